Background: an optimization exercise with open tools, aiming at small area and a short achievable clock period. Do not read the settings as production practice.
At most, simulation tests tie the RTL to the original design; equivalence was not proved.
The runs stand in the order in which they began. Some may have run side by side, so a run need not build on the results above it, and the first need not be the original design.
Not every run is shown, and edits may drop behaviour that the tests do not exercise.
For runs 2 to 4, 6, 9, 35 and 36, only the layout was checked, not whether the RTL still works.
The flow treats the clock pin as an ideal source, which a real chip does not have.

`flow/constraint.sdc`:
```
create_clock -name core_clock -period 3.5 [get_ports {clk}]
set_input_delay 0.7000 -clock core_clock [delete_from_list [all_inputs] [get_ports {clk}]]
set_output_delay 0.7000 -clock core_clock [all_outputs]
set_load 0.01 [all_outputs]
```
`flow/run.sh`:
```
#!/bin/bash
# synth_recipe.tcl (not shown) runs the flow's synth.tcl, then flattens the netlist and writes it again
# the make line also repeats each setting of config.mk as NAME=value (left out here)
make -C /OpenROAD-flow-scripts/flow DESIGN_CONFIG=/design/flow/config.mk WORK_HOME=/design/flow/orfs CLKGATE_MAP_FILE= SYNTH_SCRIPT=/design/flow/synth_recipe.tcl finish
```
`flow/design.v`:
```
module sync_fifo
(
input               clk,
input               rst_n,
input               wen,
input   [15:0]      data_in,
output              full,
input               ren,
output  [15:0]      data_out,
output              empty
);
reg  [4:0] wr_cnt;
reg  [4:0] rd_cnt;
wire [3:0] wr_p,rd_p;
assign wr_p = wr_cnt[3:0];
assign rd_p = rd_cnt[3:0];
reg [15:0] mem [16-1:0];
reg [15:0] data_out_r;
assign data_out = data_out_r;
assign full = (wr_cnt[4]!= rd_cnt[4]&&wr_p==rd_p)? 1:0;
assign empty = (wr_cnt== rd_cnt)?1:0;
always@(posedge clk or negedge rst_n)
begin
    if(!rst_n)
    begin
        wr_cnt <=0;
        rd_cnt <=0;
    end
    else
    begin
        if(!full&&wen)  
        begin
            mem[wr_p] <=  data_in;
            wr_cnt <= wr_cnt +1;
        end
        if(!empty&&ren)
        begin
            data_out_r  <= mem[rd_p];
            rd_cnt <= rd_cnt + 1;
        end
    end
end
endmodule
```
`flow/config.mk`:
```
export PLATFORM = sky130hd
export DESIGN_NAME = sync_fifo
export DESIGN_NICKNAME = sync_fifo
export VERILOG_FILES = /design/flow/design.v
export SDC_FILE = /design/flow/constraint.sdc
export NUM_CORES = 4
export LEC_CHECK = 0
export CAP_MARGIN = 20
export CORE_MARGIN = 2
export CORE_UTILIZATION = 40
export SLEW_MARGIN = 20
```
==> results.txt, run 1 <==
Clock Root Buffer -> clkbuf_16
Vias after detailed routing -> 6557
Total area of sequential cells -> 0.00842 mm²
Result of the run -> complete, no violations
Clock tree from TritonCTS -> done
Number of sinks handled by clock tree synthesis -> 282
Total iterations of the first detailed-routing run -> 6
Startpoint kind of the worst setup timing path -> flip-flop
Required time at the worst-slack endpoint -> 2.80 ns
Clock Tree Buf Depth -> 3
Share of flip-flops with an asynchronous set or reset after synthesis -> 3.55%
Initial DRC count -> 757
Global-route wire length before repair -> 42200 µm
Cell accounting for the most synthesized area -> edfxtp_1
Number of nets at the end of the flow -> 752
# setup viols final -> 0
Slew at the pin closest to its max-slew limit -> 0.809 ns
Max-slew violation count -> 0
Unrepaired setup endpoints after global routing -> false
Minimum period implied by the final worst setup slack -> 3.07 ns
Number of buffers added by the clock tree synthesis step -> 29
Hold buffer count at cts -> 0
Fmax -> 0.326 GHz
Critical R2R Launch -> rd_cnt[2]
Depth of the most critical reg-to-reg path -> 5
Max-cap violations -> 0
Number of different library cells in the post-synthesis netlist -> 55
Weighted congestion at the end of routability-driven global placement -> 0.824
Number of remaining DRC errors -> 0
Avg Synthesized Cell Area -> 16.4 µm²
Beginning of the critical path -> rd_cnt[2]
Post-route fraction of the period consumed by the critical path -> 87.7%
Maximum net fanout on the critical path -> 16
Net count after synthesis -> 698
Worst r2r dst -> data_out_r[15]
Layout overhead on the synthesized area -> 16.9%
Synthesized area -> 0.0110 mm²
Count of final hold-check violations -> 0
Via-per-instance ratio -> 6.03
Type of the worst setup path -> reg2out
Critical path capture point type -> output pin
Clock latency reported for the late side of the worst-skew pair -> 0.54 ns
Reg-to-reg slack, setup -> 0.94 ns
Top post-synthesis cells by count -> 272 x edfxtp_1, 37 x a22oi_1, 28 x nand2_1, 27 x a21oi_1, 24 x nor2_1
Flip-flop cell with the highest count after synthesis -> edfxtp_1
Worst clock skew on the final layout -> 0.0120 ns
Worst relative slew slack -> 46.0%
Number of instances in the synthesized netlist -> 670
Sum of negative setup slack -> 0 ns
Leftover overflow at the end of global routing -> 0
Height of the die -> 170 µm
Std cell rows -> 60
Number of post-CTS setup repair buffers -> 0
Port Buffers -> 37
Number of diodes added for antenna fixing -> 0
Number of enable-type register cells in the synthesized netlist -> 272
Count of warnings emitted by yosys -> 2
Vias in the first global route -> 6547
Number of gates given a new drive strength after cts -> 0
Arrival time worst endpoint -> 2.37 ns
FILL cells -> 2269
Die span in x -> 170 µm
Clock-pin transition on the worst setup and hold timing paths -> 0.06 ns
Number of nets still failing antenna checks after routing -> 0
Placed wire-length estimate -> 16200 µm
Pin count of the biggest net entering global routing -> 59
Seq/Total Area, Yosys -> 76.7%
Io pins -> 38
Global Route Usage Sum -> 19.9%
Share of post-route cells with drive strength above 1 -> 13.8%
Effective utilization at floorplan -> 40.7%
Number of synthesized register bits -> 282
Worst min path class -> in2async
Multi-input gate area -> 0.00239 mm²
Die area -> 0.0288 mm²
Ranking of synthesized cells by area -> edfxtp_1 74%, a22oi_1 2.5%, dfrtp_1 2.3%, mux2i_1 1.7%, a222oi_1 1.3%
Number of levels the H-tree was split into -> 1
Number of antenna violations at the first check in global routing -> 0
Most frequent cell after synthesis -> edfxtp_1
Detailed-route wire length -> 28700 µm
Share of Yosys cell area claimed by the top area cell type -> 74.4%
Core outline area -> 0.0270 mm²
Routed length per instance -> 26.4 µm
==> critical path: stages (launching register included) <==
cell and delay, ns:
dfrtp_2 0.55, xnor2_1 0.26, nand4_2 0.30, nor2_1 0.17
clkdlybuf4s50_1 0.55
==> cells by family after synthesis <==
family | share of synthesized area [%]
flops | 76.7
compound gates | 11.7
simple gates | 5.11
buf+inv | 2.36
mux | 2.14
xor+xnor | 1.12
fa+ha+maj | 0.912
==> how the worst max path moves through the flow <==
stage,end,slack [ns],cells after the start
2_1_floorplan,mem[0][0],0.45,5
3_3_place_gp,data_out_r[12],0.85,6
3_5_place_dp,data_out_r[15],0.76,7
4_1_cts,full,0.40,4
5_1_grt,empty,0.28,4
6_report,full,0.43,4
==> per-stage QoR <==
stage | setup slack [ns] | cells | util (%) | hold slack [ns] | instance area (µm²)
2_1_floorplan | 0.450 | 670 | - | 0.404 | 11000
3_3_place_gp | 0.854 | 1034 | 44.2 | 0.524 | 11900
3_5_place_dp | 0.761 | 1034 | 44.2 | 0.532 | 11900
4_1_cts | 0.396 | 1087 | 47.6 | 0.413 | 12800
5_1_grt | 0.276 | 1087 | 47.6 | 0.443 | 12800
6_report | 0.432 | 1087 | 47.6 | 0.425 | 12800
==> metal layers <==
metal  global-route usage (%)  vias up  wire [µm]
li1                         -     2828          -
met1                     28.2     3352      12100
met2                     32.0      324      13500
met3                     3.59       53       2540
met4                     5.20        0        557
met5                        0        -          0
==> flip-flops by register name, summed over array words and instances, names as in the netlist <==
register	flops
mem	256
data_out_r	16
rd_cnt	5
wr_cnt	5
==> cell usage in the layout (no fill, tap or decap), types with 5 or more instances in the layout <==
| master | n |
|---|---|
| and3_1 | 7 |
| nor3_2 | 12 |
| inv_1 | 11 |
| o22ai_1 | 10 |
| o211ai_1 | 6 |
| o21ai_0 | 14 |
| a221oi_1 | 9 |
| edfxtp_1 | 272 |
| a22oi_1 | 37 |
| clkdlybuf4s50_1 | 37 |
| nor2_1 | 23 |
| a211oi_1 | 9 |
| clkinv_1 | 6 |
| clkinv_2 | 9 |
| o221ai_1 | 5 |
| nand3_1 | 14 |
| a31oi_1 | 12 |
| clkbuf_16 | 29 |
| mux2i_1 | 19 |
| xnor2_1 | 13 |
| nand2b_1 | 5 |
| nand2_1 | 28 |
| a22o_1 | 6 |
| a21oi_1 | 27 |
| dfrtp_1 | 8 |
| buf_4 | 29 |
| a222oi_1 | 14 |
==> final cells by class <==
| class | instances | share of cell area, % |
|---|---|---|
| flip-flops and latches | 282 | 65.6 |
| well taps | 341 | 3.33 |
| repair buffers | 68 | 4.90 |
| multi-input cells | 332 | 18.7 |
| clock inverters | 20 | 1.38 |
| clock buffers | 33 | 5.77 |
| inverters | 11 | 0.322 |
Power of run 1 is not shown: the default activity estimate is doubtful for this run.
==> inputs of run 2 (changes only) <==
==> flow/design.v (replaced) <==
module sync_fifo
(
input               clk,
input               rst_n,
input               wen,
input   [15:0]      data_in,
output              full,
input               ren,
output  [15:0]      data_out,
output              empty
);
reg  [3:0]  wr_p;
reg  [15:0] rd_oh;
reg         full_r;
reg         empty_r;
reg  [15:0] mem [0:15];
reg  [15:0] data_out_r;
assign full     = full_r;
assign empty    = empty_r;
assign data_out = data_out_r;
wire push = wen & ~full_r;
wire pop  = ren & ~empty_r;
wire [3:0]  wr_p1      = wr_p + 4'd1;
wire [15:0] wr_dec     = 16'd1 << wr_p;
wire [15:0] wr_dec1    = {wr_dec[14:0], wr_dec[15]};
wire [15:0] rd_oh1     = {rd_oh[14:0], rd_oh[15]};
wire        last_word  = |(rd_oh1 & wr_dec);
wire        last_space = |(wr_dec1 & rd_oh);
always @(posedge clk or negedge rst_n)
begin
    if (!rst_n) begin
        wr_p    <= 4'd0;
        rd_oh   <= 16'd1;
        full_r  <= 1'b0;
        empty_r <= 1'b1;
    end else begin
        if (push) wr_p  <= wr_p1;
        if (pop)  rd_oh <= rd_oh1;
        if (push)
            empty_r <= 1'b0;
        else if (pop)
            empty_r <= last_word;
        if (pop)
            full_r <= 1'b0;
        else if (push)
            full_r <= last_space;
    end
end
reg [15:0] rd_word;
integer k;
always @*
begin
    rd_word = 16'd0;
    for (k = 0; k < 16; k = k + 1)
        rd_word = rd_word | (mem[k] & {16{rd_oh[k]}});
end
always @(posedge clk)
begin
    if (!full_r)
        mem[wr_p] <= data_in;
    if (pop)
        data_out_r <= rd_word;
end
endmodule
--- a/flow/config.mk
+++ b/flow/config.mk
@@ -7,5 +7,6 @@
 export LEC_CHECK = 0
 export CAP_MARGIN = 20
 export CORE_MARGIN = 2
-export CORE_UTILIZATION = 40
+export CORE_UTILIZATION = 55
+export SETUP_SLACK_MARGIN = 1.6
 export SLEW_MARGIN = 20
==> run 2 against run 1 <==
First-iteration DRC count up 13%. Count of clock-buffer cells in the layout down 1. Setup slack better by 1.2 ns. Global-route usage up 7.8 points. Design area up 1.6%. Critical path type is now reg2reg. Critical endpoint is now data_out_r[12]. Highest routed layer unchanged.
==> results.txt, run 2 <==
Count of final hold-check violations -> 0 (unchanged)
Number of antenna violations at the first check in global routing -> 0 (unchanged)
Clock-pin transition on the worst setup and hold timing paths -> 0.06 ns (about the same)
Top Usage Layer GRT -> met1 (was met2)
Number of nets still failing antenna checks after routing -> 0 (unchanged)
Flip-flop count of the largest register after layout -> 256 (unchanged)
Top register by number of flip-flops -> mem (unchanged)
Clock Root Buffer -> clkbuf_16 (unchanged)
Depth of the most critical reg-to-reg path -> 3 (was 5)
Slowest-stage cell, CP -> dfrtp_2 (unchanged)
Type of the worst setup path -> reg2reg (was reg2out)
Core outline area -> 0.0194 mm² (was 0.0270 mm²)
GR Util met3 -> 6.32% (was 3.59%)
Height of the die -> 144 µm (was 170 µm)
Max-cap violations -> 0 (unchanged)
FILL cells -> 1338 (was 2269)
Startpoint kind of the worst setup timing path -> flip-flop (unchanged)
Global routing usage on met1 -> 42.8% (was 28.2%)
Global-route wire length before repair -> 40500 µm (was 42200 µm)
Required time at the worst-slack endpoint -> 3.75 ns (was 2.80 ns)
Share of flip-flops with an asynchronous set or reset after synthesis -> 7.48% (was 3.55%)
Unrepaired setup endpoints after global routing -> true (was false)
Die area -> 0.0209 mm² (was 0.0288 mm²)
Pin count of the biggest net entering global routing -> 23 (was 59)
Final cell area excluding filler cells -> 0.0130 mm² (was 0.0128 mm²)
Routed length per instance -> 29.9 µm (was 26.4 µm)
Effective utilization at floorplan -> 55.9% (was 40.7%)
Worst r2r dst -> data_out_r[12] (was data_out_r[15])
Worst relative slew slack -> 30.8% (was 46.0%)
Share of post-route cells with drive strength above 1 -> 23.2% (was 13.8%)
Clock Tree Buf Depth -> 3 (unchanged)
Met2 layer usage reported by global route -> 40.6% (was 32.0%)
Via-per-instance ratio -> 6.58 (was 6.03)
Worst min path class -> in2async (unchanged)
Port Buffers -> 37 (unchanged)
Slew at the pin closest to its max-slew limit -> 1.04 ns (was 0.809 ns)
Top Registers -> mem (256), data_out_r (16), rd_oh (16) (was mem (256), data_out_r (16))
Critical R2R Launch -> rd_oh[5] (was rd_cnt[2])
Std cell rows -> 51 (was 60)
Die span in x -> 144 µm (was 170 µm)
Io pins -> 38 (unchanged)
Total iterations of the first detailed-routing run -> 5 (was 6)
Number of remaining DRC errors -> 0 (unchanged)
Placed wire-length estimate -> 16300 µm (was 16200 µm)
Clock latency reported for the late side of the worst-skew pair -> 0.54 ns (about the same)
Minimum period implied by the final worst setup slack -> 1.89 ns (was 3.07 ns)
Share of Yosys cell area claimed by the top area cell type -> 75.3% (was 74.4%)
Largest incremental delay on the critical path -> 0.60 ns (was 0.55 ns)
Number of diodes added for antenna fixing -> 0 (unchanged)
Synthesized area -> 0.0108 mm² (was 0.0110 mm²)
Flip-flop cell with the highest count after synthesis -> edfxtp_1 (unchanged)
CP Cell Sequence -> a22o_1 -> a221oi_1 -> nand4_1 (was xnor2_1 -> nand4_2 -> nor2_1 -> clkdlybuf4s50_1)
Detailed-route wire length -> 27900 µm (was 28700 µm)
Initial DRC count -> 859 (was 757)
Layout overhead on the synthesized area -> 20.3% (was 16.9%)
Worst clock skew on the final layout -> 0.00985 ns (was 0.0120 ns)
# setup viols final -> 0 (unchanged)
Fmax -> 0.529 GHz (was 0.326 GHz)
Count of warnings emitted by yosys -> 1 (was 2)
Clock tree from TritonCTS -> done (unchanged)
Number of levels the H-tree was split into -> 1 (unchanged)
Reg-to-reg slack, setup -> 1.61 ns (was 0.94 ns)
Weighted congestion at the end of routability-driven global placement -> 0.803 (was 0.824)
Ranking of synthesized cells by area -> edfxtp_1 75%, a221oi_1 5.2%, a22o_1 5.2%, dfrtp_1 4.6%, mux2_2 1.7% (was edfxtp_1 74%, a22oi_1 2.5%, dfrtp_1 2.3%, mux2i_1 1.7%, a222oi_1 1.3%)
Vias in the first global route -> 6009 (was 6547)
Arrival time worst endpoint -> 2.14 ns (was 2.37 ns)
Number of different library cells in the post-synthesis netlist -> 36 (was 55)
Critical path capture point type -> flip-flop (was output pin)
Post-place instance area -> 0.0115 mm² (was 0.0119 mm²)
Result of the run -> complete, no violations (unchanged)
Worst setup slack before clock tree synthesis -> 1.12 ns (was 0.761 ns)
Number of synthesized register bits -> 294 (was 282)
Sum of negative setup slack -> 0 ns (unchanged)
Number of buffers added by the clock tree synthesis step -> 30 (was 29)
Global Route Usage Sum -> 27.7% (was 19.9%)
Maximum net fanout on the critical path -> 20 (was 16)
Number of instances in the synthesized netlist -> 581 (was 670)
Net count after synthesis -> 607 (was 698)
Most frequent cell after synthesis -> edfxtp_1 (unchanged)
Vias after detailed routing -> 6136 (was 6557)
Number of nets at the end of the flow -> 669 (was 752)
Leftover overflow at the end of global routing -> 0 (unchanged)
Top post-synthesis cells by count -> 272 x edfxtp_1, 64 x a221oi_1, 64 x a22o_1, 20 x dfrtp_1 (was 272 x edfxtp_1, 37 x a22oi_1, 28 x nand2_1, 27 x a21oi_1, 24 x nor2_1)
Max-slew violation count -> 0 (unchanged)
Avg Synthesized Cell Area -> 18.7 µm² (was 16.4 µm²)
Number of sinks handled by clock tree synthesis -> 294 (was 282)
Seq/Total Area, Yosys -> 80.4% (was 76.7%)
Number of enable-type register cells in the synthesized netlist -> 272 (unchanged)
Commonest cells after routing, fill and taps aside -> 272 x edfxtp_1, 64 x a22o_1, 58 x a221oi_1 (was 272 x edfxtp_1, 37 x a22oi_1, 37 x clkdlybuf4s50_1)
Cell accounting for the most synthesized area -> edfxtp_1 (unchanged)
Setup slack of the critical path after layout -> 1.61 ns (was 0.432 ns)
Post-route fraction of the period consumed by the critical path -> 54.0% (was 87.7%)
Most common cell after layout, fill and taps aside -> edfxtp_1 (unchanged)
Core Util, Final -> 67.2% (was 47.6%)
run 2: cell count changes after synthesis, moves of 12 or more:
cell and delta:
mux2_2 +14, a21oi_1 -21, nor2_1 -12, xnor2_1 -12, nand2_1 -18, a222oi_1 -13, a22o_1 +58, mux2i_1 -17
a221oi_1 +55, a22oi_1 -34, nand4_1 +16
run 2: kinds of logic (layout without fill, tap and decap cells):
family,Yosys count,count (layout),share of synthesized area [%]
buf+inv,46,132,2.00
flops,294,294,80.4
fa+ha+maj,6,6,0.692
compound gates,155,155,12.0
xor+xnor,2,2,0.162
mux,18,18,1.85
simple gates,60,60,2.90
run 2: worst max path at each step:
stage                  startpoint        endpoint  slack [ns]
global placement              ren   data_out_r[2]        1.13
detailed placement        wr_p[0]      mem[12][4]        1.12
floorplan                 wr_p[2]      mem[13][0]        1.47
global route              empty_r           empty        1.59
finish                   rd_oh[5]  data_out_r[12]        1.61
CTS                 data_out_r[5]     data_out[5]        1.60
run 2: worst max-delay path: cells and delay by family, from the launching register on:
kind             cells  cell delay, ns
flip-flops           1            0.60
AND/OR/NAND/NOR      1            0.20
AO/OA/AOI/OAI        2            0.81
run 2: routing by layer:
| layer | wire [µm] | up-vias |
|---|---|---|
| met5 | 0 | - |
| met3 | 2930 | 43 |
| li1 | - | 2577 |
| met2 | 12600 | 360 |
| met1 | 11800 | 3156 |
| met4 | 471 | 0 |
run 2: area by class of cell:
cell class	count	area, µm²	area share [%]
clock buffer	32	779	5.98
clock inverter	24	345	2.65
inverter	7	28.8	0.221
multi-input combinational	241	2080	16.0
sequential	294	8740	67.0
tap	265	332	2.54
timing repair buffer	69	733	5.62
run 2: metrics by stage:
stage	cells	hold slack [ns]
finish	932	0.125
global route	932	0.145
CTS	930	0.542
detailed placement	855	0.527
global placement	855	0.524
floorplan	581	0.404
run 2: repair_timing:
action	4_1_cts	5_1_grt
endpoints found under the setup margin	235	129
pin swaps	11	1
hold buffers	0	0
resized for setup	70	18
setup buffers	19	2
endpoints found under the hold margin	0	0
gates cloned	0	0
Power of run 2 is not shown: the default activity estimate is doubtful for this run.
==> inputs of run 3 (changes only) <==
--- a/flow/config.mk
+++ b/flow/config.mk
@@ -8,5 +8,5 @@
 export CAP_MARGIN = 20
 export CORE_MARGIN = 2
 export CORE_UTILIZATION = 55
-export SETUP_SLACK_MARGIN = 1.6
+export SETUP_SLACK_MARGIN = 2.4
 export SLEW_MARGIN = 20
==> run 3 against run 2 <==
Global-route usage increased by 3.6 points. Critical path depth fell by 2. Routed wire length increased by 21%.
==> results.txt, run 3 <==
Commonest cells after routing, fill and taps aside -> 272 x edfxtp_1, 63 x a22o_1, 62 x a221oi_2 (was 272 x edfxtp_1, 64 x a22o_1, 58 x a221oi_1)
Clock latency reported for the late side of the worst-skew pair -> 0.56 ns (was 0.54 ns)
Slowest-stage cell, CP -> dfstp_2 (was dfrtp_2)
Routed length per instance -> 33.1 µm (was 29.9 µm)
Top Registers -> mem (256), data_out_r (16), rd_oh (16) (unchanged)
Number of synthesized register bits -> 294 (unchanged)
CP Cell Sequence -> buf_6 (was a22o_1 -> a221oi_1 -> nand4_1)
Fmax -> 0.525 GHz (was 0.529 GHz)
Area fraction in compound gates after synthesis -> 12.0% (unchanged)
Core outline area -> 0.0194 mm² (unchanged)
Most frequent cell after synthesis -> edfxtp_1 (unchanged)
Die area -> 0.0209 mm² (unchanged)
Avg Synthesized Cell Area -> 18.7 µm² (unchanged)
Placed wire-length estimate -> 14600 µm (was 16300 µm)
Worst clock skew on the final layout -> 0.0151 ns (was 0.00985 ns)
Std cell rows -> 51 (unchanged)
Global Route Usage Sum -> 31.4% (was 27.7%)
Post-route fraction of the period consumed by the critical path -> 54.4% (was 54.0%)
Leftover overflow at the end of global routing -> 0 (unchanged)
Count of warnings emitted by yosys -> 1 (unchanged)
Kind of cell adding the most delay to the critical path -> flip-flops (was compound AO/OA/AOI/OAI gates)
Number of levels the H-tree was split into -> 1 (unchanged)
Worst setup slack before clock tree synthesis -> 1.04 ns (was 1.12 ns)
Clock Root Buffer -> clkbuf_16 (unchanged)
Hold buffer count at cts -> 0 (unchanged)
Sum of negative setup slack -> 0 ns (unchanged)
Vias after detailed routing -> 6819 (was 6136)
Setup slack of the critical path after layout -> 1.60 ns (was 1.61 ns)
Result of the run -> complete, no violations (unchanged)
Layout overhead on the synthesized area -> 36.3% (was 20.3%)
Seq/Total Area, Yosys -> 80.4% (unchanged)
Cell accounting for the most synthesized area -> edfxtp_1 (unchanged)
Startpoint kind of the worst setup timing path -> flip-flop (unchanged)
Number of antenna violations at the first check in global routing -> 0 (unchanged)
Placed Cells incl. Taps -> 859 (was 855)
Height of the die -> 144 µm (unchanged)
Reg-to-reg slack, setup -> 1.66 ns (was 1.61 ns)
Maximum net fanout on the critical path -> 2 (was 20)
Number of instances in the synthesized netlist -> 581 (unchanged)
Number of nets still failing antenna checks after routing -> 0 (unchanged)
Port Buffers -> 37 (unchanged)
# setup viols final -> 0 (unchanged)
FILL cells -> 1090 (was 1338)
Filler-free cell count of the finished design -> 1022 (was 932)
Largest incremental delay on the critical path -> 0.55 ns (was 0.60 ns)
Weighted congestion at the end of routability-driven global placement -> 0.770 (was 0.803)
Number of enable-type register cells in the synthesized netlist -> 272 (unchanged)
Flip-flop count of the largest register after layout -> 256 (unchanged)
Top register by number of flip-flops -> mem (unchanged)
Max-cap violations -> 0 (unchanged)
Pin count of the biggest net entering global routing -> 23 (unchanged)
Io pins -> 38 (unchanged)
Number of sinks handled by clock tree synthesis -> 294 (unchanged)
Clock Tree Buf Depth -> 3 (unchanged)
Top post-synthesis cells by count -> 272 x edfxtp_1, 64 x a221oi_1, 64 x a22o_1, 20 x dfrtp_1 (unchanged)
Initial DRC count -> 757 (was 859)
Minimum period implied by the final worst setup slack -> 1.90 ns (was 1.89 ns)
Count of final hold-check violations -> 0 (unchanged)
Worst relative slew slack -> 58.3% (was 30.8%)
Simple-gate share of the synthesized area -> 2.90% (unchanged)
Combinational family with the most area after synthesis -> compound AO/OA/AOI/OAI gates (unchanged)
Via-per-instance ratio -> 6.67 (was 6.58)
Clock tree from TritonCTS -> done (unchanged)
Number of different library cells in the post-synthesis netlist -> 36 (unchanged)
Share of flip-flops with an asynchronous set or reset after synthesis -> 7.48% (unchanged)
Total iterations of the first detailed-routing run -> 5 (unchanged)
Slew at the pin closest to its max-slew limit -> 0.626 ns (was 1.04 ns)
Most common cell after layout, fill and taps aside -> edfxtp_1 (unchanged)
Share of Yosys cell area claimed by the top area cell type -> 75.3% (unchanged)
Clock-pin transition on the worst setup and hold timing paths -> 0.07 ns (was 0.06 ns)
Share of the synthesized netlist area taken by xor and xnor gates -> 0.162% (unchanged)
Ranking of synthesized cells by area -> edfxtp_1 75%, a221oi_1 5.2%, a22o_1 5.2%, dfrtp_1 4.6%, mux2_2 1.7% (unchanged)
Vias in the first global route -> 6579 (was 6009)
Die span in x -> 144 µm (unchanged)
Mux share of post-synthesis cell area -> 1.85% (unchanged)
Critical path buffers and inverters -> 1 (was 0)
Global-route wire length before repair -> 44900 µm (was 40500 µm)
Synthesized area -> 0.0108 mm² (unchanged)
Arrival time worst endpoint -> 1.20 ns (was 2.14 ns)
Net count after synthesis -> 607 (unchanged)
Adder-cell area share of the yosys netlist -> 0.692% (unchanged)
Required time at the worst-slack endpoint -> 2.80 ns (was 3.75 ns)
Share of post-route cells with drive strength above 1 -> 42.8% (was 23.2%)
Flip-flop cell with the highest count after synthesis -> edfxtp_1 (unchanged)
Type of the worst setup path -> reg2out (was reg2reg)
Worst min path class -> in2async (unchanged)
Number of buffers added by the clock tree synthesis step -> 30 (unchanged)
Effective utilization at floorplan -> 55.9% (unchanged)
Number of diodes added for antenna fixing -> 0 (unchanged)
Max-slew violation count -> 0 (unchanged)
Unrepaired setup endpoints after global routing -> true (unchanged)
Critical path capture point type -> output pin (was flip-flop)
Number of remaining DRC errors -> 0 (unchanged)
Detailed-route wire length -> 33800 µm (was 27900 µm)
Number of nets at the end of the flow -> 759 (was 669)
-- run 3: area by class of cell --
type | count | area, µm² | share of cell area, %
Sequential cell | 294 | 8770 | 59.3
Multi-Input combinational cell | 242 | 2680 | 18.1
Timing Repair Buffer | 158 | 1970 | 13.3
Clock buffer | 38 | 781 | 5.28
Tap cell | 265 | 332 | 2.24
Clock inverter | 18 | 209 | 1.41
Inverter | 7 | 37.5 | 0.254
-- run 3: cells by family (layout without fill, tap and decap cells) --
family,after synthesis,after routing
AND/OR/NAND/NOR,60,61
flip-flops,294,294
XOR/XNOR,2,2
multiplexers,18,18
buffers and inverters,46,221
adder cells (fa/ha/maj),6,6
AO/OA/AOI/OAI,155,155
-- run 3: what timing repair did --
| action | CTS | global route |
|---|---|---|
| pin swaps | 35 | 24 |
| buffers inserted | 85 | 14 |
| setup endpoints to repair | 605 | 328 |
| cloned | 6 | 2 |
| resized for setup | 207 | 34 |
-- run 3: final timing paths --
kind                                      end  cells after the start  startpoint
min in group core_clock         data_out_r[9]                      2  mem[13][9]
worst min register to register  data_out_r[9]                      2  mem[13][9]
worst max-delay path                    empty                      1     empty_r
max in group asynchronous            rd_oh[4]                      1       rst_n
worst min-delay path                rd_oh[15]                      1       rst_n
worst max register to register      mem[2][9]                      7     wr_p[1]
-- run 3: per-stage QoR --
| stage | util, % | instance area (µm²) | hold WS, ns |
|---|---|---|---|
| detailed placement | 62.0 | 12000 | 0.543 |
| global placement | 62.0 | 12000 | 0.532 |
| global route | 76.2 | 14800 | 0.280 |
| floorplan | - | 11600 | 0.404 |
| CTS | 74.4 | 14400 | 0.233 |
| finish | 76.2 | 14800 | 0.238 |
-- run 3: metal layers --
| layer | up-vias | track usage, % | share of wire, % |
|---|---|---|---|
| met5 | - | 0 | 0 |
| met4 | 0 | 12.2 | 4.4 |
| met3 | 120 | 5.73 | 10 |
| met2 | 436 | 48.3 | 47 |
| met1 | 3499 | 45.2 | 39 |
| li1 | 2764 | - | - |
Power of run 3 is not shown: the default activity estimate is doubtful for this run.
==> inputs of run 4 (changes only) <==
--- a/flow/config.mk
+++ b/flow/config.mk
@@ -8,5 +8,5 @@
 export CAP_MARGIN = 20
 export CORE_MARGIN = 2
 export CORE_UTILIZATION = 55
-export SETUP_SLACK_MARGIN = 2.4
+export SETUP_SLACK_MARGIN = 2.0
 export SLEW_MARGIN = 20
==> run 4 against run 3 <==
Register-to-register slack got worse by 0.03 ns. Non-clock buffer count rose by 7. Utilization fell by 0.39 points.
==> results.txt, run 4 <==
Worst relative slew slack -> 53.3% (was 58.3%)
Critical path capture point type -> output pin (unchanged)
Number of sinks handled by clock tree synthesis -> 294 (unchanged)
Startpoint kind of the worst setup timing path -> flip-flop (unchanged)
Fmax -> 0.526 GHz (was 0.525 GHz)
Critical R2R Launch -> wr_p[1] (unchanged)
Cell accounting for the most synthesized area -> edfxtp_1 (unchanged)
Global-route wire length before repair -> 47700 µm (was 44900 µm)
Synthesized area -> 0.0108 mm² (unchanged)
Core outline area -> 0.0194 mm² (unchanged)
Number of enable-type register cells in the synthesized netlist -> 272 (unchanged)
Vias after detailed routing -> 6982 (was 6819)
Number of nets still failing antenna checks after routing -> 0 (unchanged)
Layout overhead on the synthesized area -> 35.6% (was 36.3%)
Kind of cell adding the most delay to the critical path -> flip-flops (unchanged)
Global Route Usage Sum -> 33.6% (was 31.4%)
Effective utilization at floorplan -> 55.9% (unchanged)
Initial DRC count -> 1015 (was 757)
Pin count of the biggest net entering global routing -> 25 (was 23)
Worst r2r dst -> full_r (was mem[2][9])
Post-route fraction of the period consumed by the critical path -> 54.3% (was 54.4%)
Count of warnings emitted by yosys -> 1 (unchanged)
Most frequent cell after synthesis -> edfxtp_1 (unchanged)
Port Buffers -> 37 (unchanged)
Share of post-route cells with drive strength above 1 -> 42.8% (about the same)
Reg-to-reg slack, setup -> 1.63 ns (was 1.66 ns)
Max-cap violations -> 0 (unchanged)
Arrival time worst endpoint -> 1.20 ns (about the same)
Leftover overflow at the end of global routing -> 0 (unchanged)
Io pins -> 38 (unchanged)
Critical path buffers and inverters -> 1 (unchanged)
Ranking of synthesized cells by area -> edfxtp_1 75%, a221oi_1 5.2%, a22o_1 5.2%, dfrtp_1 4.6%, mux2_2 1.7% (unchanged)
Clock latency reported for the late side of the worst-skew pair -> 0.56 ns (about the same)
Detailed-route wire length -> 34400 µm (was 33800 µm)
Worst min path class -> in2async (unchanged)
Weighted congestion at the end of routability-driven global placement -> 0.827 (was 0.770)
Flip-flop cell with the highest count after synthesis -> edfxtp_1 (unchanged)
Seq/Total Area, Yosys -> 80.4% (unchanged)
Routed length per instance -> 33.5 µm (was 33.1 µm)
Via-per-instance ratio -> 6.80 (was 6.67)
Max-slew violation count -> 0 (unchanged)
Clock Tree Buf Depth -> 3 (unchanged)
Avg Synthesized Cell Area -> 18.7 µm² (unchanged)
Clock tree from TritonCTS -> done (unchanged)
Number of levels the H-tree was split into -> 1 (unchanged)
Vias in the first global route -> 6775 (was 6579)
Number of synthesized register bits -> 294 (unchanged)
Number of different library cells in the post-synthesis netlist -> 36 (unchanged)
Number of buffers added by the clock tree synthesis step -> 30 (unchanged)
Largest incremental delay on the critical path -> 0.54 ns (was 0.55 ns)
Slowest-stage cell, CP -> dfstp_2 (unchanged)
Flip-flop count of the largest register after layout -> 256 (unchanged)
Net count after synthesis -> 607 (unchanged)
Share of flip-flops with an asynchronous set or reset after synthesis -> 7.48% (unchanged)
Commonest cells after routing, fill and taps aside -> 272 x edfxtp_1, 62 x a22o_1, 53 x a221oi_2 (was 272 x edfxtp_1, 63 x a22o_1, 62 x a221oi_2)
Placed wire-length estimate -> 14900 µm (was 14600 µm)
Depth of the most critical reg-to-reg path -> 7 (unchanged)
Share of Yosys cell area claimed by the top area cell type -> 75.3% (unchanged)
Number of remaining DRC errors -> 0 (unchanged)
Clock-pin transition on the worst setup and hold timing paths -> 0.07 ns (about the same)
Total iterations of the first detailed-routing run -> 6 (was 5)
Std cell rows -> 51 (unchanged)
Worst clock skew on the final layout -> 0.0124 ns (was 0.0151 ns)
Most common cell after layout, fill and taps aside -> edfxtp_1 (unchanged)
Minimum period implied by the final worst setup slack -> 1.90 ns (about the same)
CP Cell Sequence -> buf_6 (unchanged)
Top register by number of flip-flops -> mem (unchanged)
Top Registers -> mem (256), data_out_r (16), rd_oh (16) (unchanged)
Number of nets at the end of the flow -> 765 (was 759)
# setup viols final -> 0 (unchanged)
Sum of negative setup slack -> 0 ns (unchanged)
Number of diodes added for antenna fixing -> 0 (unchanged)
Count of final hold-check violations -> 0 (unchanged)
Slew at the pin closest to its max-slew limit -> 0.700 ns (was 0.626 ns)
Clock Root Buffer -> clkbuf_16 (unchanged)
Height of the die -> 144 µm (unchanged)
Number of antenna violations at the first check in global routing -> 0 (unchanged)
Type of the worst setup path -> reg2out (unchanged)
Unrepaired setup endpoints after global routing -> true (unchanged)
Number of instances in the synthesized netlist -> 581 (unchanged)
Die span in x -> 144 µm (unchanged)
Required time at the worst-slack endpoint -> 2.80 ns (about the same)
Maximum net fanout on the critical path -> 2 (unchanged)
Result of the run -> complete, no violations (unchanged)
Top post-synthesis cells by count -> 272 x edfxtp_1, 64 x a221oi_1, 64 x a22o_1, 20 x dfrtp_1 (unchanged)
Die area -> 0.0209 mm² (unchanged)
-- run 4: cell counts after synthesis --
No cell type changed its count.
-- run 4: worst max path at each step --
stage / to / startpoint / depth (start not counted) / slack [ns]
after floorplan: mem[1][0] / wr_p[1] / 5 / 1.76
after global placement: mem[11][3] / wr_p[3] / 2 / 1.15
after detailed placement: mem[11][3] / wr_p[3] / 2 / 1.06
after CTS: empty / empty_r / 1 / 1.60
after global routing: empty / empty_r / 1 / 1.57
final: empty / empty_r / 1 / 1.60
-- run 4: kinds of logic after synthesis --
family                     Yosys count  synth area share, %
buffers and inverters               46                 2.00
adders and majority gates            6                0.692
xor gates and xnor gates             2                0.162
and+or+nand+nor                     60                 2.90
muxes                               18                 1.85
AOI/OAI and AO/OA                  155                 12.0
DFF                                294                 80.4
-- run 4: cell type report --
| type | instances | area (µm²) |
|---|---|---|
| clock buffers | 34 | 787 |
| clock inverters | 21 | 230 |
| fillers | 1097 | 4700 |
| inverters | 7 | 37.5 |
| multi-input cells | 241 | 2550 |
| flip-flops and latches | 294 | 8780 |
| well taps | 265 | 332 |
| repair buffers | 165 | 1980 |
-- run 4: layer usage --
metal  wire length (µm)  GRT usage (%)  share of wire [%]
met1              13300           47.9                 39
met4               1640           12.7                4.8
met5                  0              0                  0
met2              15500           50.9                 45
met3               3980           8.28                 12
-- run 4: what timing repair did --
action / 4_1_cts / 5_1_grt
gates resized for setup: 222 / 29
endpoints found under the setup margin: 310 / 306
hold buffers: 0 / 0
setup buffers: 107 / 7
pin swaps: 32 / 32
gates cloned: 6 / 1
-- run 4: per-stage QoR --
stage                     area, µm²  hold WS (ns)  utilization, %  std cells  setup WS, ns
after global routing          14700         0.157            75.8       1027          1.57
after global placement        11600         0.537            59.7        851          1.15
final                         14700         0.127            75.8       1027          1.60
after floorplan               11000         0.404               -        581          1.76
after detailed placement      11600         0.542            59.7        851          1.06
after CTS                     14500         0.560            74.6       1019          1.60
Power of run 4 is not shown: the default activity estimate is doubtful for this run.
==> inputs of run 5 (changes only) <==
==> flow/design.v (replaced) <==
module sync_fifo
(
input               clk,
input               rst_n,
input               wen,
input   [15:0]      data_in,
output              full,
input               ren,
output  [15:0]      data_out,
output              empty
);
reg  [15:0] wr_oh;
reg  [15:0] rd_oh;
reg         full_r;
reg         nempty_r;
reg  [15:0] mem [0:15];
reg  [15:0] data_out_r;
assign full     = full_r;
assign empty    = ~nempty_r;
assign data_out = data_out_r;
wire push = wen & ~full_r;
wire pop  = ren & nempty_r;
wire [15:0] wr_oh1     = {wr_oh[14:0], wr_oh[15]};
wire [15:0] rd_oh1     = {rd_oh[14:0], rd_oh[15]};
wire        last_word  = |(rd_oh1 & wr_oh);
wire        last_space = |(wr_oh1 & rd_oh);
always @(posedge clk or negedge rst_n)
begin
    if (!rst_n) begin
        wr_oh    <= 16'd1;
        rd_oh    <= 16'd1;
        full_r   <= 1'b0;
        nempty_r <= 1'b0;
    end else begin
        if (push) wr_oh <= wr_oh1;
        if (pop)  rd_oh <= rd_oh1;
        if (push)
            nempty_r <= 1'b1;
        else if (pop)
            nempty_r <= ~last_word;
        if (pop)
            full_r <= 1'b0;
        else if (push)
            full_r <= last_space;
    end
end
reg [15:0] rd_word;
integer k;
always @*
begin
    rd_word = 16'd0;
    for (k = 0; k < 16; k = k + 1)
        rd_word = rd_word | (mem[k] & {16{rd_oh[k]}});
end
genvar i;
generate
    for (i = 0; i < 16; i = i + 1) begin : row
        always @(posedge clk)
            if (wr_oh[i] & ~full_r)
                mem[i] <= data_in;
    end
endgenerate
always @(posedge clk)
    if (pop)
        data_out_r <= rd_word;
endmodule
--- a/flow/config.mk
+++ b/flow/config.mk
@@ -8,5 +8,5 @@
 export CAP_MARGIN = 20
 export CORE_MARGIN = 2
 export CORE_UTILIZATION = 55
-export SETUP_SLACK_MARGIN = 2.0
+export SETUP_SLACK_MARGIN = 1.7
 export SLEW_MARGIN = 20
==> run 5 against run 4 <==
Still clean on timing, DRC and antenna. First-iteration DRC count down 50%. Register-to-register slack improved by 0.13 ns. Final cell count is 12% lower. Setup slack improved by 0.044 ns. Sequential cell count up 12. Critical path depth unchanged. Global-route usage down 7.9 points.
==> results.txt, run 5 <==
Result of the run -> complete, no violations (unchanged)
Critical path capture point type -> output pin (unchanged)
Vias in the first global route -> 5818 (was 6775)
FILL cells -> 1372 (was 1097)
Reg-to-reg slack, setup -> 1.76 ns (was 1.63 ns)
Port Buffers -> 37 (unchanged)
Max-cap violations -> 0 (unchanged)
Synthesized area -> 0.0111 mm² (was 0.0108 mm²)
Ranking of synthesized cells by area -> edfxtp_1 74%, dfrtp_1 7.2%, a22o_1 5.1%, a221oi_1 5.1%, mux2_2 3.1% (was edfxtp_1 75%, a221oi_1 5.2%, a22o_1 5.2%, dfrtp_1 4.6%, mux2_2 1.7%)
Fmax -> 0.539 GHz (was 0.526 GHz)
Weighted congestion at the end of routability-driven global placement -> 0.765 (was 0.827)
Startpoint kind of the worst setup timing path -> flip-flop (unchanged)
Filler-free cell count of the finished design -> 907 (was 1027)
Global-route wire length before repair -> 39600 µm (was 47700 µm)
Share of Yosys cell area claimed by the top area cell type -> 73.7% (was 75.3%)
Most common cell after layout, fill and taps aside -> edfxtp_1 (unchanged)
Vias after detailed routing -> 5901 (was 6982)
Die area -> 0.0213 mm² (was 0.0209 mm²)
Initial DRC count -> 509 (was 1015)
Number of levels the H-tree was split into -> 1 (unchanged)
Required time at the worst-slack endpoint -> 2.80 ns (about the same)
Share of flip-flops with an asynchronous set or reset after synthesis -> 11.1% (was 7.48%)
Number of different library cells in the post-synthesis netlist -> 28 (was 36)
Number of nets at the end of the flow -> 639 (was 765)
Hold buffer count at cts -> 0 (unchanged)
Type of the worst setup path -> reg2out (unchanged)
Slowest-stage cell, CP -> dfrtp_4 (was dfstp_2)
Slew at the pin closest to its max-slew limit -> 0.686 ns (was 0.700 ns)
Critical path buffers and inverters -> 1 (unchanged)
Total area of sequential cells -> 0.00904 mm² (was 0.00878 mm²)
Clock tree from TritonCTS -> done (unchanged)
Number of remaining DRC errors -> 0 (unchanged)
Die span in x -> 146 µm (was 144 µm)
Detailed-route wire length -> 26900 µm (was 34400 µm)
Most frequent cell after synthesis -> edfxtp_1 (unchanged)
Number of instances in the synthesized netlist -> 561 (was 581)
Number of sinks handled by clock tree synthesis -> 306 (was 294)
Routed length per instance -> 29.7 µm (was 33.5 µm)
Avg Synthesized Cell Area -> 19.8 µm² (was 18.7 µm²)
Count of warnings emitted by yosys -> 2 (was 1)
Number of buffers added by the clock tree synthesis step -> 30 (unchanged)
Flip-flop count of the largest register after layout -> 256 (unchanged)
Worst min-delay path startpoint -> mem[14][11]
Clock latency reported for the late side of the worst-skew pair -> 0.56 ns (about the same)
Placed wire-length estimate -> 13800 µm (was 14900 µm)
Number of diodes added for antenna fixing -> 0 (unchanged)
Share of post-route cells with drive strength above 1 -> 24.1% (was 42.8%)
Number of nets still failing antenna checks after routing -> 0 (unchanged)
Largest incremental delay on the critical path -> 0.48 ns (was 0.54 ns)
Top register by number of flip-flops -> mem (unchanged)
Layout overhead on the synthesized area -> 15.6% (was 35.6%)
Pin count of the biggest net entering global routing -> 35 (was 25)
Multi-input gate area -> 0.00194 mm² (was 0.00255 mm²)
Global Route Usage Sum -> 25.7% (was 33.6%)
Endpoint, Worst Hold -> data_out_r[11]
Cell accounting for the most synthesized area -> edfxtp_1 (unchanged)
Clock-pin transition on the worst setup and hold timing paths -> 0.06 ns (was 0.07 ns)
Effective utilization at floorplan -> 56.4% (was 55.9%)
Placed Cells incl. Taps -> 844 (was 851)
Top post-synthesis cells by count -> 272 x edfxtp_1, 65 x a22o_1, 64 x a221oi_1, 32 x dfrtp_1, 31 x mux2_2 (was 272 x edfxtp_1, 64 x a221oi_1, 64 x a22o_1, 20 x dfrtp_1)
Critical R2R Launch -> rd_oh[5] (was wr_p[1])
Worst Hold Path Cells -> 2
Leftover overflow at the end of global routing -> 0 (unchanged)
Worst relative slew slack -> 54.3% (was 53.3%)
Worst min path class -> reg2reg (was in2async)
Worst clock skew on the final layout -> 0.0132 ns (was 0.0124 ns)
Max-slew violation count -> 0 (unchanged)
Sum of negative setup slack -> 0 ns (unchanged)
Clock Root Buffer -> clkbuf_16 (unchanged)
Post-route fraction of the period consumed by the critical path -> 53.0% (was 54.3%)
CP Cell Sequence -> buf_6 (unchanged)
Minimum period implied by the final worst setup slack -> 1.86 ns (was 1.90 ns)
Worst r2r dst -> full_r (unchanged)
Unrepaired setup endpoints after global routing -> true (unchanged)
Core outline area -> 0.0197 mm² (was 0.0194 mm²)
Via-per-instance ratio -> 6.51 (was 6.80)
Number of enable-type register cells in the synthesized netlist -> 272 (unchanged)
Depth of the most critical reg-to-reg path -> 4 (was 7)
Seq/Total Area, Yosys -> 81.4% (was 80.4%)
Io pins -> 38 (unchanged)
Count of final hold-check violations -> 0 (unchanged)
Total iterations of the first detailed-routing run -> 5 (was 6)
Net count after synthesis -> 581 (was 607)
Number of synthesized register bits -> 306 (was 294)
Number of antenna violations at the first check in global routing -> 1 (was 0)
Flip-flop cell with the highest count after synthesis -> edfxtp_1 (unchanged)
Clock Tree Buf Depth -> 3 (unchanged)
# setup viols final -> 0 (unchanged)
Maximum net fanout on the critical path -> 2 (unchanged)
Kind of cell adding the most delay to the critical path -> flip-flops (unchanged)
Std cell rows -> 51 (unchanged)
Arrival time worst endpoint -> 1.16 ns (was 1.20 ns)
Commonest cells after routing, fill and taps aside -> 272 x edfxtp_1, 65 x a22o_1, 64 x a221oi_1 (was 272 x edfxtp_1, 62 x a22o_1, 53 x a221oi_2)
Height of the die -> 146 µm (was 144 µm)
==> run 5: routing by layer <==
metal | track usage, % | part of all wire [%]
met5 | 0 | 0
met4 | 6.26 | 1.9
met3 | 3.79 | 6.8
met2 | 41.4 | 48
met1 | 37.7 | 43
==> run 5: cell type report <==
class	count	share of cell area, %
sequential	306	70.5
clock buffer	34	6.14
multi-input combinational	217	15.1
inverter	2	0.0878
tap	265	2.59
clock inverter	21	1.49
timing repair buffer	62	4.05
==> run 5: worst max-delay path by stage <==
stage	startpoint	end	slack, ns	depth (start not counted)
after CTS	full_r	full	1.62	1
after floorplan	full_r	mem[0][0]	1.64	2
final	full_r	full	1.64	1
after global placement	ren	data_out_r[9]	1.05	4
after global routing	full_r	full	1.61	1
after detailed placement	ren	data_out_r[9]	0.98	4
==> run 5: cells by family after synthesis <==
| family | share of synthesized area (%) |
|---|---|
| muxes | 3.28 |
| DFF | 81.4 |
| AOI/OAI and AO/OA | 11.5 |
| buffers and inverters | 1.61 |
| and+or+nand+nor | 2.26 |
==> run 5: repair_timing <==
item,CTS,global route
setup endpoints to repair,133,28
gates resized for setup,92,9
buffers inserted,7,1
==> run 5: stage by stage <==
step	instance area (µm²)	hold slack (ns)	setup WS, ns	utilization [%]
after global placement	11800	0.536	1.05	59.9
after CTS	12800	0.557	1.62	65.0
after detailed placement	11800	0.545	0.984	59.9
final	12800	0.553	1.64	65.2
after global routing	12800	0.586	1.61	65.2
after floorplan	11100	0.404	1.64	-
Power of run 5 is not shown: the default activity estimate is doubtful for this run.
==> inputs of run 6 (changes only) <==
--- a/flow/design.v
+++ b/flow/design.v
@@ -11,15 +11,17 @@
 );
 reg  [15:0] wr_oh;
 reg  [15:0] rd_oh;
-reg         full_r;
-reg         nempty_r;
+reg         full_r;      
+reg         nempty_r;    
+reg         nfull_i;     
+reg         empty_i;     
 reg  [15:0] mem [0:15];
 reg  [15:0] data_out_r;
 assign full     = full_r;
 assign empty    = ~nempty_r;
 assign data_out = data_out_r;
-wire push = wen & ~full_r;
-wire pop  = ren & nempty_r;
+wire push = wen & nfull_i;
+wire pop  = ren & ~empty_i;
 wire [15:0] wr_oh1     = {wr_oh[14:0], wr_oh[15]};
 wire [15:0] rd_oh1     = {rd_oh[14:0], rd_oh[15]};
 wire        last_word  = |(rd_oh1 & wr_oh);
@@ -31,17 +33,25 @@
         rd_oh    <= 16'd1;
         full_r   <= 1'b0;
         nempty_r <= 1'b0;
+        nfull_i  <= 1'b1;
+        empty_i  <= 1'b1;
     end else begin
         if (push) wr_oh <= wr_oh1;
         if (pop)  rd_oh <= rd_oh1;
-        if (push)
+        if (push) begin
             nempty_r <= 1'b1;
-        else if (pop)
+            empty_i  <= 1'b0;
+        end else if (pop) begin
             nempty_r <= ~last_word;
-        if (pop)
-            full_r <= 1'b0;
-        else if (push)
-            full_r <= last_space;
+            empty_i  <= last_word;
+        end
+        if (pop) begin
+            full_r  <= 1'b0;
+            nfull_i <= 1'b1;
+        end else if (push) begin
+            full_r  <= last_space;
+            nfull_i <= ~last_space;
+        end
     end
 end
 reg [15:0] rd_word;
@@ -56,7 +66,7 @@
 generate
     for (i = 0; i < 16; i = i + 1) begin : row
         always @(posedge clk)
-            if (wr_oh[i] & ~full_r)
+            if (wr_oh[i] & nfull_i)
                 mem[i] <= data_in;
     end
 endgenerate
--- a/flow/config.mk
+++ b/flow/config.mk
@@ -7,6 +7,8 @@
 export LEC_CHECK = 0
 export CAP_MARGIN = 20
 export CORE_MARGIN = 2
-export CORE_UTILIZATION = 55
-export SETUP_SLACK_MARGIN = 1.7
+export CORE_UTILIZATION = 60
+export CTS_CLUSTER_DIAMETER = 100
+export CTS_CLUSTER_SIZE = 30
+export SETUP_SLACK_MARGIN = 1.8
 export SLEW_MARGIN = 20
==> run 6 against run 5 <==
First-iteration DRC count up 49%. Die area down 6.4%. Clock skew up 0.016 ns.
==> results.txt, run 6 <==
Result of the run -> complete, no violations (unchanged)
Number of synthesized register bits -> 308 (was 306)
Critical path capture point type -> output pin (unchanged)
Initial DRC count -> 759 (was 509)
Placed wire-length estimate -> 15300 µm (was 13800 µm)
Io pins -> 38 (unchanged)
Worst setup slack before clock tree synthesis -> 0.890 ns (was 0.984 ns)
Flip-flop cell with the highest count after synthesis -> edfxtp_1 (unchanged)
Kind of cell adding the most delay to the critical path -> flip-flops (unchanged)
Net count after synthesis -> 624 (was 581)
Type of the worst setup path -> reg2out (unchanged)
Worst min-delay path startpoint -> empty_i (was mem[14][11])
Layout overhead on the synthesized area -> 12.1% (was 15.6%)
Hold buffer count at cts -> 0 (unchanged)
Startpoint kind of the worst setup timing path -> flip-flop (unchanged)
Multi-input gate area -> 0.00202 mm² (was 0.00194 mm²)
Core Util, Final -> 68.2% (was 65.2%)
Weighted congestion at the end of routability-driven global placement -> 0.775 (was 0.765)
Clock-pin transition on the worst setup and hold timing paths -> 0.11 ns (was 0.06 ns)
Minimum period implied by the final worst setup slack -> 1.78 ns (was 1.86 ns)
Detailed-route wire length -> 28800 µm (was 26900 µm)
Clock latency reported for the late side of the worst-skew pair -> 0.51 ns (was 0.56 ns)
Port Buffers -> 37 (unchanged)
Critical path buffers and inverters -> 1 (unchanged)
Commonest cells after routing, fill and taps aside -> 272 x edfxtp_1, 68 x a22o_1, 63 x a221oi_1 (was 272 x edfxtp_1, 65 x a22o_1, 64 x a221oi_1)
Std cell rows -> 50 (was 51)
Die area -> 0.0200 mm² (was 0.0213 mm²)
Post-route fraction of the period consumed by the critical path -> 50.9% (was 53.0%)
Global-route wire length before repair -> 40700 µm (was 39600 µm)
Synthesized area -> 0.0113 mm² (was 0.0111 mm²)
Number of nets still failing antenna checks after routing -> 0 (unchanged)
Number of enable-type register cells in the synthesized netlist -> 272 (unchanged)
Effective utilization at floorplan -> 60.8% (was 56.4%)
Clock Root Buffer -> clkbuf_16 (unchanged)
Ranking of synthesized cells by area -> edfxtp_1 72%, dfrtp_1 7.1%, a22o_1 5.3%, a221oi_1 5.2%, nand2_1 1.7% (was edfxtp_1 74%, dfrtp_1 7.2%, a22o_1 5.1%, a221oi_1 5.1%, mux2_2 3.1%)
Critical R2R Launch -> rd_oh[1] (was rd_oh[5])
Unrepaired setup endpoints after global routing -> true (unchanged)
Die span in x -> 141 µm (was 146 µm)
Leftover overflow at the end of global routing -> 0 (unchanged)
Via-per-instance ratio -> 6.81 (was 6.51)
Avg Synthesized Cell Area -> 18.7 µm² (was 19.8 µm²)
FILL cells -> 1208 (was 1372)
Worst min path class -> reg2reg (unchanged)
Sum of negative setup slack -> 0 ns (unchanged)
CP Cell Sequence -> buf_2 (was buf_6)
Total area of sequential cells -> 0.00912 mm² (was 0.00904 mm²)
Share of flip-flops with an asynchronous set or reset after synthesis -> 11.7% (was 11.1%)
Core outline area -> 0.0186 mm² (was 0.0197 mm²)
Clock Tree Buf Depth -> 3 (unchanged)
Count of warnings emitted by yosys -> 2 (unchanged)
Clock tree from TritonCTS -> done (unchanged)
Max-cap violations -> 0 (unchanged)
Worst clock skew on the final layout -> 0.0294 ns (was 0.0132 ns)
Slew at the pin closest to its max-slew limit -> 0.644 ns (was 0.686 ns)
Setup slack of the critical path after layout -> 1.72 ns (was 1.64 ns)
Seq/Total Area, Yosys -> 80.3% (was 81.4%)
Vias in the first global route -> 5930 (was 5818)
Number of levels the H-tree was split into -> 1 (unchanged)
Cell accounting for the most synthesized area -> edfxtp_1 (unchanged)
Share of Yosys cell area claimed by the top area cell type -> 72.3% (was 73.7%)
Fmax -> 0.562 GHz (was 0.539 GHz)
Global Route Usage Sum -> 28.8% (was 25.7%)
Number of different library cells in the post-synthesis netlist -> 31 (was 28)
Max-slew violation count -> 0 (unchanged)
Largest incremental delay on the critical path -> 0.43 ns (was 0.48 ns)
Number of nets at the end of the flow -> 692 (was 639)
Most frequent cell after synthesis -> edfxtp_1 (unchanged)
Required time at the worst-slack endpoint -> 2.80 ns (about the same)
Height of the die -> 141 µm (was 146 µm)
# setup viols final -> 0 (unchanged)
Arrival time worst endpoint -> 1.08 ns (was 1.16 ns)
Top post-synthesis cells by count -> 272 x edfxtp_1, 68 x a22o_1, 67 x a221oi_1, 50 x nand2_1, 32 x dfrtp_1 (was 272 x edfxtp_1, 65 x a22o_1, 64 x a221oi_1, 32 x dfrtp_1, 31 x mux2_2)
Count of final hold-check violations -> 0 (unchanged)
Flip-flop count of the largest register after layout -> 256 (unchanged)
Number of antenna violations at the first check in global routing -> 1 (unchanged)
Maximum net fanout on the critical path -> 1 (was 2)
Number of buffers added by the clock tree synthesis step -> 14 (was 30)
Slowest-stage cell, CP -> edfxtp_1 (was dfrtp_4)
Share of post-route cells with drive strength above 1 -> 21.3% (was 24.1%)
Most common cell after layout, fill and taps aside -> edfxtp_1 (unchanged)
Beginning of the critical path -> data_out_r[9] (was full_r)
Pin count of the biggest net entering global routing -> 37 (was 35)
Number of instances in the synthesized netlist -> 604 (was 561)
Vias after detailed routing -> 6232 (was 5901)
Total iterations of the first detailed-routing run -> 7 (was 5)
Worst relative slew slack -> 57.1% (was 54.3%)
Number of remaining DRC errors -> 0 (unchanged)
Top register by number of flip-flops -> mem (unchanged)
Worst-case hold slack -> 0.485 ns (was 0.553 ns)
Routed length per instance -> 31.5 µm (was 29.7 µm)
Number of sinks handled by clock tree synthesis -> 308 (was 306)
run 6: cell types whose count changed in the layout (fill, tap and decap cells not counted), sizes merged, moves of 2 or more:
cell,delta
nand2,+49
buf,+29
and2,+16
clkinv,-16
mux2,-16
nor2b,-11
clkbuf,-10
and2b,-5
a22oi,-4
bufinv,-4
a221oi,+3
a22o,+3
dfstp,+2
nand4,-2
run 6: area by class of cell:
| cell class | count | area share (%) |
|---|---|---|
| sequential | 308 | 72.0 |
| clock buffer | 23 | 3.20 |
| antenna | 1 | 0.0198 |
| multi-input combinational | 253 | 16.0 |
| tap | 234 | 2.31 |
| inverter | 3 | 0.119 |
| timing repair buffer | 92 | 6.13 |
| clock inverter | 1 | 0.237 |
run 6: layer usage:
layer / routed length, µm / part of all wire (%) / GRT usage [%]
met1: 11600 / 40 / 43.9
met2: 13300 / 46 / 44.7
met3: 3110 / 11 / 4.18
met4: 741 / 2.6 / 7.63
met5: 0 / 0 / 0
run 6: through the flow:
step	instances	area, µm²
after floorplan	604	11300
final	915	12700
after global placement	860	11900
after CTS	894	12400
after detailed placement	861	11900
after global routing	915	12700
run 6: logic make-up after synthesis:
| kind of cell | after synthesis | share of synthesized area (%) |
|---|---|---|
| DFF | 308 | 80.3 |
| AOI/OAI and AO/OA | 149 | 12.0 |
| and+or+nand+nor | 88 | 3.82 |
| buffers and inverters | 43 | 2.30 |
| muxes | 16 | 1.59 |
run 6: repair_timing:
item | in CTS | in global routing
setup endpoints to repair | 153 | 56
pin swaps | 1 | 2
cloned | 0 | 0
gates resized for setup | 105 | 16
setup buffers | 9 | 20
run 6: path summary, 6_finish.rpt:
check,to,slack (ns),cells after the start
max,data_out[9],1.72,1
min,empty_i,0.48,2
max reg2reg,data_out_r[1],1.83,4
min reg2reg,empty_i,0.48,2
max in group asynchronous,rd_oh[3],2.52,2
min in group asynchronous,rd_oh[14],0.60,2
Power of run 6 is not shown: the default activity estimate is doubtful for this run.
==> inputs of run 7 (changes only) <==
==> flow/design.v (replaced) <==
module sync_fifo
(
input               clk,
input               rst_n,
input               wen,
input   [15:0]      data_in,
output              full,
input               ren,
output  [15:0]      data_out,
output              empty
);
reg  [15:0] wr_oh;
reg  [15:0] rd_oh;
reg         full_r;
reg         nempty_r;
reg  [15:0] mem [0:15];
reg  [15:0] data_out_r;
assign full     = full_r;
assign empty    = ~nempty_r;
assign data_out = data_out_r;
wire push = wen & ~full_r;
wire pop  = ren & nempty_r;
wire [15:0] wr_oh1     = {wr_oh[14:0], wr_oh[15]};
wire [15:0] rd_oh1     = {rd_oh[14:0], rd_oh[15]};
wire        last_word  = |(rd_oh1 & wr_oh);
wire        last_space = |(wr_oh1 & rd_oh);
always @(posedge clk or negedge rst_n)
begin
    if (!rst_n) begin
        wr_oh    <= 16'd1;
        rd_oh    <= 16'd1;
        full_r   <= 1'b0;
        nempty_r <= 1'b0;
    end else begin
        if (push) wr_oh <= wr_oh1;
        if (pop)  rd_oh <= rd_oh1;
        if (push)
            nempty_r <= 1'b1;
        else if (pop)
            nempty_r <= ~last_word;
        if (pop)
            full_r <= 1'b0;
        else if (push)
            full_r <= last_space;
    end
end
reg [15:0] rd_word;
integer k;
always @*
begin
    rd_word = 16'd0;
    for (k = 0; k < 16; k = k + 1)
        rd_word = rd_word | (mem[k] & {16{rd_oh[k]}});
end
genvar i;
generate
    for (i = 0; i < 16; i = i + 1) begin : row
        always @(posedge clk)
            if (wr_oh[i] & ~full_r)
                mem[i] <= data_in;
    end
endgenerate
always @(posedge clk)
    if (pop)
        data_out_r <= rd_word;
endmodule
==> run 7 against run 6 <==
Count of clock-buffer cells in the layout down 4. Sequential cell count down 2. Die area down 1.9%. Via count down 4.2%. Worst hold slack better by 0.074 ns. Global-route usage down 1.5 points. Synthesized cell count down 7.1%. Critical endpoint is now full.
==> results.txt, run 7 <==
Placed Cells incl. Taps -> 809 (was 861)
Via-per-instance ratio -> 7.09 (was 6.81)
Commonest cells after routing, fill and taps aside -> 272 x edfxtp_1, 65 x a22o_1, 64 x a221oi_1 (was 272 x edfxtp_1, 68 x a22o_1, 63 x a221oi_1)
Io pins -> 38 (unchanged)
Number of buffers added by the clock tree synthesis step -> 14 (unchanged)
Port Buffers -> 37 (unchanged)
Slowest-stage cell, CP -> dfrtp_4 (was edfxtp_1)
Share of flip-flops with an asynchronous set or reset after synthesis -> 11.1% (was 11.7%)
Placed wire-length estimate -> 13800 µm (was 15300 µm)
Die area -> 0.0196 mm² (was 0.0200 mm²)
Effective utilization at floorplan -> 61.5% (was 60.8%)
Synthesized area -> 0.0111 mm² (was 0.0113 mm²)
Slew at the pin closest to its max-slew limit -> 0.636 ns (was 0.644 ns)
Maximum net fanout on the critical path -> 2 (was 1)
# setup viols final -> 0 (unchanged)
Number of remaining DRC errors -> 0 (unchanged)
Number of sinks handled by clock tree synthesis -> 306 (was 308)
Post-route fraction of the period consumed by the critical path -> 51.9% (was 50.9%)
Clock-pin transition on the worst setup and hold timing paths -> 0.11 ns (about the same)
Count of warnings emitted by yosys -> 2 (unchanged)
Required time at the worst-slack endpoint -> 2.80 ns (about the same)
FILL cells -> 1183 (was 1208)
Kind of cell adding the most delay to the critical path -> flip-flops (unchanged)
Number of different library cells in the post-synthesis netlist -> 28 (was 31)
Most frequent cell after synthesis -> edfxtp_1 (unchanged)
Avg Synthesized Cell Area -> 19.8 µm² (was 18.7 µm²)
Net count after synthesis -> 581 (was 624)
Top post-synthesis cells by count -> 272 x edfxtp_1, 65 x a22o_1, 64 x a221oi_1, 32 x dfrtp_1, 31 x mux2_2 (was 272 x edfxtp_1, 68 x a22o_1, 67 x a221oi_1, 50 x nand2_1, 32 x dfrtp_1)
Worst-case hold slack -> 0.559 ns (was 0.485 ns)
Max-slew violation count -> 0 (unchanged)
Number of enable-type register cells in the synthesized netlist -> 272 (unchanged)
Seq/Total Area, Yosys -> 81.4% (was 80.3%)
Arrival time worst endpoint -> 1.12 ns (was 1.08 ns)
Number of antenna violations at the first check in global routing -> 0 (was 1)
Number of instances in the synthesized netlist -> 561 (was 604)
Max-cap violations -> 0 (unchanged)
Initial DRC count -> 676 (was 759)
Startpoint kind of the worst setup timing path -> flip-flop (unchanged)
Most common cell after layout, fill and taps aside -> edfxtp_1 (unchanged)
Vias in the first global route -> 5811 (was 5930)
Critical path buffers and inverters -> 1 (unchanged)
Routed length per instance -> 31.7 µm (was 31.5 µm)
Cell accounting for the most synthesized area -> edfxtp_1 (unchanged)
Clock tree from TritonCTS -> done (unchanged)
Unrepaired setup endpoints after global routing -> true (unchanged)
Share of post-route cells with drive strength above 1 -> 21.7% (was 21.3%)
Layout overhead on the synthesized area -> 11.0% (was 12.1%)
Hold buffer count at cts -> 0 (unchanged)
Core outline area -> 0.0180 mm² (was 0.0186 mm²)
Fmax -> 0.550 GHz (was 0.562 GHz)
Flip-flop cell with the highest count after synthesis -> edfxtp_1 (unchanged)
Std cell rows -> 49 (was 50)
Sum of negative setup slack -> 0 ns (unchanged)
Worst setup slack before clock tree synthesis -> 1.00 ns (was 0.890 ns)
Leftover overflow at the end of global routing -> 0 (unchanged)
Detailed-route wire length -> 26700 µm (was 28800 µm)
Critical path capture point type -> output pin (unchanged)
Number of diodes added for antenna fixing -> 0 (was 1)
Top register by number of flip-flops -> mem (unchanged)
Count of final hold-check violations -> 0 (unchanged)
Number of levels the H-tree was split into -> 1 (unchanged)
Global-route wire length before repair -> 38500 µm (was 40700 µm)
Worst relative slew slack -> 57.6% (was 57.1%)
Height of the die -> 140 µm (was 141 µm)
Pin count of the biggest net entering global routing -> 35 (was 37)
Largest incremental delay on the critical path -> 0.50 ns (was 0.43 ns)
Vias after detailed routing -> 5972 (was 6232)
Worst min path class -> reg2reg (unchanged)
Result of the run -> complete, no violations (unchanged)
CP Cell Sequence -> buf_6 (was buf_2)
Ranking of synthesized cells by area -> edfxtp_1 74%, dfrtp_1 7.2%, a22o_1 5.1%, a221oi_1 5.1%, mux2_2 3.1% (was edfxtp_1 72%, dfrtp_1 7.1%, a22o_1 5.3%, a221oi_1 5.2%, nand2_1 1.7%)
Number of synthesized register bits -> 306 (was 308)
Setup slack of the critical path after layout -> 1.68 ns (was 1.72 ns)
Type of the worst setup path -> reg2out (unchanged)
Number of nets at the end of the flow -> 629 (was 692)
Flip-flop count of the largest register after layout -> 256 (unchanged)
Clock Tree Buf Depth -> 3 (unchanged)
Minimum period implied by the final worst setup slack -> 1.82 ns (was 1.78 ns)
Worst clock skew on the final layout -> 0.0330 ns (was 0.0294 ns)
Clock Root Buffer -> clkbuf_16 (unchanged)
Filler-free cell count of the finished design -> 842 (was 915)
Number of nets still failing antenna checks after routing -> 0 (unchanged)
Die span in x -> 140 µm (was 141 µm)
Weighted congestion at the end of routability-driven global placement -> 0.792 (was 0.775)
Share of Yosys cell area claimed by the top area cell type -> 73.7% (was 72.3%)
Clock latency reported for the late side of the worst-skew pair -> 0.50 ns (was 0.51 ns)
Global Route Usage Sum -> 27.2% (was 28.8%)
Total iterations of the first detailed-routing run -> 5 (was 7)
[run 7: cell types whose count changed after synthesis, moves of 5 or more]
| cell | before | now |
|---|---|---|
| buf_6 | 8 | 2 |
| and2_1 | 16 | 0 |
| a22oi_1 | 2 | 9 |
| clkbuf_1 | 5 | 14 |
| and2b_1 | 0 | 5 |
| nand2_1 | 50 | 1 |
| buf_2 | 19 | 14 |
| mux2_2 | 16 | 31 |
| nor2b_1 | 0 | 11 |
[run 7: cell families after synthesis]
kind of cell	share of synthesized area, %
simple gates	2.26
mux	3.28
buf+inv	1.61
flops	81.4
compound gates	11.5
[run 7: metrics by stage]
step           utilization, %  cell area [µm²]
6_report                 68.3            12300
5_1_grt                  68.3            12300
4_1_cts                  67.6            12200
3_5_place_dp             65.1            11700
3_3_place_gp             65.1            11700
2_1_floorplan               -            11100
[run 7: path summary, 6_finish.rpt]
check,from,to,slack [ns],cells past startpoint
max in group asynchronous,rst_n,rd_oh[9],2.56,2
min in group asynchronous,rst_n,wr_oh[3],0.60,2
max,full_r,full,1.68,1
min reg2reg,mem[8][4],data_out_r[4],0.56,2
max reg2reg,rd_oh[12],data_out_r[8],1.80,4
min,mem[8][4],data_out_r[4],0.56,2
[run 7: per-layer routing]
layer / up-vias / wire length (µm) / GRT usage (%)
met5: - / 0 / 0
met4: 0 / 694 / 7.68
met3: 54 / 2310 / 3.69
met2: 310 / 12800 / 43.4
met1: 3148 / 10800 / 40.6
li1: 2460 / - / -
[run 7: layout make-up]
| class | instances | area [µm²] | share of cell area (%) |
|---|---|---|---|
| clock buffer | 19 | 390 | 3.17 |
| clock inverter | 1 | 30.0 | 0.244 |
| inverter | 2 | 11.3 | 0.0915 |
| multi-input combinational | 217 | 1950 | 15.8 |
| sequential | 306 | 9060 | 73.6 |
| tap | 229 | 287 | 2.33 |
| timing repair buffer | 68 | 584 | 4.75 |
[run 7: timing repair]
action | CTS | global route
setup buffers | 7 | 6
endpoints found under the setup margin | 174 | 155
pin swaps | 0 | 1
gates cloned | 0 | 0
gates resized for setup | 94 | 21
Power of run 7 is not shown: the default activity estimate is doubtful for this run.
==> inputs of run 8 (changes only) <==
--- a/flow/config.mk
+++ b/flow/config.mk
@@ -7,8 +7,8 @@
 export LEC_CHECK = 0
 export CAP_MARGIN = 20
 export CORE_MARGIN = 2
-export CORE_UTILIZATION = 60
+export CORE_UTILIZATION = 55
 export CTS_CLUSTER_DIAMETER = 100
 export CTS_CLUSTER_SIZE = 30
-export SETUP_SLACK_MARGIN = 1.8
+export SETUP_SLACK_MARGIN = 1.7
 export SLEW_MARGIN = 20
==> run 8 against run 7 <==
Sequential share of layout area rose by 0.33 points. Non-clock buffer count is 7 lower. Final cell count up 3.6%. Setup slack improved by 0.0071 ns. Die area increased by 8.8%. Utilization down 6.0 points.
==> results.txt, run 8 <==
Synthesized area -> 0.0111 mm² (unchanged)
Most frequent cell after synthesis -> edfxtp_1 (unchanged)
Slowest-stage cell, CP -> dfrtp_4 (unchanged)
Commonest cells after routing, fill and taps aside -> 272 x edfxtp_1, 65 x a22o_1, 64 x a221oi_1 (unchanged)
Slew at the pin closest to its max-slew limit -> 0.699 ns (was 0.636 ns)
Die span in x -> 146 µm (was 140 µm)
Minimum period implied by the final worst setup slack -> 1.81 ns (was 1.82 ns)
Total iterations of the first detailed-routing run -> 5 (unchanged)
Die area -> 0.0213 mm² (was 0.0196 mm²)
Top register by number of flip-flops -> mem (unchanged)
Io pins -> 38 (unchanged)
Cell accounting for the most synthesized area -> edfxtp_1 (unchanged)
Max-cap violations -> 0 (unchanged)
Share of post-route cells with drive strength above 1 -> 21.5% (was 21.7%)
Maximum net fanout on the critical path -> 2 (unchanged)
Share of flip-flops with an asynchronous set or reset after synthesis -> 11.1% (unchanged)
Flip-flop count of the largest register after layout -> 256 (unchanged)
Port Buffers -> 37 (unchanged)
Worst min path class -> reg2reg (unchanged)
Clock Root Buffer -> clkbuf_16 (unchanged)
Critical path capture point type -> output pin (unchanged)
Detailed-route wire length -> 26400 µm (was 26700 µm)
Clock latency reported for the late side of the worst-skew pair -> 0.49 ns (was 0.50 ns)
Result of the run -> complete, no violations (unchanged)
Number of synthesized register bits -> 306 (unchanged)
Type of the worst setup path -> reg2out (unchanged)
Most common cell after layout, fill and taps aside -> edfxtp_1 (unchanged)
Largest incremental delay on the critical path -> 0.50 ns (about the same)
Startpoint kind of the worst setup timing path -> flip-flop (unchanged)
Number of different library cells in the post-synthesis netlist -> 28 (unchanged)
Unrepaired setup endpoints after global routing -> true (unchanged)
Height of the die -> 146 µm (was 140 µm)
Net count after synthesis -> 581 (unchanged)
Leftover overflow at the end of global routing -> 0 (unchanged)
Vias in the first global route -> 5621 (was 5811)
Sum of negative setup slack -> 0 ns (unchanged)
CP Cell Sequence -> clkbuf_2 (was buf_6)
Effective utilization at floorplan -> 56.4% (was 61.5%)
Layout overhead on the synthesized area -> 10.4% (was 11.0%)
# setup viols final -> 0 (unchanged)
Worst clock skew on the final layout -> 0.0244 ns (was 0.0330 ns)
Core outline area -> 0.0197 mm² (was 0.0180 mm²)
Number of enable-type register cells in the synthesized netlist -> 272 (unchanged)
Ranking of synthesized cells by area -> edfxtp_1 74%, dfrtp_1 7.2%, a22o_1 5.1%, a221oi_1 5.1%, mux2_2 3.1% (unchanged)
Kind of cell adding the most delay to the critical path -> flip-flops (unchanged)
Critical path buffers and inverters -> 1 (unchanged)
Number of sinks handled by clock tree synthesis -> 306 (unchanged)
Vias after detailed routing -> 5761 (was 5972)
Placed wire-length estimate -> 13800 µm (about the same)
Pin count of the biggest net entering global routing -> 35 (unchanged)
Arrival time worst endpoint -> 1.11 ns (was 1.12 ns)
Flip-flop cell with the highest count after synthesis -> edfxtp_1 (unchanged)
Routed length per instance -> 30.3 µm (was 31.7 µm)
Count of final hold-check violations -> 0 (unchanged)
Number of remaining DRC errors -> 0 (unchanged)
Top post-synthesis cells by count -> 272 x edfxtp_1, 65 x a22o_1, 64 x a221oi_1, 32 x dfrtp_1, 31 x mux2_2 (unchanged)
Number of buffers added by the clock tree synthesis step -> 14 (unchanged)
Global Route Usage Sum -> 25.0% (was 27.2%)
Number of nets at the end of the flow -> 622 (was 629)
Count of warnings emitted by yosys -> 2 (unchanged)
Required time at the worst-slack endpoint -> 2.80 ns (about the same)
Max-slew violation count -> 0 (unchanged)
Clock tree from TritonCTS -> done (unchanged)
Worst relative slew slack -> 53.4% (was 57.6%)
Clock Tree Buf Depth -> 3 (unchanged)
Post-route fraction of the period consumed by the critical path -> 51.7% (was 51.9%)
Number of nets still failing antenna checks after routing -> 0 (unchanged)
Post-place instance area -> 0.0118 mm² (was 0.0117 mm²)
Hold buffer count at cts -> 0 (unchanged)
Weighted congestion at the end of routability-driven global placement -> 0.765 (was 0.792)
Global-route wire length before repair -> 38500 µm (unchanged)
Avg Synthesized Cell Area -> 19.8 µm² (unchanged)
Via-per-instance ratio -> 6.61 (was 7.09)
Number of instances in the synthesized netlist -> 561 (unchanged)
Initial DRC count -> 568 (was 676)
Std cell rows -> 51 (was 49)
Seq/Total Area, Yosys -> 81.4% (unchanged)
Final cell area excluding filler cells -> 0.0122 mm² (was 0.0123 mm²)
Clock-pin transition on the worst setup and hold timing paths -> 0.11 ns (about the same)
Number of antenna violations at the first check in global routing -> 1 (was 0)
FILL cells -> 1412 (was 1183)
Number of levels the H-tree was split into -> 1 (unchanged)
Fmax -> 0.552 GHz (was 0.550 GHz)
Share of Yosys cell area claimed by the top area cell type -> 73.7% (unchanged)
run 8: cell counts after synthesis:
Identical to the previous run, type by type.
run 8: cell type report:
cell class                 count  area, µm²  area share [%]
clock buffer                  19        390            3.19
multi-input combinational    217       1940            15.8
timing repair buffer          61        489            4.00
sequential                   306       9040            73.9
antenna                        1       2.50          0.0204
clock inverter                 1       30.0           0.245
inverter                       2       11.3          0.0920
tap                          265        332            2.71
run 8: worst paths after layout:
kind / startpoint / end / slack [ns] / depth (start not counted)
worst max-delay path: full_r / full / 1.69 / 1
worst min-delay path: mem[5][14] / data_out_r[14] / 0.57 / 2
worst max register to register: rd_oh[5] / full_r / 1.77 / 4
worst min register to register: mem[5][14] / data_out_r[14] / 0.57 / 2
max in group asynchronous: rst_n / full_r / 2.56 / 2
min in group asynchronous: rst_n / wr_oh[5] / 0.61 / 2
run 8: cell families (layout without fill, tap and decap cells):
kind of cell	after synthesis	in the layout	synth area share (%)
buffers and inverters	38	83	1.61
muxes	32	32	3.28
and+or+nand+nor	40	40	2.26
other	0	1	0
DFF	306	306	81.4
AOI/OAI and AO/OA	145	145	11.5
run 8: repair_timing:
item | in CTS | in global routing
setup buffers | 6 | 1
resized for setup | 91 | 8
gates cloned | 0 | 0
endpoints found under the setup margin | 133 | 33
run 8: metal layers:
metal,part of all wire (%),vias to the layer above,global-route usage (%)
met5,0,-,0
met4,1.4,0,4.66
met3,6.7,25,3.54
met2,49,220,40.8
met1,43,3060,36.9
li1,-,2456,-
run 8: metrics by stage:
| stage | utilization [%] | hold WS (ns) | std cells | setup WS [ns] |
|---|---|---|---|---|
| after global routing | 62.2 | 0.602 | 871 | 1.63 |
| final | 62.3 | 0.569 | 872 | 1.69 |
| after floorplan | - | 0.404 | 561 | 1.64 |
| after global placement | 59.9 | 0.536 | 844 | 1.05 |
| after CTS | 62.1 | 0.572 | 870 | 1.57 |
| after detailed placement | 59.9 | 0.545 | 844 | 0.984 |
Power of run 8 is not shown: the default activity estimate is doubtful for this run.
==> inputs of run 9 (changes only) <==
==> flow/design.v (replaced) <==
module sync_fifo
(
input               clk,
input               rst_n,
input               wen,
input   [15:0]      data_in,
output              full,
input               ren,
output  [15:0]      data_out,
output              empty
);
reg  [3:0]  wr_hi, wr_lo;
reg  [3:0]  rd_hi, rd_lo;
reg         full_r;
reg         nempty_r;
reg  [15:0] mem [0:15];
reg  [15:0] data_out_r;
assign full     = full_r;
assign empty    = ~nempty_r;
assign data_out = data_out_r;
wire push = wen & ~full_r;
wire pop  = ren & nempty_r;
wire [3:0] wr_lo1 = {wr_lo[2:0], wr_lo[3]};
wire [3:0] wr_hi1 = wr_lo[3] ? {wr_hi[2:0], wr_hi[3]} : wr_hi;
wire [3:0] rd_lo1 = {rd_lo[2:0], rd_lo[3]};
wire [3:0] rd_hi1 = rd_lo[3] ? {rd_hi[2:0], rd_hi[3]} : rd_hi;
wire last_word  = (|(rd_lo1 & wr_lo)) & (|(rd_hi1 & wr_hi));
wire last_space = (|(wr_lo1 & rd_lo)) & (|(wr_hi1 & rd_hi));
always @(posedge clk or negedge rst_n)
begin
    if (!rst_n) begin
        wr_hi    <= 4'd1;
        wr_lo    <= 4'd1;
        rd_hi    <= 4'd1;
        rd_lo    <= 4'd1;
        full_r   <= 1'b0;
        nempty_r <= 1'b0;
    end else begin
        if (push) begin
            wr_hi <= wr_hi1;
            wr_lo <= wr_lo1;
        end
        if (pop) begin
            rd_hi <= rd_hi1;
            rd_lo <= rd_lo1;
        end
        if (push)
            nempty_r <= 1'b1;
        else if (pop)
            nempty_r <= ~last_word;
        if (pop)
            full_r <= 1'b0;
        else if (push)
            full_r <= last_space;
    end
end
reg [15:0] rd_word;
integer k;
always @*
begin
    rd_word = 16'd0;
    for (k = 0; k < 16; k = k + 1)
        rd_word = rd_word | (mem[k] & {16{rd_hi[k/4] & rd_lo[k%4]}});
end
genvar i;
generate
    for (i = 0; i < 16; i = i + 1) begin : row
        always @(posedge clk)
            if (wr_hi[i/4] & wr_lo[i%4] & ~full_r)
                mem[i] <= data_in;
    end
endgenerate
always @(posedge clk)
    if (pop)
        data_out_r <= rd_word;
endmodule
==> run 9 against run 8 <==
Die area fell by 3.3%. Non-clock buffer count rose by 51. First-iteration DRC count rose by 48%. Synthesized cell count rose by 8.7%. Routed wire length rose by 9.1%.
==> results.txt, run 9 <==
Layout overhead on the synthesized area -> 15.7% (was 10.4%)
Height of the die -> 144 µm (was 146 µm)
Required time at the worst-slack endpoint -> 3.72 ns (was 2.80 ns)
Unrepaired setup endpoints after global routing -> true (unchanged)
Share of post-route cells with drive strength above 1 -> 21.0% (was 21.5%)
Startpoint kind of the worst setup timing path -> flip-flop (unchanged)
Core outline area -> 0.0193 mm² (was 0.0197 mm²)
Vias after detailed routing -> 6449 (was 5761)
Result of the run -> complete, no violations (unchanged)
Top post-synthesis cells by count -> 272 x edfxtp_1, 60 x a22oi_1, 42 x a222oi_1, 26 x o22ai_1, 25 x nand2_1 (was 272 x edfxtp_1, 65 x a22o_1, 64 x a221oi_1, 32 x dfrtp_1, 31 x mux2_2)
Initial DRC count -> 843 (was 568)
# setup viols final -> 0 (unchanged)
Number of buffers added by the clock tree synthesis step -> 13 (was 14)
Count of final hold-check violations -> 0 (unchanged)
Std cell rows -> 51 (unchanged)
Number of remaining DRC errors -> 0 (unchanged)
Number of nets at the end of the flow -> 718 (was 622)
Flip-flop count of the largest register after layout -> 256 (unchanged)
Vias in the first global route -> 6170 (was 5621)
Share of flip-flops with an asynchronous set or reset after synthesis -> 6.21% (was 11.1%)
Post-place instance area -> 0.0114 mm² (was 0.0118 mm²)
FILL cells -> 1414 (was 1412)
Type of the worst setup path -> reg2reg (was reg2out)
Ranking of synthesized cells by area -> edfxtp_1 76%, a22oi_1 4.2%, a222oi_1 3.9%, dfrtp_1 3.3%, o22ai_1 1.5% (was edfxtp_1 74%, dfrtp_1 7.2%, a22o_1 5.1%, a221oi_1 5.1%, mux2_2 3.1%)
Leftover overflow at the end of global routing -> 0 (unchanged)
Top Registers -> mem (256), data_out_r (16)
Number of diodes added for antenna fixing -> 0 (was 1)
Net count after synthesis -> 630 (was 581)
Share of Yosys cell area claimed by the top area cell type -> 76.2% (was 73.7%)
Number of instances in the synthesized netlist -> 610 (was 561)
Count of warnings emitted by yosys -> 2 (unchanged)
Cell accounting for the most synthesized area -> edfxtp_1 (unchanged)
Worst clock skew on the final layout -> 0.0129 ns (was 0.0244 ns)
Io pins -> 38 (unchanged)
Clock tree from TritonCTS -> done (unchanged)
Maximum net fanout on the critical path -> 6 (was 2)
Critical path capture point type -> flip-flop (was output pin)
Final cell area excluding filler cells -> 0.0124 mm² (was 0.0122 mm²)
Top register by number of flip-flops -> mem (unchanged)
Arrival time worst endpoint -> 2.33 ns (was 1.11 ns)
Global-route wire length before repair -> 40600 µm (was 38500 µm)
Placed wire-length estimate -> 14700 µm (was 13800 µm)
Most common cell after layout, fill and taps aside -> edfxtp_1 (unchanged)
Number of synthesized register bits -> 290 (was 306)
Most frequent cell after synthesis -> edfxtp_1 (unchanged)
Worst min path class -> reg2reg (unchanged)
Number of antenna violations at the first check in global routing -> 0 (was 1)
Clock Root Buffer -> clkbuf_16 (unchanged)
Via-per-instance ratio -> 6.66 (was 6.61)
Die span in x -> 144 µm (was 146 µm)
Max-slew violation count -> 0 (unchanged)
Post-route fraction of the period consumed by the critical path -> 60.3% (was 51.7%)
Flip-flop cell with the highest count after synthesis -> edfxtp_1 (unchanged)
Minimum period implied by the final worst setup slack -> 2.11 ns (was 1.81 ns)
Commonest cells after routing, fill and taps aside -> 272 x edfxtp_1, 54 x a22oi_1, 50 x buf_4 (was 272 x edfxtp_1, 65 x a22o_1, 64 x a221oi_1)
Pin count of the biggest net entering global routing -> 32 (was 35)
Number of different library cells in the post-synthesis netlist -> 31 (was 28)
Die area -> 0.0206 mm² (was 0.0213 mm²)
Number of levels the H-tree was split into -> 1 (unchanged)
Detailed-route wire length -> 28800 µm (was 26400 µm)
Number of enable-type register cells in the synthesized netlist -> 272 (unchanged)
Number of sinks handled by clock tree synthesis -> 290 (was 306)
Global Route Usage Sum -> 27.8% (was 25.0%)
Worst relative slew slack -> 38.4% (was 53.4%)
Clock latency reported for the late side of the worst-skew pair -> 0.48 ns (was 0.49 ns)
Max-cap violations -> 0 (unchanged)
Seq/Total Area, Yosys -> 80.5% (was 81.4%)
Clock-pin transition on the worst setup and hold timing paths -> 0.11 ns (about the same)
Number of nets still failing antenna checks after routing -> 0 (unchanged)
Synthesized area -> 0.0107 mm² (was 0.0111 mm²)
Total iterations of the first detailed-routing run -> 8 (was 5)
Sum of negative setup slack -> 0 ns (unchanged)
Effective utilization at floorplan -> 55.6% (was 56.4%)
Weighted congestion at the end of routability-driven global placement -> 0.749 (was 0.765)
Port Buffers -> 37 (unchanged)
Slew at the pin closest to its max-slew limit -> 0.921 ns (was 0.699 ns)
Avg Synthesized Cell Area -> 17.6 µm² (was 19.8 µm²)
Routed length per instance -> 29.7 µm (was 30.3 µm)
Clock Tree Buf Depth -> 3 (unchanged)
Fmax -> 0.474 GHz (was 0.552 GHz)
-- run 9: per-stage QoR --
stage | hold WS [ns] | utilization, % | worst slack [ns] | std cells
3_5_place_dp | 0.513 | 59.1 | 1.05 | 897
6_report | 0.532 | 64.3 | 1.39 | 969
3_3_place_gp | 0.502 | 59.1 | 1.10 | 897
2_1_floorplan | 0.404 | - | 1.81 | 610
4_1_cts | 0.524 | 62.9 | 1.50 | 949
5_1_grt | 0.545 | 64.3 | 1.39 | 969
-- run 9: area by class of cell --
| cell class | count | area [µm²] | area share [%] |
|---|---|---|---|
| Sequential cell | 290 | 8640 | 69.7 |
| Multi-Input combinational cell | 270 | 1900 | 15.3 |
| Timing Repair Buffer | 112 | 1080 | 8.73 |
| Clock buffer | 19 | 348 | 2.81 |
| Tap cell | 265 | 332 | 2.67 |
| Inverter | 11 | 73.8 | 0.596 |
| Clock inverter | 2 | 13.8 | 0.111 |
-- run 9: repair_timing --
action | in CTS | in global routing
resized for setup | 122 | 21
hold buffers | 0 | 0
pin swaps | 30 | 22
gates cloned | 1 | 4
buffers inserted | 30 | 16
endpoints found under the setup margin | 120 | 55
-- run 9: cell families (layout without fill, tap and decap cells) --
group	count (synthesis)	count (layout)	share of synthesized area, %
flops	290	290	80.5
simple gates	91	91	4.33
mux	9	9	0.888
compound gates	170	170	12.0
buf+inv	50	144	2.30
-- run 9: path summary, 6_finish.rpt --
check,start,to,slack (ns),depth (start not counted)
hold reg to reg,wr_lo[0],wr_lo[0],0.53,2
min in group asynchronous,rst_n,rd_lo[3],0.73,1
setup reg to reg,rd_hi[1],data_out_r[9],1.39,4
setup / recovery,rd_hi[1],data_out_r[9],1.39,4
max in group asynchronous,rst_n,rd_hi[1],2.11,1
hold / removal,wr_lo[0],wr_lo[0],0.53,2
-- run 9: layer usage --
metal,global-route usage [%],vias up,wire length (µm)
met4,8.36,0,1000
met3,3.67,74,2600
met1,39.4,3273,11200
li1,-,2702,-
met5,0,-,0
met2,45.8,400,14000
-- run 9: worst max-delay path, stage by stage, from the launching register on --
cell and delay (ns):
dfrtp_4 0.52, buf_8 0.15, a222oi_1 0.48, o22ai_1 0.14, or4_1 0.55
Power of run 9 is not shown: the default activity estimate is doubtful for this run.
==> inputs of run 10 (changes only) <==
==> flow/design.v (replaced) <==
module sync_fifo
(
input               clk,
input               rst_n,
input               wen,
input   [15:0]      data_in,
output              full,
input               ren,
output  [15:0]      data_out,
output              empty
);
reg  [15:0] wr_oh;
reg  [15:0] rd_oh;
reg         full_r;
reg         nempty_r;
reg  [15:0] mem [0:15];
reg  [15:0] data_out_r;
assign full     = full_r;
assign empty    = ~nempty_r;
assign data_out = data_out_r;
wire push = wen & ~full_r;
wire pop  = ren & nempty_r;
wire [15:0] wr_oh1     = {wr_oh[14:0], wr_oh[15]};
wire [15:0] rd_oh1     = {rd_oh[14:0], rd_oh[15]};
wire        last_word  = |(rd_oh1 & wr_oh);
wire        last_space = |(wr_oh1 & rd_oh);
always @(posedge clk or negedge rst_n)
begin
    if (!rst_n) begin
        wr_oh    <= 16'd1;
        rd_oh    <= 16'd1;
        full_r   <= 1'b0;
        nempty_r <= 1'b0;
    end else begin
        if (push) wr_oh <= wr_oh1;
        if (pop)  rd_oh <= rd_oh1;
        if (push)
            nempty_r <= 1'b1;
        else if (pop)
            nempty_r <= ~last_word;
        if (pop)
            full_r <= 1'b0;
        else if (push)
            full_r <= last_space;
    end
end
reg [15:0] rd_word;
integer k;
always @*
begin
    rd_word = 16'd0;
    for (k = 0; k < 16; k = k + 1)
        rd_word = rd_word | (mem[k] & {16{rd_oh[k]}});
end
genvar i;
generate
    for (i = 0; i < 16; i = i + 1) begin : row
        always @(posedge clk)
            if (wr_oh[i] & ~full_r)
                mem[i] <= data_in;
    end
endgenerate
always @(posedge clk)
    if (pop)
        data_out_r <= rd_word;
endmodule
--- a/flow/config.mk
+++ b/flow/config.mk
@@ -7,8 +7,9 @@
 export LEC_CHECK = 0
 export CAP_MARGIN = 20
 export CORE_MARGIN = 2
-export CORE_UTILIZATION = 55
+export CORE_UTILIZATION = 65
 export CTS_CLUSTER_DIAMETER = 100
 export CTS_CLUSTER_SIZE = 30
-export SETUP_SLACK_MARGIN = 1.7
+export PLACE_DENSITY = 0.7
+export SETUP_SLACK_MARGIN = 1.75
 export SLEW_MARGIN = 20
==> run 10 against run 9 <==
Register-to-register slack better by 0.36 ns. Maximum frequency up 14%. Sequential share of layout area up 3.6 points. Critical path depth fell by 3. Still clean on timing, DRC and antenna. Setup slack improved by 0.27 ns. Count of clock-buffer cells in the layout up 4. Final cell count is 13% lower. Critical path type is now reg2out. Critical endpoint is now full. Die area decreased by 12%. Sequential cell count grew 16. Routed wire length fell by 4.9%. Clock skew increased by 0.024 ns.
==> results.txt, run 10 <==
Fmax -> 0.543 GHz (was 0.474 GHz)
Vias in the first global route -> 5847 (was 6170)
Layout overhead on the synthesized area -> 11.3% (was 15.7%)
Placed wire-length estimate -> 14200 µm (was 14700 µm)
Most frequent cell after synthesis -> edfxtp_1 (unchanged)
Final cell area excluding filler cells -> 0.0123 mm² (was 0.0124 mm²)
Unrepaired setup endpoints after global routing -> true (unchanged)
Number of antenna violations at the first check in global routing -> 0 (unchanged)
Clock Tree Buf Depth -> 3 (unchanged)
Critical path capture point type -> output pin (was flip-flop)
Synthesized area -> 0.0111 mm² (was 0.0107 mm²)
Number of remaining DRC errors -> 0 (unchanged)
Number of different library cells in the post-synthesis netlist -> 28 (was 31)
Count of final hold-check violations -> 0 (unchanged)
Via-per-instance ratio -> 7.31 (was 6.66)
Pin count of the biggest net entering global routing -> 35 (was 32)
Post-route fraction of the period consumed by the critical path -> 52.6% (was 60.3%)
# setup viols final -> 0 (unchanged)
Weighted congestion at the end of routability-driven global placement -> 0.824 (was 0.749)
Io pins -> 38 (unchanged)
Max-cap violations -> 0 (unchanged)
Number of buffers added by the clock tree synthesis step -> 14 (was 13)
Share of post-route cells with drive strength above 1 -> 22.8% (was 21.0%)
Setup slack of the critical path after layout -> 1.66 ns (was 1.39 ns)
Post-place instance area -> 0.0118 mm² (was 0.0114 mm²)
Worst clock skew on the final layout -> 0.0371 ns (was 0.0129 ns)
Total iterations of the first detailed-routing run -> 13 (was 8)
Arrival time worst endpoint -> 1.14 ns (was 2.33 ns)
Initial DRC count -> 730 (was 843)
FILL cells -> 981 (was 1414)
Depth of the most critical reg-to-reg path -> 3 (was 4)
Beginning of the critical path -> full_r (was rd_hi[1])
Number of nets still failing antenna checks after routing -> 0 (unchanged)
Maximum net fanout on the critical path -> 2 (was 6)
Global Route Usage Sum -> 30.3% (was 27.8%)
Top register by number of flip-flops -> mem (unchanged)
Critical R2R Launch -> full_r (was rd_hi[1])
CP Cell Sequence -> buf_2 (was buf_8 -> a222oi_1 -> o22ai_1 -> or4_1)
Net count after synthesis -> 581 (was 630)
Worst setup slack before clock tree synthesis -> 0.972 ns (was 1.05 ns)
Critical path buffers and inverters -> 1 (unchanged)
Number of synthesized register bits -> 306 (was 290)
Share of flip-flops with an asynchronous set or reset after synthesis -> 11.1% (was 6.21%)
Required time at the worst-slack endpoint -> 2.80 ns (was 3.72 ns)
Worst relative slew slack -> 57.0% (was 38.4%)
Routed length per instance -> 32.3 µm (was 29.7 µm)
Number of enable-type register cells in the synthesized netlist -> 272 (unchanged)
Number of nets at the end of the flow -> 639 (was 718)
Max-slew violation count -> 0 (unchanged)
Clock tree from TritonCTS -> done (unchanged)
Most common cell after layout, fill and taps aside -> edfxtp_1 (unchanged)
Number of sinks handled by clock tree synthesis -> 306 (was 290)
Vias after detailed routing -> 6188 (was 6449)
Clock Root Buffer -> clkbuf_16 (unchanged)
Result of the run -> complete, no violations (unchanged)
Number of levels the H-tree was split into -> 1 (unchanged)
Std cell rows -> 47 (was 51)
Slowest-stage cell, CP -> dfrtp_4 (was or4_1)
Count of warnings emitted by yosys -> 2 (unchanged)
Top post-synthesis cells by count -> 272 x edfxtp_1, 65 x a22o_1, 64 x a221oi_1, 32 x dfrtp_1, 31 x mux2_2 (was 272 x edfxtp_1, 60 x a22oi_1, 42 x a222oi_1, 26 x o22ai_1, 25 x nand2_1)
Global-route wire length before repair -> 38400 µm (was 40600 µm)
Sum of negative setup slack -> 0 ns (unchanged)
Hold buffer count at cts -> 0 (unchanged)
Startpoint kind of the worst setup timing path -> flip-flop (unchanged)
Flip-flop count of the largest register after layout -> 256 (unchanged)
Flip-flop cell with the highest count after synthesis -> edfxtp_1 (unchanged)
Leftover overflow at the end of global routing -> 0 (unchanged)
Termination of the worst setup path -> full (was data_out_r[9])
Cell accounting for the most synthesized area -> edfxtp_1 (unchanged)
Instance count on the critical path -> 1 (was 4)
Reg-to-reg slack, setup -> 1.75 ns (was 1.39 ns)
Number of diodes added for antenna fixing -> 0 (unchanged)
Kind of cell adding the most delay to the critical path -> flip-flops (was compound AO/OA/AOI/OAI gates)
Core outline area -> 0.0166 mm² (was 0.0193 mm²)
Type of the worst setup path -> reg2out (was reg2reg)
Clock latency reported for the late side of the worst-skew pair -> 0.49 ns (was 0.48 ns)
Die area -> 0.0181 mm² (was 0.0206 mm²)
Worst min path class -> reg2reg (unchanged)
Die span in x -> 135 µm (was 144 µm)
Detailed-route wire length -> 27400 µm (was 28800 µm)
Avg Synthesized Cell Area -> 19.8 µm² (was 17.6 µm²)
Number of instances in the synthesized netlist -> 561 (was 610)
Port Buffers -> 37 (unchanged)
Share of Yosys cell area claimed by the top area cell type -> 73.7% (was 76.2%)
Core Util, Final -> 74.1% (was 64.3%)
Commonest cells after routing, fill and taps aside -> 272 x edfxtp_1, 65 x a22o_1, 64 x a221oi_1 (was 272 x edfxtp_1, 54 x a22oi_1, 50 x buf_4)
Ranking of synthesized cells by area -> edfxtp_1 74%, dfrtp_1 7.2%, a22o_1 5.1%, a221oi_1 5.1%, mux2_2 3.1% (was edfxtp_1 76%, a22oi_1 4.2%, a222oi_1 3.9%, dfrtp_1 3.3%, o22ai_1 1.5%)
Effective utilization at floorplan -> 66.6% (was 55.6%)
Minimum period implied by the final worst setup slack -> 1.84 ns (was 2.11 ns)
Height of the die -> 135 µm (was 144 µm)
Largest incremental delay on the critical path -> 0.50 ns (was 0.55 ns)
Clock-pin transition on the worst setup and hold timing paths -> 0.11 ns (about the same)
Seq/Total Area, Yosys -> 81.4% (was 80.5%)
Worst r2r dst -> mem[12][10] (was data_out_r[9])
Worst min-delay path startpoint -> mem[14][7] (was wr_lo[0])
Slew at the pin closest to its max-slew limit -> 0.644 ns (was 0.921 ns)
==> run 10: cell types whose count changed after synthesis, moves of 11 or more <==
cell | before | now
a221oi_1 | 3 | 64
o21ai_0 | 12 | 1
o22ai_1 | 26 | 0
nor2_1 | 15 | 1
dfrtp_1 | 14 | 32
nand3_1 | 14 | 1
a222oi_1 | 42 | 2
nand2_1 | 25 | 1
a21oi_1 | 15 | 0
a22o_1 | 2 | 65
and2_1 | 16 | 0
nand4_1 | 0 | 19
mux2_2 | 4 | 31
a22oi_1 | 60 | 9
==> run 10: what timing repair did <==
| item | CTS | global route |
|---|---|---|
| endpoints found under the setup margin | 156 | 67 |
| gates resized for setup | 90 | 14 |
| pin swaps | 0 | 1 |
| hold endpoints to repair | 0 | 0 |
| buffers inserted | 6 | 13 |
==> run 10: worst min-delay path by stage <==
stage	end	slack (ns)	cells after the start
5_1_grt	data_out_r[8]	0.58	2
6_report	data_out_r[7]	0.56	2
3_5_place_dp	data_out_r[7]	0.54	2
2_1_floorplan	full_r	0.40	0
4_1_cts	data_out_r[2]	0.57	2
3_3_place_gp	data_out_r[13]	0.53	2
==> run 10: layer usage <==
metal  up-vias  share of wire, %  track usage [%]
met3        76                11             5.63
met2       444                47             47.2
met5         -                 0                0
li1       2498                 -                -
met4         0               3.4             10.6
met1      3170                38             44.3
==> run 10: per-stage QoR <==
stage | instances | hold WS (ns)
after floorplan | 561 | 0.404
after global placement | 804 | 0.534
after detailed placement | 804 | 0.544
after CTS | 834 | 0.567
after global routing | 847 | 0.580
final | 847 | 0.558
==> run 10: worst register-to-register path: cells and delay by family, from the launching register on <==
| kind | cells | cell delay [ns] |
|---|---|---|
| buffers and inverters | 2 | 0.47 |
| flip-flops | 1 | 0.50 |
| AND/OR/NAND/NOR | 1 | 0.49 |
==> run 10: kinds of logic (layout without fill, tap and decap cells) <==
logic type / Yosys count / in the layout / synth area share [%]
AND/OR/NAND/NOR: 40 / 40 / 2.26
multiplexers: 32 / 32 / 3.28
buffers and inverters: 38 / 104 / 1.61
AO/OA/AOI/OAI: 145 / 145 / 11.5
flip-flops: 306 / 306 / 81.4
==> run 10: area by class of cell <==
| type | count | area [µm²] | share of cell area (%) |
|---|---|---|---|
| Sequential cell | 306 | 9050 | 73.4 |
| Multi-Input combinational cell | 217 | 1950 | 15.8 |
| Timing Repair Buffer | 78 | 617 | 5.00 |
| Clock buffer | 23 | 405 | 3.29 |
| Tap cell | 220 | 275 | 2.23 |
| Clock inverter | 1 | 30.0 | 0.243 |
| Inverter | 2 | 11.3 | 0.0913 |
Power of run 10 is not shown: the default activity estimate is doubtful for this run.
==> inputs of run 11 (changes only) <==
--- a/flow/design.v
+++ b/flow/design.v
@@ -9,7 +9,7 @@
 output  [15:0]      data_out,
 output              empty
 );
-reg  [15:0] wr_oh;
+reg  [3:0]  wr_hi, wr_lo;
 reg  [15:0] rd_oh;
 reg         full_r;
 reg         nempty_r;
@@ -20,19 +20,35 @@
 assign data_out = data_out_r;
 wire push = wen & ~full_r;
 wire pop  = ren & nempty_r;
-wire [15:0] wr_oh1     = {wr_oh[14:0], wr_oh[15]};
-wire [15:0] rd_oh1     = {rd_oh[14:0], rd_oh[15]};
+wire [15:0] wr_oh;
+genvar i;
+generate
+    for (i = 0; i < 16; i = i + 1) begin : sel
+        assign wr_oh[i] = wr_hi[i/4] & wr_lo[i%4];
+    end
+endgenerate
+wire [3:0]  wr_lo1 = {wr_lo[2:0], wr_lo[3]};
+wire [3:0]  wr_hi1 = {wr_hi[2:0], wr_hi[3]};
+wire [15:0] wr_oh1 = {wr_oh[14:0], wr_oh[15]};
+wire [15:0] rd_oh1 = {rd_oh[14:0], rd_oh[15]};
+wire [3:0]  rd_lo  = rd_oh[3:0] | rd_oh[7:4] | rd_oh[11:8] | rd_oh[15:12];
 wire        last_word  = |(rd_oh1 & wr_oh);
 wire        last_space = |(wr_oh1 & rd_oh);
 always @(posedge clk or negedge rst_n)
 begin
     if (!rst_n) begin
-        wr_oh    <= 16'd1;
+        wr_hi    <= 4'd1;
+        wr_lo    <= 4'd1;
         rd_oh    <= 16'd1;
         full_r   <= 1'b0;
         nempty_r <= 1'b0;
     end else begin
-        if (push) wr_oh <= wr_oh1;
+        if (push & wr_lo[3])
+            wr_hi <= wr_hi1;
+        if (push)
+            wr_lo <= (last_space & ~pop) ? 4'd0 : wr_lo1;
+        else if (pop & full_r)
+            wr_lo <= rd_lo;
         if (pop)  rd_oh <= rd_oh1;
         if (push)
             nempty_r <= 1'b1;
@@ -52,11 +68,10 @@
     for (k = 0; k < 16; k = k + 1)
         rd_word = rd_word | (mem[k] & {16{rd_oh[k]}});
 end
-genvar i;
 generate
     for (i = 0; i < 16; i = i + 1) begin : row
         always @(posedge clk)
-            if (wr_oh[i] & ~full_r)
+            if (wr_oh[i])
                 mem[i] <= data_in;
     end
 endgenerate
--- a/flow/config.mk
+++ b/flow/config.mk
@@ -7,9 +7,8 @@
 export LEC_CHECK = 0
 export CAP_MARGIN = 20
 export CORE_MARGIN = 2
-export CORE_UTILIZATION = 65
+export CORE_UTILIZATION = 55
 export CTS_CLUSTER_DIAMETER = 100
 export CTS_CLUSTER_SIZE = 30
-export PLACE_DENSITY = 0.7
-export SETUP_SLACK_MARGIN = 1.75
+export SETUP_SLACK_MARGIN = 1.8
 export SLEW_MARGIN = 20
==> run 11 against run 10 <==
Sequential share of layout area decreased by 1.6 points. Worst hold slack got worse by 0.35 ns. Utilization fell by 11 points. Global-route usage is 2.9 points lower. Maximum frequency is 3.3% higher. Critical path depth stayed put. Die area increased by 17%. First-iteration DRC count is 1.9% lower. Still clean. Largest cell class unchanged. Count of clock-buffer cells in the layout fell by 3. Via count rose by 3.0%. Design area grew 0.14%. Non-clock buffer count is 14 higher.
==> results.txt, run 11 <==
Type of the worst setup path -> reg2out (unchanged)
Leftover overflow at the end of global routing -> 0 (unchanged)
Total area of sequential cells -> 0.00887 mm² (was 0.00905 mm²)
Result of the run -> complete, no violations (unchanged)
Routed length per instance -> 30.7 µm (was 32.3 µm)
Number of different library cells in the post-synthesis netlist -> 31 (was 28)
Detailed-route wire length -> 29300 µm (was 27400 µm)
Clock-pin transition on the worst setup and hold timing paths -> 0.11 ns (about the same)
Weighted congestion at the end of routability-driven global placement -> 0.848 (was 0.824)
FILL cells -> 1411 (was 981)
Clock Tree Buf Depth -> 3 (unchanged)
Hold buffer count at cts -> 0 (unchanged)
Minimum period implied by the final worst setup slack -> 1.78 ns (was 1.84 ns)
Share of post-route cells with drive strength above 1 -> 19.0% (was 22.8%)
Top post-synthesis cells by count -> 272 x edfxtp_1, 76 x a22o_1, 64 x a221oi_1, 49 x nand2_1, 38 x clkbuf_1 (was 272 x edfxtp_1, 65 x a22o_1, 64 x a221oi_1, 32 x dfrtp_1, 31 x mux2_2)
Core outline area -> 0.0195 mm² (was 0.0166 mm²)
Synthesized area -> 0.0110 mm² (was 0.0111 mm²)
Net count after synthesis -> 641 (was 581)
Setup slack of the critical path after layout -> 1.72 ns (was 1.66 ns)
CP Cell Sequence -> buf_2 (unchanged)
Flip-flop cell with the highest count after synthesis -> edfxtp_1 (unchanged)
Count of warnings emitted by yosys -> 2 (unchanged)
Most common cell after layout, fill and taps aside -> edfxtp_1 (unchanged)
Maximum net fanout on the critical path -> 1 (was 2)
Die area -> 0.0212 mm² (was 0.0181 mm²)
Global Route Usage Sum -> 27.4% (was 30.3%)
Pin count of the biggest net entering global routing -> 32 (was 35)
Number of remaining DRC errors -> 0 (unchanged)
Vias in the first global route -> 6155 (was 5847)
Height of the die -> 146 µm (was 135 µm)
Most frequent cell after synthesis -> edfxtp_1 (unchanged)
Required time at the worst-slack endpoint -> 2.80 ns (about the same)
Number of buffers added by the clock tree synthesis step -> 13 (was 14)
Sum of negative setup slack -> 0 ns (unchanged)
Slew at the pin closest to its max-slew limit -> 0.611 ns (was 0.644 ns)
Ranking of synthesized cells by area -> edfxtp_1 74%, a22o_1 6.0%, dfrtp_1 5.2%, a221oi_1 5.1%, nand2_1 1.7% (was edfxtp_1 74%, dfrtp_1 7.2%, a22o_1 5.1%, a221oi_1 5.1%, mux2_2 3.1%)
Share of flip-flops with an asynchronous set or reset after synthesis -> 8.72% (was 11.1%)
Critical path capture point type -> output pin (unchanged)
Number of nets at the end of the flow -> 702 (was 639)
Number of antenna violations at the first check in global routing -> 0 (unchanged)
Reg-to-reg slack, setup -> 1.82 ns (was 1.75 ns)
Worst min path class -> in2async (was reg2reg)
# setup viols final -> 0 (unchanged)
Worst relative slew slack -> 59.3% (was 57.0%)
Startpoint kind of the worst setup timing path -> flip-flop (unchanged)
Worst setup slack before clock tree synthesis -> 0.980 ns (was 0.972 ns)
Post-route fraction of the period consumed by the critical path -> 51.0% (was 52.6%)
Number of diodes added for antenna fixing -> 0 (unchanged)
Effective utilization at floorplan -> 56.4% (was 66.6%)
Multi-input gate area -> 0.00204 mm² (was 0.00195 mm²)
Die span in x -> 146 µm (was 135 µm)
Clock Root Buffer -> clkbuf_16 (unchanged)
Clock latency reported for the late side of the worst-skew pair -> 0.50 ns (was 0.49 ns)
Std cell rows -> 51 (was 47)
Commonest cells after routing, fill and taps aside -> 272 x edfxtp_1, 76 x a22o_1, 61 x a221oi_1 (was 272 x edfxtp_1, 65 x a22o_1, 64 x a221oi_1)
Vias after detailed routing -> 6376 (was 6188)
Flip-flop count of the largest register after layout -> 256 (unchanged)
Layout overhead on the synthesized area -> 12.2% (was 11.3%)
Io pins -> 38 (unchanged)
Global-route wire length before repair -> 41600 µm (was 38400 µm)
Slowest-stage cell, CP -> edfxtp_1 (was dfrtp_4)
Top Registers -> mem (256), data_out_r (16), rd_oh (16)
Number of enable-type register cells in the synthesized netlist -> 272 (unchanged)
Arrival time worst endpoint -> 1.08 ns (was 1.14 ns)
Initial DRC count -> 716 (was 730)
Number of instances in the synthesized netlist -> 621 (was 561)
Critical path buffers and inverters -> 1 (unchanged)
Max-slew violation count -> 0 (unchanged)
Max-cap violations -> 0 (unchanged)
Count of final hold-check violations -> 0 (unchanged)
Placed wire-length estimate -> 14800 µm (was 14200 µm)
Clock tree from TritonCTS -> done (unchanged)
Worst clock skew on the final layout -> 0.0147 ns (was 0.0371 ns)
Number of sinks handled by clock tree synthesis -> 298 (was 306)
Share of Yosys cell area claimed by the top area cell type -> 74.2% (was 73.7%)
Fmax -> 0.561 GHz (was 0.543 GHz)
Number of nets still failing antenna checks after routing -> 0 (unchanged)
Cell accounting for the most synthesized area -> edfxtp_1 (unchanged)
Seq/Total Area, Yosys -> 80.1% (was 81.4%)
Top register by number of flip-flops -> mem (unchanged)
Port Buffers -> 37 (unchanged)
Total iterations of the first detailed-routing run -> 5 (was 13)
Avg Synthesized Cell Area -> 17.7 µm² (was 19.8 µm²)
Kind of cell adding the most delay to the critical path -> flip-flops (unchanged)
Largest incremental delay on the critical path -> 0.43 ns (was 0.50 ns)
Via-per-instance ratio -> 6.68 (was 7.31)
Number of levels the H-tree was split into -> 1 (unchanged)
Unrepaired setup endpoints after global routing -> true (unchanged)
Number of synthesized register bits -> 298 (was 306)
-- run 11: cells by family after synthesis --
| group | count (synthesis) | synth area share (%) |
|---|---|---|
| and+or+nand+nor | 100 | 4.54 |
| DFF | 298 | 80.1 |
| buffers and inverters | 48 | 1.75 |
| muxes | 8 | 0.773 |
| AOI/OAI and AO/OA | 167 | 12.8 |
-- run 11: stage by stage --
stage               cell area (µm²)  instances  utilization, %  hold WS (ns)
floorplan                     11000        621               -         0.404
global placement              11700        901            60.0         0.545
detailed placement            11700        901            60.0         0.548
CTS                           12200        943            62.5         0.574
global route                  12400        954            63.3         0.242
finish                        12400        954            63.3         0.204
-- run 11: worst paths after layout --
kind / from / to / depth (start not counted)
worst max-delay path: data_out_r[4] / data_out[4] / 1
worst min-delay path: rst_n / wr_hi[1] / 1
worst max register to register: rd_oh[11] / data_out_r[5] / 4
worst min register to register: mem[14][11] / data_out_r[11] / 2
max in group asynchronous: rst_n / rd_oh[0] / 2
min in group core_clock: mem[14][11] / data_out_r[11] / 2
-- run 11: metal layers --
layer	GRT usage, %	share of wire [%]	vias to the layer above
met5	0	0	-
met4	8.33	2.7	0
met3	3.61	7.2	59
met2	44.4	49	326
met1	39.4	41	3320
li1	-	-	2671
-- run 11: what timing repair did --
| action | CTS | global route |
|---|---|---|
| resized for setup | 99 | 19 |
| setup endpoints to repair | 102 | 54 |
| buffers inserted | 20 | 11 |
| pin swaps | 1 | 3 |
-- run 11: layout make-up --
type,count,share of cell area [%]
well taps,265,2.68
flip-flops and latches,298,71.8
multi-input cells,275,16.5
repair buffers,92,5.96
clock buffers,20,2.85
clock inverters,2,0.101
inverters,2,0.0608
-- run 11: worst reg2reg max path, stage by stage, from the launching register on --
cell and delay [ns]:
dfrtp_4 0.62, buf_6 0.21, a22o_1 0.21, a221oi_1 0.25
nand4_1 0.13
Power of run 11 is not shown: the default activity estimate is doubtful for this run.
==> inputs of run 12 (changes only) <==
--- a/flow/config.mk
+++ b/flow/config.mk
@@ -10,5 +10,5 @@
 export CORE_UTILIZATION = 55
 export CTS_CLUSTER_DIAMETER = 100
 export CTS_CLUSTER_SIZE = 30
-export SETUP_SLACK_MARGIN = 1.8
+export SETUP_SLACK_MARGIN = 1.6
 export SLEW_MARGIN = 20
==> run 12 against run 11 <==
Still clean. Critical path depth rose by 1. Routed wire length fell by 3.0%. Via count fell by 2.4%. Synthesized cell count did not move. First-iteration DRC count fell by 1.8%. Sequential cell count did not move. Worst hold slack improved by 0.35 ns. Sequential share of layout area rose by 1.1 points. Synthesized area did not move. Final cell count fell by 3.2%. Die area did not move. Non-clock buffer count fell by 30. Critical path type is now reg2reg. Largest cell class unchanged. Highest routed layer unchanged.
==> results.txt, run 12 <==
Result of the run -> complete, no violations (unchanged)
Critical R2R Launch -> wr_lo[2] (was rd_oh[11])
Number of different library cells in the post-synthesis netlist -> 31 (unchanged)
Clock tree from TritonCTS -> done (unchanged)
Global Route Usage Sum -> 26.8% (was 27.4%)
Routed length per instance -> 30.7 µm (about the same)
Ranking of synthesized cells by area -> edfxtp_1 74%, a22o_1 6.0%, dfrtp_1 5.2%, a221oi_1 5.1%, nand2_1 1.7% (unchanged)
Synthesized area -> 0.0110 mm² (unchanged)
Most common cell after layout, fill and taps aside -> edfxtp_1 (unchanged)
Top Registers -> mem (256), data_out_r (16), rd_oh (16) (unchanged)
Final cell area excluding filler cells -> 0.0121 mm² (was 0.0124 mm²)
Port Buffers -> 37 (unchanged)
Share of Yosys cell area claimed by the top area cell type -> 74.2% (unchanged)
Std cell rows -> 51 (unchanged)
Clock-pin transition on the worst setup and hold timing paths -> 0.12 ns (was 0.11 ns)
Layout overhead on the synthesized area -> 10.1% (was 12.2%)
Maximum net fanout on the critical path -> 12 (was 1)
Avg Synthesized Cell Area -> 17.7 µm² (unchanged)
Number of instances in the synthesized netlist -> 621 (unchanged)
Number of nets still failing antenna checks after routing -> 0 (unchanged)
Effective utilization at floorplan -> 56.4% (unchanged)
Max-cap violations -> 0 (unchanged)
Flip-flop count of the largest register after layout -> 256 (unchanged)
Worst clock skew on the final layout -> 0.0204 ns (was 0.0147 ns)
Count of warnings emitted by yosys -> 2 (unchanged)
Top register by number of flip-flops -> mem (unchanged)
Vias in the first global route -> 6029 (was 6155)
Most frequent cell after synthesis -> edfxtp_1 (unchanged)
Weighted congestion at the end of routability-driven global placement -> 0.818 (was 0.848)
Number of antenna violations at the first check in global routing -> 0 (unchanged)
Clock Root Buffer -> clkbuf_16 (unchanged)
Top post-synthesis cells by count -> 272 x edfxtp_1, 76 x a22o_1, 64 x a221oi_1, 49 x nand2_1, 38 x clkbuf_1 (unchanged)
Die area -> 0.0212 mm² (unchanged)
Slew at the pin closest to its max-slew limit -> 0.769 ns (was 0.611 ns)
Commonest cells after routing, fill and taps aside -> 272 x edfxtp_1, 76 x a22o_1, 64 x a221oi_1 (was 272 x edfxtp_1, 76 x a22o_1, 61 x a221oi_1)
Height of the die -> 146 µm (unchanged)
Detailed-route wire length -> 28400 µm (was 29300 µm)
Vias after detailed routing -> 6220 (was 6376)
Reg-to-reg slack, setup -> 1.60 ns (was 1.82 ns)
Clock Tree Buf Depth -> 3 (unchanged)
Global-route wire length before repair -> 41200 µm (was 41600 µm)
FILL cells -> 1492 (was 1411)
Depth of the most critical reg-to-reg path -> 2 (was 4)
Fmax -> 0.526 GHz (was 0.561 GHz)
Number of synthesized register bits -> 298 (unchanged)
Number of buffers added by the clock tree synthesis step -> 13 (unchanged)
Worst min path class -> in2async (unchanged)
Worst-case hold slack -> 0.553 ns (was 0.204 ns)
Die span in x -> 146 µm (unchanged)
Type of the worst setup path -> reg2reg (was reg2out)
Leftover overflow at the end of global routing -> 0 (unchanged)
# setup viols final -> 0 (unchanged)
Worst r2r dst -> mem[14][12] (was data_out_r[5])
Cell accounting for the most synthesized area -> edfxtp_1 (unchanged)
Io pins -> 38 (unchanged)
Pin count of the biggest net entering global routing -> 38 (was 32)
Critical path capture point type -> flip-flop (was output pin)
Clock latency reported for the late side of the worst-skew pair -> 0.50 ns (about the same)
Number of sinks handled by clock tree synthesis -> 298 (unchanged)
Max-slew violation count -> 0 (unchanged)
Total iterations of the first detailed-routing run -> 5 (unchanged)
Flip-flop cell with the highest count after synthesis -> edfxtp_1 (unchanged)
Number of levels the H-tree was split into -> 1 (unchanged)
Required time at the worst-slack endpoint -> 3.68 ns (was 2.80 ns)
Initial DRC count -> 703 (was 716)
Number of nets at the end of the flow -> 672 (was 702)
Net count after synthesis -> 641 (unchanged)
Count of final hold-check violations -> 0 (unchanged)
Unrepaired setup endpoints after global routing -> false (was true)
Post-place instance area -> 0.0117 mm² (about the same)
Share of flip-flops with an asynchronous set or reset after synthesis -> 8.72% (unchanged)
Seq/Total Area, Yosys -> 80.1% (unchanged)
Via-per-instance ratio -> 6.74 (was 6.68)
Sum of negative setup slack -> 0 ns (unchanged)
Share of post-route cells with drive strength above 1 -> 11.4% (was 19.0%)
Number of enable-type register cells in the synthesized netlist -> 272 (unchanged)
Worst relative slew slack -> 48.7% (was 59.3%)
Number of diodes added for antenna fixing -> 0 (unchanged)
Placed wire-length estimate -> 15000 µm (was 14800 µm)
Core outline area -> 0.0195 mm² (unchanged)
Arrival time worst endpoint -> 2.08 ns (was 1.08 ns)
Post-route fraction of the period consumed by the critical path -> 54.4% (was 51.0%)
Startpoint kind of the worst setup timing path -> flip-flop (unchanged)
Number of remaining DRC errors -> 0 (unchanged)
Minimum period implied by the final worst setup slack -> 1.90 ns (was 1.78 ns)
run 12: cell counts after synthesis:
Identical to the previous run, type by type.
run 12: layer usage:
layer	vias to the layer above	GRT usage [%]	wire length, µm
li1	2607	-	-
met1	3276	38.2	11600
met2	296	44.2	13800
met3	41	4.33	2440
met4	0	6.52	609
met5	-	0	0
run 12: area by class of cell:
cell class              count  area, µm²  share of cell area, %
flip-flops and latches    298       8840                   72.9
multi-input cells         275       2010                   16.5
clock buffers              21        365                   3.01
repair buffers             62        569                   4.70
well taps                 265        332                   2.74
inverters                   2       7.51                 0.0619
run 12: cells by family (layout without fill, tap and decap cells):
| group | after synthesis | in the layout | synth area share [%] |
|---|---|---|---|
| AOI/OAI and AO/OA | 167 | 167 | 12.8 |
| buffers and inverters | 48 | 85 | 1.75 |
| DFF | 298 | 298 | 80.1 |
| muxes | 8 | 8 | 0.773 |
| and+or+nand+nor | 100 | 100 | 4.54 |
run 12: worst max path at each step:
stage | startpoint | to | slack (ns) | cells past startpoint
after floorplan | ren | data_out_r[0] | 1.73 | 4
after global routing | data_out_r[10] | data_out[10] | 1.60 | 1
after global placement | ren | wr_lo[3] | 0.95 | 7
after detailed placement | ren | wr_lo[2] | 0.85 | 7
final | wr_lo[2] | mem[14][12] | 1.60 | 2
after CTS | full_r | full | 1.40 | 1
run 12: timing repair:
action                     CTS  global route
pin swaps                    0             0
setup buffers                2             0
hold buffers                 0             0
cloned                       0             0
gates resized for setup     38            16
setup endpoints to repair   52            26
run 12: worst max-delay path, stage by stage, from the launching register on:
cell     delay, ns
dfrtp_1       0.62
and2_1        0.58
buf_4         0.38
run 12: metrics by stage:
stage / instances / util, % / setup WS [ns]
finish: 923 / 62.1 / 1.60
detailed placement: 900 / 60.0 / 0.853
floorplan: 621 / - / 1.73
global route: 923 / 62.1 / 1.60
global placement: 899 / 59.9 / 0.947
CTS: 923 / 62.1 / 1.40
Power of run 12 is not shown: the default activity estimate is doubtful for this run.
==> inputs of run 13 (changes only) <==
--- a/flow/config.mk
+++ b/flow/config.mk
@@ -10,5 +10,5 @@
 export CORE_UTILIZATION = 55
 export CTS_CLUSTER_DIAMETER = 100
 export CTS_CLUSTER_SIZE = 30
-export SETUP_SLACK_MARGIN = 1.6
+export SETUP_SLACK_MARGIN = 1.7
 export SLEW_MARGIN = 20
==> run 13 against run 12 <==
Still clean on timing, DRC and antenna. Global-route usage grew 0.097 points. Clock skew shrank 0.0030 ns. Routed wire length grew 1.1%. Largest cell class unchanged.
==> results.txt, run 13 <==
Height of the die -> 146 µm (unchanged)
Minimum period implied by the final worst setup slack -> 1.80 ns (was 1.90 ns)
Avg Synthesized Cell Area -> 17.7 µm² (unchanged)
Worst min path class -> in2async (unchanged)
Io pins -> 38 (unchanged)
Vias after detailed routing -> 6292 (was 6220)
Global-route wire length before repair -> 41300 µm (was 41200 µm)
Share of Yosys cell area claimed by the top area cell type -> 74.2% (unchanged)
Kind of cell adding the most delay to the critical path -> flip-flops (unchanged)
Effective utilization at floorplan -> 56.4% (unchanged)
Share of post-route cells with drive strength above 1 -> 15.4% (was 11.4%)
Fmax -> 0.554 GHz (was 0.526 GHz)
Top register by number of flip-flops -> mem (unchanged)
Critical path buffers and inverters -> 1 (unchanged)
Count of final hold-check violations -> 0 (unchanged)
Max-cap violations -> 0 (unchanged)
Count of warnings emitted by yosys -> 2 (unchanged)
Die area -> 0.0212 mm² (unchanged)
Leftover overflow at the end of global routing -> 0 (unchanged)
Most common cell after layout, fill and taps aside -> edfxtp_1 (unchanged)
Maximum net fanout on the critical path -> 1 (was 12)
FILL cells -> 1486 (was 1492)
Placed wire-length estimate -> 15000 µm (unchanged)
Critical path capture point type -> output pin (was flip-flop)
Clock Root Buffer -> clkbuf_16 (unchanged)
CP Cell Sequence -> buf_2 (was and2_1 -> buf_4)
Most frequent cell after synthesis -> edfxtp_1 (unchanged)
Flip-flop count of the largest register after layout -> 256 (unchanged)
Total iterations of the first detailed-routing run -> 5 (unchanged)
Pin count of the biggest net entering global routing -> 32 (was 38)
Arrival time worst endpoint -> 1.10 ns (was 2.08 ns)
Std cell rows -> 51 (unchanged)
Top Registers -> mem (256), data_out_r (16), rd_oh (16) (unchanged)
Layout overhead on the synthesized area -> 10.5% (was 10.1%)
Required time at the worst-slack endpoint -> 2.80 ns (was 3.68 ns)
Share of flip-flops with an asynchronous set or reset after synthesis -> 8.72% (unchanged)
Cell accounting for the most synthesized area -> edfxtp_1 (unchanged)
Number of buffers added by the clock tree synthesis step -> 13 (unchanged)
Number of instances in the synthesized netlist -> 621 (unchanged)
Net count after synthesis -> 641 (unchanged)
Ranking of synthesized cells by area -> edfxtp_1 74%, a22o_1 6.0%, dfrtp_1 5.2%, a221oi_1 5.1%, nand2_1 1.7% (unchanged)
Startpoint kind of the worst setup timing path -> flip-flop (unchanged)
Slowest-stage cell, CP -> edfxtp_1 (was dfrtp_1)
Clock Tree Buf Depth -> 3 (unchanged)
Global Route Usage Sum -> 26.9% (was 26.8%)
Core outline area -> 0.0195 mm² (unchanged)
Via-per-instance ratio -> 6.75 (was 6.74)
Slew at the pin closest to its max-slew limit -> 0.743 ns (was 0.769 ns)
Sum of negative setup slack -> 0 ns (unchanged)
Top post-synthesis cells by count -> 272 x edfxtp_1, 76 x a22o_1, 64 x a221oi_1, 49 x nand2_1, 38 x clkbuf_1 (unchanged)
Post-route fraction of the period consumed by the critical path -> 51.5% (was 54.4%)
Worst relative slew slack -> 50.5% (was 48.7%)
Number of sinks handled by clock tree synthesis -> 298 (unchanged)
Detailed-route wire length -> 28700 µm (was 28400 µm)
Result of the run -> complete, no violations (unchanged)
Clock-pin transition on the worst setup and hold timing paths -> 0.12 ns (about the same)
Type of the worst setup path -> reg2out (was reg2reg)
Multi-input gate area -> 0.00201 mm² (about the same)
# setup viols final -> 0 (unchanged)
Clock latency reported for the late side of the worst-skew pair -> 0.49 ns (was 0.50 ns)
Number of diodes added for antenna fixing -> 0 (unchanged)
Seq/Total Area, Yosys -> 80.1% (unchanged)
Max-slew violation count -> 0 (unchanged)
Number of synthesized register bits -> 298 (unchanged)
Number of remaining DRC errors -> 0 (unchanged)
Unrepaired setup endpoints after global routing -> true (was false)
Number of antenna violations at the first check in global routing -> 0 (unchanged)
Weighted congestion at the end of routability-driven global placement -> 0.818 (unchanged)
Number of nets at the end of the flow -> 681 (was 672)
Clock tree from TritonCTS -> done (unchanged)
Number of enable-type register cells in the synthesized netlist -> 272 (unchanged)
Vias in the first global route -> 6044 (was 6029)
Number of nets still failing antenna checks after routing -> 0 (unchanged)
Die span in x -> 146 µm (unchanged)
Number of levels the H-tree was split into -> 1 (unchanged)
Initial DRC count -> 751 (was 703)
Commonest cells after routing, fill and taps aside -> 272 x edfxtp_1, 76 x a22o_1, 64 x a221oi_1 (unchanged)
Worst clock skew on the final layout -> 0.0173 ns (was 0.0204 ns)
Largest incremental delay on the critical path -> 0.44 ns (was 0.62 ns)
Total area of sequential cells -> 0.00885 mm² (was 0.00884 mm²)
Port Buffers -> 37 (unchanged)
Number of different library cells in the post-synthesis netlist -> 31 (unchanged)
Synthesized area -> 0.0110 mm² (unchanged)
Routed length per instance -> 30.8 µm (was 30.7 µm)
Flip-flop cell with the highest count after synthesis -> edfxtp_1 (unchanged)
==> run 13: changes by cell type in the layout (fill, tap and decap cells not counted), moves of 2 or more <==
cell / previous run / this run
and2_1: 11 / 9
buf_2: 0 / 15
buf_4: 22 / 29
buf_6: 1 / 3
clkbuf_2: 4 / 2
clkdlybuf4s15_1: 5 / 0
dfrtp_1: 9 / 7
dfrtp_4: 1 / 3
dlygate4sd2_1: 8 / 1
dlymetal6s2s_1: 2 / 0
==> run 13: cell families after synthesis <==
| family | count (synthesis) | share of synthesized area (%) |
|---|---|---|
| muxes | 8 | 0.773 |
| buffers and inverters | 48 | 1.75 |
| and+or+nand+nor | 100 | 4.54 |
| DFF | 298 | 80.1 |
| AOI/OAI and AO/OA | 167 | 12.8 |
==> run 13: routing by layer <==
| metal | vias to the layer above | track usage [%] | share of wire (%) |
|---|---|---|---|
| met1 | 3307 | 38.3 | 41 |
| met5 | - | 0 | 0 |
| li1 | 2627 | - | - |
| met3 | 55 | 4.33 | 8.4 |
| met4 | 0 | 6.57 | 2.5 |
| met2 | 303 | 44.4 | 48 |
==> run 13: final cells by class <==
cell class	instances	area share, %
flip-flops and latches	298	72.7
multi-input cells	275	16.5
repair buffers	71	4.98
clock buffers	21	3.00
well taps	265	2.72
inverters	2	0.0617
==> run 13: what timing repair did <==
action,in CTS,in global routing
setup buffers,5,5
endpoints found under the setup margin,111,15
hold buffers,0,0
pin swaps,1,0
gates resized for setup,91,11
cloned,1,0
==> run 13: through the flow <==
| stage | setup slack, ns | area [µm²] | cells | utilization [%] | hold slack [ns] |
|---|---|---|---|---|---|
| after floorplan | 1.73 | 11000 | 621 | - | 0.404 |
| after global placement | 0.947 | 11700 | 899 | 59.9 | 0.539 |
| after detailed placement | 0.853 | 11700 | 900 | 60.0 | 0.545 |
| after CTS | 1.66 | 12100 | 927 | 62.2 | 0.568 |
| after global routing | 1.65 | 12200 | 932 | 62.3 | 0.597 |
| final | 1.70 | 12200 | 932 | 62.3 | 0.556 |
==> run 13: worst paths after layout <==
kind / startpoint / endpoint / slack [ns] / cells past startpoint
setup / recovery: data_out_r[0] / data_out[0] / 1.70 / 1
hold / removal: rst_n / wr_hi[1] / 0.56 / 2
setup reg to reg: rd_oh[10] / data_out_r[4] / 1.71 / 4
hold reg to reg: mem[14][11] / data_out_r[11] / 0.57 / 2
max in group asynchronous: rst_n / rd_oh[0] / 2.63 / 2
min in group core_clock: mem[14][11] / data_out_r[11] / 0.57 / 2
Power of run 13 is not shown: the default activity estimate is doubtful for this run.
==> inputs of run 14 (changes only) <==
--- a/flow/config.mk
+++ b/flow/config.mk
@@ -8,7 +8,7 @@
 export CAP_MARGIN = 20
 export CORE_MARGIN = 2
 export CORE_UTILIZATION = 55
-export CTS_CLUSTER_DIAMETER = 100
-export CTS_CLUSTER_SIZE = 30
+export CTS_CLUSTER_DIAMETER = 80
+export CTS_CLUSTER_SIZE = 20
 export SETUP_SLACK_MARGIN = 1.7
 export SLEW_MARGIN = 20
==> run 14 against run 13 <==
Still clean on timing, DRC and antenna. Synthesized area unchanged. Sequential share of layout area decreased by 0.72 points. Non-clock buffer count decreased by 4. Via count increased by 0.57%. Setup slack improved by 0.0011 ns. First-iteration DRC count decreased by 12%. Maximum frequency about the same. Critical endpoint unchanged.
==> results.txt, run 14 <==
Vias in the first global route -> 6068 (was 6044)
Arrival time worst endpoint -> 1.10 ns (about the same)
Startpoint kind of the worst setup timing path -> flip-flop (unchanged)
Final cell area excluding filler cells -> 0.0123 mm² (was 0.0122 mm²)
Synthesized area -> 0.0110 mm² (unchanged)
Vias after detailed routing -> 6328 (was 6292)
Type of the worst setup path -> reg2out (unchanged)
Weighted congestion at the end of routability-driven global placement -> 0.818 (unchanged)
Number of levels the H-tree was split into -> 1 (unchanged)
Hold buffer count at cts -> 0 (unchanged)
Max-cap violations -> 0 (unchanged)
Clock latency reported for the late side of the worst-skew pair -> 0.51 ns (was 0.49 ns)
Share of flip-flops with an asynchronous set or reset after synthesis -> 8.72% (unchanged)
Number of instances in the synthesized netlist -> 621 (unchanged)
Maximum net fanout on the critical path -> 1 (unchanged)
Reg-to-reg slack, setup -> 1.73 ns (was 1.71 ns)
Routed length per instance -> 30.6 µm (was 30.8 µm)
Cell accounting for the most synthesized area -> edfxtp_1 (unchanged)
Number of antenna violations at the first check in global routing -> 0 (unchanged)
Global-route wire length before repair -> 41300 µm (unchanged)
Instance count on the critical path -> 1 (unchanged)
Kind of cell adding the most delay to the critical path -> flip-flops (unchanged)
Top Registers -> mem (256), data_out_r (16), rd_oh (16) (unchanged)
Top register by number of flip-flops -> mem (unchanged)
Effective utilization at floorplan -> 56.4% (unchanged)
Max-slew violation count -> 0 (unchanged)
Global Route Usage Sum -> 26.9% (about the same)
Multi-input gate area -> 0.00201 mm² (unchanged)
Flip-flop cell with the highest count after synthesis -> edfxtp_1 (unchanged)
Beginning of the critical path -> data_out_r[0] (unchanged)
Post-place instance area -> 0.0117 mm² (unchanged)
Number of diodes added for antenna fixing -> 0 (unchanged)
CP Cell Sequence -> buf_2 (unchanged)
Number of buffers added by the clock tree synthesis step -> 18 (was 13)
Avg Synthesized Cell Area -> 17.7 µm² (unchanged)
Initial DRC count -> 664 (was 751)
Result of the run -> complete, no violations (unchanged)
Worst min path class -> reg2reg (was in2async)
Fmax -> 0.555 GHz (was 0.554 GHz)
FILL cells -> 1473 (was 1486)
Top post-synthesis cells by count -> 272 x edfxtp_1, 76 x a22o_1, 64 x a221oi_1, 49 x nand2_1, 38 x clkbuf_1 (unchanged)
Core outline area -> 0.0195 mm² (unchanged)
Placed wire-length estimate -> 15000 µm (unchanged)
Clock Tree Buf Depth -> 3 (unchanged)
Pin count of the biggest net entering global routing -> 27 (was 32)
Total iterations of the first detailed-routing run -> 5 (unchanged)
Layout overhead on the synthesized area -> 11.5% (was 10.5%)
Worst Hold Path Cells -> 2
Number of synthesized register bits -> 298 (unchanged)
Ranking of synthesized cells by area -> edfxtp_1 74%, a22o_1 6.0%, dfrtp_1 5.2%, a221oi_1 5.1%, nand2_1 1.7% (unchanged)
Clock Root Buffer -> clkbuf_16 (unchanged)
Count of warnings emitted by yosys -> 2 (unchanged)
Required time at the worst-slack endpoint -> 2.80 ns (about the same)
Most common cell after layout, fill and taps aside -> edfxtp_1 (unchanged)
Number of remaining DRC errors -> 0 (unchanged)
Depth of the most critical reg-to-reg path -> 5 (was 4)
Height of the die -> 146 µm (unchanged)
Number of sinks handled by clock tree synthesis -> 298 (unchanged)
Minimum period implied by the final worst setup slack -> 1.80 ns (about the same)
Die area -> 0.0212 mm² (unchanged)
Detailed-route wire length -> 28700 µm (about the same)
Critical R2R Launch -> wr_lo[0] (was rd_oh[10])
Worst clock skew on the final layout -> 0.0225 ns (was 0.0173 ns)
Worst relative slew slack -> 50.1% (was 50.5%)
Via-per-instance ratio -> 6.74 (was 6.75)
Clock tree from TritonCTS -> done (unchanged)
Clock-pin transition on the worst setup and hold timing paths -> 0.08 ns (was 0.12 ns)
Critical path buffers and inverters -> 1 (unchanged)
Most frequent cell after synthesis -> edfxtp_1 (unchanged)
Io pins -> 38 (unchanged)
Port Buffers -> 37 (unchanged)
Slew at the pin closest to its max-slew limit -> 0.749 ns (was 0.743 ns)
# setup viols final -> 0 (unchanged)
Number of enable-type register cells in the synthesized netlist -> 272 (unchanged)
Leftover overflow at the end of global routing -> 0 (unchanged)
Count of final hold-check violations -> 0 (unchanged)
Std cell rows -> 51 (unchanged)
Net count after synthesis -> 641 (unchanged)
Die span in x -> 146 µm (unchanged)
Share of Yosys cell area claimed by the top area cell type -> 74.2% (unchanged)
Flip-flop count of the largest register after layout -> 256 (unchanged)
Total area of sequential cells -> 0.00884 mm² (was 0.00885 mm²)
Largest incremental delay on the critical path -> 0.43 ns (was 0.44 ns)
Share of post-route cells with drive strength above 1 -> 15.4% (about the same)
Commonest cells after routing, fill and taps aside -> 272 x edfxtp_1, 76 x a22o_1, 64 x a221oi_1 (unchanged)
Seq/Total Area, Yosys -> 80.1% (unchanged)
Critical path capture point type -> output pin (unchanged)
Unrepaired setup endpoints after global routing -> true (unchanged)
Number of nets at the end of the flow -> 682 (was 681)
Slowest-stage cell, CP -> edfxtp_1 (unchanged)
Worst r2r dst -> nempty_r (was data_out_r[4])
Post-route fraction of the period consumed by the critical path -> 51.5% (about the same)
Number of different library cells in the post-synthesis netlist -> 31 (unchanged)
Sum of negative setup slack -> 0 ns (unchanged)
Number of nets still failing antenna checks after routing -> 0 (unchanged)
Termination of the worst setup path -> data_out[0] (unchanged)
-- run 14: worst min-delay path by stage --
stage / startpoint / to / slack [ns]
global route: mem[13][7] / data_out_r[7] / 0.59
CTS: rst_n / rd_oh[8] / 0.56
global placement: mem[13][9] / data_out_r[9] / 0.54
finish: mem[14][11] / data_out_r[11] / 0.56
detailed placement: mem[14][11] / data_out_r[11] / 0.54
floorplan: rst_n / full_r / 0.40
-- run 14: layer usage --
metal	global-route usage, %	vias up	wire [µm]
met5	0	-	0
met4	7.16	0	809
met3	4.23	51	2370
met2	44.2	316	13700
met1	38.3	3322	11800
li1	-	2639	-
-- run 14: per-stage QoR --
step / hold WS [ns] / setup WS (ns) / utilization (%) / instances
floorplan: 0.404 / 1.73 / - / 621
global placement: 0.539 / 0.947 / 59.9 / 899
detailed placement: 0.545 / 0.853 / 60.0 / 900
CTS: 0.561 / 1.66 / 62.9 / 938
global route: 0.590 / 1.66 / 62.9 / 939
finish: 0.555 / 1.70 / 62.9 / 939
-- run 14: cell type report --
type                    count  area share, %
multi-input cells         275           16.4
well taps                 265           2.70
clock inverters             2          0.163
repair buffers             67           4.69
clock buffers              30           4.03
flip-flops and latches    298           72.0
inverters                   2         0.0611
-- run 14: repair_timing --
item                                    CTS  global route
pin swaps                                 1             0
gates resized for setup                  93             7
gates cloned                              1             0
endpoints found under the setup margin  104            10
setup buffers                             5             1
-- run 14: cells by family after synthesis --
kind of cell | Yosys count | share of synthesized area (%)
flip-flops | 298 | 80.1
AO/OA/AOI/OAI | 167 | 12.8
AND/OR/NAND/NOR | 100 | 4.54
buffers and inverters | 48 | 1.75
multiplexers | 8 | 0.773
Power of run 14 is not shown: the default activity estimate is doubtful for this run.
==> inputs of run 15 (changes only) <==
--- a/flow/config.mk
+++ b/flow/config.mk
@@ -8,7 +8,8 @@
 export CAP_MARGIN = 20
 export CORE_MARGIN = 2
 export CORE_UTILIZATION = 55
-export CTS_CLUSTER_DIAMETER = 80
-export CTS_CLUSTER_SIZE = 20
-export SETUP_SLACK_MARGIN = 1.7
+export CTS_CLUSTER_DIAMETER = 100
+export CTS_CLUSTER_SIZE = 30
+export SETUP_SLACK_MARGIN = 1.75
 export SLEW_MARGIN = 20
+export TNS_END_PERCENT = 5
==> run 15 against run 14 <==
Non-clock buffer count grew 4. Sequential cell count unchanged. Sequential share of layout area rose by 0.92 points. Design area fell by 1.3%. Final cell count shrank 0.64%. Maximum frequency down 0.97%. Setup slack worse by 0.018 ns. First-iteration DRC count increased by 9.8%. Global-route usage down 0.075 points. Die area stayed put. Clock skew shrank 0.0080 ns.
==> results.txt, run 15 <==
Result of the run -> complete, no violations (unchanged)
Top Usage Layer GRT -> met2 (unchanged)
Most common cell after layout, fill and taps aside -> edfxtp_1 (unchanged)
Core outline area -> 0.0195 mm² (unchanged)
Total iterations of the first detailed-routing run -> 5 (unchanged)
Clock tree from TritonCTS -> done (unchanged)
Post-route fraction of the period consumed by the critical path -> 52.0% (was 51.5%)
Flip-flop cell with the highest count after synthesis -> edfxtp_1 (unchanged)
CP Cell Sequence -> and2_1 -> buf_4 (was buf_2)
Number of instances in the synthesized netlist -> 621 (unchanged)
Initial DRC count -> 729 (was 664)
Global-route wire length before repair -> 40900 µm (was 41300 µm)
Kind of cell adding the most delay to the critical path -> flip-flops (unchanged)
Vias in the first global route -> 6058 (was 6068)
Largest incremental delay on the critical path -> 0.68 ns (was 0.43 ns)
Count of final hold-check violations -> 0 (unchanged)
Top Registers -> mem (256), data_out_r (16), rd_oh (16) (unchanged)
Std cell rows -> 51 (unchanged)
Count of warnings emitted by yosys -> 2 (unchanged)
Minimum period implied by the final worst setup slack -> 1.82 ns (was 1.80 ns)
Slew at the pin closest to its max-slew limit -> 0.701 ns (was 0.749 ns)
Number of buffers added by the clock tree synthesis step -> 13 (was 18)
Io pins -> 38 (unchanged)
Cell accounting for the most synthesized area -> edfxtp_1 (unchanged)
Ranking of synthesized cells by area -> edfxtp_1 74%, a22o_1 6.0%, dfrtp_1 5.2%, a221oi_1 5.1%, nand2_1 1.7% (unchanged)
Worst min path class -> in2async (was reg2reg)
Worst relative slew slack -> 53.3% (was 50.1%)
Commonest cells after routing, fill and taps aside -> 272 x edfxtp_1, 76 x a22o_1, 63 x a221oi_1 (was 272 x edfxtp_1, 76 x a22o_1, 64 x a221oi_1)
Share of flip-flops with an asynchronous set or reset after synthesis -> 8.72% (unchanged)
Number of enable-type register cells in the synthesized netlist -> 272 (unchanged)
Arrival time worst endpoint -> 2.00 ns (was 1.10 ns)
Number of nets still failing antenna checks after routing -> 0 (unchanged)
Share of Yosys cell area claimed by the top area cell type -> 74.2% (unchanged)
Number of sinks handled by clock tree synthesis -> 298 (unchanged)
Via-per-instance ratio -> 6.64 (was 6.74)
Unrepaired setup endpoints after global routing -> true (unchanged)
Weighted congestion at the end of routability-driven global placement -> 0.848 (was 0.818)
Slowest-stage cell, CP -> dfstp_2 (was edfxtp_1)
Startpoint kind of the worst setup timing path -> flip-flop (unchanged)
Global routing usage on met1 -> 38.2% (was 38.3%)
Number of remaining DRC errors -> 0 (unchanged)
Net count after synthesis -> 641 (unchanged)
Detailed-route wire length -> 28200 µm (was 28700 µm)
Number of levels the H-tree was split into -> 1 (unchanged)
Leftover overflow at the end of global routing -> 0 (unchanged)
Maximum net fanout on the critical path -> 13 (was 1)
GR Util met3 -> 3.92% (was 4.23%)
Hold buffer count at cts -> 0 (unchanged)
FILL cells -> 1437 (was 1473)
Clock latency reported for the late side of the worst-skew pair -> 0.50 ns (was 0.51 ns)
Critical path capture point type -> flip-flop (was output pin)
Avg Synthesized Cell Area -> 17.7 µm² (unchanged)
Met2 layer usage reported by global route -> 44.1% (was 44.2%)
Height of the die -> 146 µm (unchanged)
Flip-flop count of the largest register after layout -> 256 (unchanged)
Routed length per instance -> 30.2 µm (was 30.6 µm)
Global Route Usage Sum -> 26.8% (was 26.9%)
Number of antenna violations at the first check in global routing -> 0 (unchanged)
Vias after detailed routing -> 6199 (was 6328)
Seq/Total Area, Yosys -> 80.1% (unchanged)
Total area of sequential cells -> 0.00884 mm² (unchanged)
Max-cap violations -> 0 (unchanged)
Die area -> 0.0212 mm² (unchanged)
Clock Root Buffer -> clkbuf_16 (unchanged)
Pin count of the biggest net entering global routing -> 32 (was 27)
Share of post-route cells with drive strength above 1 -> 14.2% (was 15.4%)
Clock-pin transition on the worst setup and hold timing paths -> 0.11 ns (was 0.08 ns)
Sum of negative setup slack -> 0 ns (unchanged)
# setup viols final -> 0 (unchanged)
Critical path buffers and inverters -> 1 (unchanged)
Number of synthesized register bits -> 298 (unchanged)
Type of the worst setup path -> reg2reg (was reg2out)
Fmax -> 0.549 GHz (was 0.555 GHz)
Number of nets at the end of the flow -> 681 (was 682)
Port Buffers -> 37 (unchanged)
Most frequent cell after synthesis -> edfxtp_1 (unchanged)
Top post-synthesis cells by count -> 272 x edfxtp_1, 76 x a22o_1, 64 x a221oi_1, 49 x nand2_1, 38 x clkbuf_1 (unchanged)
Worst clock skew on the final layout -> 0.0146 ns (was 0.0225 ns)
Die span in x -> 146 µm (unchanged)
Effective utilization at floorplan -> 56.4% (unchanged)
Max-slew violation count -> 0 (unchanged)
Top register by number of flip-flops -> mem (unchanged)
Layout overhead on the synthesized area -> 10.1% (was 11.5%)
Number of different library cells in the post-synthesis netlist -> 31 (unchanged)
Synthesized area -> 0.0110 mm² (unchanged)
Number of diodes added for antenna fixing -> 0 (unchanged)
Required time at the worst-slack endpoint -> 3.68 ns (was 2.80 ns)
Clock Tree Buf Depth -> 3 (unchanged)
Multi-input gate area -> 0.00201 mm² (about the same)
Placed wire-length estimate -> 14800 µm (was 15000 µm)
run 15: cell counts after synthesis:
Identical to the previous run, type by type.
run 15: timing repair:
action	4_1_cts	5_1_grt
pin swaps	0	1
setup buffers	2	8
gates resized for setup	32	38
endpoints found under the setup margin	91	109
run 15: cell type report:
type                    count  area share (%)
flip-flops and latches    298            72.9
multi-input cells         275            16.6
repair buffers             71            4.70
clock buffers              20            2.90
well taps                 265            2.73
clock inverters             2           0.103
inverters                   2          0.0619
run 15: final timing paths:
check	start	to	slack, ns	cells after the start
max	wr_lo[0]	mem[0][8]	1.68	2
min	rst_n	wr_hi[1]	0.20	1
max reg2reg	wr_lo[0]	mem[0][8]	1.68	2
min reg2reg	mem[13][6]	data_out_r[6]	0.57	2
max in group asynchronous	rst_n	rd_oh[0]	2.74	2
min in group core_clock	mem[13][6]	data_out_r[6]	0.57	2
run 15: logic make-up (layout without fill, tap and decap cells):
group | Yosys count | in the layout | synth area share (%)
buffers and inverters | 48 | 95 | 1.75
AND/OR/NAND/NOR | 100 | 100 | 4.54
flip-flops | 298 | 298 | 80.1
multiplexers | 8 | 8 | 0.773
AO/OA/AOI/OAI | 167 | 167 | 12.8
run 15: metal layers:
| layer | up-vias | share of wire, % |
|---|---|---|
| met2 | 305 | 49 |
| met3 | 42 | 7.2 |
| li1 | 2629 | - |
| met1 | 3223 | 41 |
| met4 | 0 | 2.3 |
| met5 | - | 0 |
run 15: through the flow:
step / cell area, µm² / utilization [%] / hold slack [ns] / setup slack, ns / instances
global placement: 11700 / 60.0 / 0.545 / 1.02 / 901
floorplan: 11000 / - / 0.404 / 1.85 / 621
global route: 12100 / 62.1 / 0.243 / 1.64 / 933
CTS: 12100 / 61.8 / 0.574 / 1.52 / 925
finish: 12100 / 62.1 / 0.202 / 1.68 / 933
detailed placement: 11700 / 60.0 / 0.548 / 0.980 / 901
Power of run 15 is not shown: the default activity estimate is doubtful for this run.
==> inputs of run 16 (changes only) <==
==> flow/flow/run.sh (new file) <==
#!/bin/bash
# The standard layout (standard.sh: standard synthesis, floorplan,
# placement, CTS, routing, finish) with one change, made by a hook at the end
# of the CTS step (post_cts.tcl): the clock tree's upper levels are replaced by
# a few buffers fed straight from the clock port, each driving the nearest leaf
# buffers. Every register still gets its clock through two buffers, with the
# same arrival time for all of them; only the tree's depth shrinks.
set -euo pipefail
here=$(pwd)
export POST_CTS_TCL="$here/flow/post_cts.tcl"
export CLOCK_ROOTS=4
bash standard.sh > "$here/standard.log" 2>&1
==> flow/flow/post_cts.tcl (new file) <==
# Sourced by ORFS's cts.tcl (POST_CTS_TCL) after CTS and its timing repair.
# Replaces the clock tree's upper levels by CLOCK_ROOTS buffers fed straight
# from the clock port; each drives the leaf buffers nearest to it (k-means on
# the leaf buffers' positions). Then legalizes and repairs timing again.

proc restructure_clock {K} {
  set block [ord::get_db_block]
  set clknet [[$block findBTerm clk] getNet]
  set leaves {}
  set upper {}
  foreach inst [$block getInsts] {
    set n [$inst getName]
    if {[string match clkbuf_leaf_* $n]} {
      lappend leaves $inst
    } elseif {[string match clkbuf_* $n]} {
      lappend upper $inst
    }
  }
  set n [llength $leaves]
  if {$n < $K || [llength $upper] == 0} {
    puts "restructure_clock: $n leaf buffers, [llength $upper] upper buffers; tree left as it is"
    return
  }
  set pts {}
  foreach l $leaves {
    set b [$l getBBox]
    lappend pts [list [expr {([$b xMin] + [$b xMax]) / 2.0}] [expr {([$b yMin] + [$b yMax]) / 2.0}]]
  }
  # k-means, seeded by the leaves sorted by angle around their centre
  set cx 0.0; set cy 0.0
  foreach p $pts { set cx [expr {$cx + [lindex $p 0]}]; set cy [expr {$cy + [lindex $p 1]}] }
  set cx [expr {$cx / $n}]; set cy [expr {$cy / $n}]
  set ang {}
  foreach p $pts { lappend ang [list [expr {atan2([lindex $p 1] - $cy, [lindex $p 0] - $cx)}] $p] }
  set ang [lsort -real -index 0 $ang]
  set cents {}
  for {set k 0} {$k < $K} {incr k} { lappend cents [lindex [lindex $ang [expr {int(($k + 0.5) * $n / $K)}]] 1] }
  set asg {}
  for {set it 0} {$it < 100} {incr it} {
    set asg {}
    foreach p $pts {
      set best 0; set bd 1e30
      for {set k 0} {$k < $K} {incr k} {
        set c [lindex $cents $k]
        set d [expr {pow([lindex $p 0] - [lindex $c 0], 2) + pow([lindex $p 1] - [lindex $c 1], 2)}]
        if {$d < $bd} { set bd $d; set best $k }
      }
      lappend asg $best
    }
    set new {}
    for {set k 0} {$k < $K} {incr k} {
      set sx 0.0; set sy 0.0; set c 0
      foreach p $pts a $asg {
        if {$a == $k} { set sx [expr {$sx + [lindex $p 0]}]; set sy [expr {$sy + [lindex $p 1]}]; incr c }
      }
      if {$c > 0} { lappend new [list [expr {$sx / $c}] [expr {$sy / $c}]] } else { lappend new [lindex $cents $k] }
    }
    set cents $new
  }
  # every load of an upper-level buffer must be a buffer of the tree or a
  # dummy load; otherwise leave the tree as it is
  foreach u $upper {
    foreach it [[[$u findITerm X] getNet] getITerms] {
      set m [[$it getInst] getName]
      if {[$it getInst] ne $u && ![string match clkbuf_* $m] && ![string match clkload* $m]} {
        puts "restructure_clock: $m hangs on an upper level; tree left as it is"
        return
      }
    }
  }
  foreach u $upper {
    set onet [[$u findITerm X] getNet]
    foreach it [$onet getITerms] {
      set i [$it getInst]
      if {$i eq $u} continue
      if {[string match clkload* [$i getName]]} { odb::dbInst_destroy $i } else { $it disconnect }
    }
    odb::dbInst_destroy $u
    odb::dbNet_destroy $onet
  }
  set master [[ord::get_db] findMaster sky130_fd_sc_hd__clkbuf_16]
  for {set k 0} {$k < $K} {incr k} {
    set cnt 0
    foreach a $asg { if {$a == $k} { incr cnt } }
    if {$cnt == 0} continue
    set b [odb::dbInst_create $block $master clkroot_$k]
    set net [odb::dbNet_create $block clknet_root_$k]
    $net setSigType CLOCK
    [$b findITerm A] connect $clknet
    [$b findITerm X] connect $net
    set c [lindex $cents $k]
    $b setLocation [expr {int([lindex $c 0])}] [expr {int([lindex $c 1])}]
    $b setPlacementStatus PLACED
    foreach l $leaves a $asg { if {$a == $k} { [$l findITerm A] connect $net } }
    puts "restructure_clock: clkroot_$k drives $cnt leaf buffers"
  }
}

restructure_clock $::env(CLOCK_ROOTS)
detailed_placement
estimate_parasitics -placement
report_clock_latency -clock [all_clocks]
repair_timing_helper
detailed_placement
check_placement -verbose
estimate_parasitics -placement
report_clock_latency -clock [all_clocks]
puts "post_cts: setup WNS [worst_slack -max], hold WNS [worst_slack -min]"
==> flow/standard.sh (new file) <==
#!/bin/bash
# synth_recipe.tcl (not shown) runs the flow's synth.tcl, then flattens the netlist and writes it again
# the make line also repeats each setting of config.mk as NAME=value (left out here)
make -C /OpenROAD-flow-scripts/flow DESIGN_CONFIG=/design/flow/config.mk WORK_HOME=/design/flow/orfs CLKGATE_MAP_FILE= SYNTH_SCRIPT=/design/flow/synth_recipe.tcl "${@:-finish}"
--- a/flow/config.mk
+++ b/flow/config.mk
@@ -10,6 +10,5 @@
 export CORE_UTILIZATION = 55
 export CTS_CLUSTER_DIAMETER = 100
 export CTS_CLUSTER_SIZE = 30
-export SETUP_SLACK_MARGIN = 1.75
+export SETUP_SLACK_MARGIN = 1.85
 export SLEW_MARGIN = 20
-export TNS_END_PERCENT = 5
removed: flow/run.sh
==> run 16 against run 15 <==
Clock skew is 0.018 ns higher. Register-to-register slack gained 0.18 ns. Synthesized cell count unchanged. First-iteration DRC count increased by 1.1%. Highest routed layer unchanged.
==> results.txt, run 16 <==
Effective utilization at floorplan -> 56.4% (unchanged)
Area fraction in compound gates after synthesis -> 12.8% (unchanged)
Depth of the most critical reg-to-reg path -> 4 (was 2)
Vias in the first global route -> 6207 (was 6058)
Top register by number of flip-flops -> mem (unchanged)
Count of warnings emitted by yosys -> 2 (unchanged)
Number of sinks handled by clock tree synthesis -> 298 (unchanged)
Std cell rows -> 51 (unchanged)
Vias after detailed routing -> 6441 (was 6199)
Startpoint kind of the worst setup timing path -> flip-flop (unchanged)
Mux share of post-synthesis cell area -> 0.773% (unchanged)
Clock tree from TritonCTS -> done (unchanged)
Placed wire-length estimate -> 14800 µm (unchanged)
Post-route fraction of the period consumed by the critical path -> 46.9% (was 52.0%)
Maximum net fanout on the critical path -> 21 (was 13)
FILL cells -> 1401 (was 1437)
Most common cell after layout, fill and taps aside -> edfxtp_1 (unchanged)
Flip-flop count of the largest register after layout -> 256 (unchanged)
Height of the die -> 146 µm (unchanged)
Clock-pin transition on the worst setup and hold timing paths -> 0.11 ns (about the same)
Io pins -> 38 (unchanged)
Fmax -> 0.609 GHz (was 0.549 GHz)
Flip-flop cell with the highest count after synthesis -> edfxtp_1 (unchanged)
Worst relative slew slack -> 60.3% (was 53.3%)
Clock latency reported for the late side of the worst-skew pair -> 0.32 ns (was 0.50 ns)
Critical path capture point type -> flip-flop (unchanged)
# setup viols final -> 0 (unchanged)
Cell accounting for the most synthesized area -> edfxtp_1 (unchanged)
Worst min path class -> in2async (unchanged)
Net count after synthesis -> 641 (unchanged)
Count of final hold-check violations -> 0 (unchanged)
Sum of negative setup slack -> 0 ns (unchanged)
Port Buffers -> 37 (unchanged)
Share of post-route cells with drive strength above 1 -> 22.2% (was 14.2%)
Global-route wire length before repair -> 41700 µm (was 40900 µm)
Number of different library cells in the post-synthesis netlist -> 31 (unchanged)
Detailed-route wire length -> 29300 µm (was 28200 µm)
Required time at the worst-slack endpoint -> 3.71 ns (was 3.68 ns)
Simple-gate share of the synthesized area -> 4.54% (unchanged)
Layout overhead on the synthesized area -> 14.1% (was 10.1%)
Leftover overflow at the end of global routing -> 0 (unchanged)
Avg Synthesized Cell Area -> 17.7 µm² (unchanged)
Routed length per instance -> 30.4 µm (was 30.2 µm)
Worst clock skew on the final layout -> 0.0324 ns (was 0.0146 ns)
Ranking of synthesized cells by area -> edfxtp_1 74%, a22o_1 6.0%, dfrtp_1 5.2%, a221oi_1 5.1%, nand2_1 1.7% (unchanged)
Adder-cell area share of the yosys netlist -> 0% (unchanged)
Share of flip-flops with an asynchronous set or reset after synthesis -> 8.72% (unchanged)
Number of instances in the synthesized netlist -> 621 (unchanged)
Die area -> 0.0212 mm² (unchanged)
Result of the run -> complete, no violations (unchanged)
Total iterations of the first detailed-routing run -> 5 (unchanged)
Top Registers -> mem (256), data_out_r (16), rd_oh (16) (unchanged)
Via-per-instance ratio -> 6.68 (was 6.64)
Share of the synthesized netlist area taken by xor and xnor gates -> 0% (unchanged)
Number of remaining DRC errors -> 0 (unchanged)
Number of enable-type register cells in the synthesized netlist -> 272 (unchanged)
Number of nets still failing antenna checks after routing -> 0 (unchanged)
Number of antenna violations at the first check in global routing -> 0 (unchanged)
Slew at the pin closest to its max-slew limit -> 0.596 ns (was 0.701 ns)
Minimum period implied by the final worst setup slack -> 1.64 ns (was 1.82 ns)
Arrival time worst endpoint -> 1.85 ns (was 2.00 ns)
Pin count of the biggest net entering global routing -> 32 (unchanged)
Most frequent cell after synthesis -> edfxtp_1 (unchanged)
Max-cap violations -> 0 (unchanged)
Max-slew violation count -> 0 (unchanged)
Commonest cells after routing, fill and taps aside -> 272 x edfxtp_1, 76 x a22o_1, 52 x a221oi_1 (was 272 x edfxtp_1, 76 x a22o_1, 63 x a221oi_1)
Number of nets at the end of the flow -> 713 (was 681)
Unrepaired setup endpoints after global routing -> true (unchanged)
Die span in x -> 146 µm (unchanged)
Core outline area -> 0.0195 mm² (unchanged)
Synthesized area -> 0.0110 mm² (unchanged)
Share of Yosys cell area claimed by the top area cell type -> 74.2% (unchanged)
Type of the worst setup path -> reg2reg (unchanged)
Number of diodes added for antenna fixing -> 0 (unchanged)
Weighted congestion at the end of routability-driven global placement -> 0.848 (unchanged)
Combinational family with the most area after synthesis -> compound AO/OA/AOI/OAI gates (unchanged)
Top post-synthesis cells by count -> 272 x edfxtp_1, 76 x a22o_1, 64 x a221oi_1, 49 x nand2_1, 38 x clkbuf_1 (unchanged)
Seq/Total Area, Yosys -> 80.1% (unchanged)
Global Route Usage Sum -> 27.5% (was 26.8%)
Initial DRC count -> 737 (was 729)
Number of synthesized register bits -> 298 (unchanged)
==> run 16: cells by family (layout without fill, tap and decap cells) <==
| family | count (synthesis) | after routing |
|---|---|---|
| compound gates | 167 | 167 |
| buf+inv | 48 | 126 |
| flops | 298 | 298 |
| mux | 8 | 8 |
| simple gates | 100 | 100 |
==> run 16: layout make-up, clock buffers not listed <==
type	instances	area [µm²]	area share [%]
plain buffers	4	100	0.796
clock inverters	1	3.75	0.0299
inverters	2	11.3	0.0896
multi-input cells	275	2110	16.8
flip-flops and latches	298	8880	70.6
well taps	265	332	2.64
repair buffers	102	860	6.84
==> run 16: routing by layer <==
metal | GRT usage [%] | wire length, µm | vias up
met3 | 4.73 | 2580 | 61
met1 | 39.2 | 11600 | 3323
met4 | 7.40 | 746 | 0
met5 | 0 | 0 | -
met2 | 44.9 | 14400 | 360
li1 | - | - | 2697
==> run 16: final timing paths <==
check,endpoint,slack (ns),start
worst max register to register,full_r,1.86,rd_oh[8]
min in group core_clock,data_out_r[1],0.56,mem[8][1]
worst max-delay path,full_r,1.86,rd_oh[8]
max in group asynchronous,rd_oh[0],2.58,rst_n
worst min register to register,data_out_r[1],0.56,mem[8][1]
worst min-delay path,wr_hi[1],0.37,rst_n
==> run 16: critical path, stage by stage (launching register included) <==
cell and delay, ns:
dfrtp_4 0.68, a22o_1 0.26, a22oi_1 0.17, nand4_2 0.16
a22o_1 0.25
==> run 16: stage by stage <==
step	hold slack (ns)	worst slack [ns]	util [%]	std cells	instance area [µm²]
after floorplan	0.404	1.85	-	621	11000
final	0.367	1.86	64.4	964	12600
after global placement	0.545	1.02	60.0	901	11700
after detailed placement	0.548	0.980	60.0	901	11700
after global routing	0.410	1.81	64.4	964	12600
Power of run 16 is not shown: the default activity estimate is doubtful for this run.
==> inputs of run 17 (changes only) <==
--- a/flow/config.mk
+++ b/flow/config.mk
@@ -10,5 +10,5 @@
 export CORE_UTILIZATION = 55
 export CTS_CLUSTER_DIAMETER = 100
 export CTS_CLUSTER_SIZE = 30
-export SETUP_SLACK_MARGIN = 1.85
+export SETUP_SLACK_MARGIN = 2.05
 export SLEW_MARGIN = 20
==> run 17 against run 16 <==
Still clean. Routed wire length is 8.5% higher. Critical path depth is 1 higher. Design area is 10% higher. Synthesized cell count stayed put. Clock skew is 0.014 ns higher. Final cell count is 4.4% higher. Via count is 4.2% higher. Largest cell class unchanged.
==> results.txt, run 17 <==
Required time at the worst-slack endpoint -> 3.73 ns (was 3.71 ns)
Critical path capture point type -> flip-flop (unchanged)
Minimum period implied by the final worst setup slack -> 1.67 ns (was 1.64 ns)
Net count after synthesis -> 641 (unchanged)
CP Cell Sequence -> buf_12 -> a22o_4 -> a22oi_2 -> nand4_4 -> a22o_1 (was a22o_1 -> a22oi_1 -> nand4_2 -> a22o_1)
Result of the run -> complete, no violations (unchanged)
# setup viols final -> 0 (unchanged)
Global Route Usage Sum -> 30.1% (was 27.5%)
Final cell area excluding filler cells -> 0.0138 mm² (was 0.0126 mm²)
Count of final hold-check violations -> 0 (unchanged)
Number of nets at the end of the flow -> 760 (was 713)
Number of enable-type register cells in the synthesized netlist -> 272 (unchanged)
Number of instances in the synthesized netlist -> 621 (unchanged)
Type of the worst setup path -> reg2reg (unchanged)
Global-route wire length before repair -> 45400 µm (was 41700 µm)
Std cell rows -> 51 (unchanged)
Number of sinks handled by clock tree synthesis -> 298 (unchanged)
Height of the die -> 146 µm (unchanged)
Routed length per instance -> 31.6 µm (was 30.4 µm)
Startpoint kind of the worst setup timing path -> flip-flop (unchanged)
Effective utilization at floorplan -> 56.4% (unchanged)
Number of diodes added for antenna fixing -> 0 (unchanged)
Setup slack of the critical path after layout -> 1.83 ns (was 1.86 ns)
Number of synthesized register bits -> 298 (unchanged)
Worst-case hold slack -> 0.367 ns (about the same)
Clock tree from TritonCTS -> done (unchanged)
Top register by number of flip-flops -> mem (unchanged)
Unrepaired setup endpoints after global routing -> true (unchanged)
Ranking of synthesized cells by area -> edfxtp_1 74%, a22o_1 6.0%, dfrtp_1 5.2%, a221oi_1 5.1%, nand2_1 1.7% (unchanged)
Depth of the most critical reg-to-reg path -> 5 (was 4)
Number of different library cells in the post-synthesis netlist -> 31 (unchanged)
Flip-flop cell with the highest count after synthesis -> edfxtp_1 (unchanged)
Reg-to-reg slack, setup -> 1.83 ns (was 1.86 ns)
Avg Synthesized Cell Area -> 17.7 µm² (unchanged)
Share of post-route cells with drive strength above 1 -> 36.3% (was 22.2%)
Max-cap violations -> 0 (unchanged)
Synthesized area -> 0.0110 mm² (unchanged)
Sum of negative setup slack -> 0 ns (unchanged)
Vias in the first global route -> 6589 (was 6207)
Weighted congestion at the end of routability-driven global placement -> 0.839 (was 0.848)
Top post-synthesis cells by count -> 272 x edfxtp_1, 76 x a22o_1, 64 x a221oi_1, 49 x nand2_1, 38 x clkbuf_1 (unchanged)
Number of nets still failing antenna checks after routing -> 0 (unchanged)
Detailed-route wire length -> 31800 µm (was 29300 µm)
Port Buffers -> 37 (unchanged)
Total area of sequential cells -> 0.00887 mm² (was 0.00888 mm²)
Most common cell after layout, fill and taps aside -> edfxtp_1 (unchanged)
Via-per-instance ratio -> 6.67 (was 6.68)
Worst setup slack before clock tree synthesis -> 0.701 ns (was 0.980 ns)
Placed wire-length estimate -> 14900 µm (was 14800 µm)
Worst min path class -> in2async (unchanged)
Pin count of the biggest net entering global routing -> 38 (was 32)
Share of flip-flops with an asynchronous set or reset after synthesis -> 8.72% (unchanged)
Number of remaining DRC errors -> 0 (unchanged)
Count of warnings emitted by yosys -> 2 (unchanged)
Leftover overflow at the end of global routing -> 0 (unchanged)
Cell accounting for the most synthesized area -> edfxtp_1 (unchanged)
Total iterations of the first detailed-routing run -> 5 (unchanged)
Number of antenna violations at the first check in global routing -> 0 (unchanged)
Maximum net fanout on the critical path -> 8 (was 21)
Top Registers -> mem (256), data_out_r (16), rd_oh (16) (unchanged)
Arrival time worst endpoint -> 1.91 ns (was 1.85 ns)
Clock latency reported for the late side of the worst-skew pair -> 0.33 ns (was 0.32 ns)
Share of Yosys cell area claimed by the top area cell type -> 74.2% (unchanged)
Flip-flop count of the largest register after layout -> 256 (unchanged)
Multi-input gate area -> 0.00251 mm² (was 0.00211 mm²)
Post-route fraction of the period consumed by the critical path -> 47.8% (was 46.9%)
Critical R2R Launch -> rd_oh[1] (was rd_oh[8])
Post-place instance area -> 0.0117 mm² (about the same)
Max-slew violation count -> 0 (unchanged)
Worst r2r dst -> full_r (unchanged)
Core outline area -> 0.0195 mm² (unchanged)
Worst relative slew slack -> 59.2% (was 60.3%)
FILL cells -> 1243 (was 1401)
Seq/Total Area, Yosys -> 80.1% (unchanged)
Layout overhead on the synthesized area -> 25.5% (was 14.1%)
Most frequent cell after synthesis -> edfxtp_1 (unchanged)
Commonest cells after routing, fill and taps aside -> 272 x edfxtp_1, 76 x a22o_1, 56 x a221oi_2 (was 272 x edfxtp_1, 76 x a22o_1, 52 x a221oi_1)
Die span in x -> 146 µm (unchanged)
Initial DRC count -> 875 (was 737)
Worst clock skew on the final layout -> 0.0463 ns (was 0.0324 ns)
Clock-pin transition on the worst setup and hold timing paths -> 0.11 ns (about the same)
Slew at the pin closest to its max-slew limit -> 0.612 ns (was 0.596 ns)
Fmax -> 0.597 GHz (was 0.609 GHz)
Vias after detailed routing -> 6710 (was 6441)
Slowest-stage cell, CP -> dfrtp_4 (unchanged)
Io pins -> 38 (unchanged)
Die area -> 0.0212 mm² (unchanged)
Largest incremental delay on the critical path -> 0.54 ns (was 0.68 ns)
[run 17: cell counts after synthesis]
No cell type changed its count.
[run 17: cell families after synthesis]
| group | after synthesis | share of synthesized area, % |
|---|---|---|
| flip-flops | 298 | 80.1 |
| multiplexers | 8 | 0.773 |
| AND/OR/NAND/NOR | 100 | 4.54 |
| AO/OA/AOI/OAI | 167 | 12.8 |
| buffers and inverters | 48 | 1.75 |
[run 17: critical path: cells and delay by family, from the launching register on]
family / cells / cell delay (ns)
AO/OA/AOI/OAI: 3 / 0.69
flip-flops: 1 / 0.54
AND/OR/NAND/NOR: 1 / 0.18
buffers and inverters: 1 / 0.17
[run 17: area by class of cell, clock buffers not listed]
type                    count  area share, %
repair buffers            149           12.5
clock inverters             1         0.0272
multi-input cells         275           18.2
plain buffers               4          0.724
flip-flops and latches    298           64.2
well taps                 265           2.40
inverters                   2          0.172
[run 17: layer usage]
layer / routed length (µm) / global-route usage [%] / up-vias
met1: 12700 / 43.5 / 3453
li1: - / - / 2788
met5: 0 / 0 / -
met4: 1250 / 11.3 / 0
met2: 15200 / 47.6 / 393
met3: 2640 / 3.95 / 76
[run 17: worst max path at each step]
stage                   from  cells past startpoint  endpoint
finish              rd_oh[1]                      5    full_r
global route        rd_oh[3]                      5    full_r
detailed placement       ren                      6  wr_lo[1]
global placement         ren                      6  wr_lo[2]
floorplan                wen                      4  wr_hi[3]
[run 17: metrics by stage]
step / cells / util [%]
2_1_floorplan: 621 / -
3_3_place_gp: 891 / 59.8
3_5_place_dp: 891 / 59.8
5_1_grt: 1006 / 70.8
6_report: 1006 / 70.8
Power of run 17 is not shown: the default activity estimate is doubtful for this run.
==> inputs of run 18 (changes only) <==
--- a/flow/config.mk
+++ b/flow/config.mk
@@ -10,5 +10,5 @@
 export CORE_UTILIZATION = 55
 export CTS_CLUSTER_DIAMETER = 100
 export CTS_CLUSTER_SIZE = 30
-export SETUP_SLACK_MARGIN = 2.05
+export SETUP_SLACK_MARGIN = 1.95
 export SLEW_MARGIN = 20
==> run 18 against run 17 <==
Register-to-register slack improved by 0.06 ns. Routed wire length fell by 3.3%. Maximum frequency up 3.4%. Sequential share of layout area is 2.8 points higher. Critical path depth is 4 lower. Still clean. Largest cell class unchanged. Die area stayed put. Synthesized cell count did not move. Final cell count down 2.7%. First-iteration DRC count down 12%. Utilization fell by 3.0 points.
==> results.txt, run 18 <==
Result of the run -> complete, no violations (unchanged)
Avg Synthesized Cell Area -> 17.7 µm² (unchanged)
Number of nets at the end of the flow -> 732 (was 760)
Leftover overflow at the end of global routing -> 0 (unchanged)
Met2 layer usage reported by global route -> 47.5% (was 47.6%)
Seq/Total Area, Yosys -> 80.1% (unchanged)
Number of diodes added for antenna fixing -> 0 (unchanged)
Critical R2R Launch -> rd_oh[14] (was rd_oh[1])
Number of different library cells in the post-synthesis netlist -> 31 (unchanged)
Count of final hold-check violations -> 0 (unchanged)
Sum of negative setup slack -> 0 ns (unchanged)
Maximum net fanout on the critical path -> 1 (was 8)
Type of the worst setup path -> reg2out (was reg2reg)
Detailed-route wire length -> 30800 µm (was 31800 µm)
Die span in x -> 146 µm (unchanged)
FILL cells -> 1331 (was 1243)
Vias in the first global route -> 6484 (was 6589)
# setup viols final -> 0 (unchanged)
Die area -> 0.0212 mm² (unchanged)
Core Util, Final -> 67.8% (was 70.8%)
Global routing usage on met1 -> 42.1% (was 43.5%)
Std cell rows -> 51 (unchanged)
Slew at the pin closest to its max-slew limit -> 0.681 ns (was 0.612 ns)
Number of enable-type register cells in the synthesized netlist -> 272 (unchanged)
Initial DRC count -> 772 (was 875)
Most frequent cell after synthesis -> edfxtp_1 (unchanged)
Arrival time worst endpoint -> 0.92 ns (was 1.91 ns)
Most common cell after layout, fill and taps aside -> edfxtp_1 (unchanged)
Port Buffers -> 37 (unchanged)
Post-route fraction of the period consumed by the critical path -> 46.3% (was 47.8%)
Placed wire-length estimate -> 14800 µm (was 14900 µm)
Number of instances in the synthesized netlist -> 621 (unchanged)
Fmax -> 0.618 GHz (was 0.597 GHz)
Routed length per instance -> 31.4 µm (was 31.6 µm)
Via-per-instance ratio -> 6.77 (was 6.67)
Layout overhead on the synthesized area -> 20.2% (was 25.5%)
Number of sinks handled by clock tree synthesis -> 298 (unchanged)
Largest incremental delay on the critical path -> 0.44 ns (was 0.54 ns)
Worst clock skew on the final layout -> 0.0301 ns (was 0.0463 ns)
Startpoint kind of the worst setup timing path -> flip-flop (unchanged)
Number of antenna violations at the first check in global routing -> 0 (unchanged)
Required time at the worst-slack endpoint -> 2.80 ns (was 3.73 ns)
Core outline area -> 0.0195 mm² (unchanged)
Number of nets still failing antenna checks after routing -> 0 (unchanged)
Global Route Usage Sum -> 29.6% (was 30.1%)
Unrepaired setup endpoints after global routing -> true (unchanged)
Critical path capture point type -> output pin (was flip-flop)
Number of synthesized register bits -> 298 (unchanged)
Ranking of synthesized cells by area -> edfxtp_1 74%, a22o_1 6.0%, dfrtp_1 5.2%, a221oi_1 5.1%, nand2_1 1.7% (unchanged)
Net count after synthesis -> 641 (unchanged)
Io pins -> 38 (unchanged)
Top Usage Layer GRT -> met2 (unchanged)
Share of Yosys cell area claimed by the top area cell type -> 74.2% (unchanged)
Clock latency reported for the late side of the worst-skew pair -> 0.32 ns (was 0.33 ns)
Top Registers -> mem (256), data_out_r (16), rd_oh (16) (unchanged)
Critical path buffers and inverters -> 1 (unchanged)
Worst relative slew slack -> 54.6% (was 59.2%)
Count of warnings emitted by yosys -> 2 (unchanged)
Share of flip-flops with an asynchronous set or reset after synthesis -> 8.72% (unchanged)
Worst min path class -> in2async (unchanged)
Commonest cells after routing, fill and taps aside -> 272 x edfxtp_1, 76 x a22o_1, 48 x nand2_1 (was 272 x edfxtp_1, 76 x a22o_1, 56 x a221oi_2)
Cell accounting for the most synthesized area -> edfxtp_1 (unchanged)
Height of the die -> 146 µm (unchanged)
Minimum period implied by the final worst setup slack -> 1.62 ns (was 1.67 ns)
Reg-to-reg slack, setup -> 1.89 ns (was 1.83 ns)
Flip-flop count of the largest register after layout -> 256 (unchanged)
Pin count of the biggest net entering global routing -> 32 (was 38)
Weighted congestion at the end of routability-driven global placement -> 0.788 (was 0.839)
Kind of cell adding the most delay to the critical path -> flip-flops (was compound AO/OA/AOI/OAI gates)
Max-cap violations -> 0 (unchanged)
Total iterations of the first detailed-routing run -> 5 (unchanged)
Placed Cells incl. Taps -> 894 (was 891)
Synthesized area -> 0.0110 mm² (unchanged)
CP Cell Sequence -> buf_2 (was buf_12 -> a22o_4 -> a22oi_2 -> nand4_4 -> a22o_1)
Effective utilization at floorplan -> 56.4% (unchanged)
Clock-pin transition on the worst setup and hold timing paths -> 0.12 ns (was 0.11 ns)
Global-route wire length before repair -> 44600 µm (was 45400 µm)
Vias after detailed routing -> 6627 (was 6710)
Share of post-route cells with drive strength above 1 -> 31.0% (was 36.3%)
Total area of sequential cells -> 0.00887 mm² (about the same)
Multi-input gate area -> 0.00239 mm² (was 0.00251 mm²)
Flip-flop cell with the highest count after synthesis -> edfxtp_1 (unchanged)
Slowest-stage cell, CP -> edfxtp_1 (was dfrtp_4)
Worst r2r dst -> full_r (unchanged)
Top register by number of flip-flops -> mem (unchanged)
Worst-case hold slack -> 0.499 ns (was 0.367 ns)
Depth of the most critical reg-to-reg path -> 5 (unchanged)
Number of remaining DRC errors -> 0 (unchanged)
Top post-synthesis cells by count -> 272 x edfxtp_1, 76 x a22o_1, 64 x a221oi_1, 49 x nand2_1, 38 x clkbuf_1 (unchanged)
GR Util met3 -> 4.73% (was 3.95%)
Clock tree from TritonCTS -> done (unchanged)
Filler-free cell count of the finished design -> 979 (was 1006)
Max-slew violation count -> 0 (unchanged)
-- run 18: how the worst max path moves through the flow --
stage | from | end | slack [ns] | cells past startpoint
floorplan | wen | wr_hi[2] | 1.95 | 4
global placement | ren | data_out_r[13] | 0.92 | 4
detailed placement | ren | data_out_r[13] | 0.82 | 4
global route | rd_oh[3] | data_out_r[2] | 1.86 | 5
finish | data_out_r[2] | data_out[2] | 1.88 | 1
-- run 18: layer usage --
metal	part of all wire (%)	vias to the layer above
met5	0	-
met4	3.0	0
met3	8.3	65
met2	49	380
met1	40	3449
li1	-	2733
-- run 18: logic make-up after synthesis --
group,share of synthesized area (%)
compound gates,12.8
simple gates,4.54
mux,0.773
buf+inv,1.75
flops,80.1
-- run 18: area by class of cell, clock buffers not listed --
cell class                      count  area share, %
Sequential cell                   298           67.0
Multi-Input combinational cell    275           18.1
Tap cell                          265           2.51
Buffer                              4          0.756
Timing Repair Buffer              121           9.54
Inverter                            2         0.0851
-- run 18: metrics by stage --
stage,cell area (µm²),setup slack (ns)
after floorplan,11000,1.95
after global placement,11700,0.921
after detailed placement,11700,0.824
after global routing,13200,1.86
final,13200,1.88
Power of run 18 is not shown: the default activity estimate is doubtful for this run.
==> inputs of run 19 (changes only) <==
--- a/flow/config.mk
+++ b/flow/config.mk
@@ -10,5 +10,5 @@
 export CORE_UTILIZATION = 55
 export CTS_CLUSTER_DIAMETER = 100
 export CTS_CLUSTER_SIZE = 30
-export SETUP_SLACK_MARGIN = 1.95
+export SETUP_SLACK_MARGIN = 1.75
 export SLEW_MARGIN = 20
==> run 19 against run 18 <==
Still clean. Synthesized cell count did not move. Critical path depth unchanged. Register-to-register slack lost 0.12 ns.
==> results.txt, run 19 <==
Most frequent cell after synthesis -> edfxtp_1 (unchanged)
Post-route fraction of the period consumed by the critical path -> 49.4% (was 46.3%)
Ranking of synthesized cells by area -> edfxtp_1 74%, a22o_1 6.0%, dfrtp_1 5.2%, a221oi_1 5.1%, nand2_1 1.7% (unchanged)
Critical path capture point type -> flip-flop (was output pin)
Fmax -> 0.578 GHz (was 0.618 GHz)
Clock-pin transition on the worst setup and hold timing paths -> 0.11 ns (was 0.12 ns)
Most common cell after layout, fill and taps aside -> edfxtp_1 (unchanged)
Number of synthesized register bits -> 298 (unchanged)
Startpoint kind of the worst setup timing path -> flip-flop (unchanged)
Unrepaired setup endpoints after global routing -> true (unchanged)
Type of the worst setup path -> reg2reg (was reg2out)
Global Route Usage Sum -> 27.2% (was 29.6%)
Die area -> 0.0212 mm² (unchanged)
Met2 layer usage reported by global route -> 44.0% (was 47.5%)
Effective utilization at floorplan -> 56.4% (unchanged)
Synthesized area -> 0.0110 mm² (unchanged)
Die span in x -> 146 µm (unchanged)
Std cell rows -> 51 (unchanged)
Max-slew violation count -> 0 (unchanged)
Count of final hold-check violations -> 0 (unchanged)
Vias after detailed routing -> 6264 (was 6627)
Port Buffers -> 37 (unchanged)
Largest incremental delay on the critical path -> 0.70 ns (was 0.44 ns)
Arrival time worst endpoint -> 1.67 ns (was 0.92 ns)
Io pins -> 38 (unchanged)
Vias in the first global route -> 6109 (was 6484)
Top Registers -> mem (256), data_out_r (16), rd_oh (16) (unchanged)
Detailed-route wire length -> 28700 µm (was 30800 µm)
Cell accounting for the most synthesized area -> edfxtp_1 (unchanged)
Number of antenna violations at the first check in global routing -> 0 (unchanged)
Number of nets at the end of the flow -> 693 (was 732)
Global-route wire length before repair -> 41200 µm (was 44600 µm)
Sum of negative setup slack -> 0 ns (unchanged)
GR Util met3 -> 4.58% (was 4.73%)
Number of nets still failing antenna checks after routing -> 0 (unchanged)
Pin count of the biggest net entering global routing -> 32 (unchanged)
# setup viols final -> 0 (unchanged)
Placed wire-length estimate -> 14800 µm (about the same)
Clock latency reported for the late side of the worst-skew pair -> 0.32 ns (about the same)
Number of sinks handled by clock tree synthesis -> 298 (unchanged)
Kind of cell adding the most delay to the critical path -> simple AND/OR/NAND/NOR gates (was flip-flops)
Share of Yosys cell area claimed by the top area cell type -> 74.2% (unchanged)
Minimum period implied by the final worst setup slack -> 1.73 ns (was 1.62 ns)
Worst relative slew slack -> 53.6% (was 54.6%)
Number of enable-type register cells in the synthesized netlist -> 272 (unchanged)
Max-cap violations -> 0 (unchanged)
Slowest-stage cell, CP -> and2_2 (was edfxtp_1)
Required time at the worst-slack endpoint -> 3.44 ns (was 2.80 ns)
Seq/Total Area, Yosys -> 80.1% (unchanged)
Core outline area -> 0.0195 mm² (unchanged)
Worst min path class -> in2async (unchanged)
CP Cell Sequence -> and2_2 (was buf_2)
Weighted congestion at the end of routability-driven global placement -> 0.848 (was 0.788)
Worst-case hold slack -> 0.381 ns (was 0.499 ns)
Initial DRC count -> 747 (was 772)
Leftover overflow at the end of global routing -> 0 (unchanged)
Critical path buffers and inverters -> 0 (was 1)
Number of diodes added for antenna fixing -> 0 (unchanged)
Count of warnings emitted by yosys -> 2 (unchanged)
Via-per-instance ratio -> 6.64 (was 6.77)
Number of remaining DRC errors -> 0 (unchanged)
Top register by number of flip-flops -> mem (unchanged)
Number of different library cells in the post-synthesis netlist -> 31 (unchanged)
Flip-flop count of the largest register after layout -> 256 (unchanged)
Share of post-route cells with drive strength above 1 -> 17.5% (was 31.0%)
Top post-synthesis cells by count -> 272 x edfxtp_1, 76 x a22o_1, 64 x a221oi_1, 49 x nand2_1, 38 x clkbuf_1 (unchanged)
Net count after synthesis -> 641 (unchanged)
Total iterations of the first detailed-routing run -> 5 (unchanged)
Slew at the pin closest to its max-slew limit -> 0.696 ns (was 0.681 ns)
Worst clock skew on the final layout -> 0.0305 ns (was 0.0301 ns)
Flip-flop cell with the highest count after synthesis -> edfxtp_1 (unchanged)
Maximum net fanout on the critical path -> 16 (was 1)
Layout overhead on the synthesized area -> 11.5% (was 20.2%)
Avg Synthesized Cell Area -> 17.7 µm² (unchanged)
Reg-to-reg slack, setup -> 1.77 ns (was 1.89 ns)
Number of instances in the synthesized netlist -> 621 (unchanged)
Global routing usage on met1 -> 38.8% (was 42.1%)
FILL cells -> 1417 (was 1331)
Height of the die -> 146 µm (unchanged)
Top Usage Layer GRT -> met2 (unchanged)
Result of the run -> complete, no violations (unchanged)
Clock tree from TritonCTS -> done (unchanged)
Commonest cells after routing, fill and taps aside -> 272 x edfxtp_1, 76 x a22o_1, 62 x a221oi_1 (was 272 x edfxtp_1, 76 x a22o_1, 48 x nand2_1)
Routed length per instance -> 30.4 µm (was 31.4 µm)
Share of flip-flops with an asynchronous set or reset after synthesis -> 8.72% (unchanged)
-- run 19: changes by cell type in the layout (fill, tap and decap cells not counted), sizes merged --
cell and delta:
dlygate4sd2 +2, clkinv +1, clkinvlp -1, buf -39
clkdlybuf4s15 -2, inv +1, clkbuf +3
-- run 19: cells by family (layout without fill, tap and decap cells) --
group,Yosys count,after routing,share of synthesized area (%)
AO/OA/AOI/OAI,167,167,12.8
multiplexers,8,8,0.773
flip-flops,298,298,80.1
buffers and inverters,48,106,1.75
AND/OR/NAND/NOR,100,100,4.54
-- run 19: worst paths after layout --
check / startpoint / cells after the start / to
worst max-delay path: wr_lo[1] / 1 / mem[9][0]
worst min-delay path: rst_n / 1 / wr_hi[3]
worst max register to register: wr_lo[1] / 1 / mem[9][0]
worst min register to register: mem[15][0] / 2 / data_out_r[0]
max in group asynchronous: rst_n / 2 / rd_oh[0]
min in group core_clock: mem[15][0] / 2 / data_out_r[0]
-- run 19: cell type report, clock buffers not listed --
type / count / area (µm²) / share of cell area [%]
flip-flops and latches: 298 / 8870 / 72.2
multi-input cells: 275 / 2030 / 16.5
repair buffers: 82 / 663 / 5.40
well taps: 265 / 332 / 2.70
plain buffers: 4 / 100 / 0.815
inverters: 2 / 7.51 / 0.0611
clock inverters: 1 / 3.75 / 0.0306
-- run 19: metal layers --
metal,vias to the layer above,wire length (µm)
met2,320,14000
li1,2654,-
met1,3240,11700
met5,-,0
met4,0,748
met3,50,2250
-- run 19: through the flow --
step	utilization (%)	setup WS (ns)	area, µm²	cells
final	62.9	1.77	12300	944
after global routing	62.9	1.74	12300	944
after detailed placement	60.0	0.980	11700	901
after global placement	60.0	1.02	11700	901
after floorplan	-	1.85	11000	621
Power of run 19 is not shown: the default activity estimate is doubtful for this run.
==> inputs of run 20 (changes only) <==
--- a/flow/config.mk
+++ b/flow/config.mk
@@ -10,5 +10,5 @@
 export CORE_UTILIZATION = 55
 export CTS_CLUSTER_DIAMETER = 100
 export CTS_CLUSTER_SIZE = 30
-export SETUP_SLACK_MARGIN = 1.75
+export SETUP_SLACK_MARGIN = 1.8
 export SLEW_MARGIN = 20
==> run 20 against run 19 <==
Critical path type is now reg2out. Register-to-register slack better by 0.08 ns. Sequential cell count unchanged. Maximum frequency grew 4.6%. Utilization rose by 0.46 points. Synthesized cell count unchanged. Synthesized area unchanged. Still clean. First-iteration DRC count down 0.13%. Routed wire length increased by 1.4%.
==> results.txt, run 20 <==
Via-per-instance ratio -> 6.65 (was 6.64)
Routed length per instance -> 30.5 µm (was 30.4 µm)
Top register by number of flip-flops -> mem (unchanged)
Maximum net fanout on the critical path -> 2 (was 16)
Startpoint kind of the worst setup timing path -> flip-flop (unchanged)
Die area -> 0.0212 mm² (unchanged)
Clock-pin transition on the worst setup and hold timing paths -> 0.11 ns (about the same)
FILL cells -> 1404 (was 1417)
Number of different library cells in the post-synthesis netlist -> 31 (unchanged)
Std cell rows -> 51 (unchanged)
Critical path capture point type -> output pin (was flip-flop)
Worst setup slack before clock tree synthesis -> 0.980 ns (unchanged)
Slowest-stage cell, CP -> dfrtp_2 (was and2_2)
# setup viols final -> 0 (unchanged)
Effective utilization at floorplan -> 56.4% (unchanged)
Area fraction in compound gates after synthesis -> 12.8% (unchanged)
Number of sinks handled by clock tree synthesis -> 298 (unchanged)
Total iterations of the first detailed-routing run -> 5 (unchanged)
Fmax -> 0.605 GHz (was 0.578 GHz)
Commonest cells after routing, fill and taps aside -> 272 x edfxtp_1, 76 x a22o_1, 60 x a221oi_1 (was 272 x edfxtp_1, 76 x a22o_1, 62 x a221oi_1)
Vias in the first global route -> 6136 (was 6109)
Core outline area -> 0.0195 mm² (unchanged)
Number of diodes added for antenna fixing -> 0 (unchanged)
Simple-gate share of the synthesized area -> 4.54% (unchanged)
Number of antenna violations at the first check in global routing -> 0 (unchanged)
Final cell area excluding filler cells -> 0.0124 mm² (was 0.0123 mm²)
Ranking of synthesized cells by area -> edfxtp_1 74%, a22o_1 6.0%, dfrtp_1 5.2%, a221oi_1 5.1%, nand2_1 1.7% (unchanged)
Kind of cell adding the most delay to the critical path -> flip-flops (was simple AND/OR/NAND/NOR gates)
Number of nets at the end of the flow -> 703 (was 693)
Type of the worst setup path -> reg2out (was reg2reg)
Avg Synthesized Cell Area -> 17.7 µm² (unchanged)
Worst min path class -> in2async (unchanged)
Global Route Usage Sum -> 27.4% (was 27.2%)
Slew at the pin closest to its max-slew limit -> 0.614 ns (was 0.696 ns)
Cell accounting for the most synthesized area -> edfxtp_1 (unchanged)
Minimum period implied by the final worst setup slack -> 1.65 ns (was 1.73 ns)
Largest incremental delay on the critical path -> 0.41 ns (was 0.70 ns)
CP Cell Sequence -> clkdlybuf4s15_1 (was and2_2)
Top post-synthesis cells by count -> 272 x edfxtp_1, 76 x a22o_1, 64 x a221oi_1, 49 x nand2_1, 38 x clkbuf_1 (unchanged)
Sum of negative setup slack -> 0 ns (unchanged)
Pin count of the biggest net entering global routing -> 32 (unchanged)
Top Registers -> mem (256), data_out_r (16), rd_oh (16) (unchanged)
Required time at the worst-slack endpoint -> 2.80 ns (was 3.44 ns)
Post-place instance area -> 0.0117 mm² (unchanged)
Share of the synthesized netlist area taken by xor and xnor gates -> 0% (unchanged)
Share of flip-flops with an asynchronous set or reset after synthesis -> 8.72% (unchanged)
Flip-flop count of the largest register after layout -> 256 (unchanged)
Weighted congestion at the end of routability-driven global placement -> 0.848 (unchanged)
Worst relative slew slack -> 59.1% (was 53.6%)
Placed Cells incl. Taps -> 901 (unchanged)
Global-route wire length before repair -> 41500 µm (was 41200 µm)
Placed wire-length estimate -> 14800 µm (unchanged)
Share of Yosys cell area claimed by the top area cell type -> 74.2% (unchanged)
Share of post-route cells with drive strength above 1 -> 19.0% (was 17.5%)
Height of the die -> 146 µm (unchanged)
Clock latency reported for the late side of the worst-skew pair -> 0.32 ns (about the same)
Flip-flop cell with the highest count after synthesis -> edfxtp_1 (unchanged)
Clock tree from TritonCTS -> done (unchanged)
Count of final hold-check violations -> 0 (unchanged)
Die span in x -> 146 µm (unchanged)
Initial DRC count -> 746 (was 747)
Number of remaining DRC errors -> 0 (unchanged)
Most common cell after layout, fill and taps aside -> edfxtp_1 (unchanged)
Number of nets still failing antenna checks after routing -> 0 (unchanged)
Most frequent cell after synthesis -> edfxtp_1 (unchanged)
Number of instances in the synthesized netlist -> 621 (unchanged)
Leftover overflow at the end of global routing -> 0 (unchanged)
Unrepaired setup endpoints after global routing -> true (unchanged)
Seq/Total Area, Yosys -> 80.1% (unchanged)
Layout overhead on the synthesized area -> 12.3% (was 11.5%)
Detailed-route wire length -> 29100 µm (was 28700 µm)
Number of enable-type register cells in the synthesized netlist -> 272 (unchanged)
Vias after detailed routing -> 6343 (was 6264)
Filler-free cell count of the finished design -> 954 (was 944)
Io pins -> 38 (unchanged)
Port Buffers -> 37 (unchanged)
Worst clock skew on the final layout -> 0.0293 ns (was 0.0305 ns)
Critical path buffers and inverters -> 1 (was 0)
Count of warnings emitted by yosys -> 2 (unchanged)
Adder-cell area share of the yosys netlist -> 0% (unchanged)
Max-slew violation count -> 0 (unchanged)
Synthesized area -> 0.0110 mm² (unchanged)
Post-route fraction of the period consumed by the critical path -> 47.3% (was 49.4%)
Number of synthesized register bits -> 298 (unchanged)
Arrival time worst endpoint -> 0.95 ns (was 1.67 ns)
Net count after synthesis -> 641 (unchanged)
Combinational family with the most area after synthesis -> compound AO/OA/AOI/OAI gates (unchanged)
Setup slack of the critical path after layout -> 1.85 ns (was 1.77 ns)
Result of the run -> complete, no violations (unchanged)
Mux share of post-synthesis cell area -> 0.773% (unchanged)
Max-cap violations -> 0 (unchanged)
run 20: cell counts after synthesis:
Identical to the previous run, type by type.
run 20: cell type report, clock buffers not listed:
class	count	area, µm²	share of cell area (%)
Tap cell	265	332	2.68
Sequential cell	298	8870	71.7
Clock inverter	1	3.75	0.0303
Buffer	4	100	0.809
Inverter	2	7.51	0.0607
Timing Repair Buffer	92	732	5.92
Multi-Input combinational cell	275	2050	16.5
run 20: worst paths after layout:
path                       slack [ns]  startpoint            end  cells past startpoint
max                              1.85      full_r           full                      1
min                              0.37       rst_n       wr_hi[1]                      1
max reg2reg                      1.85   rd_oh[14]  data_out_r[0]                      4
min reg2reg                      0.56  mem[15][0]  data_out_r[0]                      2
max in group asynchronous        2.57       rst_n       rd_oh[0]                      2
min in group core_clock          0.56  mem[15][0]  data_out_r[0]                      2
run 20: per-layer routing:
metal / track usage (%) / vias up / share of wire (%)
met5: 0 / - / 0
met4: 7.70 / 0 / 2.4
met3: 4.14 / 47 / 6.9
met2: 44.5 / 309 / 49
met1: 39.3 / 3313 / 42
li1: - / 2674 / -
run 20: kinds of logic (layout without fill, tap and decap cells):
group,Yosys count,count (layout)
flops,298,298
compound gates,167,167
simple gates,100,100
buf+inv,48,116
mux,8,8
run 20: through the flow:
step | hold slack (ns) | utilization, %
floorplan | 0.404 | -
global placement | 0.545 | 60.0
detailed placement | 0.548 | 60.0
global route | 0.409 | 63.4
finish | 0.367 | 63.4
Power of run 20 is not shown: the default activity estimate is doubtful for this run.
==> inputs of run 21 (changes only) <==
--- a/flow/config.mk
+++ b/flow/config.mk
@@ -7,8 +7,9 @@
 export LEC_CHECK = 0
 export CAP_MARGIN = 20
 export CORE_MARGIN = 2
-export CORE_UTILIZATION = 55
+export CORE_UTILIZATION = 65
 export CTS_CLUSTER_DIAMETER = 100
 export CTS_CLUSTER_SIZE = 30
+export PLACE_DENSITY = 0.72
 export SETUP_SLACK_MARGIN = 1.8
 export SLEW_MARGIN = 20
==> run 21 against run 20 <==
Synthesized area unchanged. Clock skew down 0.0061 ns. Critical path depth up 1. Utilization is 10 points higher. Still clean. Maximum frequency decreased by 2.5%. Sequential cell count stayed put. Register-to-register slack lost 0.04 ns. Global-route usage rose by 4.6 points. First-iteration DRC count rose by 5.2%. Synthesized cell count is the same. Final cell count decreased by 6.5%.
==> results.txt, run 21 <==
Fmax -> 0.590 GHz (was 0.605 GHz)
Number of remaining DRC errors -> 0 (unchanged)
Number of antenna violations at the first check in global routing -> 0 (unchanged)
Port Buffers -> 37 (unchanged)
Net count after synthesis -> 641 (unchanged)
Global Route Usage Sum -> 32.0% (was 27.4%)
Startpoint kind of the worst setup timing path -> flip-flop (unchanged)
Setup slack of the critical path after layout -> 1.80 ns (was 1.85 ns)
Initial DRC count -> 785 (was 746)
Flip-flop cell with the highest count after synthesis -> edfxtp_1 (unchanged)
Cell accounting for the most synthesized area -> edfxtp_1 (unchanged)
Post-route fraction of the period consumed by the critical path -> 48.5% (was 47.3%)
Number of enable-type register cells in the synthesized netlist -> 272 (unchanged)
Core outline area -> 0.0166 mm² (was 0.0195 mm²)
Weighted congestion at the end of routability-driven global placement -> 0.816 (was 0.848)
Number of sinks handled by clock tree synthesis -> 298 (unchanged)
Top Registers -> mem (256), data_out_r (16), rd_oh (16) (unchanged)
Max-cap violations -> 0 (unchanged)
Number of nets still failing antenna checks after routing -> 0 (unchanged)
Std cell rows -> 47 (was 51)
Layout overhead on the synthesized area -> 10.7% (was 12.3%)
Height of the die -> 134 µm (was 146 µm)
Core Util, Final -> 73.5% (was 63.4%)
Global-route wire length before repair -> 40400 µm (was 41500 µm)
Count of warnings emitted by yosys -> 2 (unchanged)
Number of instances in the synthesized netlist -> 621 (unchanged)
Slew at the pin closest to its max-slew limit -> 0.659 ns (was 0.614 ns)
Clock latency reported for the late side of the worst-skew pair -> 0.32 ns (about the same)
# setup viols final -> 0 (unchanged)
Die span in x -> 134 µm (was 146 µm)
Arrival time worst endpoint -> 1.71 ns (was 0.95 ns)
Maximum net fanout on the critical path -> 13 (was 2)
Share of flip-flops with an asynchronous set or reset after synthesis -> 8.72% (unchanged)
Max-slew violation count -> 0 (unchanged)
Unrepaired setup endpoints after global routing -> true (unchanged)
Die area -> 0.0180 mm² (was 0.0212 mm²)
Vias after detailed routing -> 6407 (was 6343)
Seq/Total Area, Yosys -> 80.1% (unchanged)
Ranking of synthesized cells by area -> edfxtp_1 74%, a22o_1 6.0%, dfrtp_1 5.2%, a221oi_1 5.1%, nand2_1 1.7% (unchanged)
Clock tree from TritonCTS -> done (unchanged)
Worst min path class -> reg2reg (was in2async)
Detailed-route wire length -> 28100 µm (was 29100 µm)
Flip-flop count of the largest register after layout -> 256 (unchanged)
Top register by number of flip-flops -> mem (unchanged)
Pin count of the biggest net entering global routing -> 32 (unchanged)
Most frequent cell after synthesis -> edfxtp_1 (unchanged)
Worst setup slack before clock tree synthesis -> 1.03 ns (was 0.980 ns)
Commonest cells after routing, fill and taps aside -> 272 x edfxtp_1, 76 x a22o_1, 63 x a221oi_1 (was 272 x edfxtp_1, 76 x a22o_1, 60 x a221oi_1)
Synthesized area -> 0.0110 mm² (unchanged)
Type of the worst setup path -> reg2reg (was reg2out)
Leftover overflow at the end of global routing -> 0 (unchanged)
Most common cell after layout, fill and taps aside -> edfxtp_1 (unchanged)
Share of post-route cells with drive strength above 1 -> 17.7% (was 19.0%)
Sum of negative setup slack -> 0 ns (unchanged)
Effective utilization at floorplan -> 66.4% (was 56.4%)
Routed length per instance -> 31.5 µm (was 30.5 µm)
Number of diodes added for antenna fixing -> 0 (unchanged)
Required time at the worst-slack endpoint -> 3.52 ns (was 2.80 ns)
Minimum period implied by the final worst setup slack -> 1.70 ns (was 1.65 ns)
Placed wire-length estimate -> 14900 µm (was 14800 µm)
Number of nets at the end of the flow -> 686 (was 703)
Number of different library cells in the post-synthesis netlist -> 31 (unchanged)
FILL cells -> 1006 (was 1404)
Worst relative slew slack -> 56.1% (was 59.1%)
Number of synthesized register bits -> 298 (unchanged)
Result of the run -> complete, no violations (unchanged)
Share of Yosys cell area claimed by the top area cell type -> 74.2% (unchanged)
Clock-pin transition on the worst setup and hold timing paths -> 0.11 ns (about the same)
Avg Synthesized Cell Area -> 17.7 µm² (unchanged)
Total iterations of the first detailed-routing run -> 5 (unchanged)
Critical path capture point type -> flip-flop (was output pin)
Count of final hold-check violations -> 0 (unchanged)
Worst clock skew on the final layout -> 0.0232 ns (was 0.0293 ns)
Via-per-instance ratio -> 7.18 (was 6.65)
Io pins -> 38 (unchanged)
Vias in the first global route -> 6265 (was 6136)
Top post-synthesis cells by count -> 272 x edfxtp_1, 76 x a22o_1, 64 x a221oi_1, 49 x nand2_1, 38 x clkbuf_1 (unchanged)
-- run 21: changes by cell type in the layout (fill, tap and decap cells not counted), moves of 2 or more --
cell,delta
dfrtp_4,-2
and2_4,-3
buf_4,-18
buf_2,-3
buf_6,+2
buf_8,+2
and2_2,+9
and2_1,-6
dfrtp_1,-2
dfrtp_2,+4
a221oi_1,+3
a221oi_2,-3
-- run 21: cells by family after synthesis --
family / count (synthesis) / share of synthesized area [%]
muxes: 8 / 0.773
AOI/OAI and AO/OA: 167 / 12.8
and+or+nand+nor: 100 / 4.54
buffers and inverters: 48 / 1.75
DFF: 298 / 80.1
-- run 21: path summary, 6_finish.rpt --
check / start / slack [ns] / to / cells past startpoint
max in group asynchronous: rst_n / 2.44 / rd_oh[0] / 2
setup reg to reg: wr_lo[1] / 1.80 / mem[1][8] / 2
setup / recovery: wr_lo[1] / 1.80 / mem[1][8] / 2
min in group asynchronous: rst_n / 0.76 / wr_hi[1] / 2
hold reg to reg: mem[4][7] / 0.57 / data_out_r[7] / 2
hold / removal: mem[4][7] / 0.57 / data_out_r[7] / 2
-- run 21: cell type report, clock buffers not listed --
type                            instances  area (µm²)  share of cell area [%]
Timing Repair Buffer                   75         624                    5.12
Sequential cell                       298        8870                    72.8
Inverter                                2        7.51                  0.0616
Buffer                                  4         100                   0.821
Multi-Input combinational cell        275        2030                    16.6
Clock inverter                          1        3.75                  0.0308
Tap cell                              220         275                    2.26
-- run 21: through the flow --
step | hold WS (ns) | cell area, µm² | instances
2_1_floorplan | 0.404 | 11000 | 621
3_3_place_gp | 0.534 | 11600 | 848
3_5_place_dp | 0.543 | 11600 | 850
5_1_grt | 0.597 | 12200 | 892
6_report | 0.571 | 12200 | 892
-- run 21: routing by layer --
metal	GRT usage (%)	wire (µm)	vias to the layer above
li1	-	-	2638
met1	44.4	10300	3252
met2	52.5	13900	444
met3	6.27	3100	73
met4	10.1	839	0
met5	0	0	-
-- run 21: critical path: stages (launching register included) --
cell and delay [ns]:
dfrtp_1 0.63, and2_2 0.47, buf_4 0.29
Power of run 21 is not shown: the default activity estimate is doubtful for this run.
==> inputs of run 22 (changes only) <==
--- a/flow/config.mk
+++ b/flow/config.mk
@@ -7,9 +7,8 @@
 export LEC_CHECK = 0
 export CAP_MARGIN = 20
 export CORE_MARGIN = 2
-export CORE_UTILIZATION = 65
+export CORE_UTILIZATION = 55
 export CTS_CLUSTER_DIAMETER = 100
 export CTS_CLUSTER_SIZE = 30
-export PLACE_DENSITY = 0.72
-export SETUP_SLACK_MARGIN = 1.8
+export SETUP_SLACK_MARGIN = 1.9
 export SLEW_MARGIN = 20
==> run 22 against run 21 <==
Still clean on timing, DRC and antenna. Sequential cell count stayed put. Die area is 18% higher. Register-to-register slack better by 0.05 ns. Critical path type unchanged. Highest routed layer unchanged.
==> results.txt, run 22 <==
Required time at the worst-slack endpoint -> 3.51 ns (was 3.52 ns)
Adder-cell area share of the yosys netlist -> 0% (unchanged)
Top register by number of flip-flops -> mem (unchanged)
Via-per-instance ratio -> 6.78 (was 7.18)
Number of sinks handled by clock tree synthesis -> 298 (unchanged)
Std cell rows -> 51 (was 47)
CP Cell Sequence -> buf_12 -> a22o_1 -> a221oi_2 -> nand4_1 (was and2_2 -> buf_4)
Mux share of post-synthesis cell area -> 0.773% (unchanged)
# setup viols final -> 0 (unchanged)
Worst min-delay path startpoint -> rd_oh[8] (was mem[4][7])
Slew at the pin closest to its max-slew limit -> 0.641 ns (was 0.659 ns)
Clock-pin transition on the worst setup and hold timing paths -> 0.12 ns (was 0.11 ns)
Endpoint, Worst Hold -> rd_oh[9] (was data_out_r[7])
Vias after detailed routing -> 6577 (was 6407)
Count of final hold-check violations -> 0 (unchanged)
Number of synthesized register bits -> 298 (unchanged)
Count of warnings emitted by yosys -> 2 (unchanged)
Die span in x -> 146 µm (was 134 µm)
Flip-flop count of the largest register after layout -> 256 (unchanged)
Critical R2R Launch -> rd_oh[3] (was wr_lo[1])
Met2 Wirelength -> 14300 µm (was 13900 µm)
Share of post-route cells with drive strength above 1 -> 29.9% (was 17.7%)
Cell accounting for the most synthesized area -> edfxtp_1 (unchanged)
Startpoint kind of the worst setup timing path -> flip-flop (unchanged)
Synthesized area -> 0.0110 mm² (unchanged)
Number of nets at the end of the flow -> 724 (was 686)
Critical path capture point type -> flip-flop (unchanged)
Worst Hold Path Cells -> 2 (unchanged)
Die area -> 0.0212 mm² (was 0.0180 mm²)
Global-route wire length before repair -> 43300 µm (was 40400 µm)
Layout overhead on the synthesized area -> 18.6% (was 10.7%)
Arrival time worst endpoint -> 1.66 ns (was 1.71 ns)
Top Registers -> mem (256), data_out_r (16), rd_oh (16) (unchanged)
Number of remaining DRC errors -> 0 (unchanged)
Combinational family with the most area after synthesis -> compound AO/OA/AOI/OAI gates (unchanged)
Slowest-stage cell, CP -> dfrtp_4 (was dfrtp_1)
Number of enable-type register cells in the synthesized netlist -> 272 (unchanged)
Commonest cells after routing, fill and taps aside -> 272 x edfxtp_1, 76 x a22o_1, 49 x nand2_1 (was 272 x edfxtp_1, 76 x a22o_1, 63 x a221oi_1)
Vias in the first global route -> 6327 (was 6265)
Effective utilization at floorplan -> 56.4% (was 66.4%)
Total iterations of the first detailed-routing run -> 5 (unchanged)
Critical path buffers and inverters -> 1 (unchanged)
Ranking of synthesized cells by area -> edfxtp_1 74%, a22o_1 6.0%, dfrtp_1 5.2%, a221oi_1 5.1%, nand2_1 1.7% (unchanged)
Worst min path class -> reg2reg (unchanged)
Area fraction in compound gates after synthesis -> 12.8% (unchanged)
Post-route fraction of the period consumed by the critical path -> 47.1% (was 48.5%)
Met1 routed wirelength after detailed routing -> 11900 µm (was 10300 µm)
Share of Yosys cell area claimed by the top area cell type -> 74.2% (unchanged)
Simple-gate share of the synthesized area -> 4.54% (unchanged)
Number of diodes added for antenna fixing -> 0 (unchanged)
Avg Synthesized Cell Area -> 17.7 µm² (unchanged)
Fmax -> 0.606 GHz (was 0.590 GHz)
Sum of negative setup slack -> 0 ns (unchanged)
Initial DRC count -> 785 (unchanged)
Clock tree from TritonCTS -> done (unchanged)
Core outline area -> 0.0195 mm² (was 0.0166 mm²)
Io pins -> 38 (unchanged)
Top post-synthesis cells by count -> 272 x edfxtp_1, 76 x a22o_1, 64 x a221oi_1, 49 x nand2_1, 38 x clkbuf_1 (unchanged)
Routed length per instance -> 31.4 µm (was 31.5 µm)
Depth of the most critical reg-to-reg path -> 4 (was 2)
Most frequent cell after synthesis -> edfxtp_1 (unchanged)
Share of the synthesized netlist area taken by xor and xnor gates -> 0% (unchanged)
Most common cell after layout, fill and taps aside -> edfxtp_1 (unchanged)
Type of the worst setup path -> reg2reg (unchanged)
Kind of cell adding the most delay to the critical path -> flip-flops (unchanged)
Detailed-route wire length -> 30500 µm (was 28100 µm)
Clock latency reported for the late side of the worst-skew pair -> 0.32 ns (about the same)
Net count after synthesis -> 641 (unchanged)
Top metal layer carrying routed signals -> met4 (unchanged)
Unrepaired setup endpoints after global routing -> true (unchanged)
Port Buffers -> 37 (unchanged)
Maximum net fanout on the critical path -> 4 (was 13)
Placed wire-length estimate -> 15200 µm (was 14900 µm)
Number of instances in the synthesized netlist -> 621 (unchanged)
Flip-flop cell with the highest count after synthesis -> edfxtp_1 (unchanged)
Global Route Usage Sum -> 28.9% (was 32.0%)
Max-cap violations -> 0 (unchanged)
Number of nets still failing antenna checks after routing -> 0 (unchanged)
Pin count of the biggest net entering global routing -> 32 (unchanged)
Largest incremental delay on the critical path -> 0.53 ns (was 0.63 ns)
Reg-to-reg slack, setup -> 1.85 ns (was 1.80 ns)
Share of flip-flops with an asynchronous set or reset after synthesis -> 8.72% (unchanged)
Worst r2r dst -> data_out_r[0] (was mem[1][8])
Number of different library cells in the post-synthesis netlist -> 31 (unchanged)
Met3 routed wirelength -> 3280 µm (was 3100 µm)
Leftover overflow at the end of global routing -> 0 (unchanged)
Result of the run -> complete, no violations (unchanged)
Height of the die -> 146 µm (was 134 µm)
Number of antenna violations at the first check in global routing -> 0 (unchanged)
Seq/Total Area, Yosys -> 80.1% (unchanged)
Minimum period implied by the final worst setup slack -> 1.65 ns (was 1.70 ns)
Worst relative slew slack -> 57.3% (was 56.1%)
Max-slew violation count -> 0 (unchanged)
Worst clock skew on the final layout -> 0.0372 ns (was 0.0232 ns)
Weighted congestion at the end of routability-driven global placement -> 0.820 (was 0.816)
-- run 22: logic make-up after synthesis --
family                 count (synthesis)
AOI/OAI and AO/OA                    167
buffers and inverters                 48
DFF                                  298
and+or+nand+nor                      100
muxes                                  8
-- run 22: worst register-to-register path: cells and delay by family (launching register included) --
kind / cells / cell delay (ns)
buffers and inverters: 1 / 0.16
DFF: 1 / 0.53
and+or+nand+nor: 1 / 0.24
AOI/OAI and AO/OA: 2 / 0.41
-- run 22: cell type report, clock buffers not listed --
type                            instances  area (µm²)
Sequential cell                       298        8870
Fill cell                            1327        6470
Multi-Input combinational cell        275        2340
Timing Repair Buffer                  113        1130
Tap cell                              265         332
Buffer                                  4         100
Inverter                                2        11.3
-- run 22: worst max-delay path by stage --
stage,startpoint,to,depth (start not counted)
2_1_floorplan,wr_hi[0],mem[3][0],2
3_3_place_gp,ren,data_out_r[0],4
3_5_place_dp,ren,data_out_r[1],4
5_1_grt,rd_oh[13],nempty_r,6
6_report,rd_oh[3],data_out_r[0],4
-- run 22: stage by stage --
step                      setup slack, ns  area [µm²]  hold WS, ns  instances  util (%)
after global placement              0.905       11700        0.542        896      59.9
after global routing                 1.83       13100        0.548        970      66.9
after detailed placement            0.807       11700        0.543        898      60.1
after floorplan                      1.90       11000        0.404        621         -
final                                1.85       13100        0.535        970      66.9
-- run 22: metal layers --
metal / vias to the layer above / track usage (%)
met1: 3411 / 41.3
met5: - / 0
met4: 0 / 6.47
li1: 2719 / -
met2: 382 / 46.5
met3: 65 / 6.36
Power of run 22 is not shown: the default activity estimate is doubtful for this run.
==> inputs of run 23 (changes only) <==
--- a/flow/config.mk
+++ b/flow/config.mk
@@ -8,7 +8,7 @@
 export CAP_MARGIN = 20
 export CORE_MARGIN = 2
 export CORE_UTILIZATION = 55
-export CTS_CLUSTER_DIAMETER = 100
-export CTS_CLUSTER_SIZE = 30
-export SETUP_SLACK_MARGIN = 1.9
+export CTS_CLUSTER_DIAMETER = 70
+export CTS_CLUSTER_SIZE = 20
+export SETUP_SLACK_MARGIN = 1.8
 export SLEW_MARGIN = 20
==> run 23 against run 22 <==
Still clean on timing, DRC and antenna. Die area unchanged. Design area down 4.0%. Utilization down 2.7 points. Maximum frequency down 0.84%. Critical path depth unchanged. Highest routed layer unchanged.
==> results.txt, run 23 <==
Clock tree from TritonCTS -> done (unchanged)
Share of post-route cells with drive strength above 1 -> 19.5% (was 29.9%)
Total iterations of the first detailed-routing run -> 5 (unchanged)
Die span in x -> 146 µm (unchanged)
Net count after synthesis -> 641 (unchanged)
Number of instances in the synthesized netlist -> 621 (unchanged)
Weighted congestion at the end of routability-driven global placement -> 0.848 (was 0.820)
Startpoint kind of the worst setup timing path -> flip-flop (unchanged)
Met3 routed wirelength -> 2460 µm (was 3280 µm)
Post-place instance area -> 0.0117 mm² (about the same)
Via-per-instance ratio -> 6.72 (was 6.78)
Worst min path class -> in2async (was reg2reg)
Height of the die -> 146 µm (unchanged)
Most frequent cell after synthesis -> edfxtp_1 (unchanged)
Detailed-route wire length -> 29200 µm (was 30500 µm)
Maximum net fanout on the critical path -> 12 (was 4)
Most common cell after layout, fill and taps aside -> edfxtp_1 (unchanged)
Fmax -> 0.601 GHz (was 0.606 GHz)
Port Buffers -> 37 (unchanged)
Sum of negative setup slack -> 0 ns (unchanged)
Minimum period implied by the final worst setup slack -> 1.66 ns (was 1.65 ns)
Top metal layer carrying routed signals -> met4 (unchanged)
FILL cells -> 1393 (was 1327)
Number of different library cells in the post-synthesis netlist -> 31 (unchanged)
Placed wire-length estimate -> 14800 µm (was 15200 µm)
Worst relative slew slack -> 59.6% (was 57.3%)
Adder-cell area share of the yosys netlist -> 0% (unchanged)
Largest incremental delay on the critical path -> 0.61 ns (was 0.53 ns)
Met2 Wirelength -> 14200 µm (was 14300 µm)
Simple-gate share of the synthesized area -> 4.54% (unchanged)
Effective utilization at floorplan -> 56.4% (unchanged)
Top Registers -> mem (256), data_out_r (16), rd_oh (16) (unchanged)
Area fraction in compound gates after synthesis -> 12.8% (unchanged)
Global Route Usage Sum -> 27.7% (was 28.9%)
Post-route fraction of the period consumed by the critical path -> 47.5% (was 47.1%)
Unrepaired setup endpoints after global routing -> false (was true)
Core outline area -> 0.0195 mm² (unchanged)
Routed length per instance -> 30.5 µm (was 31.4 µm)
Multi-input gate area -> 0.00203 mm² (was 0.00234 mm²)
Ranking of synthesized cells by area -> edfxtp_1 74%, a22o_1 6.0%, dfrtp_1 5.2%, a221oi_1 5.1%, nand2_1 1.7% (unchanged)
Initial DRC count -> 789 (was 785)
Clock-pin transition on the worst setup and hold timing paths -> 0.08 ns (was 0.12 ns)
Max-slew violation count -> 0 (unchanged)
Result of the run -> complete, no violations (unchanged)
Mux share of post-synthesis cell area -> 0.773% (unchanged)
Number of antenna violations at the first check in global routing -> 0 (unchanged)
Number of enable-type register cells in the synthesized netlist -> 272 (unchanged)
Met1 routed wirelength after detailed routing -> 11700 µm (was 11900 µm)
Top register by number of flip-flops -> mem (unchanged)
CP Cell Sequence -> buf_6 -> a22o_1 -> a221oi_1 -> nand4_1 (was buf_12 -> a22o_1 -> a221oi_2 -> nand4_1)
Combinational family with the most area after synthesis -> compound AO/OA/AOI/OAI gates (unchanged)
Worst-case hold slack -> 0.387 ns (was 0.535 ns)
Total area of sequential cells -> 0.00887 mm² (about the same)
Required time at the worst-slack endpoint -> 3.55 ns (was 3.51 ns)
Arrival time worst endpoint -> 1.72 ns (was 1.66 ns)
Number of diodes added for antenna fixing -> 0 (unchanged)
Leftover overflow at the end of global routing -> 0 (unchanged)
Worst clock skew on the final layout -> 0.0367 ns (was 0.0372 ns)
Io pins -> 38 (unchanged)
Number of nets still failing antenna checks after routing -> 0 (unchanged)
Avg Synthesized Cell Area -> 17.7 µm² (unchanged)
Cell accounting for the most synthesized area -> edfxtp_1 (unchanged)
Top post-synthesis cells by count -> 272 x edfxtp_1, 76 x a22o_1, 64 x a221oi_1, 49 x nand2_1, 38 x clkbuf_1 (unchanged)
Std cell rows -> 51 (unchanged)
Final cell area excluding filler cells -> 0.0125 mm² (was 0.0131 mm²)
Number of nets at the end of the flow -> 708 (was 724)
Synthesized area -> 0.0110 mm² (unchanged)
Slew at the pin closest to its max-slew limit -> 0.606 ns (was 0.641 ns)
Critical path buffers and inverters -> 1 (unchanged)
Clock latency reported for the late side of the worst-skew pair -> 0.32 ns (about the same)
Slowest-stage cell, CP -> dfrtp_4 (unchanged)
Global-route wire length before repair -> 41800 µm (was 43300 µm)
Vias in the first global route -> 6222 (was 6327)
Type of the worst setup path -> reg2reg (unchanged)
Pin count of the biggest net entering global routing -> 28 (was 32)
Commonest cells after routing, fill and taps aside -> 272 x edfxtp_1, 76 x a22o_1, 62 x a221oi_1 (was 272 x edfxtp_1, 76 x a22o_1, 49 x nand2_1)
# setup viols final -> 0 (unchanged)
Share of the synthesized netlist area taken by xor and xnor gates -> 0% (unchanged)
Share of Yosys cell area claimed by the top area cell type -> 74.2% (unchanged)
Seq/Total Area, Yosys -> 80.1% (unchanged)
Number of remaining DRC errors -> 0 (unchanged)
Layout overhead on the synthesized area -> 13.8% (was 18.6%)
Count of final hold-check violations -> 0 (unchanged)
Number of synthesized register bits -> 298 (unchanged)
Kind of cell adding the most delay to the critical path -> flip-flops (unchanged)
Count of warnings emitted by yosys -> 2 (unchanged)
Vias after detailed routing -> 6448 (was 6577)
Share of flip-flops with an asynchronous set or reset after synthesis -> 8.72% (unchanged)
Number of sinks handled by clock tree synthesis -> 298 (unchanged)
Max-cap violations -> 0 (unchanged)
Die area -> 0.0212 mm² (unchanged)
Critical path capture point type -> flip-flop (unchanged)
Flip-flop cell with the highest count after synthesis -> edfxtp_1 (unchanged)
Flip-flop count of the largest register after layout -> 256 (unchanged)
-- run 23: cell counts after synthesis --
No cell type changed its count.
-- run 23: cell families after synthesis --
| family | Yosys count |
|---|---|
| mux | 8 |
| flops | 298 |
| compound gates | 167 |
| buf+inv | 48 |
| simple gates | 100 |
-- run 23: metrics by stage --
step	instances	setup slack (ns)	utilization, %
floorplan	621	1.85	-
global placement	901	1.02	60.0
detailed placement	901	0.980	60.0
global route	959	1.80	64.2
finish	959	1.84	64.2
-- run 23: layout make-up, clock buffers not listed --
class / count / area share [%]
Inverter: 2 / 0.0599
Buffer: 4 / 0.799
Tap cell: 265 / 2.65
Clock inverter: 3 / 0.240
Sequential cell: 298 / 70.8
Multi-Input combinational cell: 275 / 16.2
Timing Repair Buffer: 91 / 5.92
-- run 23: final timing paths --
check	from	end	slack [ns]	cells after the start
setup / recovery	rd_oh[11]	data_out_r[5]	1.84	4
hold / removal	rst_n	wr_lo[1]	0.39	1
setup reg to reg	rd_oh[11]	data_out_r[5]	1.84	4
hold reg to reg	mem[4][2]	data_out_r[2]	0.56	2
max in group asynchronous	rst_n	rd_oh[0]	2.56	2
min in group core_clock	mem[4][2]	data_out_r[2]	0.56	2
-- run 23: per-layer routing --
metal	vias to the layer above	track usage [%]
met3	62	4.67
met5	-	0
met4	0	8.14
met2	356	45.2
li1	2686	-
met1	3344	39.0
Power of run 23 is not shown: the default activity estimate is doubtful for this run.
==> inputs of run 24 (changes only) <==
--- a/flow/flow/run.sh
+++ b/flow/flow/run.sh
@@ -5,8 +5,10 @@
 # a few buffers fed straight from the clock port, each driving the nearest leaf
 # buffers. Every register still gets its clock through two buffers, with the
 # same arrival time for all of them; only the tree's depth shrinks.
+# The port buffers are buf_2 cells (BUFFER_PORTS_ARGS).
 set -euo pipefail
 here=$(pwd)
 export POST_CTS_TCL="$here/flow/post_cts.tcl"
 export CLOCK_ROOTS=4
+export BUFFER_PORTS_ARGS="-buffer_cell sky130_fd_sc_hd__buf_2"
 bash standard.sh > "$here/standard.log" 2>&1
--- a/flow/config.mk
+++ b/flow/config.mk
@@ -8,7 +8,7 @@
 export CAP_MARGIN = 20
 export CORE_MARGIN = 2
 export CORE_UTILIZATION = 55
-export CTS_CLUSTER_DIAMETER = 70
-export CTS_CLUSTER_SIZE = 20
+export CTS_CLUSTER_DIAMETER = 100
+export CTS_CLUSTER_SIZE = 30
 export SETUP_SLACK_MARGIN = 1.8
 export SLEW_MARGIN = 20
==> run 24 against run 23 <==
Utilization down 1.1 points. Synthesized area unchanged. Critical path type unchanged. Design area down 1.8%. First-iteration DRC count down 10%. Setup slack worse by 0.019 ns. Maximum frequency down 1.1%. Die area unchanged. Critical endpoint is now data_out_r[8]. Register-to-register slack worse by 0.02 ns. Global-route usage down 0.53 points. Sequential cell count unchanged. Synthesized cell count unchanged. Sequential share of layout area up 1.3 points.
==> results.txt, run 24 <==
Number of diodes added for antenna fixing -> 0 (unchanged)
Number of remaining DRC errors -> 0 (unchanged)
Flip-flop cell with the highest count after synthesis -> edfxtp_1 (unchanged)
Std cell rows -> 51 (unchanged)
Routed length per instance -> 30.8 µm (was 30.5 µm)
Result of the run -> complete, no violations (unchanged)
Critical R2R Launch -> rd_oh[4] (was rd_oh[11])
Depth of the most critical reg-to-reg path -> 3 (was 4)
Core outline area -> 0.0195 mm² (unchanged)
Number of nets still failing antenna checks after routing -> 0 (unchanged)
Height of the die -> 146 µm (unchanged)
Fmax -> 0.594 GHz (was 0.601 GHz)
Maximum net fanout on the critical path -> 12 (unchanged)
Placed wire-length estimate -> 14700 µm (was 14800 µm)
Number of instances in the synthesized netlist -> 621 (unchanged)
Reg-to-reg slack, setup -> 1.82 ns (was 1.84 ns)
Leftover overflow at the end of global routing -> 0 (unchanged)
Unrepaired setup endpoints after global routing -> false (unchanged)
Slew at the pin closest to its max-slew limit -> 0.667 ns (was 0.606 ns)
Flip-flop count of the largest register after layout -> 256 (unchanged)
Type of the worst setup path -> reg2reg (unchanged)
Ranking of synthesized cells by area -> edfxtp_1 74%, a22o_1 6.0%, dfrtp_1 5.2%, a221oi_1 5.1%, nand2_1 1.7% (unchanged)
Worst min path class -> in2async (unchanged)
Initial DRC count -> 707 (was 789)
Avg Synthesized Cell Area -> 17.7 µm² (unchanged)
Worst r2r dst -> data_out_r[8] (was data_out_r[5])
Vias after detailed routing -> 6390 (was 6448)
Number of sinks handled by clock tree synthesis -> 298 (unchanged)
Mux share of post-synthesis cell area -> 0.773% (unchanged)
Count of final hold-check violations -> 0 (unchanged)
Area fraction in compound gates after synthesis -> 12.8% (unchanged)
Commonest cells after routing, fill and taps aside -> 272 x edfxtp_1, 76 x a22o_1, 64 x a221oi_1 (was 272 x edfxtp_1, 76 x a22o_1, 62 x a221oi_1)
Worst clock skew on the final layout -> 0.0356 ns (was 0.0367 ns)
Clock-pin transition on the worst setup and hold timing paths -> 0.11 ns (was 0.08 ns)
Via-per-instance ratio -> 6.68 (was 6.72)
Max-slew violation count -> 0 (unchanged)
Io pins -> 38 (unchanged)
Number of different library cells in the post-synthesis netlist -> 31 (unchanged)
Net count after synthesis -> 641 (unchanged)
Share of Yosys cell area claimed by the top area cell type -> 74.2% (unchanged)
Number of enable-type register cells in the synthesized netlist -> 272 (unchanged)
Die span in x -> 146 µm (unchanged)
Top Registers -> mem (256), data_out_r (16), rd_oh (16) (unchanged)
Share of the synthesized netlist area taken by xor and xnor gates -> 0% (unchanged)
Adder-cell area share of the yosys netlist -> 0% (unchanged)
Detailed-route wire length -> 29400 µm (was 29200 µm)
Vias in the first global route -> 6152 (was 6222)
Most frequent cell after synthesis -> edfxtp_1 (unchanged)
Filler-free cell count of the finished design -> 956 (was 959)
Total iterations of the first detailed-routing run -> 5 (unchanged)
Sum of negative setup slack -> 0 ns (unchanged)
Count of warnings emitted by yosys -> 2 (unchanged)
Global Route Usage Sum -> 27.1% (was 27.7%)
Cell accounting for the most synthesized area -> edfxtp_1 (unchanged)
Die area -> 0.0212 mm² (unchanged)
# setup viols final -> 0 (unchanged)
Worst relative slew slack -> 55.6% (was 59.6%)
Layout overhead on the synthesized area -> 11.8% (was 13.8%)
Number of antenna violations at the first check in global routing -> 0 (unchanged)
Combinational family with the most area after synthesis -> compound AO/OA/AOI/OAI gates (unchanged)
Synthesized area -> 0.0110 mm² (unchanged)
Most common cell after layout, fill and taps aside -> edfxtp_1 (unchanged)
Critical path capture point type -> flip-flop (unchanged)
Port Buffers -> 37 (unchanged)
Share of flip-flops with an asynchronous set or reset after synthesis -> 8.72% (unchanged)
Minimum period implied by the final worst setup slack -> 1.68 ns (was 1.66 ns)
Post-route fraction of the period consumed by the critical path -> 48.1% (was 47.5%)
Required time at the worst-slack endpoint -> 3.52 ns (was 3.55 ns)
Number of nets at the end of the flow -> 705 (was 708)
Share of post-route cells with drive strength above 1 -> 21.7% (was 19.5%)
Startpoint kind of the worst setup timing path -> flip-flop (unchanged)
Seq/Total Area, Yosys -> 80.1% (unchanged)
Pin count of the biggest net entering global routing -> 32 (was 28)
Number of synthesized register bits -> 298 (unchanged)
Core Util, Final -> 63.0% (was 64.2%)
Effective utilization at floorplan -> 56.4% (unchanged)
Top post-synthesis cells by count -> 272 x edfxtp_1, 76 x a22o_1, 64 x a221oi_1, 49 x nand2_1, 38 x clkbuf_1 (unchanged)
Simple-gate share of the synthesized area -> 4.54% (unchanged)
Arrival time worst endpoint -> 1.70 ns (was 1.72 ns)
Placed Cells incl. Taps -> 897 (was 901)
Top register by number of flip-flops -> mem (unchanged)
Max-cap violations -> 0 (unchanged)
Weighted congestion at the end of routability-driven global placement -> 0.815 (was 0.848)
Global-route wire length before repair -> 41300 µm (was 41800 µm)
Clock latency reported for the late side of the worst-skew pair -> 0.32 ns (about the same)
Clock tree from TritonCTS -> done (unchanged)
## run 24: area by class of cell, clock buffers not listed
cell class                 count  area (µm²)
tap                          265         332
clock inverter                 1        3.75
fill                        1386        7220
sequential                   298        8870
multi-input combinational    275        2020
inverter                       2        11.3
timing repair buffer          94         699
buffer                         4         100
## run 24: layer usage
layer | GRT usage, % | part of all wire [%] | routed length, µm | vias to the layer above
met5 | 0 | 0 | 0 | -
met4 | 7.55 | 2.5 | 745 | 0
met3 | 5.24 | 8.8 | 2580 | 52
met2 | 43.4 | 47 | 14000 | 330
met1 | 38.9 | 41 | 12100 | 3333
li1 | - | - | - | 2675
## run 24: per-stage QoR
step	hold slack (ns)	worst slack [ns]	instance area (µm²)
2_1_floorplan	0.404	1.85	11000
3_3_place_gp	0.540	1.18	11500
3_5_place_dp	0.550	1.11	11500
5_1_grt	0.410	1.80	12300
6_report	0.368	1.82	12300
## run 24: cell families (layout without fill, tap and decap cells)
| family | Yosys count | in the layout |
|---|---|---|
| and+or+nand+nor | 100 | 100 |
| AOI/OAI and AO/OA | 167 | 167 |
| muxes | 8 | 8 |
| buffers and inverters | 48 | 118 |
| DFF | 298 | 298 |
## run 24: how the worst max path moves through the flow
stage	start	slack, ns	cells past startpoint	endpoint
finish	rd_oh[4]	1.82	3	data_out_r[8]
floorplan	ren	1.85	4	data_out_r[0]
global placement	ren	1.18	4	data_out_r[11]
global route	rd_oh[15]	1.80	5	full_r
detailed placement	ren	1.11	4	data_out_r[11]
## run 24: worst max-delay path, cell delays in order, from the launching register on
cell	delay [ns]
dfrtp_4	0.62
a22o_1	0.25
a221oi_1	0.27
nand4_1	0.24
Power of run 24 is not shown: the default activity estimate is doubtful for this run.
==> inputs of run 25 (changes only) <==
--- a/flow/config.mk
+++ b/flow/config.mk
@@ -10,5 +10,5 @@
 export CORE_UTILIZATION = 55
 export CTS_CLUSTER_DIAMETER = 100
 export CTS_CLUSTER_SIZE = 30
-export SETUP_SLACK_MARGIN = 1.8
+export SETUP_SLACK_MARGIN = 1.85
 export SLEW_MARGIN = 20
==> run 25 against run 24 <==
Critical path type unchanged. Utilization rose by 0.88 points. Die area is the same. First-iteration DRC count down 2.0%. Design area grew 1.4%. Worst hold slack improved by 0.0078 ns. Synthesized area did not move. Register-to-register slack better by 0.04 ns. Via count rose by 1.6%. Still clean. Sequential cell count did not move. Clock skew is 0.0037 ns lower.
==> results.txt, run 25 <==
Result of the run -> complete, no violations (unchanged)
Fmax -> 0.607 GHz (was 0.594 GHz)
Clock latency reported for the late side of the worst-skew pair -> 0.32 ns (about the same)
Unrepaired setup endpoints after global routing -> true (was false)
Clock tree from TritonCTS -> done (unchanged)
Vias after detailed routing -> 6495 (was 6390)
Worst min path class -> in2async (unchanged)
Seq/Total Area, Yosys -> 80.1% (unchanged)
Minimum period implied by the final worst setup slack -> 1.65 ns (was 1.68 ns)
Global Route Usage Sum -> 27.8% (was 27.1%)
Global-route wire length before repair -> 42200 µm (was 41300 µm)
Share of post-route cells with drive strength above 1 -> 23.8% (was 21.7%)
Height of the die -> 146 µm (unchanged)
Synthesized area -> 0.0110 mm² (unchanged)
Port Buffers -> 37 (unchanged)
Type of the worst setup path -> reg2reg (unchanged)
Number of remaining DRC errors -> 0 (unchanged)
Number of nets still failing antenna checks after routing -> 0 (unchanged)
Met2 layer usage reported by global route -> 44.3% (was 43.4%)
Cell accounting for the most synthesized area -> edfxtp_1 (unchanged)
Max-cap violations -> 0 (unchanged)
Placed wire-length estimate -> 14700 µm (unchanged)
Std cell rows -> 51 (unchanged)
Via-per-instance ratio -> 6.72 (was 6.68)
Share of flip-flops with an asynchronous set or reset after synthesis -> 8.72% (unchanged)
Slew at the pin closest to its max-slew limit -> 0.589 ns (was 0.667 ns)
Routed length per instance -> 30.9 µm (was 30.8 µm)
# setup viols final -> 0 (unchanged)
Worst-case hold slack -> 0.375 ns (was 0.368 ns)
Top post-synthesis cells by count -> 272 x edfxtp_1, 76 x a22o_1, 64 x a221oi_1, 49 x nand2_1, 38 x clkbuf_1 (unchanged)
Critical path capture point type -> flip-flop (unchanged)
Worst setup slack before clock tree synthesis -> 1.11 ns (unchanged)
Simple-gate share of the synthesized area -> 4.54% (unchanged)
GR Util met3 -> 5.20% (was 5.24%)
Share of the synthesized netlist area taken by xor and xnor gates -> 0% (unchanged)
Number of nets at the end of the flow -> 715 (was 705)
Total iterations of the first detailed-routing run -> 5 (unchanged)
Number of enable-type register cells in the synthesized netlist -> 272 (unchanged)
Number of synthesized register bits -> 298 (unchanged)
Worst relative slew slack -> 60.8% (was 55.6%)
Ranking of synthesized cells by area -> edfxtp_1 74%, a22o_1 6.0%, dfrtp_1 5.2%, a221oi_1 5.1%, nand2_1 1.7% (unchanged)
Filler-free cell count of the finished design -> 966 (was 956)
Effective utilization at floorplan -> 56.4% (unchanged)
Most frequent cell after synthesis -> edfxtp_1 (unchanged)
Combinational family with the most area after synthesis -> compound AO/OA/AOI/OAI gates (unchanged)
Number of diodes added for antenna fixing -> 0 (unchanged)
Maximum net fanout on the critical path -> 10 (was 12)
Required time at the worst-slack endpoint -> 3.56 ns (was 3.52 ns)
Mux share of post-synthesis cell area -> 0.773% (unchanged)
Core outline area -> 0.0195 mm² (unchanged)
Number of antenna violations at the first check in global routing -> 0 (unchanged)
Post-route fraction of the period consumed by the critical path -> 47.0% (was 48.1%)
Top Registers -> mem (256), data_out_r (16), rd_oh (16) (unchanged)
Worst clock skew on the final layout -> 0.0319 ns (was 0.0356 ns)
Initial DRC count -> 693 (was 707)
Max-slew violation count -> 0 (unchanged)
Flip-flop cell with the highest count after synthesis -> edfxtp_1 (unchanged)
Top register by number of flip-flops -> mem (unchanged)
Top Usage Layer GRT -> met2 (unchanged)
Global routing usage on met1 -> 40.5% (was 38.9%)
Share of Yosys cell area claimed by the top area cell type -> 74.2% (unchanged)
Vias in the first global route -> 6235 (was 6152)
Setup slack of the critical path after layout -> 1.85 ns (was 1.82 ns)
Detailed-route wire length -> 29900 µm (was 29400 µm)
Avg Synthesized Cell Area -> 17.7 µm² (unchanged)
Layout overhead on the synthesized area -> 13.3% (was 11.8%)
Io pins -> 38 (unchanged)
Count of warnings emitted by yosys -> 2 (unchanged)
Number of instances in the synthesized netlist -> 621 (unchanged)
Flip-flop count of the largest register after layout -> 256 (unchanged)
Number of different library cells in the post-synthesis netlist -> 31 (unchanged)
Commonest cells after routing, fill and taps aside -> 272 x edfxtp_1, 76 x a22o_1, 58 x a221oi_1 (was 272 x edfxtp_1, 76 x a22o_1, 64 x a221oi_1)
Net count after synthesis -> 641 (unchanged)
Die area -> 0.0212 mm² (unchanged)
Pin count of the biggest net entering global routing -> 32 (unchanged)
Sum of negative setup slack -> 0 ns (unchanged)
Number of sinks handled by clock tree synthesis -> 298 (unchanged)
Die span in x -> 146 µm (unchanged)
Leftover overflow at the end of global routing -> 0 (unchanged)
Area fraction in compound gates after synthesis -> 12.8% (unchanged)
Placed Cells incl. Taps -> 897 (unchanged)
Weighted congestion at the end of routability-driven global placement -> 0.815 (unchanged)
Count of final hold-check violations -> 0 (unchanged)
Arrival time worst endpoint -> 1.70 ns (about the same)
Adder-cell area share of the yosys netlist -> 0% (unchanged)
Startpoint kind of the worst setup timing path -> flip-flop (unchanged)
Most common cell after layout, fill and taps aside -> edfxtp_1 (unchanged)
Clock-pin transition on the worst setup and hold timing paths -> 0.11 ns (about the same)
## run 25: cell counts after synthesis
Identical to the previous run, type by type.
## run 25: through the flow
step	area, µm²	util [%]
after floorplan	11000	-
after global placement	11500	58.9
after detailed placement	11500	58.9
after global routing	12500	63.9
final	12500	63.9
## run 25: path summary, 6_finish.rpt
kind / startpoint / end / slack (ns) / cells past startpoint
setup / recovery: rd_oh[13] / data_out_r[9] / 1.85 / 4
hold / removal: rst_n / wr_lo[2] / 0.38 / 1
setup reg to reg: rd_oh[13] / data_out_r[9] / 1.85 / 4
hold reg to reg: mem[10][12] / data_out_r[12] / 0.58 / 2
max in group asynchronous: rst_n / rd_oh[6] / 2.67 / 1
min in group core_clock: mem[10][12] / data_out_r[12] / 0.58 / 2
## run 25: area by class of cell, clock buffers not listed
type,count,area (µm²)
fill,1387,7050
multi-input combinational,275,2070
buffer,4,100
clock inverter,1,3.75
timing repair buffer,104,823
tap,265,332
inverter,2,11.3
sequential,298,8870
## run 25: kinds of logic after synthesis
group                  count (synthesis)
AO/OA/AOI/OAI                        167
buffers and inverters                 48
flip-flops                           298
multiplexers                           8
AND/OR/NAND/NOR                      100
## run 25: critical path, stage by stage, from the launching register on
cell	delay [ns]
dfrtp_4	0.56
buf_4	0.16
buf_6	0.15
a221oi_1	0.37
nand4_1	0.14
## run 25: metal layers
metal / vias to the layer above / share of wire (%) / wire length (µm)
met5: - / 0 / 0
met4: 0 / 2.0 / 612
met3: 48 / 9.0 / 2690
met2: 384 / 48 / 14300
met1: 3365 / 41 / 12300
li1: 2698 / - / -
Power of run 25 is not shown: the default activity estimate is doubtful for this run.
==> inputs of run 26 (changes only) <==
--- a/flow/config.mk
+++ b/flow/config.mk
@@ -10,5 +10,5 @@
 export CORE_UTILIZATION = 55
 export CTS_CLUSTER_DIAMETER = 100
 export CTS_CLUSTER_SIZE = 30
-export SETUP_SLACK_MARGIN = 1.85
+export SETUP_SLACK_MARGIN = 1.9
 export SLEW_MARGIN = 20
==> run 26 against run 25 <==
Still clean on timing, DRC and antenna. First-iteration DRC count rose by 18%. Design area increased by 2.8%. Synthesized cell count stayed put. Final cell count fell by 0.72%. Clock skew is 0.010 ns higher.
==> results.txt, run 26 <==
Result of the run -> complete, no violations (unchanged)
Number of different library cells in the post-synthesis netlist -> 31 (unchanged)
Ranking of synthesized cells by area -> edfxtp_1 74%, a22o_1 6.0%, dfrtp_1 5.2%, a221oi_1 5.1%, nand2_1 1.7% (unchanged)
Avg Synthesized Cell Area -> 17.7 µm² (unchanged)
Slew at the pin closest to its max-slew limit -> 0.604 ns (was 0.589 ns)
Clock-pin transition on the worst setup and hold timing paths -> 0.12 ns (was 0.11 ns)
Share of post-route cells with drive strength above 1 -> 30.1% (was 23.8%)
Total iterations of the first detailed-routing run -> 5 (unchanged)
Slowest-stage cell, CP -> dfrtp_4 (unchanged)
Arrival time worst endpoint -> 1.65 ns (was 1.70 ns)
Most common cell after layout, fill and taps aside -> edfxtp_1 (unchanged)
Layout overhead on the synthesized area -> 16.5% (was 13.3%)
Placed wire-length estimate -> 14000 µm (was 14700 µm)
Required time at the worst-slack endpoint -> 3.53 ns (was 3.56 ns)
Effective utilization at floorplan -> 56.4% (unchanged)
Cell accounting for the most synthesized area -> edfxtp_1 (unchanged)
Number of instances in the synthesized netlist -> 621 (unchanged)
Global-route wire length before repair -> 43800 µm (was 42200 µm)
Number of sinks handled by clock tree synthesis -> 298 (unchanged)
Count of warnings emitted by yosys -> 2 (unchanged)
Io pins -> 38 (unchanged)
Die area -> 0.0212 mm² (unchanged)
Commonest cells after routing, fill and taps aside -> 272 x edfxtp_1, 76 x a22o_1, 49 x nand2_1 (was 272 x edfxtp_1, 76 x a22o_1, 58 x a221oi_1)
Die span in x -> 146 µm (unchanged)
Largest incremental delay on the critical path -> 0.55 ns (was 0.56 ns)
Number of synthesized register bits -> 298 (unchanged)
Minimum period implied by the final worst setup slack -> 1.62 ns (was 1.65 ns)
Sum of negative setup slack -> 0 ns (unchanged)
Maximum net fanout on the critical path -> 5 (was 10)
Seq/Total Area, Yosys -> 80.1% (unchanged)
Post-route fraction of the period consumed by the critical path -> 46.3% (was 47.0%)
Number of nets still failing antenna checks after routing -> 0 (unchanged)
Height of the die -> 146 µm (unchanged)
Worst-case hold slack -> 0.363 ns (was 0.375 ns)
Global Route Usage Sum -> 29.0% (was 27.8%)
Weighted congestion at the end of routability-driven global placement -> 0.825 (was 0.815)
Filler-free cell count of the finished design -> 959 (was 966)
Via-per-instance ratio -> 6.75 (was 6.72)
Top post-synthesis cells by count -> 272 x edfxtp_1, 76 x a22o_1, 64 x a221oi_1, 49 x nand2_1, 38 x clkbuf_1 (unchanged)
Core outline area -> 0.0195 mm² (unchanged)
Count of final hold-check violations -> 0 (unchanged)
Flip-flop count of the largest register after layout -> 256 (unchanged)
Critical path capture point type -> flip-flop (unchanged)
Instance count on the critical path -> 4 (unchanged)
Share of flip-flops with an asynchronous set or reset after synthesis -> 8.72% (unchanged)
Depth of the most critical reg-to-reg path -> 4 (unchanged)
Number of antenna violations at the first check in global routing -> 1 (was 0)
Unrepaired setup endpoints after global routing -> true (unchanged)
Most frequent cell after synthesis -> edfxtp_1 (unchanged)
Top register by number of flip-flops -> mem (unchanged)
Placed Cells incl. Taps -> 886 (was 897)
Startpoint kind of the worst setup timing path -> flip-flop (unchanged)
Type of the worst setup path -> reg2reg (unchanged)
Vias after detailed routing -> 6469 (was 6495)
Clock latency reported for the late side of the worst-skew pair -> 0.33 ns (was 0.32 ns)
Detailed-route wire length -> 30200 µm (was 29900 µm)
Critical path buffers and inverters -> 1 (was 2)
Flip-flop cell with the highest count after synthesis -> edfxtp_1 (unchanged)
Std cell rows -> 51 (unchanged)
Pin count of the biggest net entering global routing -> 33 (was 32)
Net count after synthesis -> 641 (unchanged)
Number of nets at the end of the flow -> 713 (was 715)
Share of Yosys cell area claimed by the top area cell type -> 74.2% (unchanged)
Vias in the first global route -> 6398 (was 6235)
Number of diodes added for antenna fixing -> 0 (unchanged)
# setup viols final -> 0 (unchanged)
Max-cap violations -> 0 (unchanged)
Number of remaining DRC errors -> 0 (unchanged)
Port Buffers -> 37 (unchanged)
Worst relative slew slack -> 59.8% (was 60.8%)
CP Cell Sequence -> buf_4 -> a22o_1 -> a221oi_1 -> nand4_1 (was buf_4 -> buf_6 -> a221oi_1 -> nand4_1)
Routed length per instance -> 31.5 µm (was 30.9 µm)
Top Registers -> mem (256), data_out_r (16), rd_oh (16) (unchanged)
Initial DRC count -> 818 (was 693)
Fmax -> 0.617 GHz (was 0.607 GHz)
Max-slew violation count -> 0 (unchanged)
Clock tree from TritonCTS -> done (unchanged)
Number of enable-type register cells in the synthesized netlist -> 272 (unchanged)
Worst clock skew on the final layout -> 0.0421 ns (was 0.0319 ns)
Kind of cell adding the most delay to the critical path -> flip-flops (unchanged)
Leftover overflow at the end of global routing -> 0 (unchanged)
Worst min path class -> in2async (unchanged)
Synthesized area -> 0.0110 mm² (unchanged)
[run 26: cell types whose count changed in the layout (fill, tap and decap cells not counted), sizes merged]
cell | previous run | this run
clkinv | 1 | 0
clkinvlp | 1 | 0
buf | 103 | 101
clkbuf | 22 | 18
inv | 1 | 2
[run 26: cell type report, clock buffers not listed]
| cell class | count | area, µm² |
|---|---|---|
| repair buffers | 102 | 916 |
| plain buffers | 4 | 100 |
| multi-input cells | 275 | 2320 |
| well taps | 265 | 332 |
| inverters | 2 | 7.51 |
| fillers | 1356 | 6700 |
| flip-flops and latches | 298 | 8880 |
[run 26: final timing paths]
kind	startpoint	to	slack [ns]
hold / removal	rst_n	wr_lo[3]	0.36
min in group core_clock	mem[12][2]	data_out_r[2]	0.57
setup reg to reg	rd_oh[10]	data_out_r[5]	1.88
setup / recovery	rd_oh[10]	data_out_r[5]	1.88
hold reg to reg	mem[12][2]	data_out_r[2]	0.57
max in group asynchronous	rst_n	rd_oh[6]	2.68
[run 26: per-layer routing]
layer | up-vias | wire length, µm | global-route usage (%) | part of all wire (%)
met5 | - | 10 | 0 | 0.033
met2 | 350 | 14400 | 46.2 | 48
met4 | 2 | 941 | 9.26 | 3.1
li1 | 2689 | - | - | -
met1 | 3362 | 12400 | 41.9 | 41
met3 | 66 | 2450 | 4.58 | 8.1
[run 26: logic make-up (layout without fill, tap and decap cells)]
group	Yosys count	count (layout)	share of synthesized area, %
flip-flops	298	298	80.1
AO/OA/AOI/OAI	167	167	12.8
AND/OR/NAND/NOR	100	100	4.54
buffers and inverters	48	121	1.75
multiplexers	8	8	0.773
[run 26: stage by stage]
step / worst slack, ns / util, % / area [µm²]
after floorplan: 1.90 / - / 11000
after global placement: 1.44 / 58.5 / 11400
after detailed placement: 1.38 / 58.5 / 11400
after global routing: 1.79 / 65.7 / 12800
final: 1.88 / 65.7 / 12800
Power of run 26 is not shown: the default activity estimate is doubtful for this run.
==> inputs of run 27 (changes only) <==
--- a/flow/flow/run.sh
+++ b/flow/flow/run.sh
@@ -5,10 +5,8 @@
 # a few buffers fed straight from the clock port, each driving the nearest leaf
 # buffers. Every register still gets its clock through two buffers, with the
 # same arrival time for all of them; only the tree's depth shrinks.
-# The port buffers are buf_2 cells (BUFFER_PORTS_ARGS).
 set -euo pipefail
 here=$(pwd)
 export POST_CTS_TCL="$here/flow/post_cts.tcl"
 export CLOCK_ROOTS=4
-export BUFFER_PORTS_ARGS="-buffer_cell sky130_fd_sc_hd__buf_2"
 bash standard.sh > "$here/standard.log" 2>&1
--- a/flow/config.mk
+++ b/flow/config.mk
@@ -10,5 +10,6 @@
 export CORE_UTILIZATION = 55
 export CTS_CLUSTER_DIAMETER = 100
 export CTS_CLUSTER_SIZE = 30
-export SETUP_SLACK_MARGIN = 1.9
+export PLACE_DENSITY = 0.75
+export SETUP_SLACK_MARGIN = 1.8
 export SLEW_MARGIN = 20
==> run 27 against run 26 <==
Register-to-register slack got worse by 0.08 ns. Sequential share of layout area up 2.9 points. Sequential cell count is the same. Highest routed layer is now met4. Largest cell class unchanged.
==> results.txt, run 27 <==
Port Buffers -> 37 (unchanged)
Avg Synthesized Cell Area -> 17.7 µm² (unchanged)
Top Registers -> mem (256), data_out_r (16), rd_oh (16) (unchanged)
Leftover overflow at the end of global routing -> 0 (unchanged)
Required time at the worst-slack endpoint -> 3.49 ns (was 3.53 ns)
Most frequent cell after synthesis -> edfxtp_1 (unchanged)
Post-route fraction of the period consumed by the critical path -> 48.5% (was 46.3%)
Die span in x -> 146 µm (unchanged)
Count of final hold-check violations -> 0 (unchanged)
Share of post-route cells with drive strength above 1 -> 18.5% (was 30.1%)
Top Usage Layer GRT -> met2 (unchanged)
Global-route wire length before repair -> 39000 µm (was 43800 µm)
Number of remaining DRC errors -> 0 (unchanged)
Worst min path class -> in2async (unchanged)
Filler-free cell count of the finished design -> 942 (was 959)
Cell accounting for the most synthesized area -> edfxtp_1 (unchanged)
Top register by number of flip-flops -> mem (unchanged)
Ranking of synthesized cells by area -> edfxtp_1 74%, a22o_1 6.0%, dfrtp_1 5.2%, a221oi_1 5.1%, nand2_1 1.7% (unchanged)
Flip-flop count of the largest register after layout -> 256 (unchanged)
Io pins -> 38 (unchanged)
Sum of negative setup slack -> 0 ns (unchanged)
Share of Yosys cell area claimed by the top area cell type -> 74.2% (unchanged)
Pin count of the biggest net entering global routing -> 32 (was 33)
Fmax -> 0.589 GHz (was 0.617 GHz)
Minimum period implied by the final worst setup slack -> 1.70 ns (was 1.62 ns)
Clock-pin transition on the worst setup and hold timing paths -> 0.11 ns (was 0.12 ns)
Met2 layer usage reported by global route -> 40.5% (was 46.2%)
Slowest-stage cell, CP -> dfstp_2 (was dfrtp_4)
Core outline area -> 0.0195 mm² (unchanged)
Synthesized area -> 0.0110 mm² (unchanged)
Most common cell after layout, fill and taps aside -> edfxtp_1 (unchanged)
Detailed-route wire length -> 28200 µm (was 30200 µm)
Flip-flop cell with the highest count after synthesis -> edfxtp_1 (unchanged)
Clock latency reported for the late side of the worst-skew pair -> 0.32 ns (was 0.33 ns)
Placed wire-length estimate -> 14200 µm (was 14000 µm)
Clock tree from TritonCTS -> done (unchanged)
Critical path capture point type -> flip-flop (unchanged)
Core Util, Final -> 63.1% (was 65.7%)
Std cell rows -> 51 (unchanged)
Number of nets still failing antenna checks after routing -> 0 (unchanged)
Number of nets at the end of the flow -> 691 (was 713)
# setup viols final -> 0 (unchanged)
Number of antenna violations at the first check in global routing -> 0 (was 1)
Height of the die -> 146 µm (unchanged)
Effective utilization at floorplan -> 56.4% (unchanged)
Post-place instance area -> 0.0117 mm² (was 0.0114 mm²)
Number of enable-type register cells in the synthesized netlist -> 272 (unchanged)
CP Cell Sequence -> and2_2 -> buf_4 (was buf_4 -> a22o_1 -> a221oi_1 -> nand4_1)
Seq/Total Area, Yosys -> 80.1% (unchanged)
Arrival time worst endpoint -> 1.69 ns (was 1.65 ns)
Top post-synthesis cells by count -> 272 x edfxtp_1, 76 x a22o_1, 64 x a221oi_1, 49 x nand2_1, 38 x clkbuf_1 (unchanged)
Total iterations of the first detailed-routing run -> 6 (was 5)
Initial DRC count -> 1027 (was 818)
Number of sinks handled by clock tree synthesis -> 298 (unchanged)
Die area -> 0.0212 mm² (unchanged)
FILL cells -> 1352 (was 1356)
Type of the worst setup path -> reg2reg (unchanged)
Max-cap violations -> 0 (unchanged)
Commonest cells after routing, fill and taps aside -> 272 x edfxtp_1, 76 x a22o_1, 64 x a221oi_1 (was 272 x edfxtp_1, 76 x a22o_1, 49 x nand2_1)
Number of instances in the synthesized netlist -> 621 (unchanged)
Slew at the pin closest to its max-slew limit -> 0.684 ns (was 0.604 ns)
Number of diodes added for antenna fixing -> 0 (unchanged)
Vias in the first global route -> 6187 (was 6398)
Via-per-instance ratio -> 6.95 (was 6.75)
Placed Cells incl. Taps -> 891 (was 886)
Multi-input gate area -> 0.00202 mm² (was 0.00232 mm²)
Weighted congestion at the end of routability-driven global placement -> 0.821 (was 0.825)
Vias after detailed routing -> 6544 (was 6469)
Total area of sequential cells -> 0.00888 mm² (unchanged)
Number of synthesized register bits -> 298 (unchanged)
Worst clock skew on the final layout -> 0.0312 ns (was 0.0421 ns)
Net count after synthesis -> 641 (unchanged)
Final cell area excluding filler cells -> 0.0123 mm² (was 0.0128 mm²)
Maximum net fanout on the critical path -> 13 (was 5)
Share of flip-flops with an asynchronous set or reset after synthesis -> 8.72% (unchanged)
Max-slew violation count -> 0 (unchanged)
Startpoint kind of the worst setup timing path -> flip-flop (unchanged)
Worst relative slew slack -> 54.4% (was 59.8%)
Count of warnings emitted by yosys -> 2 (unchanged)
Result of the run -> complete, no violations (unchanged)
Routed length per instance -> 29.9 µm (was 31.5 µm)
Largest incremental delay on the critical path -> 0.70 ns (was 0.55 ns)
Layout overhead on the synthesized area -> 11.8% (was 16.5%)
Unrepaired setup endpoints after global routing -> true (unchanged)
Global routing usage on met1 -> 35.0% (was 41.9%)
GR Util met3 -> 3.42% (was 4.58%)
Global Route Usage Sum -> 25.1% (was 29.0%)
Number of different library cells in the post-synthesis netlist -> 31 (unchanged)
[run 27: cell counts after synthesis]
Identical to the previous run, type by type.
[run 27: metrics by stage]
stage	hold slack (ns)	worst slack [ns]
3_3_place_gp	0.537	1.19
6_report	0.367	1.80
5_1_grt	0.414	1.75
3_5_place_dp	0.541	1.08
2_1_floorplan	0.404	1.85
[run 27: path summary, 6_finish.rpt]
check,start,endpoint,slack [ns],depth (start not counted)
setup / recovery,wr_lo[0],mem[4][0],1.80,2
hold / removal,rst_n,wr_hi[2],0.37,1
setup reg to reg,wr_lo[0],mem[4][0],1.80,2
hold reg to reg,mem[13][14],data_out_r[14],0.56,2
max in group asynchronous,rst_n,rd_oh[8],2.68,1
min in group core_clock,mem[13][14],data_out_r[14],0.56,2
[run 27: kinds of logic (layout without fill, tap and decap cells)]
family          Yosys count  in the layout  synth area share [%]
flops                   298            298                  80.1
mux                       8              8                 0.773
simple gates            100            100                  4.54
compound gates          167            167                  12.8
buf+inv                  48            104                  1.75
[run 27: metal layers]
layer	up-vias	share of wire [%]	wire length [µm]
met4	0	4.3	1220
li1	2645	-	-
met5	-	0	0
met1	3290	37	10500
met2	510	47	13400
met3	99	11	3110
[run 27: area by class of cell, clock buffers not listed]
type	instances	share of cell area, %
repair buffers	80	5.56
flip-flops and latches	298	72.1
plain buffers	4	0.813
inverters	2	0.0610
multi-input cells	275	16.4
well taps	265	2.69
[run 27: worst max-delay path: cells and delay by family, from the launching register on]
kind | cells | cell delay, ns
DFF | 1 | 0.70
buffers and inverters | 1 | 0.32
and+or+nand+nor | 1 | 0.34
Power of run 27 is not shown: the default activity estimate is doubtful for this run.
==> inputs of run 28 (changes only) <==
--- a/flow/config.mk
+++ b/flow/config.mk
@@ -10,6 +10,6 @@
 export CORE_UTILIZATION = 55
 export CTS_CLUSTER_DIAMETER = 100
 export CTS_CLUSTER_SIZE = 30
-export PLACE_DENSITY = 0.75
+export PLACE_DENSITY = 0.85
 export SETUP_SLACK_MARGIN = 1.8
 export SLEW_MARGIN = 20
==> run 28 against run 27 <==
Design area decreased by 1.3%. Routed wire length decreased by 0.80%. First-iteration DRC count decreased by 7.9%. Register-to-register slack about the same. Critical path depth decreased by 1. Synthesized cell count unchanged. Utilization decreased by 0.82 points.
==> results.txt, run 28 <==
Multi-input gate area -> 0.00203 mm² (was 0.00202 mm²)
Die span in x -> 146 µm (unchanged)
Core outline area -> 0.0195 mm² (unchanged)
Total iterations of the first detailed-routing run -> 7 (was 6)
Number of diodes added for antenna fixing -> 0 (unchanged)
Cell accounting for the most synthesized area -> edfxtp_1 (unchanged)
Number of instances in the synthesized netlist -> 621 (unchanged)
Unrepaired setup endpoints after global routing -> true (unchanged)
Number of sinks handled by clock tree synthesis -> 298 (unchanged)
Sum of negative setup slack -> 0 ns (unchanged)
FILL cells -> 1328 (was 1352)
Critical path capture point type -> flip-flop (unchanged)
Maximum net fanout on the critical path -> 16 (was 13)
Layout overhead on the synthesized area -> 10.4% (was 11.8%)
Critical path buffers and inverters -> 0 (was 1)
CP Cell Sequence -> and2_2 (was and2_2 -> buf_4)
Number of enable-type register cells in the synthesized netlist -> 272 (unchanged)
Slowest-stage cell, CP -> dfrtp_1 (was dfstp_2)
Kind of cell adding the most delay to the critical path -> flip-flops (unchanged)
Total area of sequential cells -> 0.00888 mm² (about the same)
Number of synthesized register bits -> 298 (unchanged)
Clock latency reported for the late side of the worst-skew pair -> 0.31 ns (was 0.32 ns)
Pin count of the biggest net entering global routing -> 32 (unchanged)
Routed length per instance -> 30.3 µm (was 29.9 µm)
Commonest cells after routing, fill and taps aside -> 272 x edfxtp_1, 76 x a22o_1, 62 x a221oi_1 (was 272 x edfxtp_1, 76 x a22o_1, 64 x a221oi_1)
Net count after synthesis -> 641 (unchanged)
Slew at the pin closest to its max-slew limit -> 0.699 ns (was 0.684 ns)
Minimum period implied by the final worst setup slack -> 1.71 ns (was 1.70 ns)
Number of nets at the end of the flow -> 674 (was 691)
Vias after detailed routing -> 6529 (was 6544)
Weighted congestion at the end of routability-driven global placement -> 0.803 (was 0.821)
Ranking of synthesized cells by area -> edfxtp_1 74%, a22o_1 6.0%, dfrtp_1 5.2%, a221oi_1 5.1%, nand2_1 1.7% (unchanged)
Die area -> 0.0212 mm² (unchanged)
Clock tree from TritonCTS -> done (unchanged)
Io pins -> 38 (unchanged)
Largest incremental delay on the critical path -> 0.67 ns (was 0.70 ns)
Max-slew violation count -> 0 (unchanged)
Share of Yosys cell area claimed by the top area cell type -> 74.2% (unchanged)
Share of flip-flops with an asynchronous set or reset after synthesis -> 8.72% (unchanged)
Core Util, Final -> 62.3% (was 63.1%)
Worst min path class -> in2async (unchanged)
Placed Cells incl. Taps -> 883 (was 891)
# setup viols final -> 0 (unchanged)
Number of antenna violations at the first check in global routing -> 0 (unchanged)
Worst clock skew on the final layout -> 0.0235 ns (was 0.0312 ns)
Setup slack of the critical path after layout -> 1.79 ns (was 1.80 ns)
Flip-flop cell with the highest count after synthesis -> edfxtp_1 (unchanged)
Avg Synthesized Cell Area -> 17.7 µm² (unchanged)
Clock-pin transition on the worst setup and hold timing paths -> 0.12 ns (was 0.11 ns)
Post-route fraction of the period consumed by the critical path -> 48.8% (was 48.5%)
Std cell rows -> 51 (unchanged)
Type of the worst setup path -> reg2reg (unchanged)
Initial DRC count -> 946 (was 1027)
Number of nets still failing antenna checks after routing -> 0 (unchanged)
Seq/Total Area, Yosys -> 80.1% (unchanged)
Flip-flop count of the largest register after layout -> 256 (unchanged)
Leftover overflow at the end of global routing -> 0 (unchanged)
Height of the die -> 146 µm (unchanged)
Arrival time worst endpoint -> 1.65 ns (was 1.69 ns)
Result of the run -> complete, no violations (unchanged)
Most common cell after layout, fill and taps aside -> edfxtp_1 (unchanged)
Required time at the worst-slack endpoint -> 3.44 ns (was 3.49 ns)
Worst setup slack before clock tree synthesis -> 0.868 ns (was 1.08 ns)
Number of remaining DRC errors -> 0 (unchanged)
Fmax -> 0.586 GHz (was 0.589 GHz)
Effective utilization at floorplan -> 56.4% (unchanged)
Number of different library cells in the post-synthesis netlist -> 31 (unchanged)
Placed wire-length estimate -> 13800 µm (was 14200 µm)
Top register by number of flip-flops -> mem (unchanged)
Top post-synthesis cells by count -> 272 x edfxtp_1, 76 x a22o_1, 64 x a221oi_1, 49 x nand2_1, 38 x clkbuf_1 (unchanged)
Filler-free cell count of the finished design -> 921 (was 942)
Count of warnings emitted by yosys -> 2 (unchanged)
Max-cap violations -> 0 (unchanged)
Count of final hold-check violations -> 0 (unchanged)
Via-per-instance ratio -> 7.09 (was 6.95)
Port Buffers -> 37 (unchanged)
Vias in the first global route -> 6320 (was 6187)
Synthesized area -> 0.0110 mm² (unchanged)
Detailed-route wire length -> 27900 µm (was 28200 µm)
Most frequent cell after synthesis -> edfxtp_1 (unchanged)
Worst relative slew slack -> 53.4% (was 54.4%)
Share of post-route cells with drive strength above 1 -> 16.0% (was 18.5%)
Global-route wire length before repair -> 39300 µm (was 39000 µm)
Startpoint kind of the worst setup timing path -> flip-flop (unchanged)
Top Registers -> mem (256), data_out_r (16), rd_oh (16) (unchanged)
Global Route Usage Sum -> 25.3% (was 25.1%)
## run 28: changes by cell type in the layout (fill, tap and decap cells not counted), moves of 2 or more
cell	before	now
clkbuf_1	7	3
dfrtp_2	9	6
and2_1	2	4
and2_2	13	11
buf_4	27	15
a221oi_2	0	2
dfrtp_4	11	13
a221oi_1	64	62
buf_6	13	9
## run 28: kinds of logic (layout without fill, tap and decap cells)
family / count (synthesis) / after routing / share of synthesized area [%]
flip-flops: 298 / 298 / 80.1
AO/OA/AOI/OAI: 167 / 167 / 12.8
AND/OR/NAND/NOR: 100 / 100 / 4.54
buffers and inverters: 48 / 83 / 1.75
multiplexers: 8 / 8 / 0.773
## run 28: layout make-up, clock buffers not listed
type	instances	area share, %
Buffer	4	0.823
Clock inverter	1	0.0309
Multi-Input combinational cell	275	16.7
Timing Repair Buffer	63	4.42
Inverter	2	0.0926
Sequential cell	298	73.1
Tap cell	265	2.73
## run 28: routing by layer
layer,track usage (%),wire [µm]
met5,0,0
met4,10.3,1180
met3,5.49,3560
met2,40.5,13300
met1,34.2,9940
## run 28: worst paths after layout
check / from / to / slack [ns] / cells past startpoint
min in group core_clock: mem[14][13] / data_out_r[13] / 0.56 / 2
min: rst_n / wr_hi[2] / 0.38 / 1
min reg2reg: mem[14][13] / data_out_r[13] / 0.56 / 2
max in group asynchronous: rst_n / rd_oh[4] / 2.66 / 1
max reg2reg: wr_lo[3] / mem[15][4] / 1.79 / 1
max: wr_lo[3] / mem[15][4] / 1.79 / 1
## run 28: per-stage QoR
step	hold WS, ns	cell area (µm²)
global placement	0.524	11600
floorplan	0.404	11000
global route	0.405	12200
detailed placement	0.551	11600
finish	0.381	12200
Power of run 28 is not shown: the default activity estimate is doubtful for this run.
==> inputs of run 29 (changes only) <==
--- a/flow/flow/run.sh
+++ b/flow/flow/run.sh
@@ -5,8 +5,9 @@
 # a few buffers fed straight from the clock port, each driving the nearest leaf
 # buffers. Every register still gets its clock through two buffers, with the
 # same arrival time for all of them; only the tree's depth shrinks.
+# Sizing may also swap a cell for one of another footprint (MATCH_CELL_FOOTPRINT=0).
 set -euo pipefail
 here=$(pwd)
 export POST_CTS_TCL="$here/flow/post_cts.tcl"
 export CLOCK_ROOTS=4
-bash standard.sh > "$here/standard.log" 2>&1
+bash standard.sh MATCH_CELL_FOOTPRINT=0 finish > "$here/standard.log" 2>&1
--- a/flow/config.mk
+++ b/flow/config.mk
@@ -10,6 +10,5 @@
 export CORE_UTILIZATION = 55
 export CTS_CLUSTER_DIAMETER = 100
 export CTS_CLUSTER_SIZE = 30
-export PLACE_DENSITY = 0.85
-export SETUP_SLACK_MARGIN = 1.8
+export SETUP_SLACK_MARGIN = 1.9
 export SLEW_MARGIN = 20
==> run 29 against run 28 <==
Sequential share of layout area decreased by 5.2 points. Critical path type unchanged. Clock skew increased by 0.0088 ns. Highest routed layer unchanged. Utilization increased by 4.6 points. Via count increased by 1.3%. Register-to-register slack improved by 0.06 ns.
==> results.txt, run 29 <==
Slowest-stage cell, CP -> dfrtp_4 (was dfrtp_1)
Number of nets still failing antenna checks after routing -> 0 (unchanged)
Count of warnings emitted by yosys -> 2 (unchanged)
Leftover overflow at the end of global routing -> 0 (unchanged)
Critical path capture point type -> flip-flop (unchanged)
Adder-cell area share of the yosys netlist -> 0% (unchanged)
Vias after detailed routing -> 6616 (was 6529)
Max-cap violations -> 0 (unchanged)
Initial DRC count -> 795 (was 946)
Reg-to-reg slack, setup -> 1.86 ns (was 1.79 ns)
Placed wire-length estimate -> 15200 µm (was 13800 µm)
Largest incremental delay on the critical path -> 0.53 ns (was 0.67 ns)
Flip-flop cell with the highest count after synthesis -> edfxtp_1 (unchanged)
Top post-synthesis cells by count -> 272 x edfxtp_1, 76 x a22o_1, 64 x a221oi_1, 49 x nand2_1, 38 x clkbuf_1 (unchanged)
Type of the worst setup path -> reg2reg (unchanged)
Core outline area -> 0.0195 mm² (unchanged)
Kind of cell adding the most delay to the critical path -> flip-flops (unchanged)
Height of the die -> 146 µm (unchanged)
Weighted congestion at the end of routability-driven global placement -> 0.820 (was 0.803)
Top register by number of flip-flops -> mem (unchanged)
Share of the synthesized netlist area taken by xor and xnor gates -> 0% (unchanged)
Number of synthesized register bits -> 298 (unchanged)
Critical path buffers and inverters -> 1 (was 0)
Worst Hold Path Cells -> 2
Combinational family with the most area after synthesis -> compound AO/OA/AOI/OAI gates (unchanged)
Effective utilization at floorplan -> 56.4% (unchanged)
Mux share of post-synthesis cell area -> 0.773% (unchanged)
Share of post-route cells with drive strength above 1 -> 29.9% (was 16.0%)
Die area -> 0.0212 mm² (unchanged)
Clock-pin transition on the worst setup and hold timing paths -> 0.12 ns (about the same)
Endpoint, Worst Hold -> rd_oh[9]
Total iterations of the first detailed-routing run -> 5 (was 7)
Share of Yosys cell area claimed by the top area cell type -> 74.2% (unchanged)
Routed length per instance -> 31.5 µm (was 30.3 µm)
Top Registers -> mem (256), data_out_r (16), rd_oh (16) (unchanged)
Number of different library cells in the post-synthesis netlist -> 31 (unchanged)
Clock tree from TritonCTS -> done (unchanged)
# setup viols final -> 0 (unchanged)
Io pins -> 38 (unchanged)
Vias in the first global route -> 6333 (was 6320)
Number of instances in the synthesized netlist -> 621 (unchanged)
Minimum period implied by the final worst setup slack -> 1.64 ns (was 1.71 ns)
Port Buffers -> 37 (unchanged)
Ranking of synthesized cells by area -> edfxtp_1 74%, a22o_1 6.0%, dfrtp_1 5.2%, a221oi_1 5.1%, nand2_1 1.7% (unchanged)
Post-route fraction of the period consumed by the critical path -> 47.0% (was 48.8%)
Number of sinks handled by clock tree synthesis -> 298 (unchanged)
Flip-flop count of the largest register after layout -> 256 (unchanged)
Number of nets at the end of the flow -> 724 (was 674)
Worst min path class -> reg2reg (was in2async)
Pin count of the biggest net entering global routing -> 32 (unchanged)
Number of diodes added for antenna fixing -> 0 (unchanged)
Worst clock skew on the final layout -> 0.0323 ns (was 0.0235 ns)
Global Route Usage Sum -> 28.9% (was 25.3%)
Via-per-instance ratio -> 6.82 (was 7.09)
Depth of the most critical reg-to-reg path -> 4 (was 1)
Arrival time worst endpoint -> 1.66 ns (was 1.65 ns)
Number of remaining DRC errors -> 0 (unchanged)
Share of flip-flops with an asynchronous set or reset after synthesis -> 8.72% (unchanged)
Detailed-route wire length -> 30500 µm (was 27900 µm)
Net count after synthesis -> 641 (unchanged)
Maximum net fanout on the critical path -> 4 (was 16)
Most common cell after layout, fill and taps aside -> edfxtp_1 (unchanged)
Clock latency reported for the late side of the worst-skew pair -> 0.32 ns (was 0.31 ns)
Sum of negative setup slack -> 0 ns (unchanged)
Slew at the pin closest to its max-slew limit -> 0.654 ns (was 0.699 ns)
Startpoint kind of the worst setup timing path -> flip-flop (unchanged)
Worst r2r dst -> data_out_r[0] (was mem[15][4])
Layout overhead on the synthesized area -> 18.6% (was 10.4%)
Simple-gate share of the synthesized area -> 4.54% (unchanged)
Commonest cells after routing, fill and taps aside -> 272 x edfxtp_1, 76 x a22o_1, 49 x nand2_1 (was 272 x edfxtp_1, 76 x a22o_1, 62 x a221oi_1)
Number of antenna violations at the first check in global routing -> 0 (unchanged)
Synthesized area -> 0.0110 mm² (unchanged)
Cell accounting for the most synthesized area -> edfxtp_1 (unchanged)
Std cell rows -> 51 (unchanged)
Fmax -> 0.608 GHz (was 0.586 GHz)
Number of enable-type register cells in the synthesized netlist -> 272 (unchanged)
Seq/Total Area, Yosys -> 80.1% (unchanged)
Most frequent cell after synthesis -> edfxtp_1 (unchanged)
Required time at the worst-slack endpoint -> 3.51 ns (was 3.44 ns)
Unrepaired setup endpoints after global routing -> true (unchanged)
Max-slew violation count -> 0 (unchanged)
Global-route wire length before repair -> 43400 µm (was 39300 µm)
Avg Synthesized Cell Area -> 17.7 µm² (unchanged)
Worst min-delay path startpoint -> rd_oh[8]
Area fraction in compound gates after synthesis -> 12.8% (unchanged)
Count of final hold-check violations -> 0 (unchanged)
Critical R2R Launch -> rd_oh[3] (was wr_lo[3])
Result of the run -> complete, no violations (unchanged)
Die span in x -> 146 µm (unchanged)
Worst relative slew slack -> 56.4% (was 53.4%)
CP Cell Sequence -> buf_12 -> a22o_1 -> a221oi_2 -> nand4_1 (was and2_2)
[run 29: cell counts after synthesis]
Identical to the previous run, type by type.
[run 29: how the worst max path moves through the flow]
stage	from	to	slack (ns)	depth (start not counted)
global route	rd_oh[13]	nempty_r	1.82	6
global placement	ren	data_out_r[0]	0.91	4
floorplan	wr_hi[0]	mem[3][0]	1.90	2
detailed placement	ren	data_out_r[1]	0.81	4
finish	rd_oh[3]	data_out_r[0]	1.86	4
[run 29: cell type report, clock buffers not listed]
| type | instances | area [µm²] |
|---|---|---|
| sequential | 298 | 8870 |
| fill | 1324 | 6460 |
| buffer | 4 | 100 |
| tap | 265 | 332 |
| multi-input combinational | 275 | 2350 |
| inverter | 2 | 11.3 |
| timing repair buffer | 113 | 1130 |
[run 29: logic make-up after synthesis]
family / count (synthesis)
flip-flops: 298
multiplexers: 8
buffers and inverters: 48
AND/OR/NAND/NOR: 100
AO/OA/AOI/OAI: 167
[run 29: worst min-delay path: cells and delay by family, from the launching register on]
| family | cells | cell delay (ns) |
|---|---|---|
| DFF | 1 | 0.41 |
| and+or+nand+nor | 2 | 0.10 |
[run 29: metrics by stage]
stage | setup WS, ns | cell area [µm²] | hold WS [ns] | util (%) | cells
3_3_place_gp | 0.905 | 11700 | 0.542 | 59.9 | 896
5_1_grt | 1.82 | 13100 | 0.548 | 66.9 | 970
6_report | 1.86 | 13100 | 0.536 | 66.9 | 970
2_1_floorplan | 1.90 | 11000 | 0.404 | - | 621
3_5_place_dp | 0.807 | 11700 | 0.543 | 60.1 | 898
[run 29: layer usage]
| layer | routed length, µm | up-vias | track usage, % |
|---|---|---|---|
| li1 | - | 2721 | - |
| met1 | 12000 | 3436 | 41.2 |
| met2 | 14500 | 401 | 46.4 |
| met3 | 3120 | 58 | 6.39 |
| met4 | 946 | 0 | 6.47 |
| met5 | 0 | - | 0 |
Power of run 29 is not shown: the default activity estimate is doubtful for this run.
==> inputs of run 30 (changes only) <==
--- a/flow/config.mk
+++ b/flow/config.mk
@@ -10,5 +10,5 @@
 export CORE_UTILIZATION = 55
 export CTS_CLUSTER_DIAMETER = 100
 export CTS_CLUSTER_SIZE = 30
-export SETUP_SLACK_MARGIN = 1.9
+export SETUP_SLACK_MARGIN = 1.8
 export SLEW_MARGIN = 20
==> run 30 against run 29 <==
Via count decreased by 3.0%. Routed wire length decreased by 3.9%. Register-to-register slack got worse by 0.03 ns. Global-route usage decreased by 1.6 points. Final cell count decreased by 1.5%. Setup slack got worse by 0.026 ns.
==> results.txt, run 30 <==
Ranking of synthesized cells by area -> edfxtp_1 74%, a22o_1 6.0%, dfrtp_1 5.2%, a221oi_1 5.1%, nand2_1 1.7% (unchanged)
Vias after detailed routing -> 6419 (was 6616)
Clock tree from TritonCTS -> done (unchanged)
Port Buffers -> 37 (unchanged)
Count of warnings emitted by yosys -> 2 (unchanged)
Leftover overflow at the end of global routing -> 0 (unchanged)
Global-route wire length before repair -> 41600 µm (was 43400 µm)
Critical path capture point type -> flip-flop (unchanged)
Vias in the first global route -> 6092 (was 6333)
Count of final hold-check violations -> 0 (unchanged)
Effective utilization at floorplan -> 56.4% (unchanged)
Unrepaired setup endpoints after global routing -> false (was true)
Multi-input gate area -> 0.00205 mm² (was 0.00235 mm²)
Number of nets still failing antenna checks after routing -> 0 (unchanged)
Commonest cells after routing, fill and taps aside -> 272 x edfxtp_1, 76 x a22o_1, 59 x a221oi_1 (was 272 x edfxtp_1, 76 x a22o_1, 49 x nand2_1)
Simple-gate share of the synthesized area -> 4.54% (unchanged)
Share of the synthesized netlist area taken by xor and xnor gates -> 0% (unchanged)
Layout overhead on the synthesized area -> 12.5% (was 18.6%)
Total iterations of the first detailed-routing run -> 6 (was 5)
Depth of the most critical reg-to-reg path -> 2 (was 4)
Max-cap violations -> 0 (unchanged)
Number of instances in the synthesized netlist -> 621 (unchanged)
Mux share of post-synthesis cell area -> 0.773% (unchanged)
Sum of negative setup slack -> 0 ns (unchanged)
Number of different library cells in the post-synthesis netlist -> 31 (unchanged)
Startpoint kind of the worst setup timing path -> flip-flop (unchanged)
Top register by number of flip-flops -> mem (unchanged)
Maximum net fanout on the critical path -> 12 (was 4)
Arrival time worst endpoint -> 1.67 ns (was 1.66 ns)
Die area -> 0.0212 mm² (unchanged)
Height of the die -> 146 µm (unchanged)
Required time at the worst-slack endpoint -> 3.50 ns (was 3.51 ns)
Die span in x -> 146 µm (unchanged)
Core outline area -> 0.0195 mm² (unchanged)
Top post-synthesis cells by count -> 272 x edfxtp_1, 76 x a22o_1, 64 x a221oi_1, 49 x nand2_1, 38 x clkbuf_1 (unchanged)
Net count after synthesis -> 641 (unchanged)
Number of remaining DRC errors -> 0 (unchanged)
Number of diodes added for antenna fixing -> 0 (unchanged)
Number of sinks handled by clock tree synthesis -> 298 (unchanged)
Global Route Usage Sum -> 27.3% (was 28.9%)
Top Registers -> mem (256), data_out_r (16), rd_oh (16) (unchanged)
Minimum period implied by the final worst setup slack -> 1.67 ns (was 1.64 ns)
Detailed-route wire length -> 29400 µm (was 30500 µm)
Synthesized area -> 0.0110 mm² (unchanged)
Result of the run -> complete, no violations (unchanged)
Fmax -> 0.598 GHz (was 0.608 GHz)
FILL cells -> 1422 (was 1324)
Flip-flop cell with the highest count after synthesis -> edfxtp_1 (unchanged)
Met3 routed wirelength -> 2380 µm (was 3120 µm)
Share of flip-flops with an asynchronous set or reset after synthesis -> 8.72% (unchanged)
Initial DRC count -> 802 (was 795)
Worst clock skew on the final layout -> 0.0355 ns (was 0.0323 ns)
Worst min path class -> reg2reg (unchanged)
Reg-to-reg slack, setup -> 1.83 ns (was 1.86 ns)
Number of synthesized register bits -> 298 (unchanged)
Pin count of the biggest net entering global routing -> 32 (unchanged)
Share of Yosys cell area claimed by the top area cell type -> 74.2% (unchanged)
Seq/Total Area, Yosys -> 80.1% (unchanged)
Cell accounting for the most synthesized area -> edfxtp_1 (unchanged)
Met2 Wirelength -> 14600 µm (was 14500 µm)
Flip-flop count of the largest register after layout -> 256 (unchanged)
Number of enable-type register cells in the synthesized netlist -> 272 (unchanged)
Combinational family with the most area after synthesis -> compound AO/OA/AOI/OAI gates (unchanged)
Routed length per instance -> 30.7 µm (was 31.5 µm)
Area fraction in compound gates after synthesis -> 12.8% (unchanged)
Via-per-instance ratio -> 6.72 (was 6.82)
Post-route fraction of the period consumed by the critical path -> 47.7% (was 47.0%)
Std cell rows -> 51 (unchanged)
Top metal layer carrying routed signals -> met4 (unchanged)
Io pins -> 38 (unchanged)
Worst Hold Path Cells -> 2 (unchanged)
Type of the worst setup path -> reg2reg (unchanged)
Max-slew violation count -> 0 (unchanged)
Avg Synthesized Cell Area -> 17.7 µm² (unchanged)
Adder-cell area share of the yosys netlist -> 0% (unchanged)
Met1 routed wirelength after detailed routing -> 11600 µm (was 12000 µm)
Worst relative slew slack -> 56.7% (was 56.4%)
Share of post-route cells with drive strength above 1 -> 19.6% (was 29.9%)
Most frequent cell after synthesis -> edfxtp_1 (unchanged)
Clock-pin transition on the worst setup and hold timing paths -> 0.12 ns (about the same)
Placed wire-length estimate -> 15500 µm (was 15200 µm)
# setup viols final -> 0 (unchanged)
Weighted congestion at the end of routability-driven global placement -> 0.802 (was 0.820)
Most common cell after layout, fill and taps aside -> edfxtp_1 (unchanged)
Total area of sequential cells -> 0.00887 mm² (about the same)
Number of nets at the end of the flow -> 704 (was 724)
Number of antenna violations at the first check in global routing -> 0 (unchanged)
Slew at the pin closest to its max-slew limit -> 0.650 ns (was 0.654 ns)
Clock latency reported for the late side of the worst-skew pair -> 0.33 ns (was 0.32 ns)
## run 30: final timing paths
path                             from       endpoint
max in group asynchronous       rst_n       rd_oh[0]
setup / recovery             wr_hi[0]      mem[3][3]
hold reg to reg            mem[12][2]  data_out_r[2]
min in group asynchronous       rst_n       wr_hi[2]
hold / removal             mem[12][2]  data_out_r[2]
setup reg to reg             wr_hi[0]      mem[3][3]
## run 30: metal layers
metal / vias to the layer above / GRT usage [%]
li1: 2676 / -
met1: 3358 / 38.8
met2: 339 / 45.3
met3: 46 / 3.86
met4: 0 / 6.96
met5: - / 0
## run 30: through the flow
step / util [%] / instance area [µm²] / cells / setup slack [ns] / hold slack, ns
finish: 63.4 / 12400 / 955 / 1.83 / 0.571
global route: 63.4 / 12400 / 955 / 1.80 / 0.583
detailed placement: 60.1 / 11700 / 903 / 1.12 / 0.543
global placement: 60.0 / 11700 / 903 / 1.16 / 0.542
floorplan: - / 11000 / 621 / 1.81 / 0.404
## run 30: layout make-up, clock buffers not listed
| class | instances | area share, % |
|---|---|---|
| plain buffers | 4 | 0.808 |
| inverters | 2 | 0.0606 |
| multi-input cells | 275 | 16.5 |
| flip-flops and latches | 298 | 71.6 |
| well taps | 265 | 2.68 |
| repair buffers | 93 | 5.97 |
## run 30: kinds of logic (layout without fill, tap and decap cells)
group / count (synthesis) / count (layout)
muxes: 8 / 8
and+or+nand+nor: 100 / 100
AOI/OAI and AO/OA: 167 / 167
DFF: 298 / 298
buffers and inverters: 48 / 117
## run 30: critical path: stages, from the launching register on
cell	delay, ns
dfstp_2	0.69
and2_2	0.35
buf_4	0.29
Power of run 30 is not shown: the default activity estimate is doubtful for this run.
==> inputs of run 31 (changes only) <==
==> flow/flow/run.sh (replaced) <==
#!/bin/bash
# The standard layout (standard.sh: standard synthesis, floorplan,
# placement, CTS, routing, finish) with one change, made by a hook at the end
# of the CTS step (post_cts.tcl):
# - the clock tree's upper levels are replaced by CLOCK_ROOTS buffers fed
#   straight from the clock port, each driving the nearest leaf buffers, so
#   the registers get their clock through two buffers, all at the same time;
set -euo pipefail
here=$(pwd)
export POST_CTS_TCL="$here/flow/post_cts.tcl"
export CLOCK_ROOTS=3
bash standard.sh > "$here/standard.log" 2>&1
--- a/flow/flow/post_cts.tcl
+++ b/flow/flow/post_cts.tcl
@@ -96,7 +96,59 @@
   }
 }
 
+
+# Useful skew for the paths between registers: the registers whose names
+# match EARLY_REGS (the FIFO pointers, which start the longest register-to-
+# register paths and feed no output) get their clock from one buffer fed
+# straight from the clock port, so it reaches them one buffer level earlier.
+proc early_clock {patterns} {
+  set block [ord::get_db_block]
+  set clknet [[$block findBTerm clk] getNet]
+  set sinks {}
+  foreach inst [$block getInsts] {
+    set n [$inst getName]
+    foreach p $patterns {
+      if {[string match $p $n]} {
+        set ck [$inst findITerm CLK]
+        if {$ck ne "NULL" && $ck ne ""} { lappend sinks $ck }
+        break
+      }
+    }
+  }
+  if {[llength $sinks] == 0} { puts "early_clock: no registers match"; return }
+  set sx 0.0; set sy 0.0
+  foreach ck $sinks {
+    set b [[$ck getInst] getBBox]
+    set sx [expr {$sx + ([$b xMin] + [$b xMax]) / 2.0}]
+    set sy [expr {$sy + ([$b yMin] + [$b yMax]) / 2.0}]
+  }
+  set n [llength $sinks]
+  set master [[ord::get_db] findMaster sky130_fd_sc_hd__clkbuf_16]
+  set b [odb::dbInst_create $block $master clkearly]
+  set net [odb::dbNet_create $block clknet_early]
+  $net setSigType CLOCK
+  [$b findITerm A] connect $clknet
+  [$b findITerm X] connect $net
+  $b setLocation [expr {int($sx / $n)}] [expr {int($sy / $n)}]
+  $b setPlacementStatus PLACED
+  foreach ck $sinks { $ck disconnect; $ck connect $net }
+  puts "early_clock: clkearly drives $n registers"
+  # leaf buffers left without loads
+  foreach inst [$block getInsts] {
+    if {[string match clkbuf_leaf_* [$inst getName]]} {
+      set onet [[$inst findITerm X] getNet]
+      if {[llength [$onet getITerms]] <= 1} {
+        [$inst findITerm A] disconnect
+        odb::dbInst_destroy $inst
+        odb::dbNet_destroy $onet
+        puts "early_clock: removed an empty leaf buffer"
+      }
+    }
+  }
+}
+
 restructure_clock $::env(CLOCK_ROOTS)
+if {[info exists ::env(EARLY_REGS)]} { early_clock $::env(EARLY_REGS) }
 detailed_placement
 estimate_parasitics -placement
 report_clock_latency -clock [all_clocks]
==> run 31 against run 30 <==
Synthesized area is the same. Worst hold slack lost 0.20 ns. Via count grew 0.19%. Routed wire length grew 0.38%. Design area is essentially flat. Die area is the same. Sequential cell count is the same. Final cell count grew 0.31%. Global-route usage is essentially flat. Critical path type unchanged. Utilization is essentially flat.
==> results.txt, run 31 <==
Number of enable-type register cells in the synthesized netlist -> 272 (unchanged)
Arrival time worst endpoint -> 1.95 ns (was 1.67 ns)
Std cell rows -> 51 (unchanged)
Simple-gate share of the synthesized area -> 4.54% (unchanged)
Routed length per instance -> 30.8 µm (was 30.7 µm)
Most common cell after layout, fill and taps aside -> edfxtp_1 (unchanged)
Most frequent cell after synthesis -> edfxtp_1 (unchanged)
Worst relative slew slack -> 59.0% (was 56.7%)
Sum of negative setup slack -> 0 ns (unchanged)
Via-per-instance ratio -> 6.71 (was 6.72)
Post-route fraction of the period consumed by the critical path -> 48.3% (was 47.7%)
Type of the worst setup path -> reg2reg (unchanged)
Clock-pin transition on the worst setup and hold timing paths -> 0.11 ns (was 0.12 ns)
Synthesized area -> 0.0110 mm² (unchanged)
Vias after detailed routing -> 6431 (was 6419)
Global routing usage on met1 -> 39.2% (was 38.8%)
Ranking of synthesized cells by area -> edfxtp_1 74%, a22o_1 6.0%, dfrtp_1 5.2%, a221oi_1 5.1%, nand2_1 1.7% (unchanged)
Io pins -> 38 (unchanged)
Weighted congestion at the end of routability-driven global placement -> 0.848 (was 0.802)
FILL cells -> 1407 (was 1422)
Required time at the worst-slack endpoint -> 3.76 ns (was 3.50 ns)
Maximum net fanout on the critical path -> 14 (was 12)
Total iterations of the first detailed-routing run -> 5 (was 6)
Effective utilization at floorplan -> 56.4% (unchanged)
Vias in the first global route -> 6144 (was 6092)
Number of antenna violations at the first check in global routing -> 0 (unchanged)
Initial DRC count -> 737 (was 802)
Combinational family with the most area after synthesis -> compound AO/OA/AOI/OAI gates (unchanged)
Top post-synthesis cells by count -> 272 x edfxtp_1, 76 x a22o_1, 64 x a221oi_1, 49 x nand2_1, 38 x clkbuf_1 (unchanged)
Number of diodes added for antenna fixing -> 0 (unchanged)
Top register by number of flip-flops -> mem (unchanged)
# setup viols final -> 0 (unchanged)
Slew at the pin closest to its max-slew limit -> 0.615 ns (was 0.650 ns)
Total area of sequential cells -> 0.00887 mm² (about the same)
Met2 layer usage reported by global route -> 44.5% (was 45.3%)
Top Registers -> mem (256), data_out_r (16), rd_oh (16) (unchanged)
Minimum period implied by the final worst setup slack -> 1.69 ns (was 1.67 ns)
Number of nets at the end of the flow -> 707 (was 704)
Setup slack of the critical path after layout -> 1.81 ns (was 1.83 ns)
Result of the run -> complete, no violations (unchanged)
Worst setup slack before clock tree synthesis -> 0.980 ns (was 1.12 ns)
Flip-flop cell with the highest count after synthesis -> edfxtp_1 (unchanged)
Leftover overflow at the end of global routing -> 0 (unchanged)
Top Usage Layer GRT -> met2 (unchanged)
GR Util met3 -> 3.82% (was 3.86%)
Global Route Usage Sum -> 27.3% (about the same)
Seq/Total Area, Yosys -> 80.1% (unchanged)
Cell accounting for the most synthesized area -> edfxtp_1 (unchanged)
Share of post-route cells with drive strength above 1 -> 19.5% (was 19.6%)
Detailed-route wire length -> 29500 µm (was 29400 µm)
Commonest cells after routing, fill and taps aside -> 272 x edfxtp_1, 76 x a22o_1, 60 x a221oi_1 (was 272 x edfxtp_1, 76 x a22o_1, 59 x a221oi_1)
Clock latency reported for the late side of the worst-skew pair -> 0.34 ns (was 0.33 ns)
Max-cap violations -> 0 (unchanged)
Port Buffers -> 37 (unchanged)
Die span in x -> 146 µm (unchanged)
Critical path capture point type -> flip-flop (unchanged)
Area fraction in compound gates after synthesis -> 12.8% (unchanged)
Mux share of post-synthesis cell area -> 0.773% (unchanged)
Pin count of the biggest net entering global routing -> 32 (unchanged)
Number of sinks handled by clock tree synthesis -> 298 (unchanged)
Die area -> 0.0212 mm² (unchanged)
Count of warnings emitted by yosys -> 2 (unchanged)
Reg-to-reg slack, setup -> 1.81 ns (was 1.83 ns)
Fmax -> 0.592 GHz (was 0.598 GHz)
Placed wire-length estimate -> 14800 µm (was 15500 µm)
Adder-cell area share of the yosys netlist -> 0% (unchanged)
Core outline area -> 0.0195 mm² (unchanged)
Number of instances in the synthesized netlist -> 621 (unchanged)
Share of Yosys cell area claimed by the top area cell type -> 74.2% (unchanged)
Worst clock skew on the final layout -> 0.0256 ns (was 0.0355 ns)
Worst min path class -> in2async (was reg2reg)
Share of flip-flops with an asynchronous set or reset after synthesis -> 8.72% (unchanged)
Layout overhead on the synthesized area -> 12.5% (about the same)
Number of synthesized register bits -> 298 (unchanged)
Flip-flop count of the largest register after layout -> 256 (unchanged)
Net count after synthesis -> 641 (unchanged)
Clock tree from TritonCTS -> done (unchanged)
Number of nets still failing antenna checks after routing -> 0 (unchanged)
Avg Synthesized Cell Area -> 17.7 µm² (unchanged)
Number of different library cells in the post-synthesis netlist -> 31 (unchanged)
Max-slew violation count -> 0 (unchanged)
Count of final hold-check violations -> 0 (unchanged)
Global-route wire length before repair -> 41600 µm (about the same)
Share of the synthesized netlist area taken by xor and xnor gates -> 0% (unchanged)
Unrepaired setup endpoints after global routing -> true (was false)
Number of remaining DRC errors -> 0 (unchanged)
Height of the die -> 146 µm (unchanged)
Startpoint kind of the worst setup timing path -> flip-flop (unchanged)
Multi-input gate area -> 0.00204 mm² (was 0.00205 mm²)
==> run 31: cell counts after synthesis <==
Identical to the previous run, type by type.
==> run 31: layout make-up, clock buffers not listed <==
cell class / count / area share, %
Sequential cell: 298 / 71.6
Buffer: 3 / 0.606
Timing Repair Buffer: 97 / 6.27
Inverter: 2 / 0.0606
Multi-Input combinational cell: 275 / 16.5
Clock inverter: 1 / 0.0303
Tap cell: 265 / 2.68
==> run 31: critical path, cell delays in order (launching register included) <==
cell and delay, ns:
dfrtp_2 0.45, buf_4 0.24, a22o_1 0.24, a22oi_1 0.20
nand4_2 0.16, buf_4 0.19, a21oi_1 0.13
==> run 31: cells by family after synthesis <==
family                 Yosys count
DFF                            298
AOI/OAI and AO/OA              167
and+or+nand+nor                100
buffers and inverters           48
muxes                            8
==> run 31: per-layer routing <==
layer / up-vias / share of wire (%)
met2: 332 / 49
met5: - / 0
li1: 2681 / -
met4: 0 / 2.6
met1: 3363 / 41
met3: 55 / 7.6
==> run 31: path summary, 6_finish.rpt <==
path,start,endpoint,cells past startpoint
hold reg to reg,mem[14][11],data_out_r[11],2
hold / removal,rst_n,rd_oh[15],1
setup / recovery,rd_oh[2],wr_lo[0],6
setup reg to reg,rd_oh[2],wr_lo[0],6
min in group core_clock,mem[14][11],data_out_r[11],2
max in group asynchronous,rst_n,rd_oh[0],2
==> run 31: stage by stage <==
step	std cells	area, µm²	util (%)	hold WS (ns)
2_1_floorplan	621	11000	-	0.404
3_3_place_gp	901	11700	60.0	0.545
3_5_place_dp	901	11700	60.0	0.548
5_1_grt	958	12400	63.4	0.404
6_report	958	12400	63.4	0.369
Power of run 31 is not shown: the default activity estimate is doubtful for this run.
==> inputs of run 32 (changes only) <==
--- a/flow/flow/run.sh
+++ b/flow/flow/run.sh
@@ -9,4 +9,5 @@
 here=$(pwd)
 export POST_CTS_TCL="$here/flow/post_cts.tcl"
 export CLOCK_ROOTS=3
+export EARLY_REGS="rd_oh* wr_hi* wr_lo*"
 bash standard.sh > "$here/standard.log" 2>&1
--- a/flow/config.mk
+++ b/flow/config.mk
@@ -10,5 +10,5 @@
 export CORE_UTILIZATION = 55
 export CTS_CLUSTER_DIAMETER = 100
 export CTS_CLUSTER_SIZE = 30
-export SETUP_SLACK_MARGIN = 1.8
+export SETUP_SLACK_MARGIN = 2.0
 export SLEW_MARGIN = 20
==> run 32 against run 31 <==
Still clean on timing, DRC and antenna. Critical path depth shrank 5. Synthesized cell count is the same. Sequential cell count is the same. First-iteration DRC count shrank 13%. Clock skew grew 0.15 ns. Utilization grew 4.4 points. Largest cell class unchanged.
==> results.txt, run 32 <==
Result of the run -> complete, no violations (unchanged)
Number of instances in the synthesized netlist -> 621 (unchanged)
Height of the die -> 146 µm (unchanged)
Kind of cell adding the most delay to the critical path -> flip-flops (was compound AO/OA/AOI/OAI gates)
Fmax -> 0.619 GHz (was 0.592 GHz)
Instance count on the critical path -> 1 (was 6)
Clock tree from TritonCTS -> done (unchanged)
Number of sinks handled by clock tree synthesis -> 298 (unchanged)
Placed wire-length estimate -> 14900 µm (was 14800 µm)
Avg Synthesized Cell Area -> 17.7 µm² (unchanged)
Die area -> 0.0212 mm² (unchanged)
Required time at the worst-slack endpoint -> 2.80 ns (was 3.76 ns)
Number of nets still failing antenna checks after routing -> 0 (unchanged)
Type of the worst setup path -> reg2out (was reg2reg)
Top post-synthesis cells by count -> 272 x edfxtp_1, 76 x a22o_1, 64 x a221oi_1, 49 x nand2_1, 38 x clkbuf_1 (unchanged)
Layout overhead on the synthesized area -> 20.3% (was 12.5%)
# setup viols final -> 0 (unchanged)
Number of enable-type register cells in the synthesized netlist -> 272 (unchanged)
Number of nets at the end of the flow -> 734 (was 707)
Share of flip-flops with an asynchronous set or reset after synthesis -> 8.72% (unchanged)
Depth of the most critical reg-to-reg path -> 5 (was 6)
Count of warnings emitted by yosys -> 2 (unchanged)
Termination of the worst setup path -> data_out[11] (was wr_lo[0])
CP Cell Sequence -> buf_2 (was buf_4 -> a22o_1 -> a22oi_1 -> nand4_2 -> buf_4 -> a21oi_1)
Synthesized area -> 0.0110 mm² (unchanged)
Worst clock skew on the final layout -> 0.173 ns (was 0.0256 ns)
Initial DRC count -> 643 (was 737)
Slowest-stage cell, CP -> edfxtp_1 (was dfrtp_2)
Most frequent cell after synthesis -> edfxtp_1 (unchanged)
Commonest cells after routing, fill and taps aside -> 272 x edfxtp_1, 76 x a22o_1, 49 x buf_4 (was 272 x edfxtp_1, 76 x a22o_1, 60 x a221oi_1)
Routed length per instance -> 32.4 µm (was 30.8 µm)
Pin count of the biggest net entering global routing -> 32 (unchanged)
Critical path capture point type -> output pin (was flip-flop)
Worst r2r dst -> wr_lo[3] (was wr_lo[0])
Number of diodes added for antenna fixing -> 0 (unchanged)
Minimum period implied by the final worst setup slack -> 1.62 ns (was 1.69 ns)
Most common cell after layout, fill and taps aside -> edfxtp_1 (unchanged)
Startpoint kind of the worst setup timing path -> flip-flop (unchanged)
Max-cap violations -> 0 (unchanged)
Effective utilization at floorplan -> 56.4% (unchanged)
Net count after synthesis -> 641 (unchanged)
Max-slew violation count -> 0 (unchanged)
Top Registers -> mem (256), data_out_r (16), rd_oh (16) (unchanged)
Count of final hold-check violations -> 0 (unchanged)
Leftover overflow at the end of global routing -> 0 (unchanged)
Unrepaired setup endpoints after global routing -> true (unchanged)
Number of synthesized register bits -> 298 (unchanged)
Share of post-route cells with drive strength above 1 -> 31.6% (was 19.5%)
Post-route fraction of the period consumed by the critical path -> 46.2% (was 48.3%)
Detailed-route wire length -> 31800 µm (was 29500 µm)
Beginning of the critical path -> data_out_r[11] (was rd_oh[2])
Top register by number of flip-flops -> mem (unchanged)
Cell accounting for the most synthesized area -> edfxtp_1 (unchanged)
Slew at the pin closest to its max-slew limit -> 0.598 ns (was 0.615 ns)
Share of Yosys cell area claimed by the top area cell type -> 74.2% (unchanged)
Number of different library cells in the post-synthesis netlist -> 31 (unchanged)
Port Buffers -> 37 (unchanged)
Clock-pin transition on the worst setup and hold timing paths -> 0.10 ns (was 0.11 ns)
Clock latency reported for the late side of the worst-skew pair -> 0.34 ns (about the same)
Vias after detailed routing -> 6657 (was 6431)
Arrival time worst endpoint -> 0.92 ns (was 1.95 ns)
Die span in x -> 146 µm (unchanged)
Seq/Total Area, Yosys -> 80.1% (unchanged)
Vias in the first global route -> 6510 (was 6144)
Number of remaining DRC errors -> 0 (unchanged)
Worst relative slew slack -> 60.1% (was 59.0%)
Global Route Usage Sum -> 30.3% (was 27.3%)
Critical path buffers and inverters -> 1 (was 2)
Reg-to-reg slack, setup -> 1.96 ns (was 1.81 ns)
Flip-flop count of the largest register after layout -> 256 (unchanged)
Ranking of synthesized cells by area -> edfxtp_1 74%, a22o_1 6.0%, dfrtp_1 5.2%, a221oi_1 5.1%, nand2_1 1.7% (unchanged)
Number of antenna violations at the first check in global routing -> 0 (unchanged)
Largest incremental delay on the critical path -> 0.42 ns (was 0.45 ns)
Std cell rows -> 51 (unchanged)
Core outline area -> 0.0195 mm² (unchanged)
Global-route wire length before repair -> 45500 µm (was 41600 µm)
Total iterations of the first detailed-routing run -> 5 (unchanged)
Critical R2R Launch -> rd_oh[7] (was rd_oh[2])
Sum of negative setup slack -> 0 ns (unchanged)
Io pins -> 38 (unchanged)
Flip-flop cell with the highest count after synthesis -> edfxtp_1 (unchanged)
Maximum net fanout on the critical path -> 1 (was 14)
Weighted congestion at the end of routability-driven global placement -> 0.799 (was 0.848)
Via-per-instance ratio -> 6.79 (was 6.71)
Worst min path class -> in2async (unchanged)
[run 32: logic make-up after synthesis]
logic type             count (synthesis)  share of synthesized area, %
AO/OA/AOI/OAI                        167                          12.8
AND/OR/NAND/NOR                      100                          4.54
flip-flops                           298                          80.1
multiplexers                           8                         0.773
buffers and inverters                 48                          1.75
[run 32: cell type report, clock buffers not listed]
cell class	count	area, µm²
flip-flops and latches	298	8870
fillers	1302	6280
multi-input cells	275	2410
repair buffers	123	1250
well taps	265	332
plain buffers	4	100
inverters	2	7.51
[run 32: how the worst min path moves through the flow]
stage | start | endpoint | slack [ns] | cells past startpoint
final | rst_n | nempty_r | 0.37 | 1
after global routing | rst_n | nempty_r | 0.41 | 1
after detailed placement | mem[13][14] | data_out_r[14] | 0.53 | 2
after global placement | mem[13][14] | data_out_r[14] | 0.53 | 2
after floorplan | rst_n | full_r | 0.40 | 0
[run 32: per-stage QoR]
step	util [%]	hold WS, ns	setup WS (ns)	area (µm²)	cells
after global placement	60.0	0.530	1.20	11700	898
after detailed placement	60.0	0.532	1.13	11700	898
after global routing	67.8	0.410	1.85	13200	980
after floorplan	-	0.404	1.97	11100	621
final	67.8	0.371	1.88	13200	980
[run 32: routing by layer]
| metal | routed length [µm] | track usage, % |
|---|---|---|
| met1 | 12300 | 43.0 |
| met2 | 14900 | 47.8 |
| met3 | 3450 | 6.77 |
| met4 | 1110 | 9.31 |
| met5 | 0 | 0 |
Power of run 32 is not shown: the default activity estimate is doubtful for this run.
==> inputs of run 33 (changes only) <==
--- a/flow/config.mk
+++ b/flow/config.mk
@@ -10,5 +10,5 @@
 export CORE_UTILIZATION = 55
 export CTS_CLUSTER_DIAMETER = 100
 export CTS_CLUSTER_SIZE = 30
-export SETUP_SLACK_MARGIN = 2.0
+export SETUP_SLACK_MARGIN = 1.9
 export SLEW_MARGIN = 20
==> run 33 against run 32 <==
Still clean. Critical path depth up 4. Maximum frequency is 1.3% lower. Utilization fell by 1.7 points. Synthesized area stayed put. Sequential cell count unchanged. Via count down 1.2%. Routed wire length down 3.4%. Design area is 2.5% lower. Register-to-register slack worse by 0.098 ns. First-iteration DRC count up 19%. Die area stayed put. Worst hold slack improved by 0.15 ns. Largest cell class unchanged. Highest routed layer unchanged.
==> results.txt, run 33 <==
Result of the run -> complete, no violations (unchanged)
Minimum period implied by the final worst setup slack -> 1.64 ns (was 1.62 ns)
Maximum net fanout on the critical path -> 10 (was 1)
Number of different library cells in the post-synthesis netlist -> 31 (unchanged)
Port Buffers -> 37 (unchanged)
Avg Synthesized Cell Area -> 17.7 µm² (unchanged)
Most frequent cell after synthesis -> edfxtp_1 (unchanged)
Simple-gate share of the synthesized area -> 4.54% (unchanged)
Fmax -> 0.611 GHz (was 0.619 GHz)
Pin count of the biggest net entering global routing -> 32 (unchanged)
Number of enable-type register cells in the synthesized netlist -> 272 (unchanged)
Top post-synthesis cells by count -> 272 x edfxtp_1, 76 x a22o_1, 64 x a221oi_1, 49 x nand2_1, 38 x clkbuf_1 (unchanged)
Count of warnings emitted by yosys -> 2 (unchanged)
Die span in x -> 146 µm (unchanged)
Number of sinks handled by clock tree synthesis -> 298 (unchanged)
Clock latency reported for the late side of the worst-skew pair -> 0.33 ns (was 0.34 ns)
Global Route Usage Sum -> 29.2% (was 30.3%)
Depth of the most critical reg-to-reg path -> 5 (unchanged)
Max-cap violations -> 0 (unchanged)
Critical R2R Launch -> rd_oh[0] (was rd_oh[7])
Global-route wire length before repair -> 43700 µm (was 45500 µm)
Area fraction in compound gates after synthesis -> 12.8% (unchanged)
Share of Yosys cell area claimed by the top area cell type -> 74.2% (unchanged)
Routed length per instance -> 31.6 µm (was 32.4 µm)
Startpoint kind of the worst setup timing path -> flip-flop (unchanged)
Number of instances in the synthesized netlist -> 621 (unchanged)
Mux share of post-synthesis cell area -> 0.773% (unchanged)
Type of the worst setup path -> reg2reg (was reg2out)
Endpoint, Worst Hold -> rd_oh[9]
Worst Hold Path Cells -> 2
Height of the die -> 146 µm (unchanged)
Total iterations of the first detailed-routing run -> 5 (unchanged)
Top Registers -> mem (256), data_out_r (16), rd_oh (16) (unchanged)
Critical path capture point type -> flip-flop (was output pin)
Worst min path class -> reg2reg (was in2async)
Placed wire-length estimate -> 15200 µm (was 14900 µm)
Worst r2r dst -> wr_lo[0] (was wr_lo[3])
Clock-pin transition on the worst setup and hold timing paths -> 0.10 ns (about the same)
Number of nets at the end of the flow -> 725 (was 734)
Share of the synthesized netlist area taken by xor and xnor gates -> 0% (unchanged)
Clock tree from TritonCTS -> done (unchanged)
Detailed-route wire length -> 30700 µm (was 31800 µm)
Initial DRC count -> 768 (was 643)
Combinational family with the most area after synthesis -> compound AO/OA/AOI/OAI gates (unchanged)
Net count after synthesis -> 641 (unchanged)
Vias in the first global route -> 6324 (was 6510)
Flip-flop count of the largest register after layout -> 256 (unchanged)
Number of nets still failing antenna checks after routing -> 0 (unchanged)
Leftover overflow at the end of global routing -> 0 (unchanged)
Largest incremental delay on the critical path -> 0.54 ns (was 0.42 ns)
Seq/Total Area, Yosys -> 80.1% (unchanged)
Most common cell type on the critical path -> a21oi_2
Cell accounting for the most synthesized area -> edfxtp_1 (unchanged)
Setup slack of the critical path after layout -> 1.86 ns (was 1.88 ns)
Worst clock skew on the final layout -> 0.175 ns (was 0.173 ns)
Worst relative slew slack -> 57.3% (was 60.1%)
Commonest cells after routing, fill and taps aside -> 272 x edfxtp_1, 76 x a22o_1, 49 x buf_4 (unchanged)
Effective utilization at floorplan -> 56.4% (unchanged)
Number of antenna violations at the first check in global routing -> 0 (unchanged)
Worst min-delay path startpoint -> rd_oh[8]
Most common cell after layout, fill and taps aside -> edfxtp_1 (unchanged)
Post-route fraction of the period consumed by the critical path -> 46.8% (was 46.2%)
Slowest-stage cell, CP -> nor4_1 (was edfxtp_1)
Max-slew violation count -> 0 (unchanged)
Core Util, Final -> 66.1% (was 67.8%)
Die area -> 0.0212 mm² (unchanged)
Unrepaired setup endpoints after global routing -> true (unchanged)
Number of remaining DRC errors -> 0 (unchanged)
Count of final hold-check violations -> 0 (unchanged)
Synthesized area -> 0.0110 mm² (unchanged)
Adder-cell area share of the yosys netlist -> 0% (unchanged)
Worst setup slack before clock tree synthesis -> 0.807 ns (was 1.13 ns)
Layout overhead on the synthesized area -> 17.2% (was 20.3%)
Std cell rows -> 51 (unchanged)
Top register by number of flip-flops -> mem (unchanged)
CP Cell Sequence -> buf_6 -> nor4_1 -> a21oi_4 -> a21oi_2 -> a21oi_2 (was buf_2)
Via-per-instance ratio -> 6.77 (was 6.79)
Flip-flop cell with the highest count after synthesis -> edfxtp_1 (unchanged)
Vias after detailed routing -> 6578 (was 6657)
Ranking of synthesized cells by area -> edfxtp_1 74%, a22o_1 6.0%, dfrtp_1 5.2%, a221oi_1 5.1%, nand2_1 1.7% (unchanged)
Sum of negative setup slack -> 0 ns (unchanged)
Required time at the worst-slack endpoint -> 3.60 ns (was 2.80 ns)
Core outline area -> 0.0195 mm² (unchanged)
Arrival time worst endpoint -> 1.74 ns (was 0.92 ns)
Number of diodes added for antenna fixing -> 0 (unchanged)
FILL cells -> 1341 (was 1302)
Reg-to-reg slack, setup -> 1.86 ns (was 1.96 ns)
Slew at the pin closest to its max-slew limit -> 0.640 ns (was 0.598 ns)
Number of synthesized register bits -> 298 (unchanged)
Share of flip-flops with an asynchronous set or reset after synthesis -> 8.72% (unchanged)
Io pins -> 38 (unchanged)
# setup viols final -> 0 (unchanged)
Weighted congestion at the end of routability-driven global placement -> 0.820 (was 0.799)
Share of post-route cells with drive strength above 1 -> 27.3% (was 31.6%)
run 33: logic make-up after synthesis:
kind of cell / after synthesis
flip-flops: 298
AO/OA/AOI/OAI: 167
AND/OR/NAND/NOR: 100
buffers and inverters: 48
multiplexers: 8
run 33: worst max-delay path by stage:
| stage | from | to | slack [ns] | cells after the start |
|---|---|---|---|---|
| floorplan | wr_hi[0] | mem[3][0] | 1.90 | 2 |
| finish | rd_oh[0] | wr_lo[0] | 1.86 | 5 |
| global route | rd_oh[0] | wr_lo[0] | 1.81 | 5 |
| global placement | ren | data_out_r[0] | 0.91 | 4 |
| detailed placement | ren | data_out_r[1] | 0.81 | 4 |
run 33: layout make-up, clock buffers not listed:
class	instances	area, µm²	share of cell area, %
plain buffers	4	100	0.775
multi-input cells	275	2240	17.3
well taps	265	332	2.57
inverters	2	11.3	0.0872
repair buffers	114	1090	8.48
flip-flops and latches	298	8860	68.7
run 33: layer usage:
layer	routed length, µm	vias to the layer above	global-route usage, %
li1	-	2722	-
met1	12000	3419	41.3
met2	14700	388	46.8
met3	3270	49	7.08
met4	740	0	6.57
met5	0	-	0
run 33: metrics by stage:
step / std cells / hold WS [ns] / cell area, µm²
2_1_floorplan: 621 / 0.404 / 11000
3_3_place_gp: 896 / 0.542 / 11700
3_5_place_dp: 898 / 0.543 / 11700
5_1_grt: 971 / 0.548 / 12900
6_report: 971 / 0.526 / 12900
run 33: critical path, delay by kind of cell, from the launching register on:
family,cells,cell delay (ns)
and+or+nand+nor,1,0.54
AOI/OAI and AO/OA,3,0.33
DFF,1,0.52
buffers and inverters,1,0.19
Power of run 33 is not shown: the default activity estimate is doubtful for this run.
==> inputs of run 34 (changes only) <==
--- a/flow/config.mk
+++ b/flow/config.mk
@@ -10,5 +10,5 @@
 export CORE_UTILIZATION = 55
 export CTS_CLUSTER_DIAMETER = 100
 export CTS_CLUSTER_SIZE = 30
-export SETUP_SLACK_MARGIN = 1.9
+export SETUP_SLACK_MARGIN = 1.8
 export SLEW_MARGIN = 20
==> run 34 against run 33 <==
Critical path depth is 4 lower. Final cell count is 2.8% lower. First-iteration DRC count decreased by 9.6%. Setup slack got worse by 0.011 ns. Maximum frequency fell by 0.69%. Critical path type is now reg2out. Synthesized cell count did not move. Routed wire length is 6.8% lower. Die area stayed put. Sequential share of layout area rose by 3.6 points. Synthesized area is the same. Still clean on timing, DRC and antenna. Design area is 5.0% lower. Utilization is 3.3 points lower.
==> results.txt, run 34 <==
Fmax -> 0.606 GHz (was 0.611 GHz)
Unrepaired setup endpoints after global routing -> false (was true)
Share of flip-flops with an asynchronous set or reset after synthesis -> 8.72% (unchanged)
# setup viols final -> 0 (unchanged)
Initial DRC count -> 694 (was 768)
Count of warnings emitted by yosys -> 2 (unchanged)
CP Cell Sequence -> clkdlybuf4s15_1 (was buf_6 -> nor4_1 -> a21oi_4 -> a21oi_2 -> a21oi_2)
Sum of negative setup slack -> 0 ns (unchanged)
Post-route fraction of the period consumed by the critical path -> 47.1% (was 46.8%)
Max-slew violation count -> 0 (unchanged)
Depth of the most critical reg-to-reg path -> 5 (unchanged)
Count of final hold-check violations -> 0 (unchanged)
Placed wire-length estimate -> 14800 µm (was 15200 µm)
Result of the run -> complete, no violations (unchanged)
Seq/Total Area, Yosys -> 80.1% (unchanged)
Vias in the first global route -> 6178 (was 6324)
Std cell rows -> 51 (unchanged)
Vias after detailed routing -> 6317 (was 6578)
Adder-cell area share of the yosys netlist -> 0% (unchanged)
Share of the synthesized netlist area taken by xor and xnor gates -> 0% (unchanged)
Combinational family with the most area after synthesis -> compound AO/OA/AOI/OAI gates (unchanged)
Cell accounting for the most synthesized area -> edfxtp_1 (unchanged)
Global-route wire length before repair -> 41900 µm (was 43700 µm)
Max-cap violations -> 0 (unchanged)
Critical R2R Launch -> rd_oh[3] (was rd_oh[0])
Ranking of synthesized cells by area -> edfxtp_1 74%, a22o_1 6.0%, dfrtp_1 5.2%, a221oi_1 5.1%, nand2_1 1.7% (unchanged)
Termination of the worst setup path -> full (was wr_lo[0])
Arrival time worst endpoint -> 0.95 ns (was 1.74 ns)
Most frequent cell after synthesis -> edfxtp_1 (unchanged)
Number of remaining DRC errors -> 0 (unchanged)
Detailed-route wire length -> 28600 µm (was 30700 µm)
Net count after synthesis -> 641 (unchanged)
Simple-gate share of the synthesized area -> 4.54% (unchanged)
Height of the die -> 146 µm (unchanged)
Worst relative slew slack -> 54.8% (was 57.3%)
Clock-pin transition on the worst setup and hold timing paths -> 0.10 ns (about the same)
Share of post-route cells with drive strength above 1 -> 17.2% (was 27.3%)
Critical path capture point type -> output pin (was flip-flop)
Leftover overflow at the end of global routing -> 0 (unchanged)
Worst r2r dst -> wr_lo[3] (was wr_lo[0])
Die span in x -> 146 µm (unchanged)
Worst clock skew on the final layout -> 0.174 ns (was 0.175 ns)
Via-per-instance ratio -> 6.69 (was 6.77)
Flip-flop count of the largest register after layout -> 256 (unchanged)
Instance count on the critical path -> 1 (was 5)
Core outline area -> 0.0195 mm² (unchanged)
Area fraction in compound gates after synthesis -> 12.8% (unchanged)
Commonest cells after routing, fill and taps aside -> 272 x edfxtp_1, 76 x a22o_1, 64 x a221oi_1 (was 272 x edfxtp_1, 76 x a22o_1, 49 x buf_4)
Number of enable-type register cells in the synthesized netlist -> 272 (unchanged)
Number of nets at the end of the flow -> 693 (was 725)
Startpoint kind of the worst setup timing path -> flip-flop (unchanged)
Number of sinks handled by clock tree synthesis -> 298 (unchanged)
Io pins -> 38 (unchanged)
Share of Yosys cell area claimed by the top area cell type -> 74.2% (unchanged)
Number of diodes added for antenna fixing -> 0 (unchanged)
Most common cell after layout, fill and taps aside -> edfxtp_1 (unchanged)
Total iterations of the first detailed-routing run -> 6 (was 5)
Weighted congestion at the end of routability-driven global placement -> 0.848 (was 0.820)
Flip-flop cell with the highest count after synthesis -> edfxtp_1 (unchanged)
Number of different library cells in the post-synthesis netlist -> 31 (unchanged)
Die area -> 0.0212 mm² (unchanged)
Beginning of the critical path -> full_r (was rd_oh[0])
Synthesized area -> 0.0110 mm² (unchanged)
Port Buffers -> 37 (unchanged)
Mux share of post-synthesis cell area -> 0.773% (unchanged)
Number of synthesized register bits -> 298 (unchanged)
Maximum net fanout on the critical path -> 2 (was 10)
Number of antenna violations at the first check in global routing -> 0 (unchanged)
Clock tree from TritonCTS -> done (unchanged)
Layout overhead on the synthesized area -> 11.4% (was 17.2%)
Slowest-stage cell, CP -> dfrtp_2 (was nor4_1)
Worst min path class -> in2async (was reg2reg)
Avg Synthesized Cell Area -> 17.7 µm² (unchanged)
Slew at the pin closest to its max-slew limit -> 0.678 ns (was 0.640 ns)
Minimum period implied by the final worst setup slack -> 1.65 ns (was 1.64 ns)
Largest incremental delay on the critical path -> 0.41 ns (was 0.54 ns)
Critical path buffers and inverters -> 1 (unchanged)
Routed length per instance -> 30.3 µm (was 31.6 µm)
Clock latency reported for the late side of the worst-skew pair -> 0.33 ns (about the same)
Top Registers -> mem (256), data_out_r (16), rd_oh (16) (unchanged)
Number of instances in the synthesized netlist -> 621 (unchanged)
Reg-to-reg slack, setup -> 1.89 ns (was 1.86 ns)
Top post-synthesis cells by count -> 272 x edfxtp_1, 76 x a22o_1, 64 x a221oi_1, 49 x nand2_1, 38 x clkbuf_1 (unchanged)
Pin count of the biggest net entering global routing -> 32 (unchanged)
Required time at the worst-slack endpoint -> 2.80 ns (was 3.60 ns)
Kind of cell adding the most delay to the critical path -> flip-flops (was simple AND/OR/NAND/NOR gates)
Top register by number of flip-flops -> mem (unchanged)
Type of the worst setup path -> reg2out (was reg2reg)
Effective utilization at floorplan -> 56.4% (unchanged)
Number of nets still failing antenna checks after routing -> 0 (unchanged)
Global Route Usage Sum -> 27.6% (was 29.2%)
run 34: cells by family (layout without fill, tap and decap cells):
family          Yosys count  count (layout)
compound gates          167             167
flops                   298             298
mux                       8               8
simple gates            100             100
buf+inv                  48             106
run 34: per-stage QoR:
stage               instances  instance area (µm²)  setup WS [ns]  hold WS (ns)  utilization [%]
global placement          901                11700           1.02         0.545             60.0
global route              944                12300           1.80         0.565             62.8
finish                    944                12300           1.85         0.503             62.8
floorplan                 621                11000           1.85         0.404                -
detailed placement        901                11700          0.980         0.548             60.0
run 34: worst reg2reg max path, delay by kind of cell (launching register included):
| kind | cells | cell delay [ns] |
|---|---|---|
| AOI/OAI and AO/OA | 3 | 0.32 |
| buffers and inverters | 1 | 0.21 |
| DFF | 1 | 0.61 |
| and+or+nand+nor | 1 | 0.36 |
run 34: worst min path at each step:
stage / startpoint / to / cells after the start
final: rst_n / full_r / 1
after global routing: rst_n / full_r / 1
after detailed placement: mem[1][3] / data_out_r[3] / 2
after global placement: mem[10][12] / data_out_r[12] / 2
after floorplan: rst_n / full_r / 0
run 34: cell type report, clock buffers not listed:
cell class              count  area, µm²
inverters                   2       7.51
flip-flops and latches    298       8860
fillers                  1423       7250
clock inverters             1       3.75
multi-input cells         275       2020
repair buffers             82        668
plain buffers               4        100
well taps                 265        332
run 34: layer usage:
| metal | share of wire (%) | GRT usage [%] | vias to the layer above |
|---|---|---|---|
| li1 | - | - | 2650 |
| met1 | 40 | 39.6 | 3271 |
| met2 | 49 | 44.5 | 331 |
| met3 | 7.9 | 3.92 | 65 |
| met4 | 3.2 | 8.68 | 0 |
| met5 | 0 | 0 | - |
Power of run 34 is not shown: the default activity estimate is doubtful for this run.
==> inputs of run 35 (changes only) <==
==> flow/design.v (replaced) <==
module sync_fifo
(
input               clk,
input               rst_n,
input               wen,
input   [15:0]      data_in,
output              full,
input               ren,
output  [15:0]      data_out,
output              empty
);
reg  [3:0]  wr_hi, wr_lo;
reg  [15:0] rd_oh;
reg         full_r;      
reg         nempty_r;    
reg         nfull_i;     
reg         empty_i;     
reg  [15:0] mem [0:15];
reg  [15:0] data_out_r;
assign full     = full_r;
assign empty    = ~nempty_r;
assign data_out = data_out_r;
wire push = wen & nfull_i;
wire pop  = ren & ~empty_i;
wire [15:0] wr_oh;
genvar i;
generate
    for (i = 0; i < 16; i = i + 1) begin : sel
        assign wr_oh[i] = wr_hi[i/4] & wr_lo[i%4];
    end
endgenerate
wire [3:0]  wr_lo1 = {wr_lo[2:0], wr_lo[3]};
wire [3:0]  wr_hi1 = {wr_hi[2:0], wr_hi[3]};
wire [15:0] wr_oh1 = {wr_oh[14:0], wr_oh[15]};
wire [15:0] rd_oh1 = {rd_oh[14:0], rd_oh[15]};
wire        last_word  = |(rd_oh1 & wr_oh);
wire        last_space = |(wr_oh1 & rd_oh);
always @(posedge clk or negedge rst_n)
begin
    if (!rst_n) begin
        wr_hi    <= 4'd1;
        wr_lo    <= 4'd1;
        rd_oh    <= 16'd1;
        full_r   <= 1'b0;
        nempty_r <= 1'b0;
        nfull_i  <= 1'b1;
        empty_i  <= 1'b1;
    end else begin
        if (push & wr_lo[3]) wr_hi <= wr_hi1;
        if (push)            wr_lo <= wr_lo1;
        if (pop)             rd_oh <= rd_oh1;
        if (push) begin
            nempty_r <= 1'b1;
            empty_i  <= 1'b0;
        end else if (pop) begin
            nempty_r <= ~last_word;
            empty_i  <= last_word;
        end
        if (pop) begin
            full_r  <= 1'b0;
            nfull_i <= 1'b1;
        end else if (push) begin
            full_r  <= last_space;
            nfull_i <= ~last_space;
        end
    end
end
reg [15:0] rd_word;
integer k;
always @*
begin
    rd_word = 16'd0;
    for (k = 0; k < 16; k = k + 1)
        rd_word = rd_word | (mem[k] & {16{rd_oh[k]}});
end
generate
    for (i = 0; i < 16; i = i + 1) begin : row
        always @(posedge clk)
            if (wr_oh[i] & nfull_i)
                mem[i] <= data_in;
    end
endgenerate
always @(posedge clk)
    if (pop)
        data_out_r <= rd_word;
endmodule
--- a/flow/flow/run.sh
+++ b/flow/flow/run.sh
@@ -9,5 +9,5 @@
 here=$(pwd)
 export POST_CTS_TCL="$here/flow/post_cts.tcl"
 export CLOCK_ROOTS=3
-export EARLY_REGS="rd_oh* wr_hi* wr_lo*"
+export EARLY_REGS="rd_oh* wr_hi* wr_lo* nfull_i* empty_i*"
 bash standard.sh > "$here/standard.log" 2>&1
==> run 35 against run 34 <==
Routed wire length is 0.88% lower. Sequential cell count is 2 higher. Register-to-register slack worse by 0.07 ns. Maximum frequency is 1.8% lower. Synthesized area is 0.76% higher.
==> results.txt, run 35 <==
Reg-to-reg slack, setup -> 1.82 ns (was 1.89 ns)
Unrepaired setup endpoints after global routing -> true (was false)
Max-slew violation count -> 0 (unchanged)
Pin count of the biggest net entering global routing -> 32 (unchanged)
Worst r2r dst -> nfull_i (was wr_lo[3])
Via-per-instance ratio -> 6.74 (was 6.69)
CP Cell Sequence -> a22o_1 -> a22oi_1 -> nand4_1 -> a31oi_4 (was clkdlybuf4s15_1)
Routed length per instance -> 31.2 µm (was 30.3 µm)
Core outline area -> 0.0197 mm² (was 0.0195 mm²)
Detailed-route wire length -> 28300 µm (was 28600 µm)
Minimum period implied by the final worst setup slack -> 1.68 ns (was 1.65 ns)
Depth of the most critical reg-to-reg path -> 4 (was 5)
Flip-flop cell with the highest count after synthesis -> edfxtp_1 (unchanged)
Share of flip-flops with an asynchronous set or reset after synthesis -> 9.33% (was 8.72%)
Ranking of synthesized cells by area -> edfxtp_1 74%, a22o_1 6.2%, dfrtp_1 5.2%, a221oi_1 4.5%, nand2_1 1.8% (was edfxtp_1 74%, a22o_1 6.0%, dfrtp_1 5.2%, a221oi_1 5.1%, nand2_1 1.7%)
Number of nets at the end of the flow -> 657 (was 693)
Vias after detailed routing -> 6117 (was 6317)
Leftover overflow at the end of global routing -> 0 (unchanged)
Vias in the first global route -> 5812 (was 6178)
Top Registers -> mem (256), data_out_r (16), rd_oh (16) (unchanged)
Number of antenna violations at the first check in global routing -> 0 (unchanged)
Die span in x -> 146 µm (about the same)
Flip-flop count of the largest register after layout -> 256 (unchanged)
Initial DRC count -> 752 (was 694)
Clock latency reported for the late side of the worst-skew pair -> 0.34 ns (was 0.33 ns)
Weighted congestion at the end of routability-driven global placement -> 0.774 (was 0.848)
Net count after synthesis -> 623 (was 641)
Maximum net fanout on the critical path -> 20 (was 2)
Clock tree from TritonCTS -> done (unchanged)
Worst min-delay path startpoint -> nempty_r
Total iterations of the first detailed-routing run -> 4 (was 6)
Type of the worst setup path -> reg2reg (was reg2out)
Count of warnings emitted by yosys -> 2 (unchanged)
Number of instances in the synthesized netlist -> 603 (was 621)
Number of diodes added for antenna fixing -> 0 (unchanged)
Number of enable-type register cells in the synthesized netlist -> 272 (unchanged)
Synthesized area -> 0.0111 mm² (was 0.0110 mm²)
Slew at the pin closest to its max-slew limit -> 0.688 ns (was 0.678 ns)
Worst clock skew on the final layout -> 0.173 ns (was 0.174 ns)
Worst min path class -> reg2reg (was in2async)
Number of different library cells in the post-synthesis netlist -> 30 (was 31)
Placed Cells incl. Taps -> 877 (was 901)
Required time at the worst-slack endpoint -> 3.61 ns (was 2.80 ns)
Post-route fraction of the period consumed by the critical path -> 48.0% (was 47.1%)
Final cell area excluding filler cells -> 0.0122 mm² (was 0.0123 mm²)
Critical R2R Launch -> rd_oh[14] (was rd_oh[3])
Fmax -> 0.595 GHz (was 0.606 GHz)
Commonest cells after routing, fill and taps aside -> 272 x edfxtp_1, 79 x a22o_1, 57 x a221oi_1 (was 272 x edfxtp_1, 76 x a22o_1, 64 x a221oi_1)
Io pins -> 38 (unchanged)
Top register by number of flip-flops -> mem (unchanged)
Startpoint kind of the worst setup timing path -> flip-flop (unchanged)
Post-place instance area -> 0.0117 mm² (about the same)
Sum of negative setup slack -> 0 ns (unchanged)
Critical path capture point type -> flip-flop (was output pin)
Arrival time worst endpoint -> 1.79 ns (was 0.95 ns)
Number of synthesized register bits -> 300 (was 298)
Top post-synthesis cells by count -> 272 x edfxtp_1, 79 x a22o_1, 57 x a221oi_1, 52 x nand2_1, 27 x buf_2 (was 272 x edfxtp_1, 76 x a22o_1, 64 x a221oi_1, 49 x nand2_1, 38 x clkbuf_1)
Number of remaining DRC errors -> 0 (unchanged)
Std cell rows -> 51 (unchanged)
Most frequent cell after synthesis -> edfxtp_1 (unchanged)
Height of the die -> 146 µm (about the same)
# setup viols final -> 0 (unchanged)
Port Buffers -> 37 (unchanged)
Count of final hold-check violations -> 0 (unchanged)
Placed wire-length estimate -> 14600 µm (was 14800 µm)
Slowest-stage cell, CP -> dfrtp_2 (unchanged)
Effective utilization at floorplan -> 56.5% (was 56.4%)
Cell accounting for the most synthesized area -> edfxtp_1 (unchanged)
Seq/Total Area, Yosys -> 80.0% (was 80.1%)
Largest incremental delay on the critical path -> 0.67 ns (was 0.41 ns)
Worst Hold Path Cells -> 2
Share of Yosys cell area claimed by the top area cell type -> 73.6% (was 74.2%)
Die area -> 0.0213 mm² (was 0.0212 mm²)
Max-cap violations -> 0 (unchanged)
Share of post-route cells with drive strength above 1 -> 17.1% (was 17.2%)
Most common cell after layout, fill and taps aside -> edfxtp_1 (unchanged)
Number of sinks handled by clock tree synthesis -> 300 (was 298)
Worst-case hold slack -> 0.515 ns (was 0.503 ns)
Filler-free cell count of the finished design -> 908 (was 944)
Layout overhead on the synthesized area -> 9.65% (was 11.4%)
Clock-pin transition on the worst setup and hold timing paths -> 0.10 ns (about the same)
Number of nets still failing antenna checks after routing -> 0 (unchanged)
Avg Synthesized Cell Area -> 18.4 µm² (was 17.7 µm²)
Endpoint, Worst Hold -> nempty_r
Global-route wire length before repair -> 40700 µm (was 41900 µm)
Global Route Usage Sum -> 26.7% (was 27.6%)
Result of the run -> complete, no violations (unchanged)
Worst relative slew slack -> 54.2% (was 54.8%)
-- run 35: cell count changes in the layout (fill, tap and decap cells not counted), sizes merged, moves of 4 or more --
| cell | previous run | this run |
|---|---|---|
| nor2 | 6 | 2 |
| nand3 | 0 | 5 |
| mux2i | 4 | 0 |
| a21oi | 16 | 1 |
| buf | 62 | 42 |
| nor4 | 4 | 0 |
| and2 | 17 | 1 |
| and3 | 3 | 16 |
-- run 35: metal layers --
| layer | GRT usage [%] | wire length [µm] | up-vias |
|---|---|---|---|
| met5 | 0 | 0 | - |
| met4 | 6.46 | 626 | 0 |
| met3 | 4.41 | 2000 | 41 |
| met2 | 42.2 | 13400 | 277 |
| met1 | 39.8 | 12300 | 3237 |
| li1 | - | - | 2562 |
-- run 35: per-stage QoR --
step / utilization, % / setup slack, ns
detailed placement: 59.5 / 1.13
finish: 61.9 / 1.82
global placement: 59.0 / 1.18
floorplan: - / 1.91
global route: 61.9 / 1.77
-- run 35: kinds of logic after synthesis --
group,synth area share (%)
DFF,80.0
AOI/OAI and AO/OA,12.4
and+or+nand+nor,4.16
buffers and inverters,2.78
muxes,0.710
-- run 35: worst max-delay path by stage --
stage	to	depth (start not counted)	startpoint	slack, ns
after floorplan	data_out_r[0]	3	ren	1.91
after detailed placement	rd_oh[8]	7	ren	1.13
after global placement	rd_oh[4]	7	ren	1.18
after global routing	nfull_i	4	rd_oh[9]	1.77
final	nfull_i	4	rd_oh[14]	1.82
-- run 35: layout make-up, clock buffers not listed --
cell class | instances | area (µm²)
Buffer | 4 | 100
Multi-Input combinational cell | 257 | 1970
Timing Repair Buffer | 62 | 567
Fill cell | 1449 | 7490
Sequential cell | 300 | 8900
Inverter | 2 | 20.0
Tap cell | 265 | 332
-- run 35: worst max-delay path, delay by kind of cell, from the launching register on --
family | cells | cell delay [ns]
flops | 1 | 0.67
compound gates | 3 | 0.72
simple gates | 1 | 0.22
Power of run 35 is not shown: the default activity estimate is doubtful for this run.
==> inputs of run 36 (changes only) <==
--- a/flow/flow/run.sh
+++ b/flow/flow/run.sh
@@ -9,5 +9,5 @@
 here=$(pwd)
 export POST_CTS_TCL="$here/flow/post_cts.tcl"
 export CLOCK_ROOTS=3
-export EARLY_REGS="rd_oh* wr_hi* wr_lo* nfull_i* empty_i*"
+export EARLY_REGS="rd_oh* wr_hi* wr_lo*"
 bash standard.sh > "$here/standard.log" 2>&1
==> run 36 against run 35 <==
Sequential cell count unchanged. Setup slack got worse by 0.0029 ns. Largest cell class unchanged. Design area decreased by 0.12%. Routed wire length decreased by 0.12%. Synthesized area unchanged. Register-to-register slack about the same. Still clean. Via count decreased by 1.3%. Utilization decreased by 0.076 points. Highest routed layer unchanged.
==> results.txt, run 36 <==
Minimum period implied by the final worst setup slack -> 1.68 ns (about the same)
Initial DRC count -> 723 (was 752)
Number of nets at the end of the flow -> 657 (unchanged)
Placed wire-length estimate -> 14600 µm (unchanged)
Required time at the worst-slack endpoint -> 3.48 ns (was 3.61 ns)
Commonest cells after routing, fill and taps aside -> 272 x edfxtp_1, 79 x a22o_1, 57 x a221oi_1 (unchanged)
# setup viols final -> 0 (unchanged)
Largest incremental delay on the critical path -> 0.62 ns (was 0.67 ns)
Depth of the most critical reg-to-reg path -> 3 (was 4)
Number of nets still failing antenna checks after routing -> 0 (unchanged)
Vias in the first global route -> 5784 (was 5812)
Global-route wire length before repair -> 40700 µm (about the same)
Unrepaired setup endpoints after global routing -> false (was true)
Clock latency reported for the late side of the worst-skew pair -> 0.34 ns (about the same)
Reg-to-reg slack, setup -> 1.82 ns (about the same)
Worst min-delay path startpoint -> nempty_r (unchanged)
Height of the die -> 146 µm (unchanged)
Startpoint kind of the worst setup timing path -> flip-flop (unchanged)
Worst r2r dst -> mem[10][1] (was nfull_i)
FILL cells -> 1455 (was 1449)
Combinational family with the most area after synthesis -> compound AO/OA/AOI/OAI gates (unchanged)
Most frequent cell after synthesis -> edfxtp_1 (unchanged)
Via-per-instance ratio -> 6.65 (was 6.74)
Io pins -> 38 (unchanged)
Type of the worst setup path -> reg2reg (unchanged)
Detailed-route wire length -> 28300 µm (about the same)
Top register by number of flip-flops -> mem (unchanged)
Max-slew violation count -> 0 (unchanged)
Weighted congestion at the end of routability-driven global placement -> 0.774 (unchanged)
Ranking of synthesized cells by area -> edfxtp_1 74%, a22o_1 6.2%, dfrtp_1 5.2%, a221oi_1 4.5%, nand2_1 1.8% (unchanged)
Arrival time worst endpoint -> 1.67 ns (was 1.79 ns)
Core outline area -> 0.0197 mm² (unchanged)
Simple-gate share of the synthesized area -> 4.16% (unchanged)
Worst min path class -> reg2reg (unchanged)
Share of Yosys cell area claimed by the top area cell type -> 73.6% (unchanged)
Leftover overflow at the end of global routing -> 0 (unchanged)
Layout overhead on the synthesized area -> 9.52% (was 9.65%)
Die span in x -> 146 µm (unchanged)
Top Registers -> mem (256), data_out_r (16), rd_oh (16) (unchanged)
Seq/Total Area, Yosys -> 80.0% (unchanged)
Worst Hold Path Cells -> 2 (unchanged)
Clock tree from TritonCTS -> done (unchanged)
Slowest-stage cell, CP -> dfstp_2 (was dfrtp_2)
Cell accounting for the most synthesized area -> edfxtp_1 (unchanged)
Net count after synthesis -> 623 (unchanged)
Worst clock skew on the final layout -> 0.178 ns (was 0.173 ns)
Area fraction in compound gates after synthesis -> 12.4% (unchanged)
Slew at the pin closest to its max-slew limit -> 0.701 ns (was 0.688 ns)
CP Cell Sequence -> buf_4 -> and3_1 -> buf_4 (was a22o_1 -> a22oi_1 -> nand4_1 -> a31oi_4)
Effective utilization at floorplan -> 56.5% (unchanged)
Sum of negative setup slack -> 0 ns (unchanged)
Count of final hold-check violations -> 0 (unchanged)
Number of instances in the synthesized netlist -> 603 (unchanged)
Port Buffers -> 37 (unchanged)
Critical path capture point type -> flip-flop (unchanged)
Routed length per instance -> 31.2 µm (about the same)
Top post-synthesis cells by count -> 272 x edfxtp_1, 79 x a22o_1, 57 x a221oi_1, 52 x nand2_1, 27 x buf_2 (unchanged)
Most common cell after layout, fill and taps aside -> edfxtp_1 (unchanged)
Number of synthesized register bits -> 300 (unchanged)
Mux share of post-synthesis cell area -> 0.710% (unchanged)
Maximum net fanout on the critical path -> 16 (was 20)
Max-cap violations -> 0 (unchanged)
Number of diodes added for antenna fixing -> 0 (unchanged)
Post-route fraction of the period consumed by the critical path -> 48.1% (was 48.0%)
Endpoint, Worst Hold -> nempty_r (unchanged)
Number of antenna violations at the first check in global routing -> 0 (unchanged)
Fmax -> 0.594 GHz (was 0.595 GHz)
Synthesized area -> 0.0111 mm² (unchanged)
Result of the run -> complete, no violations (unchanged)
Vias after detailed routing -> 6037 (was 6117)
Total iterations of the first detailed-routing run -> 5 (was 4)
Critical R2R Launch -> nfull_i (was rd_oh[14])
Number of enable-type register cells in the synthesized netlist -> 272 (unchanged)
Share of post-route cells with drive strength above 1 -> 17.0% (was 17.1%)
Flip-flop count of the largest register after layout -> 256 (unchanged)
Std cell rows -> 51 (unchanged)
Share of flip-flops with an asynchronous set or reset after synthesis -> 9.33% (unchanged)
Die area -> 0.0213 mm² (unchanged)
Global Route Usage Sum -> 26.7% (about the same)
Flip-flop cell with the highest count after synthesis -> edfxtp_1 (unchanged)
Pin count of the biggest net entering global routing -> 32 (unchanged)
Number of sinks handled by clock tree synthesis -> 300 (unchanged)
Avg Synthesized Cell Area -> 18.4 µm² (unchanged)
Adder-cell area share of the yosys netlist -> 0% (unchanged)
Share of the synthesized netlist area taken by xor and xnor gates -> 0% (unchanged)
Count of warnings emitted by yosys -> 2 (unchanged)
Number of different library cells in the post-synthesis netlist -> 30 (unchanged)
Most common cell type on the critical path -> buf_4
Worst relative slew slack -> 53.2% (was 54.2%)
Number of remaining DRC errors -> 0 (unchanged)
Clock-pin transition on the worst setup and hold timing paths -> 0.10 ns (about the same)
## run 36: cell counts after synthesis
No cell type changed its count.
## run 36: area by class of cell, clock buffers not listed
| class | count | area [µm²] | area share, % |
|---|---|---|---|
| plain buffers | 4 | 100 | 0.824 |
| inverters | 2 | 20.0 | 0.165 |
| multi-input cells | 257 | 1960 | 16.1 |
| flip-flops and latches | 300 | 8900 | 73.2 |
| well taps | 265 | 332 | 2.73 |
| repair buffers | 62 | 567 | 4.66 |
## run 36: worst max-delay path by stage
| stage | start | to | slack [ns] | cells after the start |
|---|---|---|---|---|
| after floorplan | ren | data_out_r[0] | 1.91 | 3 |
| after global placement | ren | rd_oh[4] | 1.18 | 7 |
| after detailed placement | ren | rd_oh[8] | 1.13 | 7 |
| after global routing | nfull_i | mem[11][0] | 1.80 | 3 |
| final | nfull_i | mem[10][1] | 1.82 | 3 |
## run 36: critical path: cells and delay by family, from the launching register on
family | cells | cell delay (ns)
buffers and inverters | 2 | 0.58
DFF | 1 | 0.62
and+or+nand+nor | 1 | 0.17
## run 36: layer usage
layer	GRT usage [%]	vias up	wire, µm
met5	0	-	0
li1	-	2562	-
met4	5.97	0	580
met2	42.4	269	13500
met3	4.19	40	2190
met1	40.0	3166	12000
## run 36: logic make-up (layout without fill, tap and decap cells)
kind of cell | Yosys count | in the layout
and+or+nand+nor | 96 | 96
AOI/OAI and AO/OA | 154 | 154
DFF | 300 | 300
buffers and inverters | 46 | 86
muxes | 7 | 7
## run 36: metrics by stage
step / hold WS, ns / utilization, % / std cells / cell area, µm² / setup slack [ns]
2_1_floorplan: 0.404 / - / 603 / 11100 / 1.91
3_3_place_gp: 0.500 / 59.0 / 872 / 11600 / 1.18
3_5_place_dp: 0.504 / 59.5 / 877 / 11700 / 1.13
5_1_grt: 0.564 / 61.8 / 908 / 12200 / 1.80
6_report: 0.523 / 61.8 / 908 / 12200 / 1.82
Power of run 36 is not shown: the default activity estimate is doubtful for this run.
==> inputs of run 37 (changes only) <==
==> flow/design.v (replaced) <==
module sync_fifo
(
input               clk,
input               rst_n,
input               wen,
input   [15:0]      data_in,
output              full,
input               ren,
output  [15:0]      data_out,
output              empty
);
reg  [3:0]  wr_hi, wr_lo;
reg  [15:0] rd_oh;
reg         full_r;
reg         nempty_r;
reg  [15:0] mem [0:15];
reg  [15:0] data_out_r;
assign full     = full_r;
assign empty    = ~nempty_r;
assign data_out = data_out_r;
wire push = wen & ~full_r;
wire pop  = ren & nempty_r;
wire [15:0] wr_oh;
genvar i;
generate
    for (i = 0; i < 16; i = i + 1) begin : sel
        assign wr_oh[i] = wr_hi[i/4] & wr_lo[i%4];
    end
endgenerate
wire [3:0]  wr_lo1 = {wr_lo[2:0], wr_lo[3]};
wire [3:0]  wr_hi1 = {wr_hi[2:0], wr_hi[3]};
wire [15:0] wr_oh1 = {wr_oh[14:0], wr_oh[15]};
wire [15:0] rd_oh1 = {rd_oh[14:0], rd_oh[15]};
wire [3:0]  rd_lo  = rd_oh[3:0] | rd_oh[7:4] | rd_oh[11:8] | rd_oh[15:12];
wire        last_word  = |(rd_oh1 & wr_oh);
wire        last_space = |(wr_oh1 & rd_oh);
always @(posedge clk or negedge rst_n)
begin
    if (!rst_n) begin
        wr_hi    <= 4'd1;
        wr_lo    <= 4'd1;
        rd_oh    <= 16'd1;
        full_r   <= 1'b0;
        nempty_r <= 1'b0;
    end else begin
        if (push & wr_lo[3])
            wr_hi <= wr_hi1;
        if (push)
            wr_lo <= (last_space & ~pop) ? 4'd0 : wr_lo1;
        else if (pop & full_r)
            wr_lo <= rd_lo;
        if (pop)  rd_oh <= rd_oh1;
        if (push)
            nempty_r <= 1'b1;
        else if (pop)
            nempty_r <= ~last_word;
        if (pop)
            full_r <= 1'b0;
        else if (push)
            full_r <= last_space;
    end
end
reg [15:0] rd_word;
integer k;
always @*
begin
    rd_word = 16'd0;
    for (k = 0; k < 16; k = k + 1)
        rd_word = rd_word | (mem[k] & {16{rd_oh[k]}});
end
generate
    for (i = 0; i < 16; i = i + 1) begin : row
        always @(posedge clk)
            if (wr_oh[i])
                mem[i] <= data_in;
    end
endgenerate
always @(posedge clk)
    if (pop)
        data_out_r <= rd_word;
endmodule
--- a/flow/config.mk
+++ b/flow/config.mk
@@ -10,5 +10,5 @@
 export CORE_UTILIZATION = 55
 export CTS_CLUSTER_DIAMETER = 100
 export CTS_CLUSTER_SIZE = 30
-export SETUP_SLACK_MARGIN = 1.8
+export SETUP_SLACK_MARGIN = 1.85
 export SLEW_MARGIN = 20
==> run 37 against run 36 <==
Utilization grew 2.1 points. Sequential share of layout area shrank 2.1 points. Highest routed layer unchanged. Register-to-register slack gained 0.09 ns. Final cell count grew 6.1%.
==> results.txt, run 37 <==
FILL cells -> 1400 (was 1455)
Sum of negative setup slack -> 0 ns (unchanged)
Global Route Usage Sum -> 27.6% (was 26.7%)
Top post-synthesis cells by count -> 272 x edfxtp_1, 76 x a22o_1, 64 x a221oi_1, 49 x nand2_1, 38 x clkbuf_1 (was 272 x edfxtp_1, 79 x a22o_1, 57 x a221oi_1, 52 x nand2_1, 27 x buf_2)
Number of diodes added for antenna fixing -> 0 (unchanged)
Unrepaired setup endpoints after global routing -> false (unchanged)
Clock-pin transition on the worst setup and hold timing paths -> 0.11 ns (was 0.10 ns)
Startpoint kind of the worst setup timing path -> flip-flop (unchanged)
Maximum net fanout on the critical path -> 1 (was 16)
Share of Yosys cell area claimed by the top area cell type -> 74.2% (was 73.6%)
Minimum period implied by the final worst setup slack -> 1.60 ns (was 1.68 ns)
Setup slack of the critical path after layout -> 1.90 ns (was 1.82 ns)
Arrival time worst endpoint -> 0.90 ns (was 1.67 ns)
Clock latency reported for the late side of the worst-skew pair -> 0.33 ns (was 0.34 ns)
Number of nets still failing antenna checks after routing -> 0 (unchanged)
Slowest-stage cell, CP -> edfxtp_1 (was dfstp_2)
Routed length per instance -> 30.6 µm (was 31.2 µm)
Total area of sequential cells -> 0.00888 mm² (was 0.00890 mm²)
Flip-flop cell with the highest count after synthesis -> edfxtp_1 (unchanged)
Type of the worst setup path -> reg2out (was reg2reg)
Most common cell after layout, fill and taps aside -> edfxtp_1 (unchanged)
Die area -> 0.0212 mm² (was 0.0213 mm²)
Worst min path class -> in2async (was reg2reg)
CP Cell Sequence -> buf_2 (was buf_4 -> and3_1 -> buf_4)
Synthesized area -> 0.0110 mm² (was 0.0111 mm²)
Kind of cell adding the most delay to the critical path -> flip-flops (unchanged)
Net count after synthesis -> 641 (was 623)
Number of sinks handled by clock tree synthesis -> 298 (was 300)
Number of synthesized register bits -> 298 (was 300)
Weighted congestion at the end of routability-driven global placement -> 0.848 (was 0.774)
Max-cap violations -> 0 (unchanged)
Global-route wire length before repair -> 41900 µm (was 40700 µm)
Area fraction in compound gates after synthesis -> 12.8% (was 12.4%)
Fmax -> 0.625 GHz (was 0.594 GHz)
Pin count of the biggest net entering global routing -> 32 (unchanged)
Via-per-instance ratio -> 6.67 (was 6.65)
Count of final hold-check violations -> 0 (unchanged)
Share of post-route cells with drive strength above 1 -> 21.2% (was 17.0%)
Largest incremental delay on the critical path -> 0.41 ns (was 0.62 ns)
Core outline area -> 0.0195 mm² (was 0.0197 mm²)
Port Buffers -> 37 (unchanged)
Detailed-route wire length -> 29400 µm (was 28300 µm)
Result of the run -> complete, no violations (unchanged)
Number of nets at the end of the flow -> 712 (was 657)
Clock tree from TritonCTS -> done (unchanged)
Post-route fraction of the period consumed by the critical path -> 45.7% (was 48.1%)
Worst clock skew on the final layout -> 0.172 ns (was 0.178 ns)
# setup viols final -> 0 (unchanged)
Total iterations of the first detailed-routing run -> 5 (unchanged)
Share of flip-flops with an asynchronous set or reset after synthesis -> 8.72% (was 9.33%)
Vias after detailed routing -> 6422 (was 6037)
Simple-gate share of the synthesized area -> 4.54% (was 4.16%)
Vias in the first global route -> 6225 (was 5784)
Count of warnings emitted by yosys -> 2 (unchanged)
Most frequent cell after synthesis -> edfxtp_1 (unchanged)
Cell accounting for the most synthesized area -> edfxtp_1 (unchanged)
Commonest cells after routing, fill and taps aside -> 272 x edfxtp_1, 76 x a22o_1, 63 x a221oi_1 (was 272 x edfxtp_1, 79 x a22o_1, 57 x a221oi_1)
Number of enable-type register cells in the synthesized netlist -> 272 (unchanged)
Max-slew violation count -> 0 (unchanged)
Avg Synthesized Cell Area -> 17.7 µm² (was 18.4 µm²)
Critical path buffers and inverters -> 1 (was 2)
Combinational family with the most area after synthesis -> compound AO/OA/AOI/OAI gates (unchanged)
Ranking of synthesized cells by area -> edfxtp_1 74%, a22o_1 6.0%, dfrtp_1 5.2%, a221oi_1 5.1%, nand2_1 1.7% (was edfxtp_1 74%, a22o_1 6.2%, dfrtp_1 5.2%, a221oi_1 4.5%, nand2_1 1.8%)
Io pins -> 38 (unchanged)
Initial DRC count -> 716 (was 723)
Top Registers -> mem (256), data_out_r (16), rd_oh (16) (unchanged)
Adder-cell area share of the yosys netlist -> 0% (unchanged)
Slew at the pin closest to its max-slew limit -> 0.671 ns (was 0.701 ns)
Flip-flop count of the largest register after layout -> 256 (unchanged)
Critical path capture point type -> output pin (was flip-flop)
Share of the synthesized netlist area taken by xor and xnor gates -> 0% (unchanged)
Number of instances in the synthesized netlist -> 621 (was 603)
Std cell rows -> 51 (unchanged)
Leftover overflow at the end of global routing -> 0 (unchanged)
Number of remaining DRC errors -> 0 (unchanged)
Number of antenna violations at the first check in global routing -> 0 (unchanged)
Effective utilization at floorplan -> 56.4% (was 56.5%)
Layout overhead on the synthesized area -> 13.4% (was 9.52%)
Die span in x -> 146 µm (about the same)
Placed wire-length estimate -> 14800 µm (was 14600 µm)
Mux share of post-synthesis cell area -> 0.773% (was 0.710%)
Seq/Total Area, Yosys -> 80.1% (was 80.0%)
Required time at the worst-slack endpoint -> 2.80 ns (was 3.48 ns)
Multi-input gate area -> 0.00206 mm² (was 0.00196 mm²)
Number of different library cells in the post-synthesis netlist -> 31 (was 30)
Worst relative slew slack -> 55.3% (was 53.2%)
Worst setup slack before clock tree synthesis -> 0.980 ns (was 1.13 ns)
Top register by number of flip-flops -> mem (unchanged)
Height of the die -> 146 µm (about the same)
==> run 37: cell families (layout without fill, tap and decap cells) <==
family | Yosys count | in the layout
and+or+nand+nor | 100 | 100
AOI/OAI and AO/OA | 167 | 167
DFF | 298 | 298
muxes | 8 | 8
buffers and inverters | 48 | 125
==> run 37: final timing paths <==
path / startpoint / to / slack, ns / depth (start not counted)
max in group asynchronous: rst_n / rd_oh[0] / 2.27 / 2
max: data_out_r[2] / data_out[2] / 1.90 / 1
max reg2reg: rd_oh[10] / wr_lo[2] / 1.91 / 6
min in group core_clock: mem[8][7] / data_out_r[7] / 0.54 / 2
min: rst_n / full_r / 0.50 / 1
min reg2reg: mem[8][7] / data_out_r[7] / 0.54 / 2
==> run 37: cell type report, clock buffers not listed <==
| cell class | instances | area share [%] |
|---|---|---|
| Sequential cell | 298 | 71.1 |
| Inverter | 2 | 0.0601 |
| Timing Repair Buffer | 101 | 6.68 |
| Buffer | 4 | 0.802 |
| Multi-Input combinational cell | 275 | 16.5 |
| Clock inverter | 1 | 0.0301 |
| Tap cell | 265 | 2.66 |
==> run 37: layer usage <==
metal,GRT usage [%],vias to the layer above,routed length (µm)
met3,3.82,52,2270
li1,-,2694,-
met1,39.5,3347,12000
met5,0,-,0
met2,45.1,329,14500
met4,8.14,0,752
==> run 37: stage by stage <==
stage / util (%) / hold slack [ns] / area [µm²] / std cells
floorplan: - / 0.404 / 11000 / 621
global placement: 60.0 / 0.545 / 11700 / 901
detailed placement: 60.0 / 0.548 / 11700 / 901
global route: 64.0 / 0.565 / 12500 / 963
finish: 64.0 / 0.503 / 12500 / 963
Power of run 37 is not shown: the default activity estimate is doubtful for this run.
==> inputs of run 38 (changes only) <==
--- a/flow/config.mk
+++ b/flow/config.mk
@@ -7,7 +7,7 @@
 export LEC_CHECK = 0
 export CAP_MARGIN = 20
 export CORE_MARGIN = 2
-export CORE_UTILIZATION = 55
+export CORE_UTILIZATION = 60
 export CTS_CLUSTER_DIAMETER = 100
 export CTS_CLUSTER_SIZE = 30
 export SETUP_SLACK_MARGIN = 1.85
==> run 38 against run 37 <==
Still clean on timing, DRC and antenna. Critical path depth unchanged. Die area down 8.1%. Routed wire length about the same. Setup slack worse by 0.023 ns. Design area about the same. Clock skew down 0.0032 ns. Worst hold slack better by 0.047 ns. Largest cell class unchanged. Highest routed layer unchanged.
==> results.txt, run 38 <==
Seq/Total Area, Yosys -> 80.1% (unchanged)
Placed wire-length estimate -> 14500 µm (was 14800 µm)
Max-slew violation count -> 0 (unchanged)
Post-place instance area -> 0.0117 mm² (about the same)
Initial DRC count -> 881 (was 716)
Port Buffers -> 37 (unchanged)
Sum of negative setup slack -> 0 ns (unchanged)
Slew at the pin closest to its max-slew limit -> 0.709 ns (was 0.671 ns)
Synthesized area -> 0.0110 mm² (unchanged)
Result of the run -> complete, no violations (unchanged)
Top register by number of flip-flops -> mem (unchanged)
Top post-synthesis cells by count -> 272 x edfxtp_1, 76 x a22o_1, 64 x a221oi_1, 49 x nand2_1, 38 x clkbuf_1 (unchanged)
Clock-pin transition on the worst setup and hold timing paths -> 0.11 ns (about the same)
Maximum net fanout on the critical path -> 1 (unchanged)
Post-route fraction of the period consumed by the critical path -> 46.4% (was 45.7%)
Critical path buffers and inverters -> 1 (unchanged)
Cell accounting for the most synthesized area -> edfxtp_1 (unchanged)
Max-cap violations -> 0 (unchanged)
Startpoint kind of the worst setup timing path -> flip-flop (unchanged)
Die area -> 0.0195 mm² (was 0.0212 mm²)
Fmax -> 0.616 GHz (was 0.625 GHz)
Ranking of synthesized cells by area -> edfxtp_1 74%, a22o_1 6.0%, dfrtp_1 5.2%, a221oi_1 5.1%, nand2_1 1.7% (unchanged)
Global-route wire length before repair -> 42400 µm (was 41900 µm)
Net count after synthesis -> 641 (unchanged)
Required time at the worst-slack endpoint -> 2.80 ns (about the same)
Pin count of the biggest net entering global routing -> 32 (unchanged)
# setup viols final -> 0 (unchanged)
Vias after detailed routing -> 6542 (was 6422)
Layout overhead on the synthesized area -> 13.4% (about the same)
Global Route Usage Sum -> 30.5% (was 27.6%)
Core outline area -> 0.0180 mm² (was 0.0195 mm²)
Worst clock skew on the final layout -> 0.169 ns (was 0.172 ns)
Number of enable-type register cells in the synthesized netlist -> 272 (unchanged)
Detailed-route wire length -> 29500 µm (was 29400 µm)
Commonest cells after routing, fill and taps aside -> 272 x edfxtp_1, 76 x a22o_1, 64 x a221oi_1 (was 272 x edfxtp_1, 76 x a22o_1, 63 x a221oi_1)
Number of antenna violations at the first check in global routing -> 1 (was 0)
Number of nets still failing antenna checks after routing -> 0 (unchanged)
Routed length per instance -> 31.9 µm (was 30.6 µm)
Clock tree from TritonCTS -> done (unchanged)
Leftover overflow at the end of global routing -> 0 (unchanged)
Critical path capture point type -> output pin (unchanged)
Number of sinks handled by clock tree synthesis -> 298 (unchanged)
Number of different library cells in the post-synthesis netlist -> 31 (unchanged)
Number of nets at the end of the flow -> 709 (was 712)
Most common cell after layout, fill and taps aside -> edfxtp_1 (unchanged)
CP Cell Sequence -> buf_2 (unchanged)
Height of the die -> 139 µm (was 146 µm)
Number of remaining DRC errors -> 0 (unchanged)
Effective utilization at floorplan -> 61.3% (was 56.4%)
Minimum period implied by the final worst setup slack -> 1.62 ns (was 1.60 ns)
Io pins -> 38 (unchanged)
Slowest-stage cell, CP -> edfxtp_1 (unchanged)
Kind of cell adding the most delay to the critical path -> flip-flops (unchanged)
Vias in the first global route -> 6191 (was 6225)
Avg Synthesized Cell Area -> 17.7 µm² (unchanged)
Std cell rows -> 49 (was 51)
Weighted congestion at the end of routability-driven global placement -> 0.777 (was 0.848)
Clock latency reported for the late side of the worst-skew pair -> 0.33 ns (about the same)
Worst min path class -> reg2reg (was in2async)
Most frequent cell after synthesis -> edfxtp_1 (unchanged)
Via-per-instance ratio -> 7.07 (was 6.67)
Number of synthesized register bits -> 298 (unchanged)
Count of final hold-check violations -> 0 (unchanged)
Worst relative slew slack -> 52.7% (was 55.3%)
Placed Cells incl. Taps -> 862 (was 901)
Flip-flop count of the largest register after layout -> 256 (unchanged)
Arrival time worst endpoint -> 0.92 ns (was 0.90 ns)
Unrepaired setup endpoints after global routing -> true (was false)
Count of warnings emitted by yosys -> 2 (unchanged)
Largest incremental delay on the critical path -> 0.43 ns (was 0.41 ns)
Reg-to-reg slack, setup -> 1.88 ns (was 1.91 ns)
Filler-free cell count of the finished design -> 925 (was 963)
Share of flip-flops with an asynchronous set or reset after synthesis -> 8.72% (unchanged)
Number of instances in the synthesized netlist -> 621 (unchanged)
Flip-flop cell with the highest count after synthesis -> edfxtp_1 (unchanged)
Final cell area excluding filler cells -> 0.0125 mm² (about the same)
Top Registers -> mem (256), data_out_r (16), rd_oh (16) (unchanged)
Total iterations of the first detailed-routing run -> 5 (unchanged)
Die span in x -> 139 µm (was 146 µm)
Share of post-route cells with drive strength above 1 -> 20.6% (was 21.2%)
Share of Yosys cell area claimed by the top area cell type -> 74.2% (unchanged)
Type of the worst setup path -> reg2out (unchanged)
[run 38: through the flow]
step / hold WS (ns) / utilization (%) / setup WS, ns
after global placement: 0.529 / 64.9 / 1.02
after floorplan: 0.404 / - / 1.85
final: 0.551 / 69.5 / 1.88
after detailed placement: 0.540 / 64.9 / 0.950
after global routing: 0.581 / 69.5 / 1.82
[run 38: per-layer routing]
| metal | vias to the layer above | GRT usage, % | routed length [µm] |
|---|---|---|---|
| met5 | - | 0 | 0 |
| met4 | 0 | 9.52 | 895 |
| met3 | 86 | 6.19 | 3080 |
| met2 | 417 | 46.7 | 13800 |
| met1 | 3352 | 44.9 | 11700 |
| li1 | 2687 | - | - |
[run 38: cell type report, clock buffers not listed]
class | count | area, µm²
diodes | 1 | 2.50
plain buffers | 4 | 100
clock inverters | 1 | 3.75
fillers | 1145 | 5470
inverters | 2 | 11.3
multi-input cells | 275 | 2040
flip-flops and latches | 298 | 8870
well taps | 229 | 287
repair buffers | 98 | 901
[run 38: worst paths after layout]
kind                                     start             to  cells past startpoint
worst max register to register       rd_oh[15]       wr_lo[2]                      5
worst max-delay path            data_out_r[11]   data_out[11]                      1
min in group asynchronous                rst_n       nempty_r                      1
worst min register to register      mem[13][4]  data_out_r[4]                      2
worst min-delay path                mem[13][4]  data_out_r[4]                      2
max in group asynchronous                rst_n      rd_oh[12]                      1
[run 38: logic make-up after synthesis]
family | synth area share (%)
DFF | 80.1
muxes | 0.773
and+or+nand+nor | 4.54
AOI/OAI and AO/OA | 12.8
buffers and inverters | 1.75
[run 38: worst min-delay path: cells and delay by family, from the launching register on]
family / cells / cell delay (ns)
AND/OR/NAND/NOR: 1 / 0.06
AO/OA/AOI/OAI: 1 / 0.06
flip-flops: 1 / 0.33
Power of run 38 is not shown: the default activity estimate is doubtful for this run.

## port drivers added, routing unchanged
How much do the figures lean on ideal ports? The routed layouts below were timed once more, with nothing changed but the port constraints. Step 1 (the two cells are an assumption about what drives the block):
set clk [get_ports {clk}]
set_driving_cell -lib_cell sky130_fd_sc_hd__clkbuf_16 $clk
set_driving_cell -lib_cell sky130_fd_sc_hd__buf_2 [delete_from_list [all_inputs] $clk]
Step 2, shift: input delay + t, output delay - t, t = (earliest + latest rising clock arrival at the registers) / 2. This alone moves slack from input paths to output paths. Three values: ideal, step 1, step 2; two values: the first two.
| run | t (ns) | setup slack, ns | worst setup path at the end | latest minus earliest clock arrival (ns) |
|---|---|---|---|---|
| run 1 | 0.581 | 0.432 / 0.386 / 0.901 | input to register | 0.014 / 0.014 |
| run 2 | 0.584 | 1.609 / 1.579 / 1.077 | input to register | 0.014 / 0.014 |
| run 3 | 0.599 | 1.597 / 1.551 / 1.655 | register to register | 0.017 / 0.017 |
| run 4 | 0.595 | 1.599 / 1.553 / 1.531 | input to register | 0.013 / 0.013 |
| run 5 | 0.597 | 1.644 / 1.596 / 1.339 | input to register | 0.014 / 0.014 |
| run 6 | 0.544 | 1.719 / 1.674 / 1.383 | input to register | 0.037 / 0.037 |
| run 7 | 0.525 | 1.682 / 1.640 / 1.319 | input to register | 0.037 / 0.038 |
| run 8 | 0.522 | 1.689 / 1.645 / 1.354 | input to register | 0.026 / 0.026 |
| run 9 | 0.521 | 1.391 / 1.391 / 1.334 | input to register | 0.014 / 0.014 |
| run 10 | 0.522 | 1.657 / 1.612 / 1.429 | input to register | 0.039 / 0.038 |
| run 11 | 0.537 | 1.716 / 1.667 / 1.429 | input to register | 0.018 / 0.018 |
| run 12 | 0.530 | 1.598 / 1.598 / 1.329 | input to register | 0.023 / 0.023 |
| run 13 | 0.531 | 1.696 / 1.652 / 1.316 | input to register | 0.020 / 0.020 |
| run 14 | 0.546 | 1.697 / 1.651 / 1.309 | input to register | 0.024 / 0.024 |
| run 15 | 0.536 | 1.679 / 1.639 / 1.328 | input to register | 0.018 / 0.018 |
| run 16 | 0.402 | 1.858 / 1.788 / 1.588 | input to register | 0.036 / 0.035 |
| run 17 | 0.405 | 1.825 / 1.806 / 1.626 | input to register | 0.046 / 0.046 |
| run 18 | 0.403 | 1.881 / 1.784 / 1.680 | input to register | 0.030 / 0.030 |
| run 19 | 0.402 | 1.770 / 1.701 / 1.624 | input to register | 0.034 / 0.034 |
| run 20 | 0.405 | 1.846 / 1.749 / 1.613 | input to register | 0.032 / 0.032 |
| run 21 | 0.404 | 1.804 / 1.750 / 1.588 | input to register | 0.027 / 0.027 |
| run 22 | 0.402 | 1.851 / 1.798 / 1.618 | input to register | 0.038 / 0.037 |
| run 23 | 0.403 | 1.837 / 1.750 / 1.586 | input to register | 0.037 / 0.037 |
| run 24 | 0.398 | 1.818 / 1.783 / 1.573 | input to register | 0.036 / 0.036 |
| run 25 | 0.399 | 1.853 / 1.780 / 1.627 | input to register | 0.032 / 0.032 |
| run 26 | 0.403 | 1.879 / 1.796 / 1.597 | input to register | 0.043 / 0.042 |
| run 27 | 0.402 | 1.801 / 1.740 / 1.620 | input to register | 0.033 / 0.034 |
| run 28 | 0.394 | 1.793 / 1.750 / 1.620 | input to register | 0.026 / 0.026 |
| run 29 | 0.403 | 1.855 / 1.800 / 1.677 | input to register | 0.038 / 0.037 |
| run 30 | 0.398 | 1.829 / 1.802 / 1.658 | input to register | 0.035 / 0.035 |
| run 31 | 0.399 | 1.811 / 1.765 / 1.595 | input to register | 0.028 / 0.028 |
| run 32 | 0.346 | 1.884 / 1.789 / 1.757 | input to register | 0.174 / 0.174 |
| run 33 | 0.343 | 1.862 / 1.783 / 1.674 | input to register | 0.175 / 0.175 |
| run 34 | 0.336 | 1.851 / 1.760 / 1.703 | input to register | 0.174 / 0.174 |
| run 35 | 0.344 | 1.820 / 1.796 / 1.754 | input to register | 0.174 / 0.173 |
| run 36 | 0.341 | 1.817 / 1.794 / 1.753 | input to register | 0.179 / 0.178 |
| run 37 | 0.337 | 1.899 / 1.809 / 1.636 | input to register | 0.172 / 0.172 |
| run 38 | 0.350 | 1.876 / 1.775 / 1.635 | input to register | 0.169 / 0.169 |
After both steps every run listed still meets setup and hold. The setup slack of run 2, which loses most, moves by -0.030 ns with the drivers and by -0.532 ns with both steps.
